From an optimization exercise on the open Yosys and OpenROAD flow, aimed at small area; shortcuts taken in it are not production practice.
Where RTL was checked, it was by simulation tests only, not by an equivalence proof against the original.
The runs stand in the order in which they began. Some may have run side by side, so a run need not build on the results above it, and the first need not be the original design.
The series may have gaps, and a smaller design here may also do less where the tests do not look.
Only the layout flow was run in runs 12, 16 and 17; the RTL was not checked for function there.
The clock port is modelled as an ideal driver; clocking choices that lean on that would not hold on a real chip.
No activity file was given, so power comes from the tool's default toggle rates.

===== design/flow/config.mk =====
export PLATFORM = sky130hd
export DESIGN_NAME = MouseTransceiver
export DESIGN_NICKNAME = MouseTransceiver
export VERILOG_FILES = /design/flow/design.v
export SDC_FILE = /design/flow/constraint.sdc
export NUM_CORES = 4
export LEC_CHECK = 0
export CAP_MARGIN = 20
export CORE_MARGIN = 2
export CORE_UTILIZATION = 40
export SLEW_MARGIN = 20

===== design/flow/constraint.sdc =====
create_clock -name core_clock -period 10.0 [get_ports {CLK}]
set_input_delay 2.0000 -clock core_clock [delete_from_list [all_inputs] [get_ports {CLK}]]
set_output_delay 2.0000 -clock core_clock [all_outputs]
set_load 0.01 [all_outputs]

===== design/flow/design.v =====
`timescale 1ns / 1ps
module MouseTransmitter(
	input 		RESET,
	input 		CLK,
	input 		CLK_MOUSE_IN,
	output 		CLK_MOUSE_OUT_EN,  
	input 		DATA_MOUSE_IN,
	output 		DATA_MOUSE_OUT,
	output 		DATA_MOUSE_OUT_EN,
	input 		SEND_BYTE,
	input [7:0] BYTE_TO_SEND,
	output 		BYTE_SENT
);
	reg ClkMouseInDly;
	always@(posedge CLK)
		ClkMouseInDly <= CLK_MOUSE_IN;
	reg [3:0] 	Curr_State, Next_State;
	reg 			Curr_MouseClkOutWE, Next_MouseClkOutWE;
	reg 			Curr_MouseDataOut, Next_MouseDataOut;
	reg 			Curr_MouseDataOutWE, Next_MouseDataOutWE;
	reg [15:0] 	Curr_SendCounter, Next_SendCounter;
	reg 			Curr_ByteSent, Next_ByteSent;
	reg [7:0] 	Curr_ByteToSend, Next_ByteToSend;
	always@(posedge CLK)
		begin
			if(RESET) 
				begin
					Curr_State 					<= 0;
					Curr_MouseClkOutWE 		<= 1'b0;
					Curr_MouseDataOut 		<= 1'b0;
					Curr_MouseDataOutWE 		<= 1'b0;
					Curr_SendCounter 			<= 0;
					Curr_ByteSent 				<= 1'b0;
					Curr_ByteToSend 			<= 0;
				end
			else
				begin
					Curr_State 					<= Next_State;
					Curr_MouseClkOutWE 		<= Next_MouseClkOutWE;
					Curr_MouseDataOut 		<= Next_MouseDataOut;
					Curr_MouseDataOutWE 		<= Next_MouseDataOutWE;
					Curr_SendCounter 			<= Next_SendCounter;
					Curr_ByteSent 				<= Next_ByteSent;
					Curr_ByteToSend 			<= Next_ByteToSend;
				end
		end
	always@* 
		begin
			Next_State 				= Curr_State;
			Next_MouseClkOutWE 	= 1'b0;
			Next_MouseDataOut 	= 1'b0;
			Next_MouseDataOutWE 	= Curr_MouseDataOutWE;
			Next_SendCounter 		= Curr_SendCounter;
			Next_ByteSent 			= 1'b0;
			Next_ByteToSend 		= Curr_ByteToSend;
			case(Curr_State)
				0: 
					begin
						if(SEND_BYTE) 
							begin
								Next_State 				= 1;
								Next_ByteToSend 		= BYTE_TO_SEND;
							end
						Next_MouseDataOutWE 		= 1'b0;
					end
				1: 
					begin
							if(Curr_SendCounter == 6000)
								begin
									Next_State 			= 2;
									Next_SendCounter 	= 0;
								end
							else
								Next_SendCounter 	= Curr_SendCounter + 1'b1;
							Next_MouseClkOutWE 	= 1'b1;
					end
				2: 
					begin
						Next_State 					= 3;
						Next_MouseDataOutWE 		= 1'b1;
					end
				3: 
					begin  
						if(ClkMouseInDly & ~CLK_MOUSE_IN)
							Next_State 				= 4;
					end
				4: 
					begin  
						if(ClkMouseInDly & ~CLK_MOUSE_IN) 
							begin
								if(Curr_SendCounter == 7) 
									begin
										Next_State 			= 5;
										Next_SendCounter 	= 0;
									end 
								else
									Next_SendCounter 		= Curr_SendCounter + 1'b1;
						end
						Next_MouseDataOut 		= Curr_ByteToSend[Curr_SendCounter];
					end
				5:
					begin  
						if(ClkMouseInDly & ~CLK_MOUSE_IN)
							Next_State 				= 6;
						Next_MouseDataOut 		= ~^Curr_ByteToSend[7:0];
					end
				6: 
					begin 
						if(ClkMouseInDly & ~CLK_MOUSE_IN)
							Next_State 				= 7;
						Next_MouseDataOut 		= 1'b1;
					end
				7: 
					begin
						Next_State 					= 8;
						Next_MouseDataOutWE 		= 1'b0;
					end
				8: 
					begin
						if(!DATA_MOUSE_IN)								 
							Next_State 			= 9;
					end
				9: 
					begin
						if(!CLK_MOUSE_IN)									 
							Next_State 			= 10;
					end
				10: 
					begin
						if(DATA_MOUSE_IN & CLK_MOUSE_IN)				 
							begin
								Next_State 		= 0;					 
								Next_ByteSent 	= 1'b1;					 
							end
					end				
			endcase
		end
	assign CLK_MOUSE_OUT_EN 			= Curr_MouseClkOutWE;
	assign DATA_MOUSE_OUT 				= Curr_MouseDataOut;
	assign DATA_MOUSE_OUT_EN 			= Curr_MouseDataOutWE;
	assign BYTE_SENT 						= Curr_ByteSent;
endmodule
`timescale 1ns / 1ps
module MouseReceiver(
	input 				RESET,
	input 				CLK,
	input 				CLK_MOUSE_IN,
	input 				DATA_MOUSE_IN,
	input 				READ_ENABLE,
	output [7:0] 		BYTE_READ,
	output [1:0] 		BYTE_ERROR_CODE,
	output 				BYTE_READY
);
	reg ClkMouseInDly;
	always@(posedge CLK)
		ClkMouseInDly <= CLK_MOUSE_IN;
	reg [2:0] 			Curr_State, Next_State;
	reg [7:0] 			Curr_MSCodeShiftReg, Next_MSCodeShiftReg;
	reg [3:0] 			Curr_BitCounter, Next_BitCounter;
	reg 					Curr_ByteReceived, Next_ByteReceived;
	reg [1:0] 			Curr_MSCodeStatus, Next_MSCodeStatus;
	reg [15:0] 			Curr_TimeoutCounter, Next_TimeoutCounter;
	always@(posedge CLK) 
		begin
			if(RESET) 
				begin
					Curr_State 				<= 0;
					Curr_MSCodeShiftReg 	<= 8'h00;
					Curr_BitCounter 		<= 0;
					Curr_ByteReceived 	<= 1'b0;
					Curr_MSCodeStatus 	<= 2'b00;
					Curr_TimeoutCounter 	<= 0;
				end 
			else 
				begin
					Curr_State 				<= Next_State;
					Curr_MSCodeShiftReg 	<= Next_MSCodeShiftReg;
					Curr_BitCounter 		<= Next_BitCounter;
					Curr_ByteReceived 	<= Next_ByteReceived;
					Curr_MSCodeStatus 	<= Next_MSCodeStatus;
					Curr_TimeoutCounter 	<= Next_TimeoutCounter;
				end
		end
	always@* 
		begin
			Next_State 				= Curr_State;
			Next_MSCodeShiftReg 	= Curr_MSCodeShiftReg;
			Next_BitCounter 		= Curr_BitCounter;
			Next_ByteReceived 	= 1'b0;
			Next_MSCodeStatus 	= Curr_MSCodeStatus;
			Next_TimeoutCounter 	= Curr_TimeoutCounter + 1'b1;
			case (Curr_State)
				0: 
					begin
						if(READ_ENABLE & ClkMouseInDly & ~CLK_MOUSE_IN & ~DATA_MOUSE_IN) 
							begin
								Next_State 						= 1;
								Next_MSCodeStatus 			= 2'b00;
							end
						Next_BitCounter 					= 0;
					end
				1: 
					begin
						if(Curr_TimeoutCounter == 50000)  
							Next_State 						= 0;
						else if(Curr_BitCounter == 8)
							begin  
								Next_State 						= 2;
								Next_BitCounter 				= 0;
							end 
						else if(ClkMouseInDly & ~CLK_MOUSE_IN)
							begin  
								Next_MSCodeShiftReg[6:0] 	= Curr_MSCodeShiftReg[7:1];
								Next_MSCodeShiftReg[7] 		= DATA_MOUSE_IN;
								Next_BitCounter 				= Curr_BitCounter + 1;
								Next_TimeoutCounter 			= 0;
							end
					end
				2: 
					begin
						if(Curr_TimeoutCounter == 50000)
							Next_State 						= 0;
						else if(ClkMouseInDly & ~CLK_MOUSE_IN)
							begin
								if (DATA_MOUSE_IN != ~^Curr_MSCodeShiftReg[7:0])  
									Next_MSCodeStatus[0] 	= 1'b1;
								Next_BitCounter 			= 0;	 
								Next_State 					= 3;
								Next_TimeoutCounter 		= 0;
							end
					end
				3: 
					begin
						if(Curr_TimeoutCounter == 100000)
							Next_State 									= 0;
						else if(ClkMouseInDly & ~CLK_MOUSE_IN) 
							begin
								if (DATA_MOUSE_IN) 
									Next_MSCodeStatus[1] 			= 1'b0;	 
								else
									Next_MSCodeStatus[1] 			= 1'b1;
								Next_State 								= 4;
								Next_TimeoutCounter 					= 0;
							end
					end	
				4:
					begin  
						Next_ByteReceived 					= 1'b1;		 
						Next_State 								= 0;	 
					end
				default:
					begin
						Next_State 								= 0;
						Next_MSCodeShiftReg 					= 8'h00;
						Next_BitCounter 						= 0;
						Next_ByteReceived 					= 1'b0;
						Next_MSCodeStatus 					= 2'b00;
						Next_TimeoutCounter 					= 0;	
					end
			endcase
		end
	assign BYTE_READY 		= Curr_ByteReceived;
	assign BYTE_READ 			= Curr_MSCodeShiftReg;
	assign BYTE_ERROR_CODE 	= Curr_MSCodeStatus;
endmodule
`timescale 1ns / 1ps
module MouseMasterSM(
	input 			CLK,
	input 			RESET,
	output 			SEND_BYTE,
	output [7:0] 	BYTE_TO_SEND,
	input 			BYTE_SENT,
	output 			READ_ENABLE,
	input [7:0] 	BYTE_READ,
	input [1:0] 	BYTE_ERROR_CODE,
	input 			BYTE_READY,
	output [7:0] 	MOUSE_DX,
	output [7:0] 	MOUSE_DY,
	output [7:0] 	MOUSE_STATUS,
	output 			SEND_INTERRUPT
);
	reg [3:0] 	Curr_State, Next_State;
	reg [23:0] 	Curr_Counter, Next_Counter;
	reg [25:0]	Curr_Timeout_Counter, Next_Timeout_Counter;
	reg 			Curr_SendByte, Next_SendByte;
	reg [7:0] 	Curr_ByteToSend, Next_ByteToSend;
	reg 			Curr_ReadEnable, Next_ReadEnable;
	reg [7:0] 	Curr_Status, Next_Status;
	reg [7:0] 	Curr_Dx, Next_Dx;
	reg [7:0] 	Curr_Dy, Next_Dy;
	reg 			Curr_SendInterrupt, Next_SendInterrupt;
	always@(posedge CLK)
		begin
			if(RESET)
				begin
					Curr_State 				<= 4'h0;
					Curr_Counter 			<= 0;
					Curr_SendByte 			<= 1'b0;
					Curr_ByteToSend 		<= 8'h00;
					Curr_ReadEnable 		<= 1'b0;
					Curr_Status 			<= 8'h00;
					Curr_Dx 					<= 8'h00;
					Curr_Dy 					<= 8'h00;
					Curr_SendInterrupt 	<= 1'b0;
					Curr_Timeout_Counter <= 0;
				end
			else 
				begin
					Curr_State 				<= Next_State;
					Curr_Counter 			<= Next_Counter;
					Curr_SendByte 			<= Next_SendByte;
					Curr_ByteToSend 		<= Next_ByteToSend;
					Curr_ReadEnable 		<= Next_ReadEnable;
					Curr_Status 			<= Next_Status;
					Curr_Dx 					<= Next_Dx;
					Curr_Dy 					<= Next_Dy;
					Curr_SendInterrupt 	<= Next_SendInterrupt;
					Curr_Timeout_Counter <= Next_Timeout_Counter;
				end
		end
	always@* 
		begin
			Next_State 				= Curr_State;
			Next_Counter 			= Curr_Counter;
			Next_SendByte 			= 1'b0;
			Next_ByteToSend 		= Curr_ByteToSend;
			Next_ReadEnable 		= 1'b0;
			Next_Status 			= Curr_Status;
			Next_Dx 					= Curr_Dx;
			Next_Dy 					= Curr_Dy;
			Next_SendInterrupt 	= 1'b0;
			Next_Timeout_Counter = Curr_Timeout_Counter;
			case(Curr_State)
				0: 
					begin
						if(Curr_Counter == 500000)
							begin  
								Next_State 			= 1;
								Next_Counter 		= 0;
							end 
						else	
							Next_Counter 			= Curr_Counter + 1'b1;
					end
				1: 
					begin
						Next_State 					= 2;
						Next_SendByte 				= 1'b1;
						Next_ByteToSend 			= 8'hFF;
					end
				2: 
					begin
						if(BYTE_SENT)
							Next_State 				= 3;
					end
				3: 
					begin
						if(BYTE_READY)
							begin
								if((BYTE_READ == 8'hFA) & (BYTE_ERROR_CODE == 2'b00))
									Next_State 		= 4;
								else
									Next_State 		= 0;
							end
						Next_ReadEnable 			= 1'b1;
					end
				4: 
					begin
						if(BYTE_READY) 
							begin
								if((BYTE_READ == 8'hAA) & (BYTE_ERROR_CODE == 2'b00))
									Next_State 		= 5;
								else
									Next_State 		= 0;
							end
						Next_ReadEnable 			= 1'b1;
					end
				5: 
					begin
						if(BYTE_READY) 
							begin
								if((BYTE_READ == 8'h00) & (BYTE_ERROR_CODE == 2'b00))
									Next_State 		= 6;
								else
									Next_State 		= 0;
							end
						Next_ReadEnable = 1'b1;
					end
				6: 
					begin
						Next_State 					= 7;
						Next_SendByte 				= 1'b1;
						Next_ByteToSend 			= 8'hF4;
					end
				7: if(BYTE_SENT) Next_State = 4'h8;
				8: 
					begin
						if(BYTE_READY) 
							begin
								if((BYTE_READ == 8'hFA) & (BYTE_ERROR_CODE == 2'b00))
									Next_State 		= 9;
								else
									Next_State 		= 0;
							end
						Next_ReadEnable 			= 1'b1;
					end
				9:
					begin
						if(BYTE_READY)
							begin
								if(BYTE_ERROR_CODE == 2'b00)
									begin
										Next_State 					= 10;
										Next_Status 				= BYTE_READ;
										Next_Timeout_Counter 	= 0;	
									end
								else
									Next_State 						= 0;					 
									Next_Timeout_Counter 		= 0;
							end
						else if(Curr_Timeout_Counter == 5000000)		 
							begin
								Next_Timeout_Counter 			= 0;			 
								Next_State							= 0;
							end
						else
							Next_Timeout_Counter = Curr_Timeout_Counter + 1;
						Next_ReadEnable 					= 1'b1;
					end
				10:
					begin
						if(BYTE_READY)
							begin
								if(BYTE_ERROR_CODE == 2'b00)
									begin
										Next_State 			= 11;
										Next_Dx 				= BYTE_READ;
									end
								else
									Next_State 				= 0;
							end
						Next_ReadEnable 					= 1'b1;
					end
				11:
					begin
						if(BYTE_READY)
							begin
								if(BYTE_ERROR_CODE == 2'b00)
									begin
										Next_State 			= 12;
										Next_Dy 				= BYTE_READ;
									end
								else
									Next_State 				= 0;
							end
						Next_ReadEnable 					= 1'b1;
					end
				12: begin
					Next_State 								= 9;
					Next_SendInterrupt 					= 1'b1;
				end
				default: begin
					Next_State 				= 4'h0;
					Next_Counter 			= 0;
					Next_SendByte 			= 1'b0;
					Next_ByteToSend 		= 8'hFF;
					Next_ReadEnable 		= 1'b0;
					Next_Status 			= 8'h00;
					Next_Dx 					= 8'h00;
					Next_Dy 					= 8'h00;
					Next_SendInterrupt 	= 1'b0;
				end
			endcase
		end
	assign SEND_BYTE 			= Curr_SendByte;
	assign BYTE_TO_SEND 		= Curr_ByteToSend;
	assign READ_ENABLE 		= Curr_ReadEnable;
	assign MOUSE_DX 			= Curr_Dx;
	assign MOUSE_DY 			= Curr_Dy;
	assign MOUSE_STATUS 		= Curr_Status;
	assign SEND_INTERRUPT 	= Curr_SendInterrupt;
endmodule
`timescale 1ns / 1ps
module SevenSegmentDisplay(
	input 			       CLK,
	input 			       RESET,
	input       [3:0]	   DIGIT1, DIGIT2, DIGIT3, DIGIT4,
	input				   DOT_IN,
    output reg	[3:0]	   SEG_SELECT_OUT,
    output reg  [7:0]      HEX_OUT
);
	reg [2:0] SEG_SELECT_IN;
	reg [3:0] BIN_IN;
	reg [19:0] counter;
	always@(posedge CLK)
	begin
		 if (RESET)
			  begin
					SEG_SELECT_IN = 0;
					BIN_IN = 0;
					counter = 0;
			  end
		 else if (SEG_SELECT_IN== 0)
			  begin
					if (counter == 200000)
						 begin
							  SEG_SELECT_IN= 1;
						 end
					else
						 begin
						 counter = counter + 1;
						 BIN_IN = DIGIT1;
						 end
			  end
		 else if (SEG_SELECT_IN== 1)
			  begin
					if (counter == 400000)
						 begin
							  SEG_SELECT_IN= 2;
						 end
					else
						 begin
							  counter = counter + 1;
							  BIN_IN = DIGIT2;
						 end
			  end
		 else if (SEG_SELECT_IN== 2)
			  begin
					if (counter == 600000)
						 begin
							  SEG_SELECT_IN= 3;
						 end
					else
						 begin
							  counter = counter + 1;
							  BIN_IN = DIGIT3;
						 end
			  end
		 else if (SEG_SELECT_IN== 3)
			  begin
					if (counter == 800000)
						 begin
							  SEG_SELECT_IN= 0;
							  counter = 0;
						 end 
					else
						 begin
							  counter = counter + 1;
							  BIN_IN = DIGIT4;
						 end
			  end 
	end
	always@(BIN_IN) begin
        case(BIN_IN)
            4'b0000:    HEX_OUT[6:0] <= 7'b1000000;  
            4'b0001:    HEX_OUT[6:0] <= 7'b1111001;  
            4'b0010:    HEX_OUT[6:0] <= 7'b0100100;  
            4'b0011:    HEX_OUT[6:0] <= 7'b0110000;  
            4'b0100:    HEX_OUT[6:0] <= 7'b0011001;  
            4'b0101:    HEX_OUT[6:0] <= 7'b0010010;  
            4'b0110:    HEX_OUT[6:0] <= 7'b0000010;  
            4'b0111:    HEX_OUT[6:0] <= 7'b1111000;  
            4'b1000:    HEX_OUT[6:0] <= 7'b0000000;  
            4'b1001:    HEX_OUT[6:0] <= 7'b0011000;  
            4'b1010:    HEX_OUT[6:0] <= 7'b0001000;  
            4'b1011:    HEX_OUT[6:0] <= 7'b0000011;  
            4'b1100:    HEX_OUT[6:0] <= 7'b1000110;  
            4'b1101:    HEX_OUT[6:0] <= 7'b0100001;  
            4'b1110:    HEX_OUT[6:0] <= 7'b0000110;  
            4'b1111:    HEX_OUT[6:0] <= 7'b0001110;  
            default:    HEX_OUT[6:0] <= 7'b1111111;  
        endcase
    end
    always@(DOT_IN) begin
        HEX_OUT[7] <= ~DOT_IN;
    end
    always@(SEG_SELECT_IN) begin
        case(SEG_SELECT_IN)
            2'b00:        SEG_SELECT_OUT <= 4'b1110;  
            2'b01:        SEG_SELECT_OUT <= 4'b1101;
            2'b10:        SEG_SELECT_OUT <= 4'b1011;
            2'b11:        SEG_SELECT_OUT <= 4'b0111;  
            default:    SEG_SELECT_OUT <= 4'b1111;  
        endcase
    end
endmodule
`timescale 1ns / 1ps
module MouseTransceiver(
	input 			RESET,
	input 			CLK,
	input 			CLK_MOUSE_IN,		 
	output 			CLK_MOUSE_OUT_EN,	 
	input 			DATA_MOUSE_IN,		 
	output 			DATA_MOUSE_OUT,		 
	output 			DATA_MOUSE_OUT_EN,	 
        output  [3:0] SEG_SELECT_OUT,
        output  [7:0] HEX_OUT,
        output  [1:0] LED_OUT
);
	reg [3:0] 	MouseStatus;		 
	reg [7:0] 	MouseX;
	reg [7:0] 	MouseY;
	parameter [7:0] MouseLimitX = 160;
	parameter [7:0] MouseLimitY = 120;
	reg 	ClkMouseIn;
	wire 	ClkMouseOutEnTrans;
	wire 	DataMouseIn;
	wire 	DataMouseOutTrans;
	wire 	DataMouseOutEnTrans;
	assign CLK_MOUSE_OUT_EN = ClkMouseOutEnTrans;
	assign DataMouseIn = DATA_MOUSE_IN;
	assign DATA_MOUSE_OUT = DataMouseOutTrans;
	assign DATA_MOUSE_OUT_EN = DataMouseOutEnTrans;
	reg [7:0] MouseClkFilter;
	always@(posedge CLK) begin
		if(RESET)
			ClkMouseIn <= 1'b0;
		else 
			begin
				MouseClkFilter[7:1] <= MouseClkFilter[6:0];
				MouseClkFilter[0] <= CLK_MOUSE_IN;
				if(ClkMouseIn & (MouseClkFilter == 8'h00))			
					ClkMouseIn <= 1'b0;
				else if(~ClkMouseIn & (MouseClkFilter == 8'hFF))
					ClkMouseIn <= 1'b1;
			end
	end
	wire 			SendByteToMouse;
	wire 			ByteSentToMouse;
	wire [7:0] 	ByteToSendToMouse;
	MouseTransmitter T(
					.RESET (RESET),
					.CLK(CLK),
					.CLK_MOUSE_IN(ClkMouseIn),
					.CLK_MOUSE_OUT_EN(ClkMouseOutEnTrans),
					.DATA_MOUSE_IN(DataMouseIn),
					.DATA_MOUSE_OUT(DataMouseOutTrans),
					.DATA_MOUSE_OUT_EN (DataMouseOutEnTrans),
					.SEND_BYTE(SendByteToMouse),
					.BYTE_TO_SEND(ByteToSendToMouse),
					.BYTE_SENT(ByteSentToMouse)
	);
	wire 					ReadEnable;
	wire [7:0] 			ByteRead;
	wire [1:0] 			ByteErrorCode;
	wire 					ByteReady;
	MouseReceiver R(
							.RESET(RESET),
							.CLK(CLK),
							.CLK_MOUSE_IN(ClkMouseIn),
							.DATA_MOUSE_IN(DataMouseIn),
							.READ_ENABLE (ReadEnable),
							.BYTE_READ(ByteRead),
							.BYTE_ERROR_CODE(ByteErrorCode),
							.BYTE_READY(ByteReady)
	);
	wire [7:0] 				MouseStatusRaw;
	wire [7:0] 				MouseDxRaw;
	wire [7:0] 				MouseDyRaw;
	wire 						SendInterrupt;
	MouseMasterSM MSM(
								.RESET(RESET),
								.CLK(CLK),
								.SEND_BYTE(SendByteToMouse),
								.BYTE_TO_SEND(ByteToSendToMouse),
								.BYTE_SENT(ByteSentToMouse),
								.READ_ENABLE (ReadEnable),
								.BYTE_READ(ByteRead),
								.BYTE_ERROR_CODE(ByteErrorCode),
								.BYTE_READY(ByteReady),
								.MOUSE_STATUS(MouseStatusRaw),
								.MOUSE_DX(MouseDxRaw),
								.MOUSE_DY(MouseDyRaw),
								.SEND_INTERRUPT(SendInterrupt)
	);
	SevenSegmentDisplay SevenSeg(
								.CLK(CLK),
								.RESET(RESET),
								.DOT_IN(1'b0),
	                            .HEX_OUT(HEX_OUT),
                                .SEG_SELECT_OUT(SEG_SELECT_OUT), 
								.DIGIT1(MouseY[3:0]), 
								.DIGIT2(MouseY[7:4]), 
								.DIGIT3(MouseX[3:0]), 
								.DIGIT4(MouseX[7:4])  
	);
	wire signed [8:0] MouseDx;
	wire signed [8:0] MouseDy;
	wire signed [8:0] MouseNewX;
	wire signed [8:0] MouseNewY;
	assign MouseDx = (MouseStatusRaw[6]) ? (MouseStatusRaw[4] ? {MouseStatusRaw[4],8'h00} : {MouseStatusRaw[4],8'hFF} ) : {MouseStatusRaw[4],MouseDxRaw[7:0]};
	assign MouseDy = (MouseStatusRaw[7]) ? (MouseStatusRaw[5] ? {MouseStatusRaw[5],8'h00} : {MouseStatusRaw[5],8'hFF} ) : {MouseStatusRaw[5],MouseDyRaw[7:0]};
	assign MouseNewX = {1'b0,MouseX} + MouseDx;
	assign MouseNewY = {1'b0,MouseY} + MouseDy;
	always@(posedge CLK)
		begin
			if(RESET) 
				begin
					MouseStatus 	<= 0;
					MouseX 			<= MouseLimitX/2;
					MouseY 			<= MouseLimitY/2;
				end 
			else if (SendInterrupt) 
				begin
					MouseStatus 	<= MouseStatusRaw[3:0];
					if(MouseNewX < 0)
						MouseX 		<= 0;
					else if(MouseNewX > (MouseLimitX-1))
						MouseX 		<= MouseLimitX-1;
					else
						MouseX 		<= MouseNewX[7:0];
					if(MouseNewY < 0)
						MouseY 		<= 0;
					else if(MouseNewY > (MouseLimitY-1))
						MouseY 		<= MouseLimitY-1;
					else
						MouseY 		<= MouseNewY[7:0];
				end
		end
        assign LED_OUT 						= MouseStatus[1:0];
endmodule

===== design/flow/run.sh =====
#!/bin/bash
# synth_recipe.tcl (not shown) runs the flow's synth.tcl, then flattens the netlist and writes it again
# the make line also repeats each setting of config.mk as NAME=value (left out here)
make -C /OpenROAD-flow-scripts/flow DESIGN_CONFIG=/design/flow/config.mk WORK_HOME=/design/flow/orfs CLKGATE_MAP_FILE= SYNTH_SCRIPT=/design/flow/synth_recipe.tcl finish

==> flow_summary.html, run 1 <==
<table>
<tr><th>Metric</th><th>Value</th></tr>
<tr><th colspan="2">Logic synthesis</th></tr>
<tr><td>Area of the mapped netlist</td><td>between 10000 and 15000 um^2</td></tr>
<tr><td>Area share of and/or/nand/nor cells after synthesis</td><td>between 20 and 30%</td></tr>
<tr><td>Number of enable flip-flop cells after synthesis</td><td>8</td></tr>
<tr><td>Sequential cell area fraction in the yosys report</td><td>between 30% and 40%</td></tr>
<tr><td>Compound-cell area share of the yosys netlist</td><td>19.0%</td></tr>
<tr><td>Warning count from the yosys run</td><td>5</td></tr>
<tr><td>Syn nets</td><td>~1400</td></tr>
<tr><td>Unique masters post-synth</td><td>99</td></tr>
<tr><td>Post-Synthesis Mean Instance Area</td><td>8.13 um^2</td></tr>
<tr><td>Xor and xnor area share after synthesis</td><td>under 10%</td></tr>
<tr><td>Synth Flop Type</td><td>sky130_fd_sc_hd__dfxtp_1</td></tr>
<tr><td>Number of synthesized register bits</td><td>about 200</td></tr>
<tr><td>Post-synthesis cell count</td><td>~1400</td></tr>
<tr><td>Ys async rst share</td><td>0%</td></tr>
<tr><td>Synth Area in Adders</td><td>under 10%</td></tr>
<tr><td>Multiplexer fraction of the synthesized cell area</td><td>under 10%</td></tr>
<tr><td>Main combinational cell family by area after synthesis</td><td>simple AND/OR/NAND/NOR gates</td></tr>
<tr><th colspan="2">Global routing</th></tr>
<tr><td>Met2 track demand over resource in global routing</td><td>between 20% and 30%</td></tr>
<tr><td>Routing layer with the top usage in global route</td><td>met2</td></tr>
<tr><td>Via count of the first global-routing pass</td><td>roughly 9000</td></tr>
<tr><td>Global-route wire length before repair</td><td>43600 um</td></tr>
<tr><td>Met3 demand-to-capacity share in global routing</td><td>around 2.7%</td></tr>
<tr><td>GRT Overall Usage</td><td>between 10% and 20%</td></tr>
<tr><td>Pin count of the biggest net entering global routing</td><td>between 80 and 90</td></tr>
<tr><td>GRT Residual Overflow</td><td>0</td></tr>
<tr><td>Initial antenna violation count</td><td>0</td></tr>
<tr><td>Met1 layer usage reported by global route</td><td>between 20% and 30%</td></tr>
<tr><th colspan="2">STA</th></tr>
<tr><td>Final number of hold-violating endpoints</td><td>0</td></tr>
<tr><td>Setup repair after global routing missed its margin</td><td>no</td></tr>
<tr><td>Minimum clock period</td><td>3950 ps</td></tr>
<tr><td>Clock Skews</td><td>12.5 ps</td></tr>
<tr><td>Final count of pins violating max slew</td><td>0</td></tr>
<tr><td>Total negative setup slack</td><td>0 ps</td></tr>
<tr><td>Worst slew pin tran</td><td>between 1000 and 1500 ps</td></tr>
<tr><td>Setup violation total in the final timing report</td><td>0</td></tr>
<tr><td>Slew headroom</td><td>approximately 28%</td></tr>
<tr><td>Period utilisation layout</td><td>39.5%</td></tr>
<tr><td>Maximum frequency from static timing analysis</td><td>253 MHz</td></tr>
<tr><th colspan="2">Floorplan</th></tr>
<tr><td>Std cell rows</td><td>61</td></tr>
<tr><td>Boundary pin count</td><td>21</td></tr>
<tr><td>Die outline width</td><td>between 150 and 200 um</td></tr>
<tr><td>Total Die Area</td><td>between 20000 and 30000 um^2</td></tr>
<tr><td>Starting density of the core</td><td>about two fifths</td></tr>
<tr><td>Std-Cell Core Area</td><td>27800 um^2</td></tr>
<tr><td>Floorplan die height</td><td>about 170 um</td></tr>
<tr><th colspan="2">Finish</th></tr>
<tr><td>Fillers</td><td>2794</td></tr>
<tr><td>Count of placed standard cells in the final layout, fillers left out</td><td>approximately 1800</td></tr>
<tr><td>Layout cells sized above 1</td><td>around 6.5%</td></tr>
<tr><td>Final net count</td><td>1434</td></tr>
<tr><td>Sequential cell area</td><td>just over 4000 um^2</td></tr>
<tr><td>Synthesis-to-layout area growth</td><td>10.7%</td></tr>
<tr><td>Area of combinational cells with multiple inputs</td><td>around 6600 um^2</td></tr>
<tr><td>Final antenna diode count</td><td>0</td></tr>
<tr><th colspan="2">Worst setup path</th></tr>
<tr><td>CP top delay family</td><td>simple AND/OR/NAND/NOR gates</td></tr>
<tr><td>Critical-path cell with the highest stage delay</td><td>sky130_fd_sc_hd__nor2_4</td></tr>
<tr><td>Minimum setup slack among reg-to-reg paths</td><td>between 6000 and 7000 ps</td></tr>
<tr><td>Crit Path Max Fanout</td><td>22</td></tr>
<tr><td>Worst Setup Path Type</td><td>reg2reg</td></tr>
<tr><td>Critical register-to-register path startpoint</td><td>SevenSeg.SEG_SELECT_IN[0]</td></tr>
<tr><td>Crit end category</td><td>flop</td></tr>
<tr><td>CP Launch Point</td><td>SevenSeg.SEG_SELECT_IN[0]</td></tr>
<tr><td>Required arrival time at the worst endpoint</td><td>10370 ps</td></tr>
<tr><td>Highest cell delay on the worst timing path</td><td>roughly 520 ps</td></tr>
<tr><td>Ordered cell list for the critical path</td><td>inv_1, ha_1, nor4b_2, nand4_2, nor2_4, nor3_4, mux2i_2, nor2_1, inv_1, ha_1, nor2b_1, o221ai_1, o311ai_0, o311ai_0</td></tr>
<tr><td>Crit path launch type</td><td>flop</td></tr>
<tr><td>Number of buffer and inverter instances along the worst setup path</td><td>2</td></tr>
<tr><td>Data arrival time of the critical path</td><td>4320 ps</td></tr>
<tr><th colspan="2">Power and ir drop</th></tr>
<tr><td>Power density relative to cell area</td><td>between 150 and 200 nW/um^2</td></tr>
<tr><td>Leakage Power</td><td>4.33 nW</td></tr>
<tr><td>Overall power of the completed layout</td><td>roughly 1.9 mW</td></tr>
<tr><td>Worst vdd rail ir drop</td><td>around 0.10 mV</td></tr>
<tr><th colspan="2">Min path</th></tr>
<tr><td>Hold path startpoint</td><td>MSM.Curr_Dx[3]</td></tr>
<tr><td>Path class of the lowest-slack min-delay path</td><td>reg2reg</td></tr>
<tr><th colspan="2">Clock tree</th></tr>
<tr><td>Max Root-Sink Buffers</td><td>3</td></tr>
<tr><td>Clk sinks</td><td>202</td></tr>
<tr><td>Post-CTS setup buffer count</td><td>0</td></tr>
<tr><td>H-tree lvl count</td><td>1</td></tr>
<tr><td>Post-cts sizing count</td><td>0</td></tr>
<tr><td>CTS Root Buffer Type</td><td>sky130_fd_sc_hd__clkbuf_16</td></tr>
<tr><td>Clock slew seen by the registers of the worst setup and hold paths</td><td>roughly 60 ps</td></tr>
<tr><td>Total of hold buffers inserted after clock tree synthesis</td><td>0</td></tr>
<tr><td>Clock tree from TritonCTS</td><td>yes</td></tr>
<tr><td>Number of buffers created by CTS</td><td>24</td></tr>
<tr><td>Clock insertion delay at the later pin of the skew report</td><td>about 530 ps</td></tr>
<tr><th colspan="2">Drt</th></tr>
<tr><td>Average via count per standard cell</td><td>5.44</td></tr>
<tr><td>Number of search-and-repair iterations in the first detailed-routing pass</td><td>4</td></tr>
<tr><td>Number of remaining DRC errors</td><td>0</td></tr>
<tr><td>Wire length reported by the detailed router</td><td>25600 um</td></tr>
<tr><td>DRC violation total after the first TritonRoute iteration</td><td>roughly 680</td></tr>
<tr><td>Via count of the routed design</td><td>slightly below 10000</td></tr>
<tr><td>Antenna violation net count after detailed routing</td><td>0</td></tr>
<tr><td>Wirelength per Cell</td><td>14.4 um</td></tr>
<tr><th colspan="2">Place</th></tr>
<tr><td>Post-placement cell count</td><td>1727</td></tr>
<tr><td>Final estimated routing congestion in global placement</td><td>approximately 0.81</td></tr>
<tr><td>Post-detailed-placement half-perimeter wirelength</td><td>~17000 um</td></tr>
<tr><td>Input/output buffers</td><td>19</td></tr>
<tr><th colspan="2">Run</th></tr>
<tr><td>Number of max-capacitance violations reported</td><td>0</td></tr>
<tr><th colspan="2">Status</th></tr>
<tr><td>Result of the run</td><td>no timing/DRC/antenna violations</td></tr>
</table>
[stage by stage]
step	utilization [%]	instance area, um^2	hold slack, ps	setup slack [ps]
6_report	44.9	12500	455	6050
5_1_grt	44.9	12500	470	5630
4_1_cts	44.9	12500	455	6020
3_5_place_dp	42.1	11700	446	5790
3_3_place_gp	42.1	11700	442	5860
2_1_floorplan	-	11300	403	6370
[worst register-to-register path: cells and delay by family, from the launching register on]
kind                     cells  cell delay (ps)
AND/OR/NAND/NOR              6             1700
multiplexers                 1              260
adder cells (fa/ha/maj)      2              690
AO/OA/AOI/OAI                3              470
flip-flops                   1              440
buffers and inverters        2              240
[report_power, final]
group          internal [mW]  switching, mW
clock                  0.500          0.348
combinational         0.0789          0.137
sequential             0.834         0.0336
[cells in the mapped netlist (5+ instances only)]
cell type,number,area (um^2)
sky130_fd_sc_hd__a22oi_1,11,82.6
sky130_fd_sc_hd__o21a_1,9,67.6
sky130_fd_sc_hd__nand2_1,118,443
sky130_fd_sc_hd__or3_1,20,125
sky130_fd_sc_hd__nor2_1,163,612
sky130_fd_sc_hd__xor2_1,32,280
sky130_fd_sc_hd__inv_1,59,221
sky130_fd_sc_hd__mux2i_1,14,140
sky130_fd_sc_hd__a21oi_1,126,631
sky130_fd_sc_hd__nand4b_1,7,61.3
sky130_fd_sc_hd__nor3b_1,5,37.5
sky130_fd_sc_hd__edfxtp_1,8,240
sky130_fd_sc_hd__nand2b_1,17,106
sky130_fd_sc_hd__nor2b_1,22,138
sky130_fd_sc_hd__or2_2,7,43.8
sky130_fd_sc_hd__xnor2_1,29,254
sky130_fd_sc_hd__buf_1,7,26.3
sky130_fd_sc_hd__and3_1,25,156
sky130_fd_sc_hd__nand3b_1,8,60.1
sky130_fd_sc_hd__ha_1,53,663
sky130_fd_sc_hd__nor3_1,24,120
sky130_fd_sc_hd__clkbuf_1,41,154
sky130_fd_sc_hd__or4_1,11,82.6
sky130_fd_sc_hd__dfxtp_1,194,3880
sky130_fd_sc_hd__o21ai_0,93,465
sky130_fd_sc_hd__a21o_1,9,67.6
sky130_fd_sc_hd__nand3_1,72,360
sky130_fd_sc_hd__o211ai_1,5,37.5
sky130_fd_sc_hd__o22ai_1,5,31.3
sky130_fd_sc_hd__a31oi_1,9,56.3
sky130_fd_sc_hd__buf_2,7,35.0
sky130_fd_sc_hd__nor4_1,23,144
sky130_fd_sc_hd__a32oi_1,5,43.8
sky130_fd_sc_hd__o31ai_1,5,37.5
sky130_fd_sc_hd__nand4_1,23,144
[logic make-up (layout without fill, tap and decap cells)]
| family | count (synthesis) | count (layout) |
|---|---|---|
| AOI/OAI and AO/OA | 341 | 341 |
| xor gates and xnor gates | 61 | 61 |
| adders and majority gates | 55 | 55 |
| buffers and inverters | 124 | 131 |
| DFF | 202 | 202 |
| muxes | 20 | 20 |
| other | 1 | 1 |
| and+or+nand+nor | 582 | 582 |
[cell type report]
class	instances	area share [%]
Clock buffer	34	5.77
Sequential cell	202	33.1
Timing Repair Buffer	23	1.75
Inverter	64	1.93
Tap cell	378	3.79
Multi-Input combinational cell	1060	53.3
Clock inverter	10	0.451
[per-layer routing]
metal  share of wire [%]  wire, um  vias up
li1                    -         -     4938
met1                  51     13000     4499
met2                  44     11200      152
met3                 3.8       962       40
met4                 1.8       458        0
met5                   0         0        -
[worst paths after layout]
check	cells past startpoint	endpoint
hold / removal	2	MSM.Curr_Dx[3]
hold reg to reg	2	MSM.Curr_Dx[3]
setup reg to reg	14	HEX_OUT[3]
setup / recovery	14	HEX_OUT[3]
[cells in the final DEF, fill, tap and decap left out, drive strengths merged, types with 32 or more instances in the layout]
cell type,count
nand3,72
nor2,165
a21oi,126
nand2,118
ha,53
xor2,32
dfxtp,194
o21ai,97
clkbuf,34
inv,62
[sequential cells by signal, summed over array words and instances (netlist names), 2 cells and up]
signal	cells
MouseX	8
T.Curr_ByteToSend	2
MouseStatus	2
MSM.Curr_Status	6
MSM.Curr_ByteToSend	2
T.Curr_State	4
R.Curr_MSCodeShiftReg	8
HEX_OUT	7
SevenSeg.SEG_SELECT_IN	2
MSM.Curr_Dy	8
MSM.Curr_State	4
MSM.Curr_Counter	24
R.Curr_BitCounter	4
MouseClkFilter	8
R.Curr_MSCodeStatus	2
MSM.Curr_Timeout_Counter	26
SevenSeg.BIN_IN	4
R.Curr_State	3
MSM.Curr_Dx	8
MouseY	8
R.Curr_TimeoutCounter	16
T.Curr_SendCounter	16
SevenSeg.counter	20
==> run 2: changes to the inputs <==
==> design/flow/design.v (replaced) <==
`timescale 1ns / 1ps
module MouseTransmitter(
	input 		RESET,
	input 		CLK,
	input 		CLK_MOUSE_IN,		 
	input 		FALL,				 
	input 		DATA_MOUSE_IN,
	output 		CLK_MOUSE_OUT_EN,
	output 		DATA_MOUSE_OUT,
	output 		DATA_MOUSE_OUT_EN,
	input 		SEND_BYTE,
	input 		IS_F4,
	input 		CLK_LOW_DONE,		 
	output 		CLK_LOW_COUNT,		 
	output 		BYTE_SENT
);
	localparam [4:0] T_IDLE = 5'd0, T_SB = 5'd1, T_1A = 5'd2, T_1 = 5'd3, T_2 = 5'd4,
	                 T_3 = 5'd5, T_B0 = 5'd8, T_5 = 5'd16, T_6 = 5'd17,
	                 T_7 = 5'd18, T_8 = 5'd19, T_9 = 5'd20, T_10 = 5'd21, T_BS = 5'd22;
	reg [4:0] State;
	reg       DataOut;
	wire in_bits = (State[4:3] == 2'b01);
	wire [2:0] bit_idx = State[2:0];
	wire [2:0] bit_inc = {bit_idx[2] ^ (&bit_idx[1:0]), bit_idx[1] ^ bit_idx[0], ~bit_idx[0]};
	always @(posedge CLK) begin
		if (RESET)
			State <= T_IDLE;
		else if (in_bits) begin
			if (FALL)
				State <= (bit_idx == 3'd7) ? T_5 : {2'b01, bit_inc};
		end else case (State)
			T_IDLE: if (SEND_BYTE) State <= T_SB;
			T_SB:   State <= T_1A;
			T_1A:   State <= T_1;
			T_1:    if (CLK_LOW_DONE) State <= T_2;
			T_2:    State <= T_3;
			T_3:    if (FALL) State <= T_B0;
			T_5:    if (FALL) State <= T_6;
			T_6:    if (FALL) State <= T_7;
			T_7:    State <= T_8;
			T_8:    if (~DATA_MOUSE_IN) State <= T_9;
			T_9:    if (~CLK_MOUSE_IN) State <= T_10;
			T_10:   if (DATA_MOUSE_IN & CLK_MOUSE_IN) State <= T_BS;
			default: State <= T_IDLE;
		endcase
	end
	wire bit_zero = IS_F4 & ((bit_idx == 3'd0) | (bit_idx == 3'd1) | (bit_idx == 3'd3));
	always @(posedge CLK) begin
		if (RESET)
			DataOut <= 1'b0;
		else if (in_bits)
			DataOut <= ~bit_zero;
		else if (State == T_5)
			DataOut <= ~IS_F4;
		else
			DataOut <= (State == T_6);
	end
	assign CLK_MOUSE_OUT_EN  = (State == T_1) | (State == T_2);
	assign DATA_MOUSE_OUT_EN = (State >= T_3) & (State <= T_7);
	assign DATA_MOUSE_OUT    = DataOut;
	assign CLK_LOW_COUNT     = (State == T_1);
	assign BYTE_SENT         = (State == T_BS);
endmodule
`timescale 1ns / 1ps
module MouseReceiver(
	input 				RESET,
	input 				CLK,
	input 				FALL,			 
	input 				DATA_MOUSE_IN,
	input 				READ_ENABLE,
	input 				SHIFT_IN,		 
	output 				START,			 
	output 				SHIFT,			 
	output [2:0] 		BIT_INDEX,
	output [7:0] 		BYTE_READ,
	output 				BYTE_ERROR,		 
	output 				BYTE_READY
);
	localparam [3:0] S_B8 = 4'd8, S_PAR = 4'd9, S_STOP = 4'd10, S_DONE = 4'd11,
	                 S_READY = 4'd12, S_IDLE = 4'd13;
	reg [3:0]  State;
	reg [7:0]  ShiftReg;
	reg        Err;
	reg [15:0] Tmo;
	wire       timeout = (Tmo == 16'hbd88);	 
	wire       in_bits = ~State[3];			 
	wire       idle    = (State == S_READY) | (State == S_IDLE);
	wire       s_par   = (State == S_PAR);
	wire       s_stop  = (State == S_STOP);
	assign START = idle & READ_ENABLE & FALL & ~DATA_MOUSE_IN;
	assign SHIFT = FALL & in_bits;
	wire       tmo_clr = FALL & ((~timeout & (in_bits | s_par)) | s_stop);
	wire       tmo_fb  = Tmo[15] ^ Tmo[14] ^ Tmo[12] ^ Tmo[3] ^ ~|Tmo[14:0];
	always @(posedge CLK) begin
		if (RESET | tmo_clr)
			Tmo <= 16'd0;
		else
			Tmo <= {Tmo[14:0], tmo_fb};
	end
	wire [3:0] inc = {State[3] ^ (&State[2:0]), State[2] ^ (&State[1:0]),
	                  State[1] ^ State[0], ~State[0]};
	always @(posedge CLK) begin
		if (RESET)
			State <= S_IDLE;
		else if (idle)
			State <= START ? 4'd0 : S_IDLE;
		else if (State <= S_PAR) begin
			if (timeout)
				State <= S_IDLE;
			else if ((State == S_B8) | FALL)
				State <= inc;
		end else if (s_stop) begin
			if (FALL)
				State <= S_DONE;
		end else if (State == S_DONE)
			State <= S_READY;
		else
			State <= S_IDLE;
	end
	always @(posedge CLK)
		if (SHIFT)
			ShiftReg <= {SHIFT_IN, ShiftReg[7:1]};
	always @(posedge CLK) begin
		if (idle)
			Err <= 1'b1;
		else if (FALL & (in_bits | s_par))
			Err <= Err ^ DATA_MOUSE_IN;
		else if (FALL & s_stop)
			Err <= Err | ~DATA_MOUSE_IN;
	end
	assign BIT_INDEX  = State[2:0];
	assign BYTE_READY = (State == S_READY);
	assign BYTE_READ  = ShiftReg;
	assign BYTE_ERROR = Err;
endmodule
`timescale 1ns / 1ps
module MouseMasterSM(
	input 			CLK,
	input 			RESET,
	output 			SEND_BYTE,
	output 			IS_F4,
	input 			BYTE_SENT,
	input 			CLK_LOW_COUNT,
	output 			CLK_LOW_DONE,
	output 			READ_ENABLE,
	input [7:0] 	BYTE_READ,
	input 			BYTE_ERROR,
	input 			BYTE_READY,
	output 			STATUS_LOAD,	 
	output 			DX_LOAD,		 
	output 			ADD_X,			 
	output 			ADD_Y,			 
	output 			SEND_INTERRUPT
);
	reg [3:0]  State;
	reg [22:0] Cnt;
	reg        ReadEnable;
	reg        SendInterrupt;
	wire good = BYTE_READY & ~BYTE_ERROR;
	wire wait_done = ((Cnt & 23'h7ff7d8) == 23'h1bd110);	 
	wire tmo_done  = ((Cnt & 23'h7ffff5) == 23'h413051);	 
	assign CLK_LOW_DONE = ((Cnt & 23'h7fb020) == 23'h212020);	 
	wire cnt_run = ((State == 4'd0) & ~wait_done)
	             | ((State == 4'd9) & ~BYTE_READY & ~tmo_done)
	             | (CLK_LOW_COUNT & ~CLK_LOW_DONE);
	always @(posedge CLK) begin
		if (RESET | ~cnt_run)
			Cnt <= 23'd0;
		else
			Cnt <= {Cnt[21:0], ~(Cnt[22] ^ Cnt[17])};
	end
	always @(posedge CLK) begin
		if (RESET)
			State <= 4'd0;
		else case (State)
			4'd0:  if (wait_done) State <= 4'd1;
			4'd1:  State <= 4'd2;
			4'd2:  if (BYTE_SENT) State <= 4'd3;
			4'd3:  if (BYTE_READY) State <= (good & (BYTE_READ == 8'hFA)) ? 4'd4 : 4'd0;
			4'd4:  if (BYTE_READY) State <= (good & (BYTE_READ == 8'hAA)) ? 4'd5 : 4'd0;
			4'd5:  if (BYTE_READY) State <= (good & (BYTE_READ == 8'h00)) ? 4'd6 : 4'd0;
			4'd6:  State <= 4'd7;
			4'd7:  if (BYTE_SENT) State <= 4'd8;
			4'd8:  if (BYTE_READY) State <= (good & (BYTE_READ == 8'hFA)) ? 4'd9 : 4'd0;
			4'd9:  if (BYTE_READY) State <= good ? 4'd10 : 4'd0;
			       else if (tmo_done) State <= 4'd0;
			4'd10: if (BYTE_READY) State <= good ? 4'd11 : 4'd0;
			4'd11: if (BYTE_READY) State <= good ? 4'd12 : 4'd0;
			4'd12: State <= 4'd9;
			default: State <= 4'd0;
		endcase
	end
	always @(posedge CLK) begin
		if (RESET) begin
			ReadEnable    <= 1'b0;
			SendInterrupt <= 1'b0;
		end else begin
			ReadEnable    <= (State == 4'd3) | (State == 4'd4) | (State == 4'd5) | (State == 4'd8)
			               | (State == 4'd9) | (State == 4'd10) | (State == 4'd11);
			SendInterrupt <= (State == 4'd12);
		end
	end
	assign SEND_BYTE      = (State == 4'd1) | (State == 4'd6);
	assign IS_F4          = (State == 4'd7);
	assign READ_ENABLE    = ReadEnable;
	assign STATUS_LOAD    = (State == 4'd9) & good;
	assign DX_LOAD        = (State == 4'd10) & good;
	assign ADD_X          = (State == 4'd10);
	assign ADD_Y          = (State == 4'd11);
	assign SEND_INTERRUPT = SendInterrupt;
endmodule
`timescale 1ns / 1ps
module SevenSegmentDisplay(
	input 			       CLK,
	input 			       RESET,
	input       [3:0]	   DIGIT1, DIGIT2, DIGIT3, DIGIT4,
    output reg	[3:0]	   SEG_SELECT_OUT,
    output reg  [7:0]      HEX_OUT
);
	reg [1:0]  Sel;
	reg [3:0]  Bin;
	reg [17:0] Cnt;
	wire last = ((Cnt & 18'h3ffdd) == 18'h111c4);	 
	always @(posedge CLK) begin
		if (RESET) begin
			Sel <= 2'd0;
			Bin <= 4'd0;
			Cnt <= 18'd0;
		end else if (last) begin
			Sel <= {Sel[1] ^ Sel[0], ~Sel[0]};
			Cnt <= 18'd0;
		end else begin
			Cnt <= {Cnt[16:0], ~(Cnt[17] ^ Cnt[10])};
			case (Sel)
				2'd0: Bin <= DIGIT1;
				2'd1: Bin <= DIGIT2;
				2'd2: Bin <= DIGIT3;
				2'd3: Bin <= DIGIT4;
			endcase
		end
	end
	localparam [15:0] SEG0 = 16'h2812;
	localparam [15:0] SEG1 = 16'hd860;
	localparam [15:0] SEG2 = 16'hd004;
	localparam [15:0] SEG3 = 16'h8692;
	localparam [15:0] SEG4 = 16'h02ba;
	localparam [15:0] SEG5 = 16'h208e;
	localparam [15:0] SEG6 = 16'h1083;
	always @* begin
		HEX_OUT[0] = SEG0[Bin];
		HEX_OUT[1] = SEG1[Bin];
		HEX_OUT[2] = SEG2[Bin];
		HEX_OUT[3] = SEG3[Bin];
		HEX_OUT[4] = SEG4[Bin];
		HEX_OUT[5] = SEG5[Bin];
		HEX_OUT[6] = SEG6[Bin];
		HEX_OUT[7] = 1'b1;
		case (Sel)
			2'd0: SEG_SELECT_OUT = 4'b1110;
			2'd1: SEG_SELECT_OUT = 4'b1101;
			2'd2: SEG_SELECT_OUT = 4'b1011;
			default: SEG_SELECT_OUT = 4'b0111;
		endcase
	end
endmodule
`timescale 1ns / 1ps
module MouseTransceiver(
	input 			RESET,
	input 			CLK,
	input 			CLK_MOUSE_IN,		 
	output 			CLK_MOUSE_OUT_EN,	 
	input 			DATA_MOUSE_IN,		 
	output 			DATA_MOUSE_OUT,		 
	output 			DATA_MOUSE_OUT_EN,	 
        output  [3:0] SEG_SELECT_OUT,
        output  [7:0] HEX_OUT,
        output  [1:0] LED_OUT
);
	reg       ClkMouseIn;
	reg       ClkLast;
	reg [2:0] ClkRun;		 
	reg       ClkMouseInDly;
	wire      run_full = &ClkRun;
	always @(posedge CLK) begin
		if (RESET)
			ClkMouseIn <= 1'b0;
		else if (run_full)
			ClkMouseIn <= ClkLast;
	end
	always @(posedge CLK) begin
		if (~RESET) begin
			ClkLast <= CLK_MOUSE_IN;
			if (CLK_MOUSE_IN != ClkLast)
				ClkRun <= 3'd0;
			else if (~run_full)
				ClkRun <= {ClkRun[2] ^ (&ClkRun[1:0]), ClkRun[1] ^ ClkRun[0], ~ClkRun[0]};
		end
	end
	always @(posedge CLK)
		ClkMouseInDly <= ClkMouseIn;
	wire Fall = ClkMouseInDly & ~ClkMouseIn;
	wire 			SendByte, IsF4, ByteSent, ClkLowCount, ClkLowDone;
	MouseTransmitter T(
					.RESET (RESET),
					.CLK(CLK),
					.CLK_MOUSE_IN(ClkMouseIn),
					.FALL(Fall),
					.DATA_MOUSE_IN(DATA_MOUSE_IN),
					.CLK_MOUSE_OUT_EN(CLK_MOUSE_OUT_EN),
					.DATA_MOUSE_OUT(DATA_MOUSE_OUT),
					.DATA_MOUSE_OUT_EN(DATA_MOUSE_OUT_EN),
					.SEND_BYTE(SendByte),
					.IS_F4(IsF4),
					.CLK_LOW_DONE(ClkLowDone),
					.CLK_LOW_COUNT(ClkLowCount),
					.BYTE_SENT(ByteSent)
	);
	wire 			ReadEnable;
	wire [7:0] 		ByteRead;
	wire 			ByteError;
	wire 			ByteReady;
	wire 			RxStart, RxShift, ShiftIn;
	wire [2:0] 		BitIndex;
	MouseReceiver R(
					.RESET(RESET),
					.CLK(CLK),
					.FALL(Fall),
					.DATA_MOUSE_IN(DATA_MOUSE_IN),
					.READ_ENABLE(ReadEnable),
					.SHIFT_IN(ShiftIn),
					.START(RxStart),
					.SHIFT(RxShift),
					.BIT_INDEX(BitIndex),
					.BYTE_READ(ByteRead),
					.BYTE_ERROR(ByteError),
					.BYTE_READY(ByteReady)
	);
	wire 			StatusLoad, DxLoad, AddX, AddY, SendInterrupt;
	MouseMasterSM MSM(
					.RESET(RESET),
					.CLK(CLK),
					.SEND_BYTE(SendByte),
					.IS_F4(IsF4),
					.BYTE_SENT(ByteSent),
					.CLK_LOW_COUNT(ClkLowCount),
					.CLK_LOW_DONE(ClkLowDone),
					.READ_ENABLE(ReadEnable),
					.BYTE_READ(ByteRead),
					.BYTE_ERROR(ByteError),
					.BYTE_READY(ByteReady),
					.STATUS_LOAD(StatusLoad),
					.DX_LOAD(DxLoad),
					.ADD_X(AddX),
					.ADD_Y(AddY),
					.SEND_INTERRUPT(SendInterrupt)
	);
	reg [7:0] MouseX;
	reg [6:0] MouseY;
	reg [7:0] NextX;
	reg [5:0] Status;		 
	reg       Carry;
	reg [1:0] Led;
	wire       SignX = Status[2];
	wire       SignY = Status[3];
	wire       Add   = AddX | AddY;
	wire       Ovf   = AddX ? Status[4] : Status[5];
	wire       Sign  = AddX ? SignX : SignY;
	wire       MoveBit = Ovf ? ~Sign : DATA_MOUSE_IN;
	wire       PosBit  = AddX ? MouseX[BitIndex] : ((BitIndex != 3'd7) & MouseY[BitIndex[2:0]]);
	assign     ShiftIn = Add ? (MoveBit ^ PosBit ^ Carry) : DATA_MOUSE_IN;
	always @(posedge CLK) begin
		if (RxStart)
			Carry <= 1'b0;
		else if (RxShift)
			Carry <= (MoveBit & PosBit) | (Carry & (MoveBit | PosBit));
	end
	always @(posedge CLK) begin
		if (StatusLoad)
			Status <= {ByteRead[7:4], ByteRead[1:0]};
		if (DxLoad)
			NextX <= (Carry ^ SignX) ? 8'd0 :
			         (~SignX & ByteRead[7] & (ByteRead[6] | ByteRead[5])) ? 8'd159 : ByteRead;
	end
	always @(posedge CLK) begin
		if (RESET) begin
			Led    <= 2'd0;
			MouseX <= 8'd80;
			MouseY <= 7'd60;
		end else if (SendInterrupt) begin
			Led    <= Status[1:0];
			MouseX <= NextX;
			MouseY <= (Carry ^ SignY) ? 7'd0 :
			          (~SignY & (ByteRead[7] | (&ByteRead[6:3]))) ? 7'd119 : ByteRead[6:0];
		end
	end
	SevenSegmentDisplay SevenSeg(
					.CLK(CLK),
					.RESET(RESET),
					.HEX_OUT(HEX_OUT),
					.SEG_SELECT_OUT(SEG_SELECT_OUT),
					.DIGIT1(MouseY[3:0]),
					.DIGIT2({1'b0, MouseY[6:4]}),
					.DIGIT3(MouseX[3:0]),
					.DIGIT4(MouseX[7:4])
	);
	assign LED_OUT = Led;
endmodule
==> flow_summary.html, run 2 <==
<table>
<tr><th>Metric</th><th>Value</th></tr>
<tr><th colspan="2">Clock tree</th></tr>
<tr><td>H-tree lvl count</td><td>4</td></tr>
<tr><td>Number of buffers created by CTS</td><td>17</td></tr>
<tr><td>CTS Root Buffer Type</td><td>sky130_fd_sc_hd__clkbuf_16</td></tr>
<tr><td>Clock insertion delay at the later pin of the skew report</td><td>~410 ps</td></tr>
<tr><td>Post-cts sizing count</td><td>0</td></tr>
<tr><td>Clock slew seen by the registers of the worst setup and hold paths</td><td>about 50 ps</td></tr>
<tr><td>Clock tree from TritonCTS</td><td>yes</td></tr>
<tr><td>Clk sinks</td><td>126</td></tr>
<tr><td>Max Root-Sink Buffers</td><td>2</td></tr>
<tr><td>Total of hold buffers inserted after clock tree synthesis</td><td>0</td></tr>
<tr><td>Post-CTS setup buffer count</td><td>0</td></tr>
<tr><th colspan="2">Global routing</th></tr>
<tr><td>Initial antenna violation count</td><td>0</td></tr>
<tr><td>Via count of the first global-routing pass</td><td>4190</td></tr>
<tr><td>GRT Overall Usage</td><td>between 15 and 20%</td></tr>
<tr><td>GRT Residual Overflow</td><td>0</td></tr>
<tr><td>Pin count of the biggest net entering global routing</td><td>43</td></tr>
<tr><td>Global-route wire length before repair</td><td>20800 um</td></tr>
<tr><th colspan="2">Logic synthesis</th></tr>
<tr><td>Sequential cell area fraction in the yosys report</td><td>46.9%</td></tr>
<tr><td>Share of the synthesized area in the top cell type</td><td>33.8%</td></tr>
<tr><td>Area of the mapped netlist</td><td>5930 um^2</td></tr>
<tr><td>Number of enable flip-flop cells after synthesis</td><td>26</td></tr>
<tr><td>Most frequent cells after synthesis</td><td>sky130_fd_sc_hd__dfxtp_1, sky130_fd_sc_hd__nand2_1, sky130_fd_sc_hd__and2_1</td></tr>
<tr><td>Unique masters post-synth</td><td>76</td></tr>
<tr><td>Syn nets</td><td>around 650</td></tr>
<tr><td>Synth Flop Type</td><td>sky130_fd_sc_hd__dfxtp_1</td></tr>
<tr><td>Number of synthesized register bits</td><td>roughly 130</td></tr>
<tr><td>Most common cell in the synthesized netlist</td><td>sky130_fd_sc_hd__dfxtp_1</td></tr>
<tr><td>Ys async rst share</td><td>0%</td></tr>
<tr><td>Post-Synthesis Mean Instance Area</td><td>9.64 um^2</td></tr>
<tr><td>Cell type with the largest total area after synthesis</td><td>sky130_fd_sc_hd__dfxtp_1</td></tr>
<tr><td>Top post-synthesis cells by area</td><td>sky130_fd_sc_hd__dfxtp_1, sky130_fd_sc_hd__edfxtp_1, sky130_fd_sc_hd__ha_1</td></tr>
<tr><td>Post-synthesis cell count</td><td>between 600 and 700</td></tr>
<tr><td>Warning count from the yosys run</td><td>5</td></tr>
<tr><th colspan="2">STA</th></tr>
<tr><td>Worst slew pin tran</td><td>just under 900 ps</td></tr>
<tr><td>Final count of pins violating max slew</td><td>0</td></tr>
<tr><td>Setup violation total in the final timing report</td><td>0</td></tr>
<tr><td>Setup repair after global routing missed its margin</td><td>no</td></tr>
<tr><td>Hold slack final</td><td>about 430 ps</td></tr>
<tr><td>Period utilisation layout</td><td>42.6%</td></tr>
<tr><td>Clock Skews</td><td>about 9.0 ps</td></tr>
<tr><td>Slew headroom</td><td>a little over two fifths</td></tr>
<tr><td>Min setup slack post-route</td><td>between 5000 and 6000 ps</td></tr>
<tr><td>Final number of hold-violating endpoints</td><td>0</td></tr>
<tr><td>Maximum frequency from static timing analysis</td><td>roughly 230 MHz</td></tr>
<tr><td>Minimum clock period</td><td>roughly 4300 ps</td></tr>
<tr><td>Total negative setup slack</td><td>0 ps</td></tr>
<tr><th colspan="2">Finish</th></tr>
<tr><td>Final core utilization</td><td>between 40% and 50%</td></tr>
<tr><td>Area of combinational cells with multiple inputs</td><td>about 2900 um^2</td></tr>
<tr><td>Final non-filler cell area</td><td>just under 7000 um^2</td></tr>
<tr><td>Synthesis-to-layout area growth</td><td>16.2%</td></tr>
<tr><td>Final antenna diode count</td><td>0</td></tr>
<tr><td>Most used cells in the layout excluding fill and tap cells</td><td>sky130_fd_sc_hd__dfxtp_1, sky130_fd_sc_hd__nand2_1, sky130_fd_sc_hd__and2_1</td></tr>
<tr><td>Layout cells sized above 1</td><td>7.23%</td></tr>
<tr><td>Count of placed standard cells in the final layout, fillers left out</td><td>slightly above 800</td></tr>
<tr><td>Number of flip-flops under the largest register name</td><td>23</td></tr>
<tr><td>Fillers</td><td>1315</td></tr>
<tr><td>Most flop-heavy register</td><td>MSM.Cnt</td></tr>
<tr><td>Final net count</td><td>about 650</td></tr>
<tr><td>Sequential cell area</td><td>2780 um^2</td></tr>
<tr><td>Most common cell after layout, fill and taps aside</td><td>sky130_fd_sc_hd__dfxtp_1</td></tr>
<tr><th colspan="2">Place</th></tr>
<tr><td>Final estimated routing congestion in global placement</td><td>0.832</td></tr>
<tr><td>Post-detailed-placement half-perimeter wirelength</td><td>8610 um</td></tr>
<tr><td>Cell area after placement</td><td>slightly above 6000 um^2</td></tr>
<tr><td>Post-placement worst setup slack</td><td>around 5900 ps</td></tr>
<tr><td>Post-placement cell count</td><td>a little under 800</td></tr>
<tr><td>Input/output buffers</td><td>19</td></tr>
<tr><th colspan="2">Worst setup path</th></tr>
<tr><td>Critical register-to-register path startpoint</td><td>MSM.State[2]</td></tr>
<tr><td>Minimum setup slack among reg-to-reg paths</td><td>around 7400 ps</td></tr>
<tr><td>Crit path launch type</td><td>flop</td></tr>
<tr><td>CP Launch Point</td><td>T.State[0]</td></tr>
<tr><td>Logic depth of the worst register-to-register path</td><td>5</td></tr>
<tr><td>Required arrival time at the worst endpoint</td><td>8000 ps</td></tr>
<tr><td>Crit Path Max Fanout</td><td>8</td></tr>
<tr><td>Worst Setup Path Type</td><td>reg2out</td></tr>
<tr><td>Crit end category</td><td>output port</td></tr>
<tr><td>Reg-to-Reg End</td><td>T.State[3]</td></tr>
<tr><td>Data arrival time of the critical path</td><td>2260 ps</td></tr>
<tr><th colspan="2">Floorplan</th></tr>
<tr><td>Std-Cell Core Area</td><td>between 10000 and 15000 um^2</td></tr>
<tr><td>Total Die Area</td><td>about 16000 um^2</td></tr>
<tr><td>Starting density of the core</td><td>between 40 and 50%</td></tr>
<tr><td>Boundary pin count</td><td>21</td></tr>
<tr><td>Floorplan die height</td><td>~130 um</td></tr>
<tr><td>Std cell rows</td><td>44</td></tr>
<tr><td>Die outline width</td><td>between 100 and 150 um</td></tr>
<tr><th colspan="2">Min path</th></tr>
<tr><td>Destination of the worst hold path</td><td>MSM.Cnt[2]</td></tr>
<tr><td>Hold path startpoint</td><td>MSM.Cnt[1]</td></tr>
<tr><td>Path class of the lowest-slack min-delay path</td><td>reg2reg</td></tr>
<tr><td>Cell depth of the worst hold path</td><td>1</td></tr>
<tr><th colspan="2">Power and ir drop</th></tr>
<tr><td>Leakage Power</td><td>about 2.7 nW</td></tr>
<tr><td>Overall power of the completed layout</td><td>1.38 mW</td></tr>
<tr><td>Power density relative to cell area</td><td>201 nW/um^2</td></tr>
<tr><td>Worst vdd rail ir drop</td><td>roughly 0.14 mV</td></tr>
<tr><th colspan="2">Drt</th></tr>
<tr><td>Number of remaining DRC errors</td><td>0</td></tr>
<tr><td>DRC violation total after the first TritonRoute iteration</td><td>350</td></tr>
<tr><td>Via count of the routed design</td><td>~4400</td></tr>
<tr><td>M1 wire length</td><td>approximately 5900 um</td></tr>
<tr><td>DR WL met3</td><td>around 630 um</td></tr>
<tr><td>Highest layer used for signal routing</td><td>met4</td></tr>
<tr><td>Wire length reported by the detailed router</td><td>12500 um</td></tr>
<tr><td>Average via count per standard cell</td><td>between 5 and 6</td></tr>
<tr><td>Number of search-and-repair iterations in the first detailed-routing pass</td><td>6</td></tr>
<tr><td>Wirelength per Cell</td><td>around 15 um</td></tr>
<tr><td>Antenna violation net count after detailed routing</td><td>0</td></tr>
<tr><td>Met2 wire len</td><td>5840 um</td></tr>
<tr><th colspan="2">Status</th></tr>
<tr><td>Result of the run</td><td>no timing/DRC/antenna violations</td></tr>
<tr><th colspan="2">Run</th></tr>
<tr><td>Number of max-capacitance violations reported</td><td>0</td></tr>
</table>
-- run 2: cell type report --
class | count | area share (%)
repair buffers | 20 | 2.87
multi-input cells | 428 | 42.2
flip-flops and latches | 126 | 40.4
clock inverters | 6 | 1.27
clock buffers | 26 | 8.32
inverters | 30 | 1.63
well taps | 184 | 3.34
-- run 2: logic make-up after synthesis --
family	after synthesis	synth area share [%]
adder cells (fa/ha/maj)	27	5.82
multiplexers	24	4.68
AND/OR/NAND/NOR	246	23.4
XOR/XNOR	9	1.33
buffers and inverters	61	4.14
AO/OA/AOI/OAI	121	13.6
other	1	0.0632
flip-flops	126	46.9
-- run 2: routing by layer --
layer,up-vias,track usage [%]
met3,18,4.67
li1,2222,-
met1,2071,21.7
met5,-,0
met2,119,25.4
met4,0,5.11
-- run 2: worst max-delay path by stage --
| stage | end | slack [ps] | cells after the start |
|---|---|---|---|
| after floorplan | CLK_MOUSE_OUT_EN | 6830 | 3 |
| after global placement | MSM.Cnt[1] | 5920 | 5 |
| after detailed placement | MSM.Cnt[12] | 5860 | 5 |
| after CTS | CLK_MOUSE_OUT_EN | 5700 | 5 |
| after global routing | CLK_MOUSE_OUT_EN | 5590 | 5 |
| final | CLK_MOUSE_OUT_EN | 5740 | 5 |
-- run 2: worst max-delay path: stages, from the launching register on --
cell and delay (ps):
sky130_fd_sc_hd__dfxtp_1 380, sky130_fd_sc_hd__inv_1 130, sky130_fd_sc_hd__ha_1 340, sky130_fd_sc_hd__nand2_1 100, sky130_fd_sc_hd__a211oi_1 300, sky130_fd_sc_hd__clkdlybuf4s50_1 600
-- run 2: power by group --
| part | internal (mW) | switching, mW |
|---|---|---|
| Sequential | 0.533 | 0.0235 |
| Clock | 0.445 | 0.216 |
| Combinational | 0.0754 | 0.0894 |
==> run 3: changes to the inputs <==
--- a/design/flow/config.mk
+++ b/design/flow/config.mk
@@ -9,3 +9,6 @@
 export CORE_MARGIN = 2
-export CORE_UTILIZATION = 40
+export CORE_UTILIZATION = 60
+export CTS_BUF_LIST = sky130_fd_sc_hd__clkbuf_4
+export CTS_CLUSTER_DIAMETER = 100
+export CTS_CLUSTER_SIZE = 30
 export SLEW_MARGIN = 20
==> flow_summary.html, run 3 <==
<table>
<tr><th>Metric</th><th>Value</th></tr>
<tr><th colspan="2">Drt</th></tr>
<tr><td>Antenna violation net count after detailed routing</td><td>0</td></tr>
<tr><td>DRC violation total after the first TritonRoute iteration</td><td>279</td></tr>
<tr><td>Number of search-and-repair iterations in the first detailed-routing pass</td><td>5</td></tr>
<tr><td>Wirelength per Cell</td><td>around 16 um</td></tr>
<tr><td>Via count of the routed design</td><td>approximately 4500</td></tr>
<tr><td>Number of remaining DRC errors</td><td>0</td></tr>
<tr><td>Average via count per standard cell</td><td>roughly 5.8</td></tr>
<tr><td>Wire length reported by the detailed router</td><td>roughly 12000 um</td></tr>
<tr><th colspan="2">Clock tree</th></tr>
<tr><td>Clk sinks</td><td>126</td></tr>
<tr><td>Max Root-Sink Buffers</td><td>2</td></tr>
<tr><td>Total of hold buffers inserted after clock tree synthesis</td><td>0</td></tr>
<tr><td>Clock insertion delay at the later pin of the skew report</td><td>around 540 ps</td></tr>
<tr><td>Number of buffers created by CTS</td><td>17</td></tr>
<tr><td>Clock slew seen by the registers of the worst setup and hold paths</td><td>around 120 ps</td></tr>
<tr><td>CTS Root Buffer Type</td><td>sky130_fd_sc_hd__clkbuf_4</td></tr>
<tr><td>Clock tree from TritonCTS</td><td>yes</td></tr>
<tr><td>Post-CTS setup buffer count</td><td>0</td></tr>
<tr><td>H-tree lvl count</td><td>4</td></tr>
<tr><td>Post-cts sizing count</td><td>0</td></tr>
<tr><th colspan="2">Finish</th></tr>
<tr><td>Most common cell after layout, fill and taps aside</td><td>sky130_fd_sc_hd__dfxtp_1</td></tr>
<tr><td>Number of flip-flops under the largest register name</td><td>23</td></tr>
<tr><td>Most used cells in the layout excluding fill and tap cells</td><td>sky130_fd_sc_hd__dfxtp_1, sky130_fd_sc_hd__nand2_1, sky130_fd_sc_hd__and2_1</td></tr>
<tr><td>Synthesis-to-layout area growth</td><td>8.74%</td></tr>
<tr><td>Layout cells sized above 1</td><td>under 10%</td></tr>
<tr><td>Most flop-heavy register</td><td>MSM.Cnt</td></tr>
<tr><td>Final net count</td><td>654</td></tr>
<tr><th colspan="2">Logic synthesis</th></tr>
<tr><td>Sequential cell area fraction in the yosys report</td><td>a little under half</td></tr>
<tr><td>Top post-synthesis cells by area</td><td>sky130_fd_sc_hd__dfxtp_1, sky130_fd_sc_hd__edfxtp_1, sky130_fd_sc_hd__ha_1</td></tr>
<tr><td>Post-Synthesis Mean Instance Area</td><td>just under 10 um^2</td></tr>
<tr><td>Post-synthesis cell count</td><td>just over 600</td></tr>
<tr><td>Area of the mapped netlist</td><td>~6000 um^2</td></tr>
<tr><td>Cell type with the largest total area after synthesis</td><td>sky130_fd_sc_hd__dfxtp_1</td></tr>
<tr><td>Synth Flop Type</td><td>sky130_fd_sc_hd__dfxtp_1</td></tr>
<tr><td>Unique masters post-synth</td><td>76</td></tr>
<tr><td>Share of the synthesized area in the top cell type</td><td>between 30% and 40%</td></tr>
<tr><td>Most common cell in the synthesized netlist</td><td>sky130_fd_sc_hd__dfxtp_1</td></tr>
<tr><td>Number of synthesized register bits</td><td>approximately 130</td></tr>
<tr><td>Most frequent cells after synthesis</td><td>sky130_fd_sc_hd__dfxtp_1, sky130_fd_sc_hd__nand2_1, sky130_fd_sc_hd__and2_1</td></tr>
<tr><td>Syn nets</td><td>between 600 and 700</td></tr>
<tr><td>Number of enable flip-flop cells after synthesis</td><td>26</td></tr>
<tr><td>Warning count from the yosys run</td><td>5</td></tr>
<tr><td>Ys async rst share</td><td>0%</td></tr>
<tr><th colspan="2">Power and ir drop</th></tr>
<tr><td>Worst vdd rail ir drop</td><td>between 0.15 and 0.2 mV</td></tr>
<tr><td>Leakage Power</td><td>approximately 2.5 nW</td></tr>
<tr><td>Overall power of the completed layout</td><td>roughly 1.1 mW</td></tr>
<tr><td>Power density relative to cell area</td><td>165 nW/um^2</td></tr>
<tr><th colspan="2">Global routing</th></tr>
<tr><td>Initial antenna violation count</td><td>0</td></tr>
<tr><td>Via count of the first global-routing pass</td><td>around 4300</td></tr>
<tr><td>Global-route wire length before repair</td><td>19800 um</td></tr>
<tr><td>Pin count of the biggest net entering global routing</td><td>43</td></tr>
<tr><td>GRT Overall Usage</td><td>roughly a quarter</td></tr>
<tr><td>GRT Residual Overflow</td><td>0</td></tr>
<tr><th colspan="2">STA</th></tr>
<tr><td>Setup violation total in the final timing report</td><td>0</td></tr>
<tr><td>Period utilisation layout</td><td>around 44%</td></tr>
<tr><td>Total negative setup slack</td><td>0 ps</td></tr>
<tr><td>Final count of pins violating max slew</td><td>0</td></tr>
<tr><td>Slew headroom</td><td>between 40 and 50%</td></tr>
<tr><td>Setup repair after global routing missed its margin</td><td>no</td></tr>
<tr><td>Final number of hold-violating endpoints</td><td>0</td></tr>
<tr><td>Clock Skews</td><td>roughly 17 ps</td></tr>
<tr><td>Worst slew pin tran</td><td>880 ps</td></tr>
<tr><td>Minimum clock period</td><td>~4400 ps</td></tr>
<tr><td>Maximum frequency from static timing analysis</td><td>227 MHz</td></tr>
<tr><td>Min setup slack post-route</td><td>roughly 5600 ps</td></tr>
<tr><th colspan="2">Worst setup path</th></tr>
<tr><td>Data arrival time of the critical path</td><td>~2400 ps</td></tr>
<tr><td>Minimum setup slack among reg-to-reg paths</td><td>about 7300 ps</td></tr>
<tr><td>Crit path launch type</td><td>flop</td></tr>
<tr><td>Crit end category</td><td>output port</td></tr>
<tr><td>Highest cell delay on the worst timing path</td><td>590 ps</td></tr>
<tr><td>Ordered cell list for the critical path</td><td>ha_1, nand2_1, a211oi_1, clkdlybuf4s50_1</td></tr>
<tr><td>Critical-path cell with the highest stage delay</td><td>sky130_fd_sc_hd__clkdlybuf4s50_1</td></tr>
<tr><td>Required arrival time at the worst endpoint</td><td>8000 ps</td></tr>
<tr><td>Crit Path Max Fanout</td><td>8</td></tr>
<tr><td>Worst Setup Path Type</td><td>reg2out</td></tr>
<tr><th colspan="2">Floorplan</th></tr>
<tr><td>Std cell rows</td><td>36</td></tr>
<tr><td>Die outline width</td><td>103 um</td></tr>
<tr><td>Std-Cell Core Area</td><td>9680 um^2</td></tr>
<tr><td>Boundary pin count</td><td>21</td></tr>
<tr><td>Total Die Area</td><td>10700 um^2</td></tr>
<tr><td>Floorplan die height</td><td>~100 um</td></tr>
<tr><td>Starting density of the core</td><td>61.2%</td></tr>
<tr><th colspan="2">Place</th></tr>
<tr><td>Post-detailed-placement half-perimeter wirelength</td><td>between 8000 and 9000 um</td></tr>
<tr><td>Post-placement worst setup slack</td><td>roughly 6000 ps</td></tr>
<tr><td>Input/output buffers</td><td>19</td></tr>
<tr><td>Final estimated routing congestion in global placement</td><td>a little under 0.9</td></tr>
<tr><th colspan="2">Run</th></tr>
<tr><td>Number of max-capacitance violations reported</td><td>0</td></tr>
<tr><th colspan="2">Min path</th></tr>
<tr><td>Path class of the lowest-slack min-delay path</td><td>reg2reg</td></tr>
<tr><th colspan="2">Status</th></tr>
<tr><td>Result of the run</td><td>no timing/DRC/antenna violations</td></tr>
</table>
[run 3: area by class of cell]
cell class	instances	area, um^2
Fill cell	810	3240
Multi-Input combinational cell	428	2910
Sequential cell	126	2780
Antenna cell	2	5.00
Tap cell	133	166
Clock buffer	18	135
Timing Repair Buffer	20	198
Clock inverter	14	141
Inverter	30	113
[run 3: worst paths after layout]
check	startpoint	end	cells after the start
max	T.State[0]	CLK_MOUSE_OUT_EN	4
min	R.Tmo[5]	R.Tmo[6]	1
max reg2reg	MSM.State[2]	T.State[3]	5
min reg2reg	R.Tmo[5]	R.Tmo[6]	1
[run 3: metrics by stage]
step	hold slack [ps]	utilization (%)	instance area, um^2	cells
after floorplan	383	-	5930	615
after global placement	420	63.6	6160	737
after detailed placement	413	63.6	6160	737
after CTS	457	66.5	6440	769
after global routing	472	66.5	6440	769
final	451	66.6	6450	771
[run 3: kinds of logic after synthesis]
family / Yosys count / synth area share (%)
other: 1 / 0.0632
buffers and inverters: 61 / 4.14
xor gates and xnor gates: 9 / 1.33
and+or+nand+nor: 246 / 23.4
muxes: 24 / 4.68
AOI/OAI and AO/OA: 121 / 13.6
DFF: 126 / 46.9
adders and majority gates: 27 / 5.82
[run 3: report_power, final]
group	switching (mW)	leakage [nW]	internal, mW	total [mW]
Combinational	0.0881	1.31	0.0752	0.163
Clock	0.195	0.153	0.151	0.347
Sequential	0.0227	1.05	0.532	0.555
Total	0.306	2.51	0.759	1.06
[run 3: critical path, delay by kind of cell, from the launching register on]
family                   cells  cell delay, ps
buffers and inverters        1             590
flip-flops                   1             480
adder cells (fa/ha/maj)      1             360
AO/OA/AOI/OAI                1             300
AND/OR/NAND/NOR              1             130
[run 3: per-layer routing]
layer  track usage (%)  wire, um  vias to the layer above
met5                 0         0                        -
met4              12.2       361                        0
met3              5.71       498                       30
met2              39.0      5660                      104
met1              29.8      5450                     2106
li1                  -         -                     2231
==> run 4: changes to the inputs <==
==> design/flow/flow/run.sh (new file) <==
#!/bin/bash
# The standard layout (standard.sh), with three changes to how it is made:
#  - no full/half-adder extraction before ABC (ADDER_MAP_FILE empty), so ABC
#    maps all the logic itself; registers are mapped exactly as before;
#  - clock tree from small clkbuf_4 buffers in large clusters, without dummy
#    loads;
#  - port buffers are buf_1 cells.
# Each tool's full output goes to flow.log (and ORFS's own logs under orfs/).
set -euo pipefail
bash standard.sh \
  ADDER_MAP_FILE= \
  "CTS_ARGS=-sink_clustering_enable -repair_clock_nets -buf_list sky130_fd_sc_hd__clkbuf_4 -sink_clustering_size 30 -sink_clustering_max_diameter 100 -dont_use_dummy_load" \
  "BUFFER_PORTS_ARGS=-buffer_cell sky130_fd_sc_hd__buf_1" \
  finish > flow.log 2>&1
==> design/flow/standard.sh (new file) <==
#!/bin/bash
# synth_recipe.tcl (not shown) runs the flow's synth.tcl, then flattens the netlist and writes it again
# the make line also repeats each setting of config.mk as NAME=value (left out here)
make -C /OpenROAD-flow-scripts/flow DESIGN_CONFIG=/design/flow/config.mk WORK_HOME=/design/flow/orfs CLKGATE_MAP_FILE= SYNTH_SCRIPT=/design/flow/synth_recipe.tcl "${@:-finish}"
--- a/design/flow/config.mk
+++ b/design/flow/config.mk
@@ -10,5 +10,2 @@
 export CORE_UTILIZATION = 60
-export CTS_BUF_LIST = sky130_fd_sc_hd__clkbuf_4
-export CTS_CLUSTER_DIAMETER = 100
-export CTS_CLUSTER_SIZE = 30
 export SLEW_MARGIN = 20
removed: design/flow/run.sh
==> flow_summary.html, run 4 <==
<table>
<tr><th>Metric</th><th>Value</th></tr>
<tr><th colspan="2">Global routing</th></tr>
<tr><td>GRT Overall Usage</td><td>between 20% and 30%</td></tr>
<tr><td>Initial antenna violation count</td><td>0</td></tr>
<tr><td>Via count of the first global-routing pass</td><td>roughly 3900</td></tr>
<tr><td>Global-route wire length before repair</td><td>18600 um</td></tr>
<tr><td>GRT Residual Overflow</td><td>0</td></tr>
<tr><td>Pin count of the biggest net entering global routing</td><td>43</td></tr>
<tr><th colspan="2">Finish</th></tr>
<tr><td>Final antenna diode count</td><td>0</td></tr>
<tr><td>Sequential cell area</td><td>roughly 2800 um^2</td></tr>
<tr><td>Final net count</td><td>a little under 600</td></tr>
<tr><td>Count of placed standard cells in the final layout, fillers left out</td><td>690</td></tr>
<tr><td>Area of combinational cells with multiple inputs</td><td>about 2500 um^2</td></tr>
<tr><td>Fillers</td><td>a little under 800</td></tr>
<tr><td>Number of flip-flops under the largest register name</td><td>23</td></tr>
<tr><td>Layout cells sized above 1</td><td>roughly 5.2%</td></tr>
<tr><td>Most flop-heavy register</td><td>MSM.Cnt</td></tr>
<tr><td>Most used cells in the layout excluding fill and tap cells</td><td>sky130_fd_sc_hd__dfxtp_1, sky130_fd_sc_hd__nor2_1, sky130_fd_sc_hd__and2_1</td></tr>
<tr><td>Most common cell after layout, fill and taps aside</td><td>sky130_fd_sc_hd__dfxtp_1</td></tr>
<tr><td>Synthesis-to-layout area growth</td><td>3.46%</td></tr>
<tr><th colspan="2">Logic synthesis</th></tr>
<tr><td>Synth Flop Type</td><td>sky130_fd_sc_hd__dfxtp_1</td></tr>
<tr><td>Post-Synthesis Mean Instance Area</td><td>between 9 and 10 um^2</td></tr>
<tr><td>Most frequent cells after synthesis</td><td>sky130_fd_sc_hd__dfxtp_1, sky130_fd_sc_hd__nor2_1, sky130_fd_sc_hd__and2_1</td></tr>
<tr><td>Number of enable flip-flop cells after synthesis</td><td>26</td></tr>
<tr><td>Unique masters post-synth</td><td>61</td></tr>
<tr><td>Cell type with the largest total area after synthesis</td><td>sky130_fd_sc_hd__dfxtp_1</td></tr>
<tr><td>Post-synthesis cell count</td><td>580</td></tr>
<tr><td>Number of synthesized register bits</td><td>between 100 and 150</td></tr>
<tr><td>Share of the synthesized area in the top cell type</td><td>36.2%</td></tr>
<tr><td>Syn nets</td><td>584</td></tr>
<tr><td>Sequential cell area fraction in the yosys report</td><td>between 50 and 60%</td></tr>
<tr><td>Top post-synthesis cells by area</td><td>sky130_fd_sc_hd__dfxtp_1, sky130_fd_sc_hd__edfxtp_1, sky130_fd_sc_hd__and2_1</td></tr>
<tr><td>Area of the mapped netlist</td><td>5540 um^2</td></tr>
<tr><td>Warning count from the yosys run</td><td>5</td></tr>
<tr><td>Most common cell in the synthesized netlist</td><td>sky130_fd_sc_hd__dfxtp_1</td></tr>
<tr><td>Ys async rst share</td><td>0%</td></tr>
<tr><th colspan="2">STA</th></tr>
<tr><td>Min setup slack post-route</td><td>a little over 6000 ps</td></tr>
<tr><td>Slew headroom</td><td>around 37%</td></tr>
<tr><td>Final count of pins violating max slew</td><td>0</td></tr>
<tr><td>Setup violation total in the final timing report</td><td>0</td></tr>
<tr><td>Maximum frequency from static timing analysis</td><td>263 MHz</td></tr>
<tr><td>Worst slew pin tran</td><td>roughly 940 ps</td></tr>
<tr><td>Minimum clock period</td><td>3800 ps</td></tr>
<tr><td>Final number of hold-violating endpoints</td><td>0</td></tr>
<tr><td>Total negative setup slack</td><td>0 ps</td></tr>
<tr><td>Period utilisation layout</td><td>about two fifths</td></tr>
<tr><td>Setup repair after global routing missed its margin</td><td>no</td></tr>
<tr><td>Clock Skews</td><td>43.2 ps</td></tr>
<tr><th colspan="2">Min path</th></tr>
<tr><td>Destination of the worst hold path</td><td>ClkMouseInDly</td></tr>
<tr><td>Cell depth of the worst hold path</td><td>0</td></tr>
<tr><td>Hold path startpoint</td><td>ClkMouseIn</td></tr>
<tr><td>Path class of the lowest-slack min-delay path</td><td>reg2reg</td></tr>
<tr><th colspan="2">Worst setup path</th></tr>
<tr><td>Data arrival time of the critical path</td><td>around 1800 ps</td></tr>
<tr><td>Crit Path Max Fanout</td><td>15</td></tr>
<tr><td>Critical-path cell with the highest stage delay</td><td>sky130_fd_sc_hd__dfxtp_1</td></tr>
<tr><td>Logic depth of the worst register-to-register path</td><td>3</td></tr>
<tr><td>Reg-to-Reg End</td><td>Status[4]</td></tr>
<tr><td>Crit end category</td><td>output port</td></tr>
<tr><td>Ordered cell list for the critical path</td><td>or2_2, a21o_1, and3_1, buf_1</td></tr>
<tr><td>Highest cell delay on the worst timing path</td><td>460 ps</td></tr>
<tr><td>CP Launch Point</td><td>T.State[2]</td></tr>
<tr><td>Required arrival time at the worst endpoint</td><td>8000 ps</td></tr>
<tr><td>Worst Setup Path Type</td><td>reg2out</td></tr>
<tr><td>Critical register-to-register path startpoint</td><td>R.State[2]</td></tr>
<tr><td>Minimum setup slack among reg-to-reg paths</td><td>roughly 7600 ps</td></tr>
<tr><td>Crit path launch type</td><td>flop</td></tr>
<tr><th colspan="2">Place</th></tr>
<tr><td>Post-detailed-placement half-perimeter wirelength</td><td>approximately 7100 um</td></tr>
<tr><td>Post-placement cell count</td><td>around 670</td></tr>
<tr><td>Post-placement worst setup slack</td><td>around 6200 ps</td></tr>
<tr><td>Input/output buffers</td><td>19</td></tr>
<tr><td>Final estimated routing congestion in global placement</td><td>0.858</td></tr>
<tr><th colspan="2">Floorplan</th></tr>
<tr><td>Std-Cell Core Area</td><td>roughly 9100 um^2</td></tr>
<tr><td>Starting density of the core</td><td>approximately three fifths</td></tr>
<tr><td>Boundary pin count</td><td>21</td></tr>
<tr><td>Std cell rows</td><td>35</td></tr>
<tr><td>Floorplan die height</td><td>between 100 and 150 um</td></tr>
<tr><td>Die outline width</td><td>about 100 um</td></tr>
<tr><td>Total Die Area</td><td>10000 um^2</td></tr>
<tr><th colspan="2">Clock tree</th></tr>
<tr><td>Total of hold buffers inserted after clock tree synthesis</td><td>0</td></tr>
<tr><td>Post-CTS setup buffer count</td><td>0</td></tr>
<tr><td>CTS Root Buffer Type</td><td>sky130_fd_sc_hd__clkbuf_4</td></tr>
<tr><td>H-tree lvl count</td><td>4</td></tr>
<tr><td>Clock tree from TritonCTS</td><td>yes</td></tr>
<tr><td>Clock insertion delay at the later pin of the skew report</td><td>~500 ps</td></tr>
<tr><td>Number of buffers created by CTS</td><td>17</td></tr>
<tr><td>Post-cts sizing count</td><td>0</td></tr>
<tr><td>Max Root-Sink Buffers</td><td>2</td></tr>
<tr><td>Clk sinks</td><td>between 100 and 150</td></tr>
<tr><td>Clock slew seen by the registers of the worst setup and hold paths</td><td>approximately 90 ps</td></tr>
<tr><th colspan="2">Power and ir drop</th></tr>
<tr><td>Worst vdd rail ir drop</td><td>approximately 0.10 mV</td></tr>
<tr><td>Power density relative to cell area</td><td>158 nW/um^2</td></tr>
<tr><td>Leakage Power</td><td>just over 2 nW</td></tr>
<tr><th colspan="2">Drt</th></tr>
<tr><td>Wirelength per Cell</td><td>between 15 and 20 um</td></tr>
<tr><td>DRC violation total after the first TritonRoute iteration</td><td>about 190</td></tr>
<tr><td>Number of search-and-repair iterations in the first detailed-routing pass</td><td>4</td></tr>
<tr><td>Via count of the routed design</td><td>4071</td></tr>
<tr><td>Wire length reported by the detailed router</td><td>~11000 um</td></tr>
<tr><td>Antenna violation net count after detailed routing</td><td>0</td></tr>
<tr><td>Number of remaining DRC errors</td><td>0</td></tr>
<tr><td>Average via count per standard cell</td><td>roughly 6</td></tr>
<tr><th colspan="2">Status</th></tr>
<tr><td>Result of the run</td><td>no timing/DRC/antenna violations</td></tr>
<tr><th colspan="2">Run</th></tr>
<tr><td>Number of max-capacitance violations reported</td><td>0</td></tr>
</table>
[run 4: through the flow]
stage / instance area [um^2] / total power, mW / util (%) / hold WS [ps]
floorplan: 5540 / 0.663 / - / 383
global placement: 5590 / 0.684 / 61.4 / 414
detailed placement: 5600 / 0.689 / 61.5 / 411
CTS: 5730 / 0.913 / 62.9 / 426
global route: 5730 / 0.955 / 62.9 / 437
finish: 5730 / 0.906 / 62.9 / 426
[run 4: area by class of cell]
class | instances | share of cell area, %
clock buffers | 17 | 2.23
inverters | 17 | 1.11
multi-input cells | 400 | 44.4
flip-flops and latches | 126 | 48.6
well taps | 111 | 2.43
repair buffers | 19 | 1.27
[run 4: cells by family after synthesis]
logic type | share of synthesized area (%)
other | 0.0677
DFF | 50.3
xor gates and xnor gates | 2.22
and+or+nand+nor | 24.8
AOI/OAI and AO/OA | 12.1
buffers and inverters | 3.93
muxes | 6.60
[run 4: layer usage]
layer | track usage (%) | vias up | routed length (um)
met5 | 0 | - | 0
met4 | 8.11 | 0 | 138
met3 | 5.64 | 18 | 462
met2 | 35.9 | 84 | 4790
met1 | 31.9 | 1906 | 5280
li1 | - | 2063 | -
[run 4: how the worst max path moves through the flow]
stage | end | slack, ps
6_report | DATA_MOUSE_OUT_EN | 6200
5_1_grt | CLK_MOUSE_OUT_EN | 5990
4_1_cts | DATA_MOUSE_OUT_EN | 6170
3_5_place_dp | R.Tmo[8] | 6210
3_3_place_gp | MSM.Cnt[0] | 6050
2_1_floorplan | HEX_OUT[1] | 6870
[run 4: where the power goes]
group / leakage (nW) / switching (mW) / total, mW / internal [mW]
Clock: 0.0782 / 0.150 / 0.228 / 0.0778
Combinational: 0.951 / 0.0667 / 0.120 / 0.0534
Sequential: 1.05 / 0.0261 / 0.558 / 0.532
[run 4: critical path, delay by kind of cell, from the launching register on]
family	cells	cell delay, ps
flops	1	460
compound gates	1	170
simple gates	2	570
buf+inv	1	120
==> run 5: changes to the inputs <==
==> design/flow/flow/run.sh (replaced) <==
#!/bin/bash
# The standard layout (standard.sh) with these changes to how it is made:
#  - synthesis is the standard synthesis script, but ABC maps with an
#    area-oriented script (flow/area.abc) and no full/half-adder extraction
#    runs before it; registers are mapped exactly as in the standard synthesis;
#  - the clock tree uses clkbuf cells named in CTS_BUFS, in large clusters,
#    without dummy loads;
#  - port buffers are buf_1 cells.
# Each tool's full output goes to flow.log, next to ORFS's own logs in orfs/.
set -euo pipefail
W=$(pwd)
CTS_BUFS=${CTS_BUFS:-"sky130_fd_sc_hd__clkbuf_8"}
CTS_CLUSTER=${CTS_CLUSTER:-"-sink_clustering_size 40 -sink_clustering_max_diameter 200"}
sed "/synth_preamble.tcl/a set abc_args [lreplace \$abc_args 1 1 $W/flow/area.abc]" \
  "$FLOW_HOME/scripts/synth.tcl" > "$W/orfs_synth.tcl"
sed "s#\$::env(SCRIPTS_DIR)/synth.tcl#$W/orfs_synth.tcl#" "$W/synth_recipe.tcl" > "$W/own_synth.tcl"
bash standard.sh \
  SYNTH_SCRIPT="$W/own_synth.tcl" \
  ADDER_MAP_FILE= \
  "CTS_ARGS=-sink_clustering_enable -repair_clock_nets -buf_list $CTS_BUFS $CTS_CLUSTER -dont_use_dummy_load" \
  "BUFFER_PORTS_ARGS=-buffer_cell sky130_fd_sc_hd__buf_1" \
  finish > flow.log 2>&1
==> design/flow/flow/area.abc (new file) <==
strash
&get -n
&fraig -x
&put
scorr
dc2
strash
&get -n
&dch -f
&nf -R 1000
&put
==> flow_summary.html, run 5 <==
<table>
<tr><th>Metric</th><th>Value</th></tr>
<tr><th colspan="2">Power and ir drop</th></tr>
<tr><td>Share of total power in sequential cells</td><td>53.4%</td></tr>
<tr><td>Design internal power</td><td>roughly 0.76 mW</td></tr>
<tr><td>Part of the power in the clock network</td><td>28.9%</td></tr>
<tr><td>Comb power frac</td><td>between 10% and 20%</td></tr>
<tr><td>P_sw</td><td>about 0.32 mW</td></tr>
<tr><td>Worst vdd rail ir drop</td><td>about 0.13 mV</td></tr>
<tr><td>Power density relative to cell area</td><td>190 nW/um^2</td></tr>
<tr><td>Leakage Power</td><td>1.99 nW</td></tr>
<tr><td>Overall power of the completed layout</td><td>approximately 1.1 mW</td></tr>
<tr><td>Switching Fraction</td><td>a little under 30%</td></tr>
<tr><th colspan="2">Floorplan</th></tr>
<tr><td>Total Die Area</td><td>around 9400 um^2</td></tr>
<tr><td>Boundary pin count</td><td>21</td></tr>
<tr><td>Std cell rows</td><td>34</td></tr>
<tr><td>Starting density of the core</td><td>between 60% and 70%</td></tr>
<tr><td>Floorplan die height</td><td>97.2 um</td></tr>
<tr><td>Std-Cell Core Area</td><td>roughly 8600 um^2</td></tr>
<tr><td>Die outline width</td><td>approximately 97 um</td></tr>
<tr><th colspan="2">Place</th></tr>
<tr><td>Post-detailed-placement half-perimeter wirelength</td><td>approximately 7500 um</td></tr>
<tr><td>Final estimated routing congestion in global placement</td><td>about 0.93</td></tr>
<tr><td>Input/output buffers</td><td>19</td></tr>
<tr><td>Cell area after placement</td><td>around 5400 um^2</td></tr>
<tr><td>Post-placement cell count</td><td>between 600 and 700</td></tr>
<tr><td>Post-placement worst setup slack</td><td>slightly above 6000 ps</td></tr>
<tr><th colspan="2">STA</th></tr>
<tr><td>Final number of hold-violating endpoints</td><td>0</td></tr>
<tr><td>Maximum frequency from static timing analysis</td><td>between 200 and 300 MHz</td></tr>
<tr><td>Clock Skews</td><td>between 20 and 30 ps</td></tr>
<tr><td>Min setup slack post-route</td><td>6160 ps</td></tr>
<tr><td>Setup violation total in the final timing report</td><td>0</td></tr>
<tr><td>Final count of pins violating max slew</td><td>0</td></tr>
<tr><td>Worst slew pin tran</td><td>1020 ps</td></tr>
<tr><td>Total negative setup slack</td><td>0 ps</td></tr>
<tr><td>Slew headroom</td><td>approximately 31%</td></tr>
<tr><td>Minimum clock period</td><td>just under 4000 ps</td></tr>
<tr><td>Setup repair after global routing missed its margin</td><td>no</td></tr>
<tr><td>Period utilisation layout</td><td>between 30% and 40%</td></tr>
<tr><td>Hold slack final</td><td>436 ps</td></tr>
<tr><th colspan="2">Worst setup path</th></tr>
<tr><td>Reg-to-Reg End</td><td>MSM.State[3]</td></tr>
<tr><td>Data arrival time of the critical path</td><td>approximately 1800 ps</td></tr>
<tr><td>Minimum setup slack among reg-to-reg paths</td><td>around 7300 ps</td></tr>
<tr><td>Required arrival time at the worst endpoint</td><td>~8000 ps</td></tr>
<tr><td>Logic depth of the worst register-to-register path</td><td>7</td></tr>
<tr><td>Crit Path Max Fanout</td><td>10</td></tr>
<tr><td>Critical register-to-register path startpoint</td><td>R.State[2]</td></tr>
<tr><td>Worst Setup Path Type</td><td>reg2out</td></tr>
<tr><td>Crit end category</td><td>output port</td></tr>
<tr><td>Crit path launch type</td><td>flop</td></tr>
<tr><th colspan="2">Clock tree</th></tr>
<tr><td>Clock tree from TritonCTS</td><td>yes</td></tr>
<tr><td>Post-CTS setup buffer count</td><td>0</td></tr>
<tr><td>CTS Root Buffer Type</td><td>sky130_fd_sc_hd__clkbuf_8</td></tr>
<tr><td>Number of buffers created by CTS</td><td>17</td></tr>
<tr><td>Total of hold buffers inserted after clock tree synthesis</td><td>0</td></tr>
<tr><td>Clk sinks</td><td>roughly 130</td></tr>
<tr><td>Max Root-Sink Buffers</td><td>2</td></tr>
<tr><td>H-tree lvl count</td><td>4</td></tr>
<tr><td>Clock slew seen by the registers of the worst setup and hold paths</td><td>roughly 60 ps</td></tr>
<tr><td>Clock insertion delay at the later pin of the skew report</td><td>430 ps</td></tr>
<tr><td>Post-cts sizing count</td><td>0</td></tr>
<tr><th colspan="2">Logic synthesis</th></tr>
<tr><td>Unique masters post-synth</td><td>50</td></tr>
<tr><td>Number of synthesized register bits</td><td>between 100 and 150</td></tr>
<tr><td>Most frequent cells after synthesis</td><td>sky130_fd_sc_hd__dfxtp_1, sky130_fd_sc_hd__nor2_1, sky130_fd_sc_hd__and2_0</td></tr>
<tr><td>Ys async rst share</td><td>0%</td></tr>
<tr><td>Top post-synthesis cells by area</td><td>sky130_fd_sc_hd__dfxtp_1, sky130_fd_sc_hd__edfxtp_1, sky130_fd_sc_hd__and2_0</td></tr>
<tr><td>Syn nets</td><td>569</td></tr>
<tr><td>Cell type with the largest total area after synthesis</td><td>sky130_fd_sc_hd__dfxtp_1</td></tr>
<tr><td>Post-Synthesis Mean Instance Area</td><td>9.23 um^2</td></tr>
<tr><td>Synth Flop Type</td><td>sky130_fd_sc_hd__dfxtp_1</td></tr>
<tr><td>Warning count from the yosys run</td><td>5</td></tr>
<tr><td>Sequential cell area fraction in the yosys report</td><td>between 50% and 60%</td></tr>
<tr><td>Area of the mapped netlist</td><td>approximately 5200 um^2</td></tr>
<tr><td>Most common cell in the synthesized netlist</td><td>sky130_fd_sc_hd__dfxtp_1</td></tr>
<tr><td>Post-synthesis cell count</td><td>between 500 and 600</td></tr>
<tr><td>Share of the synthesized area in the top cell type</td><td>between 30 and 40%</td></tr>
<tr><td>Number of enable flip-flop cells after synthesis</td><td>26</td></tr>
<tr><th colspan="2">Finish</th></tr>
<tr><td>Number of flip-flops under the largest register name</td><td>23</td></tr>
<tr><td>Sequential cell area</td><td>~2800 um^2</td></tr>
<tr><td>Most flop-heavy register</td><td>MSM.Cnt</td></tr>
<tr><td>Most used cells in the layout excluding fill and tap cells</td><td>sky130_fd_sc_hd__dfxtp_1, sky130_fd_sc_hd__nor2_1, sky130_fd_sc_hd__and2_0</td></tr>
<tr><td>Layout cells sized above 1</td><td>about 3.7%</td></tr>
<tr><td>Count of placed standard cells in the final layout, fillers left out</td><td>between 700 and 800</td></tr>
<tr><td>Final core utilization</td><td>between 60 and 70%</td></tr>
<tr><td>Final non-filler cell area</td><td>5680 um^2</td></tr>
<tr><td>Most common cell after layout, fill and taps aside</td><td>sky130_fd_sc_hd__dfxtp_1</td></tr>
<tr><td>Final antenna diode count</td><td>0</td></tr>
<tr><td>Final net count</td><td>roughly 610</td></tr>
<tr><td>Area of combinational cells with multiple inputs</td><td>~2400 um^2</td></tr>
<tr><td>Synthesis-to-layout area growth</td><td>8.95%</td></tr>
<tr><td>Fillers</td><td>705</td></tr>
<tr><th colspan="2">Global routing</th></tr>
<tr><td>Initial antenna violation count</td><td>0</td></tr>
<tr><td>GRT Overall Usage</td><td>roughly a quarter</td></tr>
<tr><td>Pin count of the biggest net entering global routing</td><td>37</td></tr>
<tr><td>Via count of the first global-routing pass</td><td>3937</td></tr>
<tr><td>GRT Residual Overflow</td><td>0</td></tr>
<tr><td>Global-route wire length before repair</td><td>between 15000 and 20000 um</td></tr>
<tr><th colspan="2">Min path</th></tr>
<tr><td>Path class of the lowest-slack min-delay path</td><td>reg2reg</td></tr>
<tr><td>Destination of the worst hold path</td><td>MSM.Cnt[2]</td></tr>
<tr><td>Cell depth of the worst hold path</td><td>1</td></tr>
<tr><td>Hold path startpoint</td><td>MSM.Cnt[1]</td></tr>
<tr><th colspan="2">Drt</th></tr>
<tr><td>Average via count per standard cell</td><td>~6.0</td></tr>
<tr><td>Wirelength per Cell</td><td>between 15 and 20 um</td></tr>
<tr><td>Via count of the routed design</td><td>4244</td></tr>
<tr><td>Number of search-and-repair iterations in the first detailed-routing pass</td><td>5</td></tr>
<tr><td>Number of remaining DRC errors</td><td>0</td></tr>
<tr><td>Wire length reported by the detailed router</td><td>~11000 um</td></tr>
<tr><td>Antenna violation net count after detailed routing</td><td>0</td></tr>
<tr><td>DRC violation total after the first TritonRoute iteration</td><td>360</td></tr>
<tr><th colspan="2">Status</th></tr>
<tr><td>Result of the run</td><td>no timing/DRC/antenna violations</td></tr>
<tr><th colspan="2">Run</th></tr>
<tr><td>Number of max-capacitance violations reported</td><td>0</td></tr>
</table>
-- run 5: cell count changes after synthesis, moves of 7 or more --
cell / previous run / this run
sky130_fd_sc_hd__and3_1: 16 / 6
sky130_fd_sc_hd__and2_0: 0 / 55
sky130_fd_sc_hd__nand2_1: 39 / 46
sky130_fd_sc_hd__o21ai_0: 27 / 37
sky130_fd_sc_hd__nor2_1: 57 / 78
sky130_fd_sc_hd__mux2i_1: 23 / 2
sky130_fd_sc_hd__inv_1: 17 / 0
sky130_fd_sc_hd__clkinv_1: 0 / 8
sky130_fd_sc_hd__or2_0: 0 / 7
sky130_fd_sc_hd__nand3_1: 14 / 21
sky130_fd_sc_hd__and2_1: 41 / 0
sky130_fd_sc_hd__clkbuf_1: 29 / 0
-- run 5: worst max path at each step --
stage,from,end,slack [ps],depth (start not counted)
after floorplan,DATA_MOUSE_IN,T.State[4],6740,6
after CTS,T.State[1],CLK_MOUSE_OUT_EN,6190,4
after detailed placement,DATA_MOUSE_IN,T.State[1],6120,7
after global placement,DATA_MOUSE_IN,T.State[4],6300,7
final,T.State[1],CLK_MOUSE_OUT_EN,6160,4
after global routing,T.State[1],CLK_MOUSE_OUT_EN,5950,4
-- run 5: power by group through the flow --
| stage | clock network (mW) | logic [mW] | registers [mW] |
|---|---|---|---|
| finish | 0.312 | 0.192 | 0.577 |
| global route | 0.337 | 0.211 | 0.581 |
| CTS | 0.317 | 0.187 | 0.576 |
| detailed placement | 0 | 0.186 | 0.586 |
| global placement | 0 | 0.182 | 0.586 |
| floorplan | 0 | 0.145 | 0.577 |
-- run 5: kinds of logic after synthesis --
| kind of cell | after synthesis | share of synthesized area (%) |
|---|---|---|
| compound gates | 127 | 14.9 |
| xor+xnor | 12 | 2.02 |
| buf+inv | 9 | 0.720 |
| flops | 126 | 53.4 |
| mux | 2 | 0.384 |
| other cells | 1 | 0.0719 |
| simple gates | 288 | 28.6 |
-- run 5: critical path, stage by stage, from the launching register on --
cell                      delay (ps)
sky130_fd_sc_hd__dfxtp_1         520
sky130_fd_sc_hd__and2_0          380
sky130_fd_sc_hd__nand2_1         180
sky130_fd_sc_hd__o21ai_0         170
sky130_fd_sc_hd__buf_1           170
-- run 5: area by class of cell --
type / count / area share (%)
clock buffer: 17 / 4.12
timing repair buffer: 21 / 1.54
multi-input combinational: 430 / 42.4
tap: 108 / 2.38
inverter: 8 / 0.529
sequential: 126 / 49.0
-- run 5: per-layer routing --
| layer | track usage, % | vias up | share of wire (%) |
|---|---|---|---|
| li1 | - | 2094 | - |
| met1 | 33.2 | 2018 | 48 |
| met2 | 37.4 | 121 | 46 |
| met3 | 6.12 | 11 | 4.6 |
| met4 | 6.39 | 0 | 0.84 |
| met5 | 0 | - | 0 |
==> run 6: changes to the inputs <==
--- a/design/flow/design.v
+++ b/design/flow/design.v
@@ -84,3 +84,3 @@
 	reg [15:0] Tmo;
-	wire       timeout = (Tmo == 16'hbd88);	 
+	wire       timeout = (Tmo == 16'h18fa);	 
 	wire       in_bits = ~State[3];			 
@@ -92,3 +92,3 @@
 	wire       tmo_clr = FALL & ((~timeout & (in_bits | s_par)) | s_stop);
-	wire       tmo_fb  = Tmo[15] ^ Tmo[14] ^ Tmo[12] ^ Tmo[3] ^ ~|Tmo[14:0];
+	wire       tmo_fb  = Tmo[15] ^ Tmo[14] ^ Tmo[12] ^ Tmo[3] ^ (Tmo[14:0] == 15'h2aaa);
 	always @(posedge CLK) begin
@@ -97,3 +97,3 @@
 		else
-			Tmo <= {Tmo[14:0], tmo_fb};
+			Tmo <= {~Tmo[14:0], tmo_fb};
 	end
@@ -159,5 +159,5 @@
 	wire good = BYTE_READY & ~BYTE_ERROR;
-	wire wait_done = ((Cnt & 23'h7ff7d8) == 23'h1bd110);	 
-	wire tmo_done  = ((Cnt & 23'h7ffff5) == 23'h413051);	 
-	assign CLK_LOW_DONE = ((Cnt & 23'h7fb020) == 23'h212020);	 
+	wire wait_done = ((Cnt & 23'h6fffc8) == 23'h6d6e08);	 
+	wire tmo_done  = ((Cnt & 23'h7ffffc) == 23'h01df9c);	 
+	assign CLK_LOW_DONE = ((Cnt & 23'h7de420) == 23'h3c4400);	 
 	wire cnt_run = ((State == 4'd0) & ~wait_done)
@@ -169,3 +169,3 @@
 		else
-			Cnt <= {Cnt[21:0], ~(Cnt[22] ^ Cnt[17])};
+			Cnt <= {~Cnt[21:0], Cnt[22] ^ Cnt[17]};
 	end
@@ -222,3 +222,3 @@
 	reg [17:0] Cnt;
-	wire last = ((Cnt & 18'h3ffdd) == 18'h111c4);	 
+	wire last = ((Cnt & 18'h3ffbf) == 18'h21e84);	 
 	always @(posedge CLK) begin
@@ -232,3 +232,3 @@
 		end else begin
-			Cnt <= {Cnt[16:0], ~(Cnt[17] ^ Cnt[10])};
+			Cnt <= {~Cnt[16:0], Cnt[17] ^ Cnt[10]};
 			case (Sel)
@@ -358,11 +358,10 @@
 	reg [6:0] MouseY;
-	reg [7:0] NextX;
-	reg [5:0] Status;		 
+	reg [7:0] NextX;		 
+	reg [3:0] Status;		 
 	reg       Carry;
 	reg [1:0] Led;
-	wire       SignX = Status[2];
-	wire       SignY = Status[3];
+	wire       SignY = Status[2];
 	wire       Add   = AddX | AddY;
-	wire       Ovf   = AddX ? Status[4] : Status[5];
-	wire       Sign  = AddX ? SignX : SignY;
+	wire       Ovf   = AddX ? NextX[1] : Status[3];
+	wire       Sign  = AddX ? NextX[0] : SignY;
 	wire       MoveBit = Ovf ? ~Sign : DATA_MOUSE_IN;
@@ -377,7 +376,9 @@
 	always @(posedge CLK) begin
-		if (StatusLoad)
-			Status <= {ByteRead[7:4], ByteRead[1:0]};
+		if (StatusLoad) begin
+			Status <= {ByteRead[7], ByteRead[5], ByteRead[1:0]};
+			NextX[1:0] <= {ByteRead[6], ByteRead[4]};
+		end
 		if (DxLoad)
-			NextX <= (Carry ^ SignX) ? 8'd0 :
-			         (~SignX & ByteRead[7] & (ByteRead[6] | ByteRead[5])) ? 8'd159 : ByteRead;
+			NextX <= (Carry ^ NextX[0]) ? 8'd0 :
+			         (~NextX[0] & ByteRead[7] & (ByteRead[6] | ByteRead[5])) ? 8'd159 : ByteRead;
 	end
--- a/design/flow/flow/run.sh
+++ b/design/flow/flow/run.sh
@@ -11,4 +11,4 @@
 W=$(pwd)
-CTS_BUFS=${CTS_BUFS:-"sky130_fd_sc_hd__clkbuf_8"}
-CTS_CLUSTER=${CTS_CLUSTER:-"-sink_clustering_size 40 -sink_clustering_max_diameter 200"}
+CTS_BUFS=${CTS_BUFS:-"sky130_fd_sc_hd__clkbuf_4"}
+CTS_CLUSTER=${CTS_CLUSTER:-"-sink_clustering_size 30 -sink_clustering_max_diameter 100"}
 sed "/synth_preamble.tcl/a set abc_args [lreplace \$abc_args 1 1 $W/flow/area.abc]" \
==> flow_summary.html, run 6 <==
<table>
<tr><th>Metric</th><th>Value</th></tr>
<tr><th colspan="2">Floorplan</th></tr>
<tr><td>Std-Cell Core Area</td><td>roughly 8100 um^2</td></tr>
<tr><td>Total Die Area</td><td>approximately 9100 um^2</td></tr>
<tr><td>Boundary pin count</td><td>21</td></tr>
<tr><td>Floorplan die height</td><td>95.4 um</td></tr>
<tr><td>Std cell rows</td><td>33</td></tr>
<tr><td>Starting density of the core</td><td>roughly three fifths</td></tr>
<tr><td>Die outline width</td><td>approximately 95 um</td></tr>
<tr><th colspan="2">Drt</th></tr>
<tr><td>Number of remaining DRC errors</td><td>0</td></tr>
<tr><td>Wirelength per Cell</td><td>about 15 um</td></tr>
<tr><td>Average via count per standard cell</td><td>5.94</td></tr>
<tr><td>Via count of the routed design</td><td>4273</td></tr>
<tr><td>Number of search-and-repair iterations in the first detailed-routing pass</td><td>9</td></tr>
<tr><td>DRC violation total after the first TritonRoute iteration</td><td>approximately 370</td></tr>
<tr><td>Antenna violation net count after detailed routing</td><td>0</td></tr>
<tr><td>Wire length reported by the detailed router</td><td>10900 um</td></tr>
<tr><th colspan="2">Min path</th></tr>
<tr><td>Path class of the lowest-slack min-delay path</td><td>reg2reg</td></tr>
<tr><td>Cell depth of the worst hold path</td><td>1</td></tr>
<tr><th colspan="2">Logic synthesis</th></tr>
<tr><td>Unique masters post-synth</td><td>45</td></tr>
<tr><td>Post-synthesis cell count</td><td>576</td></tr>
<tr><td>Area of the mapped netlist</td><td>5010 um^2</td></tr>
<tr><td>Warning count from the yosys run</td><td>5</td></tr>
<tr><td>Post-Synthesis Mean Instance Area</td><td>a little under 9 um^2</td></tr>
<tr><td>Most frequent cells after synthesis</td><td>sky130_fd_sc_hd__nor2_1, sky130_fd_sc_hd__dfxtp_1, sky130_fd_sc_hd__nand2_1</td></tr>
<tr><td>Top post-synthesis cells by area</td><td>sky130_fd_sc_hd__dfxtp_1, sky130_fd_sc_hd__edfxtp_1, sky130_fd_sc_hd__nor2_1</td></tr>
<tr><td>Sequential cell area fraction in the yosys report</td><td>a little over half</td></tr>
<tr><td>Number of enable flip-flop cells after synthesis</td><td>24</td></tr>
<tr><td>Share of the synthesized area in the top cell type</td><td>40.0%</td></tr>
<tr><td>Most common cell in the synthesized netlist</td><td>sky130_fd_sc_hd__nor2_1</td></tr>
<tr><td>Synth Flop Type</td><td>sky130_fd_sc_hd__dfxtp_1</td></tr>
<tr><td>Ys async rst share</td><td>0%</td></tr>
<tr><td>Number of synthesized register bits</td><td>124</td></tr>
<tr><td>Syn nets</td><td>580</td></tr>
<tr><td>Cell type with the largest total area after synthesis</td><td>sky130_fd_sc_hd__dfxtp_1</td></tr>
<tr><th colspan="2">Place</th></tr>
<tr><td>Input/output buffers</td><td>19</td></tr>
<tr><td>Final estimated routing congestion in global placement</td><td>~0.89</td></tr>
<tr><td>Cell area after placement</td><td>between 5000 and 6000 um^2</td></tr>
<tr><td>Post-placement worst setup slack</td><td>6080 ps</td></tr>
<tr><td>Post-detailed-placement half-perimeter wirelength</td><td>7530 um</td></tr>
<tr><th colspan="2">Finish</th></tr>
<tr><td>Final non-filler cell area</td><td>about 5400 um^2</td></tr>
<tr><td>Synthesis-to-layout area growth</td><td>6.89%</td></tr>
<tr><td>Most used cells in the layout excluding fill and tap cells</td><td>sky130_fd_sc_hd__nor2_1, sky130_fd_sc_hd__dfxtp_1, sky130_fd_sc_hd__nand2_1</td></tr>
<tr><td>Fillers</td><td>just over 700</td></tr>
<tr><td>Number of flip-flops under the largest register name</td><td>23</td></tr>
<tr><td>Sequential cell area</td><td>~2700 um^2</td></tr>
<tr><td>Final net count</td><td>just over 600</td></tr>
<tr><td>Most flop-heavy register</td><td>MSM.Cnt</td></tr>
<tr><td>Area of combinational cells with multiple inputs</td><td>around 2200 um^2</td></tr>
<tr><td>Most common cell after layout, fill and taps aside</td><td>sky130_fd_sc_hd__nor2_1</td></tr>
<tr><td>Final antenna diode count</td><td>0</td></tr>
<tr><td>Layout cells sized above 1</td><td>around 3.3%</td></tr>
<tr><th colspan="2">Power and ir drop</th></tr>
<tr><td>Overall power of the completed layout</td><td>~1.1 mW</td></tr>
<tr><td>Worst vdd rail ir drop</td><td>0.136 mV</td></tr>
<tr><td>Leakage Power</td><td>slightly below 2 nW</td></tr>
<tr><td>Power density relative to cell area</td><td>roughly 210 nW/um^2</td></tr>
<tr><th colspan="2">Clock tree</th></tr>
<tr><td>Total of hold buffers inserted after clock tree synthesis</td><td>0</td></tr>
<tr><td>CTS Root Buffer Type</td><td>sky130_fd_sc_hd__clkbuf_4</td></tr>
<tr><td>Post-CTS setup buffer count</td><td>0</td></tr>
<tr><td>Max Root-Sink Buffers</td><td>2</td></tr>
<tr><td>Clk sinks</td><td>around 120</td></tr>
<tr><td>Clock insertion delay at the later pin of the skew report</td><td>about 500 ps</td></tr>
<tr><td>Clock tree from TritonCTS</td><td>yes</td></tr>
<tr><td>Post-cts sizing count</td><td>0</td></tr>
<tr><td>Clock slew seen by the registers of the worst setup and hold paths</td><td>100 ps</td></tr>
<tr><td>Number of buffers created by CTS</td><td>17</td></tr>
<tr><td>H-tree lvl count</td><td>4</td></tr>
<tr><th colspan="2">STA</th></tr>
<tr><td>Slew headroom</td><td>a little under 50%</td></tr>
<tr><td>Setup violation total in the final timing report</td><td>0</td></tr>
<tr><td>Minimum clock period</td><td>approximately 3800 ps</td></tr>
<tr><td>Period utilisation layout</td><td>38.2%</td></tr>
<tr><td>Setup repair after global routing missed its margin</td><td>no</td></tr>
<tr><td>Final number of hold-violating endpoints</td><td>0</td></tr>
<tr><td>Worst slew pin tran</td><td>roughly 800 ps</td></tr>
<tr><td>Total negative setup slack</td><td>0 ps</td></tr>
<tr><td>Maximum frequency from static timing analysis</td><td>262 MHz</td></tr>
<tr><td>Hold slack final</td><td>around 370 ps</td></tr>
<tr><td>Min setup slack post-route</td><td>6180 ps</td></tr>
<tr><td>Clock Skews</td><td>about 38 ps</td></tr>
<tr><td>Final count of pins violating max slew</td><td>0</td></tr>
<tr><th colspan="2">Global routing</th></tr>
<tr><td>Via count of the first global-routing pass</td><td>between 3000 and 4000</td></tr>
<tr><td>GRT Residual Overflow</td><td>0</td></tr>
<tr><td>Pin count of the biggest net entering global routing</td><td>30</td></tr>
<tr><td>GRT Overall Usage</td><td>a little over a quarter</td></tr>
<tr><td>Initial antenna violation count</td><td>0</td></tr>
<tr><td>Global-route wire length before repair</td><td>approximately 19000 um</td></tr>
<tr><th colspan="2">Worst setup path</th></tr>
<tr><td>Dominant cell type by count on the critical path</td><td>sky130_fd_sc_hd__nor2_1</td></tr>
<tr><td>Required arrival time at the worst endpoint</td><td>about 8000 ps</td></tr>
<tr><td>CP top delay family</td><td>simple AND/OR/NAND/NOR gates</td></tr>
<tr><td>Ordered cell list for the critical path</td><td>clkinv_1, nor2_1, nor2_1, nor2_1, xnor2_1, buf_1</td></tr>
<tr><td>Crit path launch type</td><td>flop</td></tr>
<tr><td>Minimum setup slack among reg-to-reg paths</td><td>7400 ps</td></tr>
<tr><td>Highest cell delay on the worst timing path</td><td>roughly 420 ps</td></tr>
<tr><td>Count of cell instances traversed by the critical path</td><td>6</td></tr>
<tr><td>Worst Setup Path Type</td><td>reg2out</td></tr>
<tr><td>Number of buffer and inverter instances along the worst setup path</td><td>2</td></tr>
<tr><td>Logic depth of the worst register-to-register path</td><td>9</td></tr>
<tr><td>Critical-path cell with the highest stage delay</td><td>sky130_fd_sc_hd__dfxtp_1</td></tr>
<tr><td>Crit Path Max Fanout</td><td>6</td></tr>
<tr><td>Data arrival time of the critical path</td><td>1820 ps</td></tr>
<tr><td>Crit end category</td><td>output port</td></tr>
<tr><th colspan="2">Run</th></tr>
<tr><td>Number of max-capacitance violations reported</td><td>0</td></tr>
<tr><th colspan="2">Status</th></tr>
<tr><td>Result of the run</td><td>no timing/DRC/antenna violations</td></tr>
</table>
-- run 6: worst reg2reg max path, stage by stage (launching register included) --
cell                       delay, ps
sky130_fd_sc_hd__dfxtp_1         640
sky130_fd_sc_hd__nor2_1          230
sky130_fd_sc_hd__nand3_1         240
sky130_fd_sc_hd__nor2_1          120
sky130_fd_sc_hd__nand2_1         120
sky130_fd_sc_hd__clkinv_1        310
sky130_fd_sc_hd__nor2_1          240
sky130_fd_sc_hd__clkinv_1        150
sky130_fd_sc_hd__nor3_1          290
sky130_fd_sc_hd__a31oi_1         140
-- run 6: power breakdown --
group | switching [mW] | internal [mW] | leakage (nW) | total (mW)
Combinational | 0.151 | 0.0943 | 0.842 | 0.246
Sequential | 0.0747 | 0.576 | 1.05 | 0.650
Clock | 0.151 | 0.0779 | 0.0782 | 0.229
-- run 6: worst paths after layout --
kind / from / end
setup reg to reg: R.State[1] / MSM.State[3]
setup / recovery: SevenSeg.Bin[2] / HEX_OUT[3]
hold reg to reg: MSM.Cnt[1] / MSM.Cnt[2]
hold / removal: MSM.Cnt[1] / MSM.Cnt[2]
-- run 6: final cells by class --
class	count	area share [%]
clock buffer	17	2.38
timing repair buffer	22	1.75
inverter	13	0.911
sequential	124	50.8
multi-input combinational	438	41.7
tap	105	2.45
-- run 6: logic make-up (layout without fill, tap and decap cells) --
group           after synthesis  after routing  share of synthesized area, %
simple gates                303            303                          27.6
flops                       124            124                          54.3
compound gates              121            121                          14.5
buf+inv                      14             52                          1.12
xor+xnor                     11             11                          1.92
mux                           2              2                         0.400
other cells                   1              1                        0.0749
-- run 6: metal layers --
layer	share of wire [%]	global-route usage, %	vias up
met3	6.1	6.64	19
li1	-	-	2118
met2	46	40.6	166
met5	0	0	-
met4	1.6	7.62	0
met1	46	36.3	1970
-- run 6: per-stage QoR --
| stage | utilization (%) | instances |
|---|---|---|
| detailed placement | 64.3 | 702 |
| floorplan | - | 576 |
| global route | 65.8 | 719 |
| global placement | 64.3 | 702 |
| CTS | 65.8 | 719 |
| finish | 65.8 | 719 |
==> run 7: changes to the inputs <==
--- a/design/flow/design.v
+++ b/design/flow/design.v
@@ -4,60 +4,25 @@
 	input 		CLK,
-	input 		CLK_MOUSE_IN,		 
-	input 		FALL,				 
-	input 		DATA_MOUSE_IN,
+	input [5:0] STATE,
 	output 		CLK_MOUSE_OUT_EN,
 	output 		DATA_MOUSE_OUT,
-	output 		DATA_MOUSE_OUT_EN,
-	input 		SEND_BYTE,
-	input 		IS_F4,
-	input 		CLK_LOW_DONE,		 
-	output 		CLK_LOW_COUNT,		 
-	output 		BYTE_SENT
+	output 		DATA_MOUSE_OUT_EN
 );
-	localparam [4:0] T_IDLE = 5'd0, T_SB = 5'd1, T_1A = 5'd2, T_1 = 5'd3, T_2 = 5'd4,
-	                 T_3 = 5'd5, T_B0 = 5'd8, T_5 = 5'd16, T_6 = 5'd17,
-	                 T_7 = 5'd18, T_8 = 5'd19, T_9 = 5'd20, T_10 = 5'd21, T_BS = 5'd22;
-	reg [4:0] State;
 	reg       DataOut;
-	wire in_bits = (State[4:3] == 2'b01);
-	wire [2:0] bit_idx = State[2:0];
-	wire [2:0] bit_inc = {bit_idx[2] ^ (&bit_idx[1:0]), bit_idx[1] ^ bit_idx[0], ~bit_idx[0]};
+	wire       send  = STATE[5];
+	wire       is_f4 = STATE[4];
+	wire [3:0] ts    = STATE[3:0];
+	wire       bit_zero = is_f4 & ((ts[2:0] == 3'd0) | (ts[2:0] == 3'd1) | (ts[2:0] == 3'd3));
 	always @(posedge CLK) begin
-		if (RESET)
-			State <= T_IDLE;
-		else if (in_bits) begin
-			if (FALL)
-				State <= (bit_idx == 3'd7) ? T_5 : {2'b01, bit_inc};
-		end else case (State)
-			T_IDLE: if (SEND_BYTE) State <= T_SB;
-			T_SB:   State <= T_1A;
-			T_1A:   State <= T_1;
-			T_1:    if (CLK_LOW_DONE) State <= T_2;
-			T_2:    State <= T_3;
-			T_3:    if (FALL) State <= T_B0;
-			T_5:    if (FALL) State <= T_6;
-			T_6:    if (FALL) State <= T_7;
-			T_7:    State <= T_8;
-			T_8:    if (~DATA_MOUSE_IN) State <= T_9;
-			T_9:    if (~CLK_MOUSE_IN) State <= T_10;
-			T_10:   if (DATA_MOUSE_IN & CLK_MOUSE_IN) State <= T_BS;
-			default: State <= T_IDLE;
-		endcase
-	end
-	wire bit_zero = IS_F4 & ((bit_idx == 3'd0) | (bit_idx == 3'd1) | (bit_idx == 3'd3));
-	always @(posedge CLK) begin
-		if (RESET)
+		if (RESET | ~send)
 			DataOut <= 1'b0;
-		else if (in_bits)
+		else if (ts[3])
 			DataOut <= ~bit_zero;
-		else if (State == T_5)
-			DataOut <= ~IS_F4;
+		else if (ts == 4'd5)
+			DataOut <= ~is_f4;
 		else
-			DataOut <= (State == T_6);
+			DataOut <= (ts == 4'd6);
 	end
-	assign CLK_MOUSE_OUT_EN  = (State == T_1) | (State == T_2);
-	assign DATA_MOUSE_OUT_EN = (State >= T_3) & (State <= T_7);
+	assign CLK_MOUSE_OUT_EN  = send & (ts == 4'd0);
+	assign DATA_MOUSE_OUT_EN = send & (ts[3] | ts[2]);
 	assign DATA_MOUSE_OUT    = DataOut;
-	assign CLK_LOW_COUNT     = (State == T_1);
-	assign BYTE_SENT         = (State == T_BS);
 endmodule
@@ -139,7 +104,6 @@
 	input 			RESET,
-	output 			SEND_BYTE,
-	output 			IS_F4,
-	input 			BYTE_SENT,
-	input 			CLK_LOW_COUNT,
-	output 			CLK_LOW_DONE,
+	input 			FALL,			 
+	input 			CLK_MOUSE_IN,	 
+	input 			DATA_MOUSE_IN,
+	output [5:0] 	STATE,
 	output 			READ_ENABLE,
@@ -154,13 +118,25 @@
 );
-	reg [3:0]  State;
+	localparam [5:0] S0 = 6'd0, PRE_FF = 6'd1, BS_FF = 6'd2, S12 = 6'd4,
+	                 PRE_F4 = 6'd17, BS_F4 = 6'd18,
+	                 S3 = 6'd8, S4 = 6'd9, S5 = 6'd10, S8 = 6'd11, S9 = 6'd12, S9I = 6'd13,
+	                 S10 = 6'd14, S11 = 6'd15;
+	localparam [3:0] T_LOW = 4'd0, T_WDATA = 4'd1, T_WCLK = 4'd2, T_WBOTH = 4'd3,
+	                 T_START = 4'd4, T_PAR = 4'd5, T_STOP = 4'd6, T_REL = 4'd7;
+	reg [5:0]  State;
 	reg [22:0] Cnt;
 	reg        ReadEnable;
-	reg        SendInterrupt;
 	wire good = BYTE_READY & ~BYTE_ERROR;
+	wire send = State[5];
+	wire [3:0] ts = State[3:0];
+	wire s9 = (State[5:1] == 5'b00110);		 
+	wire pre = (State[5] == 1'b0) & (State[3:0] == 4'd1);
+	wire low = send & (ts == T_LOW);
 	wire wait_done = ((Cnt & 23'h6fffc8) == 23'h6d6e08);	 
 	wire tmo_done  = ((Cnt & 23'h7ffffc) == 23'h01df9c);	 
-	assign CLK_LOW_DONE = ((Cnt & 23'h7de420) == 23'h3c4400);	 
-	wire cnt_run = ((State == 4'd0) & ~wait_done)
-	             | ((State == 4'd9) & ~BYTE_READY & ~tmo_done)
-	             | (CLK_LOW_COUNT & ~CLK_LOW_DONE);
+	wire pre_done  = ((Cnt & 23'h400002) == 23'h000002);	 
+	wire low_done  = ((Cnt & 23'h7f6240) == 23'h646040);	 
+	wire cnt_run = ((State == S0) & ~wait_done)
+	             | (s9 & ~BYTE_READY & ~tmo_done)
+	             | pre
+	             | (low & ~low_done);
 	always @(posedge CLK) begin
@@ -171,21 +147,37 @@
 	end
+	wire [2:0] bit_inc = {ts[2] ^ (&ts[1:0]), ts[1] ^ ts[0], ~ts[0]};
 	always @(posedge CLK) begin
 		if (RESET)
-			State <= 4'd0;
-		else case (State)
-			4'd0:  if (wait_done) State <= 4'd1;
-			4'd1:  State <= 4'd2;
-			4'd2:  if (BYTE_SENT) State <= 4'd3;
-			4'd3:  if (BYTE_READY) State <= (good & (BYTE_READ == 8'hFA)) ? 4'd4 : 4'd0;
-			4'd4:  if (BYTE_READY) State <= (good & (BYTE_READ == 8'hAA)) ? 4'd5 : 4'd0;
-			4'd5:  if (BYTE_READY) State <= (good & (BYTE_READ == 8'h00)) ? 4'd6 : 4'd0;
-			4'd6:  State <= 4'd7;
-			4'd7:  if (BYTE_SENT) State <= 4'd8;
-			4'd8:  if (BYTE_READY) State <= (good & (BYTE_READ == 8'hFA)) ? 4'd9 : 4'd0;
-			4'd9:  if (BYTE_READY) State <= good ? 4'd10 : 4'd0;
-			       else if (tmo_done) State <= 4'd0;
-			4'd10: if (BYTE_READY) State <= good ? 4'd11 : 4'd0;
-			4'd11: if (BYTE_READY) State <= good ? 4'd12 : 4'd0;
-			4'd12: State <= 4'd9;
-			default: State <= 4'd0;
+			State <= S0;
+		else if (send) begin
+			if (ts[3]) begin
+				if (FALL) State[3:0] <= (ts[2:0] == 3'd7) ? T_PAR : {1'b1, bit_inc};
+			end else case (ts[2:0])
+				T_LOW:   if (low_done) State[3:0] <= T_START;
+				T_START: if (FALL) State[3:0] <= 4'd8;
+				T_PAR:   if (FALL) State[3:0] <= T_STOP;
+				T_STOP:  if (FALL) State[3:0] <= T_REL;
+				T_REL:   State[3:0] <= T_WDATA;
+				T_WDATA: if (~DATA_MOUSE_IN) State[3:0] <= T_WCLK;
+				T_WCLK:  if (~CLK_MOUSE_IN) State[3:0] <= T_WBOTH;
+				default: if (DATA_MOUSE_IN & CLK_MOUSE_IN) State <= {1'b0, State[4], 4'b0010};	 
+			endcase
+		end else case (State)
+			S0:     if (wait_done) State <= PRE_FF;
+			PRE_FF, PRE_F4:
+			        if (pre_done) State <= {1'b1, State[4], 4'b0000};	 
+			BS_FF:  State <= S3;
+			S3:     if (BYTE_READY) State <= (good & (BYTE_READ == 8'hFA)) ? S4 : S0;
+			S4:     if (BYTE_READY) State <= (good & (BYTE_READ == 8'hAA)) ? S5 : S0;
+			S5:     if (BYTE_READY) State <= (good & (BYTE_READ == 8'h00)) ? PRE_F4 : S0;
+			BS_F4:  State <= S8;
+			S8:     if (BYTE_READY) State <= (good & (BYTE_READ == 8'hFA)) ? S9 : S0;
+			S9, S9I:
+			        if (BYTE_READY) State <= good ? S10 : S0;
+			        else if (tmo_done) State <= S0;
+			        else State <= S9;
+			S10:    if (BYTE_READY) State <= good ? S11 : S0;
+			S11:    if (BYTE_READY) State <= good ? S12 : S0;
+			S12:    State <= S9I;
+			default: State <= S0;
 		endcase
@@ -193,19 +185,14 @@
 	always @(posedge CLK) begin
-		if (RESET) begin
-			ReadEnable    <= 1'b0;
-			SendInterrupt <= 1'b0;
-		end else begin
-			ReadEnable    <= (State == 4'd3) | (State == 4'd4) | (State == 4'd5) | (State == 4'd8)
-			               | (State == 4'd9) | (State == 4'd10) | (State == 4'd11);
-			SendInterrupt <= (State == 4'd12);
-		end
+		if (RESET)
+			ReadEnable <= 1'b0;
+		else
+			ReadEnable <= (State[5:3] == 3'b001);	 
 	end
-	assign SEND_BYTE      = (State == 4'd1) | (State == 4'd6);
-	assign IS_F4          = (State == 4'd7);
+	assign STATE          = State;
 	assign READ_ENABLE    = ReadEnable;
-	assign STATUS_LOAD    = (State == 4'd9) & good;
-	assign DX_LOAD        = (State == 4'd10) & good;
-	assign ADD_X          = (State == 4'd10);
-	assign ADD_Y          = (State == 4'd11);
-	assign SEND_INTERRUPT = SendInterrupt;
+	assign STATUS_LOAD    = s9 & good;
+	assign DX_LOAD        = (State == S10) & good;
+	assign ADD_X          = (State == S10);
+	assign ADD_Y          = (State == S11);
+	assign SEND_INTERRUPT = (State == S9I);
 endmodule
@@ -301,3 +288,3 @@
 	wire Fall = ClkMouseInDly & ~ClkMouseIn;
-	wire 			SendByte, IsF4, ByteSent, ClkLowCount, ClkLowDone;
+	wire [5:0]		MasterState;
 	MouseTransmitter T(
@@ -305,13 +292,6 @@
 					.CLK(CLK),
-					.CLK_MOUSE_IN(ClkMouseIn),
-					.FALL(Fall),
-					.DATA_MOUSE_IN(DATA_MOUSE_IN),
+					.STATE(MasterState),
 					.CLK_MOUSE_OUT_EN(CLK_MOUSE_OUT_EN),
 					.DATA_MOUSE_OUT(DATA_MOUSE_OUT),
-					.DATA_MOUSE_OUT_EN(DATA_MOUSE_OUT_EN),
-					.SEND_BYTE(SendByte),
-					.IS_F4(IsF4),
-					.CLK_LOW_DONE(ClkLowDone),
-					.CLK_LOW_COUNT(ClkLowCount),
-					.BYTE_SENT(ByteSent)
+					.DATA_MOUSE_OUT_EN(DATA_MOUSE_OUT_EN)
 	);
@@ -341,7 +321,6 @@
 					.CLK(CLK),
-					.SEND_BYTE(SendByte),
-					.IS_F4(IsF4),
-					.BYTE_SENT(ByteSent),
-					.CLK_LOW_COUNT(ClkLowCount),
-					.CLK_LOW_DONE(ClkLowDone),
+					.FALL(Fall),
+					.CLK_MOUSE_IN(ClkMouseIn),
+					.DATA_MOUSE_IN(DATA_MOUSE_IN),
+					.STATE(MasterState),
 					.READ_ENABLE(ReadEnable),
==> flow_summary.html, run 7 <==
<table>
<tr><th>Metric</th><th>Value</th></tr>
<tr><th colspan="2">Worst setup path</th></tr>
<tr><td>Crit end category</td><td>output port</td></tr>
<tr><td>Number of buffer and inverter instances along the worst setup path</td><td>3</td></tr>
<tr><td>Data arrival time of the critical path</td><td>roughly 1900 ps</td></tr>
<tr><td>Required arrival time at the worst endpoint</td><td>8000 ps</td></tr>
<tr><td>CP top delay family</td><td>buffers and inverters</td></tr>
<tr><td>Critical-path cell with the highest stage delay</td><td>sky130_fd_sc_hd__dfxtp_1</td></tr>
<tr><td>Ordered cell list for the critical path</td><td>clkinv_1, nor2_1, clkinv_1, o22ai_1, nor2_1, a21oi_1, buf_1</td></tr>
<tr><td>Crit path launch type</td><td>flop</td></tr>
<tr><td>Worst Setup Path Type</td><td>reg2out</td></tr>
<tr><td>Crit Path Max Fanout</td><td>6</td></tr>
<tr><td>Highest cell delay on the worst timing path</td><td>about 430 ps</td></tr>
<tr><th colspan="2">Floorplan</th></tr>
<tr><td>Floorplan die height</td><td>93.7 um</td></tr>
<tr><td>Die outline width</td><td>93.7 um</td></tr>
<tr><td>Std cell rows</td><td>32</td></tr>
<tr><td>Total Die Area</td><td>just under 9000 um^2</td></tr>
<tr><td>Boundary pin count</td><td>21</td></tr>
<tr><td>Starting density of the core</td><td>62.1%</td></tr>
<tr><td>Std-Cell Core Area</td><td>slightly below 8000 um^2</td></tr>
<tr><th colspan="2">Min path</th></tr>
<tr><td>Path class of the lowest-slack min-delay path</td><td>reg2reg</td></tr>
<tr><th colspan="2">Run</th></tr>
<tr><td>Number of max-capacitance violations reported</td><td>0</td></tr>
<tr><th colspan="2">Drt</th></tr>
<tr><td>Via count of the routed design</td><td>approximately 4100</td></tr>
<tr><td>M1 wire length</td><td>between 4000 and 5000 um</td></tr>
<tr><td>Number of remaining DRC errors</td><td>0</td></tr>
<tr><td>Met2 wire len</td><td>4780 um</td></tr>
<tr><td>Average via count per standard cell</td><td>5.94</td></tr>
<tr><td>Wire length reported by the detailed router</td><td>around 11000 um</td></tr>
<tr><td>DR WL met3</td><td>between 600 and 700 um</td></tr>
<tr><td>Number of search-and-repair iterations in the first detailed-routing pass</td><td>5</td></tr>
<tr><td>Antenna violation net count after detailed routing</td><td>0</td></tr>
<tr><td>DRC violation total after the first TritonRoute iteration</td><td>approximately 340</td></tr>
<tr><td>Highest layer used for signal routing</td><td>met4</td></tr>
<tr><td>Wirelength per Cell</td><td>approximately 15 um</td></tr>
<tr><th colspan="2">Global routing</th></tr>
<tr><td>Initial antenna violation count</td><td>0</td></tr>
<tr><td>GRT Overall Usage</td><td>26.0%</td></tr>
<tr><td>Via count of the first global-routing pass</td><td>3868</td></tr>
<tr><td>GRT Residual Overflow</td><td>0</td></tr>
<tr><td>Pin count of the biggest net entering global routing</td><td>slightly above 40</td></tr>
<tr><td>Global-route wire length before repair</td><td>17700 um</td></tr>
<tr><th colspan="2">Place</th></tr>
<tr><td>Post-detailed-placement half-perimeter wirelength</td><td>7380 um</td></tr>
<tr><td>Final estimated routing congestion in global placement</td><td>approximately 1.0</td></tr>
<tr><td>Input/output buffers</td><td>19</td></tr>
<tr><td>Post-placement cell count</td><td>~670</td></tr>
<tr><th colspan="2">Finish</th></tr>
<tr><td>Count of placed standard cells in the final layout, fillers left out</td><td>~680</td></tr>
<tr><td>Most common cell after layout, fill and taps aside</td><td>sky130_fd_sc_hd__nor2_1</td></tr>
<tr><td>Synthesis-to-layout area growth</td><td>7.06%</td></tr>
<tr><td>Final antenna diode count</td><td>0</td></tr>
<tr><td>Layout cells sized above 1</td><td>under 10%</td></tr>
<tr><td>Number of flip-flops under the largest register name</td><td>23</td></tr>
<tr><td>Most flop-heavy register</td><td>MSM.Cnt</td></tr>
<tr><td>Most used cells in the layout excluding fill and tap cells</td><td>sky130_fd_sc_hd__nor2_1, sky130_fd_sc_hd__dfxtp_1, sky130_fd_sc_hd__nand2_1</td></tr>
<tr><td>Final net count</td><td>between 500 and 600</td></tr>
<tr><th colspan="2">STA</th></tr>
<tr><td>Period utilisation layout</td><td>approximately 39%</td></tr>
<tr><td>Final count of pins violating max slew</td><td>0</td></tr>
<tr><td>Total negative setup slack</td><td>0 ps</td></tr>
<tr><td>Final number of hold-violating endpoints</td><td>0</td></tr>
<tr><td>Worst slew pin tran</td><td>811 ps</td></tr>
<tr><td>Setup repair after global routing missed its margin</td><td>no</td></tr>
<tr><td>Clock Skews</td><td>between 40 and 50 ps</td></tr>
<tr><td>Minimum clock period</td><td>3930 ps</td></tr>
<tr><td>Setup violation total in the final timing report</td><td>0</td></tr>
<tr><td>Slew headroom</td><td>between 40% and 50%</td></tr>
<tr><td>Maximum frequency from static timing analysis</td><td>between 200 and 300 MHz</td></tr>
<tr><th colspan="2">Logic synthesis</th></tr>
<tr><td>Area of the mapped netlist</td><td>4820 um^2</td></tr>
<tr><td>Warning count from the yosys run</td><td>5</td></tr>
<tr><td>Ys async rst share</td><td>0%</td></tr>
<tr><td>Post-Synthesis Mean Instance Area</td><td>just under 9 um^2</td></tr>
<tr><td>Synth Flop Type</td><td>sky130_fd_sc_hd__dfxtp_1</td></tr>
<tr><td>Number of enable flip-flop cells after synthesis</td><td>24</td></tr>
<tr><td>Most frequent cells after synthesis</td><td>sky130_fd_sc_hd__nor2_1, sky130_fd_sc_hd__dfxtp_1, sky130_fd_sc_hd__nand2_1</td></tr>
<tr><td>Cell type with the largest total area after synthesis</td><td>sky130_fd_sc_hd__dfxtp_1</td></tr>
<tr><td>Sequential cell area fraction in the yosys report</td><td>a little over half</td></tr>
<tr><td>Syn nets</td><td>between 500 and 600</td></tr>
<tr><td>Number of synthesized register bits</td><td>120</td></tr>
<tr><td>Share of the synthesized area in the top cell type</td><td>between 30% and 40%</td></tr>
<tr><td>Top post-synthesis cells by area</td><td>sky130_fd_sc_hd__dfxtp_1, sky130_fd_sc_hd__edfxtp_1, sky130_fd_sc_hd__nor2_1</td></tr>
<tr><td>Post-synthesis cell count</td><td>~540</td></tr>
<tr><td>Most common cell in the synthesized netlist</td><td>sky130_fd_sc_hd__nor2_1</td></tr>
<tr><td>Unique masters post-synth</td><td>47</td></tr>
<tr><th colspan="2">Clock tree</th></tr>
<tr><td>Clock slew seen by the registers of the worst setup and hold paths</td><td>approximately 90 ps</td></tr>
<tr><td>Clock insertion delay at the later pin of the skew report</td><td>510 ps</td></tr>
<tr><td>Clk sinks</td><td>120</td></tr>
<tr><td>Clock tree from TritonCTS</td><td>yes</td></tr>
<tr><td>CTS Root Buffer Type</td><td>sky130_fd_sc_hd__clkbuf_4</td></tr>
<tr><td>Max Root-Sink Buffers</td><td>2</td></tr>
<tr><td>Post-cts sizing count</td><td>0</td></tr>
<tr><td>Post-CTS setup buffer count</td><td>0</td></tr>
<tr><td>H-tree lvl count</td><td>4</td></tr>
<tr><td>Total of hold buffers inserted after clock tree synthesis</td><td>0</td></tr>
<tr><td>Number of buffers created by CTS</td><td>17</td></tr>
<tr><th colspan="2">Status</th></tr>
<tr><td>Result of the run</td><td>no timing/DRC/antenna violations</td></tr>
<tr><th colspan="2">Power and ir drop</th></tr>
<tr><td>Worst vdd rail ir drop</td><td>approximately 0.12 mV</td></tr>
<tr><td>Leakage Power</td><td>~1.8 nW</td></tr>
<tr><td>Power density relative to cell area</td><td>between 150 and 200 nW/um^2</td></tr>
</table>
## run 7: changes by cell type after synthesis, moves of 5 or more
| cell | before | now |
|---|---|---|
| sky130_fd_sc_hd__nand3b_1 | 0 | 5 |
| sky130_fd_sc_hd__nand2_1 | 57 | 74 |
| sky130_fd_sc_hd__nor2_1 | 138 | 104 |
| sky130_fd_sc_hd__a21oi_1 | 39 | 48 |
| sky130_fd_sc_hd__nor2b_1 | 13 | 7 |
| sky130_fd_sc_hd__o21ai_0 | 40 | 30 |
## run 7: report_power, final
part | internal (mW) | switching (mW)
logic | 0.0706 | 0.107
clock network | 0.0776 | 0.144
registers | 0.559 | 0.0654
total | 0.708 | 0.317
## run 7: metrics by stage
step                      util (%)  cell area [um^2]  hold WS (ps)  setup slack (ps)  power (mW)
after global routing          66.5              5160           376              5790        1.09
final                         66.5              5160           353              6070        1.02
after floorplan                  -              4820           368              6780       0.754
after detailed placement      64.8              5030           381              6480       0.811
after global placement        64.8              5030           369              6470       0.805
after CTS                     66.4              5160           362              6050        1.03
## run 7: worst paths after layout
check | start | to | slack (ps) | depth (start not counted)
max | SevenSeg.Bin[2] | HEX_OUT[0] | 6070 | 7
min | MSM.Cnt[0] | MSM.Cnt[1] | 350 | 1
max reg2reg | R.State[2] | MSM.State[2] | 7460 | 7
min reg2reg | MSM.Cnt[0] | MSM.Cnt[1] | 350 | 1
## run 7: logic make-up after synthesis
group	Yosys count	share of synthesized area, %
simple gates	269	25.8
compound gates	121	15.1
flops	120	54.8
buf+inv	17	1.40
xor+xnor	13	2.36
mux	2	0.441
other cells	1	0.0777
## run 7: area by class of cell
| class | instances | area [um^2] |
|---|---|---|
| Clock buffer | 17 | 128 |
| Fill cell | 652 | 2600 |
| Inverter | 16 | 60.1 |
| Multi-Input combinational cell | 406 | 2120 |
| Sequential cell | 120 | 2640 |
| Tap cell | 102 | 128 |
| Timing Repair Buffer | 21 | 87.6 |
## run 7: layer usage
metal	global-route usage [%]	up-vias
li1	-	2013
met1	33.6	1855
met2	41.0	160
met3	7.22	24
met4	11.6	0
met5	0	-
==> run 8: changes to the inputs <==
--- a/design/flow/flow/run.sh
+++ b/design/flow/flow/run.sh
@@ -3,6 +3,6 @@
 #  - synthesis is the standard synthesis script, but ABC maps with an
-#    area-oriented script (flow/area.abc) and no full/half-adder extraction
-#    runs before it; registers are mapped exactly as in the standard synthesis;
-#  - the clock tree uses clkbuf cells named in CTS_BUFS, in large clusters,
-#    without dummy loads;
+#    area-oriented script (flow/area.abc, no delay target) and no full/half
+#    adder extraction runs before it; registers are mapped exactly as in the
+#    standard synthesis;
+#  - the clock tree is built from clkbuf_4 cells, without dummy loads;
 #  - port buffers are buf_1 cells.
@@ -13,3 +13,4 @@
 CTS_CLUSTER=${CTS_CLUSTER:-"-sink_clustering_size 30 -sink_clustering_max_diameter 100"}
-sed "/synth_preamble.tcl/a set abc_args [lreplace \$abc_args 1 1 $W/flow/area.abc]" \
+# ORFS's synth.tcl with the ABC script replaced and its -D delay target dropped
+sed "/synth_preamble.tcl/a set abc_args [lreplace \$abc_args 1 1 $W/flow/area.abc]\nset i [lsearch -exact \$abc_args -D]\nif {\$i >= 0} { set abc_args [lreplace \$abc_args \$i [expr {\$i + 1}]] }" \
   "$FLOW_HOME/scripts/synth.tcl" > "$W/orfs_synth.tcl"
==> flow_summary.html, run 8 <==
<table>
<tr><th>Metric</th><th>Value</th></tr>
<tr><th colspan="2">Floorplan</th></tr>
<tr><td>Std cell rows</td><td>32</td></tr>
<tr><td>Std-Cell Core Area</td><td>slightly below 8000 um^2</td></tr>
<tr><td>Starting density of the core</td><td>62.1%</td></tr>
<tr><td>Floorplan die height</td><td>93.7 um</td></tr>
<tr><td>Boundary pin count</td><td>21</td></tr>
<tr><td>Total Die Area</td><td>8770 um^2</td></tr>
<tr><td>Die outline width</td><td>93.7 um</td></tr>
<tr><th colspan="2">Worst setup path</th></tr>
<tr><td>CP Launch Point</td><td>SevenSeg.Bin[2]</td></tr>
<tr><td>Crit end category</td><td>output port</td></tr>
<tr><td>Crit path launch type</td><td>flop</td></tr>
<tr><td>Critical-path cell with the highest stage delay</td><td>sky130_fd_sc_hd__dfxtp_1</td></tr>
<tr><td>CP top delay family</td><td>buffers and inverters</td></tr>
<tr><td>Minimum setup slack among reg-to-reg paths</td><td>between 7000 and 8000 ps</td></tr>
<tr><td>Worst Setup Path Type</td><td>reg2out</td></tr>
<tr><td>Logic depth of the worst register-to-register path</td><td>7</td></tr>
<tr><td>Crit path capture</td><td>HEX_OUT[0]</td></tr>
<tr><td>Required arrival time at the worst endpoint</td><td>roughly 8000 ps</td></tr>
<tr><td>Reg-to-Reg End</td><td>MSM.State[2]</td></tr>
<tr><td>Ordered cell list for the critical path</td><td>clkinv_1, nor2_1, clkinv_1, o22ai_1, nor2_1, a21oi_1, buf_1</td></tr>
<tr><td>Highest cell delay on the worst timing path</td><td>~430 ps</td></tr>
<tr><td>Crit Path Max Fanout</td><td>6</td></tr>
<tr><td>Number of buffer and inverter instances along the worst setup path</td><td>3</td></tr>
<tr><td>Data arrival time of the critical path</td><td>between 1500 and 2000 ps</td></tr>
<tr><td>Critical register-to-register path startpoint</td><td>R.State[2]</td></tr>
<tr><td>Count of cell instances traversed by the critical path</td><td>7</td></tr>
<tr><th colspan="2">Clock tree</th></tr>
<tr><td>Clk sinks</td><td>120</td></tr>
<tr><td>Number of buffers created by CTS</td><td>17</td></tr>
<tr><td>H-tree lvl count</td><td>4</td></tr>
<tr><td>Clock insertion delay at the later pin of the skew report</td><td>a little over 500 ps</td></tr>
<tr><td>Total of hold buffers inserted after clock tree synthesis</td><td>0</td></tr>
<tr><td>Max Root-Sink Buffers</td><td>2</td></tr>
<tr><td>CTS Root Buffer Type</td><td>sky130_fd_sc_hd__clkbuf_4</td></tr>
<tr><td>Post-cts sizing count</td><td>0</td></tr>
<tr><td>Clock tree from TritonCTS</td><td>yes</td></tr>
<tr><td>Clock slew seen by the registers of the worst setup and hold paths</td><td>~90 ps</td></tr>
<tr><td>Post-CTS setup buffer count</td><td>0</td></tr>
<tr><th colspan="2">Power and ir drop</th></tr>
<tr><td>Leakage Power</td><td>1.84 nW</td></tr>
<tr><td>Power density relative to cell area</td><td>~200 nW/um^2</td></tr>
<tr><td>Worst vdd rail ir drop</td><td>between 0.1 and 0.15 mV</td></tr>
<tr><td>Overall power of the completed layout</td><td>just over 1 mW</td></tr>
<tr><th colspan="2">STA</th></tr>
<tr><td>Min setup slack post-route</td><td>between 6000 and 7000 ps</td></tr>
<tr><td>Slew headroom</td><td>a little under half</td></tr>
<tr><td>Final number of hold-violating endpoints</td><td>0</td></tr>
<tr><td>Final count of pins violating max slew</td><td>0</td></tr>
<tr><td>Period utilisation layout</td><td>39.3%</td></tr>
<tr><td>Setup repair after global routing missed its margin</td><td>no</td></tr>
<tr><td>Maximum frequency from static timing analysis</td><td>between 200 and 300 MHz</td></tr>
<tr><td>Hold slack final</td><td>roughly 350 ps</td></tr>
<tr><td>Total negative setup slack</td><td>0 ps</td></tr>
<tr><td>Clock Skews</td><td>46.6 ps</td></tr>
<tr><td>Worst slew pin tran</td><td>between 800 and 900 ps</td></tr>
<tr><td>Setup violation total in the final timing report</td><td>0</td></tr>
<tr><td>Minimum clock period</td><td>3930 ps</td></tr>
<tr><th colspan="2">Logic synthesis</th></tr>
<tr><td>Ys async rst share</td><td>0%</td></tr>
<tr><td>Cell type with the largest total area after synthesis</td><td>sky130_fd_sc_hd__dfxtp_1</td></tr>
<tr><td>Unique masters post-synth</td><td>between 40 and 50</td></tr>
<tr><td>Warning count from the yosys run</td><td>5</td></tr>
<tr><td>Most frequent cells after synthesis</td><td>sky130_fd_sc_hd__nor2_1, sky130_fd_sc_hd__dfxtp_1, sky130_fd_sc_hd__nand2_1</td></tr>
<tr><td>Synth Flop Type</td><td>sky130_fd_sc_hd__dfxtp_1</td></tr>
<tr><td>Sequential cell area fraction in the yosys report</td><td>a little over half</td></tr>
<tr><td>Share of the synthesized area in the top cell type</td><td>about 40%</td></tr>
<tr><td>Number of synthesized register bits</td><td>between 100 and 150</td></tr>
<tr><td>Post-synthesis cell count</td><td>approximately 540</td></tr>
<tr><td>Post-Synthesis Mean Instance Area</td><td>approximately 8.9 um^2</td></tr>
<tr><td>Area of the mapped netlist</td><td>just under 5000 um^2</td></tr>
<tr><td>Number of enable flip-flop cells after synthesis</td><td>24</td></tr>
<tr><td>Syn nets</td><td>roughly 550</td></tr>
<tr><td>Top post-synthesis cells by area</td><td>sky130_fd_sc_hd__dfxtp_1, sky130_fd_sc_hd__edfxtp_1, sky130_fd_sc_hd__nor2_1</td></tr>
<tr><td>Most common cell in the synthesized netlist</td><td>sky130_fd_sc_hd__nor2_1</td></tr>
<tr><th colspan="2">Finish</th></tr>
<tr><td>Final core utilization</td><td>between 60% and 70%</td></tr>
<tr><td>Final non-filler cell area</td><td>5160 um^2</td></tr>
<tr><td>Most used cells in the layout excluding fill and tap cells</td><td>sky130_fd_sc_hd__nor2_1, sky130_fd_sc_hd__dfxtp_1, sky130_fd_sc_hd__nand2_1</td></tr>
<tr><td>Final antenna diode count</td><td>0</td></tr>
<tr><td>Final net count</td><td>approximately 590</td></tr>
<tr><td>Most flop-heavy register</td><td>MSM.Cnt</td></tr>
<tr><td>Most common cell after layout, fill and taps aside</td><td>sky130_fd_sc_hd__nor2_1</td></tr>
<tr><td>Synthesis-to-layout area growth</td><td>7.06%</td></tr>
<tr><td>Count of placed standard cells in the final layout, fillers left out</td><td>682</td></tr>
<tr><td>Layout cells sized above 1</td><td>between 3 and 4%</td></tr>
<tr><td>Number of flip-flops under the largest register name</td><td>23</td></tr>
<tr><th colspan="2">Status</th></tr>
<tr><td>Result of the run</td><td>no timing/DRC/antenna violations</td></tr>
<tr><th colspan="2">Global routing</th></tr>
<tr><td>GRT Residual Overflow</td><td>0</td></tr>
<tr><td>Initial antenna violation count</td><td>0</td></tr>
<tr><td>GRT Overall Usage</td><td>a little over a quarter</td></tr>
<tr><td>Via count of the first global-routing pass</td><td>~3900</td></tr>
<tr><td>Pin count of the biggest net entering global routing</td><td>about 40</td></tr>
<tr><td>Global-route wire length before repair</td><td>approximately 18000 um</td></tr>
<tr><th colspan="2">Drt</th></tr>
<tr><td>Via count of the routed design</td><td>between 4000 and 5000</td></tr>
<tr><td>Antenna violation net count after detailed routing</td><td>0</td></tr>
<tr><td>Wire length reported by the detailed router</td><td>10500 um</td></tr>
<tr><td>DRC violation total after the first TritonRoute iteration</td><td>approximately 340</td></tr>
<tr><td>Average via count per standard cell</td><td>5.94</td></tr>
<tr><td>Wirelength per Cell</td><td>between 15 and 20 um</td></tr>
<tr><td>Number of search-and-repair iterations in the first detailed-routing pass</td><td>5</td></tr>
<tr><td>Number of remaining DRC errors</td><td>0</td></tr>
<tr><th colspan="2">Place</th></tr>
<tr><td>Input/output buffers</td><td>19</td></tr>
<tr><td>Cell area after placement</td><td>between 5000 and 6000 um^2</td></tr>
<tr><td>Post-detailed-placement half-perimeter wirelength</td><td>around 7400 um</td></tr>
<tr><td>Final estimated routing congestion in global placement</td><td>around 1.0</td></tr>
<tr><td>Post-placement worst setup slack</td><td>6480 ps</td></tr>
<tr><td>Post-placement cell count</td><td>665</td></tr>
<tr><th colspan="2">Min path</th></tr>
<tr><td>Path class of the lowest-slack min-delay path</td><td>reg2reg</td></tr>
<tr><th colspan="2">Run</th></tr>
<tr><td>Number of max-capacitance violations reported</td><td>0</td></tr>
</table>
run 8: cell counts in the layout (fill, tap and decap cells not counted):
No cell type changed its count.
run 8: power breakdown:
group / leakage [nW] / switching, mW / internal [mW]
sequential: 1.01 / 0.0654 / 0.559
combinational: 0.749 / 0.107 / 0.0706
clock: 0.0782 / 0.144 / 0.0776
total: 1.84 / 0.317 / 0.708
run 8: area by class of cell:
type                    count  area, um^2
flip-flops and latches    120        2640
fillers                   652        2600
multi-input cells         406        2120
clock buffers              17         128
well taps                 102         128
repair buffers             21        87.6
inverters                  16        60.1
run 8: worst reg2reg max path: cells and delay by family, from the launching register on:
family	cells	cell delay [ps]
flops	1	580
simple gates	7	1870
run 8: cell families (layout without fill, tap and decap cells):
kind of cell	after synthesis	in the layout	synth area share, %
AND/OR/NAND/NOR	269	269	25.8
buffers and inverters	17	54	1.40
other	1	1	0.0777
multiplexers	2	2	0.441
AO/OA/AOI/OAI	121	121	15.1
flip-flops	120	120	54.8
XOR/XNOR	13	13	2.36
run 8: how the worst min path moves through the flow:
stage,startpoint,depth (start not counted),to,slack (ps)
finish,MSM.Cnt[0],1,MSM.Cnt[1],350
floorplan,MSM.Cnt[0],1,MSM.Cnt[1],370
global route,MSM.Cnt[0],1,MSM.Cnt[1],380
global placement,SevenSeg.Cnt[6],1,SevenSeg.Cnt[7],370
detailed placement,SevenSeg.Cnt[6],1,SevenSeg.Cnt[7],380
CTS,MSM.Cnt[0],1,MSM.Cnt[1],360
run 8: routing by layer:
metal / share of wire (%) / track usage, %
met1: 46 / 33.6
met2: 46 / 41.0
met3: 6.3 / 7.22
met4: 2.4 / 11.6
met5: 0 / 0
==> run 9: changes to the inputs <==
==> design/flow/flow/run.sh (replaced) <==
#!/bin/bash
# The standard layout (standard.sh) with these changes to how it is made:
#  - synthesis is the standard synthesis script, except that no full/half
#    adder extraction runs before ABC and ABC maps with an area-oriented script
#    and no delay target. Several such scripts (flow/abc_*.txt) are tried, and
#    the one whose netlist has the least cell area is kept. Registers are
#    mapped exactly as in the standard synthesis: ABC only sees the logic
#    between them;
#  - the clock tree is built from clkbuf_4 cells, without dummy loads;
#  - port buffers are buf_1 cells.
# Each tool's full output goes to flow.log, next to ORFS's own logs in orfs/.
set -euo pipefail
W=$(pwd)
LOG=$W/flow.log
: > "$LOG"
STAT=$W/orfs/reports/sky130hd/MouseTransceiver/base/synth_stat.txt
VARS=(ADDER_MAP_FILE=
  "CTS_ARGS=-sink_clustering_enable -repair_clock_nets -buf_list sky130_fd_sc_hd__clkbuf_4 -sink_clustering_size 30 -sink_clustering_max_diameter 100 -dont_use_dummy_load"
  "BUFFER_PORTS_ARGS=-buffer_cell sky130_fd_sc_hd__buf_1")

# ORFS's synth.tcl with the ABC script replaced and its -D delay target dropped,
# and the standard flow's synthesis script sourcing it
make_synth_script() {
  sed "/synth_preamble.tcl/a set abc_args [lreplace \$abc_args 1 1 $1]\nset i [lsearch -exact \$abc_args -D]\nif {\$i >= 0} { set abc_args [lreplace \$abc_args \$i [expr {\$i + 1}]] }" \
    "$FLOW_HOME/scripts/synth.tcl" > "$W/orfs_synth.tcl"
  sed "s#\$::env(SCRIPTS_DIR)/synth.tcl#$W/orfs_synth.tcl#" "$W/synth_recipe.tcl" > "$W/own_synth.tcl"
}

best=""
best_area=""
first=1
for s in "$W"/flow/abc_*.txt; do
  make_synth_script "$s"
  if [[ $first == 1 ]]; then
    bash standard.sh SYNTH_SCRIPT="$W/own_synth.tcl" "${VARS[@]}" synth >> "$LOG" 2>&1
    first=0
  else
    bash standard.sh SYNTH_SCRIPT="$W/own_synth.tcl" "${VARS[@]}" do-yosys >> "$LOG" 2>&1
  fi
  area=$(awk '/Chip area for module/ {print $NF}' "$STAT")
  echo "ABC script $(basename "$s"): cell area $area" >> "$LOG"
  if [[ -z "$best" ]] || awk -v a="$area" -v b="$best_area" 'BEGIN { exit !(a < b) }'; then
    best=$s
    best_area=$area
  fi
done
echo "keeping ABC script $(basename "$best") ($best_area)" >> "$LOG"
make_synth_script "$best"
bash standard.sh SYNTH_SCRIPT="$W/own_synth.tcl" "${VARS[@]}" do-yosys >> "$LOG" 2>&1
bash standard.sh SYNTH_SCRIPT="$W/own_synth.tcl" "${VARS[@]}" finish >> "$LOG" 2>&1
==> design/flow/flow/abc_s11.txt (new file) <==
strash
&get -n
&fraig -x
&put
scorr
dc2
strash
balance
rewrite
refactor
balance
rewrite
rewrite -z
balance
refactor -z
rewrite -z
balance
&get -n
&dch -f
&nf -R 1000
&put
==> design/flow/flow/abc_s12.txt (new file) <==
strash
&get -n
&fraig -x
&put
scorr
dc2
strash
&get -n
&dch -f
&nf -R 1000
&put
&get -n
&st
&dch -f
&nf -R 1000
&put
==> design/flow/flow/abc_s14.txt (new file) <==
strash
&get -n
&fraig -x
&put
scorr
dc2
strash
&get -n
&dch -f
&nf -R 1000 -p
&put
==> design/flow/flow/abc_s4.txt (new file) <==
&get -n
&st
&dch
&nf -R 1000
&put
==> design/flow/flow/abc_s7.txt (new file) <==
strash
&get -n
&fraig -x
&put
scorr
dc2
strash
&get -n
&dch -f
&nf -R 1000
&put
==> design/flow/flow/abc_s8.txt (new file) <==
&get -n
&st
&dch
&nf -R 1000
&st
&dch
&nf -R 1000
&st
&dch
&nf -R 1000
&put
removed: design/flow/flow/area.abc
==> flow_summary.html, run 9 <==
<table>
<tr><th>Metric</th><th>Value</th></tr>
<tr><th colspan="2">Logic synthesis</th></tr>
<tr><td>Post-synthesis cell count</td><td>about 540</td></tr>
<tr><td>Cell type with the largest total area after synthesis</td><td>sky130_fd_sc_hd__dfxtp_1</td></tr>
<tr><td>Unique masters post-synth</td><td>48</td></tr>
<tr><td>Top post-synthesis cells by area</td><td>sky130_fd_sc_hd__dfxtp_1, sky130_fd_sc_hd__edfxtp_1, sky130_fd_sc_hd__nor2_1</td></tr>
<tr><td>Share of the synthesized area in the top cell type</td><td>~40%</td></tr>
<tr><td>Area of the mapped netlist</td><td>about 4800 um^2</td></tr>
<tr><td>Synth Flop Type</td><td>sky130_fd_sc_hd__dfxtp_1</td></tr>
<tr><td>Warning count from the yosys run</td><td>5</td></tr>
<tr><td>Most common cell in the synthesized netlist</td><td>sky130_fd_sc_hd__dfxtp_1</td></tr>
<tr><td>Number of synthesized register bits</td><td>120</td></tr>
<tr><td>Number of enable flip-flop cells after synthesis</td><td>24</td></tr>
<tr><td>Post-Synthesis Mean Instance Area</td><td>~8.9 um^2</td></tr>
<tr><td>Sequential cell area fraction in the yosys report</td><td>between 50% and 60%</td></tr>
<tr><td>Ys async rst share</td><td>0%</td></tr>
<tr><td>Syn nets</td><td>around 540</td></tr>
<tr><td>Most frequent cells after synthesis</td><td>sky130_fd_sc_hd__dfxtp_1, sky130_fd_sc_hd__nor2_1, sky130_fd_sc_hd__nand2_1</td></tr>
<tr><th colspan="2">Finish</th></tr>
<tr><td>Most common cell after layout, fill and taps aside</td><td>sky130_fd_sc_hd__dfxtp_1</td></tr>
<tr><td>Layout cells sized above 1</td><td>approximately 4%</td></tr>
<tr><td>Final antenna diode count</td><td>0</td></tr>
<tr><td>Fillers</td><td>between 600 and 700</td></tr>
<tr><td>Synthesis-to-layout area growth</td><td>7.39%</td></tr>
<tr><td>Final net count</td><td>around 580</td></tr>
<tr><td>Number of flip-flops under the largest register name</td><td>23</td></tr>
<tr><td>Final core utilization</td><td>66.8%</td></tr>
<tr><td>Most flop-heavy register</td><td>MSM.Cnt</td></tr>
<tr><td>Final non-filler cell area</td><td>around 5200 um^2</td></tr>
<tr><td>Most used cells in the layout excluding fill and tap cells</td><td>sky130_fd_sc_hd__dfxtp_1, sky130_fd_sc_hd__nor2_1, sky130_fd_sc_hd__nand2_1</td></tr>
<tr><td>Count of placed standard cells in the final layout, fillers left out</td><td>679</td></tr>
<tr><th colspan="2">Clock tree</th></tr>
<tr><td>H-tree lvl count</td><td>4</td></tr>
<tr><td>Post-cts sizing count</td><td>0</td></tr>
<tr><td>Number of buffers created by CTS</td><td>17</td></tr>
<tr><td>Total of hold buffers inserted after clock tree synthesis</td><td>0</td></tr>
<tr><td>Max Root-Sink Buffers</td><td>2</td></tr>
<tr><td>CTS Root Buffer Type</td><td>sky130_fd_sc_hd__clkbuf_4</td></tr>
<tr><td>Clock slew seen by the registers of the worst setup and hold paths</td><td>~70 ps</td></tr>
<tr><td>Clock tree from TritonCTS</td><td>yes</td></tr>
<tr><td>Clk sinks</td><td>120</td></tr>
<tr><td>Clock insertion delay at the later pin of the skew report</td><td>roughly 500 ps</td></tr>
<tr><td>Post-CTS setup buffer count</td><td>0</td></tr>
<tr><th colspan="2">Power and ir drop</th></tr>
<tr><td>Power density relative to cell area</td><td>around 200 nW/um^2</td></tr>
<tr><td>Leakage Power</td><td>around 1.8 nW</td></tr>
<tr><td>Overall power of the completed layout</td><td>slightly above 1 mW</td></tr>
<tr><td>Worst vdd rail ir drop</td><td>0.123 mV</td></tr>
<tr><th colspan="2">Drt</th></tr>
<tr><td>Number of search-and-repair iterations in the first detailed-routing pass</td><td>4</td></tr>
<tr><td>Wire length reported by the detailed router</td><td>10600 um</td></tr>
<tr><td>Number of remaining DRC errors</td><td>0</td></tr>
<tr><td>DRC violation total after the first TritonRoute iteration</td><td>around 280</td></tr>
<tr><td>Average via count per standard cell</td><td>roughly 6</td></tr>
<tr><td>Wirelength per Cell</td><td>15.6 um</td></tr>
<tr><td>Antenna violation net count after detailed routing</td><td>0</td></tr>
<tr><td>Via count of the routed design</td><td>just over 4000</td></tr>
<tr><th colspan="2">STA</th></tr>
<tr><td>Final number of hold-violating endpoints</td><td>0</td></tr>
<tr><td>Setup repair after global routing missed its margin</td><td>no</td></tr>
<tr><td>Clock Skews</td><td>around 36 ps</td></tr>
<tr><td>Setup violation total in the final timing report</td><td>0</td></tr>
<tr><td>Maximum frequency from static timing analysis</td><td>between 200 and 300 MHz</td></tr>
<tr><td>Slew headroom</td><td>between 40% and 50%</td></tr>
<tr><td>Total negative setup slack</td><td>0 ps</td></tr>
<tr><td>Final count of pins violating max slew</td><td>0</td></tr>
<tr><td>Worst slew pin tran</td><td>between 700 and 800 ps</td></tr>
<tr><td>Minimum clock period</td><td>3840 ps</td></tr>
<tr><td>Period utilisation layout</td><td>approximately two fifths</td></tr>
<tr><th colspan="2">Floorplan</th></tr>
<tr><td>Floorplan die height</td><td>~94 um</td></tr>
<tr><td>Die outline width</td><td>just over 90 um</td></tr>
<tr><td>Boundary pin count</td><td>21</td></tr>
<tr><td>Total Die Area</td><td>8750 um^2</td></tr>
<tr><td>Starting density of the core</td><td>roughly 62%</td></tr>
<tr><td>Std cell rows</td><td>32</td></tr>
<tr><td>Std-Cell Core Area</td><td>7730 um^2</td></tr>
<tr><th colspan="2">Status</th></tr>
<tr><td>Result of the run</td><td>no timing/DRC/antenna violations</td></tr>
<tr><th colspan="2">Place</th></tr>
<tr><td>Input/output buffers</td><td>19</td></tr>
<tr><td>Post-placement cell count</td><td>662</td></tr>
<tr><td>Final estimated routing congestion in global placement</td><td>~0.90</td></tr>
<tr><td>Post-detailed-placement half-perimeter wirelength</td><td>about 7500 um</td></tr>
<tr><td>Cell area after placement</td><td>5040 um^2</td></tr>
<tr><th colspan="2">Worst setup path</th></tr>
<tr><td>Crit path launch type</td><td>flop</td></tr>
<tr><td>Worst Setup Path Type</td><td>reg2out</td></tr>
<tr><td>Critical-path cell with the highest stage delay</td><td>sky130_fd_sc_hd__dfxtp_1</td></tr>
<tr><td>Crit Path Max Fanout</td><td>10</td></tr>
<tr><td>Highest cell delay on the worst timing path</td><td>~480 ps</td></tr>
<tr><td>Data arrival time of the critical path</td><td>about 1800 ps</td></tr>
<tr><td>Ordered cell list for the critical path</td><td>nor2b_1, nand2_1, o22ai_1, buf_1</td></tr>
<tr><td>Required arrival time at the worst endpoint</td><td>8000 ps</td></tr>
<tr><td>Crit end category</td><td>output port</td></tr>
<tr><td>Logic depth of the worst register-to-register path</td><td>8</td></tr>
<tr><th colspan="2">Run</th></tr>
<tr><td>Number of max-capacitance violations reported</td><td>0</td></tr>
<tr><th colspan="2">Global routing</th></tr>
<tr><td>Via count of the first global-routing pass</td><td>around 3800</td></tr>
<tr><td>Initial antenna violation count</td><td>0</td></tr>
<tr><td>Global-route wire length before repair</td><td>17700 um</td></tr>
<tr><td>Pin count of the biggest net entering global routing</td><td>42</td></tr>
<tr><td>GRT Overall Usage</td><td>about a quarter</td></tr>
<tr><td>GRT Residual Overflow</td><td>0</td></tr>
<tr><th colspan="2">Min path</th></tr>
<tr><td>Path class of the lowest-slack min-delay path</td><td>reg2reg</td></tr>
<tr><td>Cell depth of the worst hold path</td><td>1</td></tr>
</table>
-- run 9: cell count changes in the layout (fill, tap and decap cells not counted), moves of 3 or more --
cell                       before  now
sky130_fd_sc_hd__nor2_1       104   89
sky130_fd_sc_hd__nand3_1       16   24
sky130_fd_sc_hd__clkinv_1      16   11
sky130_fd_sc_hd__o21ai_0       30   35
sky130_fd_sc_hd__nand2_1       74   70
sky130_fd_sc_hd__nand4_1        9   13
sky130_fd_sc_hd__nor2b_1        7   11
sky130_fd_sc_hd__nor4_1         6   10
sky130_fd_sc_hd__xnor2_1        9    5
sky130_fd_sc_hd__a21oi_1       48   51
sky130_fd_sc_hd__a222oi_1       5    2
sky130_fd_sc_hd__nand4b_1       0    3
-- run 9: metal layers --
| layer | up-vias | GRT usage, % | share of wire, % |
|---|---|---|---|
| met5 | - | 0 | 0 |
| met4 | 0 | 8.70 | 1.5 |
| met3 | 20 | 6.61 | 5.3 |
| met2 | 132 | 40.0 | 46 |
| met1 | 1891 | 35.4 | 48 |
| li1 | 2017 | - | - |
-- run 9: cell type report --
cell class,instances,area [um^2],share of cell area [%]
multi-input combinational,406,2120,41.1
inverter,11,41.3,0.800
tap,102,128,2.47
clock buffer,17,128,2.47
sequential,120,2640,51.2
timing repair buffer,23,103,1.99
-- run 9: critical path: cells and delay by family, from the launching register on --
| kind | cells | cell delay [ps] |
|---|---|---|
| buffers and inverters | 1 | 170 |
| and+or+nand+nor | 2 | 510 |
| DFF | 1 | 480 |
| AOI/OAI and AO/OA | 1 | 220 |
-- run 9: kinds of logic (layout without fill, tap and decap cells) --
family / Yosys count / after routing / share of synthesized area [%]
other: 1 / 1 / 0.0780
buffers and inverters: 12 / 51 / 1.01
and+or+nand+nor: 264 / 264 / 25.8
muxes: 2 / 2 / 0.442
DFF: 120 / 120 / 55.0
AOI/OAI and AO/OA: 129 / 129 / 15.9
xor gates and xnor gates: 10 / 10 / 1.82
-- run 9: final timing paths --
check | from | to | slack [ps]
worst max register to register | MSM.State[0] | MSM.State[3] | 7420
worst max-delay path | SevenSeg.Bin[2] | HEX_OUT[6] | 6160
worst min register to register | MSM.Cnt[0] | MSM.Cnt[1] | 390
worst min-delay path | MSM.Cnt[0] | MSM.Cnt[1] | 390
-- run 9: power by group --
part	total, mW	internal, mW	switching, mW	leakage, nW
Combinational	0.183	0.0723	0.111	0.729
Sequential	0.625	0.559	0.0661	1.01
Clock	0.221	0.0778	0.143	0.0782
Total	1.03	0.709	0.319	1.82
-- run 9: through the flow --
| stage | setup slack [ps] | hold WS (ps) |
|---|---|---|
| 2_1_floorplan | 6840 | 368 |
| 3_3_place_gp | 6550 | 369 |
| 3_5_place_dp | 6510 | 384 |
| 4_1_cts | 6180 | 389 |
| 5_1_grt | 5970 | 390 |
| 6_report | 6160 | 386 |
==> run 10: changes to the inputs <==
--- a/design/flow/flow/run.sh
+++ b/design/flow/flow/run.sh
@@ -17,3 +17,3 @@
 VARS=(ADDER_MAP_FILE=
-  "CTS_ARGS=-sink_clustering_enable -repair_clock_nets -buf_list sky130_fd_sc_hd__clkbuf_4 -sink_clustering_size 30 -sink_clustering_max_diameter 100 -dont_use_dummy_load"
+  "CTS_ARGS=-sink_clustering_enable -repair_clock_nets -buf_list sky130_fd_sc_hd__clkbuf_4 -dont_use_dummy_load"
   "BUFFER_PORTS_ARGS=-buffer_cell sky130_fd_sc_hd__buf_1")
==> flow_summary.html, run 10 <==
<table>
<tr><th>Metric</th><th>Value</th></tr>
<tr><th colspan="2">Status</th></tr>
<tr><td>Result of the run</td><td>no timing/DRC/antenna violations</td></tr>
<tr><th colspan="2">Clock tree</th></tr>
<tr><td>Number of buffers created by CTS</td><td>17</td></tr>
<tr><td>Post-cts sizing count</td><td>0</td></tr>
<tr><td>Clock tree from TritonCTS</td><td>yes</td></tr>
<tr><td>Max Root-Sink Buffers</td><td>2</td></tr>
<tr><td>Total of hold buffers inserted after clock tree synthesis</td><td>0</td></tr>
<tr><td>CTS Root Buffer Type</td><td>sky130_fd_sc_hd__clkbuf_4</td></tr>
<tr><td>Clock slew seen by the registers of the worst setup and hold paths</td><td>70 ps</td></tr>
<tr><td>Clk sinks</td><td>120</td></tr>
<tr><td>Post-CTS setup buffer count</td><td>0</td></tr>
<tr><td>H-tree lvl count</td><td>4</td></tr>
<tr><td>Clock insertion delay at the later pin of the skew report</td><td>around 500 ps</td></tr>
<tr><th colspan="2">Floorplan</th></tr>
<tr><td>Std-Cell Core Area</td><td>between 7000 and 8000 um^2</td></tr>
<tr><td>Starting density of the core</td><td>~62%</td></tr>
<tr><td>Total Die Area</td><td>8750 um^2</td></tr>
<tr><td>Boundary pin count</td><td>21</td></tr>
<tr><td>Std cell rows</td><td>32</td></tr>
<tr><td>Die outline width</td><td>between 90 and 100 um</td></tr>
<tr><td>Floorplan die height</td><td>roughly 94 um</td></tr>
<tr><th colspan="2">STA</th></tr>
<tr><td>Setup repair after global routing missed its margin</td><td>no</td></tr>
<tr><td>Slew headroom</td><td>between 40 and 50%</td></tr>
<tr><td>Total negative setup slack</td><td>0 ps</td></tr>
<tr><td>Minimum clock period</td><td>a little under 4000 ps</td></tr>
<tr><td>Clock Skews</td><td>roughly 36 ps</td></tr>
<tr><td>Worst slew pin tran</td><td>between 700 and 800 ps</td></tr>
<tr><td>Final count of pins violating max slew</td><td>0</td></tr>
<tr><td>Setup violation total in the final timing report</td><td>0</td></tr>
<tr><td>Maximum frequency from static timing analysis</td><td>260 MHz</td></tr>
<tr><td>Hold slack final</td><td>386 ps</td></tr>
<tr><td>Final number of hold-violating endpoints</td><td>0</td></tr>
<tr><td>Period utilisation layout</td><td>slightly below 40%</td></tr>
<tr><th colspan="2">Global routing</th></tr>
<tr><td>Pin count of the biggest net entering global routing</td><td>42</td></tr>
<tr><td>Via count of the first global-routing pass</td><td>3759</td></tr>
<tr><td>GRT Residual Overflow</td><td>0</td></tr>
<tr><td>Initial antenna violation count</td><td>0</td></tr>
<tr><td>GRT Overall Usage</td><td>between 20% and 30%</td></tr>
<tr><td>Global-route wire length before repair</td><td>around 18000 um</td></tr>
<tr><th colspan="2">Logic synthesis</th></tr>
<tr><td>Post-Synthesis Mean Instance Area</td><td>just under 9 um^2</td></tr>
<tr><td>Ys async rst share</td><td>0%</td></tr>
<tr><td>Synth Flop Type</td><td>sky130_fd_sc_hd__dfxtp_1</td></tr>
<tr><td>Warning count from the yosys run</td><td>5</td></tr>
<tr><td>Number of synthesized register bits</td><td>120</td></tr>
<tr><td>Share of the synthesized area in the top cell type</td><td>between 30% and 40%</td></tr>
<tr><td>Most frequent cells after synthesis</td><td>sky130_fd_sc_hd__dfxtp_1, sky130_fd_sc_hd__nor2_1, sky130_fd_sc_hd__nand2_1</td></tr>
<tr><td>Cell type with the largest total area after synthesis</td><td>sky130_fd_sc_hd__dfxtp_1</td></tr>
<tr><td>Unique masters post-synth</td><td>48</td></tr>
<tr><td>Number of enable flip-flop cells after synthesis</td><td>24</td></tr>
<tr><td>Area of the mapped netlist</td><td>between 4000 and 5000 um^2</td></tr>
<tr><td>Syn nets</td><td>approximately 540</td></tr>
<tr><td>Top post-synthesis cells by area</td><td>sky130_fd_sc_hd__dfxtp_1, sky130_fd_sc_hd__edfxtp_1, sky130_fd_sc_hd__nor2_1</td></tr>
<tr><td>Post-synthesis cell count</td><td>538</td></tr>
<tr><td>Sequential cell area fraction in the yosys report</td><td>55.0%</td></tr>
<tr><td>Most common cell in the synthesized netlist</td><td>sky130_fd_sc_hd__dfxtp_1</td></tr>
<tr><th colspan="2">Power and ir drop</th></tr>
<tr><td>Part of the power in the clock network</td><td>between 20% and 30%</td></tr>
<tr><td>Leakage Power</td><td>between 1.5 and 2 nW</td></tr>
<tr><td>Switching Fraction</td><td>between 30 and 40%</td></tr>
<tr><td>Power density relative to cell area</td><td>around 200 nW/um^2</td></tr>
<tr><td>Comb power frac</td><td>17.8%</td></tr>
<tr><td>Design internal power</td><td>between 0.7 and 0.8 mW</td></tr>
<tr><td>P_sw</td><td>~0.32 mW</td></tr>
<tr><td>Overall power of the completed layout</td><td>approximately 1.0 mW</td></tr>
<tr><td>Worst vdd rail ir drop</td><td>approximately 0.12 mV</td></tr>
<tr><td>Share of total power in sequential cells</td><td>60.8%</td></tr>
<tr><th colspan="2">Finish</th></tr>
<tr><td>Final net count</td><td>between 500 and 600</td></tr>
<tr><td>Most flop-heavy register</td><td>MSM.Cnt</td></tr>
<tr><td>Sequential cell area</td><td>2640 um^2</td></tr>
<tr><td>Final antenna diode count</td><td>0</td></tr>
<tr><td>Synthesis-to-layout area growth</td><td>7.39%</td></tr>
<tr><td>Area of combinational cells with multiple inputs</td><td>roughly 2100 um^2</td></tr>
<tr><td>Count of placed standard cells in the final layout, fillers left out</td><td>approximately 680</td></tr>
<tr><td>Most common cell after layout, fill and taps aside</td><td>sky130_fd_sc_hd__dfxtp_1</td></tr>
<tr><td>Most used cells in the layout excluding fill and tap cells</td><td>sky130_fd_sc_hd__dfxtp_1, sky130_fd_sc_hd__nor2_1, sky130_fd_sc_hd__nand2_1</td></tr>
<tr><td>Number of flip-flops under the largest register name</td><td>23</td></tr>
<tr><td>Layout cells sized above 1</td><td>under 10%</td></tr>
<tr><td>Final core utilization</td><td>between 60% and 70%</td></tr>
<tr><td>Fillers</td><td>around 650</td></tr>
<tr><th colspan="2">Worst setup path</th></tr>
<tr><td>CP top delay family</td><td>simple AND/OR/NAND/NOR gates</td></tr>
<tr><td>Crit Path Max Fanout</td><td>10</td></tr>
<tr><td>Worst Setup Path Type</td><td>reg2out</td></tr>
<tr><td>Number of buffer and inverter instances along the worst setup path</td><td>1</td></tr>
<tr><td>Critical-path cell with the highest stage delay</td><td>sky130_fd_sc_hd__dfxtp_1</td></tr>
<tr><td>Data arrival time of the critical path</td><td>1840 ps</td></tr>
<tr><td>Crit path launch type</td><td>flop</td></tr>
<tr><td>Ordered cell list for the critical path</td><td>nor2b_1, nand2_1, o22ai_1, buf_1</td></tr>
<tr><td>Highest cell delay on the worst timing path</td><td>480 ps</td></tr>
<tr><td>Crit end category</td><td>output port</td></tr>
<tr><td>Required arrival time at the worst endpoint</td><td>about 8000 ps</td></tr>
<tr><th colspan="2">Place</th></tr>
<tr><td>Post-placement cell count</td><td>662</td></tr>
<tr><td>Input/output buffers</td><td>19</td></tr>
<tr><td>Post-detailed-placement half-perimeter wirelength</td><td>~7500 um</td></tr>
<tr><td>Final estimated routing congestion in global placement</td><td>around 0.9</td></tr>
<tr><th colspan="2">Drt</th></tr>
<tr><td>DRC violation total after the first TritonRoute iteration</td><td>between 200 and 300</td></tr>
<tr><td>Wire length reported by the detailed router</td><td>10600 um</td></tr>
<tr><td>Number of search-and-repair iterations in the first detailed-routing pass</td><td>4</td></tr>
<tr><td>Via count of the routed design</td><td>4060</td></tr>
<tr><td>Antenna violation net count after detailed routing</td><td>0</td></tr>
<tr><td>Number of remaining DRC errors</td><td>0</td></tr>
<tr><td>Average via count per standard cell</td><td>between 5 and 6</td></tr>
<tr><td>Wirelength per Cell</td><td>around 16 um</td></tr>
<tr><th colspan="2">Min path</th></tr>
<tr><td>Path class of the lowest-slack min-delay path</td><td>reg2reg</td></tr>
<tr><th colspan="2">Run</th></tr>
<tr><td>Number of max-capacitance violations reported</td><td>0</td></tr>
</table>
[run 10: cell counts in the layout (fill, tap and decap cells not counted)]
Identical to the previous run, type by type.
[run 10: cells by family after synthesis]
group	share of synthesized area (%)
other	0.0780
buffers and inverters	1.01
and+or+nand+nor	25.8
muxes	0.442
xor gates and xnor gates	1.82
AOI/OAI and AO/OA	15.9
DFF	55.0
[run 10: worst reg2reg max path: stages, from the launching register on]
cell and delay (ps):
sky130_fd_sc_hd__dfxtp_1 600, sky130_fd_sc_hd__nor2b_1 220, sky130_fd_sc_hd__nand4_1 240, sky130_fd_sc_hd__or2_0 280, sky130_fd_sc_hd__clkinv_1 340, sky130_fd_sc_hd__nor2_1 320, sky130_fd_sc_hd__nand3_1 150, sky130_fd_sc_hd__nor3b_1 250
sky130_fd_sc_hd__nor2_1 60
[run 10: layout make-up]
class	count	area share, %
Clock buffer	17	2.47
Inverter	11	0.800
Multi-Input combinational cell	406	41.1
Sequential cell	120	51.2
Tap cell	102	2.47
Timing Repair Buffer	23	1.99
[run 10: power groups by stage]
stage | clock network [mW] | logic, mW | registers, mW
2_1_floorplan | 0 | 0.141 | 0.615
3_3_place_gp | 0 | 0.174 | 0.633
3_5_place_dp | 0 | 0.180 | 0.635
4_1_cts | 0.226 | 0.181 | 0.624
5_1_grt | 0.243 | 0.210 | 0.636
6_report | 0.221 | 0.183 | 0.625
[run 10: worst paths after layout]
kind | startpoint | end | slack [ps] | depth (start not counted)
worst max-delay path | SevenSeg.Bin[2] | HEX_OUT[6] | 6160 | 4
worst min-delay path | MSM.Cnt[0] | MSM.Cnt[1] | 390 | 1
worst max register to register | MSM.State[0] | MSM.State[3] | 7420 | 8
worst min register to register | MSM.Cnt[0] | MSM.Cnt[1] | 390 | 1
[run 10: layer usage]
layer / up-vias / wire (um) / global-route usage (%)
met2: 132 / 4840 / 40.0
met4: 0 / 161 / 8.70
met5: - / 0 / 0
li1: 2017 / - / -
met1: 1891 / 5060 / 35.4
met3: 20 / 564 / 6.61
[run 10: per-stage QoR]
stage               setup slack, ps  cell area [um^2]
floorplan                      6840              4810
global placement               6550              5040
detailed placement             6510              5040
CTS                            6180              5160
global route                   5970              5160
finish                         6160              5160
==> run 11: changes to the inputs <==
--- a/design/flow/flow/run.sh
+++ b/design/flow/flow/run.sh
@@ -17,3 +17,3 @@
 VARS=(ADDER_MAP_FILE=
-  "CTS_ARGS=-sink_clustering_enable -repair_clock_nets -buf_list sky130_fd_sc_hd__clkbuf_4 -dont_use_dummy_load"
+  "CTS_ARGS=-sink_clustering_enable -repair_clock_nets -buf_list sky130_fd_sc_hd__clkbuf_4 -sink_clustering_size 30 -sink_clustering_max_diameter 100 -dont_use_dummy_load"
   "BUFFER_PORTS_ARGS=-buffer_cell sky130_fd_sc_hd__buf_1")
--- a/design/flow/config.mk
+++ b/design/flow/config.mk
@@ -10,2 +10,3 @@
 export CORE_UTILIZATION = 60
+export GPL_TIMING_DRIVEN = 0
 export SLEW_MARGIN = 20
==> flow_summary.html, run 11 <==
<table>
<tr><th>Metric</th><th>Value</th></tr>
<tr><th colspan="2">Drt</th></tr>
<tr><td>DRC violation total after the first TritonRoute iteration</td><td>between 200 and 250</td></tr>
<tr><td>Antenna violation net count after detailed routing</td><td>0</td></tr>
<tr><td>Via count of the routed design</td><td>4087</td></tr>
<tr><td>Number of remaining DRC errors</td><td>0</td></tr>
<tr><td>Wire length reported by the detailed router</td><td>between 10000 and 15000 um</td></tr>
<tr><td>Number of search-and-repair iterations in the first detailed-routing pass</td><td>8</td></tr>
<tr><td>Wirelength per Cell</td><td>15.3 um</td></tr>
<tr><td>Average via count per standard cell</td><td>between 6 and 7</td></tr>
<tr><th colspan="2">Logic synthesis</th></tr>
<tr><td>Most frequent cells after synthesis</td><td>sky130_fd_sc_hd__dfxtp_1, sky130_fd_sc_hd__nor2_1, sky130_fd_sc_hd__nand2_1</td></tr>
<tr><td>Share of the synthesized area in the top cell type</td><td>about two fifths</td></tr>
<tr><td>Xor and xnor area share after synthesis</td><td>around 1.8%</td></tr>
<tr><td>Area of the mapped netlist</td><td>between 4000 and 5000 um^2</td></tr>
<tr><td>Area share of and/or/nand/nor cells after synthesis</td><td>between 20% and 30%</td></tr>
<tr><td>Top post-synthesis cells by area</td><td>sky130_fd_sc_hd__dfxtp_1, sky130_fd_sc_hd__edfxtp_1, sky130_fd_sc_hd__nor2_1</td></tr>
<tr><td>Cell type with the largest total area after synthesis</td><td>sky130_fd_sc_hd__dfxtp_1</td></tr>
<tr><td>Most common cell in the synthesized netlist</td><td>sky130_fd_sc_hd__dfxtp_1</td></tr>
<tr><td>Main combinational cell family by area after synthesis</td><td>simple AND/OR/NAND/NOR gates</td></tr>
<tr><td>Syn nets</td><td>between 500 and 600</td></tr>
<tr><td>Unique masters post-synth</td><td>48</td></tr>
<tr><td>Sequential cell area fraction in the yosys report</td><td>55.0%</td></tr>
<tr><td>Number of synthesized register bits</td><td>between 100 and 150</td></tr>
<tr><td>Number of enable flip-flop cells after synthesis</td><td>24</td></tr>
<tr><td>Ys async rst share</td><td>0%</td></tr>
<tr><td>Synth Area in Adders</td><td>0%</td></tr>
<tr><td>Compound-cell area share of the yosys netlist</td><td>between 10% and 20%</td></tr>
<tr><td>Multiplexer fraction of the synthesized cell area</td><td>0.442%</td></tr>
<tr><td>Warning count from the yosys run</td><td>5</td></tr>
<tr><td>Post-synthesis cell count</td><td>between 500 and 600</td></tr>
<tr><td>Post-Synthesis Mean Instance Area</td><td>8.94 um^2</td></tr>
<tr><td>Synth Flop Type</td><td>sky130_fd_sc_hd__dfxtp_1</td></tr>
<tr><th colspan="2">Power and ir drop</th></tr>
<tr><td>Power density relative to cell area</td><td>approximately 200 nW/um^2</td></tr>
<tr><td>Worst vdd rail ir drop</td><td>~0.17 mV</td></tr>
<tr><td>Leakage Power</td><td>1.84 nW</td></tr>
<tr><th colspan="2">Finish</th></tr>
<tr><td>Final antenna diode count</td><td>0</td></tr>
<tr><td>Layout cells sized above 1</td><td>4.33%</td></tr>
<tr><td>Final net count</td><td>roughly 580</td></tr>
<tr><td>Number of flip-flops under the largest register name</td><td>23</td></tr>
<tr><td>Most used cells in the layout excluding fill and tap cells</td><td>sky130_fd_sc_hd__dfxtp_1, sky130_fd_sc_hd__nor2_1, sky130_fd_sc_hd__nand2_1</td></tr>
<tr><td>Most flop-heavy register</td><td>MSM.Cnt</td></tr>
<tr><td>Most common cell after layout, fill and taps aside</td><td>sky130_fd_sc_hd__dfxtp_1</td></tr>
<tr><td>Final non-filler cell area</td><td>~5200 um^2</td></tr>
<tr><td>Synthesis-to-layout area growth</td><td>8.30%</td></tr>
<tr><th colspan="2">Status</th></tr>
<tr><td>Result of the run</td><td>no timing/DRC/antenna violations</td></tr>
<tr><th colspan="2">Worst setup path</th></tr>
<tr><td>Crit end category</td><td>output port</td></tr>
<tr><td>Crit path launch type</td><td>flop</td></tr>
<tr><td>Worst Setup Path Type</td><td>reg2out</td></tr>
<tr><td>Data arrival time of the critical path</td><td>approximately 1800 ps</td></tr>
<tr><td>Crit Path Max Fanout</td><td>10</td></tr>
<tr><td>Required arrival time at the worst endpoint</td><td>8000 ps</td></tr>
<tr><th colspan="2">Floorplan</th></tr>
<tr><td>Std cell rows</td><td>32</td></tr>
<tr><td>Die outline width</td><td>~94 um</td></tr>
<tr><td>Floorplan die height</td><td>approximately 94 um</td></tr>
<tr><td>Std-Cell Core Area</td><td>approximately 7700 um^2</td></tr>
<tr><td>Starting density of the core</td><td>62.2%</td></tr>
<tr><td>Boundary pin count</td><td>21</td></tr>
<tr><td>Total Die Area</td><td>roughly 8700 um^2</td></tr>
<tr><th colspan="2">Global routing</th></tr>
<tr><td>GRT Residual Overflow</td><td>0</td></tr>
<tr><td>GRT Overall Usage</td><td>between 20% and 30%</td></tr>
<tr><td>Initial antenna violation count</td><td>0</td></tr>
<tr><td>Pin count of the biggest net entering global routing</td><td>27</td></tr>
<tr><td>Global-route wire length before repair</td><td>around 17000 um</td></tr>
<tr><td>Via count of the first global-routing pass</td><td>approximately 3700</td></tr>
<tr><th colspan="2">Clock tree</th></tr>
<tr><td>H-tree lvl count</td><td>4</td></tr>
<tr><td>Post-CTS setup buffer count</td><td>0</td></tr>
<tr><td>Total of hold buffers inserted after clock tree synthesis</td><td>0</td></tr>
<tr><td>Post-cts sizing count</td><td>0</td></tr>
<tr><td>Clock insertion delay at the later pin of the skew report</td><td>between 500 and 600 ps</td></tr>
<tr><td>Max Root-Sink Buffers</td><td>2</td></tr>
<tr><td>Clock slew seen by the registers of the worst setup and hold paths</td><td>roughly 110 ps</td></tr>
<tr><td>Clk sinks</td><td>between 100 and 150</td></tr>
<tr><td>CTS Root Buffer Type</td><td>sky130_fd_sc_hd__clkbuf_4</td></tr>
<tr><td>Number of buffers created by CTS</td><td>17</td></tr>
<tr><td>Clock tree from TritonCTS</td><td>yes</td></tr>
<tr><th colspan="2">STA</th></tr>
<tr><td>Total negative setup slack</td><td>0 ps</td></tr>
<tr><td>Maximum frequency from static timing analysis</td><td>around 260 MHz</td></tr>
<tr><td>Slew headroom</td><td>45.8%</td></tr>
<tr><td>Final number of hold-violating endpoints</td><td>0</td></tr>
<tr><td>Clock Skews</td><td>around 44 ps</td></tr>
<tr><td>Setup violation total in the final timing report</td><td>0</td></tr>
<tr><td>Period utilisation layout</td><td>a little under two fifths</td></tr>
<tr><td>Setup repair after global routing missed its margin</td><td>no</td></tr>
<tr><td>Minimum clock period</td><td>roughly 3800 ps</td></tr>
<tr><td>Worst slew pin tran</td><td>813 ps</td></tr>
<tr><td>Final count of pins violating max slew</td><td>0</td></tr>
<tr><th colspan="2">Place</th></tr>
<tr><td>Post-detailed-placement half-perimeter wirelength</td><td>between 7000 and 8000 um</td></tr>
<tr><td>Final estimated routing congestion in global placement</td><td>about 0.86</td></tr>
<tr><td>Input/output buffers</td><td>19</td></tr>
<tr><td>Cell area after placement</td><td>about 5100 um^2</td></tr>
<tr><th colspan="2">Min path</th></tr>
<tr><td>Path class of the lowest-slack min-delay path</td><td>reg2reg</td></tr>
<tr><th colspan="2">Run</th></tr>
<tr><td>Number of max-capacitance violations reported</td><td>0</td></tr>
</table>
run 11: cell families after synthesis:
group	count (synthesis)
simple gates	264
compound gates	129
flops	120
buf+inv	12
xor+xnor	10
mux	2
other cells	1
run 11: worst paths after layout:
| kind | from | slack [ps] | cells after the start | to |
|---|---|---|---|---|
| worst max-delay path | SevenSeg.Bin[2] | 6210 | 4 | HEX_OUT[3] |
| worst min-delay path | MSM.Cnt[10] | 390 | 1 | MSM.Cnt[11] |
| worst max register to register | MSM.State[1] | 7440 | 7 | R.ShiftReg[7] |
| worst min register to register | MSM.Cnt[10] | 390 | 1 | MSM.Cnt[11] |
run 11: final cells by class:
type	instances	area, um^2
multi-input combinational	406	2140
clock buffer	17	128
timing repair buffer	23	124
buffer	1	7.51
inverter	11	41.3
fill	662	2520
sequential	120	2640
tap	102	128
run 11: metrics by stage:
stage	hold WS, ps	cells	utilization [%]	setup slack, ps	power [mW]
after floorplan	368	538	-	6840	0.756
final	390	680	67.4	6210	1.04
after CTS	393	680	67.4	6190	1.04
after global routing	406	680	67.4	6020	1.10
after detailed placement	382	663	65.7	6370	0.824
after global placement	369	659	64.8	4770	0.807
run 11: worst max-delay path, stage by stage, from the launching register on:
cell	delay, ps
sky130_fd_sc_hd__dfxtp_1	470
sky130_fd_sc_hd__nor2b_1	360
sky130_fd_sc_hd__a211oi_1	90
sky130_fd_sc_hd__a211oi_1	210
sky130_fd_sc_hd__buf_1	170
run 11: report_power, final:
| part | leakage (nW) | internal [mW] | total [mW] | switching [mW] |
|---|---|---|---|---|
| combinational | 0.743 | 0.0763 | 0.192 | 0.116 |
| clock | 0.0782 | 0.0777 | 0.222 | 0.144 |
| sequential | 1.01 | 0.559 | 0.625 | 0.0662 |
| total | 1.84 | 0.713 | 1.04 | 0.327 |
run 11: per-layer routing:
metal,part of all wire [%],global-route usage (%)
met5,0,0
met1,47,35.5
met3,6.1,6.12
met2,46,38.8
met4,1.2,7.23
==> run 12: changes to the inputs <==
--- a/design/flow/design.v
+++ b/design/flow/design.v
@@ -112,2 +112,3 @@
 	input 			BYTE_READY,
+	input 			DIGIT_CHANGE,	 
 	output 			STATUS_LOAD,	 
@@ -116,3 +117,4 @@
 	output 			ADD_Y,			 
-	output 			SEND_INTERRUPT
+	output 			SEND_INTERRUPT,
+	output 			POSITION_LOAD	 
 );
@@ -120,4 +122,4 @@
 	                 PRE_F4 = 6'd17, BS_F4 = 6'd18,
-	                 S3 = 6'd8, S4 = 6'd9, S5 = 6'd10, S8 = 6'd11, S9 = 6'd12, S9I = 6'd13,
-	                 S10 = 6'd14, S11 = 6'd15;
+	                 S3 = 6'd8, S4 = 6'd9, S5 = 6'd10, S8 = 6'd11, S10 = 6'd14, S11 = 6'd15,
+	                 S9 = 6'd28, S9I = 6'd29, S9J = 6'd30, S9K = 6'd31;
 	localparam [3:0] T_LOW = 4'd0, T_WDATA = 4'd1, T_WCLK = 4'd2, T_WBOTH = 4'd3,
@@ -130,3 +132,3 @@
 	wire [3:0] ts = State[3:0];
-	wire s9 = (State[5:1] == 5'b00110);		 
+	wire s9 = (State[5:2] == 4'b0111);		 
 	wire pre = (State[5] == 1'b0) & (State[3:0] == 4'd1);
@@ -174,5 +176,7 @@
 			S8:     if (BYTE_READY) State <= (good & (BYTE_READ == 8'hFA)) ? S9 : S0;
-			S9, S9I:
+			S9, S9I, S9J, S9K:
 			        if (BYTE_READY) State <= good ? S10 : S0;
 			        else if (tmo_done) State <= S0;
+			        else if (State == S9I) State <= S9J;
+			        else if ((State == S9J) & DIGIT_CHANGE) State <= S9K;
 			        else State <= S9;
@@ -188,3 +192,3 @@
 		else
-			ReadEnable <= (State[5:3] == 3'b001);	 
+			ReadEnable <= ~State[5] & State[3];	 
 	end
@@ -197,2 +201,3 @@
 	assign SEND_INTERRUPT = (State == S9I);
+	assign POSITION_LOAD  = ((State == S9J) & ~DIGIT_CHANGE) | (State == S9K);
 endmodule
@@ -204,7 +209,10 @@
     output reg	[3:0]	   SEG_SELECT_OUT,
-    output reg  [7:0]      HEX_OUT
+    output reg  [7:0]      HEX_OUT,
+    output                 LAST
 );
 	reg [1:0]  Sel;
-	reg [3:0]  Bin;
 	reg [17:0] Cnt;
+	reg        Changed;		 
+	reg        WasReset;	 
+	reg [3:0]  Bin;
 	wire last = ((Cnt & 18'h3ffbf) == 18'h21e84);	 
@@ -213,3 +221,2 @@
 			Sel <= 2'd0;
-			Bin <= 4'd0;
 			Cnt <= 18'd0;
@@ -218,12 +225,21 @@
 			Cnt <= 18'd0;
-		end else begin
+		end else
 			Cnt <= {~Cnt[16:0], Cnt[17] ^ Cnt[10]};
-			case (Sel)
-				2'd0: Bin <= DIGIT1;
-				2'd1: Bin <= DIGIT2;
-				2'd2: Bin <= DIGIT3;
-				2'd3: Bin <= DIGIT4;
-			endcase
-		end
 	end
+	always @(posedge CLK) begin
+		Changed  <= last;
+		WasReset <= RESET;
+	end
+	wire [1:0] shown = Changed ? {Sel[1] ^ ~Sel[0], ~Sel[0]} : Sel;
+	always @* begin
+		if (WasReset)
+			Bin = 4'd0;
+		else case (shown)
+			2'd0: Bin = DIGIT1;
+			2'd1: Bin = DIGIT2;
+			2'd2: Bin = DIGIT3;
+			default: Bin = DIGIT4;
+		endcase
+	end
+	assign LAST = last;
 	localparam [15:0] SEG0 = 16'h2812;
@@ -317,3 +333,3 @@
 	);
-	wire 			StatusLoad, DxLoad, AddX, AddY, SendInterrupt;
+	wire 			StatusLoad, DxLoad, AddX, AddY, SendInterrupt, PositionLoad, DigitChange;
 	MouseMasterSM MSM(
@@ -329,2 +345,3 @@
 					.BYTE_READY(ByteReady),
+					.DIGIT_CHANGE(DigitChange),
 					.STATUS_LOAD(StatusLoad),
@@ -333,3 +350,4 @@
 					.ADD_Y(AddY),
-					.SEND_INTERRUPT(SendInterrupt)
+					.SEND_INTERRUPT(SendInterrupt),
+					.POSITION_LOAD(PositionLoad)
 	);
@@ -364,8 +382,12 @@
 	always @(posedge CLK) begin
-		if (RESET) begin
+		if (RESET)
 			Led    <= 2'd0;
+		else if (SendInterrupt)
+			Led    <= Status[1:0];
+	end
+	always @(posedge CLK) begin
+		if (RESET) begin
 			MouseX <= 8'd80;
 			MouseY <= 7'd60;
-		end else if (SendInterrupt) begin
-			Led    <= Status[1:0];
+		end else if (PositionLoad) begin
 			MouseX <= NextX;
@@ -383,3 +405,4 @@
 					.DIGIT3(MouseX[3:0]),
-					.DIGIT4(MouseX[7:4])
+					.DIGIT4(MouseX[7:4]),
+					.LAST(DigitChange)
 	);
--- a/design/flow/config.mk
+++ b/design/flow/config.mk
@@ -10,3 +10,2 @@
 export CORE_UTILIZATION = 60
-export GPL_TIMING_DRIVEN = 0
 export SLEW_MARGIN = 20
==> flow_summary.html, run 12 <==
<table>
<tr><th>Metric</th><th>Value</th></tr>
<tr><th colspan="2">Logic synthesis</th></tr>
<tr><td>Warning count from the yosys run</td><td>5</td></tr>
<tr><td>Ys async rst share</td><td>0%</td></tr>
<tr><td>Synth Flop Type</td><td>sky130_fd_sc_hd__dfxtp_1</td></tr>
<tr><td>Most common cell in the synthesized netlist</td><td>sky130_fd_sc_hd__nor2_1</td></tr>
<tr><td>Sequential cell area fraction in the yosys report</td><td>53.4%</td></tr>
<tr><td>Number of synthesized register bits</td><td>~120</td></tr>
<tr><td>Most frequent cells after synthesis</td><td>sky130_fd_sc_hd__nor2_1, sky130_fd_sc_hd__dfxtp_1, sky130_fd_sc_hd__nand2_1</td></tr>
<tr><td>Cell type with the largest total area after synthesis</td><td>sky130_fd_sc_hd__dfxtp_1</td></tr>
<tr><td>Syn nets</td><td>between 500 and 600</td></tr>
<tr><td>Number of enable flip-flop cells after synthesis</td><td>24</td></tr>
<tr><td>Unique masters post-synth</td><td>between 40 and 50</td></tr>
<tr><td>Top post-synthesis cells by area</td><td>sky130_fd_sc_hd__dfxtp_1, sky130_fd_sc_hd__edfxtp_1, sky130_fd_sc_hd__nor2_1</td></tr>
<tr><td>Post-Synthesis Mean Instance Area</td><td>roughly 8.9 um^2</td></tr>
<tr><td>Post-synthesis cell count</td><td>approximately 550</td></tr>
<tr><td>Share of the synthesized area in the top cell type</td><td>38.6%</td></tr>
<tr><td>Area of the mapped netlist</td><td>4880 um^2</td></tr>
<tr><th colspan="2">Power and ir drop</th></tr>
<tr><td>Leakage Power</td><td>about 1.9 nW</td></tr>
<tr><td>Switching Fraction</td><td>roughly 32%</td></tr>
<tr><td>Overall power of the completed layout</td><td>approximately 1.1 mW</td></tr>
<tr><td>Power density relative to cell area</td><td>between 200 and 250 nW/um^2</td></tr>
<tr><td>Design internal power</td><td>0.729 mW</td></tr>
<tr><td>Worst vdd rail ir drop</td><td>about 0.14 mV</td></tr>
<tr><td>Part of the power in the clock network</td><td>about a fifth</td></tr>
<tr><td>Comb power frac</td><td>approximately a fifth</td></tr>
<tr><td>P_sw</td><td>approximately 0.34 mW</td></tr>
<tr><td>Share of total power in sequential cells</td><td>roughly three fifths</td></tr>
<tr><th colspan="2">Worst setup path</th></tr>
<tr><td>Crit path launch type</td><td>flop</td></tr>
<tr><td>Critical-path cell with the highest stage delay</td><td>sky130_fd_sc_hd__dfxtp_1</td></tr>
<tr><td>Number of buffer and inverter instances along the worst setup path</td><td>2</td></tr>
<tr><td>Crit end category</td><td>output port</td></tr>
<tr><td>CP top delay family</td><td>compound AO/OA/AOI/OAI gates</td></tr>
<tr><td>Data arrival time of the critical path</td><td>~3200 ps</td></tr>
<tr><td>Ordered cell list for the critical path</td><td>xor2_1, nor2_1, a222oi_1, a21oi_1, o21ai_0, clkinv_1, a21boi_0, nor3_1, a311o_1, buf_1</td></tr>
<tr><td>Worst Setup Path Type</td><td>reg2out</td></tr>
<tr><td>Highest cell delay on the worst timing path</td><td>roughly 450 ps</td></tr>
<tr><td>Required arrival time at the worst endpoint</td><td>~8000 ps</td></tr>
<tr><td>Crit Path Max Fanout</td><td>8</td></tr>
<tr><th colspan="2">Global routing</th></tr>
<tr><td>GRT Overall Usage</td><td>26.7%</td></tr>
<tr><td>Pin count of the biggest net entering global routing</td><td>31</td></tr>
<tr><td>Met1 layer usage reported by global route</td><td>39.3%</td></tr>
<tr><td>Initial antenna violation count</td><td>0</td></tr>
<tr><td>Met2 track demand over resource in global routing</td><td>roughly two fifths</td></tr>
<tr><td>GRT Residual Overflow</td><td>0</td></tr>
<tr><td>Global-route wire length before repair</td><td>18400 um</td></tr>
<tr><td>Met3 demand-to-capacity share in global routing</td><td>under 10%</td></tr>
<tr><td>Routing layer with the top usage in global route</td><td>met1</td></tr>
<tr><td>Via count of the first global-routing pass</td><td>roughly 3800</td></tr>
<tr><th colspan="2">STA</th></tr>
<tr><td>Worst slew pin tran</td><td>roughly 840 ps</td></tr>
<tr><td>Maximum frequency from static timing analysis</td><td>roughly 190 MHz</td></tr>
<tr><td>Setup violation total in the final timing report</td><td>0</td></tr>
<tr><td>Clock Skews</td><td>between 40 and 50 ps</td></tr>
<tr><td>Period utilisation layout</td><td>roughly half</td></tr>
<tr><td>Final count of pins violating max slew</td><td>0</td></tr>
<tr><td>Final number of hold-violating endpoints</td><td>0</td></tr>
<tr><td>Minimum clock period</td><td>5170 ps</td></tr>
<tr><td>Setup repair after global routing missed its margin</td><td>no</td></tr>
<tr><td>Total negative setup slack</td><td>0 ps</td></tr>
<tr><td>Slew headroom</td><td>between 40% and 50%</td></tr>
<tr><th colspan="2">Floorplan</th></tr>
<tr><td>Std-Cell Core Area</td><td>roughly 7800 um^2</td></tr>
<tr><td>Boundary pin count</td><td>21</td></tr>
<tr><td>Std cell rows</td><td>32</td></tr>
<tr><td>Total Die Area</td><td>8860 um^2</td></tr>
<tr><td>Die outline width</td><td>roughly 94 um</td></tr>
<tr><td>Starting density of the core</td><td>a little over three fifths</td></tr>
<tr><td>Floorplan die height</td><td>approximately 94 um</td></tr>
<tr><th colspan="2">Finish</th></tr>
<tr><td>Layout cells sized above 1</td><td>~3.6%</td></tr>
<tr><td>Synthesis-to-layout area growth</td><td>7.16%</td></tr>
<tr><td>Most common cell after layout, fill and taps aside</td><td>sky130_fd_sc_hd__nor2_1</td></tr>
<tr><td>Final antenna diode count</td><td>0</td></tr>
<tr><td>Final non-filler cell area</td><td>about 5200 um^2</td></tr>
<tr><td>Most used cells in the layout excluding fill and tap cells</td><td>sky130_fd_sc_hd__nor2_1, sky130_fd_sc_hd__dfxtp_1, sky130_fd_sc_hd__nand2_1</td></tr>
<tr><td>Number of flip-flops under the largest register name</td><td>23</td></tr>
<tr><td>Final net count</td><td>slightly below 600</td></tr>
<tr><td>Most flop-heavy register</td><td>MSM.Cnt</td></tr>
<tr><td>Fillers</td><td>between 600 and 700</td></tr>
<tr><th colspan="2">Clock tree</th></tr>
<tr><td>Post-CTS setup buffer count</td><td>0</td></tr>
<tr><td>CTS Root Buffer Type</td><td>sky130_fd_sc_hd__clkbuf_4</td></tr>
<tr><td>Post-cts sizing count</td><td>0</td></tr>
<tr><td>Number of buffers created by CTS</td><td>17</td></tr>
<tr><td>Max Root-Sink Buffers</td><td>2</td></tr>
<tr><td>Clock insertion delay at the later pin of the skew report</td><td>around 520 ps</td></tr>
<tr><td>Clock tree from TritonCTS</td><td>yes</td></tr>
<tr><td>Clock slew seen by the registers of the worst setup and hold paths</td><td>about 80 ps</td></tr>
<tr><td>H-tree lvl count</td><td>4</td></tr>
<tr><td>Total of hold buffers inserted after clock tree synthesis</td><td>0</td></tr>
<tr><td>Clk sinks</td><td>118</td></tr>
<tr><th colspan="2">Drt</th></tr>
<tr><td>Average via count per standard cell</td><td>around 6.1</td></tr>
<tr><td>Via count of the routed design</td><td>around 4200</td></tr>
<tr><td>Number of remaining DRC errors</td><td>0</td></tr>
<tr><td>Antenna violation net count after detailed routing</td><td>0</td></tr>
<tr><td>DRC violation total after the first TritonRoute iteration</td><td>375</td></tr>
<tr><td>Wirelength per Cell</td><td>between 15 and 20 um</td></tr>
<tr><td>Wire length reported by the detailed router</td><td>10900 um</td></tr>
<tr><td>Number of search-and-repair iterations in the first detailed-routing pass</td><td>5</td></tr>
<tr><th colspan="2">Place</th></tr>
<tr><td>Post-detailed-placement half-perimeter wirelength</td><td>around 7800 um</td></tr>
<tr><td>Cell area after placement</td><td>around 5100 um^2</td></tr>
<tr><td>Final estimated routing congestion in global placement</td><td>0.978</td></tr>
<tr><td>Input/output buffers</td><td>19</td></tr>
<tr><th colspan="2">Status</th></tr>
<tr><td>Result of the run</td><td>no timing/DRC/antenna violations</td></tr>
<tr><th colspan="2">Min path</th></tr>
<tr><td>Path class of the lowest-slack min-delay path</td><td>reg2reg</td></tr>
<tr><th colspan="2">Run</th></tr>
<tr><td>Number of max-capacitance violations reported</td><td>0</td></tr>
</table>
## run 12: cell types whose count changed in the layout (fill, tap and decap cells not counted), sizes merged, moves of 7 or more
| cell | delta |
|---|---|
| nand2 | -21 |
| nor3 | +10 |
| nand3 | -12 |
| a21oi | -13 |
| nor2 | +27 |
| mux2i | +7 |
## run 12: worst reg2reg max path, stage by stage, from the launching register on
cell                       delay (ps)
sky130_fd_sc_hd__dfxtp_1          550
sky130_fd_sc_hd__nand2_1          120
sky130_fd_sc_hd__or2_0            270
sky130_fd_sc_hd__nor3_1           570
sky130_fd_sc_hd__nand2_1          270
sky130_fd_sc_hd__clkinv_1         300
sky130_fd_sc_hd__a211oi_1         120
sky130_fd_sc_hd__a31o_1           210
sky130_fd_sc_hd__a21oi_1          110
## run 12: power by group through the flow
stage	clock network, mW	registers [mW]	logic (mW)
finish	0.220	0.627	0.226
global placement	0	0.637	0.216
detailed placement	0	0.637	0.223
CTS	0.222	0.626	0.224
floorplan	0	0.617	0.179
global route	0.243	0.640	0.255
## run 12: per-layer routing
layer	vias to the layer above	wire (um)
li1	2044	-
met1	1954	5180
met2	186	4820
met3	19	789
met4	0	138
met5	-	0
## run 12: layout make-up
| cell class | instances | area [um^2] | share of cell area, % |
|---|---|---|---|
| Sequential cell | 118 | 2600 | 49.8 |
| Multi-Input combinational cell | 411 | 2200 | 42.1 |
| Clock buffer | 17 | 128 | 2.44 |
| Tap cell | 102 | 128 | 2.44 |
| Timing Repair Buffer | 23 | 101 | 1.94 |
| Inverter | 17 | 63.8 | 1.22 |
## run 12: worst paths after layout
path                                endpoint       startpoint  cells past startpoint  slack (ps)
worst min-delay path              MSM.Cnt[1]       MSM.Cnt[0]                      1         380
worst min register to register    MSM.Cnt[1]       MSM.Cnt[0]                      1         380
worst max-delay path              HEX_OUT[0]  SevenSeg.Sel[0]                     10        4830
worst max register to register  MSM.State[2]       R.State[2]                      8        7430
## run 12: through the flow
| step | util [%] | std cells | hold WS [ps] | worst slack [ps] |
|---|---|---|---|---|
| after floorplan | - | 547 | 368 | 5760 |
| after global placement | 65.3 | 671 | 371 | 5520 |
| after detailed placement | 65.3 | 671 | 383 | 5410 |
| after CTS | 66.9 | 688 | 384 | 4860 |
| after global routing | 66.9 | 688 | 395 | 4520 |
| final | 66.9 | 688 | 381 | 4830 |
## run 12: kinds of logic after synthesis
family / after synthesis / synth area share, %
other cells: 1 / 0.0769
compound gates: 121 / 15.3
flops: 118 / 53.4
simple gates: 268 / 25.8
xor+xnor: 13 / 2.34
buf+inv: 18 / 1.46
mux: 8 / 1.64
==> run 13: changes to the inputs <==
--- a/design/flow/design.v
+++ b/design/flow/design.v
@@ -43,4 +43,4 @@
 );
-	localparam [3:0] S_B8 = 4'd8, S_PAR = 4'd9, S_STOP = 4'd10, S_DONE = 4'd11,
-	                 S_READY = 4'd12, S_IDLE = 4'd13;
+	localparam [3:0] S_PAR = 4'd8, S_STOP = 4'd9, S_DONE = 4'd10,
+	                 S_READY = 4'd11, S_IDLE = 4'd12;
 	reg [3:0]  State;
@@ -74,3 +74,3 @@
 				State <= S_IDLE;
-			else if ((State == S_B8) | FALL)
+			else if (FALL)
 				State <= inc;
@@ -112,3 +112,2 @@
 	input 			BYTE_READY,
-	input 			DIGIT_CHANGE,	 
 	output 			STATUS_LOAD,	 
@@ -117,4 +116,3 @@
 	output 			ADD_Y,			 
-	output 			SEND_INTERRUPT,
-	output 			POSITION_LOAD	 
+	output 			SEND_INTERRUPT
 );
@@ -122,4 +120,4 @@
 	                 PRE_F4 = 6'd17, BS_F4 = 6'd18,
-	                 S3 = 6'd8, S4 = 6'd9, S5 = 6'd10, S8 = 6'd11, S10 = 6'd14, S11 = 6'd15,
-	                 S9 = 6'd28, S9I = 6'd29, S9J = 6'd30, S9K = 6'd31;
+	                 S3 = 6'd8, S4 = 6'd9, S5 = 6'd10, S8 = 6'd11, S9 = 6'd12, S9I = 6'd13,
+	                 S10 = 6'd14, S11 = 6'd15;
 	localparam [3:0] T_LOW = 4'd0, T_WDATA = 4'd1, T_WCLK = 4'd2, T_WBOTH = 4'd3,
@@ -132,3 +130,3 @@
 	wire [3:0] ts = State[3:0];
-	wire s9 = (State[5:2] == 4'b0111);		 
+	wire s9 = (State[5:1] == 5'b00110);		 
 	wire pre = (State[5] == 1'b0) & (State[3:0] == 4'd1);
@@ -176,7 +174,5 @@
 			S8:     if (BYTE_READY) State <= (good & (BYTE_READ == 8'hFA)) ? S9 : S0;
-			S9, S9I, S9J, S9K:
+			S9, S9I:
 			        if (BYTE_READY) State <= good ? S10 : S0;
 			        else if (tmo_done) State <= S0;
-			        else if (State == S9I) State <= S9J;
-			        else if ((State == S9J) & DIGIT_CHANGE) State <= S9K;
 			        else State <= S9;
@@ -192,3 +188,3 @@
 		else
-			ReadEnable <= ~State[5] & State[3];	 
+			ReadEnable <= (State[5:3] == 3'b001);	 
 	end
@@ -201,3 +197,2 @@
 	assign SEND_INTERRUPT = (State == S9I);
-	assign POSITION_LOAD  = ((State == S9J) & ~DIGIT_CHANGE) | (State == S9K);
 endmodule
@@ -209,10 +204,7 @@
     output reg	[3:0]	   SEG_SELECT_OUT,
-    output reg  [7:0]      HEX_OUT,
-    output                 LAST
+    output reg  [7:0]      HEX_OUT
 );
 	reg [1:0]  Sel;
-	reg [17:0] Cnt;
-	reg        Changed;		 
-	reg        WasReset;	 
 	reg [3:0]  Bin;
+	reg [17:0] Cnt;
 	wire last = ((Cnt & 18'h3ffbf) == 18'h21e84);	 
@@ -221,2 +213,3 @@
 			Sel <= 2'd0;
+			Bin <= 4'd0;
 			Cnt <= 18'd0;
@@ -225,21 +218,12 @@
 			Cnt <= 18'd0;
-		end else
+		end else begin
 			Cnt <= {~Cnt[16:0], Cnt[17] ^ Cnt[10]};
+			case (Sel)
+				2'd0: Bin <= DIGIT1;
+				2'd1: Bin <= DIGIT2;
+				2'd2: Bin <= DIGIT3;
+				2'd3: Bin <= DIGIT4;
+			endcase
+		end
 	end
-	always @(posedge CLK) begin
-		Changed  <= last;
-		WasReset <= RESET;
-	end
-	wire [1:0] shown = Changed ? {Sel[1] ^ ~Sel[0], ~Sel[0]} : Sel;
-	always @* begin
-		if (WasReset)
-			Bin = 4'd0;
-		else case (shown)
-			2'd0: Bin = DIGIT1;
-			2'd1: Bin = DIGIT2;
-			2'd2: Bin = DIGIT3;
-			default: Bin = DIGIT4;
-		endcase
-	end
-	assign LAST = last;
 	localparam [15:0] SEG0 = 16'h2812;
@@ -333,3 +317,3 @@
 	);
-	wire 			StatusLoad, DxLoad, AddX, AddY, SendInterrupt, PositionLoad, DigitChange;
+	wire 			StatusLoad, DxLoad, AddX, AddY, SendInterrupt;
 	MouseMasterSM MSM(
@@ -345,3 +329,2 @@
 					.BYTE_READY(ByteReady),
-					.DIGIT_CHANGE(DigitChange),
 					.STATUS_LOAD(StatusLoad),
@@ -350,4 +333,3 @@
 					.ADD_Y(AddY),
-					.SEND_INTERRUPT(SendInterrupt),
-					.POSITION_LOAD(PositionLoad)
+					.SEND_INTERRUPT(SendInterrupt)
 	);
@@ -382,12 +364,8 @@
 	always @(posedge CLK) begin
-		if (RESET)
-			Led    <= 2'd0;
-		else if (SendInterrupt)
-			Led    <= Status[1:0];
-	end
-	always @(posedge CLK) begin
 		if (RESET) begin
+			Led    <= 2'd0;
 			MouseX <= 8'd80;
 			MouseY <= 7'd60;
-		end else if (PositionLoad) begin
+		end else if (SendInterrupt) begin
+			Led    <= Status[1:0];
 			MouseX <= NextX;
@@ -405,4 +383,3 @@
 					.DIGIT3(MouseX[3:0]),
-					.DIGIT4(MouseX[7:4]),
-					.LAST(DigitChange)
+					.DIGIT4(MouseX[7:4])
 	);
==> flow_summary.html, run 13 <==
<table>
<tr><th>Metric</th><th>Value</th></tr>
<tr><th colspan="2">Status</th></tr>
<tr><td>Result of the run</td><td>no timing/DRC/antenna violations</td></tr>
<tr><th colspan="2">Clock tree</th></tr>
<tr><td>Total of hold buffers inserted after clock tree synthesis</td><td>0</td></tr>
<tr><td>Clk sinks</td><td>120</td></tr>
<tr><td>Clock tree from TritonCTS</td><td>yes</td></tr>
<tr><td>Max Root-Sink Buffers</td><td>2</td></tr>
<tr><td>Post-CTS setup buffer count</td><td>0</td></tr>
<tr><td>Clock insertion delay at the later pin of the skew report</td><td>just under 500 ps</td></tr>
<tr><td>Post-cts sizing count</td><td>0</td></tr>
<tr><td>Clock slew seen by the registers of the worst setup and hold paths</td><td>about 110 ps</td></tr>
<tr><td>CTS Root Buffer Type</td><td>sky130_fd_sc_hd__clkbuf_4</td></tr>
<tr><td>H-tree lvl count</td><td>4</td></tr>
<tr><td>Number of buffers created by CTS</td><td>17</td></tr>
<tr><th colspan="2">Place</th></tr>
<tr><td>Post-placement cell count</td><td>about 660</td></tr>
<tr><td>Input/output buffers</td><td>19</td></tr>
<tr><td>Post-detailed-placement half-perimeter wirelength</td><td>between 7000 and 8000 um</td></tr>
<tr><td>Post-placement worst setup slack</td><td>6330 ps</td></tr>
<tr><td>Final estimated routing congestion in global placement</td><td>between 0.9 and 1</td></tr>
<tr><th colspan="2">Drt</th></tr>
<tr><td>Average via count per standard cell</td><td>5.97</td></tr>
<tr><td>Number of search-and-repair iterations in the first detailed-routing pass</td><td>7</td></tr>
<tr><td>Highest layer used for signal routing</td><td>met4</td></tr>
<tr><td>Wirelength per Cell</td><td>around 15 um</td></tr>
<tr><td>Antenna violation net count after detailed routing</td><td>0</td></tr>
<tr><td>DR WL met3</td><td>approximately 690 um</td></tr>
<tr><td>Met2 wire len</td><td>~4700 um</td></tr>
<tr><td>DRC violation total after the first TritonRoute iteration</td><td>306</td></tr>
<tr><td>M1 wire length</td><td>approximately 4800 um</td></tr>
<tr><td>Number of remaining DRC errors</td><td>0</td></tr>
<tr><td>Wire length reported by the detailed router</td><td>approximately 10000 um</td></tr>
<tr><td>Via count of the routed design</td><td>4045</td></tr>
<tr><th colspan="2">Logic synthesis</th></tr>
<tr><td>Top post-synthesis cells by area</td><td>sky130_fd_sc_hd__dfxtp_1, sky130_fd_sc_hd__edfxtp_1, sky130_fd_sc_hd__nor2_1</td></tr>
<tr><td>Area of the mapped netlist</td><td>4820 um^2</td></tr>
<tr><td>Post-Synthesis Mean Instance Area</td><td>just under 9 um^2</td></tr>
<tr><td>Sequential cell area fraction in the yosys report</td><td>between 50 and 60%</td></tr>
<tr><td>Unique masters post-synth</td><td>between 40 and 50</td></tr>
<tr><td>Most frequent cells after synthesis</td><td>sky130_fd_sc_hd__nor2_1, sky130_fd_sc_hd__dfxtp_1, sky130_fd_sc_hd__nand2_1</td></tr>
<tr><td>Post-synthesis cell count</td><td>approximately 540</td></tr>
<tr><td>Share of the synthesized area in the top cell type</td><td>around 40%</td></tr>
<tr><td>Number of enable flip-flop cells after synthesis</td><td>24</td></tr>
<tr><td>Most common cell in the synthesized netlist</td><td>sky130_fd_sc_hd__nor2_1</td></tr>
<tr><td>Cell type with the largest total area after synthesis</td><td>sky130_fd_sc_hd__dfxtp_1</td></tr>
<tr><td>Warning count from the yosys run</td><td>5</td></tr>
<tr><td>Ys async rst share</td><td>0%</td></tr>
<tr><td>Synth Flop Type</td><td>sky130_fd_sc_hd__dfxtp_1</td></tr>
<tr><td>Syn nets</td><td>around 540</td></tr>
<tr><td>Number of synthesized register bits</td><td>120</td></tr>
<tr><th colspan="2">Finish</th></tr>
<tr><td>Final antenna diode count</td><td>0</td></tr>
<tr><td>Count of placed standard cells in the final layout, fillers left out</td><td>between 600 and 700</td></tr>
<tr><td>Synthesis-to-layout area growth</td><td>7.06%</td></tr>
<tr><td>Layout cells sized above 1</td><td>under 10%</td></tr>
<tr><td>Fillers</td><td>approximately 670</td></tr>
<tr><td>Most common cell after layout, fill and taps aside</td><td>sky130_fd_sc_hd__nor2_1</td></tr>
<tr><td>Most flop-heavy register</td><td>MSM.Cnt</td></tr>
<tr><td>Final net count</td><td>a little under 600</td></tr>
<tr><td>Number of flip-flops under the largest register name</td><td>23</td></tr>
<tr><td>Final core utilization</td><td>between 60% and 70%</td></tr>
<tr><td>Most used cells in the layout excluding fill and tap cells</td><td>sky130_fd_sc_hd__nor2_1, sky130_fd_sc_hd__dfxtp_1, sky130_fd_sc_hd__nand2_1</td></tr>
<tr><th colspan="2">Floorplan</th></tr>
<tr><td>Boundary pin count</td><td>21</td></tr>
<tr><td>Total Die Area</td><td>slightly below 9000 um^2</td></tr>
<tr><td>Die outline width</td><td>around 94 um</td></tr>
<tr><td>Std cell rows</td><td>32</td></tr>
<tr><td>Starting density of the core</td><td>~62%</td></tr>
<tr><td>Floorplan die height</td><td>approximately 94 um</td></tr>
<tr><td>Std-Cell Core Area</td><td>between 7000 and 8000 um^2</td></tr>
<tr><th colspan="2">Power and ir drop</th></tr>
<tr><td>Leakage Power</td><td>around 1.9 nW</td></tr>
<tr><td>Worst vdd rail ir drop</td><td>around 0.15 mV</td></tr>
<tr><td>Power density relative to cell area</td><td>roughly 200 nW/um^2</td></tr>
<tr><th colspan="2">Worst setup path</th></tr>
<tr><td>Ordered cell list for the critical path</td><td>or2_0, and2_0, buf_1</td></tr>
<tr><td>Crit end category</td><td>output port</td></tr>
<tr><td>Minimum setup slack among reg-to-reg paths</td><td>7510 ps</td></tr>
<tr><td>Data arrival time of the critical path</td><td>approximately 1700 ps</td></tr>
<tr><td>Crit path launch type</td><td>flop</td></tr>
<tr><td>Critical-path cell with the highest stage delay</td><td>sky130_fd_sc_hd__dfxtp_1</td></tr>
<tr><td>Number of buffer and inverter instances along the worst setup path</td><td>1</td></tr>
<tr><td>CP top delay family</td><td>flip-flops</td></tr>
<tr><td>CP Launch Point</td><td>MSM.State[2]</td></tr>
<tr><td>Required arrival time at the worst endpoint</td><td>approximately 8000 ps</td></tr>
<tr><td>Logic depth of the worst register-to-register path</td><td>9</td></tr>
<tr><td>Crit Path Max Fanout</td><td>12</td></tr>
<tr><td>Worst Setup Path Type</td><td>reg2out</td></tr>
<tr><td>Reg-to-Reg End</td><td>R.ShiftReg[7]</td></tr>
<tr><td>Highest cell delay on the worst timing path</td><td>roughly 560 ps</td></tr>
<tr><td>Critical register-to-register path startpoint</td><td>MSM.State[5]</td></tr>
<tr><th colspan="2">Run</th></tr>
<tr><td>Number of max-capacitance violations reported</td><td>0</td></tr>
<tr><th colspan="2">STA</th></tr>
<tr><td>Setup violation total in the final timing report</td><td>0</td></tr>
<tr><td>Min setup slack post-route</td><td>6270 ps</td></tr>
<tr><td>Final count of pins violating max slew</td><td>0</td></tr>
<tr><td>Worst slew pin tran</td><td>approximately 940 ps</td></tr>
<tr><td>Total negative setup slack</td><td>0 ps</td></tr>
<tr><td>Minimum clock period</td><td>roughly 3700 ps</td></tr>
<tr><td>Maximum frequency from static timing analysis</td><td>roughly 270 MHz</td></tr>
<tr><td>Period utilisation layout</td><td>37.3%</td></tr>
<tr><td>Setup repair after global routing missed its margin</td><td>no</td></tr>
<tr><td>Clock Skews</td><td>between 40 and 50 ps</td></tr>
<tr><td>Final number of hold-violating endpoints</td><td>0</td></tr>
<tr><td>Slew headroom</td><td>37.3%</td></tr>
<tr><th colspan="2">Min path</th></tr>
<tr><td>Path class of the lowest-slack min-delay path</td><td>reg2reg</td></tr>
<tr><td>Destination of the worst hold path</td><td>MSM.Cnt[1]</td></tr>
<tr><td>Hold path startpoint</td><td>MSM.Cnt[0]</td></tr>
<tr><td>Cell depth of the worst hold path</td><td>1</td></tr>
<tr><th colspan="2">Global routing</th></tr>
<tr><td>GRT Overall Usage</td><td>between 20% and 30%</td></tr>
<tr><td>Global-route wire length before repair</td><td>17300 um</td></tr>
<tr><td>Pin count of the biggest net entering global routing</td><td>38</td></tr>
<tr><td>Via count of the first global-routing pass</td><td>~3700</td></tr>
<tr><td>GRT Residual Overflow</td><td>0</td></tr>
<tr><td>Initial antenna violation count</td><td>0</td></tr>
</table>
-- run 13: cell types whose count changed after synthesis, sizes merged, moves of 5 or more --
cell,previous run,this run
nand2,49,64
nor2,116,102
a21oi,38,49
mux2i,8,0
o21ai,35,28
nor3,22,16
clkinv,17,12
nand3,12,17
nand4b,8,3
-- run 13: stage by stage --
stage                     hold WS [ps]  total power, mW  area, um^2
after floorplan                    368            0.760        4820
after global placement             372            0.812        5030
after detailed placement           379            0.816        5030
after CTS                          395             1.03        5160
after global routing               416             1.10        5160
final                              390             1.03        5160
-- run 13: kinds of logic after synthesis --
logic type | Yosys count | share of synthesized area [%]
AOI/OAI and AO/OA | 126 | 16.1
and+or+nand+nor | 269 | 26.2
other | 1 | 0.0778
xor gates and xnor gates | 10 | 1.82
DFF | 120 | 54.8
buffers and inverters | 13 | 1.09
-- run 13: area by class of cell --
| cell class | count | area [um^2] | share of cell area, % |
|---|---|---|---|
| multi-input cells | 406 | 2130 | 41.3 |
| clock buffers | 17 | 128 | 2.47 |
| flip-flops and latches | 120 | 2640 | 51.2 |
| repair buffers | 21 | 86.3 | 1.67 |
| inverters | 12 | 45.0 | 0.873 |
| well taps | 102 | 128 | 2.47 |
-- run 13: power by group --
group / internal (mW) / total (mW) / leakage, nW / switching [mW]
Clock: 0.0777 / 0.218 / 0.0782 / 0.140
Combinational: 0.0738 / 0.189 / 0.778 / 0.115
Sequential: 0.558 / 0.623 / 1.01 / 0.0652
Total: 0.709 / 1.03 / 1.87 / 0.320
-- run 13: worst max-delay path by stage --
stage / endpoint / slack, ps / depth (start not counted)
2_1_floorplan: R.ShiftReg[7] / 6850 / 7
3_3_place_gp: MSM.Cnt[0] / 6380 / 5
3_5_place_dp: MSM.Cnt[14] / 6330 / 5
4_1_cts: DATA_MOUSE_OUT_EN / 6280 / 3
5_1_grt: DATA_MOUSE_OUT_EN / 6130 / 3
6_report: DATA_MOUSE_OUT_EN / 6270 / 3
-- run 13: per-layer routing --
layer / GRT usage, % / vias to the layer above
li1: - / 2008
met4: 8.21 / 0
met5: 0 / -
met2: 40.9 / 151
met1: 33.5 / 1870
met3: 5.78 / 16
-- run 13: worst register-to-register path, stage by stage (launching register included) --
cell                       delay (ps)
sky130_fd_sc_hd__dfxtp_1          430
sky130_fd_sc_hd__nor2_1           320
sky130_fd_sc_hd__nand4_1          240
sky130_fd_sc_hd__nor2_1           290
sky130_fd_sc_hd__a211oi_1          90
sky130_fd_sc_hd__a21oi_1          150
sky130_fd_sc_hd__or3b_1           380
sky130_fd_sc_hd__nand2_1           80
sky130_fd_sc_hd__xor2_1           140
sky130_fd_sc_hd__o21ai_0           80
==> run 14: changes to the inputs <==
--- a/design/flow/design.v
+++ b/design/flow/design.v
@@ -128,2 +128,4 @@
 	wire good = BYTE_READY & ~BYTE_ERROR;
+	wire [7:0] expected = (State == S4) ? 8'hAA : (State == S5) ? 8'h00 : 8'hFA;
+	wire       match    = good & (BYTE_READ == expected);
 	wire send = State[5];
@@ -169,7 +171,7 @@
 			BS_FF:  State <= S3;
-			S3:     if (BYTE_READY) State <= (good & (BYTE_READ == 8'hFA)) ? S4 : S0;
-			S4:     if (BYTE_READY) State <= (good & (BYTE_READ == 8'hAA)) ? S5 : S0;
-			S5:     if (BYTE_READY) State <= (good & (BYTE_READ == 8'h00)) ? PRE_F4 : S0;
+			S3:     if (BYTE_READY) State <= match ? S4 : S0;
+			S4:     if (BYTE_READY) State <= match ? S5 : S0;
+			S5:     if (BYTE_READY) State <= match ? PRE_F4 : S0;
 			BS_F4:  State <= S8;
-			S8:     if (BYTE_READY) State <= (good & (BYTE_READ == 8'hFA)) ? S9 : S0;
+			S8:     if (BYTE_READY) State <= match ? S9 : S0;
 			S9, S9I:
--- a/design/flow/flow/run.sh
+++ b/design/flow/flow/run.sh
@@ -17,3 +17,3 @@
 VARS=(ADDER_MAP_FILE=
-  "CTS_ARGS=-sink_clustering_enable -repair_clock_nets -buf_list sky130_fd_sc_hd__clkbuf_4 -sink_clustering_size 30 -sink_clustering_max_diameter 100 -dont_use_dummy_load"
+  "CTS_ARGS=-sink_clustering_enable -repair_clock_nets -buf_list {sky130_fd_sc_hd__clkbuf_4 sky130_fd_sc_hd__clkbuf_8} -sink_clustering_size 30 -sink_clustering_max_diameter 100 -dont_use_dummy_load"
   "BUFFER_PORTS_ARGS=-buffer_cell sky130_fd_sc_hd__buf_1")
==> flow_summary.html, run 14 <==
<table>
<tr><th>Metric</th><th>Value</th></tr>
<tr><th colspan="2">Finish</th></tr>
<tr><td>Layout cells sized above 1</td><td>4.05%</td></tr>
<tr><td>Final antenna diode count</td><td>0</td></tr>
<tr><td>Synthesis-to-layout area growth</td><td>9.53%</td></tr>
<tr><td>Most flop-heavy register</td><td>MSM.Cnt</td></tr>
<tr><td>Most common cell after layout, fill and taps aside</td><td>sky130_fd_sc_hd__dfxtp_1</td></tr>
<tr><td>Number of flip-flops under the largest register name</td><td>23</td></tr>
<tr><td>Most used cells in the layout excluding fill and tap cells</td><td>sky130_fd_sc_hd__dfxtp_1, sky130_fd_sc_hd__nor2_1, sky130_fd_sc_hd__nand2_1</td></tr>
<tr><td>Final net count</td><td>around 570</td></tr>
<tr><th colspan="2">Logic synthesis</th></tr>
<tr><td>Synth Area in Adders</td><td>0%</td></tr>
<tr><td>Area of the mapped netlist</td><td>4790 um^2</td></tr>
<tr><td>Area share of and/or/nand/nor cells after synthesis</td><td>approximately a quarter</td></tr>
<tr><td>Top post-synthesis cells by area</td><td>sky130_fd_sc_hd__dfxtp_1, sky130_fd_sc_hd__edfxtp_1, sky130_fd_sc_hd__nor2_1</td></tr>
<tr><td>Share of the synthesized area in the top cell type</td><td>40.1%</td></tr>
<tr><td>Compound-cell area share of the yosys netlist</td><td>~15%</td></tr>
<tr><td>Multiplexer fraction of the synthesized cell area</td><td>1.36%</td></tr>
<tr><td>Number of synthesized register bits</td><td>120</td></tr>
<tr><td>Unique masters post-synth</td><td>between 40 and 50</td></tr>
<tr><td>Post-synthesis cell count</td><td>approximately 530</td></tr>
<tr><td>Synth Flop Type</td><td>sky130_fd_sc_hd__dfxtp_1</td></tr>
<tr><td>Number of enable flip-flop cells after synthesis</td><td>24</td></tr>
<tr><td>Post-Synthesis Mean Instance Area</td><td>around 9.1 um^2</td></tr>
<tr><td>Main combinational cell family by area after synthesis</td><td>simple AND/OR/NAND/NOR gates</td></tr>
<tr><td>Most frequent cells after synthesis</td><td>sky130_fd_sc_hd__dfxtp_1, sky130_fd_sc_hd__nor2_1, sky130_fd_sc_hd__nand2_1</td></tr>
<tr><td>Ys async rst share</td><td>0%</td></tr>
<tr><td>Warning count from the yosys run</td><td>5</td></tr>
<tr><td>Most common cell in the synthesized netlist</td><td>sky130_fd_sc_hd__dfxtp_1</td></tr>
<tr><td>Cell type with the largest total area after synthesis</td><td>sky130_fd_sc_hd__dfxtp_1</td></tr>
<tr><td>Xor and xnor area share after synthesis</td><td>between 1.5 and 2%</td></tr>
<tr><td>Syn nets</td><td>about 530</td></tr>
<tr><td>Sequential cell area fraction in the yosys report</td><td>a little under three fifths</td></tr>
<tr><th colspan="2">STA</th></tr>
<tr><td>Maximum frequency from static timing analysis</td><td>between 200 and 300 MHz</td></tr>
<tr><td>Hold slack final</td><td>between 300 and 400 ps</td></tr>
<tr><td>Clock Skews</td><td>~23 ps</td></tr>
<tr><td>Final number of hold-violating endpoints</td><td>0</td></tr>
<tr><td>Setup repair after global routing missed its margin</td><td>no</td></tr>
<tr><td>Setup violation total in the final timing report</td><td>0</td></tr>
<tr><td>Worst slew pin tran</td><td>roughly 800 ps</td></tr>
<tr><td>Minimum clock period</td><td>3810 ps</td></tr>
<tr><td>Period utilisation layout</td><td>a little under two fifths</td></tr>
<tr><td>Slew headroom</td><td>a little under half</td></tr>
<tr><td>Final count of pins violating max slew</td><td>0</td></tr>
<tr><td>Total negative setup slack</td><td>0 ps</td></tr>
<tr><th colspan="2">Worst setup path</th></tr>
<tr><td>Minimum setup slack among reg-to-reg paths</td><td>7050 ps</td></tr>
<tr><td>Critical-path cell with the highest stage delay</td><td>sky130_fd_sc_hd__dfxtp_1</td></tr>
<tr><td>Required arrival time at the worst endpoint</td><td>~8000 ps</td></tr>
<tr><td>Highest cell delay on the worst timing path</td><td>380 ps</td></tr>
<tr><td>Ordered cell list for the critical path</td><td>clkinv_1, nor2_1, or2_0, o21ai_0, xor2_1, buf_1</td></tr>
<tr><td>Logic depth of the worst register-to-register path</td><td>9</td></tr>
<tr><td>Reg-to-Reg End</td><td>MSM.State[3]</td></tr>
<tr><td>CP Launch Point</td><td>SevenSeg.Bin[2]</td></tr>
<tr><td>Crit path capture</td><td>HEX_OUT[3]</td></tr>
<tr><td>Data arrival time of the critical path</td><td>between 1500 and 2000 ps</td></tr>
<tr><td>Crit end category</td><td>output port</td></tr>
<tr><td>Worst Setup Path Type</td><td>reg2out</td></tr>
<tr><td>Crit Path Max Fanout</td><td>5</td></tr>
<tr><td>Critical register-to-register path startpoint</td><td>R.State[3]</td></tr>
<tr><td>Crit path launch type</td><td>flop</td></tr>
<tr><th colspan="2">Status</th></tr>
<tr><td>Result of the run</td><td>no timing/DRC/antenna violations</td></tr>
<tr><th colspan="2">Floorplan</th></tr>
<tr><td>Std-Cell Core Area</td><td>just under 8000 um^2</td></tr>
<tr><td>Boundary pin count</td><td>21</td></tr>
<tr><td>Total Die Area</td><td>roughly 8700 um^2</td></tr>
<tr><td>Die outline width</td><td>93.3 um</td></tr>
<tr><td>Floorplan die height</td><td>93.3 um</td></tr>
<tr><td>Std cell rows</td><td>32</td></tr>
<tr><td>Starting density of the core</td><td>62.0%</td></tr>
<tr><th colspan="2">Global routing</th></tr>
<tr><td>GRT Overall Usage</td><td>a little under a quarter</td></tr>
<tr><td>Pin count of the biggest net entering global routing</td><td>34</td></tr>
<tr><td>Via count of the first global-routing pass</td><td>roughly 3600</td></tr>
<tr><td>GRT Residual Overflow</td><td>0</td></tr>
<tr><td>Initial antenna violation count</td><td>0</td></tr>
<tr><td>Global-route wire length before repair</td><td>about 16000 um</td></tr>
<tr><th colspan="2">Power and ir drop</th></tr>
<tr><td>Power density relative to cell area</td><td>approximately 220 nW/um^2</td></tr>
<tr><td>Leakage Power</td><td>1.84 nW</td></tr>
<tr><td>Worst vdd rail ir drop</td><td>about 0.16 mV</td></tr>
<tr><th colspan="2">Drt</th></tr>
<tr><td>Wire length reported by the detailed router</td><td>about 10000 um</td></tr>
<tr><td>Via count of the routed design</td><td>between 3000 and 4000</td></tr>
<tr><td>Average via count per standard cell</td><td>between 5 and 6</td></tr>
<tr><td>Wirelength per Cell</td><td>14.9 um</td></tr>
<tr><td>DRC violation total after the first TritonRoute iteration</td><td>about 220</td></tr>
<tr><td>Number of search-and-repair iterations in the first detailed-routing pass</td><td>5</td></tr>
<tr><td>Antenna violation net count after detailed routing</td><td>0</td></tr>
<tr><td>Number of remaining DRC errors</td><td>0</td></tr>
<tr><th colspan="2">Clock tree</th></tr>
<tr><td>Clock slew seen by the registers of the worst setup and hold paths</td><td>80 ps</td></tr>
<tr><td>Clock insertion delay at the later pin of the skew report</td><td>420 ps</td></tr>
<tr><td>Post-CTS setup buffer count</td><td>0</td></tr>
<tr><td>Number of buffers created by CTS</td><td>17</td></tr>
<tr><td>H-tree lvl count</td><td>4</td></tr>
<tr><td>Clock tree from TritonCTS</td><td>yes</td></tr>
<tr><td>Post-cts sizing count</td><td>0</td></tr>
<tr><td>Max Root-Sink Buffers</td><td>2</td></tr>
<tr><td>CTS Root Buffer Type</td><td>sky130_fd_sc_hd__clkbuf_8</td></tr>
<tr><td>Total of hold buffers inserted after clock tree synthesis</td><td>0</td></tr>
<tr><td>Clk sinks</td><td>120</td></tr>
<tr><th colspan="2">Place</th></tr>
<tr><td>Final estimated routing congestion in global placement</td><td>about 0.98</td></tr>
<tr><td>Post-detailed-placement half-perimeter wirelength</td><td>between 6000 and 7000 um</td></tr>
<tr><td>Input/output buffers</td><td>19</td></tr>
<tr><th colspan="2">Run</th></tr>
<tr><td>Number of max-capacitance violations reported</td><td>0</td></tr>
<tr><th colspan="2">Min path</th></tr>
<tr><td>Path class of the lowest-slack min-delay path</td><td>reg2reg</td></tr>
</table>
[run 14: cell count changes in the layout (fill, tap and decap cells not counted), sizes merged, moves of 5 or more]
cell | before | now
nor2 | 102 | 92
nand4 | 11 | 6
nor4 | 6 | 11
nand3 | 17 | 23
o21ai | 28 | 33
[run 14: cells by family after synthesis]
family	count (synthesis)
DFF	120
AOI/OAI and AO/OA	125
buffers and inverters	11
other	1
and+or+nand+nor	258
muxes	4
xor gates and xnor gates	10
[run 14: critical path, delay by kind of cell (launching register included)]
| kind | cells | cell delay [ps] |
|---|---|---|
| buffers and inverters | 2 | 320 |
| and+or+nand+nor | 2 | 410 |
| DFF | 1 | 380 |
| xor gates and xnor gates | 1 | 170 |
| AOI/OAI and AO/OA | 1 | 130 |
[run 14: how the worst min path moves through the flow]
stage               startpoint               to  slack, ps  depth (start not counted)
6_report              R.Tmo[1]         R.Tmo[2]        390                          1
5_1_grt        SevenSeg.Cnt[0]  SevenSeg.Cnt[1]        390                          1
4_1_cts             MSM.Cnt[1]       MSM.Cnt[2]        390                          1
3_5_place_dp   SevenSeg.Cnt[6]  SevenSeg.Cnt[7]        380                          1
3_3_place_gp   SevenSeg.Cnt[6]  SevenSeg.Cnt[7]        370                          1
2_1_floorplan       MSM.Cnt[0]       MSM.Cnt[1]        370                          1
[run 14: area by class of cell]
cell class	count	area (um^2)
clock buffers	17	234
flip-flops and latches	120	2640
multi-input cells	398	2100
repair buffers	23	101
well taps	102	128
inverters	10	37.5
fillers	642	2480
[run 14: per-stage QoR]
step / total power, mW / util [%] / setup slack, ps / area [um^2] / cells
5_1_grt: 1.20 / 67.9 / 6010 / 5250 / 670
3_5_place_dp: 0.838 / 64.8 / 6390 / 5010 / 653
4_1_cts: 1.14 / 67.9 / 6190 / 5250 / 670
3_3_place_gp: 0.832 / 64.8 / 6430 / 5010 / 653
6_report: 1.14 / 67.9 / 6190 / 5250 / 670
2_1_floorplan: 0.777 / - / 6870 / 4790 / 529
[run 14: layer usage]
metal / track usage [%] / wire length [um] / vias up
li1: - / - / 1982
met1: 30.7 / 4600 / 1859
met2: 39.9 / 4730 / 122
met3: 6.12 / 537 / 15
met4: 7.48 / 142 / 0
met5: 0 / 0 / -
[run 14: report_power, final]
group	switching, mW	total, mW	internal (mW)
clock network	0.155	0.305	0.149
registers	0.0718	0.633	0.561
logic	0.124	0.201	0.0771
total	0.351	1.14	0.787
==> run 15: changes to the inputs <==
--- a/design/flow/flow/run.sh
+++ b/design/flow/flow/run.sh
@@ -8,3 +8,4 @@
 #    between them;
-#  - the clock tree is built from clkbuf_4 cells, without dummy loads;
+#  - the clock tree is built from clkbuf_4 cells, without dummy loads, and
+#    a leaf buffer driving 11 or more pins becomes a clkbuf_8 (post_cts.tcl);
 #  - port buffers are buf_1 cells.
@@ -17,4 +18,5 @@
 VARS=(ADDER_MAP_FILE=
-  "CTS_ARGS=-sink_clustering_enable -repair_clock_nets -buf_list {sky130_fd_sc_hd__clkbuf_4 sky130_fd_sc_hd__clkbuf_8} -sink_clustering_size 30 -sink_clustering_max_diameter 100 -dont_use_dummy_load"
-  "BUFFER_PORTS_ARGS=-buffer_cell sky130_fd_sc_hd__buf_1")
+  "CTS_ARGS=-sink_clustering_enable -repair_clock_nets -buf_list sky130_fd_sc_hd__clkbuf_4 -sink_clustering_size 30 -sink_clustering_max_diameter 100 -dont_use_dummy_load"
+  "BUFFER_PORTS_ARGS=-buffer_cell sky130_fd_sc_hd__buf_1"
+  "POST_CTS_TCL=$W/flow/post_cts.tcl")
 
==> design/flow/flow/post_cts.tcl (new file) <==
# After clock tree synthesis: a clkbuf_4 leaf buffer that drives 11 or more
# pins is swapped for a clkbuf_8, so no flip-flop clock pin gets a slow edge;
# the placement is then legalized again.
set upsized 0
foreach inst [get_cells -quiet clkbuf_*] {
  if {[get_property $inst ref_name] ne "sky130_fd_sc_hd__clkbuf_4"} { continue }
  set out [get_pins -of_objects $inst -filter "direction == output"]
  set net [get_nets -of_objects $out]
  set loads [llength [get_pins -of_objects $net -filter "direction == input"]]
  if {$loads >= 11} {
    puts "post_cts: [get_full_name $inst] drives $loads pins, now clkbuf_8"
    replace_cell $inst sky130_fd_sc_hd__clkbuf_8
    incr upsized
  }
}
puts "post_cts: upsized $upsized clock buffers"
if {$upsized > 0} {
  detailed_placement
  check_placement -verbose
  estimate_parasitics -placement
}
==> flow_summary.html, run 15 <==
<table>
<tr><th>Metric</th><th>Value</th></tr>
<tr><th colspan="2">Status</th></tr>
<tr><td>Result of the run</td><td>no timing/DRC/antenna violations</td></tr>
<tr><th colspan="2">Global routing</th></tr>
<tr><td>Global-route wire length before repair</td><td>16400 um</td></tr>
<tr><td>Via count of the first global-routing pass</td><td>between 3000 and 4000</td></tr>
<tr><td>Pin count of the biggest net entering global routing</td><td>34</td></tr>
<tr><td>GRT Overall Usage</td><td>about a quarter</td></tr>
<tr><td>GRT Residual Overflow</td><td>0</td></tr>
<tr><td>Initial antenna violation count</td><td>0</td></tr>
<tr><th colspan="2">Drt</th></tr>
<tr><td>Wire length reported by the detailed router</td><td>approximately 10000 um</td></tr>
<tr><td>Number of remaining DRC errors</td><td>0</td></tr>
<tr><td>DRC violation total after the first TritonRoute iteration</td><td>200</td></tr>
<tr><td>Average via count per standard cell</td><td>5.95</td></tr>
<tr><td>Number of search-and-repair iterations in the first detailed-routing pass</td><td>6</td></tr>
<tr><td>Antenna violation net count after detailed routing</td><td>0</td></tr>
<tr><td>Via count of the routed design</td><td>3987</td></tr>
<tr><td>Wirelength per Cell</td><td>~15 um</td></tr>
<tr><th colspan="2">Min path</th></tr>
<tr><td>Path class of the lowest-slack min-delay path</td><td>reg2reg</td></tr>
<tr><td>Destination of the worst hold path</td><td>R.Tmo[11]</td></tr>
<tr><td>Cell depth of the worst hold path</td><td>1</td></tr>
<tr><td>Hold path startpoint</td><td>R.Tmo[10]</td></tr>
<tr><th colspan="2">Floorplan</th></tr>
<tr><td>Floorplan die height</td><td>approximately 93 um</td></tr>
<tr><td>Std cell rows</td><td>32</td></tr>
<tr><td>Die outline width</td><td>between 90 and 100 um</td></tr>
<tr><td>Std-Cell Core Area</td><td>about 7700 um^2</td></tr>
<tr><td>Starting density of the core</td><td>about 62%</td></tr>
<tr><td>Total Die Area</td><td>8710 um^2</td></tr>
<tr><td>Boundary pin count</td><td>21</td></tr>
<tr><th colspan="2">Power and ir drop</th></tr>
<tr><td>Worst vdd rail ir drop</td><td>0.174 mV</td></tr>
<tr><td>Comb power frac</td><td>18.7%</td></tr>
<tr><td>Overall power of the completed layout</td><td>between 1 and 1.5 mW</td></tr>
<tr><td>Power density relative to cell area</td><td>between 200 and 250 nW/um^2</td></tr>
<tr><td>Share of total power in sequential cells</td><td>roughly 59%</td></tr>
<tr><td>P_sw</td><td>approximately 0.34 mW</td></tr>
<tr><td>Switching Fraction</td><td>around a third</td></tr>
<tr><td>Part of the power in the clock network</td><td>22.1%</td></tr>
<tr><td>Design internal power</td><td>just over 0.7 mW</td></tr>
<tr><td>Leakage Power</td><td>1.80 nW</td></tr>
<tr><th colspan="2">Finish</th></tr>
<tr><td>Final net count</td><td>approximately 570</td></tr>
<tr><td>Number of flip-flops under the largest register name</td><td>23</td></tr>
<tr><td>Synthesis-to-layout area growth</td><td>7.58%</td></tr>
<tr><td>Most common cell after layout, fill and taps aside</td><td>sky130_fd_sc_hd__dfxtp_1</td></tr>
<tr><td>Layout cells sized above 1</td><td>between 4 and 5%</td></tr>
<tr><td>Most used cells in the layout excluding fill and tap cells</td><td>sky130_fd_sc_hd__dfxtp_1, sky130_fd_sc_hd__nor2_1, sky130_fd_sc_hd__nand2_1</td></tr>
<tr><td>Final non-filler cell area</td><td>5150 um^2</td></tr>
<tr><td>Most flop-heavy register</td><td>MSM.Cnt</td></tr>
<tr><td>Count of placed standard cells in the final layout, fillers left out</td><td>670</td></tr>
<tr><td>Final antenna diode count</td><td>0</td></tr>
<tr><th colspan="2">Worst setup path</th></tr>
<tr><td>Logic depth of the worst register-to-register path</td><td>9</td></tr>
<tr><td>Crit Path Max Fanout</td><td>5</td></tr>
<tr><td>Critical register-to-register path startpoint</td><td>R.State[3]</td></tr>
<tr><td>Data arrival time of the critical path</td><td>approximately 1800 ps</td></tr>
<tr><td>Worst Setup Path Type</td><td>reg2out</td></tr>
<tr><td>Reg-to-Reg End</td><td>MSM.State[3]</td></tr>
<tr><td>Crit end category</td><td>output port</td></tr>
<tr><td>Minimum setup slack among reg-to-reg paths</td><td>6960 ps</td></tr>
<tr><td>Crit path launch type</td><td>flop</td></tr>
<tr><td>Required arrival time at the worst endpoint</td><td>8000 ps</td></tr>
<tr><th colspan="2">STA</th></tr>
<tr><td>Worst slew pin tran</td><td>roughly 830 ps</td></tr>
<tr><td>Setup violation total in the final timing report</td><td>0</td></tr>
<tr><td>Final count of pins violating max slew</td><td>0</td></tr>
<tr><td>Setup repair after global routing missed its margin</td><td>no</td></tr>
<tr><td>Minimum clock period</td><td>3800 ps</td></tr>
<tr><td>Period utilisation layout</td><td>38.0%</td></tr>
<tr><td>Slew headroom</td><td>roughly 44%</td></tr>
<tr><td>Final number of hold-violating endpoints</td><td>0</td></tr>
<tr><td>Clock Skews</td><td>a little over 30 ps</td></tr>
<tr><td>Total negative setup slack</td><td>0 ps</td></tr>
<tr><td>Min setup slack post-route</td><td>6200 ps</td></tr>
<tr><td>Maximum frequency from static timing analysis</td><td>263 MHz</td></tr>
<tr><th colspan="2">Logic synthesis</th></tr>
<tr><td>Area of the mapped netlist</td><td>between 4000 and 5000 um^2</td></tr>
<tr><td>Xor and xnor area share after synthesis</td><td>~1.8%</td></tr>
<tr><td>Main combinational cell family by area after synthesis</td><td>simple AND/OR/NAND/NOR gates</td></tr>
<tr><td>Most common cell in the synthesized netlist</td><td>sky130_fd_sc_hd__dfxtp_1</td></tr>
<tr><td>Number of enable flip-flop cells after synthesis</td><td>24</td></tr>
<tr><td>Cell type with the largest total area after synthesis</td><td>sky130_fd_sc_hd__dfxtp_1</td></tr>
<tr><td>Most frequent cells after synthesis</td><td>sky130_fd_sc_hd__dfxtp_1, sky130_fd_sc_hd__nor2_1, sky130_fd_sc_hd__nand2_1</td></tr>
<tr><td>Area share of and/or/nand/nor cells after synthesis</td><td>25.1%</td></tr>
<tr><td>Number of synthesized register bits</td><td>120</td></tr>
<tr><td>Multiplexer fraction of the synthesized cell area</td><td>roughly 1.4%</td></tr>
<tr><td>Top post-synthesis cells by area</td><td>sky130_fd_sc_hd__dfxtp_1, sky130_fd_sc_hd__edfxtp_1, sky130_fd_sc_hd__nor2_1</td></tr>
<tr><td>Sequential cell area fraction in the yosys report</td><td>a little under three fifths</td></tr>
<tr><td>Ys async rst share</td><td>0%</td></tr>
<tr><td>Synth Area in Adders</td><td>0%</td></tr>
<tr><td>Synth Flop Type</td><td>sky130_fd_sc_hd__dfxtp_1</td></tr>
<tr><td>Syn nets</td><td>between 500 and 600</td></tr>
<tr><td>Unique masters post-synth</td><td>46</td></tr>
<tr><td>Compound-cell area share of the yosys netlist</td><td>~15%</td></tr>
<tr><td>Warning count from the yosys run</td><td>5</td></tr>
<tr><td>Share of the synthesized area in the top cell type</td><td>between 40% and 50%</td></tr>
<tr><td>Post-Synthesis Mean Instance Area</td><td>between 9 and 10 um^2</td></tr>
<tr><td>Post-synthesis cell count</td><td>529</td></tr>
<tr><th colspan="2">Clock tree</th></tr>
<tr><td>Clock insertion delay at the later pin of the skew report</td><td>a little under 400 ps</td></tr>
<tr><td>Clk sinks</td><td>120</td></tr>
<tr><td>Clock tree from TritonCTS</td><td>yes</td></tr>
<tr><td>Clock slew seen by the registers of the worst setup and hold paths</td><td>approximately 90 ps</td></tr>
<tr><th colspan="2">Place</th></tr>
<tr><td>Cell area after placement</td><td>around 5000 um^2</td></tr>
<tr><td>Post-placement worst setup slack</td><td>6390 ps</td></tr>
<tr><td>Input/output buffers</td><td>19</td></tr>
<tr><td>Final estimated routing congestion in global placement</td><td>0.980</td></tr>
<tr><td>Post-placement cell count</td><td>approximately 650</td></tr>
<tr><td>Post-detailed-placement half-perimeter wirelength</td><td>~6900 um</td></tr>
<tr><th colspan="2">Run</th></tr>
<tr><td>Number of max-capacitance violations reported</td><td>0</td></tr>
</table>
run 15: cell counts after synthesis:
No cell type changed its count.
run 15: area by class of cell:
type / instances / area (um^2)
sequential: 120 / 2640
tap: 102 / 128
fill: 665 / 2570
multi-input combinational: 398 / 2100
inverter: 10 / 37.5
clock buffer: 17 / 140
timing repair buffer: 23 / 101
run 15: critical path: stages (launching register included):
cell and delay, ps:
sky130_fd_sc_hd__dfxtp_1 390, sky130_fd_sc_hd__clkinv_1 150, sky130_fd_sc_hd__nor2_1 210, sky130_fd_sc_hd__or2_0 200
sky130_fd_sc_hd__o21ai_0 130, sky130_fd_sc_hd__xor2_1 170, sky130_fd_sc_hd__buf_1 170
run 15: cell families (layout without fill, tap and decap cells):
group,Yosys count,count (layout)
other,1,1
and+or+nand+nor,258,258
DFF,120,120
xor gates and xnor gates,10,10
buffers and inverters,11,50
muxes,4,4
AOI/OAI and AO/OA,125,125
run 15: power by group through the flow:
stage                     clock network, mW  logic, mW  registers (mW)
after floorplan                           0      0.157           0.620
final                                 0.236      0.199           0.631
after global placement                    0      0.193           0.640
after detailed placement                  0      0.197           0.640
after global routing                  0.262      0.223           0.643
run 15: how the worst max path moves through the flow:
stage | from | end | slack (ps) | depth (start not counted)
global placement | RESET | MSM.Cnt[0] | 6430 | 6
finish | SevenSeg.Bin[2] | HEX_OUT[3] | 6200 | 6
detailed placement | DATA_MOUSE_IN | MSM.State[0] | 6390 | 7
floorplan | SevenSeg.Bin[2] | HEX_OUT[3] | 6870 | 5
global route | SevenSeg.Bin[2] | HEX_OUT[3] | 6010 | 6
run 15: layer usage:
metal	track usage (%)	vias up	wire length, um
met5	0	-	0
met4	8.70	0	163
met3	6.12	18	626
met2	39.4	134	4650
met1	30.5	1847	4580
li1	-	1988	-
run 15: through the flow:
| stage | util [%] | hold slack, ps |
|---|---|---|
| after floorplan | - | 368 |
| after global placement | 64.8 | 369 |
| after detailed placement | 64.8 | 376 |
| after global routing | 66.7 | 396 |
| final | 66.7 | 384 |
==> run 16: changes to the inputs <==
--- a/design/flow/design.v
+++ b/design/flow/design.v
@@ -44,3 +44,3 @@
 	localparam [3:0] S_PAR = 4'd8, S_STOP = 4'd9, S_DONE = 4'd10,
-	                 S_READY = 4'd11, S_IDLE = 4'd12;
+	                 S_READY = 4'd14, S_IDLE = 4'd15;
 	reg [3:0]  State;
@@ -51,3 +51,3 @@
 	wire       in_bits = ~State[3];			 
-	wire       idle    = (State == S_READY) | (State == S_IDLE);
+	wire       idle    = (State[3:1] == 3'b111);	 
 	wire       s_par   = (State == S_PAR);
==> flow_summary.html, run 16 <==
<table>
<tr><th>Metric</th><th>Value</th></tr>
<tr><th colspan="2">Status</th></tr>
<tr><td>Result of the run</td><td>no timing/DRC/antenna violations</td></tr>
<tr><th colspan="2">Floorplan</th></tr>
<tr><td>Total Die Area</td><td>about 8800 um^2</td></tr>
<tr><td>Std-Cell Core Area</td><td>just under 8000 um^2</td></tr>
<tr><td>Die outline width</td><td>~94 um</td></tr>
<tr><td>Starting density of the core</td><td>62.2%</td></tr>
<tr><td>Boundary pin count</td><td>21</td></tr>
<tr><td>Std cell rows</td><td>32</td></tr>
<tr><td>Floorplan die height</td><td>93.7 um</td></tr>
<tr><th colspan="2">STA</th></tr>
<tr><td>Final number of hold-violating endpoints</td><td>0</td></tr>
<tr><td>Minimum clock period</td><td>3740 ps</td></tr>
<tr><td>Setup repair after global routing missed its margin</td><td>no</td></tr>
<tr><td>Total negative setup slack</td><td>0 ps</td></tr>
<tr><td>Final count of pins violating max slew</td><td>0</td></tr>
<tr><td>Period utilisation layout</td><td>37.4%</td></tr>
<tr><td>Slew headroom</td><td>41.5%</td></tr>
<tr><td>Worst slew pin tran</td><td>just under 900 ps</td></tr>
<tr><td>Maximum frequency from static timing analysis</td><td>around 270 MHz</td></tr>
<tr><td>Setup violation total in the final timing report</td><td>0</td></tr>
<tr><td>Clock Skews</td><td>31.3 ps</td></tr>
<tr><th colspan="2">Logic synthesis</th></tr>
<tr><td>Warning count from the yosys run</td><td>5</td></tr>
<tr><td>Area of the mapped netlist</td><td>4830 um^2</td></tr>
<tr><td>Syn nets</td><td>between 500 and 600</td></tr>
<tr><td>Post-synthesis cell count</td><td>524</td></tr>
<tr><td>Number of enable flip-flop cells after synthesis</td><td>24</td></tr>
<tr><td>Number of synthesized register bits</td><td>120</td></tr>
<tr><td>Unique masters post-synth</td><td>52</td></tr>
<tr><td>Top post-synthesis cells by area</td><td>sky130_fd_sc_hd__dfxtp_1, sky130_fd_sc_hd__edfxtp_1, sky130_fd_sc_hd__nor2_1</td></tr>
<tr><td>Ys async rst share</td><td>0%</td></tr>
<tr><td>Cell type with the largest total area after synthesis</td><td>sky130_fd_sc_hd__dfxtp_1</td></tr>
<tr><td>Most frequent cells after synthesis</td><td>sky130_fd_sc_hd__dfxtp_1, sky130_fd_sc_hd__nor2_1, sky130_fd_sc_hd__nand2_1</td></tr>
<tr><td>Most common cell in the synthesized netlist</td><td>sky130_fd_sc_hd__dfxtp_1</td></tr>
<tr><td>Synth Flop Type</td><td>sky130_fd_sc_hd__dfxtp_1</td></tr>
<tr><td>Share of the synthesized area in the top cell type</td><td>around two fifths</td></tr>
<tr><td>Post-Synthesis Mean Instance Area</td><td>a little over 9 um^2</td></tr>
<tr><td>Sequential cell area fraction in the yosys report</td><td>54.7%</td></tr>
<tr><th colspan="2">Global routing</th></tr>
<tr><td>GRT Residual Overflow</td><td>0</td></tr>
<tr><td>Global-route wire length before repair</td><td>between 15000 and 20000 um</td></tr>
<tr><td>GRT Overall Usage</td><td>between 20% and 30%</td></tr>
<tr><td>Initial antenna violation count</td><td>0</td></tr>
<tr><td>Pin count of the biggest net entering global routing</td><td>40</td></tr>
<tr><td>Via count of the first global-routing pass</td><td>around 3700</td></tr>
<tr><th colspan="2">Worst setup path</th></tr>
<tr><td>Worst Setup Path Type</td><td>reg2out</td></tr>
<tr><td>Crit Path Max Fanout</td><td>16</td></tr>
<tr><td>Count of cell instances traversed by the critical path</td><td>3</td></tr>
<tr><td>CP top delay family</td><td>flip-flops</td></tr>
<tr><td>Crit end category</td><td>output port</td></tr>
<tr><td>Crit path launch type</td><td>flop</td></tr>
<tr><td>Highest cell delay on the worst timing path</td><td>around 650 ps</td></tr>
<tr><td>Number of buffer and inverter instances along the worst setup path</td><td>1</td></tr>
<tr><td>Ordered cell list for the critical path</td><td>or2_0, and2_0, buf_1</td></tr>
<tr><td>Critical-path cell with the highest stage delay</td><td>sky130_fd_sc_hd__dfxtp_1</td></tr>
<tr><td>Data arrival time of the critical path</td><td>roughly 1700 ps</td></tr>
<tr><td>Logic depth of the worst register-to-register path</td><td>11</td></tr>
<tr><td>Required arrival time at the worst endpoint</td><td>8000 ps</td></tr>
<tr><th colspan="2">Drt</th></tr>
<tr><td>Wire length reported by the detailed router</td><td>between 10000 and 15000 um</td></tr>
<tr><td>Wirelength per Cell</td><td>16.0 um</td></tr>
<tr><td>Average via count per standard cell</td><td>between 6 and 7</td></tr>
<tr><td>Number of search-and-repair iterations in the first detailed-routing pass</td><td>5</td></tr>
<tr><td>Via count of the routed design</td><td>between 4000 and 5000</td></tr>
<tr><td>DRC violation total after the first TritonRoute iteration</td><td>between 300 and 400</td></tr>
<tr><td>Number of remaining DRC errors</td><td>0</td></tr>
<tr><td>Antenna violation net count after detailed routing</td><td>0</td></tr>
<tr><th colspan="2">Finish</th></tr>
<tr><td>Fillers</td><td>around 640</td></tr>
<tr><td>Most common cell after layout, fill and taps aside</td><td>sky130_fd_sc_hd__dfxtp_1</td></tr>
<tr><td>Most flop-heavy register</td><td>MSM.Cnt</td></tr>
<tr><td>Number of flip-flops under the largest register name</td><td>23</td></tr>
<tr><td>Most used cells in the layout excluding fill and tap cells</td><td>sky130_fd_sc_hd__dfxtp_1, sky130_fd_sc_hd__nor2_1, sky130_fd_sc_hd__nand2_1</td></tr>
<tr><td>Synthesis-to-layout area growth</td><td>7.05%</td></tr>
<tr><td>Final antenna diode count</td><td>0</td></tr>
<tr><td>Final net count</td><td>around 570</td></tr>
<tr><td>Layout cells sized above 1</td><td>roughly 3.6%</td></tr>
<tr><th colspan="2">Power and ir drop</th></tr>
<tr><td>Power density relative to cell area</td><td>202 nW/um^2</td></tr>
<tr><td>Leakage Power</td><td>between 1.5 and 2 nW</td></tr>
<tr><td>Overall power of the completed layout</td><td>between 1 and 1.5 mW</td></tr>
<tr><td>Worst vdd rail ir drop</td><td>about 0.15 mV</td></tr>
<tr><th colspan="2">Place</th></tr>
<tr><td>Post-detailed-placement half-perimeter wirelength</td><td>approximately 7300 um</td></tr>
<tr><td>Final estimated routing congestion in global placement</td><td>~0.9</td></tr>
<tr><td>Input/output buffers</td><td>19</td></tr>
<tr><th colspan="2">Clock tree</th></tr>
<tr><td>Clock insertion delay at the later pin of the skew report</td><td>between 300 and 400 ps</td></tr>
<tr><td>Clock tree from TritonCTS</td><td>yes</td></tr>
<tr><td>Clock slew seen by the registers of the worst setup and hold paths</td><td>roughly 100 ps</td></tr>
<tr><td>Clk sinks</td><td>120</td></tr>
<tr><th colspan="2">Run</th></tr>
<tr><td>Number of max-capacitance violations reported</td><td>0</td></tr>
<tr><th colspan="2">Min path</th></tr>
<tr><td>Path class of the lowest-slack min-delay path</td><td>reg2reg</td></tr>
<tr><td>Cell depth of the worst hold path</td><td>1</td></tr>
</table>
==> run 16: cell types whose count changed after synthesis, sizes merged, moves of 4 or more <==
cell	delta
nor4	-4
a31oi	-5
nand2	-7
o21a	-5
xnor2	+4
nor3	+5
o21ai	-11
nand3	-6
and2	+4
a21o	+4
a21oi	-5
==> run 16: power breakdown <==
part / switching, mW / internal, mW / leakage (nW)
Combinational: 0.115 / 0.0766 / 0.733
Clock: 0.142 / 0.0875 / 0.0834
Sequential: 0.0654 / 0.558 / 1.01
==> run 16: layer usage <==
layer  GRT usage [%]  part of all wire (%)  vias up
met1            34.1                    46     1876
met3            7.38                   6.6       17
met5               0                     0        -
met2            40.9                    46      154
met4            7.37                   1.3        0
li1                -                     -     1973
==> run 16: per-stage QoR <==
step                utilization (%)  setup WS [ps]  hold slack [ps]  instance area [um^2]  instances
detailed placement             64.7           6290              381                  5030        645
global placement               64.7           6360              371                  5030        645
floorplan                         -           6800              368                  4830        524
global route                   66.5           6080              392                  5170        662
finish                         66.5           6260              390                  5170        662
==> run 16: logic make-up after synthesis <==
group | count (synthesis) | synth area share [%]
AOI/OAI and AO/OA | 119 | 15.8
xor gates and xnor gates | 15 | 2.72
buffers and inverters | 11 | 0.933
DFF | 120 | 54.7
muxes | 4 | 1.09
and+or+nand+nor | 254 | 24.6
other | 1 | 0.0777
==> run 16: path summary, 6_finish.rpt <==
path	to	slack, ps	startpoint
min reg2reg	SevenSeg.Cnt[7]	390	SevenSeg.Cnt[6]
min	SevenSeg.Cnt[7]	390	SevenSeg.Cnt[6]
max reg2reg	MSM.State[3]	6600	MSM.State[5]
max	DATA_MOUSE_OUT_EN	6260	MSM.State[2]
==> run 16: worst register-to-register path, delay by kind of cell (launching register included) <==
family             cells  cell delay (ps)
AOI/OAI and AO/OA      3              400
and+or+nand+nor        8             2440
DFF                    1              450
==> run 16: final cells by class <==
type,count,area [um^2],share of cell area (%)
Sequential cell,120,2640,51.1
Timing Repair Buffer,20,80.1,1.55
Tap cell,102,128,2.47
Multi-Input combinational cell,393,2140,41.4
Clock buffer,17,140,2.71
Inverter,10,37.5,0.726
==> run 17: changes to the inputs <==
==> design/flow/flow/abc_x1.txt (new file) <==
strash
&get -n
&fraig -x
&put
scorr
dc2
strash
&get -n
&dch -f
&nf -R 1000
&put
==> design/flow/flow/abc_x2.txt (new file) <==
strash
&get -n
&fraig -x
&put
scorr
dc2
strash
&get -n
&dch -f
&nf -R 2000 -a
&put
==> design/flow/flow/abc_x4.txt (new file) <==
strash
&get -n
&fraig -x
&put
scorr
dc2
strash
&get -n
&dch
&nf -R 1000
&put
==> design/flow/flow/abc_x5.txt (new file) <==
strash
&get -n
&fraig -x
&put
scorr
dc2
strash
&get -n
&dch
&nf -R 2000 -a
&put
==> design/flow/flow/abc_x7.txt (new file) <==
strash
&get -n
&fraig -x
&put
scorr
dc2
strash
&get -n
&dch -f -r
&nf -R 1000
&put
==> design/flow/flow/abc_x8.txt (new file) <==
strash
&get -n
&fraig -x
&put
scorr
dc2
strash
&get -n
&dch -f -r
&nf -R 2000 -a
&put
==> flow_summary.html, run 17 <==
<table>
<tr><th>Metric</th><th>Value</th></tr>
<tr><th colspan="2">Status</th></tr>
<tr><td>Result of the run</td><td>no timing/DRC/antenna violations</td></tr>
<tr><th colspan="2">STA</th></tr>
<tr><td>Period utilisation layout</td><td>38.2%</td></tr>
<tr><td>Final count of pins violating max slew</td><td>0</td></tr>
<tr><td>Total negative setup slack</td><td>0 ps</td></tr>
<tr><td>Maximum frequency from static timing analysis</td><td>about 260 MHz</td></tr>
<tr><td>Setup repair after global routing missed its margin</td><td>no</td></tr>
<tr><td>Slew headroom</td><td>39.3%</td></tr>
<tr><td>Clock Skews</td><td>~32 ps</td></tr>
<tr><td>Minimum clock period</td><td>~3800 ps</td></tr>
<tr><td>Hold slack final</td><td>just under 400 ps</td></tr>
<tr><td>Final number of hold-violating endpoints</td><td>0</td></tr>
<tr><td>Setup violation total in the final timing report</td><td>0</td></tr>
<tr><td>Worst slew pin tran</td><td>907 ps</td></tr>
<tr><th colspan="2">Power and ir drop</th></tr>
<tr><td>P_sw</td><td>0.327 mW</td></tr>
<tr><td>Power density relative to cell area</td><td>203 nW/um^2</td></tr>
<tr><td>Leakage Power</td><td>approximately 1.9 nW</td></tr>
<tr><td>Share of total power in sequential cells</td><td>between 50% and 60%</td></tr>
<tr><td>Worst vdd rail ir drop</td><td>approximately 0.14 mV</td></tr>
<tr><td>Part of the power in the clock network</td><td>22.4%</td></tr>
<tr><td>Design internal power</td><td>0.726 mW</td></tr>
<tr><td>Switching Fraction</td><td>a little under a third</td></tr>
<tr><td>Overall power of the completed layout</td><td>1.05 mW</td></tr>
<tr><td>Comb power frac</td><td>18.2%</td></tr>
<tr><th colspan="2">Drt</th></tr>
<tr><td>Number of search-and-repair iterations in the first detailed-routing pass</td><td>6</td></tr>
<tr><td>Wirelength per Cell</td><td>roughly 15 um</td></tr>
<tr><td>Antenna violation net count after detailed routing</td><td>0</td></tr>
<tr><td>Wire length reported by the detailed router</td><td>10200 um</td></tr>
<tr><td>DRC violation total after the first TritonRoute iteration</td><td>about 270</td></tr>
<tr><td>Via count of the routed design</td><td>3970</td></tr>
<tr><td>Average via count per standard cell</td><td>around 6.0</td></tr>
<tr><td>Number of remaining DRC errors</td><td>0</td></tr>
<tr><th colspan="2">Global routing</th></tr>
<tr><td>Via count of the first global-routing pass</td><td>roughly 3600</td></tr>
<tr><td>GRT Residual Overflow</td><td>0</td></tr>
<tr><td>Initial antenna violation count</td><td>0</td></tr>
<tr><td>Pin count of the biggest net entering global routing</td><td>40</td></tr>
<tr><td>GRT Overall Usage</td><td>24.7%</td></tr>
<tr><td>Global-route wire length before repair</td><td>roughly 17000 um</td></tr>
<tr><th colspan="2">Floorplan</th></tr>
<tr><td>Boundary pin count</td><td>21</td></tr>
<tr><td>Die outline width</td><td>around 94 um</td></tr>
<tr><td>Std cell rows</td><td>32</td></tr>
<tr><td>Std-Cell Core Area</td><td>7770 um^2</td></tr>
<tr><td>Total Die Area</td><td>about 9000 um^2</td></tr>
<tr><td>Floorplan die height</td><td>93.7 um</td></tr>
<tr><td>Starting density of the core</td><td>between 60 and 70%</td></tr>
<tr><th colspan="2">Finish</th></tr>
<tr><td>Count of placed standard cells in the final layout, fillers left out</td><td>about 660</td></tr>
<tr><td>Final core utilization</td><td>66.7%</td></tr>
<tr><td>Number of flip-flops under the largest register name</td><td>23</td></tr>
<tr><td>Most used cells in the layout excluding fill and tap cells</td><td>sky130_fd_sc_hd__dfxtp_1, sky130_fd_sc_hd__nor2_1, sky130_fd_sc_hd__nand2_1</td></tr>
<tr><td>Synthesis-to-layout area growth</td><td>7.31%</td></tr>
<tr><td>Most flop-heavy register</td><td>MSM.Cnt</td></tr>
<tr><td>Final net count</td><td>approximately 570</td></tr>
<tr><td>Final antenna diode count</td><td>0</td></tr>
<tr><td>Most common cell after layout, fill and taps aside</td><td>sky130_fd_sc_hd__dfxtp_1</td></tr>
<tr><td>Layout cells sized above 1</td><td>about 3.6%</td></tr>
<tr><th colspan="2">Worst setup path</th></tr>
<tr><td>Crit Path Max Fanout</td><td>13</td></tr>
<tr><td>CP Launch Point</td><td>MSM.State[5]</td></tr>
<tr><td>Required arrival time at the worst endpoint</td><td>around 8000 ps</td></tr>
<tr><td>Crit path launch type</td><td>flop</td></tr>
<tr><td>Logic depth of the worst register-to-register path</td><td>10</td></tr>
<tr><td>Crit end category</td><td>output port</td></tr>
<tr><td>Crit path capture</td><td>CLK_MOUSE_OUT_EN</td></tr>
<tr><td>Minimum setup slack among reg-to-reg paths</td><td>a little over 7000 ps</td></tr>
<tr><td>Reg-to-Reg End</td><td>MSM.State[2]</td></tr>
<tr><td>Worst Setup Path Type</td><td>reg2out</td></tr>
<tr><td>Critical register-to-register path startpoint</td><td>MSM.State[5]</td></tr>
<tr><td>Data arrival time of the critical path</td><td>1820 ps</td></tr>
<tr><th colspan="2">Logic synthesis</th></tr>
<tr><td>Unique masters post-synth</td><td>51</td></tr>
<tr><td>Cell type with the largest total area after synthesis</td><td>sky130_fd_sc_hd__dfxtp_1</td></tr>
<tr><td>Post-Synthesis Mean Instance Area</td><td>between 9 and 10 um^2</td></tr>
<tr><td>Post-synthesis cell count</td><td>between 500 and 600</td></tr>
<tr><td>Warning count from the yosys run</td><td>5</td></tr>
<tr><td>Top post-synthesis cells by area</td><td>sky130_fd_sc_hd__dfxtp_1, sky130_fd_sc_hd__edfxtp_1, sky130_fd_sc_hd__nor2_1</td></tr>
<tr><td>Share of the synthesized area in the top cell type</td><td>between 30% and 40%</td></tr>
<tr><td>Ys async rst share</td><td>0%</td></tr>
<tr><td>Syn nets</td><td>between 500 and 600</td></tr>
<tr><td>Most frequent cells after synthesis</td><td>sky130_fd_sc_hd__dfxtp_1, sky130_fd_sc_hd__nor2_1, sky130_fd_sc_hd__nand2_1</td></tr>
<tr><td>Area of the mapped netlist</td><td>between 4000 and 5000 um^2</td></tr>
<tr><td>Most common cell in the synthesized netlist</td><td>sky130_fd_sc_hd__dfxtp_1</td></tr>
<tr><td>Number of synthesized register bits</td><td>120</td></tr>
<tr><td>Synth Flop Type</td><td>sky130_fd_sc_hd__dfxtp_1</td></tr>
<tr><td>Number of enable flip-flop cells after synthesis</td><td>24</td></tr>
<tr><td>Sequential cell area fraction in the yosys report</td><td>a little over half</td></tr>
<tr><th colspan="2">Clock tree</th></tr>
<tr><td>Clk sinks</td><td>120</td></tr>
<tr><td>Clock slew seen by the registers of the worst setup and hold paths</td><td>roughly 80 ps</td></tr>
<tr><td>Clock insertion delay at the later pin of the skew report</td><td>400 ps</td></tr>
<tr><td>Clock tree from TritonCTS</td><td>yes</td></tr>
<tr><th colspan="2">Min path</th></tr>
<tr><td>Path class of the lowest-slack min-delay path</td><td>reg2reg</td></tr>
<tr><th colspan="2">Place</th></tr>
<tr><td>Final estimated routing congestion in global placement</td><td>between 0.9 and 1</td></tr>
<tr><td>Input/output buffers</td><td>19</td></tr>
<tr><td>Post-detailed-placement half-perimeter wirelength</td><td>7040 um</td></tr>
<tr><td>Post-placement cell count</td><td>644</td></tr>
<tr><th colspan="2">Run</th></tr>
<tr><td>Number of max-capacitance violations reported</td><td>0</td></tr>
</table>
run 17: layout make-up:
| class | instances | area [um^2] |
|---|---|---|
| well taps | 102 | 128 |
| fillers | 668 | 2590 |
| flip-flops and latches | 120 | 2640 |
| repair buffers | 21 | 86.3 |
| multi-input cells | 389 | 2130 |
| clock buffers | 17 | 146 |
| inverters | 12 | 45.0 |
run 17: power by group through the flow:
stage,combinational [mW],sequential (mW),clock (mW)
after floorplan,0.148,0.614,0
after global placement,0.185,0.633,0
after detailed placement,0.188,0.635,0
after global routing,0.217,0.636,0.264
final,0.191,0.626,0.236
run 17: how the worst min path moves through the flow:
| stage | startpoint | to | slack [ps] | cells past startpoint |
|---|---|---|---|---|
| 3_5_place_dp | MSM.Cnt[0] | MSM.Cnt[1] | 370 | 1 |
| 6_report | SevenSeg.Cnt[6] | SevenSeg.Cnt[7] | 390 | 1 |
| 5_1_grt | MSM.Cnt[14] | MSM.Cnt[15] | 390 | 1 |
| 3_3_place_gp | MSM.Cnt[0] | MSM.Cnt[1] | 370 | 1 |
| 2_1_floorplan | MSM.Cnt[0] | MSM.Cnt[1] | 370 | 1 |
run 17: critical path, stage by stage, from the launching register on:
cell and delay [ps]:
sky130_fd_sc_hd__dfxtp_1 560, sky130_fd_sc_hd__nand2b_1 160, sky130_fd_sc_hd__nor4_1 510, sky130_fd_sc_hd__buf_1 210
run 17: kinds of logic after synthesis:
| kind of cell | share of synthesized area (%) |
|---|---|
| AND/OR/NAND/NOR | 23.9 |
| buffers and inverters | 1.09 |
| flip-flops | 54.8 |
| XOR/XNOR | 2.72 |
| AO/OA/AOI/OAI | 16.4 |
| other | 0.0777 |
| multiplexers | 1.09 |
run 17: metal layers:
metal	track usage, %	part of all wire, %	up-vias
met4	10.9	2.4	0
met1	35.1	47	1836
li1	-	-	1966
met3	5.22	6.0	29
met2	36.4	44	139
met5	0	0	-
run 17: stage by stage:
step	area (um^2)	worst slack, ps
global route	5180	6070
floorplan	4830	6870
finish	5180	6180
global placement	5030	6490
detailed placement	5030	6420
==> run 18: changes to the inputs <==
--- a/design/flow/design.v
+++ b/design/flow/design.v
@@ -44,3 +44,3 @@
 	localparam [3:0] S_PAR = 4'd8, S_STOP = 4'd9, S_DONE = 4'd10,
-	                 S_READY = 4'd14, S_IDLE = 4'd15;
+	                 S_READY = 4'd11, S_IDLE = 4'd12;
 	reg [3:0]  State;
@@ -51,3 +51,3 @@
 	wire       in_bits = ~State[3];			 
-	wire       idle    = (State[3:1] == 3'b111);	 
+	wire       idle    = (State == S_READY) | (State == S_IDLE);
 	wire       s_par   = (State == S_PAR);
==> flow_summary.html, run 18 <==
<table>
<tr><th>Metric</th><th>Value</th></tr>
<tr><th colspan="2">Place</th></tr>
<tr><td>Post-detailed-placement half-perimeter wirelength</td><td>slightly below 7000 um</td></tr>
<tr><td>Input/output buffers</td><td>19</td></tr>
<tr><td>Final estimated routing congestion in global placement</td><td>just under 1</td></tr>
<tr><td>Cell area after placement</td><td>5010 um^2</td></tr>
<tr><th colspan="2">Global routing</th></tr>
<tr><td>GRT Residual Overflow</td><td>0</td></tr>
<tr><td>Initial antenna violation count</td><td>0</td></tr>
<tr><td>Via count of the first global-routing pass</td><td>around 3600</td></tr>
<tr><td>Global-route wire length before repair</td><td>~16000 um</td></tr>
<tr><td>Pin count of the biggest net entering global routing</td><td>34</td></tr>
<tr><td>GRT Overall Usage</td><td>23.9%</td></tr>
<tr><th colspan="2">Power and ir drop</th></tr>
<tr><td>Worst vdd rail ir drop</td><td>roughly 0.17 mV</td></tr>
<tr><td>Leakage Power</td><td>1.80 nW</td></tr>
<tr><td>Switching Fraction</td><td>between 30% and 40%</td></tr>
<tr><td>Part of the power in the clock network</td><td>between 20% and 30%</td></tr>
<tr><td>P_sw</td><td>roughly 0.34 mW</td></tr>
<tr><td>Design internal power</td><td>0.724 mW</td></tr>
<tr><td>Power density relative to cell area</td><td>207 nW/um^2</td></tr>
<tr><td>Share of total power in sequential cells</td><td>between 50% and 60%</td></tr>
<tr><td>Comb power frac</td><td>between 10% and 20%</td></tr>
<tr><th colspan="2">Floorplan</th></tr>
<tr><td>Std cell rows</td><td>32</td></tr>
<tr><td>Starting density of the core</td><td>around 62%</td></tr>
<tr><td>Total Die Area</td><td>approximately 8700 um^2</td></tr>
<tr><td>Boundary pin count</td><td>21</td></tr>
<tr><td>Floorplan die height</td><td>between 90 and 100 um</td></tr>
<tr><td>Die outline width</td><td>93.3 um</td></tr>
<tr><td>Std-Cell Core Area</td><td>approximately 7700 um^2</td></tr>
<tr><th colspan="2">Finish</th></tr>
<tr><td>Final non-filler cell area</td><td>roughly 5200 um^2</td></tr>
<tr><td>Final net count</td><td>between 500 and 600</td></tr>
<tr><td>Most common cell after layout, fill and taps aside</td><td>sky130_fd_sc_hd__dfxtp_1</td></tr>
<tr><td>Most used cells in the layout excluding fill and tap cells</td><td>sky130_fd_sc_hd__dfxtp_1, sky130_fd_sc_hd__nor2_1, sky130_fd_sc_hd__nand2_1</td></tr>
<tr><td>Fillers</td><td>around 670</td></tr>
<tr><td>Layout cells sized above 1</td><td>just over 4%</td></tr>
<tr><td>Final antenna diode count</td><td>0</td></tr>
<tr><td>Synthesis-to-layout area growth</td><td>7.58%</td></tr>
<tr><td>Number of flip-flops under the largest register name</td><td>23</td></tr>
<tr><td>Most flop-heavy register</td><td>MSM.Cnt</td></tr>
<tr><td>Final core utilization</td><td>66.7%</td></tr>
<tr><td>Area of combinational cells with multiple inputs</td><td>approximately 2100 um^2</td></tr>
<tr><td>Sequential cell area</td><td>2640 um^2</td></tr>
<tr><th colspan="2">STA</th></tr>
<tr><td>Worst slew pin tran</td><td>~830 ps</td></tr>
<tr><td>Period utilisation layout</td><td>a little under two fifths</td></tr>
<tr><td>Final count of pins violating max slew</td><td>0</td></tr>
<tr><td>Maximum frequency from static timing analysis</td><td>263 MHz</td></tr>
<tr><td>Minimum clock period</td><td>between 3000 and 4000 ps</td></tr>
<tr><td>Total negative setup slack</td><td>0 ps</td></tr>
<tr><td>Clock Skews</td><td>about 31 ps</td></tr>
<tr><td>Setup violation total in the final timing report</td><td>0</td></tr>
<tr><td>Slew headroom</td><td>between 40 and 50%</td></tr>
<tr><td>Final number of hold-violating endpoints</td><td>0</td></tr>
<tr><td>Setup repair after global routing missed its margin</td><td>no</td></tr>
<tr><th colspan="2">Run</th></tr>
<tr><td>Number of max-capacitance violations reported</td><td>0</td></tr>
<tr><th colspan="2">Drt</th></tr>
<tr><td>Wirelength per Cell</td><td>~15 um</td></tr>
<tr><td>Via count of the routed design</td><td>3987</td></tr>
<tr><td>Antenna violation net count after detailed routing</td><td>0</td></tr>
<tr><td>Average via count per standard cell</td><td>between 5 and 6</td></tr>
<tr><td>DRC violation total after the first TritonRoute iteration</td><td>200</td></tr>
<tr><td>Wire length reported by the detailed router</td><td>around 10000 um</td></tr>
<tr><td>Number of search-and-repair iterations in the first detailed-routing pass</td><td>6</td></tr>
<tr><td>Number of remaining DRC errors</td><td>0</td></tr>
<tr><th colspan="2">Worst setup path</th></tr>
<tr><td>Reg-to-Reg End</td><td>MSM.State[3]</td></tr>
<tr><td>Data arrival time of the critical path</td><td>1800 ps</td></tr>
<tr><td>Highest cell delay on the worst timing path</td><td>about 400 ps</td></tr>
<tr><td>Critical-path cell with the highest stage delay</td><td>sky130_fd_sc_hd__dfxtp_1</td></tr>
<tr><td>Required arrival time at the worst endpoint</td><td>around 8000 ps</td></tr>
<tr><td>Minimum setup slack among reg-to-reg paths</td><td>between 6000 and 7000 ps</td></tr>
<tr><td>Logic depth of the worst register-to-register path</td><td>9</td></tr>
<tr><td>Worst Setup Path Type</td><td>reg2out</td></tr>
<tr><td>Ordered cell list for the critical path</td><td>clkinv_1, nor2_1, or2_0, o21ai_0, xor2_1, buf_1</td></tr>
<tr><td>Crit end category</td><td>output port</td></tr>
<tr><td>CP Launch Point</td><td>SevenSeg.Bin[2]</td></tr>
<tr><td>Crit path launch type</td><td>flop</td></tr>
<tr><td>Critical register-to-register path startpoint</td><td>R.State[3]</td></tr>
<tr><td>Crit Path Max Fanout</td><td>5</td></tr>
<tr><th colspan="2">Min path</th></tr>
<tr><td>Path class of the lowest-slack min-delay path</td><td>reg2reg</td></tr>
<tr><td>Cell depth of the worst hold path</td><td>1</td></tr>
<tr><td>Hold path startpoint</td><td>R.Tmo[10]</td></tr>
<tr><td>Destination of the worst hold path</td><td>R.Tmo[11]</td></tr>
<tr><th colspan="2">Logic synthesis</th></tr>
<tr><td>Most frequent cells after synthesis</td><td>sky130_fd_sc_hd__dfxtp_1, sky130_fd_sc_hd__nor2_1, sky130_fd_sc_hd__nand2_1</td></tr>
<tr><td>Warning count from the yosys run</td><td>5</td></tr>
<tr><td>Top post-synthesis cells by area</td><td>sky130_fd_sc_hd__dfxtp_1, sky130_fd_sc_hd__edfxtp_1, sky130_fd_sc_hd__nor2_1</td></tr>
<tr><td>Most common cell in the synthesized netlist</td><td>sky130_fd_sc_hd__dfxtp_1</td></tr>
<tr><td>Share of the synthesized area in the top cell type</td><td>roughly two fifths</td></tr>
<tr><td>Post-synthesis cell count</td><td>between 500 and 600</td></tr>
<tr><td>Number of synthesized register bits</td><td>120</td></tr>
<tr><td>Sequential cell area fraction in the yosys report</td><td>about 55%</td></tr>
<tr><td>Synth Flop Type</td><td>sky130_fd_sc_hd__dfxtp_1</td></tr>
<tr><td>Syn nets</td><td>around 530</td></tr>
<tr><td>Post-Synthesis Mean Instance Area</td><td>approximately 9.1 um^2</td></tr>
<tr><td>Ys async rst share</td><td>0%</td></tr>
<tr><td>Number of enable flip-flop cells after synthesis</td><td>24</td></tr>
<tr><td>Area of the mapped netlist</td><td>approximately 4800 um^2</td></tr>
<tr><td>Unique masters post-synth</td><td>46</td></tr>
<tr><td>Cell type with the largest total area after synthesis</td><td>sky130_fd_sc_hd__dfxtp_1</td></tr>
<tr><th colspan="2">Clock tree</th></tr>
<tr><td>Clk sinks</td><td>120</td></tr>
<tr><td>Clock slew seen by the registers of the worst setup and hold paths</td><td>about 90 ps</td></tr>
<tr><td>Clock insertion delay at the later pin of the skew report</td><td>about 390 ps</td></tr>
<tr><td>Clock tree from TritonCTS</td><td>yes</td></tr>
<tr><th colspan="2">Status</th></tr>
<tr><td>Result of the run</td><td>no timing/DRC/antenna violations</td></tr>
</table>
run 18: cell types whose count changed after synthesis, sizes merged, moves of 4 or more:
| cell | before | now |
|---|---|---|
| a211o | 4 | 0 |
| a21o | 4 | 0 |
| a31oi | 3 | 8 |
| nand2 | 61 | 67 |
| nand3 | 15 | 23 |
| nor3 | 16 | 12 |
| o21a | 4 | 8 |
| o21ai | 22 | 33 |
| xnor2 | 9 | 5 |
run 18: critical path, delay by kind of cell, from the launching register on:
| family | cells | cell delay (ps) |
|---|---|---|
| XOR/XNOR | 1 | 170 |
| AO/OA/AOI/OAI | 1 | 130 |
| AND/OR/NAND/NOR | 2 | 410 |
| flip-flops | 1 | 390 |
| buffers and inverters | 2 | 320 |
run 18: how the worst max path moves through the flow:
stage,depth (start not counted),end
after floorplan,5,HEX_OUT[3]
after global placement,6,MSM.Cnt[0]
after detailed placement,7,MSM.State[0]
after global routing,6,HEX_OUT[3]
final,6,HEX_OUT[3]
run 18: power by group through the flow:
stage                     sequential [mW]  clock (mW)  combinational [mW]
after floorplan                     0.620           0               0.157
after global placement              0.640           0               0.193
after detailed placement            0.640           0               0.197
after global routing                0.643       0.262               0.223
final                               0.631       0.236               0.199
run 18: final cells by class:
cell class,count,area share (%)
multi-input cells,398,40.8
flip-flops and latches,120,51.3
clock buffers,17,2.72
inverters,10,0.729
repair buffers,23,1.97
well taps,102,2.48
run 18: cell families after synthesis:
| group | Yosys count | share of synthesized area, % |
|---|---|---|
| and+or+nand+nor | 258 | 25.1 |
| DFF | 120 | 55.2 |
| AOI/OAI and AO/OA | 125 | 15.5 |
| other | 1 | 0.0783 |
| xor gates and xnor gates | 10 | 1.83 |
| buffers and inverters | 11 | 0.941 |
| muxes | 4 | 1.36 |
run 18: through the flow:
stage / hold WS [ps] / setup WS [ps] / total power, mW / cells
global placement: 369 / 6430 / 0.832 / 653
detailed placement: 376 / 6390 / 0.838 / 653
floorplan: 368 / 6870 / 0.777 / 529
global route: 396 / 6010 / 1.13 / 670
finish: 384 / 6200 / 1.07 / 670
run 18: per-layer routing:
metal | track usage (%) | up-vias | share of wire, %
li1 | - | 1988 | -
met1 | 30.5 | 1847 | 46
met2 | 39.4 | 134 | 46
met3 | 6.12 | 18 | 6.3
met4 | 8.70 | 0 | 1.6
met5 | 0 | - | 0
==> run 19: changes to the inputs <==
--- a/design/flow/config.mk
+++ b/design/flow/config.mk
@@ -9,3 +9,3 @@
 export CORE_MARGIN = 2
-export CORE_UTILIZATION = 60
+export CORE_UTILIZATION = 50
 export SLEW_MARGIN = 20
removed: design/flow/flow/abc_x1.txt
removed: design/flow/flow/abc_x2.txt
removed: design/flow/flow/abc_x4.txt
removed: design/flow/flow/abc_x5.txt
removed: design/flow/flow/abc_x7.txt
removed: design/flow/flow/abc_x8.txt
==> flow_summary.html, run 19 <==
<table>
<tr><th>Metric</th><th>Value</th></tr>
<tr><th colspan="2">Status</th></tr>
<tr><td>Result of the run</td><td>no timing/DRC/antenna violations</td></tr>
<tr><th colspan="2">Logic synthesis</th></tr>
<tr><td>Cell type with the largest total area after synthesis</td><td>sky130_fd_sc_hd__dfxtp_1</td></tr>
<tr><td>Ys async rst share</td><td>0%</td></tr>
<tr><td>Unique masters post-synth</td><td>46</td></tr>
<tr><td>Syn nets</td><td>533</td></tr>
<tr><td>Most common cell in the synthesized netlist</td><td>sky130_fd_sc_hd__dfxtp_1</td></tr>
<tr><td>Post-synthesis cell count</td><td>around 530</td></tr>
<tr><td>Top post-synthesis cells by area</td><td>sky130_fd_sc_hd__dfxtp_1, sky130_fd_sc_hd__edfxtp_1, sky130_fd_sc_hd__nor2_1</td></tr>
<tr><td>Synth Flop Type</td><td>sky130_fd_sc_hd__dfxtp_1</td></tr>
<tr><td>Number of enable flip-flop cells after synthesis</td><td>24</td></tr>
<tr><td>Post-Synthesis Mean Instance Area</td><td>9.05 um^2</td></tr>
<tr><td>Area of the mapped netlist</td><td>about 4800 um^2</td></tr>
<tr><td>Most frequent cells after synthesis</td><td>sky130_fd_sc_hd__dfxtp_1, sky130_fd_sc_hd__nor2_1, sky130_fd_sc_hd__nand2_1</td></tr>
<tr><td>Share of the synthesized area in the top cell type</td><td>40.1%</td></tr>
<tr><td>Number of synthesized register bits</td><td>120</td></tr>
<tr><td>Sequential cell area fraction in the yosys report</td><td>a little under three fifths</td></tr>
<tr><td>Warning count from the yosys run</td><td>5</td></tr>
<tr><th colspan="2">Power and ir drop</th></tr>
<tr><td>Switching Fraction</td><td>between 30% and 40%</td></tr>
<tr><td>Share of total power in sequential cells</td><td>between 50% and 60%</td></tr>
<tr><td>Power density relative to cell area</td><td>between 200 and 250 nW/um^2</td></tr>
<tr><td>P_sw</td><td>0.344 mW</td></tr>
<tr><td>Part of the power in the clock network</td><td>~22%</td></tr>
<tr><td>Design internal power</td><td>around 0.73 mW</td></tr>
<tr><td>Worst vdd rail ir drop</td><td>0.121 mV</td></tr>
<tr><td>Comb power frac</td><td>19.1%</td></tr>
<tr><td>Leakage Power</td><td>1.81 nW</td></tr>
<tr><th colspan="2">Run</th></tr>
<tr><td>Number of max-capacitance violations reported</td><td>0</td></tr>
<tr><th colspan="2">Drt</th></tr>
<tr><td>Antenna violation net count after detailed routing</td><td>0</td></tr>
<tr><td>Wire length reported by the detailed router</td><td>10400 um</td></tr>
<tr><td>Average via count per standard cell</td><td>5.74</td></tr>
<tr><td>Wirelength per Cell</td><td>about 15 um</td></tr>
<tr><td>DRC violation total after the first TritonRoute iteration</td><td>just under 200</td></tr>
<tr><td>Via count of the routed design</td><td>~4000</td></tr>
<tr><td>Number of remaining DRC errors</td><td>0</td></tr>
<tr><td>Number of search-and-repair iterations in the first detailed-routing pass</td><td>5</td></tr>
<tr><th colspan="2">STA</th></tr>
<tr><td>Total negative setup slack</td><td>0 ps</td></tr>
<tr><td>Clock Skews</td><td>roughly 34 ps</td></tr>
<tr><td>Final number of hold-violating endpoints</td><td>0</td></tr>
<tr><td>Period utilisation layout</td><td>38.0%</td></tr>
<tr><td>Setup repair after global routing missed its margin</td><td>no</td></tr>
<tr><td>Worst slew pin tran</td><td>~890 ps</td></tr>
<tr><td>Setup violation total in the final timing report</td><td>0</td></tr>
<tr><td>Slew headroom</td><td>40.2%</td></tr>
<tr><td>Final count of pins violating max slew</td><td>0</td></tr>
<tr><td>Minimum clock period</td><td>3800 ps</td></tr>
<tr><td>Maximum frequency from static timing analysis</td><td>263 MHz</td></tr>
<tr><th colspan="2">Clock tree</th></tr>
<tr><td>Clock slew seen by the registers of the worst setup and hold paths</td><td>around 90 ps</td></tr>
<tr><td>Clk sinks</td><td>120</td></tr>
<tr><td>Clock insertion delay at the later pin of the skew report</td><td>about 390 ps</td></tr>
<tr><td>Clock tree from TritonCTS</td><td>yes</td></tr>
<tr><th colspan="2">Global routing</th></tr>
<tr><td>Initial antenna violation count</td><td>0</td></tr>
<tr><td>GRT Overall Usage</td><td>21.1%</td></tr>
<tr><td>Global-route wire length before repair</td><td>17100 um</td></tr>
<tr><td>Via count of the first global-routing pass</td><td>3609</td></tr>
<tr><td>GRT Residual Overflow</td><td>0</td></tr>
<tr><td>Pin count of the biggest net entering global routing</td><td>34</td></tr>
<tr><th colspan="2">Worst setup path</th></tr>
<tr><td>Ordered cell list for the critical path</td><td>clkinv_1, nor2_1, or2_0, o21ai_0, xor2_1, buf_1</td></tr>
<tr><td>Crit Path Max Fanout</td><td>5</td></tr>
<tr><td>Highest cell delay on the worst timing path</td><td>390 ps</td></tr>
<tr><td>Crit path launch type</td><td>flop</td></tr>
<tr><td>Critical-path cell with the highest stage delay</td><td>sky130_fd_sc_hd__dfxtp_1</td></tr>
<tr><td>Required arrival time at the worst endpoint</td><td>around 8000 ps</td></tr>
<tr><td>Worst Setup Path Type</td><td>reg2out</td></tr>
<tr><td>Crit end category</td><td>output port</td></tr>
<tr><td>Minimum setup slack among reg-to-reg paths</td><td>about 7000 ps</td></tr>
<tr><td>Data arrival time of the critical path</td><td>1800 ps</td></tr>
<tr><th colspan="2">Place</th></tr>
<tr><td>Input/output buffers</td><td>19</td></tr>
<tr><td>Post-detailed-placement half-perimeter wirelength</td><td>just over 7000 um</td></tr>
<tr><td>Final estimated routing congestion in global placement</td><td>between 0.9 and 1</td></tr>
<tr><td>Post-placement cell count</td><td>between 600 and 700</td></tr>
<tr><td>Cell area after placement</td><td>between 5000 and 6000 um^2</td></tr>
<tr><th colspan="2">Finish</th></tr>
<tr><td>Most used cells in the layout excluding fill and tap cells</td><td>sky130_fd_sc_hd__dfxtp_1, sky130_fd_sc_hd__nor2_1, sky130_fd_sc_hd__nand2_1</td></tr>
<tr><td>Final net count</td><td>approximately 570</td></tr>
<tr><td>Number of flip-flops under the largest register name</td><td>23</td></tr>
<tr><td>Most common cell after layout, fill and taps aside</td><td>sky130_fd_sc_hd__dfxtp_1</td></tr>
<tr><td>Final core utilization</td><td>a little under three fifths</td></tr>
<tr><td>Fillers</td><td>approximately 900</td></tr>
<tr><td>Synthesis-to-layout area growth</td><td>8.41%</td></tr>
<tr><td>Most flop-heavy register</td><td>MSM.Cnt</td></tr>
<tr><td>Layout cells sized above 1</td><td>4.05%</td></tr>
<tr><td>Final antenna diode count</td><td>0</td></tr>
<tr><td>Count of placed standard cells in the final layout, fillers left out</td><td>~700</td></tr>
<tr><td>Final non-filler cell area</td><td>approximately 5200 um^2</td></tr>
<tr><th colspan="2">Floorplan</th></tr>
<tr><td>Floorplan die height</td><td>around 100 um</td></tr>
<tr><td>Total Die Area</td><td>10400 um^2</td></tr>
<tr><td>Die outline width</td><td>102 um</td></tr>
<tr><td>Std cell rows</td><td>35</td></tr>
<tr><td>Starting density of the core</td><td>51.6%</td></tr>
<tr><td>Std-Cell Core Area</td><td>9280 um^2</td></tr>
<tr><td>Boundary pin count</td><td>21</td></tr>
<tr><th colspan="2">Min path</th></tr>
<tr><td>Path class of the lowest-slack min-delay path</td><td>reg2reg</td></tr>
</table>
run 19: worst paths after layout:
check                                     start         endpoint  cells past startpoint
worst max-delay path            SevenSeg.Bin[2]       HEX_OUT[3]                      6
worst min-delay path            SevenSeg.Cnt[6]  SevenSeg.Cnt[7]                      1
worst max register to register       R.State[3]     MSM.State[3]                      9
worst min register to register  SevenSeg.Cnt[6]  SevenSeg.Cnt[7]                      1
run 19: area by class of cell:
cell class | instances | area (um^2) | area share [%]
Sequential cell | 120 | 2640 | 50.9
Timing Repair Buffer | 23 | 101 | 1.95
Tap cell | 129 | 161 | 3.11
Clock buffer | 17 | 146 | 2.82
Multi-Input combinational cell | 398 | 2100 | 40.5
Inverter | 10 | 37.5 | 0.723
run 19: layer usage:
metal  up-vias  GRT usage, %  share of wire (%)
li1       1982             -                  -
met1      1862          27.4                 47
met2       140          33.6                 46
met3        20          5.95                5.3
met4         0          8.21                2.1
met5         -             0                  0
run 19: worst max-delay path, delay by kind of cell, from the launching register on:
family / cells / cell delay [ps]
buf+inv: 2 / 300
simple gates: 2 / 410
compound gates: 1 / 140
xor+xnor: 1 / 160
flops: 1 / 390
run 19: kinds of logic (layout without fill, tap and decap cells):
kind of cell	count (synthesis)	count (layout)	synth area share, %
simple gates	258	258	25.1
compound gates	125	125	15.5
flops	120	120	55.2
buf+inv	11	50	0.941
xor+xnor	10	10	1.83
mux	4	4	1.36
other cells	1	1	0.0783
run 19: power groups by stage:
stage          Sequential (mW)  Combinational (mW)  Clock [mW]
6_report                 0.632               0.205       0.237
5_1_grt                  0.643               0.228       0.269
3_5_place_dp             0.641               0.199           0
3_3_place_gp             0.642               0.196           0
2_1_floorplan            0.620               0.157           0
run 19: metrics by stage:
stage                     hold WS, ps  setup slack, ps  power [mW]
after floorplan                   368             6870       0.777
final                             387             6200        1.07
after global routing              389             6020        1.14
after global placement            369             6370       0.838
after detailed placement          372             6360       0.840
==> run 20: changes to the inputs <==
--- a/design/flow/config.mk
+++ b/design/flow/config.mk
@@ -9,3 +9,3 @@
 export CORE_MARGIN = 2
-export CORE_UTILIZATION = 50
+export CORE_UTILIZATION = 72
 export SLEW_MARGIN = 20
==> flow_summary.html, run 20 <==
<table>
<tr><th>Metric</th><th>Value</th></tr>
<tr><th colspan="2">Min path</th></tr>
<tr><td>Path class of the lowest-slack min-delay path</td><td>reg2reg</td></tr>
<tr><th colspan="2">Power and ir drop</th></tr>
<tr><td>Worst vdd rail ir drop</td><td>between 0.15 and 0.2 mV</td></tr>
<tr><td>Power density relative to cell area</td><td>~210 nW/um^2</td></tr>
<tr><td>Overall power of the completed layout</td><td>1.07 mW</td></tr>
<tr><td>Leakage Power</td><td>1.80 nW</td></tr>
<tr><th colspan="2">Logic synthesis</th></tr>
<tr><td>Share of the synthesized area in the top cell type</td><td>40.1%</td></tr>
<tr><td>Syn nets</td><td>about 530</td></tr>
<tr><td>Synth Flop Type</td><td>sky130_fd_sc_hd__dfxtp_1</td></tr>
<tr><td>Most common cell in the synthesized netlist</td><td>sky130_fd_sc_hd__dfxtp_1</td></tr>
<tr><td>Top post-synthesis cells by area</td><td>sky130_fd_sc_hd__dfxtp_1, sky130_fd_sc_hd__edfxtp_1, sky130_fd_sc_hd__nor2_1</td></tr>
<tr><td>Area of the mapped netlist</td><td>4790 um^2</td></tr>
<tr><td>Most frequent cells after synthesis</td><td>sky130_fd_sc_hd__dfxtp_1, sky130_fd_sc_hd__nor2_1, sky130_fd_sc_hd__nand2_1</td></tr>
<tr><td>Warning count from the yosys run</td><td>5</td></tr>
<tr><td>Post-synthesis cell count</td><td>approximately 530</td></tr>
<tr><td>Sequential cell area fraction in the yosys report</td><td>a little under three fifths</td></tr>
<tr><td>Post-Synthesis Mean Instance Area</td><td>about 9.1 um^2</td></tr>
<tr><td>Ys async rst share</td><td>0%</td></tr>
<tr><td>Cell type with the largest total area after synthesis</td><td>sky130_fd_sc_hd__dfxtp_1</td></tr>
<tr><td>Number of enable flip-flop cells after synthesis</td><td>24</td></tr>
<tr><td>Number of synthesized register bits</td><td>120</td></tr>
<tr><td>Unique masters post-synth</td><td>46</td></tr>
<tr><th colspan="2">Finish</th></tr>
<tr><td>Final net count</td><td>between 500 and 600</td></tr>
<tr><td>Layout cells sized above 1</td><td>between 4 and 5%</td></tr>
<tr><td>Fillers</td><td>around 430</td></tr>
<tr><td>Final core utilization</td><td>around four fifths</td></tr>
<tr><td>Most common cell after layout, fill and taps aside</td><td>sky130_fd_sc_hd__dfxtp_1</td></tr>
<tr><td>Final antenna diode count</td><td>0</td></tr>
<tr><td>Number of flip-flops under the largest register name</td><td>23</td></tr>
<tr><td>Synthesis-to-layout area growth</td><td>6.92%</td></tr>
<tr><td>Most used cells in the layout excluding fill and tap cells</td><td>sky130_fd_sc_hd__dfxtp_1, sky130_fd_sc_hd__nor2_1, sky130_fd_sc_hd__nand2_1</td></tr>
<tr><td>Most flop-heavy register</td><td>MSM.Cnt</td></tr>
<tr><th colspan="2">Worst setup path</th></tr>
<tr><td>Ordered cell list for the critical path</td><td>clkinv_1, nor2_1, or2_0, o21ai_0, xor2_1, buf_1</td></tr>
<tr><td>CP top delay family</td><td>flip-flops</td></tr>
<tr><td>Count of cell instances traversed by the critical path</td><td>6</td></tr>
<tr><td>Highest cell delay on the worst timing path</td><td>~400 ps</td></tr>
<tr><td>Data arrival time of the critical path</td><td>1780 ps</td></tr>
<tr><td>CP Launch Point</td><td>SevenSeg.Bin[2]</td></tr>
<tr><td>Critical-path cell with the highest stage delay</td><td>sky130_fd_sc_hd__dfxtp_1</td></tr>
<tr><td>Critical register-to-register path startpoint</td><td>MSM.State[0]</td></tr>
<tr><td>Minimum setup slack among reg-to-reg paths</td><td>between 6000 and 7000 ps</td></tr>
<tr><td>Logic depth of the worst register-to-register path</td><td>10</td></tr>
<tr><td>Worst Setup Path Type</td><td>reg2out</td></tr>
<tr><td>Crit path launch type</td><td>flop</td></tr>
<tr><td>Crit path capture</td><td>HEX_OUT[3]</td></tr>
<tr><td>Required arrival time at the worst endpoint</td><td>about 8000 ps</td></tr>
<tr><td>Crit Path Max Fanout</td><td>5</td></tr>
<tr><td>Reg-to-Reg End</td><td>MSM.State[3]</td></tr>
<tr><td>Number of buffer and inverter instances along the worst setup path</td><td>2</td></tr>
<tr><td>Crit end category</td><td>output port</td></tr>
<tr><th colspan="2">Global routing</th></tr>
<tr><td>GRT Residual Overflow</td><td>0</td></tr>
<tr><td>GRT Overall Usage</td><td>a little under a third</td></tr>
<tr><td>Via count of the first global-routing pass</td><td>between 3000 and 4000</td></tr>
<tr><td>Global-route wire length before repair</td><td>roughly 18000 um</td></tr>
<tr><td>Initial antenna violation count</td><td>0</td></tr>
<tr><td>Pin count of the biggest net entering global routing</td><td>34</td></tr>
<tr><th colspan="2">Drt</th></tr>
<tr><td>DRC violation total after the first TritonRoute iteration</td><td>between 300 and 400</td></tr>
<tr><td>Average via count per standard cell</td><td>6.32</td></tr>
<tr><td>Wire length reported by the detailed router</td><td>10700 um</td></tr>
<tr><td>Number of search-and-repair iterations in the first detailed-routing pass</td><td>7</td></tr>
<tr><td>Number of remaining DRC errors</td><td>0</td></tr>
<tr><td>Antenna violation net count after detailed routing</td><td>0</td></tr>
<tr><td>Wirelength per Cell</td><td>between 15 and 20 um</td></tr>
<tr><td>Via count of the routed design</td><td>approximately 4100</td></tr>
<tr><th colspan="2">Floorplan</th></tr>
<tr><td>Std cell rows</td><td>29</td></tr>
<tr><td>Boundary pin count</td><td>21</td></tr>
<tr><td>Floorplan die height</td><td>roughly 86 um</td></tr>
<tr><td>Starting density of the core</td><td>~75%</td></tr>
<tr><td>Total Die Area</td><td>7320 um^2</td></tr>
<tr><td>Die outline width</td><td>~86 um</td></tr>
<tr><td>Std-Cell Core Area</td><td>6390 um^2</td></tr>
<tr><th colspan="2">Place</th></tr>
<tr><td>Post-detailed-placement half-perimeter wirelength</td><td>~7500 um</td></tr>
<tr><td>Post-placement worst setup slack</td><td>6380 ps</td></tr>
<tr><td>Final estimated routing congestion in global placement</td><td>slightly below 1</td></tr>
<tr><td>Input/output buffers</td><td>19</td></tr>
<tr><th colspan="2">STA</th></tr>
<tr><td>Total negative setup slack</td><td>0 ps</td></tr>
<tr><td>Slew headroom</td><td>44.8%</td></tr>
<tr><td>Clock Skews</td><td>~34 ps</td></tr>
<tr><td>Minimum clock period</td><td>between 3000 and 4000 ps</td></tr>
<tr><td>Min setup slack post-route</td><td>6220 ps</td></tr>
<tr><td>Final count of pins violating max slew</td><td>0</td></tr>
<tr><td>Final number of hold-violating endpoints</td><td>0</td></tr>
<tr><td>Worst slew pin tran</td><td>between 800 and 900 ps</td></tr>
<tr><td>Setup repair after global routing missed its margin</td><td>no</td></tr>
<tr><td>Period utilisation layout</td><td>37.8%</td></tr>
<tr><td>Setup violation total in the final timing report</td><td>0</td></tr>
<tr><td>Maximum frequency from static timing analysis</td><td>265 MHz</td></tr>
<tr><th colspan="2">Clock tree</th></tr>
<tr><td>Clock tree from TritonCTS</td><td>yes</td></tr>
<tr><td>Clock insertion delay at the later pin of the skew report</td><td>roughly 400 ps</td></tr>
<tr><td>Clk sinks</td><td>120</td></tr>
<tr><td>Clock slew seen by the registers of the worst setup and hold paths</td><td>~80 ps</td></tr>
<tr><th colspan="2">Run</th></tr>
<tr><td>Number of max-capacitance violations reported</td><td>0</td></tr>
<tr><th colspan="2">Status</th></tr>
<tr><td>Result of the run</td><td>no timing/DRC/antenna violations</td></tr>
</table>
-- run 20: cell counts after synthesis --
No cell type changed its count.
-- run 20: cell families (layout without fill, tap and decap cells) --
family,Yosys count,count (layout),share of synthesized area (%)
AO/OA/AOI/OAI,125,125,15.5
buffers and inverters,11,50,0.941
AND/OR/NAND/NOR,258,258,25.1
flip-flops,120,120,55.2
multiplexers,4,4,1.36
XOR/XNOR,10,10,1.83
other,1,1,0.0783
-- run 20: how the worst min path moves through the flow --
| stage | start | to | slack, ps | depth (start not counted) |
|---|---|---|---|---|
| 3_5_place_dp | SevenSeg.Cnt[6] | SevenSeg.Cnt[7] | 380 | 1 |
| 3_3_place_gp | MSM.Cnt[0] | MSM.Cnt[1] | 370 | 1 |
| 2_1_floorplan | MSM.Cnt[0] | MSM.Cnt[1] | 370 | 1 |
| 5_1_grt | MSM.Cnt[0] | MSM.Cnt[1] | 410 | 1 |
| 6_report | SevenSeg.Cnt[6] | SevenSeg.Cnt[7] | 390 | 1 |
-- run 20: routing by layer --
layer / routed length [um] / global-route usage, % / part of all wire [%] / up-vias
met5: 0 / 0 / 0 / -
met3: 703 / 6.93 / 6.6 / 25
met4: 187 / 11.1 / 1.8 / 0
li1: - / - / - / 1982
met1: 4490 / 39.9 / 42 / 1894
met2: 5290 / 52.5 / 50 / 176
-- run 20: layout make-up --
cell class	count	area, um^2	share of cell area [%]
clock buffers	17	140	2.74
repair buffers	23	101	1.98
inverters	10	37.5	0.733
multi-input cells	398	2100	41.1
flip-flops and latches	120	2640	51.6
well taps	77	96.3	1.88
-- run 20: power by group --
| group | leakage (nW) | switching [mW] | internal (mW) |
|---|---|---|---|
| Combinational | 0.708 | 0.131 | 0.0772 |
| Clock | 0.0834 | 0.144 | 0.0876 |
| Sequential | 1.01 | 0.0730 | 0.560 |
-- run 20: metrics by stage --
| stage | hold slack [ps] | instance area [um^2] | std cells |
|---|---|---|---|
| 6_report | 388 | 5120 | 645 |
| 5_1_grt | 405 | 5120 | 645 |
| 3_5_place_dp | 380 | 4980 | 628 |
| 3_3_place_gp | 374 | 4980 | 628 |
| 2_1_floorplan | 368 | 4790 | 529 |
==> run 21: changes to the inputs <==
--- a/design/flow/config.mk
+++ b/design/flow/config.mk
@@ -7,5 +7,5 @@
 export LEC_CHECK = 0
-export CAP_MARGIN = 20
+export CAP_MARGIN = 0
 export CORE_MARGIN = 2
-export CORE_UTILIZATION = 72
-export SLEW_MARGIN = 20
+export CORE_UTILIZATION = 60
+export SLEW_MARGIN = 0
==> flow_summary.html, run 21 <==
<table>
<tr><th>Metric</th><th>Value</th></tr>
<tr><th colspan="2">Worst setup path</th></tr>
<tr><td>Crit path launch type</td><td>flop</td></tr>
<tr><td>Reg-to-Reg End</td><td>MSM.State[3]</td></tr>
<tr><td>Crit end category</td><td>output port</td></tr>
<tr><td>Critical register-to-register path startpoint</td><td>R.State[3]</td></tr>
<tr><td>Logic depth of the worst register-to-register path</td><td>9</td></tr>
<tr><td>Minimum setup slack among reg-to-reg paths</td><td>6770 ps</td></tr>
<tr><td>Worst Setup Path Type</td><td>reg2out</td></tr>
<tr><td>Data arrival time of the critical path</td><td>1800 ps</td></tr>
<tr><td>Required arrival time at the worst endpoint</td><td>~8000 ps</td></tr>
<tr><td>Crit Path Max Fanout</td><td>5</td></tr>
<tr><th colspan="2">Global routing</th></tr>
<tr><td>Via count of the first global-routing pass</td><td>3611</td></tr>
<tr><td>Met2 track demand over resource in global routing</td><td>between 30% and 40%</td></tr>
<tr><td>Global-route wire length before repair</td><td>~16000 um</td></tr>
<tr><td>Routing layer with the top usage in global route</td><td>met2</td></tr>
<tr><td>Met1 layer usage reported by global route</td><td>30.5%</td></tr>
<tr><td>GRT Residual Overflow</td><td>0</td></tr>
<tr><td>Initial antenna violation count</td><td>0</td></tr>
<tr><td>Met3 demand-to-capacity share in global routing</td><td>~6%</td></tr>
<tr><td>Pin count of the biggest net entering global routing</td><td>34</td></tr>
<tr><td>GRT Overall Usage</td><td>about a quarter</td></tr>
<tr><th colspan="2">Logic synthesis</th></tr>
<tr><td>Syn nets</td><td>~530</td></tr>
<tr><td>Share of the synthesized area in the top cell type</td><td>between 40% and 50%</td></tr>
<tr><td>Cell type with the largest total area after synthesis</td><td>sky130_fd_sc_hd__dfxtp_1</td></tr>
<tr><td>Synth Flop Type</td><td>sky130_fd_sc_hd__dfxtp_1</td></tr>
<tr><td>Sequential cell area fraction in the yosys report</td><td>between 50% and 60%</td></tr>
<tr><td>Post-Synthesis Mean Instance Area</td><td>between 9 and 10 um^2</td></tr>
<tr><td>Unique masters post-synth</td><td>46</td></tr>
<tr><td>Ys async rst share</td><td>0%</td></tr>
<tr><td>Post-synthesis cell count</td><td>~530</td></tr>
<tr><td>Most frequent cells after synthesis</td><td>sky130_fd_sc_hd__dfxtp_1, sky130_fd_sc_hd__nor2_1, sky130_fd_sc_hd__nand2_1</td></tr>
<tr><td>Top post-synthesis cells by area</td><td>sky130_fd_sc_hd__dfxtp_1, sky130_fd_sc_hd__edfxtp_1, sky130_fd_sc_hd__nor2_1</td></tr>
<tr><td>Warning count from the yosys run</td><td>5</td></tr>
<tr><td>Number of enable flip-flop cells after synthesis</td><td>24</td></tr>
<tr><td>Area of the mapped netlist</td><td>between 4000 and 5000 um^2</td></tr>
<tr><td>Most common cell in the synthesized netlist</td><td>sky130_fd_sc_hd__dfxtp_1</td></tr>
<tr><td>Number of synthesized register bits</td><td>120</td></tr>
<tr><th colspan="2">STA</th></tr>
<tr><td>Period utilisation layout</td><td>about two fifths</td></tr>
<tr><td>Clock Skews</td><td>roughly 31 ps</td></tr>
<tr><td>Setup repair after global routing missed its margin</td><td>no</td></tr>
<tr><td>Final count of pins violating max slew</td><td>0</td></tr>
<tr><td>Total negative setup slack</td><td>0 ps</td></tr>
<tr><td>Hold slack final</td><td>about 380 ps</td></tr>
<tr><td>Maximum frequency from static timing analysis</td><td>~260 MHz</td></tr>
<tr><td>Minimum clock period</td><td>between 3000 and 4000 ps</td></tr>
<tr><td>Slew headroom</td><td>approximately a quarter</td></tr>
<tr><td>Worst slew pin tran</td><td>roughly 1100 ps</td></tr>
<tr><td>Min setup slack post-route</td><td>a little over 6000 ps</td></tr>
<tr><td>Setup violation total in the final timing report</td><td>0</td></tr>
<tr><td>Final number of hold-violating endpoints</td><td>0</td></tr>
<tr><th colspan="2">Finish</th></tr>
<tr><td>Most flop-heavy register</td><td>MSM.Cnt</td></tr>
<tr><td>Synthesis-to-layout area growth</td><td>7.55%</td></tr>
<tr><td>Final core utilization</td><td>about two thirds</td></tr>
<tr><td>Most used cells in the layout excluding fill and tap cells</td><td>sky130_fd_sc_hd__dfxtp_1, sky130_fd_sc_hd__nor2_1, sky130_fd_sc_hd__nand2_1</td></tr>
<tr><td>Number of flip-flops under the largest register name</td><td>23</td></tr>
<tr><td>Count of placed standard cells in the final layout, fillers left out</td><td>670</td></tr>
<tr><td>Most common cell after layout, fill and taps aside</td><td>sky130_fd_sc_hd__dfxtp_1</td></tr>
<tr><td>Final antenna diode count</td><td>0</td></tr>
<tr><td>Final non-filler cell area</td><td>between 5000 and 6000 um^2</td></tr>
<tr><td>Layout cells sized above 1</td><td>under 10%</td></tr>
<tr><td>Fillers</td><td>roughly 660</td></tr>
<tr><td>Final net count</td><td>roughly 570</td></tr>
<tr><th colspan="2">Place</th></tr>
<tr><td>Final estimated routing congestion in global placement</td><td>just under 1</td></tr>
<tr><td>Post-placement worst setup slack</td><td>6390 ps</td></tr>
<tr><td>Post-detailed-placement half-perimeter wirelength</td><td>about 6900 um</td></tr>
<tr><td>Post-placement cell count</td><td>around 650</td></tr>
<tr><td>Cell area after placement</td><td>5010 um^2</td></tr>
<tr><td>Input/output buffers</td><td>19</td></tr>
<tr><th colspan="2">Floorplan</th></tr>
<tr><td>Boundary pin count</td><td>21</td></tr>
<tr><td>Std-Cell Core Area</td><td>approximately 7700 um^2</td></tr>
<tr><td>Total Die Area</td><td>between 8000 and 9000 um^2</td></tr>
<tr><td>Floorplan die height</td><td>93.3 um</td></tr>
<tr><td>Starting density of the core</td><td>between 60% and 70%</td></tr>
<tr><td>Std cell rows</td><td>32</td></tr>
<tr><td>Die outline width</td><td>around 93 um</td></tr>
<tr><th colspan="2">Power and ir drop</th></tr>
<tr><td>Worst vdd rail ir drop</td><td>roughly 0.17 mV</td></tr>
<tr><td>Power density relative to cell area</td><td>207 nW/um^2</td></tr>
<tr><td>Leakage Power</td><td>1.80 nW</td></tr>
<tr><td>Overall power of the completed layout</td><td>~1.1 mW</td></tr>
<tr><th colspan="2">Drt</th></tr>
<tr><td>Via count of the routed design</td><td>between 3000 and 4000</td></tr>
<tr><td>Average via count per standard cell</td><td>a little under 6</td></tr>
<tr><td>Number of search-and-repair iterations in the first detailed-routing pass</td><td>6</td></tr>
<tr><td>Wirelength per Cell</td><td>14.9 um</td></tr>
<tr><td>Wire length reported by the detailed router</td><td>about 10000 um</td></tr>
<tr><td>DRC violation total after the first TritonRoute iteration</td><td>200</td></tr>
<tr><td>Antenna violation net count after detailed routing</td><td>0</td></tr>
<tr><td>Number of remaining DRC errors</td><td>0</td></tr>
<tr><th colspan="2">Min path</th></tr>
<tr><td>Cell depth of the worst hold path</td><td>1</td></tr>
<tr><td>Destination of the worst hold path</td><td>R.Tmo[11]</td></tr>
<tr><td>Hold path startpoint</td><td>R.Tmo[10]</td></tr>
<tr><td>Path class of the lowest-slack min-delay path</td><td>reg2reg</td></tr>
<tr><th colspan="2">Clock tree</th></tr>
<tr><td>Clock tree from TritonCTS</td><td>yes</td></tr>
<tr><td>Clock slew seen by the registers of the worst setup and hold paths</td><td>~90 ps</td></tr>
<tr><td>Clock insertion delay at the later pin of the skew report</td><td>roughly 390 ps</td></tr>
<tr><td>Clk sinks</td><td>120</td></tr>
<tr><th colspan="2">Run</th></tr>
<tr><td>Number of max-capacitance violations reported</td><td>0</td></tr>
<tr><th colspan="2">Status</th></tr>
<tr><td>Result of the run</td><td>no timing/DRC/antenna violations</td></tr>
</table>
[run 21: changes by cell type in the layout (fill, tap and decap cells not counted)]
cell,delta
sky130_fd_sc_hd__a2111oi_0,+1
sky130_fd_sc_hd__a2111oi_1,-1
[run 21: critical path, cell delays in order (launching register included)]
cell	delay, ps
sky130_fd_sc_hd__dfxtp_1	390
sky130_fd_sc_hd__clkinv_1	150
sky130_fd_sc_hd__nor2_1	210
sky130_fd_sc_hd__or2_0	200
sky130_fd_sc_hd__o21ai_0	130
sky130_fd_sc_hd__xor2_1	170
sky130_fd_sc_hd__buf_1	170
[run 21: area by class of cell]
type | count | area (um^2) | area share, %
clock buffers | 17 | 140 | 2.72
flip-flops and latches | 120 | 2640 | 51.3
repair buffers | 23 | 101 | 1.97
well taps | 102 | 128 | 2.48
multi-input cells | 398 | 2100 | 40.8
inverters | 10 | 37.5 | 0.729
[run 21: report_power, final]
group          total (mW)  switching [mW]  leakage, nW  internal (mW)
clock network       0.236           0.148       0.0834         0.0876
registers           0.631          0.0714         1.01          0.560
logic               0.199           0.122        0.708         0.0771
total                1.07           0.342         1.80          0.724
[run 21: worst max-delay path by stage]
stage | start | endpoint | slack (ps) | cells after the start
2_1_floorplan | SevenSeg.Bin[2] | HEX_OUT[3] | 6870 | 5
3_3_place_gp | RESET | MSM.Cnt[0] | 6430 | 6
3_5_place_dp | DATA_MOUSE_IN | MSM.State[0] | 6390 | 7
5_1_grt | SevenSeg.Bin[2] | HEX_OUT[3] | 6010 | 6
6_report | SevenSeg.Bin[2] | HEX_OUT[3] | 6200 | 6
[run 21: cell families (layout without fill, tap and decap cells)]
family	count (synthesis)	in the layout	synth area share, %
AND/OR/NAND/NOR	258	258	25.1
other	1	1	0.0783
multiplexers	4	4	1.36
flip-flops	120	120	55.2
buffers and inverters	11	50	0.941
AO/OA/AOI/OAI	125	125	15.5
XOR/XNOR	10	10	1.83
[run 21: metal layers]
| layer | vias up | wire length, um |
|---|---|---|
| li1 | 1988 | - |
| met1 | 1843 | 4570 |
| met2 | 140 | 4630 |
| met3 | 18 | 639 |
| met4 | 0 | 164 |
| met5 | - | 0 |

## afterwards: timing with drivers on the ports
No port has a modelled driver above. Below, the same layouts with a new extraction and two added sets of constraints.
Step 1 sets driving cells, clkbuf_16 on the clock port and buf_2 on the other inputs (assumed; they add their load-dependent delay and slew).
Step 2 also shifts input and output timing later by t, the mid clock arrival at the registers, as if the neighbouring blocks saw the same clock.
a / b / c = ideal / step 1 / step 2; a / b = the first two.
run	t (ns)	setup slack, ns	hold slack, ns
run 1	0.569	6.051 / 6.001 / 5.792	0.455 / 0.455 / 0.455
run 2	0.446	5.744 / 5.707 / 5.856	0.432 / 0.432 / 0.432
run 3	0.568	5.600 / 5.563 / 5.919	0.451 / 0.451 / 0.451
run 4	0.512	6.200 / 6.166 / 6.227	0.426 / 0.426 / 0.426
run 5	0.448	6.159 / 6.127 / 6.086	0.436 / 0.436 / 0.436
run 6	0.508	6.180 / 6.150 / 6.105	0.373 / 0.373 / 0.373
run 7	0.517	6.067 / 6.037 / 6.457	0.353 / 0.353 / 0.353
run 8	0.517	6.067 / 6.037 / 6.457	0.353 / 0.353 / 0.353
run 9	0.510	6.159 / 6.127 / 6.472	0.386 / 0.386 / 0.386
run 10	0.510	6.159 / 6.127 / 6.472	0.386 / 0.386 / 0.386
run 11	0.518	6.209 / 6.174 / 6.371	0.390 / 0.390 / 0.390
run 12	0.528	4.835 / 4.803 / 5.331	0.381 / 0.381 / 0.381
run 13	0.497	6.267 / 6.237 / 6.316	0.390 / 0.390 / 0.390
run 14	0.433	6.190 / 6.158 / 6.331	0.385 / 0.385 / 0.385
run 15	0.411	6.198 / 6.164 / 6.359	0.384 / 0.384 / 0.384
run 16	0.412	6.258 / 6.224 / 6.265	0.390 / 0.390 / 0.390
run 17	0.415	6.179 / 6.149 / 6.342	0.386 / 0.386 / 0.386
run 18	0.411	6.198 / 6.164 / 6.359	0.384 / 0.384 / 0.384
run 19	0.410	6.203 / 6.167 / 6.300	0.387 / 0.387 / 0.387
run 20	0.414	6.225 / 6.194 / 6.335	0.388 / 0.388 / 0.388
run 21	0.409	6.199 / 6.165 / 6.368	0.384 / 0.384 / 0.384
After both steps every run listed still meets setup and hold. For run 1, which loses most, drivers alone change the setup slack by -0.050 ns; drivers and shift together by -0.259 ns.
